This design comes from an exercise in tuning for small area, a short achievable clock period and few clock cycles on the open sky130 flow, not from production work.
At most, simulation tests tie the RTL to the original design; equivalence was not proved.
The runs stand in the order in which they began. Some may have run side by side, so a run need not build on the results above it, and the first need not be the original design.
Some runs may be left out. An edit can pass the tests and still lose a function that they never use.
The RTL of runs 2 to 8, 10 to 16, 18 to 20, 24, 25 and 28 was laid out without a check of its function.
Power figures rest on the tool's default switching activity, not on a simulated workload.

`run.sh`:
```
#!/bin/bash
# synth_recipe.tcl (not shown) runs the flow's synth.tcl, then flattens the netlist and writes it again
# the make line also repeats each setting of config.mk as NAME=value (left out here)
make -C /OpenROAD-flow-scripts/flow DESIGN_CONFIG=/design/flow/config.mk WORK_HOME=/design/flow/orfs CLKGATE_MAP_FILE= SYNTH_SCRIPT=/design/flow/synth_recipe.tcl finish
```
`config.mk`:
```
export PLATFORM = sky130hd
export DESIGN_NAME = layer_1
export DESIGN_NICKNAME = layer_1
export VERILOG_FILES = /design/flow/design.v
export SDC_FILE = /design/flow/constraint.sdc
export NUM_CORES = 8
export LEC_CHECK = 0
export CAP_MARGIN = 20
export CORE_MARGIN = 2
export CORE_UTILIZATION = 45
export SLEW_MARGIN = 20
```
`constraint.sdc`:
```
create_clock -name core_clock -period 12.0 [get_ports {clk}]
set_input_delay 2.4000 -clock core_clock [delete_from_list [all_inputs] [get_ports {clk}]]
set_output_delay 2.4000 -clock core_clock [all_outputs]
set_load 0.01 [all_outputs]
```
`design.v`:
```
module comp2_gt
    #(parameter
        DW = 32
    )
    (
        i_a, 
        i_b,
        o_a_gt_b
    );
    input [DW-1:0] i_a, 
                   i_b;
    output o_a_gt_b;
    assign o_a_gt_b = i_a > i_b;
endmodule
module Conv1d
    #(parameter
        DW = 32,
        in_ch = 1,
        size_k = 3, 
        stride = 1,
        MaxPool = 2
    )
    (
        clk,
        RSTn,
        i_EN_w,
        i_EN_c,
        o_busy,
        i_data,
        i_stb_in,
        o_ack_in,
        o_data,
        o_stb_out,
        i_ack_out
    );
    input clk,
          RSTn;
    input i_EN_w,
          i_EN_c;
    output o_busy;
    input [DW*in_ch-1:0] i_data;
    input i_stb_in;
    output o_ack_in;
    output [DW*MaxPool-1:0] o_data;
    output o_stb_out;
    input i_ack_out;
    reg r_ack_in;
    assign o_ack_in = r_ack_in;
    reg [DW-1:0] arr_weight[0:in_ch-1][0:size_k-1];
    reg [DW-1:0] arr_data[0:in_ch-1][0:(size_k-1)+(stride*(MaxPool-1))];
    reg [DW-1:0] arr_mult[0:MaxPool-1][0:in_ch-1][0:size_k-1];
    reg [31:0] cnt_arr;
    reg [DW-1:0] r_conv[0:MaxPool-1];
    reg [DW*MaxPool-1:0] r_data;
    assign o_data = r_data;
    reg r_stb_out;
    assign o_stb_out = r_stb_out;
    wire [DW-1:0] arr_sum[0:MaxPool-1][0:in_ch-1][1:size_k-1];
    genvar m, n, o;
    generate
        for (m = 0; m < MaxPool; m = m+1) begin : gen_sum
            for (n = 0; n < in_ch; n = n+1) begin
                assign arr_sum[m][n][1] = arr_mult[m][n][1] + arr_mult[m][n][0];
                for (o = 2; o < size_k; o = o+1) begin
                    assign arr_sum[m][n][o] = arr_sum[m][n][o-1] + arr_mult[m][n][o];
                end
            end
        end
    endgenerate
    reg [2:0] state;
    localparam IDLE = 3'b000,
               LOAD = 3'b110,
               DATA = 3'b111,
               MULT = 3'b100,
               ADD  = 3'b101,
               WAIT = 3'b001;
    integer i, j, k;
    always @(posedge clk, negedge RSTn)
        if (!RSTn) begin
            state <= IDLE;
            r_ack_in <= 0;
            for (i = 0; i < in_ch; i = i+1) begin
                for (j = 0; j < size_k; j = j+1) begin
                    arr_weight[i][j] <= 0;
                    for (k = 0; k < MaxPool; k = k+1) begin 
                        arr_mult[k][i][j] <= 0;
                    end
                end
                for (j = 0; j < size_k+(stride*(MaxPool-1)); j = j+1) begin
                    arr_data[i][j] <= 0;
                end
            end
            for (i = 0; i < MaxPool; i = i+1) begin
                r_conv[i] <= 0;
            end
            r_data <= 0;
            r_stb_out <= 0;
            cnt_arr <= 0;
        end
        else begin
            case (state)
                IDLE : begin
                    r_ack_in <= 0;
                    for (i = 0; i < MaxPool; i = i+1) begin
                        for (j = 0; j < in_ch; j = j+1) begin
                            for (k = 0; k < size_k; k = k+1) begin 
                                arr_mult[i][j][k] <= 0;
                            end
                        end
                    end
                    for (i = 0; i < MaxPool; i = i+1) begin
                        r_conv[i] <= 0;
                    end
                    cnt_arr <= 0;
                    case ({i_EN_w, i_EN_c})
                        2'b10 :
                            state <= LOAD;
                        2'b01 :
                            state <= DATA;
                        default :
                            state <= IDLE;
                    endcase
                end
                LOAD : begin
                    r_ack_in <= 1;
                    if (i_stb_in && o_ack_in) begin
                        r_ack_in <= 0;
                        for (i = 0; i < in_ch; i = i+1) begin
                            for (j = 0; j < size_k-1; j = j+1) begin
                                arr_weight[i][j+1] <= arr_weight[i][j];
                            end
                            arr_weight[i][0] <= i_data[i*DW +: DW];
                        end
                        if (cnt_arr == size_k-1)
                            state <= IDLE;
                        else begin
                            state <= LOAD;
                            cnt_arr <= cnt_arr+1;
                        end
                    end
                end
                DATA : begin
                    r_ack_in <= 1;
                    if (i_stb_in && o_ack_in) begin
                        r_ack_in <= 0;
                        for (i = 0; i < in_ch; i = i+1) begin
                            for (j = 0; j < (size_k-1)+(stride*(MaxPool-1)); j = j+1) begin
                                arr_data[i][j+1] <= arr_data[i][j];
                            end
                            arr_data[i][0] <= i_data[i*DW +: DW];
                        end
                        if (cnt_arr == MaxPool-1) begin
                            state <= MULT;
                            cnt_arr <= 0;
                        end
                        else begin
                            state <= DATA;
                            cnt_arr <= cnt_arr+1;
                        end
                    end
                end
                MULT : begin
                    state <= ADD;
                    r_ack_in <= 0;
                    for (i = 0; i < MaxPool; i = i+1) begin
                        for (j = 0; j < in_ch; j = j+1) begin
                            for (k = 0; k < size_k; k = k+1) begin 
                                arr_mult[i][j][k] <= arr_data[j][(i*stride)+k] * arr_weight[j][k];
                            end
                        end
                    end
                end
                ADD : begin
                    r_ack_in <= 0;
                    for (i = 0; i < MaxPool; i = i+1)
                        r_conv[i] <= r_conv[i] + arr_sum[i][cnt_arr][size_k-1];
                    if (cnt_arr == in_ch-1) begin
                        state <= WAIT;
                        cnt_arr <= 0;
                    end
                    else begin
                        state <= ADD;
                        cnt_arr <= cnt_arr+1;
                    end
                end
                WAIT : begin
                    r_ack_in <= 0;
                    if (!o_stb_out) begin
                        state <= IDLE;
                        for (i = 0; i < MaxPool; i = i+1)
                            r_data[i*DW +: DW] <= r_conv[i];
                        r_stb_out <= 1;
                    end
                    else
                        state <= WAIT;
                end
            endcase
            if (o_stb_out && i_ack_out)
                r_stb_out <= 0;
        end
        assign o_busy = |state;
endmodule
module layer_1
    #(parameter
        DW = 32,
        in_ch = 1,
        out_ch = 2
    )
    (
        clk,
        RSTn,
        i_EN_w,
        i_EN_c,
        o_busy,
        i_data,
        i_stb_in,
        o_ack_in,
        o_data,
        o_stb_out,
        i_ack_out
    );
    input clk,
          RSTn;
    input i_EN_w, 
          i_EN_c;
    output o_busy;
    input [DW*in_ch-1:0] i_data;
    input i_stb_in;
    output o_ack_in;
    output [DW*out_ch-1:0] o_data;
    output o_stb_out;
    input i_ack_out;
    localparam size_k = 3, 
               stride = 1,
               MaxPool = 2;
    reg [DW-1:0] r_bias[0:out_ch-1];
    reg r_ack_w;
    reg r_EN_w;
    reg [31:0] cnt_arr;
    reg [1:0] state;
    localparam IDLE = 2'b00,
               BIAS = 2'b10,
               LOAD = 2'b01;
    integer i;
    always @(posedge clk, negedge RSTn)
        if (!RSTn) begin
            state <= IDLE;
            r_ack_w <= 0;
            r_EN_w <= 0;
            cnt_arr <= 0;
            for (i = 0; i < out_ch; i = i+1)
                r_bias[i] <= 0;
        end
        else begin
            case (state)
                IDLE : begin
                    r_ack_w <= 0;
                    r_EN_w <= 0;
                    cnt_arr <= 0;
                    if (i_EN_w)
                        state <= BIAS;
                    else 
                        state <= IDLE;
                end
                BIAS : begin
                    r_ack_w <= 1;
                    r_EN_w <= 0;
                    if (i_stb_in && o_ack_in) begin
                        r_ack_w <= 0;
                        for (i = 0; i < in_ch; i = i+1)
                            r_bias[(in_ch*cnt_arr)+i] <= i_data[i*DW +: DW];
                        if (cnt_arr == (out_ch/in_ch)-1) begin
                            state <= LOAD;
                            r_EN_w <= 1;
                            cnt_arr <= 0;
                        end
                        else begin
                            state <= BIAS;
                            cnt_arr <= cnt_arr+1;
                        end
                    end
                end
                LOAD : begin
                    r_ack_w <= 0;
                    r_EN_w <= 1;
                    if (i_stb_in && o_ack_in) begin
                        if (cnt_arr == size_k*out_ch-1) begin
                            state <= IDLE;
                            r_EN_w <= 0;
                        end
                        else begin
                            state <= LOAD;
                            cnt_arr <= cnt_arr+1;
                        end
                    end
                end
            endcase
        end
    wire [out_ch-1:0] w_EN_w;
    wire [out_ch-1:0] w_busy;
    wire [out_ch-1:0] w_ack_in;
    wire [DW-1:0] w_conv[0:MaxPool-1][0:out_ch-1];
    wire [DW-1:0] w_max[0:out_ch-1];
    wire [DW-1:0] w_data[0:out_ch-1];
    wire [out_ch-1:0] w_stb_out;
    wire [out_ch-1:0] o_gt_z;
    genvar m;
    generate
        for (m = 0; m < out_ch; m = m + 1) begin : gen_Conv
            assign w_EN_w[m] = r_EN_w && ((cnt_arr/size_k)==m);
            assign w_max[m] = o_gt_z[m] ? w_conv[1][m] : w_conv[0][m];
            assign w_data[m] = w_max[m] + r_bias[m];
            assign o_data[m*DW +: DW] = w_data[m];
            Conv1d
            #(
                .DW(DW),
                .in_ch(in_ch)
            )
            Conv
            (
                .clk(clk),
                .RSTn(RSTn),
                .i_EN_w(w_EN_w[m]),
                .i_EN_c(i_EN_c),
                .o_busy(w_busy[m]),
                .i_data(i_data),
                .i_stb_in(i_stb_in),
                .o_ack_in(w_ack_in[m]),
                .o_data({w_conv[1][m], w_conv[0][m]}),
                .o_stb_out(w_stb_out[m]),
                .i_ack_out(i_ack_out)
            );
            comp2_gt
            #(
                .DW(DW)
            )
            comp
            (
                .i_a(w_conv[1][m]), 
                .i_b(w_conv[0][m]),
                .o_a_gt_b(o_gt_z[m])
            );
        end
    endgenerate
    assign o_busy = (|w_busy) | (|state);
    assign o_ack_in = (state[1] && r_ack_w) | (|w_ack_in);
    assign o_stb_out = &w_stb_out;
endmodule
```
==> results of run 1 <==
## timing repair
action                                  4_1_cts  5_1_grt
pin swaps                                     4       19
endpoints found under the setup margin        5       18
gates resized for setup                      20       50
buffers inserted                              2       10
hold endpoints to repair                      0        0
## kinds of logic (layout without fill, tap and decap cells)
group | Yosys count | after routing | share of synthesized area (%)
DFF | 1262 | 1262 | 12.4
other | 0 | 25 | 0
buffers and inverters | 7906 | 7174 | 11.6
AOI/OAI and AO/OA | 2278 | 2278 | 5.45
xor gates and xnor gates | 1318 | 1318 | 4.52
adders and majority gates | 6904 | 6904 | 48.2
muxes | 737 | 737 | 3.24
and+or+nand+nor | 8455 | 8455 | 14.6
## worst paths after layout
| check | from | endpoint | cells after the start |
|---|---|---|---|
| worst max-delay path | gen_Conv[0].Conv.r_data[1] | o_data[29] | 46 |
| worst min-delay path | gen_Conv[0].Conv.arr_mult[0][2] | gen_Conv[0].Conv.arr_mult[0][2] | 2 |
| worst max register to register | cnt_arr[26] | gen_Conv[0].Conv.state[2] | 47 |
| worst min register to register | gen_Conv[0].Conv.arr_mult[0][2] | gen_Conv[0].Conv.arr_mult[0][2] | 2 |
| max in group asynchronous | RSTn | gen_Conv[1].Conv.state[2] | 3 |
| min in group asynchronous | RSTn | gen_Conv[0].Conv.arr_weight[2][22] | 1 |
## placed cells by master (no fill, tap or decap), types with 133 or more instances in the layout
cell,n
a21boi_0,134
a21oi_1,509
and2_1,1594
buf_4,497
clkbuf_16,173
dfrtp_1,1126
dfrtp_2,133
fa_1,4909
ha_1,1992
inv_1,6248
mux2_2,703
nand2_1,5702
nor2_1,454
o21ai_0,842
o31ai_1,252
xnor2_1,1023
xor2_1,294
## state kept, by name, summed over array words and instances, names as in the netlist
name                      count
gen_Conv.Conv.arr_weight    192
r_bias                       64
gen_Conv.Conv.arr_data      256
gen_Conv.Conv.r_data        128
gen_Conv.Conv.r_ack_in        2
r_ack_w                       1
gen_Conv.Conv.r_conv        128
state                         2
gen_Conv.Conv.r_stb_out       2
gen_Conv.Conv.state           6
gen_Conv.Conv.arr_mult      384
r_EN_w                        1
gen_Conv.Conv.cnt_arr        64
cnt_arr                      32
## critical path, delay by kind of cell (launching register included)
family | cells | cell delay, ns
AO/OA/AOI/OAI | 33 | 5.48
adder cells (fa/ha/maj) | 2 | 0.58
buffers and inverters | 3 | 0.72
flip-flops | 1 | 0.35
multiplexers | 1 | 0.36
AND/OR/NAND/NOR | 7 | 0.59
## report_power, final
group	leakage, uW	internal (uW)	switching [uW]
Clock	0.00289	3240	2400
Combinational	0.122	6660	11400
Sequential	0.0169	4720	1610
Total	0.142	14600	15400
## area by class of cell
cell class | count | area, sq um | area share [%]
timing repair buffer | 613 | 5020 | 1.86
clock buffer | 219 | 4730 | 1.75
multi-input combinational | 19700 | 195000 | 72.0
antenna | 25 | 62.6 | 0.0232
tap | 7506 | 9390 | 3.48
clock inverter | 91 | 1190 | 0.439
inverter | 6251 | 23500 | 8.68
sequential | 1262 | 31800 | 11.8
## per-layer routing
layer  global-route usage (%)  up-vias
li1                         -    83800
met5                        0        -
met1                     36.4    99300
met3                     4.27     1845
met4                     14.5       16
met2                     48.5     6593
## stage by stage
step	hold WS (ns)	util [%]	setup WS, ns
CTS	0.481	47.7	0.0125
detailed placement	0.467	46.7	0.386
floorplan	0.443	-	1.41
finish	0.479	47.8	0.575
global placement	0.466	46.7	0.480
global route	0.499	47.8	-0.0125
==> summary.txt, run 1 <==
CP most frequent cell a21oi_2; fin crit period about 11 ns; worst rel slew slack roughly a fifth; Synth Flop Type dfrtp_1; Pins Over Slew Limit 0; FMAX 0.0875 GHz; Post-DP HPWL 606,000 microns; average cell area after synthesis 8.86 sq um; clk root buf clkbuf_16; Final TNS setup 0 ns; most instantiated cells after synthesis 6,248 x inv_1, 5,705 x nand2_1, 4,910 x fa_1; Post-Layout Cell Count approximately 36k; Pre-antenna DRT Iters 8; DR WL met2 389,000 microns; overall routed net length 812,000 microns; Via density 5.37; initial antenna violation count 51; finished layout cell area 270,000 sq um; #FFs+latches synth 1,262; Nets 34.9k; core area 565,000 sq um; hold buffers post-CTS 0; WL met1 317,000 microns; Setup Crit Path Kind register to output pin; # setup viols final 0; Netlist cell types 108; fin crit share 95.2%; Power Dens Cells 111 nW/um^2; Worst Max-Slew Pin Slew 1.19 ns; P_leak 0.142 uW; vias 191k; Rows 276; Worst Path Required 9.60 ns; Starting Density 45.2%; routability cong. about 0.9; TritonCTS clock tree built; cell taking the most area after synthesis fa_1; Setup crit start kind register; Max-Cap Viols 0; first-pass GRT wire length 1,260,000 microns; met3 wire length ~56,000 microns; vias in the first global route 204k; Post-route DRC 0; largest net degree at the start of global routing 143; CP max stage cell clkdlybuf4s50_1; post-synthesis cell area between 200,000 and 300,000 sq um; Crit. End Element output pin; placed inst area 264,000 sq um; Tot GR Track Use around 29%; layout cells sized above 1 6.31%; CP max FO 3; data arrival time of the worst path between 9 and 10 ns; cell count after placement 35.3k; Port Buffers around 100; Cells after Synth 28.9k; worst-case clock buffer depth 4; Yosys top cell area share roughly two fifths; Overall Power 30,100 uW; Overflow after GRT 0; top sig layer met5; Die Y between 700 and 800 microns; I/O pins 105; count leader, synth inv_1; DR iter-0 viols between 10k and 15k; reg-to-reg slack, setup 0.89 ns; cts bufs inserted 171; Detail Route Antenna Nets 0; die width around 760 microns; FILL cells 54.1k; post-synthesis sequential area ratio roughly an eighth; Setup Skew 0.109 ns; Area contributors post-synth fa_1 38%, dfrtp_1 12%, ha_1 9.8%; peak supply drop 780 uV; slowest stage delay, CP approximately 0.54 ns; Sinks on Clock Net around 1.3k; Hold Crit Class register to register; # H-tree levels 4; ys async rst share 100%; number of synthesized flops with an enable pin 0; full die area ~570,000 sq um; synthesis-to-layout area growth 5.70%; Clock Latency Late Sink between 0.9 and 1 ns; Ys Warns 8; status complete, no violations; routed len/inst 22.8 microns; clk slew on worst S/H paths 0.06 ns; Final Hold Viols 0
Testbench counts, summed over its fixed seeds: cycles 24,072.
## Run 2: large edit since run 1, in outline
design.v: 348 -> 4314 lines; modules unchanged: 0
  comp2_gt: edited, 14 -> 11 lines
  Conv1d: edited, 188 -> 4104 lines, shown in part
  layer_1: edited, 146 -> 199 lines
==> module comp2_gt as of run 2 <==
module comp2_gt
    #(parameter
        DW = 32
    )
    (
        input  [DW-1:0] i_a,
        input  [DW-1:0] i_b,
        output          o_a_gt_b
    );
    assign o_a_gt_b = i_a > i_b;
endmodule
==> module Conv1d as of run 2, first 100 of 4104 lines <==
module Conv1d (
    input clk,
    input [15:0] oneA, input [15:0] twoA, input [15:0] negA,
    input [16:0] oneB, input [16:0] twoB, input [16:0] negB,
    input [16:0] oneC, input [16:0] twoC, input [16:0] negC,
    input [15:0] oneD, input [15:0] twoD, input [15:0] negD,
    input [31:0] Y0, input [32:0] YP, input [32:0] YM, input [31:0] Y2,
    output reg [32:0] SA0, output reg [32:0] SA1,
    output reg [32:0] SB0, output reg [32:0] SB1
);
    reg ra_0;
    reg ra_1;
    reg ra_2;
    reg ra_3;
    reg ra_4;
    reg ra_5;
    reg ra_6;
    reg ra_7;
    reg ra_8;
    reg ra_9;
    reg ra_10;
    reg ra_11;
    reg ra_12;
    reg ra_13;
    reg ra_14;
    reg ra_15;
    reg ra_16;
    reg ra_17;
    reg ra_18;
    reg ra_19;
    reg ra_20;
    reg ra_21;
    reg ra_22;
    reg ra_23;
    reg ra_24;
    reg ra_25;
    reg ra_26;
    reg ra_27;
    reg ra_28;
    reg ra_29;
    reg ra_30;
    reg ra_31;
    reg ra_32;
    reg ra_33;
    reg ra_34;
    reg ra_35;
    reg ra_36;
    reg ra_37;
    reg ra_38;
    reg ra_39;
    reg ra_40;
    reg ra_41;
    reg ra_42;
    reg ra_43;
    reg ra_44;
    reg ra_45;
    reg ra_46;
    reg ra_47;
    reg ra_48;
    reg ra_49;
    reg ra_50;
    reg ra_51;
    reg ra_52;
    reg ra_53;
    reg ra_54;
    reg ra_55;
    reg ra_56;
    reg ra_57;
    reg ra_58;
    reg ra_59;
    reg ra_60;
    reg ra_61;
    reg ra_62;
    reg ra_63;
    reg ra_64;
    reg ra_65;
    reg ra_66;
    reg ra_67;
    reg rq_68;
    reg rq_69;
    reg rq_70;
    reg rq_71;
    reg rq_72;
    reg rq_73;
    reg rq_74;
    reg rq_75;
    reg rq_76;
    reg rq_77;
    reg rq_78;
    reg rq_79;
    reg rq_80;
    reg rq_81;
    reg rq_82;
    reg rq_83;
    reg rq_84;
    reg rq_85;
    reg rq_86;
    reg rq_87;
    reg rq_88;
    reg rq_89;
==> module layer_1 as of run 2 <==
module layer_1
    (
        input         clk,
        input         RSTn,
        input         i_EN_w,
        input         i_EN_c,
        output        o_busy,
        input  [31:0] i_data,
        input         i_stb_in,
        output        o_ack_in,
        output [63:0] o_data,
        output        o_stb_out,
        input         i_ack_out
    );
    function [3*17-1:0] benc;
        input [32:0] x;
        input integer n;
        integer i;
        reg b2, b1, b0;
        begin
            benc = 0;
            for (i = 0; i < 17; i = i + 1) begin
                b2 = x[(2*i+1 < n) ? 2*i+1 : n-1];
                b1 = (2*i < n) ? x[2*i] : x[n-1];
                b0 = (i == 0) ? 1'b0 : x[2*i-1];
                benc[i]      = b1 ^ b0;
                benc[17 + i] = (b2 & ~b1 & ~b0) | (~b2 & b1 & b0);
                benc[34 + i] = b2;
            end
        end
    endfunction
    reg r_ph;
    always @(posedge clk or negedge RSTn)
        if (!RSTn) r_ph <= 1'b0;
        else       r_ph <= ~r_ph;
    reg        r_ack;         
    reg        r_busy;        
    reg  [2:0] r_lcnt;        
    reg        r_par;         
    reg  [1:0] r_nout;        
    reg        r_stb;
    reg        r_lv;          
    reg  [2:0] r_lidx;        
    wire xfer    = i_stb_in & r_ack;
    wire ld_word = xfer & (r_busy | i_EN_w);
    wire smp     = xfer & i_EN_c & ~r_busy;
    wire smp_a   = smp & ~r_par;           
    wire pair    = smp &  r_par;           
    wire take    = r_stb & i_ack_out;
    wire [1:0] nout_next = r_nout + pair - take;
    wire par_next = r_par ^ smp;
    function lch;
        input [2:0] k;
        lch = (k == 3'd1) | (k > 3'd4);
    endfunction
    wire do_ld   = r_lv & (r_ph == lch(r_lidx));
    wire lv_next = ld_word | (r_lv & ~do_ld);
    wire [2:0] lidx_next = ld_word ? r_lcnt : r_lidx;
    wire do_ld_next = lv_next & (~r_ph == lch(lidx_next));
    always @(posedge clk or negedge RSTn)
        if (!RSTn) begin
            r_ack  <= 1'b1;
            r_busy <= 1'b0;
            r_lcnt <= 3'd0;
            r_par  <= 1'b0;
            r_nout <= 2'd0;
            r_lv   <= 1'b0;
            r_lidx <= 3'd0;
        end else begin
            r_nout <= nout_next;
            r_par  <= par_next;
            r_lv   <= lv_next;
            r_lidx <= lidx_next;
            r_ack  <= (~par_next | (nout_next != 2'd3)) & (~lv_next | do_ld_next);
            if (i_EN_w)
                r_busy <= 1'b1;
            if (ld_word)
                r_lcnt <= r_lcnt + 3'd1;
            if (do_ld && r_lidx == 3'd7)
                r_busy <= 1'b0;
        end
    assign o_ack_in = r_ack;
    assign o_busy   = r_busy;
    reg [31:0] r_h;
    always @(posedge clk)
        if (ld_word | smp_a)
            r_h <= i_data;
    reg        r_loaded;      
    always @(posedge clk or negedge RSTn)
        if (!RSTn)
            r_loaded <= 1'b0;
        else if (do_ld && r_lidx == 3'd7)
            r_loaded <= 1'b1;
    reg [31:0] r_b_a,  r_b_b;
    reg [31:0] r_w0_a, r_w0_b, r_w2_a, r_w2_b;
    reg [32:0] r_gp_a, r_gp_b, r_gm_a, r_gm_b;
    wire [32:0] h33 = {1'b0, r_h};
    wire        l_bias  = (r_lidx < 3'd2);
    wire        l_first = (r_lidx == 3'd2) | (r_lidx == 3'd5);
    wire        l_mid   = (r_lidx == 3'd3) | (r_lidx == 3'd6);
    wire        l_last  = (r_lidx == 3'd4) | (r_lidx == 3'd7);
    always @(posedge clk) begin
        r_b_a  <= r_b_b;
        r_w0_a <= r_w0_b;
        r_w2_a <= r_w2_b;
        r_gp_a <= r_gp_b;
        r_gm_a <= r_gm_b;
        r_b_b  <= (do_ld & l_bias)  ? r_h : r_b_a;
        r_w0_b <= (do_ld & l_first) ? r_h : r_w0_a;
        r_w2_b <= (do_ld & l_last)  ? r_h : r_w2_a;
        r_gp_b <= (do_ld & ~l_bias) ? (l_first ? h33 : r_gp_a + h33) : r_gp_a;
        r_gm_b <= (do_ld & ~l_bias) ? (l_first ? h33 : (l_mid ? r_gm_a - h33 : r_gm_a + h33)) : r_gm_a;
    end
    reg [31:0] r_p0, r_p1;         
    always @(posedge clk or negedge RSTn)
        if (!RSTn) begin
            r_p0 <= 32'd0;
            r_p1 <= 32'd0;
        end else if (pair) begin
            r_p0 <= r_h;
            r_p1 <= i_data;
        end
    wire [31:0] opA = r_p0 - r_h;                       
    wire [32:0] opB = {1'b0, r_p1} + {1'b0, r_h};       
    wire [32:0] opC = {1'b0, r_h} - {1'b0, r_p1};       
    wire [31:0] opD = r_p1 - i_data;                    
    wire [50:0] eA = benc({1'b0, opA}, 32);
    wire [50:0] eB = benc(opB, 33);
    wire [50:0] eC = benc(opC, 33);
    wire [50:0] eD = benc({1'b0, opD}, 32);
    reg [15:0] r_oneA, r_twoA, r_negA, r_oneD, r_twoD, r_negD;
    reg [16:0] r_oneB, r_twoB, r_negB, r_oneC, r_twoC, r_negC;
    always @(posedge clk)
        if (pair) begin
            r_oneA <= eA[15:0];  r_twoA <= eA[32:17]; r_negA <= eA[49:34];
            r_oneB <= eB[16:0];  r_twoB <= eB[33:17]; r_negB <= eB[50:34];
            r_oneC <= eC[16:0];  r_twoC <= eC[33:17]; r_negC <= eC[50:34];
            r_oneD <= eD[15:0];  r_twoD <= eD[32:17]; r_negD <= ~eD[49:34];    
        end
    reg v1, v2, v3, v4;
    always @(posedge clk or negedge RSTn)
        if (!RSTn) begin
            v1 <= 1'b0; v2 <= 1'b0; v3 <= 1'b0; v4 <= 1'b0;
        end else begin
            v1 <= pair; v2 <= v1; v3 <= v2; v4 <= v3;
        end
    wire [32:0] sa0, sa1, sb0, sb1;
    Conv1d mult (
        .clk(clk),
        .oneA(r_oneA), .twoA(r_twoA), .negA(r_negA),
        .oneB(r_oneB), .twoB(r_twoB), .negB(r_negB),
        .oneC(r_oneC), .twoC(r_twoC), .negC(r_negC),
        .oneD(r_oneD), .twoD(r_twoD), .negD(r_negD),
        .Y0(r_w0_a), .YP(r_gp_a), .YM(r_gm_a), .Y2(r_w2_a),
        .SA0(sa0), .SA1(sa1), .SB0(sb0), .SB1(sb1)
    );
    wire [32:0] ua = sa0 + sa1;
    wire [32:0] ub = sb0 + sb1;
    wire [32:0] ra = sa0 + sa1 + {r_b_a, 1'b0};
    wire [32:0] rb = sb0 + sb1 + {r_b_a, 1'b0};
    wire a_gt_b;
    comp2_gt #(.DW(32)) comp (.i_a(ua[32:1]), .i_b(ub[32:1]), .o_a_gt_b(a_gt_b));
    wire [31:0] res = (a_gt_b ? ra[32:1] : rb[32:1]) & {32{r_loaded}};
    reg [31:0] r_hold;             
    always @(posedge clk)
        r_hold <= res;
    wire [63:0] nr = r_ph ? {res, r_hold} : {r_hold, res};
    reg        r_s1v, r_s2v;
    reg [63:0] r_out, r_s1, r_s2;
    always @(posedge clk or negedge RSTn)
        if (!RSTn) begin
            r_stb <= 1'b0;
            r_s1v <= 1'b0;
            r_s2v <= 1'b0;
        end else if (r_stb) begin
            r_stb <= ~i_ack_out;
            r_s1v <= r_s1v | v4;
            r_s2v <= r_s2v | (r_s1v & v4);
        end else begin
            r_stb <= r_s1v | v4;
            r_s1v <= r_s1v & (r_s2v | v4);
            r_s2v <= r_s2v & v4;
        end
    always @(posedge clk)
        if (r_stb) begin
            if (!r_s1v)
                r_s1 <= nr;
            else if (!r_s2v)
                r_s2 <= nr;
        end else begin
            r_out <= r_s1v ? r_s1 : nr;
            if (r_s1v)
                r_s1 <= r_s2v ? r_s2 : nr;
            if (r_s2v)
                r_s2 <= nr;
        end
    assign o_data    = r_out;
    assign o_stb_out = r_stb;
endmodule
--- a/config.mk
+++ b/config.mk
@@ -7,5 +7,5 @@
 export LEC_CHECK = 0
 export CAP_MARGIN = 20
 export CORE_MARGIN = 2
-export CORE_UTILIZATION = 45
+export CORE_UTILIZATION = 50
 export SLEW_MARGIN = 20
==> run 2 against run 1 <==
Effect of this change: synthesized cell count decreased by 65%; core utilization rose by 7.0 points; via count fell by 60%; highest routed layer unchanged; die area down 64%; clock skew shrank 0.048 ns; still clean on timing, DRC and antenna; sequential cell count is 6 higher; largest cell class unchanged; final area decreased by 60%; clock-buffer cell count down 21; synthesized area decreased by 61%.
==> summary.txt, run 2 <==
initial antenna violation count 16; post-synthesis cell area approximately 100,000 sq um; Nets 11.3k; Setup Skew 0.0605 ns; met3 wire length 32,000 microns; Die Y 452 microns; full die area 204,000 sq um; routability cong. 0.963; Starting Density between 50% and 60%; Crit. Startpoint mult.SA1[4]; first-pass GRT wire length 520,000 microns; worst rel slew slack 23.2%; post-synthesis mux area share under 10%; DR WL met2 ~160,000 microns; TritonCTS clock tree built; Simple-Gate Fraction of Synth Area 6.12%; vias 75.7k; commonest non-fill, non-tap cells in the layout 1,157 x inv_1, 1,076 x a22oi_1, 1,011 x fa_1; Compound-Gate Fraction of Synth Area 15.3%; CP max FO 25; post-cts sizing count 0; Via density 6.00; routed len/inst 28.2 microns; #FFs+latches synth around 1.3k; top sig layer met5; cts bufs inserted 151; WL met1 ~140,000 microns; Post-Layout Cell Count 12.6k; CP max stage cell and2_1; largest net degree at the start of global routing 178; Rows 164; Hold Crit Class register to register; die width 452 microns; cell count after placement roughly 12k; vias in the first global route ~77k; Overflow after GRT 0; Detail Route Antenna Nets 0; synthesis-to-layout area growth 8.97%; data arrival time of the worst path ~10 ns; # setup viols final 0; most common cell after layout, fill and taps aside inv_1; Final Hold Viols 0; Post-route DRC 0; most instantiated cells after synthesis 1,158 x inv_1, 1,076 x a22oi_1, 1,011 x fa_1; # H-tree levels 4; Post-DP HPWL 265,000 microns; Synth Area in XOR/XNOR 14.0%; worst reg2reg path startpoint mult.SA1[4]; reg-to-reg slack, setup 2.52 ns; core area 200,000 sq um; Clock Latency Late Sink 0.85 ns; r2r worst-path depth 31; number of synthesized flops with an enable pin 417; clk slew on worst S/H paths 0.06 ns; slowest stage delay, CP 0.67 ns; Cells after Synth roughly 10k; overall routed net length 355,000 microns; Setup Crit Path Kind register to register; layout cells sized above 1 7.39%; DR iter-0 viols ~9k; ys async rst share 6.70%; clk root buf clkbuf_16; Crit. End Element register; Setup crit start kind register; Pins Over Slew Limit 0; Netlist cell types 95; Tot GR Track Use 34.5%; count leader, synth inv_1; Area contributors post-synth fa_1 20%, dfxtp_1 15%, edfxtp_1 12%; FMAX 0.106 GHz; largest family of logic cells by synthesized area adder cells; RSZ-0062 raised after global routing no; Sinks on Clock Net 1,268; Port Buffers 104; setup bufs post-CTS 0; Max-Cap Viols 0; Synth Flop Type dfxtp_1; status complete, no violations; Pre-antenna DRT Iters 7; worst-case clock buffer depth 3; FF-to-FF End r_s1[29]; fin crit share 79.0%; post-synthesis sequential area ratio 29.9%; Final TNS setup 0 ns; Ys Warns 2; largest registers r_out (64), r_s1 (64), r_s2 (64); Yosys top cell area share 20.2%; average cell area after synthesis approximately 10 sq um; hold buffers post-CTS 0; CP endpoint r_s1[29]; I/O pins around 110; fin crit period 9.48 ns; cell taking the most area after synthesis fa_1; Worst Path Required 12.58 ns; Post-Synth Adder-Cell Area between 20% and 30%; Worst Max-Slew Pin Slew 1.15 ns
run 2: cell types whose count changed in the layout (fill, tap and decap cells not counted), moves of 417 or more:
| cell | previous run | this run |
|---|---|---|
| nand2_1 | 5702 | 522 |
| inv_1 | 6248 | 1157 |
| fa_1 | 4909 | 1011 |
| ha_1 | 1992 | 392 |
| and2_1 | 1594 | 32 |
| a22oi_1 | 7 | 1076 |
| dfrtp_1 | 1126 | 83 |
| dfxtp_1 | 0 | 762 |
| mux2_2 | 703 | 164 |
| xor2_1 | 294 | 828 |
| o21ai_0 | 842 | 310 |
| edfxtp_1 | 0 | 417 |
run 2: kinds of logic (layout without fill, tap and decap cells):
kind of cell / count (synthesis) / count (layout)
muxes: 246 / 246
buffers and inverters: 1880 / 1799
other: 0 / 10
xor gates and xnor gates: 1598 / 1598
and+or+nand+nor: 1377 / 1377
DFF: 1268 / 1268
AOI/OAI and AO/OA: 2244 / 2244
adders and majority gates: 1404 / 1404
run 2: worst min-delay path by stage:
stage / startpoint / endpoint / cells after the start
after global placement: r_w2_b[15] / r_w2_a[15] / 0
after CTS: r_w0_b[4] / r_w0_a[4] / 0
after floorplan: r_b_b[0] / r_b_a[0] / 0
after detailed placement: r_b_b[0] / r_b_a[0] / 0
after global routing: r_b_b[9] / r_b_a[9] / 0
final: r_b_b[19] / r_b_a[19] / 0
run 2: layer usage:
metal	GRT usage [%]	vias to the layer above
met5	0	-
li1	-	33100
met4	20.4	8
met1	45.2	37800
met3	7.49	790
met2	52.7	4003
run 2: final cells by class:
type                       instances  area [sq um]
fill                           17500         90200
multi-input combinational       6869         63400
sequential                      1268         30000
inverter                        1166          4380
clock buffer                     198          4260
tap                             2656          3320
timing repair buffer             354          2940
clock inverter                    81          1060
antenna                           10          25.0
run 2: worst max-delay path: cells and delay by family, from the launching register on:
family                     cells  cell delay [ns]
AOI/OAI and AO/OA             18             4.92
and+or+nand+nor                4             1.33
muxes                          4             1.15
adders and majority gates      3             1.03
buffers and inverters          1             0.40
DFF                            1             0.30
xor gates and xnor gates       1             0.10
run 2: through the flow:
stage                     hold WS, ns  area [sq um]  util (%)  setup WS [ns]
after floorplan                 0.310        100000         -           2.95
after global placement          0.310        104000      52.1           2.62
after detailed placement        0.312        104000      52.1           2.56
after CTS                       0.313        109000      54.8           2.55
after global routing            0.320        109000      54.8           1.75
final                           0.316        109000      54.8           2.52
Power of run 2 is not shown: default switching activity piles up to over one toggle a cycle in this logic, so the estimate is an artifact.
--- run 3: outline of the changes from run 2 ---
design.v: 4314 -> 5558 lines; modules unchanged: 1
  Conv1d: edited, 4104 -> 5329 lines, shown in part
  csa_fa: new, 4 lines
  csa_ha: new, 4 lines
  booth_sel: new, 3 lines
  add33: new, 3 lines
  layer_1: edited, 199 -> 204 lines
==> module Conv1d as of run 3, first 100 of 5329 lines <==
module Conv1d (
    input clk,
    input [15:0] oneA, input [15:0] twoA, input [15:0] negA,
    input [16:0] oneB, input [16:0] twoB, input [16:0] negB,
    input [16:0] oneC, input [16:0] twoC, input [16:0] negC,
    input [15:0] oneD, input [15:0] twoD, input [15:0] negD,
    input [31:0] Y0, input [32:0] YP, input [32:0] YM, input [31:0] Y2,
    input [31:0] BI,
    output reg [32:0] SA0, output reg [32:0] SA1,
    output reg [32:0] SB0, output reg [32:0] SB1
);
    reg ra_0;
    reg ra_1;
    reg ra_2;
    reg ra_3;
    reg ra_4;
    reg ra_5;
    reg ra_6;
    reg ra_7;
    reg ra_8;
    reg ra_9;
    reg ra_10;
    reg ra_11;
    reg ra_12;
    reg ra_13;
    reg ra_14;
    reg ra_15;
    reg ra_16;
    reg ra_17;
    reg ra_18;
    reg ra_19;
    reg ra_20;
    reg ra_21;
    reg ra_22;
    reg ra_23;
    reg ra_24;
    reg ra_25;
    reg ra_26;
    reg ra_27;
    reg ra_28;
    reg ra_29;
    reg ra_30;
    reg ra_31;
    reg ra_32;
    reg ra_33;
    reg ra_34;
    reg ra_35;
    reg ra_36;
    reg ra_37;
    reg ra_38;
    reg ra_39;
    reg ra_40;
    reg ra_41;
    reg ra_42;
    reg ra_43;
    reg ra_44;
    reg ra_45;
    reg ra_46;
    reg ra_47;
    reg ra_48;
    reg ra_49;
    reg ra_50;
    reg ra_51;
    reg ra_52;
    reg ra_53;
    reg ra_54;
    reg ra_55;
    reg ra_56;
    reg ra_57;
    reg ra_58;
    reg ra_59;
    reg ra_60;
    reg ra_61;
    reg ra_62;
    reg ra_63;
    reg ra_64;
    reg ra_65;
    reg ra_66;
    reg ra_67;
    reg rq_68;
    reg rq_69;
    reg rq_70;
    reg rq_71;
    reg rq_72;
    reg rq_73;
    reg rq_74;
    reg rq_75;
    reg rq_76;
    reg rq_77;
    reg rq_78;
    reg rq_79;
    reg rq_80;
    reg rq_81;
    reg rq_82;
    reg rq_83;
    reg rq_84;
    reg rq_85;
    reg rq_86;
    reg rq_87;
    reg rq_88;
==> module csa_fa as of run 3 <==
module csa_fa (input a, input b, input c, output s, output co);
    assign s = a ^ b ^ c;
    assign co = (a & b) | (a & c) | (b & c);
endmodule
==> module csa_ha as of run 3 <==
module csa_ha (input a, input b, output s, output co);
    assign s = a ^ b;
    assign co = a & b;
endmodule
==> module booth_sel as of run 3 <==
module booth_sel (input one, input two, input neg, input y1, input y0, output p);
    assign p = ((one & y1) | (two & y0)) ^ neg;
endmodule
==> module add33 as of run 3 <==
module add33 (input [32:0] a, input [32:0] b, output [32:0] y);
    assign y = a + b;
endmodule
==> module layer_1, changes in run 3 <==
@@ -152,15 +152,20 @@
         .oneC(r_oneC), .twoC(r_twoC), .negC(r_negC),
         .oneD(r_oneD), .twoD(r_twoD), .negD(r_negD),
         .Y0(r_w0_a), .YP(r_gp_a), .YM(r_gm_a), .Y2(r_w2_a),
+        .BI(r_b_b),                                    
         .SA0(sa0), .SA1(sa1), .SB0(sb0), .SB1(sb1)
     );
-    wire [32:0] ua = sa0 + sa1;
-    wire [32:0] ub = sb0 + sb1;
-    wire [32:0] ra = sa0 + sa1 + {r_b_a, 1'b0};
-    wire [32:0] rb = sb0 + sb1 + {r_b_a, 1'b0};
-    wire a_gt_b;
-    comp2_gt #(.DW(32)) comp (.i_a(ua[32:1]), .i_b(ub[32:1]), .o_a_gt_b(a_gt_b));
-    wire [31:0] res = (a_gt_b ? ra[32:1] : rb[32:1]) & {32{r_loaded}};
+    wire [32:0] ua, ub;
+    add33 add_a (.a(sa0), .b(sa1), .y(ua));
+    add33 add_b (.a(sb0), .b(sb1), .y(ub));
+    wire [31:0] ra = ua[32:1];
+    wire [31:0] rb = ub[32:1];
+    wire ra_gt_rb, oa, ob;
+    comp2_gt #(.DW(32)) cmp_ab (.i_a(ra), .i_b(rb), .o_a_gt_b(ra_gt_rb));
+    comp2_gt #(.DW(32)) cmp_oa (.i_a(r_b_a), .i_b(ra), .o_a_gt_b(oa));
+    comp2_gt #(.DW(32)) cmp_ob (.i_a(r_b_a), .i_b(rb), .o_a_gt_b(ob));
+    wire a_gt_b = (oa & ~ob) | (~(oa ^ ob) & ra_gt_rb);
+    wire [31:0] res = (a_gt_b ? ra : rb) & {32{r_loaded}};
     reg [31:0] r_hold;             
     always @(posedge clk)
         r_hold <= res;
--- a/config.mk
+++ b/config.mk
@@ -9,3 +9,5 @@
 export CORE_MARGIN = 2
 export CORE_UTILIZATION = 50
 export SLEW_MARGIN = 20
+export SYNTH_HIERARCHICAL = 1
+export SYNTH_MINIMUM_KEEP_SIZE = 0
==> run 3 against run 2 <==
Effect of this change: critical path type unchanged; global-route usage shrank 0.48 points; sequential cell count grew 2; clock skew grew 0.0049 ns; fmax grew 28%; final area grew 5.2%; highest routed layer unchanged; sequential share of layout area shrank 1.3 points; synthesized area grew 3.6%.
==> summary.txt, run 3 <==
cts bufs inserted between 100 and 150; Netlist cell types 94; Pins Over Slew Limit 0; largest net degree at the start of global routing 188; # setup viols final 0; Tot GR Track Use 34.1%; FMAX about 0.14 GHz; Starting Density 50.2%; routed len/inst 30.2 microns; Hold Path End r_gm_a[16]; #FFs+latches synth around 1.3k; worst-case clock buffer depth 3; Cells after Synth around 8.6k; Rows around 170; hold buffers post-CTS 0; fin crit share 61.6%; routability cong. 0.963; Area contributors post-synth fa_1 23%, dfxtp_1 15%, a22oi_2 13%; Crit. End Element register; Setup Crit Path Kind register to register; I/O pins 105; overall routed net length approximately 360,000 microns; setup bufs post-CTS 0; Hold Path Origin r_gm_b[16]; Overflow after GRT 0; worst reg2reg path startpoint mult.SB0[0]; layout cells sized above 1 21.4%; Die Y 460 microns; Yosys top cell area share 22.7%; post-cts sizing count 0; Clock Latency Late Sink 0.84 ns; fin worst setup slack between 4 and 5 ns; Crit. Startpoint mult.SB0[0]; Synth Flop Type dfxtp_1; Via density 6.21; # H-tree levels 4; most instantiated cells after synthesis 1,316 x xnor2_1, 1,179 x fa_1, 1,122 x a22oi_2; Post-DP HPWL 267,000 microns; ys async rst share approximately 6.7%; Final TNS setup 0 ns; initial antenna violation count 20; Pre-antenna DRT Iters 6; post-synthesis sequential area ratio 28.9%; number of synthesized flops with an enable pin 419; status complete, no violations; largest registers r_out (64), r_s1 (64), r_s2 (64); Ys Warns 8; die width 460 microns; Hold Path Depth 0; Hold Crit Class register to register; vias in the first global route 76.8k; worst rel slew slack 20.4%; Max-Cap Viols 0; CP most frequent cell ha_1; reg-to-reg slack, setup 4.61 ns; Port Buffers 104; fin crit period 7.39 ns; Sinks on Clock Net 1,270; most common cell after layout, fill and taps aside xnor2_1; Finished Core Util a little under three fifths; commonest non-fill, non-tap cells in the layout 1,316 x xnor2_1, 1,179 x fa_1, 1,122 x a22oi_2; clk slew on worst S/H paths 0.06 ns; first-pass GRT wire length around 530,000 microns; r2r worst-path depth 23; vias 73.9k; Final Hold Viols 0; RSZ-0062 raised after global routing no; slowest stage delay, CP 0.84 ns; data arrival time of the worst path 8.06 ns; CP max stage cell a21oi_4; Setup crit start kind register; count leader, synth xnor2_1; full die area 212,000 sq um; Nets 10.6k; core area ~210,000 sq um; synthesis-to-layout area growth 10.6%; CP Cell Sequence ha_1, fa_1, a211o_1, a211o_1, and4_1, o21ai_1, nand2b_1, a311oi_1, inv_1, ha_1, and4_1, nor4bb_1, o31ai_1, a21oi_1, inv_1, ha_1, a21oi_4, nand2_1, a21boi_0, mux2_2, mux2_2, nor2_1, a21oi_1; post-synthesis cell area 104,000 sq um; DR iter-0 viols about 6.8k; FF-to-FF End r_s1[46]; Post-route DRC 0; Detail Route Antenna Nets 0; average cell area after synthesis 12.1 sq um; TritonCTS clock tree built; Worst Max-Slew Pin Slew about 1.2 ns; cell taking the most area after synthesis fa_1; Setup Skew between 0.06 and 0.07 ns; CP max FO 32; Placement Setup Slack 4.49 ns; worst hold margin between 0.2 and 0.3 ns; Worst Path Required between 10 and 15 ns; clk root buf clkbuf_16
[run 3: changes by cell type after synthesis, moves of 132 or more]
cell / delta
xnor2_1: +547
a22oi_1: -1017
xor2_1: -724
nor2_1: -156
buf_1: -132
clkbuf_1: -411
inv_1: -791
a22oi_2: +1122
fa_1: +168
[run 3: layout make-up]
type	instances	area, sq um
inverters	371	1400
well taps	2788	3490
clock inverters	77	910
repair buffers	341	2830
clock buffers	201	4110
multi-input cells	6857	72300
flip-flops and latches	1270	30100
diodes	4	10.0
fillers	17700	92000
[run 3: logic make-up (layout without fill, tap and decap cells)]
logic type	Yosys count	count (layout)	synth area share (%)
other cells	3	73	0.0108
buf+inv	538	990	1.95
simple gates	1109	1109	5.06
fa+ha+maj	1590	1590	27.6
mux	356	356	3.73
compound gates	2312	2312	20.8
flops	1270	1270	28.9
xor+xnor	1421	1421	12.0
[run 3: how the worst max path moves through the flow]
stage                    end  slack [ns]
floorplan              r_ack        3.06
global placement    r_s1[14]        4.62
detailed placement  r_s1[46]        4.49
CTS                 r_s1[46]        4.47
global route        r_s1[47]        4.14
finish              r_s1[46]        4.61
[run 3: critical path: cells and delay by family, from the launching register on]
family / cells / cell delay, ns
compound gates: 9 / 3.58
buf+inv: 2 / 0.16
simple gates: 6 / 1.37
fa+ha+maj: 4 / 1.31
flops: 1 / 0.30
mux: 2 / 0.49
[run 3: per-stage QoR]
step | cells | cell area (sq um)
2_1_floorplan | 8665 | 104000
3_3_place_gp | 11600 | 110000
3_5_place_dp | 11600 | 110000
4_1_cts | 11900 | 115000
5_1_grt | 11900 | 115000
6_report | 11900 | 115000
[run 3: per-layer routing]
metal | GRT usage [%] | vias up | share of wire (%)
met2 | 54.7 | 3470 | 47
met1 | 43.4 | 38000 | 39
met4 | 18.2 | 4 | 6.1
met3 | 6.61 | 816 | 8.1
met5 | 0 | - | 0.0058
li1 | - | 31600 | -
[run 3: modules after synthesis (local to each module, per instance), a selection]
module	copies in the design	cells	area, sq um
booth_sel	1122	2	21.3
Conv1d	1	472	8440
layer_1	1	3762	41300
csa_fa	1171	1	20.0
csa_ha	54	1	12.5
add33	2	280	1930
Power of run 3 is left out for the same reason.
==> run 4, diff against run 3 <==
--- a/config.mk
+++ b/config.mk
@@ -5,6 +5,7 @@
 export SDC_FILE = /design/flow/constraint.sdc
 export NUM_CORES = 8
 export LEC_CHECK = 0
+export ABC_AREA = 1
 export CAP_MARGIN = 20
 export CORE_MARGIN = 2
 export CORE_UTILIZATION = 50
==> run 4 against run 3 <==
Effect of this change: synthesized area grew 12%; clock-buffer cell count shrank 3; fmax increased by 36%; critical path type unchanged; critical endpoint unchanged.
==> summary.txt, run 4 <==
status complete, no violations; clk slew on worst S/H paths 0.06 ns; Setup Skew 0.0546 ns; Synth Flop Type dfxtp_1; Yosys top cell area share between 20% and 30%; CP max stage cell a21oi_4; cts bufs inserted 152; Final Hold Viols 0; Nets 18.8k; most common cell after layout, fill and taps aside nand2_1; DR iter-0 viols 10.8k; setup bufs post-CTS 0; Via density 5.29; Worst Max-Slew Pin Slew about 1.2 ns; routed len/inst 20.9 microns; Hold Path Origin r_gm_b[15]; die width between 400 and 500 microns; layout cells sized above 1 3.40%; core area 232,000 sq um; Worst Path Required 12.68 ns; vias in the first global route 100k; FF-to-FF End r_s1[46]; #FFs+latches synth 1,270; Sinks on Clock Net ~1.3k; fin crit share ~45%; commonest non-fill, non-tap cells in the layout 8,169 x nand2_1, 2,312 x inv_1, 1,604 x nand3_1; Die Y 486 microns; count leader, synth nand2_1; reg-to-reg slack, setup about 6.6 ns; first-pass GRT wire length 635,000 microns; Setup Crit Path Kind register to register; most instantiated cells after synthesis 8,169 x nand2_1, 2,318 x inv_1, 1,605 x nand3_1; Crit. End Element register; RSZ-0062 raised after global routing no; Detail Route Antenna Nets 0; average cell area after synthesis 6.91 sq um; Pre-antenna DRT Iters 6; fin crit period roughly 5.4 ns; TritonCTS clock tree built; Finished Core Util roughly 55%; Pins Over Slew Limit 0; slowest stage delay, CP 0.65 ns; Clock Latency Late Sink 0.85 ns; post-synthesis sequential area ratio between 20% and 30%; post-cts sizing count 0; Port Buffers 104; synthesis-to-layout area growth 9.99%; Hold Crit Class register to register; # setup viols final 0; Ys Warns 8; worst reg2reg path startpoint mult.SB0[0]; Max-Cap Viols 0; Setup crit start kind register; cell taking the most area after synthesis nand2_1; Hold Path Depth 0; overall routed net length about 430,000 microns; Post-route DRC 0; post-synthesis cell area 116,000 sq um; hold buffers post-CTS 0; Overflow after GRT 0; largest registers r_out (64), r_s1 (64), r_s2 (64); initial antenna violation count 21; Area contributors post-synth nand2_1 26%, fa_1 20%, dfxtp_1 13%; full die area between 200,000 and 250,000 sq um; largest net degree at the start of global routing 169; number of synthesized flops with an enable pin 419; I/O pins around 110; r2r worst-path depth 28; # H-tree levels 4; Rows between 150 and 200; worst-case clock buffer depth 3; Hold Path End r_gm_a[15]; ys async rst share 6.69%; FMAX 0.184 GHz; Final TNS setup 0 ns; FILL cells 22.5k; fin worst setup slack 6.56 ns; worst rel slew slack between 20% and 30%; Starting Density 50.1%; CP max FO 34; Tot GR Track Use 36.0%; Placement Setup Slack between 6 and 7 ns; CP most frequent cell nand2_1; vias 108k; Post-DP HPWL 326,000 microns; clk root buf clkbuf_16; data arrival time of the worst path just over 6 ns; routability cong. 0.986; Cells after Synth 16.8k; Netlist cell types 51
==> run 4: cell type report <==
cell class	instances	area, sq um	share of cell area [%]
flip-flops and latches	1270	30100	23.5
well taps	3043	3810	2.98
clock inverters	87	1180	0.925
multi-input cells	13100	77200	60.3
repair buffers	323	2720	2.12
diodes	18	45.0	0.0352
clock buffers	198	4180	3.27
inverters	2324	8730	6.82
==> run 4: per-module statistics from Yosys (local to each module, per instance), a selection <==
module	cells	flops+latches	area, sq um
csa_ha	1	0	12.5
csa_fa	1	0	20.0
layer_1	5800	860	45300
Conv1d	472	410	8440
add33	525	0	2450
booth_sel	7	0	27.5
==> run 4: cells by family (layout without fill, tap and decap cells) <==
group,after synthesis,count (layout),synth area share [%]
buf+inv,2482,2932,8.04
flops,1270,1270,25.8
other cells,3,87,0.00968
fa+ha+maj,1590,1590,24.7
xor+xnor,201,201,1.52
mux,2,2,0.0172
simple gates,10400,10400,35.9
compound gates,842,842,3.96
==> run 4: through the flow <==
step | std cells | instance area, sq um | hold WS, ns
after floorplan | 16900 | 117000 | 0.310
after global placement | 20100 | 122000 | 0.309
after detailed placement | 20100 | 122000 | 0.312
after CTS | 20400 | 128000 | 0.309
after global routing | 20400 | 128000 | 0.323
final | 20400 | 128000 | 0.313
==> run 4: worst max-delay path by stage <==
stage	start	end	slack, ns	cells after the start
2_1_floorplan	i_stb_in	r_ack	3.15	13
3_3_place_gp	i_stb_in	r_negB[10]	6.04	6
3_5_place_dp	i_stb_in	r_negB[10]	6.04	6
4_1_cts	mult.SB0[0]	r_s1[46]	6.56	28
5_1_grt	mult.SB0[0]	r_s1[46]	5.97	28
6_report	mult.SB0[0]	r_s1[46]	6.56	28
==> run 4: per-layer routing <==
layer	vias to the layer above	global-route usage [%]	part of all wire, %
li1	52700	-	-
met1	50100	48.9	42
met2	4255	56.0	44
met3	753	6.30	8.6
met4	22	16.8	5.2
met5	-	0.939	0.11
==> run 4: critical path: cells and delay by family, from the launching register on <==
kind                     cells  cell delay [ns]
adder cells (fa/ha/maj)      4             1.34
AO/OA/AOI/OAI                5             1.32
flip-flops                   1             0.30
buffers and inverters        3             0.37
AND/OR/NAND/NOR             15             1.60
XOR/XNOR                     1             0.35
Power of run 4 is not shown: the default activity estimate is doubtful for this run.
==> run 5, diff against run 4 <==
--- a/design.v
+++ b/design.v
@@ -5391,7 +5391,7 @@
     reg        r_busy;        
     reg  [2:0] r_lcnt;        
     reg        r_par;         
-    reg  [1:0] r_nout;        
+    reg  [2:0] r_nout;        
     reg        r_stb;
     reg        r_lv;          
     reg  [2:0] r_lidx;        
@@ -5401,7 +5401,7 @@
     wire smp_a   = smp & ~r_par;           
     wire pair    = smp &  r_par;           
     wire take    = r_stb & i_ack_out;
-    wire [1:0] nout_next = r_nout + pair - take;
+    wire [2:0] nout_next = r_nout + pair - take;
     wire par_next = r_par ^ smp;
     function lch;
         input [2:0] k;
@@ -5417,7 +5417,7 @@
             r_busy <= 1'b0;
             r_lcnt <= 3'd0;
             r_par  <= 1'b0;
-            r_nout <= 2'd0;
+            r_nout <= 3'd0;
             r_lv   <= 1'b0;
             r_lidx <= 3'd0;
         end else begin
@@ -5425,7 +5425,7 @@
             r_par  <= par_next;
             r_lv   <= lv_next;
             r_lidx <= lidx_next;
-            r_ack  <= (~par_next | (nout_next != 2'd3)) & (~lv_next | do_ld_next);
+            r_ack  <= (~par_next | (nout_next != 3'd4)) & (~lv_next | do_ld_next);
             if (i_EN_w)
                 r_busy <= 1'b1;
             if (ld_word)
@@ -5453,6 +5453,7 @@
     wire        l_first = (r_lidx == 3'd2) | (r_lidx == 3'd5);
     wire        l_mid   = (r_lidx == 3'd3) | (r_lidx == 3'd6);
     wire        l_last  = (r_lidx == 3'd4) | (r_lidx == 3'd7);
+    wire [33:0] gm_sum = {r_gm_a, 1'b1} + {h33 ^ {33{l_mid}}, l_mid};
     always @(posedge clk) begin
         r_b_a  <= r_b_b;
         r_w0_a <= r_w0_b;
@@ -5463,21 +5464,30 @@
         r_w0_b <= (do_ld & l_first) ? r_h : r_w0_a;
         r_w2_b <= (do_ld & l_last)  ? r_h : r_w2_a;
         r_gp_b <= (do_ld & ~l_bias) ? (l_first ? h33 : r_gp_a + h33) : r_gp_a;
-        r_gm_b <= (do_ld & ~l_bias) ? (l_first ? h33 : (l_mid ? r_gm_a - h33 : r_gm_a + h33)) : r_gm_a;
+        r_gm_b <= (do_ld & ~l_bias) ? (l_first ? h33 : gm_sum[33:1]) : r_gm_a;
     end
     reg [31:0] r_p0, r_p1;         
+    reg [31:0] r_x3;               
+    reg        r_pend;             
+    always @(posedge clk)
+        if (pair)
+            r_x3 <= i_data;
     always @(posedge clk or negedge RSTn)
         if (!RSTn) begin
             r_p0 <= 32'd0;
             r_p1 <= 32'd0;
-        end else if (pair) begin
-            r_p0 <= r_h;
-            r_p1 <= i_data;
+            r_pend <= 1'b0;
+        end else begin
+            r_pend <= pair;
+            if (r_pend) begin
+                r_p0 <= r_h;
+                r_p1 <= r_x3;
+            end
         end
     wire [31:0] opA = r_p0 - r_h;                       
     wire [32:0] opB = {1'b0, r_p1} + {1'b0, r_h};       
     wire [32:0] opC = {1'b0, r_h} - {1'b0, r_p1};       
-    wire [31:0] opD = r_p1 - i_data;                    
+    wire [31:0] opD = r_p1 - r_x3;                      
     wire [50:0] eA = benc({1'b0, opA}, 32);
     wire [50:0] eB = benc(opB, 33);
     wire [50:0] eC = benc(opC, 33);
@@ -5485,18 +5495,18 @@
     reg [15:0] r_oneA, r_twoA, r_negA, r_oneD, r_twoD, r_negD;
     reg [16:0] r_oneB, r_twoB, r_negB, r_oneC, r_twoC, r_negC;
     always @(posedge clk)
-        if (pair) begin
+        if (r_pend) begin
             r_oneA <= eA[15:0];  r_twoA <= eA[32:17]; r_negA <= eA[49:34];
             r_oneB <= eB[16:0];  r_twoB <= eB[33:17]; r_negB <= eB[50:34];
             r_oneC <= eC[16:0];  r_twoC <= eC[33:17]; r_negC <= eC[50:34];
             r_oneD <= eD[15:0];  r_twoD <= eD[32:17]; r_negD <= ~eD[49:34];    
         end
-    reg v1, v2, v3, v4;
+    reg v1, v2, v3, v4, v5;
     always @(posedge clk or negedge RSTn)
         if (!RSTn) begin
-            v1 <= 1'b0; v2 <= 1'b0; v3 <= 1'b0; v4 <= 1'b0;
+            v1 <= 1'b0; v2 <= 1'b0; v3 <= 1'b0; v4 <= 1'b0; v5 <= 1'b0;
         end else begin
-            v1 <= pair; v2 <= v1; v3 <= v2; v4 <= v3;
+            v1 <= r_pend; v2 <= v1; v3 <= v2; v4 <= v3; v5 <= v4;
         end
     wire [32:0] sa0, sa1, sb0, sb1;
     Conv1d mult (
@@ -5512,33 +5522,39 @@
     wire [32:0] ua, ub;
     add33 add_a (.a(sa0), .b(sa1), .y(ua));
     add33 add_b (.a(sb0), .b(sb1), .y(ub));
-    wire [31:0] ra = ua[32:1];
-    wire [31:0] rb = ub[32:1];
+    reg [31:0] r_ra, r_rb;
+    always @(posedge clk) begin
+        r_ra <= ua[32:1];
+        r_rb <= ub[32:1];
+    end
     wire ra_gt_rb, oa, ob;
-    comp2_gt #(.DW(32)) cmp_ab (.i_a(ra), .i_b(rb), .o_a_gt_b(ra_gt_rb));
-    comp2_gt #(.DW(32)) cmp_oa (.i_a(r_b_a), .i_b(ra), .o_a_gt_b(oa));
-    comp2_gt #(.DW(32)) cmp_ob (.i_a(r_b_a), .i_b(rb), .o_a_gt_b(ob));
+    comp2_gt #(.DW(32)) cmp_ab (.i_a(r_ra), .i_b(r_rb), .o_a_gt_b(ra_gt_rb));
+    comp2_gt #(.DW(32)) cmp_oa (.i_a(r_b_b), .i_b(r_ra), .o_a_gt_b(oa));
+    comp2_gt #(.DW(32)) cmp_ob (.i_a(r_b_b), .i_b(r_rb), .o_a_gt_b(ob));
     wire a_gt_b = (oa & ~ob) | (~(oa ^ ob) & ra_gt_rb);
-    wire [31:0] res = (a_gt_b ? ra : rb) & {32{r_loaded}};
+    wire [31:0] res = (a_gt_b ? r_ra : r_rb) & {32{r_loaded}};
     reg [31:0] r_hold;             
     always @(posedge clk)
         r_hold <= res;
-    wire [63:0] nr = r_ph ? {res, r_hold} : {r_hold, res};
-    reg        r_s1v, r_s2v;
-    reg [63:0] r_out, r_s1, r_s2;
+    wire [63:0] nr = r_ph ? {r_hold, res} : {res, r_hold};
+    reg        r_s1v, r_s2v, r_s3v;
+    reg [63:0] r_out, r_s1, r_s2, r_s3;
     always @(posedge clk or negedge RSTn)
         if (!RSTn) begin
             r_stb <= 1'b0;
             r_s1v <= 1'b0;
             r_s2v <= 1'b0;
+            r_s3v <= 1'b0;
         end else if (r_stb) begin
             r_stb <= ~i_ack_out;
-            r_s1v <= r_s1v | v4;
-            r_s2v <= r_s2v | (r_s1v & v4);
+            r_s1v <= r_s1v | v5;
+            r_s2v <= r_s2v | (r_s1v & v5);
+            r_s3v <= r_s3v | (r_s2v & v5);
         end else begin
-            r_stb <= r_s1v | v4;
-            r_s1v <= r_s1v & (r_s2v | v4);
-            r_s2v <= r_s2v & v4;
+            r_stb <= r_s1v | v5;
+            r_s1v <= r_s1v & (r_s2v | v5);
+            r_s2v <= r_s2v & (r_s3v | v5);
+            r_s3v <= r_s3v & v5;
         end
     always @(posedge clk)
         if (r_stb) begin
@@ -5546,12 +5562,16 @@
                 r_s1 <= nr;
             else if (!r_s2v)
                 r_s2 <= nr;
+            else if (!r_s3v)
+                r_s3 <= nr;
         end else begin
             r_out <= r_s1v ? r_s1 : nr;
             if (r_s1v)
                 r_s1 <= r_s2v ? r_s2 : nr;
             if (r_s2v)
-                r_s2 <= nr;
+                r_s2 <= r_s3v ? r_s3 : nr;
+            if (r_s3v)
+                r_s3 <= nr;
         end
     assign o_data    = r_out;
     assign o_stb_out = r_stb;
==> flow/run.sh (new file) <==
#!/bin/bash
# Standard synthesis and layout; repair_timing aims at a setup slack margin so that
# the critical paths are sized for the period the design can reach.
set -uo pipefail
bash standard.sh synth > synth.log 2>&1 || exit 1
bash standard.sh finish SETUP_SLACK_MARGIN=7.6 > layout.log 2>&1 || exit 1
==> standard.sh (new file) <==
#!/bin/bash
# synth_recipe.tcl (not shown) runs the flow's synth.tcl, then flattens the netlist and writes it again
# the make line also repeats each setting of config.mk as NAME=value (left out here)
make -C /OpenROAD-flow-scripts/flow DESIGN_CONFIG=/design/flow/config.mk WORK_HOME=/design/flow/orfs CLKGATE_MAP_FILE= SYNTH_SCRIPT=/design/flow/synth_recipe.tcl "${@:-finish}"
--- a/config.mk
+++ b/config.mk
@@ -5,7 +5,6 @@
 export SDC_FILE = /design/flow/constraint.sdc
 export NUM_CORES = 8
 export LEC_CHECK = 0
-export ABC_AREA = 1
 export CAP_MARGIN = 20
 export CORE_MARGIN = 2
 export CORE_UTILIZATION = 50
removed: run.sh
==> run 5 against run 4 <==
Effect of this change: via count fell by 29%; cell count decreased by 39%; routed wire length is 13% lower; core utilization is 0.99 points higher; sequential share of layout area rose by 4.7 points; die area down 6.0%; still clean; register-to-register slack improved by 1.2 ns; highest routed layer unchanged; non-clock buffer count increased by 55; clock-buffer cell count rose by 26; largest cell class unchanged.
==> summary.txt, run 5 <==
largest net degree at the start of global routing 178; data arrival time of the worst path 1.85 ns; most common cell after layout, fill and taps aside xnor2_1; Worst Path Required 9.60 ns; number of synthesized flops with an enable pin 515; Crit. End Element output pin; post-synthesis sequential area ratio about a third; Finished Core Util 56.1%; Setup crit start kind register; core area 217,000 sq um; cell count after placement 12.1k; overall routed net length 372,000 microns; finished layout cell area 122,000 sq um; I/O pins 105; cell taking the most area after synthesis fa_1; Starting Density 50.3%; Clock Latency Late Sink 0.85 ns; worst reg2reg path startpoint r_h[23]; cts bufs inserted 162; worst rel slew slack 23.9%; Cells after Synth around 9.0k; Netlist cell types 90; vias in the first global route 79.9k; most instantiated cells after synthesis 1,334 x xnor2_1, 1,179 x fa_1, 1,122 x a22oi_2; Yosys top cell area share 21.6%; Detail Route Antenna Nets 0; routability cong. approximately 1; area of the multi-input gates 73,800 sq um; RSZ-0062 raised after global routing no; first-pass GRT wire length about 550,000 microns; Final Hold Viols 0; average cell area after synthesis approximately 12 sq um; Ys Warns 8; clk slew on worst S/H paths 0.06 ns; #FFs+latches synth 1,434; count leader, synth xnor2_1; Post-DP HPWL 275,000 microns; Synth Flop Type dfxtp_1; status complete, no violations; routed len/inst 30.0 microns; # H-tree levels 4; slowest stage delay, CP 0.58 ns; placed inst area 116,000 sq um; TritonCTS clock tree built; Setup Skew 0.0456 ns; CP max FO 1; full die area around 220,000 sq um; DR iter-0 viols 6,627; FILL cells 18.3k; Post-route DRC 0; die width roughly 470 microns; Port Buffers 104; Post-Layout Cell Count ~12k; CP max stage cell clkdlybuf4s50_1; CP Cell Sequence clkdlybuf4s50_1; Crit path buffers/inverters 1; # setup viols final 0; synthesis-to-layout area growth 11.6%; Pre-antenna DRT Iters 6; Tot GR Track Use between 30% and 40%; Sequential Area 34,400 sq um; Overflow after GRT 0; Rows 171; Area contributors post-synth fa_1 22%, dfxtp_1 15%, edfxtp_1 14%; Worst Max-Slew Pin Slew between 1 and 1.5 ns; vias 76.6k; Setup Crit Path Kind register to output pin; ys async rst share under 10%; Sinks on Clock Net 1,434; Crit. Startpoint r_out[33]; commonest non-fill, non-tap cells in the layout 1,327 x xnor2_1, 1,122 x a22oi_2, 1,016 x fa_1; Crit path max-delay family buffers and inverters; Pins Over Slew Limit 0; initial antenna violation count 22; Via density 6.17; worst-case clock buffer depth 3; layout cells sized above 1 23.3%; FMAX between 0.2 and 0.25 GHz; Die Y 471 microns; Hold Path Origin r_w0_b[7]; Max-Cap Viols 0; fin crit share 35.5%; Final TNS setup 0 ns; post-synthesis cell area around 110,000 sq um; Hold Crit Class register to register; Nets approximately 11k; hold buffers post-CTS 0; fin crit period between 4 and 5 ns; clk root buf clkbuf_16
[run 5: changes by cell type in the layout (fill, tap and decap cells not counted), sizes merged, moves of 117 or more]
cell	before	now
xnor2	53	1334
nand2b	0	117
nand2	8198	513
nand3	1605	65
a22oi	1	1134
nor2	451	220
inv	2335	377
mux2	0	257
[run 5: per-module statistics from Yosys (local to each module, per instance), excerpt]
module	copies in the design	cell area [sq um]
layer_1	1	46600
Conv1d	1	8440
add33	2	1930
booth_sel	1122	21.3
csa_fa	1171	20.0
csa_ha	54	12.5
[run 5: final timing paths]
check	slack, ns	to	depth (start not counted)
min in group asynchronous	1.57	r_pend	1
hold / removal	0.30	r_w0_a[7]	0
hold reg to reg	0.30	r_w0_a[7]	0
setup / recovery	7.75	o_data[33]	1
max in group asynchronous	8.94	r_stb	2
setup reg to reg	7.79	r_twoC[15]	12
[run 5: logic make-up (layout without fill, tap and decap cells)]
| kind of cell | Yosys count | count (layout) | share of synthesized area [%] |
|---|---|---|---|
| other cells | 3 | 80 | 0.0103 |
| compound gates | 2441 | 2442 | 20.4 |
| mux | 341 | 341 | 3.42 |
| simple gates | 1176 | 1176 | 5.08 |
| xor+xnor | 1433 | 1433 | 11.5 |
| buf+inv | 565 | 1053 | 1.95 |
| fa+ha+maj | 1589 | 1589 | 26.3 |
| flops | 1434 | 1434 | 31.4 |
[run 5: repair_timing]
item                       4_1_cts  5_1_grt
buffers inserted                33        2
gates resized for setup         37       31
gates cloned                     1        0
pin swaps                        3        2
setup endpoints to repair      250      193
[run 5: final cells by class]
class	instances	share of cell area, %
Multi-Input combinational cell	7050	60.5
Clock inverter	80	0.876
Inverter	371	1.15
Antenna cell	11	0.0226
Tap cell	2854	2.93
Sequential cell	1434	28.2
Clock buffer	224	3.73
Timing Repair Buffer	378	2.61
[run 5: stage by stage]
step | worst slack (ns) | hold slack (ns)
after detailed placement | 6.55 | 0.312
after CTS | 7.60 | 0.301
final | 7.75 | 0.299
after global routing | 7.60 | 0.306
after global placement | 6.53 | 0.310
after floorplan | 7.15 | 0.310
[run 5: metal layers]
layer	vias to the layer above	wire length [microns]	global-route usage [%]	share of wire, %
li1	33000	-	-	-
met1	39300	146000	42.7	39
met2	3458	172000	53.3	46
met3	857	29600	6.87	7.9
met4	2	25000	19.1	6.7
met5	-	13	0.0649	0.0035
Power of run 5 is not shown: default switching activity piles up to over one toggle a cycle in this logic, so the estimate is an artifact.
==> run 6, diff against run 5 <==
==> flow/run.sh (replaced) <==
#!/bin/bash
# Standard synthesis and layout; repair_timing aims at a setup slack margin so that
# the critical paths are sized for the period the design can reach.
set -uo pipefail
bash standard.sh synth > synth.log 2>&1 || exit 1
bash standard.sh finish SETUP_SLACK_MARGIN=8.0 > layout.log 2>&1 || exit 1
==> run 6 against run 5 <==
Effect of this change: sequential share of layout area fell by 0.20 points; final area grew 0.89%; via count is essentially flat; clock-buffer cell count decreased by 9; global-route usage rose by 0.26 points; synthesized cell count is the same; register-to-register slack improved by 0.28 ns; highest routed layer unchanged.
==> summary.txt, run 6 <==
status complete, no violations; Compound-Gate Fraction of Synth Area 20.4%; hold buffers post-CTS 0; Final TNS setup 0 ns; clk root buf clkbuf_16; Crit path max-delay family adder cells; Area contributors post-synth fa_1 22%, dfxtp_1 15%, edfxtp_1 14%; Post-Layout Cell Count 12.5k; Setup crit start kind input pin; Cells after Synth 8,982; Max-Cap Viols 0; fin worst setup slack 8.01 ns; Pre-antenna DRT Iters 7; overall routed net length around 380,000 microns; Tot GR Track Use 33.8%; Setup Skew just under 0.09 ns; full die area 222,000 sq um; RSZ-0062 raised after global routing yes; # H-tree levels 4; Die Y 471 microns; post-synthesis sequential area ratio around a third; Crit. End Element register; count leader, synth xnor2_1; slowest stage delay, CP 0.48 ns; most common cell after layout, fill and taps aside xnor2_1; Ys Warns 8; post-synthesis cell area 109,000 sq um; layout cells sized above 1 25.2%; Detail Route Antenna Nets 0; Pins Over Slew Limit 0; CP Cell Sequence clkdlybuf4s50_1, and4b_2, ha_4, inv_2, ha_4, inv_2, ha_4, inv_2, fa_2, xnor2_2, xnor2_2, a32oi_1; Via density 6.15; #FFs+latches synth ~1.4k; routability cong. 1.01; CP max stage cell clkdlybuf4s50_1; FMAX approximately 0.25 GHz; Nets around 11k; cts bufs inserted 164; DR iter-0 viols 7,529; FILL cells 18.1k; clk slew on worst S/H paths 0.07 ns; Final Hold Viols 0; Setup Crit Path Kind input pin to register; post-synthesis mux area share 3.42%; largest net degree at the start of global routing between 100 and 150; Worst Path Required 12.69 ns; average cell area after synthesis ~12 sq um; routed len/inst around 30 microns; largest family of logic cells by synthesized area adder cells; cell count after placement 12.1k; Port Buffers 104; number of synthesized flops with an enable pin roughly 520; Synth Flop Type dfxtp_1; Post-DP HPWL around 270,000 microns; Placement Setup Slack 6.66 ns; Starting Density approximately half; Sinks on Clock Net roughly 1.4k; initial antenna violation count 21; Synth Area in XOR/XNOR 11.5%; synthesis-to-layout area growth 12.6%; CP max FO 2; ys async rst share 6.21%; most instantiated cells after synthesis 1,334 x xnor2_1, 1,179 x fa_1, 1,122 x a22oi_2; Hold Crit Class register to register; fin crit period 3.99 ns; # setup viols final 0; Yosys top cell area share 21.6%; I/O pins 105; core area 217,000 sq um; Worst Max-Slew Pin Slew 1.19 ns; data arrival time of the worst path 4.69 ns; fin crit share 33.3%; Simple-Gate Fraction of Synth Area under 10%; die width roughly 470 microns; worst rel slew slack 20.0%; Post-route DRC 0; TritonCTS clock tree built; Post-Synth Adder-Cell Area between 20% and 30%; worst-case clock buffer depth 3; Crit path buffers/inverters 4; vias between 70k and 80k; vias in the first global route 78.6k; Overflow after GRT 0; Clock Latency Late Sink 0.86 ns; commonest non-fill, non-tap cells in the layout 1,322 x xnor2_1, 1,122 x a22oi_2, 981 x fa_1; cell taking the most area after synthesis fa_1; Rows 171; first-pass GRT wire length 551,000 microns; Netlist cell types 90
[run 6: kinds of logic after synthesis]
logic type / count (synthesis)
AND/OR/NAND/NOR: 1176
multiplexers: 341
XOR/XNOR: 1433
adder cells (fa/ha/maj): 1589
AO/OA/AOI/OAI: 2441
other: 3
buffers and inverters: 565
flip-flops: 1434
[run 6: final cells by class]
type / instances / area, sq um / share of cell area [%]
Multi-Input combinational cell: 7054 / 74300 / 60.4
Clock inverter: 95 / 1060 / 0.860
Inverter: 371 / 1410 / 1.15
Sequential cell: 1434 / 34400 / 28.0
Tap cell: 2854 / 3570 / 2.90
Clock buffer: 215 / 4640 / 3.77
Timing Repair Buffer: 422 / 3550 / 2.88
Antenna cell: 8 / 20.0 / 0.0163
[run 6: worst register-to-register path: stages (launching register included)]
cell	delay (ns)
dfxtp_2	0.33
buf_4	0.56
a22oi_2	0.22
xnor2_1	0.19
fa_1	0.47
fa_1	0.42
fa_1	0.45
fa_1	0.56
fa_1	0.51
[run 6: layer usage]
layer	share of wire (%)	vias up	global-route usage, %	routed length [microns]
li1	-	33100	-	-
met1	41	39400	45.3	153000
met2	45	3453	51.9	169000
met3	8.0	684	6.14	30300
met4	6.5	14	18.7	24500
met5	0.027	-	0	101
[run 6: what timing repair did]
action | in CTS | in global routing
cloned | 4 | 1
pin swaps | 11 | 17
endpoints found under the setup margin | 442 | 219
resized for setup | 238 | 100
buffers inserted | 33 | 33
[run 6: per-module statistics from Yosys (local to each module, per instance), excerpt]
module	flip-flops and latches	cell area [sq um]	cells inside
layer_1	1024	46600	4145
Conv1d	410	8440	472
add33	0	1930	280
booth_sel	0	21.3	2
csa_fa	0	20.0	1
csa_ha	0	12.5	1
[run 6: final timing paths]
kind                       cells past startpoint  slack, ns    endpoint        from
max                                           12       8.01       r_ack    i_stb_in
min                                            0       0.27  r_w0_a[31]  r_w0_b[31]
max reg2reg                                    8       8.07  mult.ra_42   r_w0_a[0]
min reg2reg                                    0       0.27  r_w0_a[31]  r_w0_b[31]
max in group asynchronous                      2       9.34   r_lidx[1]        RSTn
min in group asynchronous                      1       1.45    r_p1[17]        RSTn
[run 6: metrics by stage]
step / utilization, % / area (sq um) / hold WS, ns
6_report: 56.6 / 123000 / 0.270
5_1_grt: 56.6 / 123000 / 0.282
4_1_cts: 56.3 / 122000 / 0.267
3_5_place_dp: 53.4 / 116000 / 0.312
3_3_place_gp: 53.4 / 116000 / 0.310
2_1_floorplan: - / 110000 / 0.310
Power of run 6 is left out for the same reason.
==> run 7, diff against run 6 <==
==> flow/run.sh (replaced) <==
#!/bin/bash
# Standard synthesis and layout; repair_timing aims at a setup slack margin so that
# the critical paths are sized for the period the design can reach.
set -uo pipefail
bash standard.sh synth > synth.log 2>&1 || exit 1
bash standard.sh finish SETUP_SLACK_MARGIN=8.3 > layout.log 2>&1 || exit 1
==> run 7 against run 6 <==
Effect of this change: via count is 1.9% higher; highest routed layer unchanged; largest cell class unchanged; sequential share of layout area shrank 1.1 points; critical endpoint is now o_ack_in; hold slack worse by 0.010 ns.
==> summary.txt, run 7 <==
Global Route met3 Usage just over 7%; Nets approximately 11k; Sinks on Clock Net 1,434; CP max stage cell dfstp_2; routability cong. 0.974; Pins Over Slew Limit 0; GR Layer Usage met2 between 50 and 60%; Ys Warns 8; layout cells sized above 1 31.7%; Hold Crit Class register to register; Starting Density 50.3%; Area contributors post-synth fa_1 22%, dfxtp_1 15%, edfxtp_1 14%; routed len/inst 30.7 microns; worst rel slew slack 23.5%; count leader, synth xnor2_1; # setup viols final 0; clk root buf clkbuf_16; Crit path max-delay family flip-flops; Yosys top cell area share approximately 22%; Post-DP HPWL 280,000 microns; post-synthesis mux area share between 3 and 4%; first-pass GRT wire length 561,000 microns; fin crit period 4.00 ns; DR iter-0 viols 7,139; Netlist cell types 90; post-synthesis sequential area ratio 31.4%; worst hold margin 0.260 ns; Synth Area in XOR/XNOR 11.5%; Clock Latency Late Sink about 0.86 ns; Tot GR Track Use about a third; Post-Synth Adder-Cell Area 26.3%; Overflow after GRT 0; overall routed net length 387,000 microns; Simple-Gate Fraction of Synth Area 5.08%; # H-tree levels 4; Worst Path Required between 9 and 10 ns; fin crit share 33.4%; Die Y between 400 and 500 microns; cell taking the most area after synthesis fa_1; Crit. End Element output pin; worst-case clock buffer depth 3; #FFs+latches synth 1,434; post-synthesis cell area 109,000 sq um; Cells after Synth 8,982; Setup crit start kind register; largest net degree at the start of global routing 161; Detail Route Antenna Nets 0; Crit path buffers/inverters 1; largest family of logic cells by synthesized area adder cells; FILL cells 17.7k; Rows 171; number of synthesized flops with an enable pin 515; Post-route DRC 0; initial antenna violation count 25; Via density 6.18; FMAX 0.250 GHz; I/O pins ~110; Pre-antenna DRT Iters 6; core area approximately 220,000 sq um; Finished Core Util 59.1%; slowest stage delay, CP 0.67 ns; CP Cell Sequence buf_6; RSZ-0062 raised after global routing yes; Synth Flop Type dfxtp_1; commonest non-fill, non-tap cells in the layout 1,292 x xnor2_1, 1,122 x a22oi_2, 896 x fa_1; CP max FO 2; Port Buffers 104; Final Hold Viols 0; gr busiest metal met2; Worst Max-Slew Pin Slew around 1.1 ns; vias 78.0k; average cell area after synthesis 12.2 sq um; met1 usage 44.6%; data arrival time of the worst path 1.60 ns; synthesis-to-layout area growth 17.5%; Final TNS setup 0 ns; full die area 222,000 sq um; Max-Cap Viols 0; most instantiated cells after synthesis 1,334 x xnor2_1, 1,179 x fa_1, 1,122 x a22oi_2; vias in the first global route approximately 81k; Setup Skew 0.0689 ns; clk slew on worst S/H paths 0.06 ns; status complete, no violations; die width 471 microns; most common cell after layout, fill and taps aside xnor2_1; TritonCTS clock tree built; Compound-Gate Fraction of Synth Area 20.4%; ys async rst share approximately 6.2%; cts bufs inserted between 150 and 200; Setup Crit Path Kind register to output pin
run 7: cell types whose count changed in the layout (fill, tap and decap cells not counted), sizes merged, moves of 3 or more:
cell           before  now
clkinv             63   56
diode               8   11
clkbuf            217  229
clkdlybuf4s15      26    0
a21o              112  109
inv               382  365
clkinvlp           12   24
buf               327  559
dlygate4sd2        31    0
run 7: final cells by class:
class	instances	area, sq um	share of cell area, %
timing repair buffer	601	5660	4.41
inverter	371	1470	1.14
clock inverter	85	1090	0.848
antenna	11	27.5	0.0214
sequential	1434	34500	26.9
clock buffer	224	4660	3.63
tap	2854	3570	2.78
multi-input combinational	7052	77500	60.3
run 7: Yosys stat by module (local to each module, per instance), excerpt:
| module | copies in the design | area (sq um) | flops+latches | cells |
|---|---|---|---|---|
| add33 | 2 | 1930 | 0 | 280 |
| booth_sel | 1122 | 21.3 | 0 | 2 |
| csa_fa | 1171 | 20.0 | 0 | 1 |
| layer_1 | 1 | 46600 | 1024 | 4145 |
| Conv1d | 1 | 8440 | 410 | 472 |
| csa_ha | 54 | 12.5 | 0 | 1 |
run 7: repair_timing:
item,in CTS,in global routing
buffers inserted,148,103
hold buffers,0,0
setup endpoints to repair,614,455
resized for setup,856,643
pin swaps,90,161
cloned,7,3
run 7: logic make-up (layout without fill, tap and decap cells):
kind of cell             count (synthesis)  count (layout)
XOR/XNOR                              1433            1433
adder cells (fa/ha/maj)               1589            1589
flip-flops                            1434            1434
multiplexers                           341             341
other                                    3              80
AO/OA/AOI/OAI                         2441            2442
AND/OR/NAND/NOR                       1176            1178
buffers and inverters                  565            1281
run 7: through the flow:
stage,area [sq um],std cells,setup WS [ns]
4_1_cts,125000,12500,7.95
2_1_floorplan,110000,9048,7.16
6_report,128000,12600,8.00
3_3_place_gp,116000,12100,6.61
5_1_grt,128000,12600,7.96
3_5_place_dp,116000,12100,6.58
run 7: layer usage:
layer,share of wire [%],vias up
met2,46,3382
met4,6.0,6
met1,40,40300
met5,0.0096,-
li1,-,33400
met3,7.9,868
run 7: final timing paths:
check / from / to / slack [ns] / cells past startpoint
min in group asynchronous: RSTn / r_p1[25] / 1.56 / 1
max in group asynchronous: RSTn / r_stb / 8.88 / 2
setup / recovery: r_ack / o_ack_in / 8.00 / 1
hold reg to reg: r_gp_b[16] / r_gp_a[16] / 0.26 / 0
setup reg to reg: r_b_b[19] / r_s1[59] / 8.12 / 17
hold / removal: r_gp_b[16] / r_gp_a[16] / 0.26 / 0
Power of run 7 is left out for the same reason.
==> run 8, diff against run 7 <==
==> flow/run.sh (replaced) <==
#!/bin/bash
# Standard synthesis; every combinational cell resized to its smallest drive
# strength; then the standard layout, with repair_timing aiming at a setup slack
# margin so that the critical paths are sized for the period the design can reach.
set -uo pipefail
bash standard.sh synth > synth.log 2>&1 || exit 1
DS_ODB=orfs/results/sky130hd/layer_1/base/1_synth.odb openroad -no_init -exit flow/downsize.tcl > downsize.log 2>&1 || exit 1
bash standard.sh finish SETUP_SLACK_MARGIN=8.0 > layout.log 2>&1 || exit 1
==> flow/downsize.tcl (new file) <==
# Resize every combinational cell of the synthesized netlist to the smallest
# drive strength of its family; timing repair later upsizes where needed.
# Flip-flops, clock cells and physical cells are left alone.
set db [ord::get_db]
read_db $::env(DS_ODB)
set block [[$db getChip] getBlock]
set fam [dict create]
foreach lib [$db getLibs] {
  foreach m [$lib getMasters] {
    set n [$m getName]
    if {![regexp {^(sky130_fd_sc_hd__[a-z0-9]+)_([0-9]+)$} $n -> base sz]} { continue }
    if {[string match "*lpflow*" $n] || [string match "*probe*" $n]} { continue }
    dict lappend fam $base $m
  }
}
set skip {df edf sdf dl clk tap fill decap conb sdl lpflow probe diode ebuf einv bufbuf}
set nsw 0
set saved 0
foreach inst [$block getInsts] {
  set m [$inst getMaster]
  set n [$m getName]
  if {![regexp {^(sky130_fd_sc_hd__([a-z0-9]+))_([0-9]+)$} $n -> base short sz]} { continue }
  set ok 1
  foreach s $skip { if {[string match "${s}*" $short]} { set ok 0 } }
  if {!$ok} { continue }
  if {![dict exists $fam $base]} { continue }
  set best $m
  set barea [expr {[$m getWidth] * [$m getHeight]}]
  foreach c [dict get $fam $base] {
    set a [expr {[$c getWidth] * [$c getHeight]}]
    if {$a < $barea} { set best $c; set barea $a }
  }
  if {$best ne $m} {
    set old [expr {[$m getWidth] * [$m getHeight]}]
    if {[$inst swapMaster $best]} {
      incr nsw
      set saved [expr {$saved + ($old - $barea) / 1e6}]
    }
  }
}
puts "downsize: swapped $nsw cells, saved [format %.1f $saved] um2"
write_db $::env(DS_ODB)
==> run 8 against run 7 <==
Effect of this change: final area decreased by 9.4%; non-clock buffer count decreased by 225; first-iteration DRC count increased by 26%; register-to-register slack got worse by 0.10 ns; via count decreased by 0.99%; critical path type unchanged.
==> summary.txt, run 8 <==
status complete, no violations; routability cong. 0.998; clk slew on worst S/H paths 0.06 ns; I/O pins 105; Pins Over Slew Limit 0; average cell area after synthesis 11.5 sq um; Setup Crit Path Kind register to output pin; fin crit share 33.5%; fin crit period 4.03 ns; Cells after Synth 8,982; Crit path buffers/inverters 1; Sinks on Clock Net ~1.4k; Pre-antenna DRT Iters 8; core area ~210,000 sq um; Setup crit start kind register; Final Hold Viols 0; Via density 6.31; Max-Cap Viols 0; full die area 211,000 sq um; Hold Crit Class register to register; overall routed net length 367,000 microns; routed len/inst 30.0 microns; vias in the first global route 79.5k; most common cell after layout, fill and taps aside xnor2_1; worst rel slew slack a little over a fifth; Worst Path Required 9.60 ns; Port Buffers 104; # setup viols final 0; worst reg2reg path startpoint r_oneC[8]; Starting Density around 50%; worst-case clock buffer depth 3; largest net degree at the start of global routing 184; Post-route DRC 0; data arrival time of the worst path 1.63 ns; Worst Max-Slew Pin Slew 1.18 ns; Nets ~11k; Clock Latency Late Sink approximately 0.87 ns; Post-DP HPWL 269,000 microns; Crit. Startpoint r_ack; slowest stage delay, CP 0.64 ns; hold buffers post-CTS 0; post-synthesis cell area between 100,000 and 150,000 sq um; Detail Route Antenna Nets 0; Rows 166; CP max FO 2; Tot GR Track Use 34.7%; Hold Path Origin r_w0_b[4]; Crit path max-delay family flip-flops; Die Y 459 microns; FMAX 0.248 GHz; clk root buf clkbuf_16; Setup Skew about 0.07 ns; DR iter-0 viols 8,970; Ys Warns 8; vias slightly below 80k; Finished Core Util 56.7%; TritonCTS clock tree built; CP Cell Sequence buf_6; cts bufs inserted 164; Crit. End Element output pin; layout cells sized above 1 11.5%; RSZ-0062 raised after global routing yes; die width 459 microns; first-pass GRT wire length 536,000 microns; synthesis-to-layout area growth 12.5%; # H-tree levels 4; Final TNS setup 0 ns; CP max stage cell dfstp_2; Overflow after GRT 0; commonest non-fill, non-tap cells in the layout 1,315 x xnor2_1, 1,130 x a22oi_1, 1,103 x fa_1; initial antenna violation count 16
==> run 8: through the flow <==
stage	setup WS, ns	area (sq um)	instances	hold WS, ns
after floorplan	7.66	104000	9048	0.310
after CTS	7.91	116000	12200	0.294
after global routing	7.95	116000	12200	0.299
after global placement	6.64	109000	11900	0.310
final	7.97	116000	12200	0.290
after detailed placement	6.59	109000	11900	0.312
==> run 8: per-layer routing <==
| layer | up-vias | track usage (%) | wire [microns] |
|---|---|---|---|
| met1 | 39000 | 43.3 | 138000 |
| li1 | 33000 | - | - |
| met5 | - | 0 | 47 |
| met2 | 4258 | 55.5 | 170000 |
| met3 | 976 | 8.37 | 35200 |
| met4 | 8 | 19.1 | 24100 |
==> run 8: final cells by class <==
type | count | area, sq um
antenna | 14 | 35.0
clock buffer | 237 | 4750
clock inverter | 70 | 942
fill | 17500 | 88800
inverter | 371 | 1430
multi-input combinational | 7050 | 68300
sequential | 1434 | 34400
tap | 2688 | 3360
timing repair buffer | 376 | 3190
==> run 8: what timing repair did <==
item	in CTS	in global routing
setup buffers	24	33
gates cloned	1	2
pin swaps	11	24
gates resized for setup	245	122
endpoints found under the setup margin	479	253
==> run 8: path summary, 6_finish.rpt <==
check                                    to  cells after the start  slack (ns)
worst max-delay path               o_ack_in                      1        7.97
worst min-delay path              r_w0_a[4]                      0        0.29
worst max register to register  mult.rr_197                      7        8.02
worst min register to register    r_w0_a[4]                      0        0.29
max in group asynchronous             r_s3v                      2        8.96
min in group asynchronous                v1                      1        1.57
Power of run 8 is left out for the same reason.
==> run 9, diff against run 8 <==
--- a/design.v
+++ b/design.v
@@ -5451,9 +5451,7 @@
     wire [32:0] h33 = {1'b0, r_h};
     wire        l_bias  = (r_lidx < 3'd2);
     wire        l_first = (r_lidx == 3'd2) | (r_lidx == 3'd5);
-    wire        l_mid   = (r_lidx == 3'd3) | (r_lidx == 3'd6);
     wire        l_last  = (r_lidx == 3'd4) | (r_lidx == 3'd7);
-    wire [33:0] gm_sum = {r_gm_a, 1'b1} + {h33 ^ {33{l_mid}}, l_mid};
     always @(posedge clk) begin
         r_b_a  <= r_b_b;
         r_w0_a <= r_w0_b;
@@ -5463,8 +5461,8 @@
         r_b_b  <= (do_ld & l_bias)  ? r_h : r_b_a;
         r_w0_b <= (do_ld & l_first) ? r_h : r_w0_a;
         r_w2_b <= (do_ld & l_last)  ? r_h : r_w2_a;
-        r_gp_b <= (do_ld & ~l_bias) ? (l_first ? h33 : r_gp_a + h33) : r_gp_a;
-        r_gm_b <= (do_ld & ~l_bias) ? (l_first ? h33 : gm_sum[33:1]) : r_gm_a;
+        r_gp_b <= (do_ld & ~l_bias) ? (l_first ? h33 : opB) : r_gp_a;
+        r_gm_b <= (do_ld & ~l_bias) ? (l_first ? h33 : opC) : r_gm_a;
     end
     reg [31:0] r_p0, r_p1;         
     reg [31:0] r_x3;               
@@ -5485,8 +5483,10 @@
             end
         end
     wire [31:0] opA = r_p0 - r_h;                       
-    wire [32:0] opB = {1'b0, r_p1} + {1'b0, r_h};       
-    wire [32:0] opC = {1'b0, r_h} - {1'b0, r_p1};       
+    wire [32:0] bc_in = r_busy ? r_gp_a : {1'b0, r_p1};
+    wire [32:0] cc_in = r_busy ? r_gm_a : {1'b0, r_p1};
+    wire [32:0] opB = bc_in + {1'b0, r_h};              
+    wire [32:0] opC = {1'b0, r_h} - cc_in;              
     wire [31:0] opD = r_p1 - r_x3;                      
     wire [50:0] eA = benc({1'b0, opA}, 32);
     wire [50:0] eB = benc(opB, 33);
@@ -5537,42 +5537,33 @@
     always @(posedge clk)
         r_hold <= res;
     wire [63:0] nr = r_ph ? {r_hold, res} : {res, r_hold};
-    reg        r_s1v, r_s2v, r_s3v;
-    reg [63:0] r_out, r_s1, r_s2, r_s3;
+    reg  [1:0] r_wp, r_rp;         
+    reg  [1:0] r_cnt;              
+    reg [63:0] r_out, r_q0, r_q1, r_q2;
+    wire       q_pop  = ~r_stb & (r_cnt != 2'd0);
+    wire       q_push = v5 & (r_stb | (r_cnt != 2'd0));
+    wire [63:0] q_head = (r_rp == 2'd0) ? r_q0 : (r_rp == 2'd1) ? r_q1 : r_q2;
     always @(posedge clk or negedge RSTn)
         if (!RSTn) begin
             r_stb <= 1'b0;
-            r_s1v <= 1'b0;
-            r_s2v <= 1'b0;
-            r_s3v <= 1'b0;
-        end else if (r_stb) begin
-            r_stb <= ~i_ack_out;
-            r_s1v <= r_s1v | v5;
-            r_s2v <= r_s2v | (r_s1v & v5);
-            r_s3v <= r_s3v | (r_s2v & v5);
+            r_wp  <= 2'd0;
+            r_rp  <= 2'd0;
+            r_cnt <= 2'd0;
         end else begin
-            r_stb <= r_s1v | v5;
-            r_s1v <= r_s1v & (r_s2v | v5);
-            r_s2v <= r_s2v & (r_s3v | v5);
-            r_s3v <= r_s3v & v5;
-        end
-    always @(posedge clk)
-        if (r_stb) begin
-            if (!r_s1v)
-                r_s1 <= nr;
-            else if (!r_s2v)
-                r_s2 <= nr;
-            else if (!r_s3v)
-                r_s3 <= nr;
-        end else begin
-            r_out <= r_s1v ? r_s1 : nr;
-            if (r_s1v)
-                r_s1 <= r_s2v ? r_s2 : nr;
-            if (r_s2v)
-                r_s2 <= r_s3v ? r_s3 : nr;
-            if (r_s3v)
-                r_s3 <= nr;
+            r_stb <= r_stb ? ~i_ack_out : ((r_cnt != 2'd0) | v5);
+            if (q_push)
+                r_wp <= (r_wp == 2'd2) ? 2'd0 : r_wp + 2'd1;
+            if (q_pop)
+                r_rp <= (r_rp == 2'd2) ? 2'd0 : r_rp + 2'd1;
+            r_cnt <= r_cnt + q_push - q_pop;
         end
+    always @(posedge clk) begin
+        if (!r_stb)
+            r_out <= (r_cnt != 2'd0) ? q_head : nr;
+        if (q_push && r_wp == 2'd0) r_q0 <= nr;
+        if (q_push && r_wp == 2'd1) r_q1 <= nr;
+        if (q_push && r_wp == 2'd2) r_q2 <= nr;
+    end
     assign o_data    = r_out;
     assign o_stb_out = r_stb;
 endmodule
==> run 9 against run 8 <==
Effect of this change: still clean on timing, DRC and antenna; synthesized area fell by 4.8%; cell count decreased by 6.3%; register-to-register slack got worse by 0.05 ns; via count down 6.5%; critical path type is now register to register; largest cell class unchanged.
==> summary.txt, run 9 <==
status complete, no violations; Cells after Synth approximately 8.3k; vias in the first global route 74.2k; fin worst setup slack 7.97 ns; DR iter-0 viols 8,943; vias a little over 70k; Worst Path Required 12.56 ns; worst rel slew slack 16.2%; finished layout cell area about 110,000 sq um; reg-to-reg slack, setup 7.97 ns; full die area 201,000 sq um; Final Hold Viols 0; first-pass GRT wire length approximately 500,000 microns; Clock Latency Late Sink 0.86 ns; routed len/inst about 30 microns; Crit path max-delay family compound AO/OA/AOI/OAI gates; initial antenna violation count 10; Nets 10.3k; synthesis-to-layout area growth 13.0%; slowest stage delay, CP 0.51 ns; worst reg2reg path startpoint r_busy; placed inst area 104,000 sq um; core area between 150,000 and 200,000 sq um; worst-case clock buffer depth 3; clk root buf clkbuf_16; most common cell after layout, fill and taps aside xnor2_1; Tot GR Track Use 34.3%; CP max stage cell dfrtp_4; Starting Density a little over 50%; CP most frequent cell buf_12; CP max FO 4; die width 448 microns; # setup viols final 0; Max-Cap Viols 0; r2r worst-path depth 15; fin crit period 4.03 ns; average cell area after synthesis 11.9 sq um; routability cong. 0.996; I/O pins 105; Pre-antenna DRT Iters 7; layout cells sized above 1 9.95%; data arrival time of the worst path 4.58 ns; largest net degree at the start of global routing a little over 100; Sinks on Clock Net 1,438; Port Buffers between 100 and 150; Ys Warns 8; Setup crit start kind register; Detail Route Antenna Nets 0; CP Cell Sequence buf_12, buf_12, buf_12, mux2_2, ha_4, o21a_1, o31a_1, o211ai_1, nand4_1, a31o_1, a311o_1, a311o_1, a221oi_2, xnor2_2, xor2_1; overall routed net length ~340,000 microns; TritonCTS clock tree built; Setup Skew 0.0523 ns; Rows approximately 160; Die Y 448 microns; post-synthesis cell area 98,500 sq um; fin crit share 33.6%; Hold Path Depth 0; FF-to-FF End r_oneB[13]; Post-DP HPWL about 250,000 microns; cts bufs inserted 160; commonest non-fill, non-tap cells in the layout 1,245 x xnor2_1, 1,175 x fa_1, 1,156 x a22oi_1; Placement Setup Slack 6.49 ns; Hold Path Origin r_gm_b[1]; Crit path buffers/inverters 3; # H-tree levels 4; Setup Crit Path Kind register to register; RSZ-0062 raised after global routing yes; Via density 6.30; Pins Over Slew Limit 0; Post-route DRC 0; Crit. Startpoint r_busy; FMAX 0.248 GHz; Hold Path End r_gm_a[1]; Crit. End Element register; Overflow after GRT 0; hold buffers post-CTS 0; clk slew on worst S/H paths 0.07 ns; Hold Crit Class register to register; Worst Max-Slew Pin Slew 1.24 ns; Final TNS setup 0 ns
[run 9: changes by cell type in the layout (fill, tap and decap cells not counted), sizes merged, moves of 20 or more]
cell,before,now
ha,410,348
a21oi,338,298
a21o,109,83
o21ai,452,260
nand2,513,548
inv,371,295
nand2b,117,42
o211ai,86,27
a22oi,1134,1156
mux2,257,190
buf,285,265
mux2i,84,109
xnor2,1334,1258
[run 9: worst max path at each step]
stage / endpoint / depth (start not counted)
2_1_floorplan: r_ack / 12
3_3_place_gp: r_ack / 13
3_5_place_dp: r_ack / 13
4_1_cts: r_oneB[13] / 17
5_1_grt: r_twoB[13] / 15
6_report: r_oneB[13] / 15
[run 9: worst register-to-register path: stages, from the launching register on]
cell	delay, ns
dfrtp_4	0.51
buf_12	0.18
buf_12	0.15
buf_12	0.12
mux2_2	0.29
ha_4	0.24
o21a_1	0.20
o31a_1	0.14
o211ai_1	0.19
nand4_1	0.22
a31o_1	0.27
a311o_1	0.29
a311o_1	0.36
a221oi_2	0.29
xnor2_2	0.14
xor2_1	0.16
[run 9: routing by layer]
| metal | vias up | track usage (%) | wire length [microns] |
|---|---|---|---|
| li1 | 30400 | - | - |
| met1 | 36700 | 43.5 | 130000 |
| met2 | 4085 | 53.5 | 155000 |
| met3 | 973 | 8.50 | 34700 |
| met4 | 6 | 19.6 | 24000 |
| met5 | - | 0.0488 | 35 |
[run 9: metrics by stage]
step | utilization, % | hold slack, ns | instances
3_5_place_dp | 53.3 | 0.312 | 11100
2_1_floorplan | - | 0.310 | 8318
3_3_place_gp | 53.3 | 0.310 | 11100
4_1_cts | 56.6 | 0.287 | 11400
6_report | 56.9 | 0.292 | 11500
5_1_grt | 56.9 | 0.290 | 11500
[run 9: layout make-up]
type	count	area [sq um]
tap	2624	3280
multi-input combinational	6450	63500
antenna	5	12.5
timing repair buffer	357	3130
clock buffer	219	4540
sequential	1438	34500
inverter	296	1130
fill	16500	84200
clock inverter	75	1180
[run 9: repair_timing]
item	CTS	global route
gates resized for setup	216	102
setup endpoints to repair	501	260
setup buffers	34	34
pin swaps	14	27
cloned	3	0
Testbench counts for the RTL of run 9, summed over its fixed seeds: cycles 6,072.
Power of run 9 is left out for the same reason.
==> run 10, diff against run 9 <==
--- a/design.v
+++ b/design.v
@@ -5413,7 +5413,7 @@
     wire do_ld_next = lv_next & (~r_ph == lch(lidx_next));
     always @(posedge clk or negedge RSTn)
         if (!RSTn) begin
-            r_ack  <= 1'b1;
+            r_ack  <= 1'b0;
             r_busy <= 1'b0;
             r_lcnt <= 3'd0;
             r_par  <= 1'b0;
@@ -5483,8 +5483,8 @@
             end
         end
     wire [31:0] opA = r_p0 - r_h;                       
-    wire [32:0] bc_in = r_busy ? r_gp_a : {1'b0, r_p1};
-    wire [32:0] cc_in = r_busy ? r_gm_a : {1'b0, r_p1};
+    wire [32:0] bc_in = r_lv ? r_gp_a : {1'b0, r_p1};
+    wire [32:0] cc_in = r_lv ? r_gm_a : {1'b0, r_p1};
     wire [32:0] opB = bc_in + {1'b0, r_h};              
     wire [32:0] opC = {1'b0, r_h} - cc_in;              
     wire [31:0] opD = r_p1 - r_x3;                      
--- a/config.mk
+++ b/config.mk
@@ -8,6 +8,9 @@
 export CAP_MARGIN = 20
 export CORE_MARGIN = 2
 export CORE_UTILIZATION = 50
+export CTS_BUF_LIST = sky130_fd_sc_hd__clkbuf_16
+export CTS_CLUSTER_DIAMETER = 100
+export CTS_CLUSTER_SIZE = 24
 export SLEW_MARGIN = 20
 export SYNTH_HIERARCHICAL = 1
 export SYNTH_MINIMUM_KEEP_SIZE = 0
==> run 10 against run 9 <==
Effect of this change: still clean on timing, DRC and antenna; synthesized area up 0.22%; synthesized cell count grew 0.58%; non-clock buffer count increased by 9; clock-buffer cell count fell by 138; die area increased by 0.22%; cell count fell by 0.61%; setup slack better by 0.019 ns.
==> summary.txt, run 10 <==
status complete, no violations; clk root buf clkbuf_16; commonest non-fill, non-tap cells in the layout 1,244 x xnor2_1, 1,176 x fa_1, 1,146 x a22oi_1; Hold Crit Class register to register; Port Buffers 104; routed len/inst 30.8 microns; data arrival time of the worst path 4.65 ns; first-pass GRT wire length 505,000 microns; RSZ-0062 raised after global routing no; area of the multi-input gates 63,500 sq um; FILL cells 16.9k; vias 72.7k; placed inst area 105,000 sq um; Overflow after GRT 0; Final Hold Viols 0; Crit. End Element register; Pins Over Slew Limit 0; fin crit share between 30% and 40%; Max-Cap Viols 0; post-synthesis cell area roughly 99,000 sq um; Setup crit start kind input pin; most common cell after layout, fill and taps aside xnor2_1; Worst Max-Slew Pin Slew 1.13 ns; cts bufs inserted 81; TritonCTS clock tree built; layout cells sized above 1 8.42%; Detail Route Antenna Nets 0; Clock Latency Late Sink a little under 0.8 ns; # H-tree levels 3; Placement Setup Slack around 6.6 ns; average cell area after synthesis 11.9 sq um; I/O pins 105; Tot GR Track Use 34.7%; Die Y 448 microns; DR iter-0 viols a little over 9k; finished layout cell area 108,000 sq um; Sequential Area between 30,000 and 40,000 sq um; fin crit period 4.01 ns; Nets roughly 10k; Post-route DRC 0; synthesis-to-layout area growth 9.78%; Ys Warns 8; routability cong. 1.02; Sinks on Clock Net 1,438; initial antenna violation count 16; largest net degree at the start of global routing 81; die width 448 microns; Post-DP HPWL 255,000 microns; Final TNS setup 0 ns; worst rel slew slack around a quarter; overall routed net length 351,000 microns; Pre-antenna DRT Iters 7; Starting Density roughly half; Via density 6.38; CP max FO 2; core area between 150,000 and 200,000 sq um; FMAX around 0.25 GHz; # setup viols final 0; Setup Skew 0.0419 ns; worst-case clock buffer depth 3; Cells after Synth 8,300; full die area 201,000 sq um; Rows 163; clk slew on worst S/H paths 0.10 ns; Worst Path Required 12.65 ns; fin worst setup slack roughly 8.0 ns; Setup Crit Path Kind input pin to register; vias in the first global route 73.7k
[run 10: layout make-up]
cell class	count	share of cell area [%]
inverter	306	1.06
clock buffer	81	1.87
tap	2640	3.05
timing repair buffer	366	2.98
multi-input combinational	6483	58.6
sequential	1438	31.8
antenna	11	0.0254
clock inverter	69	0.555
[run 10: final timing paths]
check	startpoint	endpoint	slack, ns	cells past startpoint
setup / recovery	i_EN_c	r_ack	7.99	12
hold reg to reg	r_gm_b[8]	r_gm_a[8]	0.32	0
setup reg to reg	r_oneC[8]	mult.rr_206	8.03	7
min in group asynchronous	RSTn	r_p1[26]	1.62	1
hold / removal	r_gm_b[8]	r_gm_a[8]	0.32	0
max in group asynchronous	RSTn	r_lv	9.00	2
[run 10: worst max-delay path, stage by stage]
cell and delay (ns):
clkdlybuf4s50_1 0.45, nor3b_4 0.30, ha_4 0.19, inv_2 0.04, ha_4 0.23, inv_2 0.07, ha_4 0.12, inv_2 0.03
fa_2 0.34, xnor2_2 0.22, xnor2_2 0.14, a32oi_1 0.11
[run 10: repair_timing]
action	CTS	global route
gates cloned	2	2
endpoints found under the setup margin	504	195
endpoints found under the hold margin	0	0
pin swaps	6	13
resized for setup	157	95
setup buffers	19	32
hold buffers	0	0
[run 10: per-layer routing]
metal | up-vias | global-route usage, % | share of wire (%)
met4 | 4 | 20.2 | 7.1
met2 | 4482 | 53.5 | 45
met5 | - | 0.337 | 0.0066
li1 | 30400 | - | -
met1 | 36700 | 44.4 | 38
met3 | 1055 | 8.90 | 11
[run 10: per-stage QoR]
step                std cells  utilization, %  hold WS [ns]
floorplan                8366               -         0.310
global placement        11200            53.1         0.310
detailed placement      11200            53.1         0.312
CTS                     11300            54.6         0.325
global route            11400            55.0         0.323
finish                  11400            55.1         0.323
Power of run 10 is left out for the same reason.
==> run 11, diff against run 10 <==
--- a/design.v
+++ b/design.v
@@ -298,8 +298,7 @@
     reg rb_275;
     reg rb_276;
     reg rb_277;
-    wire pp1;
-    booth_sel upp1 (.one(oneA[0]), .two(twoA[0]), .neg(negA[0]), .y1(Y0[0]), .y0(1'b0), .p(pp1));
+    wire pp1 = (oneA[0] & Y0[0]) ^ negA[0];
     wire pp2;
     booth_sel upp2 (.one(oneA[0]), .two(twoA[0]), .neg(negA[0]), .y1(Y0[1]), .y0(Y0[0]), .p(pp2));
     wire pp3;
@@ -362,8 +361,7 @@
     booth_sel upp31 (.one(oneA[0]), .two(twoA[0]), .neg(negA[0]), .y1(Y0[30]), .y0(Y0[29]), .p(pp31));
     wire pp32;
     booth_sel upp32 (.one(oneA[0]), .two(twoA[0]), .neg(negA[0]), .y1(Y0[31]), .y0(Y0[30]), .p(pp32));
-    wire pp33;
-    booth_sel upp33 (.one(oneA[1]), .two(twoA[1]), .neg(negA[1]), .y1(Y0[0]), .y0(1'b0), .p(pp33));
+    wire pp33 = (oneA[1] & Y0[0]) ^ negA[1];
     wire pp34;
     booth_sel upp34 (.one(oneA[1]), .two(twoA[1]), .neg(negA[1]), .y1(Y0[1]), .y0(Y0[0]), .p(pp34));
     wire pp35;
@@ -422,8 +420,7 @@
     booth_sel upp61 (.one(oneA[1]), .two(twoA[1]), .neg(negA[1]), .y1(Y0[28]), .y0(Y0[27]), .p(pp61));
     wire pp62;
     booth_sel upp62 (.one(oneA[1]), .two(twoA[1]), .neg(negA[1]), .y1(Y0[29]), .y0(Y0[28]), .p(pp62));
-    wire pp63;
-    booth_sel upp63 (.one(oneA[2]), .two(twoA[2]), .neg(negA[2]), .y1(Y0[0]), .y0(1'b0), .p(pp63));
+    wire pp63 = (oneA[2] & Y0[0]) ^ negA[2];
     wire pp64;
     booth_sel upp64 (.one(oneA[2]), .two(twoA[2]), .neg(negA[2]), .y1(Y0[1]), .y0(Y0[0]), .p(pp64));
     wire pp65;
@@ -478,8 +475,7 @@
     booth_sel upp89 (.one(oneA[2]), .two(twoA[2]), .neg(negA[2]), .y1(Y0[26]), .y0(Y0[25]), .p(pp89));
     wire pp90;
     booth_sel upp90 (.one(oneA[2]), .two(twoA[2]), .neg(negA[2]), .y1(Y0[27]), .y0(Y0[26]), .p(pp90));
-    wire pp91;
-    booth_sel upp91 (.one(oneA[3]), .two(twoA[3]), .neg(negA[3]), .y1(Y0[0]), .y0(1'b0), .p(pp91));
+    wire pp91 = (oneA[3] & Y0[0]) ^ negA[3];
     wire pp92;
     booth_sel upp92 (.one(oneA[3]), .two(twoA[3]), .neg(negA[3]), .y1(Y0[1]), .y0(Y0[0]), .p(pp92));
     wire pp93;
@@ -530,8 +526,7 @@
     booth_sel upp115 (.one(oneA[3]), .two(twoA[3]), .neg(negA[3]), .y1(Y0[24]), .y0(Y0[23]), .p(pp115));
     wire pp116;
     booth_sel upp116 (.one(oneA[3]), .two(twoA[3]), .neg(negA[3]), .y1(Y0[25]), .y0(Y0[24]), .p(pp116));
-    wire pp117;
-    booth_sel upp117 (.one(oneA[4]), .two(twoA[4]), .neg(negA[4]), .y1(Y0[0]), .y0(1'b0), .p(pp117));
+    wire pp117 = (oneA[4] & Y0[0]) ^ negA[4];
     wire pp118;
     booth_sel upp118 (.one(oneA[4]), .two(twoA[4]), .neg(negA[4]), .y1(Y0[1]), .y0(Y0[0]), .p(pp118));
     wire pp119;
@@ -578,8 +573,7 @@
     booth_sel upp139 (.one(oneA[4]), .two(twoA[4]), .neg(negA[4]), .y1(Y0[22]), .y0(Y0[21]), .p(pp139));
     wire pp140;
     booth_sel upp140 (.one(oneA[4]), .two(twoA[4]), .neg(negA[4]), .y1(Y0[23]), .y0(Y0[22]), .p(pp140));
-    wire pp141;
-    booth_sel upp141 (.one(oneA[5]), .two(twoA[5]), .neg(negA[5]), .y1(Y0[0]), .y0(1'b0), .p(pp141));
+    wire pp141 = (oneA[5] & Y0[0]) ^ negA[5];
     wire pp142;
     booth_sel upp142 (.one(oneA[5]), .two(twoA[5]), .neg(negA[5]), .y1(Y0[1]), .y0(Y0[0]), .p(pp142));
     wire pp143;
@@ -622,8 +616,7 @@
     booth_sel upp161 (.one(oneA[5]), .two(twoA[5]), .neg(negA[5]), .y1(Y0[20]), .y0(Y0[19]), .p(pp161));
     wire pp162;
     booth_sel upp162 (.one(oneA[5]), .two(twoA[5]), .neg(negA[5]), .y1(Y0[21]), .y0(Y0[20]), .p(pp162));
-    wire pp163;
-    booth_sel upp163 (.one(oneA[6]), .two(twoA[6]), .neg(negA[6]), .y1(Y0[0]), .y0(1'b0), .p(pp163));
+    wire pp163 = (oneA[6] & Y0[0]) ^ negA[6];
     wire pp164;
     booth_sel upp164 (.one(oneA[6]), .two(twoA[6]), .neg(negA[6]), .y1(Y0[1]), .y0(Y0[0]), .p(pp164));
     wire pp165;
@@ -662,8 +655,7 @@
     booth_sel upp181 (.one(oneA[6]), .two(twoA[6]), .neg(negA[6]), .y1(Y0[18]), .y0(Y0[17]), .p(pp181));
     wire pp182;
     booth_sel upp182 (.one(oneA[6]), .two(twoA[6]), .neg(negA[6]), .y1(Y0[19]), .y0(Y0[18]), .p(pp182));
-    wire pp183;
-    booth_sel upp183 (.one(oneA[7]), .two(twoA[7]), .neg(negA[7]), .y1(Y0[0]), .y0(1'b0), .p(pp183));
+    wire pp183 = (oneA[7] & Y0[0]) ^ negA[7];
     wire pp184;
     booth_sel upp184 (.one(oneA[7]), .two(twoA[7]), .neg(negA[7]), .y1(Y0[1]), .y0(Y0[0]), .p(pp184));
     wire pp185;
@@ -698,8 +690,7 @@
     booth_sel upp199 (.one(oneA[7]), .two(twoA[7]), .neg(negA[7]), .y1(Y0[16]), .y0(Y0[15]), .p(pp199));
     wire pp200;
     booth_sel upp200 (.one(oneA[7]), .two(twoA[7]), .neg(negA[7]), .y1(Y0[17]), .y0(Y0[16]), .p(pp200));
-    wire pp201;
-    booth_sel upp201 (.one(oneA[8]), .two(twoA[8]), .neg(negA[8]), .y1(Y0[0]), .y0(1'b0), .p(pp201));
+    wire pp201 = (oneA[8] & Y0[0]) ^ negA[8];
     wire pp202;
     booth_sel upp202 (.one(oneA[8]), .two(twoA[8]), .neg(negA[8]), .y1(Y0[1]), .y0(Y0[0]), .p(pp202));
     wire pp203;
@@ -730,8 +721,7 @@
     booth_sel upp215 (.one(oneA[8]), .two(twoA[8]), .neg(negA[8]), .y1(Y0[14]), .y0(Y0[13]), .p(pp215));
     wire pp216;
     booth_sel upp216 (.one(oneA[8]), .two(twoA[8]), .neg(negA[8]), .y1(Y0[15]), .y0(Y0[14]), .p(pp216));
-    wire pp217;
-    booth_sel upp217 (.one(oneA[9]), .two(twoA[9]), .neg(negA[9]), .y1(Y0[0]), .y0(1'b0), .p(pp217));
+    wire pp217 = (oneA[9] & Y0[0]) ^ negA[9];
     wire pp218;
     booth_sel upp218 (.one(oneA[9]), .two(twoA[9]), .neg(negA[9]), .y1(Y0[1]), .y0(Y0[0]), .p(pp218));
     wire pp219;
@@ -758,8 +748,7 @@
     booth_sel upp229 (.one(oneA[9]), .two(twoA[9]), .neg(negA[9]), .y1(Y0[12]), .y0(Y0[11]), .p(pp229));
     wire pp230;
     booth_sel upp230 (.one(oneA[9]), .two(twoA[9]), .neg(negA[9]), .y1(Y0[13]), .y0(Y0[12]), .p(pp230));
-    wire pp231;
-    booth_sel upp231 (.one(oneA[10]), .two(twoA[10]), .neg(negA[10]), .y1(Y0[0]), .y0(1'b0), .p(pp231));
+    wire pp231 = (oneA[10] & Y0[0]) ^ negA[10];
     wire pp232;
     booth_sel upp232 (.one(oneA[10]), .two(twoA[10]), .neg(negA[10]), .y1(Y0[1]), .y0(Y0[0]), .p(pp232));
     wire pp233;
@@ -782,8 +771,7 @@
     booth_sel upp241 (.one(oneA[10]), .two(twoA[10]), .neg(negA[10]), .y1(Y0[10]), .y0(Y0[9]), .p(pp241));
     wire pp242;
     booth_sel upp242 (.one(oneA[10]), .two(twoA[10]), .neg(negA[10]), .y1(Y0[11]), .y0(Y0[10]), .p(pp242));
-    wire pp243;
-    booth_sel upp243 (.one(oneA[11]), .two(twoA[11]), .neg(negA[11]), .y1(Y0[0]), .y0(1'b0), .p(pp243));
+    wire pp243 = (oneA[11] & Y0[0]) ^ negA[11];
     wire pp244;
     booth_sel upp244 (.one(oneA[11]), .two(twoA[11]), .neg(negA[11]), .y1(Y0[1]), .y0(Y0[0]), .p(pp244));
     wire pp245;
@@ -802,8 +790,7 @@
     booth_sel upp251 (.one(oneA[11]), .two(twoA[11]), .neg(negA[11]), .y1(Y0[8]), .y0(Y0[7]), .p(pp251));
     wire pp252;
     booth_sel upp252 (.one(oneA[11]), .two(twoA[11]), .neg(negA[11]), .y1(Y0[9]), .y0(Y0[8]), .p(pp252));
-    wire pp253;
-    booth_sel upp253 (.one(oneA[12]), .two(twoA[12]), .neg(negA[12]), .y1(Y0[0]), .y0(1'b0), .p(pp253));
+    wire pp253 = (oneA[12] & Y0[0]) ^ negA[12];
     wire pp254;
     booth_sel upp254 (.one(oneA[12]), .two(twoA[12]), .neg(negA[12]), .y1(Y0[1]), .y0(Y0[0]), .p(pp254));
     wire pp255;
@@ -818,8 +805,7 @@
     booth_sel upp259 (.one(oneA[12]), .two(twoA[12]), .neg(negA[12]), .y1(Y0[6]), .y0(Y0[5]), .p(pp259));
     wire pp260;
     booth_sel upp260 (.one(oneA[12]), .two(twoA[12]), .neg(negA[12]), .y1(Y0[7]), .y0(Y0[6]), .p(pp260));
-    wire pp261;
-    booth_sel upp261 (.one(oneA[13]), .two(twoA[13]), .neg(negA[13]), .y1(Y0[0]), .y0(1'b0), .p(pp261));
+    wire pp261 = (oneA[13] & Y0[0]) ^ negA[13];
     wire pp262;
     booth_sel upp262 (.one(oneA[13]), .two(twoA[13]), .neg(negA[13]), .y1(Y0[1]), .y0(Y0[0]), .p(pp262));
     wire pp263;
@@ -830,20 +816,17 @@
     booth_sel upp265 (.one(oneA[13]), .two(twoA[13]), .neg(negA[13]), .y1(Y0[4]), .y0(Y0[3]), .p(pp265));
     wire pp266;
     booth_sel upp266 (.one(oneA[13]), .two(twoA[13]), .neg(negA[13]), .y1(Y0[5]), .y0(Y0[4]), .p(pp266));
-    wire pp267;
-    booth_sel upp267 (.one(oneA[14]), .two(twoA[14]), .neg(negA[14]), .y1(Y0[0]), .y0(1'b0), .p(pp267));
+    wire pp267 = (oneA[14] & Y0[0]) ^ negA[14];
     wire pp268;
     booth_sel upp268 (.one(oneA[14]), .two(twoA[14]), .neg(negA[14]), .y1(Y0[1]), .y0(Y0[0]), .p(pp268));
     wire pp269;
     booth_sel upp269 (.one(oneA[14]), .two(twoA[14]), .neg(negA[14]), .y1(Y0[2]), .y0(Y0[1]), .p(pp269));
     wire pp270;
     booth_sel upp270 (.one(oneA[14]), .two(twoA[14]), .neg(negA[14]), .y1(Y0[3]), .y0(Y0[2]), .p(pp270));
-    wire pp271;
-    booth_sel upp271 (.one(oneA[15]), .two(twoA[15]), .neg(negA[15]), .y1(Y0[0]), .y0(1'b0), .p(pp271));
+    wire pp271 = (oneA[15] & Y0[0]) ^ negA[15];
     wire pp272;
     booth_sel upp272 (.one(oneA[15]), .two(twoA[15]), .neg(negA[15]), .y1(Y0[1]), .y0(Y0[0]), .p(pp272));
-    wire pp273;
-    booth_sel upp273 (.one(oneB[0]), .two(twoB[0]), .neg(negB[0]), .y1(YP[0]), .y0(1'b0), .p(pp273));
+    wire pp273 = (oneB[0] & YP[0]) ^ negB[0];
     wire pp274;
     booth_sel upp274 (.one(oneB[0]), .two(twoB[0]), .neg(negB[0]), .y1(YP[1]), .y0(YP[0]), .p(pp274));
     wire pp275;
@@ -908,8 +891,7 @@
     booth_sel upp304 (.one(oneB[0]), .two(twoB[0]), .neg(negB[0]), .y1(YP[31]), .y0(YP[30]), .p(pp304));
     wire pp305;
     booth_sel upp305 (.one(oneB[0]), .two(twoB[0]), .neg(negB[0]), .y1(YP[32]), .y0(YP[31]), .p(pp305));
-    wire pp306;
-    booth_sel upp306 (.one(oneB[1]), .two(twoB[1]), .neg(negB[1]), .y1(YP[0]), .y0(1'b0), .p(pp306));
+    wire pp306 = (oneB[1] & YP[0]) ^ negB[1];
     wire pp307;
     booth_sel upp307 (.one(oneB[1]), .two(twoB[1]), .neg(negB[1]), .y1(YP[1]), .y0(YP[0]), .p(pp307));
     wire pp308;
@@ -970,8 +952,7 @@
     booth_sel upp335 (.one(oneB[1]), .two(twoB[1]), .neg(negB[1]), .y1(YP[29]), .y0(YP[28]), .p(pp335));
     wire pp336;
     booth_sel upp336 (.one(oneB[1]), .two(twoB[1]), .neg(negB[1]), .y1(YP[30]), .y0(YP[29]), .p(pp336));
-    wire pp337;
-    booth_sel upp337 (.one(oneB[2]), .two(twoB[2]), .neg(negB[2]), .y1(YP[0]), .y0(1'b0), .p(pp337));
+    wire pp337 = (oneB[2] & YP[0]) ^ negB[2];
     wire pp338;
     booth_sel upp338 (.one(oneB[2]), .two(twoB[2]), .neg(negB[2]), .y1(YP[1]), .y0(YP[0]), .p(pp338));
     wire pp339;
@@ -1028,8 +1009,7 @@
     booth_sel upp364 (.one(oneB[2]), .two(twoB[2]), .neg(negB[2]), .y1(YP[27]), .y0(YP[26]), .p(pp364));
     wire pp365;
     booth_sel upp365 (.one(oneB[2]), .two(twoB[2]), .neg(negB[2]), .y1(YP[28]), .y0(YP[27]), .p(pp365));
-    wire pp366;
-    booth_sel upp366 (.one(oneB[3]), .two(twoB[3]), .neg(negB[3]), .y1(YP[0]), .y0(1'b0), .p(pp366));
+    wire pp366 = (oneB[3] & YP[0]) ^ negB[3];
     wire pp367;
     booth_sel upp367 (.one(oneB[3]), .two(twoB[3]), .neg(negB[3]), .y1(YP[1]), .y0(YP[0]), .p(pp367));
     wire pp368;
@@ -1082,8 +1062,7 @@
     booth_sel upp391 (.one(oneB[3]), .two(twoB[3]), .neg(negB[3]), .y1(YP[25]), .y0(YP[24]), .p(pp391));
     wire pp392;
     booth_sel upp392 (.one(oneB[3]), .two(twoB[3]), .neg(negB[3]), .y1(YP[26]), .y0(YP[25]), .p(pp392));
-    wire pp393;
-    booth_sel upp393 (.one(oneB[4]), .two(twoB[4]), .neg(negB[4]), .y1(YP[0]), .y0(1'b0), .p(pp393));
+    wire pp393 = (oneB[4] & YP[0]) ^ negB[4];
     wire pp394;
     booth_sel upp394 (.one(oneB[4]), .two(twoB[4]), .neg(negB[4]), .y1(YP[1]), .y0(YP[0]), .p(pp394));
     wire pp395;
@@ -1132,8 +1111,7 @@
     booth_sel upp416 (.one(oneB[4]), .two(twoB[4]), .neg(negB[4]), .y1(YP[23]), .y0(YP[22]), .p(pp416));
     wire pp417;
     booth_sel upp417 (.one(oneB[4]), .two(twoB[4]), .neg(negB[4]), .y1(YP[24]), .y0(YP[23]), .p(pp417));
-    wire pp418;
-    booth_sel upp418 (.one(oneB[5]), .two(twoB[5]), .neg(negB[5]), .y1(YP[0]), .y0(1'b0), .p(pp418));
+    wire pp418 = (oneB[5] & YP[0]) ^ negB[5];
     wire pp419;
     booth_sel upp419 (.one(oneB[5]), .two(twoB[5]), .neg(negB[5]), .y1(YP[1]), .y0(YP[0]), .p(pp419));
     wire pp420;
@@ -1178,8 +1156,7 @@
     booth_sel upp439 (.one(oneB[5]), .two(twoB[5]), .neg(negB[5]), .y1(YP[21]), .y0(YP[20]), .p(pp439));
     wire pp440;
     booth_sel upp440 (.one(oneB[5]), .two(twoB[5]), .neg(negB[5]), .y1(YP[22]), .y0(YP[21]), .p(pp440));
-    wire pp441;
-    booth_sel upp441 (.one(oneB[6]), .two(twoB[6]), .neg(negB[6]), .y1(YP[0]), .y0(1'b0), .p(pp441));
+    wire pp441 = (oneB[6] & YP[0]) ^ negB[6];
     wire pp442;
     booth_sel upp442 (.one(oneB[6]), .two(twoB[6]), .neg(negB[6]), .y1(YP[1]), .y0(YP[0]), .p(pp442));
     wire pp443;
@@ -1220,8 +1197,7 @@
     booth_sel upp460 (.one(oneB[6]), .two(twoB[6]), .neg(negB[6]), .y1(YP[19]), .y0(YP[18]), .p(pp460));
     wire pp461;
     booth_sel upp461 (.one(oneB[6]), .two(twoB[6]), .neg(negB[6]), .y1(YP[20]), .y0(YP[19]), .p(pp461));
-    wire pp462;
-    booth_sel upp462 (.one(oneB[7]), .two(twoB[7]), .neg(negB[7]), .y1(YP[0]), .y0(1'b0), .p(pp462));
+    wire pp462 = (oneB[7] & YP[0]) ^ negB[7];
     wire pp463;
     booth_sel upp463 (.one(oneB[7]), .two(twoB[7]), .neg(negB[7]), .y1(YP[1]), .y0(YP[0]), .p(pp463));
     wire pp464;
@@ -1258,8 +1234,7 @@
     booth_sel upp479 (.one(oneB[7]), .two(twoB[7]), .neg(negB[7]), .y1(YP[17]), .y0(YP[16]), .p(pp479));
     wire pp480;
     booth_sel upp480 (.one(oneB[7]), .two(twoB[7]), .neg(negB[7]), .y1(YP[18]), .y0(YP[17]), .p(pp480));
-    wire pp481;
-    booth_sel upp481 (.one(oneB[8]), .two(twoB[8]), .neg(negB[8]), .y1(YP[0]), .y0(1'b0), .p(pp481));
+    wire pp481 = (oneB[8] & YP[0]) ^ negB[8];
     wire pp482;
     booth_sel upp482 (.one(oneB[8]), .two(twoB[8]), .neg(negB[8]), .y1(YP[1]), .y0(YP[0]), .p(pp482));
     wire pp483;
@@ -1292,8 +1267,7 @@
     booth_sel upp496 (.one(oneB[8]), .two(twoB[8]), .neg(negB[8]), .y1(YP[15]), .y0(YP[14]), .p(pp496));
     wire pp497;
     booth_sel upp497 (.one(oneB[8]), .two(twoB[8]), .neg(negB[8]), .y1(YP[16]), .y0(YP[15]), .p(pp497));
-    wire pp498;
-    booth_sel upp498 (.one(oneB[9]), .two(twoB[9]), .neg(negB[9]), .y1(YP[0]), .y0(1'b0), .p(pp498));
+    wire pp498 = (oneB[9] & YP[0]) ^ negB[9];
     wire pp499;
     booth_sel upp499 (.one(oneB[9]), .two(twoB[9]), .neg(negB[9]), .y1(YP[1]), .y0(YP[0]), .p(pp499));
     wire pp500;
@@ -1322,8 +1296,7 @@
     booth_sel upp511 (.one(oneB[9]), .two(twoB[9]), .neg(negB[9]), .y1(YP[13]), .y0(YP[12]), .p(pp511));
     wire pp512;
     booth_sel upp512 (.one(oneB[9]), .two(twoB[9]), .neg(negB[9]), .y1(YP[14]), .y0(YP[13]), .p(pp512));
-    wire pp513;
-    booth_sel upp513 (.one(oneB[10]), .two(twoB[10]), .neg(negB[10]), .y1(YP[0]), .y0(1'b0), .p(pp513));
+    wire pp513 = (oneB[10] & YP[0]) ^ negB[10];
     wire pp514;
     booth_sel upp514 (.one(oneB[10]), .two(twoB[10]), .neg(negB[10]), .y1(YP[1]), .y0(YP[0]), .p(pp514));
     wire pp515;
@@ -1348,8 +1321,7 @@
     booth_sel upp524 (.one(oneB[10]), .two(twoB[10]), .neg(negB[10]), .y1(YP[11]), .y0(YP[10]), .p(pp524));
     wire pp525;
     booth_sel upp525 (.one(oneB[10]), .two(twoB[10]), .neg(negB[10]), .y1(YP[12]), .y0(YP[11]), .p(pp525));
-    wire pp526;
-    booth_sel upp526 (.one(oneB[11]), .two(twoB[11]), .neg(negB[11]), .y1(YP[0]), .y0(1'b0), .p(pp526));
+    wire pp526 = (oneB[11] & YP[0]) ^ negB[11];
     wire pp527;
     booth_sel upp527 (.one(oneB[11]), .two(twoB[11]), .neg(negB[11]), .y1(YP[1]), .y0(YP[0]), .p(pp527));
     wire pp528;
@@ -1370,8 +1342,7 @@
     booth_sel upp535 (.one(oneB[11]), .two(twoB[11]), .neg(negB[11]), .y1(YP[9]), .y0(YP[8]), .p(pp535));
     wire pp536;
     booth_sel upp536 (.one(oneB[11]), .two(twoB[11]), .neg(negB[11]), .y1(YP[10]), .y0(YP[9]), .p(pp536));
-    wire pp537;
-    booth_sel upp537 (.one(oneB[12]), .two(twoB[12]), .neg(negB[12]), .y1(YP[0]), .y0(1'b0), .p(pp537));
+    wire pp537 = (oneB[12] & YP[0]) ^ negB[12];
     wire pp538;
     booth_sel upp538 (.one(oneB[12]), .two(twoB[12]), .neg(negB[12]), .y1(YP[1]), .y0(YP[0]), .p(pp538));
     wire pp539;
@@ -1388,8 +1359,7 @@
     booth_sel upp544 (.one(oneB[12]), .two(twoB[12]), .neg(negB[12]), .y1(YP[7]), .y0(YP[6]), .p(pp544));
     wire pp545;
     booth_sel upp545 (.one(oneB[12]), .two(twoB[12]), .neg(negB[12]), .y1(YP[8]), .y0(YP[7]), .p(pp545));
-    wire pp546;
-    booth_sel upp546 (.one(oneB[13]), .two(twoB[13]), .neg(negB[13]), .y1(YP[0]), .y0(1'b0), .p(pp546));
+    wire pp546 = (oneB[13] & YP[0]) ^ negB[13];
     wire pp547;
     booth_sel upp547 (.one(oneB[13]), .two(twoB[13]), .neg(negB[13]), .y1(YP[1]), .y0(YP[0]), .p(pp547));
     wire pp548;
@@ -1402,8 +1372,7 @@
     booth_sel upp551 (.one(oneB[13]), .two(twoB[13]), .neg(negB[13]), .y1(YP[5]), .y0(YP[4]), .p(pp551));
     wire pp552;
     booth_sel upp552 (.one(oneB[13]), .two(twoB[13]), .neg(negB[13]), .y1(YP[6]), .y0(YP[5]), .p(pp552));
-    wire pp553;
-    booth_sel upp553 (.one(oneB[14]), .two(twoB[14]), .neg(negB[14]), .y1(YP[0]), .y0(1'b0), .p(pp553));
+    wire pp553 = (oneB[14] & YP[0]) ^ negB[14];
     wire pp554;
     booth_sel upp554 (.one(oneB[14]), .two(twoB[14]), .neg(negB[14]), .y1(YP[1]), .y0(YP[0]), .p(pp554));
     wire pp555;
@@ -1412,16 +1381,13 @@
     booth_sel upp556 (.one(oneB[14]), .two(twoB[14]), .neg(negB[14]), .y1(YP[3]), .y0(YP[2]), .p(pp556));
     wire pp557;
     booth_sel upp557 (.one(oneB[14]), .two(twoB[14]), .neg(negB[14]), .y1(YP[4]), .y0(YP[3]), .p(pp557));
-    wire pp558;
-    booth_sel upp558 (.one(oneB[15]), .two(twoB[15]), .neg(negB[15]), .y1(YP[0]), .y0(1'b0), .p(pp558));
+    wire pp558 = (oneB[15] & YP[0]) ^ negB[15];
     wire pp559;
     booth_sel upp559 (.one(oneB[15]), .two(twoB[15]), .neg(negB[15]), .y1(YP[1]), .y0(YP[0]), .p(pp559));
     wire pp560;
     booth_sel upp560 (.one(oneB[15]), .two(twoB[15]), .neg(negB[15]), .y1(YP[2]), .y0(YP[1]), .p(pp560));
-    wire pp561;
-    booth_sel upp561 (.one(oneB[16]), .two(twoB[16]), .neg(negB[16]), .y1(YP[0]), .y0(1'b0), .p(pp561));
-    wire pp562;
-    booth_sel upp562 (.one(oneC[0]), .two(twoC[0]), .neg(negC[0]), .y1(YM[0]), .y0(1'b0), .p(pp562));
+    wire pp561 = (oneB[16] & YP[0]) ^ negB[16];
+    wire pp562 = (oneC[0] & YM[0]) ^ negC[0];
     wire pp563;
     booth_sel upp563 (.one(oneC[0]), .two(twoC[0]), .neg(negC[0]), .y1(YM[1]), .y0(YM[0]), .p(pp563));
     wire pp564;
@@ -1486,8 +1452,7 @@
     booth_sel upp593 (.one(oneC[0]), .two(twoC[0]), .neg(negC[0]), .y1(YM[31]), .y0(YM[30]), .p(pp593));
     wire pp594;
     booth_sel upp594 (.one(oneC[0]), .two(twoC[0]), .neg(negC[0]), .y1(YM[32]), .y0(YM[31]), .p(pp594));
-    wire pp595;
-    booth_sel upp595 (.one(oneC[1]), .two(twoC[1]), .neg(negC[1]), .y1(YM[0]), .y0(1'b0), .p(pp595));
+    wire pp595 = (oneC[1] & YM[0]) ^ negC[1];
     wire pp596;
     booth_sel upp596 (.one(oneC[1]), .two(twoC[1]), .neg(negC[1]), .y1(YM[1]), .y0(YM[0]), .p(pp596));
     wire pp597;
@@ -1548,8 +1513,7 @@
     booth_sel upp624 (.one(oneC[1]), .two(twoC[1]), .neg(negC[1]), .y1(YM[29]), .y0(YM[28]), .p(pp624));
     wire pp625;
     booth_sel upp625 (.one(oneC[1]), .two(twoC[1]), .neg(negC[1]), .y1(YM[30]), .y0(YM[29]), .p(pp625));
-    wire pp626;
-    booth_sel upp626 (.one(oneC[2]), .two(twoC[2]), .neg(negC[2]), .y1(YM[0]), .y0(1'b0), .p(pp626));
+    wire pp626 = (oneC[2] & YM[0]) ^ negC[2];
     wire pp627;
     booth_sel upp627 (.one(oneC[2]), .two(twoC[2]), .neg(negC[2]), .y1(YM[1]), .y0(YM[0]), .p(pp627));
     wire pp628;
@@ -1606,8 +1570,7 @@
     booth_sel upp653 (.one(oneC[2]), .two(twoC[2]), .neg(negC[2]), .y1(YM[27]), .y0(YM[26]), .p(pp653));
     wire pp654;
     booth_sel upp654 (.one(oneC[2]), .two(twoC[2]), .neg(negC[2]), .y1(YM[28]), .y0(YM[27]), .p(pp654));
-    wire pp655;
-    booth_sel upp655 (.one(oneC[3]), .two(twoC[3]), .neg(negC[3]), .y1(YM[0]), .y0(1'b0), .p(pp655));
+    wire pp655 = (oneC[3] & YM[0]) ^ negC[3];
     wire pp656;
     booth_sel upp656 (.one(oneC[3]), .two(twoC[3]), .neg(negC[3]), .y1(YM[1]), .y0(YM[0]), .p(pp656));
     wire pp657;
@@ -1660,8 +1623,7 @@
     booth_sel upp680 (.one(oneC[3]), .two(twoC[3]), .neg(negC[3]), .y1(YM[25]), .y0(YM[24]), .p(pp680));
     wire pp681;
     booth_sel upp681 (.one(oneC[3]), .two(twoC[3]), .neg(negC[3]), .y1(YM[26]), .y0(YM[25]), .p(pp681));
-    wire pp682;
-    booth_sel upp682 (.one(oneC[4]), .two(twoC[4]), .neg(negC[4]), .y1(YM[0]), .y0(1'b0), .p(pp682));
+    wire pp682 = (oneC[4] & YM[0]) ^ negC[4];
     wire pp683;
     booth_sel upp683 (.one(oneC[4]), .two(twoC[4]), .neg(negC[4]), .y1(YM[1]), .y0(YM[0]), .p(pp683));
     wire pp684;
@@ -1710,8 +1672,7 @@
     booth_sel upp705 (.one(oneC[4]), .two(twoC[4]), .neg(negC[4]), .y1(YM[23]), .y0(YM[22]), .p(pp705));
     wire pp706;
     booth_sel upp706 (.one(oneC[4]), .two(twoC[4]), .neg(negC[4]), .y1(YM[24]), .y0(YM[23]), .p(pp706));
-    wire pp707;
-    booth_sel upp707 (.one(oneC[5]), .two(twoC[5]), .neg(negC[5]), .y1(YM[0]), .y0(1'b0), .p(pp707));
+    wire pp707 = (oneC[5] & YM[0]) ^ negC[5];
     wire pp708;
     booth_sel upp708 (.one(oneC[5]), .two(twoC[5]), .neg(negC[5]), .y1(YM[1]), .y0(YM[0]), .p(pp708));
     wire pp709;
@@ -1756,8 +1717,7 @@
     booth_sel upp728 (.one(oneC[5]), .two(twoC[5]), .neg(negC[5]), .y1(YM[21]), .y0(YM[20]), .p(pp728));
     wire pp729;
     booth_sel upp729 (.one(oneC[5]), .two(twoC[5]), .neg(negC[5]), .y1(YM[22]), .y0(YM[21]), .p(pp729));
-    wire pp730;
-    booth_sel upp730 (.one(oneC[6]), .two(twoC[6]), .neg(negC[6]), .y1(YM[0]), .y0(1'b0), .p(pp730));
+    wire pp730 = (oneC[6] & YM[0]) ^ negC[6];
     wire pp731;
     booth_sel upp731 (.one(oneC[6]), .two(twoC[6]), .neg(negC[6]), .y1(YM[1]), .y0(YM[0]), .p(pp731));
     wire pp732;
@@ -1798,8 +1758,7 @@
     booth_sel upp749 (.one(oneC[6]), .two(twoC[6]), .neg(negC[6]), .y1(YM[19]), .y0(YM[18]), .p(pp749));
     wire pp750;
     booth_sel upp750 (.one(oneC[6]), .two(twoC[6]), .neg(negC[6]), .y1(YM[20]), .y0(YM[19]), .p(pp750));
-    wire pp751;
-    booth_sel upp751 (.one(oneC[7]), .two(twoC[7]), .neg(negC[7]), .y1(YM[0]), .y0(1'b0), .p(pp751));
+    wire pp751 = (oneC[7] & YM[0]) ^ negC[7];
     wire pp752;
     booth_sel upp752 (.one(oneC[7]), .two(twoC[7]), .neg(negC[7]), .y1(YM[1]), .y0(YM[0]), .p(pp752));
     wire pp753;
@@ -1836,8 +1795,7 @@
     booth_sel upp768 (.one(oneC[7]), .two(twoC[7]), .neg(negC[7]), .y1(YM[17]), .y0(YM[16]), .p(pp768));
     wire pp769;
     booth_sel upp769 (.one(oneC[7]), .two(twoC[7]), .neg(negC[7]), .y1(YM[18]), .y0(YM[17]), .p(pp769));
-    wire pp770;
-    booth_sel upp770 (.one(oneC[8]), .two(twoC[8]), .neg(negC[8]), .y1(YM[0]), .y0(1'b0), .p(pp770));
+    wire pp770 = (oneC[8] & YM[0]) ^ negC[8];
     wire pp771;
     booth_sel upp771 (.one(oneC[8]), .two(twoC[8]), .neg(negC[8]), .y1(YM[1]), .y0(YM[0]), .p(pp771));
     wire pp772;
@@ -1870,8 +1828,7 @@
     booth_sel upp785 (.one(oneC[8]), .two(twoC[8]), .neg(negC[8]), .y1(YM[15]), .y0(YM[14]), .p(pp785));
     wire pp786;
     booth_sel upp786 (.one(oneC[8]), .two(twoC[8]), .neg(negC[8]), .y1(YM[16]), .y0(YM[15]), .p(pp786));
-    wire pp787;
-    booth_sel upp787 (.one(oneC[9]), .two(twoC[9]), .neg(negC[9]), .y1(YM[0]), .y0(1'b0), .p(pp787));
+    wire pp787 = (oneC[9] & YM[0]) ^ negC[9];
     wire pp788;
     booth_sel upp788 (.one(oneC[9]), .two(twoC[9]), .neg(negC[9]), .y1(YM[1]), .y0(YM[0]), .p(pp788));
     wire pp789;
@@ -1900,8 +1857,7 @@
     booth_sel upp800 (.one(oneC[9]), .two(twoC[9]), .neg(negC[9]), .y1(YM[13]), .y0(YM[12]), .p(pp800));
     wire pp801;
     booth_sel upp801 (.one(oneC[9]), .two(twoC[9]), .neg(negC[9]), .y1(YM[14]), .y0(YM[13]), .p(pp801));
-    wire pp802;
-    booth_sel upp802 (.one(oneC[10]), .two(twoC[10]), .neg(negC[10]), .y1(YM[0]), .y0(1'b0), .p(pp802));
+    wire pp802 = (oneC[10] & YM[0]) ^ negC[10];
     wire pp803;
     booth_sel upp803 (.one(oneC[10]), .two(twoC[10]), .neg(negC[10]), .y1(YM[1]), .y0(YM[0]), .p(pp803));
     wire pp804;
@@ -1926,8 +1882,7 @@
     booth_sel upp813 (.one(oneC[10]), .two(twoC[10]), .neg(negC[10]), .y1(YM[11]), .y0(YM[10]), .p(pp813));
     wire pp814;
     booth_sel upp814 (.one(oneC[10]), .two(twoC[10]), .neg(negC[10]), .y1(YM[12]), .y0(YM[11]), .p(pp814));
-    wire pp815;
-    booth_sel upp815 (.one(oneC[11]), .two(twoC[11]), .neg(negC[11]), .y1(YM[0]), .y0(1'b0), .p(pp815));
+    wire pp815 = (oneC[11] & YM[0]) ^ negC[11];
     wire pp816;
     booth_sel upp816 (.one(oneC[11]), .two(twoC[11]), .neg(negC[11]), .y1(YM[1]), .y0(YM[0]), .p(pp816));
     wire pp817;
@@ -1948,8 +1903,7 @@
     booth_sel upp824 (.one(oneC[11]), .two(twoC[11]), .neg(negC[11]), .y1(YM[9]), .y0(YM[8]), .p(pp824));
     wire pp825;
     booth_sel upp825 (.one(oneC[11]), .two(twoC[11]), .neg(negC[11]), .y1(YM[10]), .y0(YM[9]), .p(pp825));
-    wire pp826;
-    booth_sel upp826 (.one(oneC[12]), .two(twoC[12]), .neg(negC[12]), .y1(YM[0]), .y0(1'b0), .p(pp826));
+    wire pp826 = (oneC[12] & YM[0]) ^ negC[12];
     wire pp827;
     booth_sel upp827 (.one(oneC[12]), .two(twoC[12]), .neg(negC[12]), .y1(YM[1]), .y0(YM[0]), .p(pp827));
     wire pp828;
@@ -1966,8 +1920,7 @@
     booth_sel upp833 (.one(oneC[12]), .two(twoC[12]), .neg(negC[12]), .y1(YM[7]), .y0(YM[6]), .p(pp833));
     wire pp834;
     booth_sel upp834 (.one(oneC[12]), .two(twoC[12]), .neg(negC[12]), .y1(YM[8]), .y0(YM[7]), .p(pp834));
-    wire pp835;
-    booth_sel upp835 (.one(oneC[13]), .two(twoC[13]), .neg(negC[13]), .y1(YM[0]), .y0(1'b0), .p(pp835));
+    wire pp835 = (oneC[13] & YM[0]) ^ negC[13];
     wire pp836;
     booth_sel upp836 (.one(oneC[13]), .two(twoC[13]), .neg(negC[13]), .y1(YM[1]), .y0(YM[0]), .p(pp836));
     wire pp837;
@@ -1980,8 +1933,7 @@
     booth_sel upp840 (.one(oneC[13]), .two(twoC[13]), .neg(negC[13]), .y1(YM[5]), .y0(YM[4]), .p(pp840));
     wire pp841;
     booth_sel upp841 (.one(oneC[13]), .two(twoC[13]), .neg(negC[13]), .y1(YM[6]), .y0(YM[5]), .p(pp841));
-    wire pp842;
-    booth_sel upp842 (.one(oneC[14]), .two(twoC[14]), .neg(negC[14]), .y1(YM[0]), .y0(1'b0), .p(pp842));
+    wire pp842 = (oneC[14] & YM[0]) ^ negC[14];
     wire pp843;
     booth_sel upp843 (.one(oneC[14]), .two(twoC[14]), .neg(negC[14]), .y1(YM[1]), .y0(YM[0]), .p(pp843));
     wire pp844;
@@ -1990,16 +1942,13 @@
     booth_sel upp845 (.one(oneC[14]), .two(twoC[14]), .neg(negC[14]), .y1(YM[3]), .y0(YM[2]), .p(pp845));
     wire pp846;
     booth_sel upp846 (.one(oneC[14]), .two(twoC[14]), .neg(negC[14]), .y1(YM[4]), .y0(YM[3]), .p(pp846));
-    wire pp847;
-    booth_sel upp847 (.one(oneC[15]), .two(twoC[15]), .neg(negC[15]), .y1(YM[0]), .y0(1'b0), .p(pp847));
+    wire pp847 = (oneC[15] & YM[0]) ^ negC[15];
     wire pp848;
     booth_sel upp848 (.one(oneC[15]), .two(twoC[15]), .neg(negC[15]), .y1(YM[1]), .y0(YM[0]), .p(pp848));
     wire pp849;
     booth_sel upp849 (.one(oneC[15]), .two(twoC[15]), .neg(negC[15]), .y1(YM[2]), .y0(YM[1]), .p(pp849));
-    wire pp850;
-    booth_sel upp850 (.one(oneC[16]), .two(twoC[16]), .neg(negC[16]), .y1(YM[0]), .y0(1'b0), .p(pp850));
-    wire pp851;
-    booth_sel upp851 (.one(oneD[0]), .two(twoD[0]), .neg(negD[0]), .y1(Y2[0]), .y0(1'b0), .p(pp851));
+    wire pp850 = (oneC[16] & YM[0]) ^ negC[16];
+    wire pp851 = (oneD[0] & Y2[0]) ^ negD[0];
     wire pp852;
     booth_sel upp852 (.one(oneD[0]), .two(twoD[0]), .neg(negD[0]), .y1(Y2[1]), .y0(Y2[0]), .p(pp852));
     wire pp853;
@@ -2062,8 +2011,7 @@
     booth_sel upp881 (.one(oneD[0]), .two(twoD[0]), .neg(negD[0]), .y1(Y2[30]), .y0(Y2[29]), .p(pp881));
     wire pp882;
     booth_sel upp882 (.one(oneD[0]), .two(twoD[0]), .neg(negD[0]), .y1(Y2[31]), .y0(Y2[30]), .p(pp882));
-    wire pp883;
-    booth_sel upp883 (.one(oneD[1]), .two(twoD[1]), .neg(negD[1]), .y1(Y2[0]), .y0(1'b0), .p(pp883));
+    wire pp883 = (oneD[1] & Y2[0]) ^ negD[1];
     wire pp884;
     booth_sel upp884 (.one(oneD[1]), .two(twoD[1]), .neg(negD[1]), .y1(Y2[1]), .y0(Y2[0]), .p(pp884));
     wire pp885;
@@ -2122,8 +2070,7 @@
     booth_sel upp911 (.one(oneD[1]), .two(twoD[1]), .neg(negD[1]), .y1(Y2[28]), .y0(Y2[27]), .p(pp911));
     wire pp912;
     booth_sel upp912 (.one(oneD[1]), .two(twoD[1]), .neg(negD[1]), .y1(Y2[29]), .y0(Y2[28]), .p(pp912));
-    wire pp913;
-    booth_sel upp913 (.one(oneD[2]), .two(twoD[2]), .neg(negD[2]), .y1(Y2[0]), .y0(1'b0), .p(pp913));
+    wire pp913 = (oneD[2] & Y2[0]) ^ negD[2];
     wire pp914;
     booth_sel upp914 (.one(oneD[2]), .two(twoD[2]), .neg(negD[2]), .y1(Y2[1]), .y0(Y2[0]), .p(pp914));
     wire pp915;
@@ -2178,8 +2125,7 @@
     booth_sel upp939 (.one(oneD[2]), .two(twoD[2]), .neg(negD[2]), .y1(Y2[26]), .y0(Y2[25]), .p(pp939));
     wire pp940;
     booth_sel upp940 (.one(oneD[2]), .two(twoD[2]), .neg(negD[2]), .y1(Y2[27]), .y0(Y2[26]), .p(pp940));
-    wire pp941;
-    booth_sel upp941 (.one(oneD[3]), .two(twoD[3]), .neg(negD[3]), .y1(Y2[0]), .y0(1'b0), .p(pp941));
+    wire pp941 = (oneD[3] & Y2[0]) ^ negD[3];
     wire pp942;
     booth_sel upp942 (.one(oneD[3]), .two(twoD[3]), .neg(negD[3]), .y1(Y2[1]), .y0(Y2[0]), .p(pp942));
     wire pp943;
@@ -2230,8 +2176,7 @@
     booth_sel upp965 (.one(oneD[3]), .two(twoD[3]), .neg(negD[3]), .y1(Y2[24]), .y0(Y2[23]), .p(pp965));
     wire pp966;
     booth_sel upp966 (.one(oneD[3]), .two(twoD[3]), .neg(negD[3]), .y1(Y2[25]), .y0(Y2[24]), .p(pp966));
-    wire pp967;
-    booth_sel upp967 (.one(oneD[4]), .two(twoD[4]), .neg(negD[4]), .y1(Y2[0]), .y0(1'b0), .p(pp967));
+    wire pp967 = (oneD[4] & Y2[0]) ^ negD[4];
     wire pp968;
     booth_sel upp968 (.one(oneD[4]), .two(twoD[4]), .neg(negD[4]), .y1(Y2[1]), .y0(Y2[0]), .p(pp968));
     wire pp969;
@@ -2278,8 +2223,7 @@
     booth_sel upp989 (.one(oneD[4]), .two(twoD[4]), .neg(negD[4]), .y1(Y2[22]), .y0(Y2[21]), .p(pp989));
     wire pp990;
     booth_sel upp990 (.one(oneD[4]), .two(twoD[4]), .neg(negD[4]), .y1(Y2[23]), .y0(Y2[22]), .p(pp990));
-    wire pp991;
-    booth_sel upp991 (.one(oneD[5]), .two(twoD[5]), .neg(negD[5]), .y1(Y2[0]), .y0(1'b0), .p(pp991));
+    wire pp991 = (oneD[5] & Y2[0]) ^ negD[5];
     wire pp992;
     booth_sel upp992 (.one(oneD[5]), .two(twoD[5]), .neg(negD[5]), .y1(Y2[1]), .y0(Y2[0]), .p(pp992));
     wire pp993;
@@ -2322,8 +2266,7 @@
     booth_sel upp1011 (.one(oneD[5]), .two(twoD[5]), .neg(negD[5]), .y1(Y2[20]), .y0(Y2[19]), .p(pp1011));
     wire pp1012;
     booth_sel upp1012 (.one(oneD[5]), .two(twoD[5]), .neg(negD[5]), .y1(Y2[21]), .y0(Y2[20]), .p(pp1012));
-    wire pp1013;
-    booth_sel upp1013 (.one(oneD[6]), .two(twoD[6]), .neg(negD[6]), .y1(Y2[0]), .y0(1'b0), .p(pp1013));
+    wire pp1013 = (oneD[6] & Y2[0]) ^ negD[6];
     wire pp1014;
     booth_sel upp1014 (.one(oneD[6]), .two(twoD[6]), .neg(negD[6]), .y1(Y2[1]), .y0(Y2[0]), .p(pp1014));
     wire pp1015;
@@ -2362,8 +2305,7 @@
     booth_sel upp1031 (.one(oneD[6]), .two(twoD[6]), .neg(negD[6]), .y1(Y2[18]), .y0(Y2[17]), .p(pp1031));
     wire pp1032;
     booth_sel upp1032 (.one(oneD[6]), .two(twoD[6]), .neg(negD[6]), .y1(Y2[19]), .y0(Y2[18]), .p(pp1032));
-    wire pp1033;
-    booth_sel upp1033 (.one(oneD[7]), .two(twoD[7]), .neg(negD[7]), .y1(Y2[0]), .y0(1'b0), .p(pp1033));
+    wire pp1033 = (oneD[7] & Y2[0]) ^ negD[7];
     wire pp1034;
     booth_sel upp1034 (.one(oneD[7]), .two(twoD[7]), .neg(negD[7]), .y1(Y2[1]), .y0(Y2[0]), .p(pp1034));
     wire pp1035;
@@ -2398,8 +2340,7 @@
     booth_sel upp1049 (.one(oneD[7]), .two(twoD[7]), .neg(negD[7]), .y1(Y2[16]), .y0(Y2[15]), .p(pp1049));
     wire pp1050;
     booth_sel upp1050 (.one(oneD[7]), .two(twoD[7]), .neg(negD[7]), .y1(Y2[17]), .y0(Y2[16]), .p(pp1050));
-    wire pp1051;
-    booth_sel upp1051 (.one(oneD[8]), .two(twoD[8]), .neg(negD[8]), .y1(Y2[0]), .y0(1'b0), .p(pp1051));
+    wire pp1051 = (oneD[8] & Y2[0]) ^ negD[8];
     wire pp1052;
     booth_sel upp1052 (.one(oneD[8]), .two(twoD[8]), .neg(negD[8]), .y1(Y2[1]), .y0(Y2[0]), .p(pp1052));
     wire pp1053;
@@ -2430,8 +2371,7 @@
     booth_sel upp1065 (.one(oneD[8]), .two(twoD[8]), .neg(negD[8]), .y1(Y2[14]), .y0(Y2[13]), .p(pp1065));
     wire pp1066;
     booth_sel upp1066 (.one(oneD[8]), .two(twoD[8]), .neg(negD[8]), .y1(Y2[15]), .y0(Y2[14]), .p(pp1066));
-    wire pp1067;
-    booth_sel upp1067 (.one(oneD[9]), .two(twoD[9]), .neg(negD[9]), .y1(Y2[0]), .y0(1'b0), .p(pp1067));
+    wire pp1067 = (oneD[9] & Y2[0]) ^ negD[9];
     wire pp1068;
     booth_sel upp1068 (.one(oneD[9]), .two(twoD[9]), .neg(negD[9]), .y1(Y2[1]), .y0(Y2[0]), .p(pp1068));
     wire pp1069;
@@ -2458,8 +2398,7 @@
     booth_sel upp1079 (.one(oneD[9]), .two(twoD[9]), .neg(negD[9]), .y1(Y2[12]), .y0(Y2[11]), .p(pp1079));
     wire pp1080;
     booth_sel upp1080 (.one(oneD[9]), .two(twoD[9]), .neg(negD[9]), .y1(Y2[13]), .y0(Y2[12]), .p(pp1080));
-    wire pp1081;
-    booth_sel upp1081 (.one(oneD[10]), .two(twoD[10]), .neg(negD[10]), .y1(Y2[0]), .y0(1'b0), .p(pp1081));
+    wire pp1081 = (oneD[10] & Y2[0]) ^ negD[10];
     wire pp1082;
     booth_sel upp1082 (.one(oneD[10]), .two(twoD[10]), .neg(negD[10]), .y1(Y2[1]), .y0(Y2[0]), .p(pp1082));
     wire pp1083;
@@ -2482,8 +2421,7 @@
     booth_sel upp1091 (.one(oneD[10]), .two(twoD[10]), .neg(negD[10]), .y1(Y2[10]), .y0(Y2[9]), .p(pp1091));
     wire pp1092;
     booth_sel upp1092 (.one(oneD[10]), .two(twoD[10]), .neg(negD[10]), .y1(Y2[11]), .y0(Y2[10]), .p(pp1092));
-    wire pp1093;
-    booth_sel upp1093 (.one(oneD[11]), .two(twoD[11]), .neg(negD[11]), .y1(Y2[0]), .y0(1'b0), .p(pp1093));
+    wire pp1093 = (oneD[11] & Y2[0]) ^ negD[11];
     wire pp1094;
     booth_sel upp1094 (.one(oneD[11]), .two(twoD[11]), .neg(negD[11]), .y1(Y2[1]), .y0(Y2[0]), .p(pp1094));
     wire pp1095;
@@ -2502,8 +2440,7 @@
     booth_sel upp1101 (.one(oneD[11]), .two(twoD[11]), .neg(negD[11]), .y1(Y2[8]), .y0(Y2[7]), .p(pp1101));
     wire pp1102;
     booth_sel upp1102 (.one(oneD[11]), .two(twoD[11]), .neg(negD[11]), .y1(Y2[9]), .y0(Y2[8]), .p(pp1102));
-    wire pp1103;
-    booth_sel upp1103 (.one(oneD[12]), .two(twoD[12]), .neg(negD[12]), .y1(Y2[0]), .y0(1'b0), .p(pp1103));
+    wire pp1103 = (oneD[12] & Y2[0]) ^ negD[12];
     wire pp1104;
     booth_sel upp1104 (.one(oneD[12]), .two(twoD[12]), .neg(negD[12]), .y1(Y2[1]), .y0(Y2[0]), .p(pp1104));
     wire pp1105;
@@ -2518,8 +2455,7 @@
     booth_sel upp1109 (.one(oneD[12]), .two(twoD[12]), .neg(negD[12]), .y1(Y2[6]), .y0(Y2[5]), .p(pp1109));
     wire pp1110;
     booth_sel upp1110 (.one(oneD[12]), .two(twoD[12]), .neg(negD[12]), .y1(Y2[7]), .y0(Y2[6]), .p(pp1110));
-    wire pp1111;
-    booth_sel upp1111 (.one(oneD[13]), .two(twoD[13]), .neg(negD[13]), .y1(Y2[0]), .y0(1'b0), .p(pp1111));
+    wire pp1111 = (oneD[13] & Y2[0]) ^ negD[13];
     wire pp1112;
     booth_sel upp1112 (.one(oneD[13]), .two(twoD[13]), .neg(negD[13]), .y1(Y2[1]), .y0(Y2[0]), .p(pp1112));
     wire pp1113;
@@ -2530,16 +2466,14 @@
     booth_sel upp1115 (.one(oneD[13]), .two(twoD[13]), .neg(negD[13]), .y1(Y2[4]), .y0(Y2[3]), .p(pp1115));
     wire pp1116;
     booth_sel upp1116 (.one(oneD[13]), .two(twoD[13]), .neg(negD[13]), .y1(Y2[5]), .y0(Y2[4]), .p(pp1116));
-    wire pp1117;
-    booth_sel upp1117 (.one(oneD[14]), .two(twoD[14]), .neg(negD[14]), .y1(Y2[0]), .y0(1'b0), .p(pp1117));
+    wire pp1117 = (oneD[14] & Y2[0]) ^ negD[14];
     wire pp1118;
     booth_sel upp1118 (.one(oneD[14]), .two(twoD[14]), .neg(negD[14]), .y1(Y2[1]), .y0(Y2[0]), .p(pp1118));
     wire pp1119;
     booth_sel upp1119 (.one(oneD[14]), .two(twoD[14]), .neg(negD[14]), .y1(Y2[2]), .y0(Y2[1]), .p(pp1119));
     wire pp1120;
     booth_sel upp1120 (.one(oneD[14]), .two(twoD[14]), .neg(negD[14]), .y1(Y2[3]), .y0(Y2[2]), .p(pp1120));
-    wire pp1121;
-    booth_sel upp1121 (.one(oneD[15]), .two(twoD[15]), .neg(negD[15]), .y1(Y2[0]), .y0(1'b0), .p(pp1121));
+    wire pp1121 = (oneD[15] & Y2[0]) ^ negD[15];
     wire pp1122;
     booth_sel upp1122 (.one(oneD[15]), .two(twoD[15]), .neg(negD[15]), .y1(Y2[1]), .y0(Y2[0]), .p(pp1122));
     wire s1123, c1124;
@@ -4778,8 +4712,8 @@
     csa_fa us3355 (.a(rb_216), .b(rq_75), .c(iv2982), .s(s3355), .co(c3356));
     wire s3357, c3358;
     csa_fa us3357 (.a(BI[5]), .b(c3352), .c(s3355), .s(s3357), .co(c3358));
-    wire s3359, c3360;
-    csa_fa us3359 (.a(1'b1), .b(rb_217), .c(rq_78), .s(s3359), .co(c3360));
+    wire s3359 = ~(rb_217 ^ rq_78);
+    wire c3360 = rb_217 | rq_78;
     wire s3361, c3362;
     csa_fa us3361 (.a(iv2983), .b(BI[6]), .c(s2835), .s(s3361), .co(c3362));
     wire s3363, c3364;
==> run 11 against run 10 <==
Effect of this change: still clean on timing, DRC and antenna; synthesized area decreased by 0.17%; routed wire length increased by 2.5%; fmax up 1.2%; via count fell by 0.92%; clock-buffer cell count is 4 lower; global-route usage rose by 1.1 points; first-iteration DRC count decreased by 4.1%; non-clock buffer count rose by 5; synthesized cell count about the same; hold slack lost 0.010 ns; clock skew rose by 0.0063 ns; die area decreased by 0.16%; largest cell class unchanged.
==> summary.txt, run 11 <==
status complete, no violations; overall routed net length 360,000 microns; Crit path max-delay family adder cells; Hold Path Origin r_w2_b[4]; r2r worst-path depth 7; Starting Density between 50 and 60%; CP max stage cell edfxtp_1; core area 195,000 sq um; I/O pins 105; hold buffers post-CTS 0; Worst Path Required 12.61 ns; # H-tree levels 3; cts bufs inserted between 70 and 80; cell count after placement 11.1k; Post-Layout Cell Count 11.3k; TritonCTS clock tree built; vias 72.0k; CP Cell Sequence a22oi_1, xnor2_1, fa_1, fa_1, fa_1, fa_1, fa_1; layout cells sized above 1 8.42%; Ys Warns 8; Pre-antenna DRT Iters 9; Sinks on Clock Net 1,438; clk slew on worst S/H paths 0.10 ns; critical path depth 7; worst reg2reg path startpoint r_oneD[6]; Crit path buffers/inverters 0; Cells after Synth 8,292; Crit. End Element register; Nets slightly above 10k; synthesis-to-layout area growth 9.37%; vias in the first global route 73.6k; post-synthesis cell area 98,500 sq um; fin crit period 3.96 ns; # setup viols final 0; fin crit share approximately 33%; worst-case clock buffer depth 3; FF-to-FF End mult.rb_246; Setup Crit Path Kind register to register; most common cell after layout, fill and taps aside xnor2_1; die width 448 microns; Finished Core Util roughly 55%; reg-to-reg slack, setup 8.04 ns; CP max FO 11; full die area 201,000 sq um; Max-Cap Viols 0; data arrival time of the worst path about 4.6 ns; clk root buf clkbuf_16; Setup crit start kind register; worst hold margin 0.313 ns; FMAX 0.253 GHz; Setup Skew 0.0482 ns; worst rel slew slack 23.3%; largest net degree at the start of global routing 94; slowest stage delay, CP 0.91 ns; Detail Route Antenna Nets 0; Final TNS setup 0 ns; routed len/inst 31.9 microns; commonest non-fill, non-tap cells in the layout 1,236 x xnor2_1, 1,176 x fa_1, 1,092 x a22oi_1; Hold Path Depth 0; RSZ-0062 raised after global routing yes; Post-route DRC 0; Clock Latency Late Sink around 0.78 ns; Worst Max-Slew Pin Slew roughly 1.1 ns; Post-DP HPWL 262,000 microns; Pins Over Slew Limit 0; CP most frequent cell fa_1; average cell area after synthesis 11.9 sq um; Overflow after GRT 0; Hold Path End r_w2_a[4]; initial antenna violation count 14; Port Buffers 104; Hold Crit Class register to register; DR iter-0 viols around 8.8k; routability cong. 1.02; first-pass GRT wire length slightly above 500,000 microns; Via density 6.38; Rows between 150 and 200; FILL cells 16.9k; Sequential Area 34,500 sq um; Final Hold Viols 0; Tot GR Track Use a little over a third; area of the multi-input gates around 63,000 sq um; Die Y 448 microns
run 11: layer usage:
metal / vias to the layer above / share of wire [%] / global-route usage, % / wire (microns)
met5: - / 0.0097 / 0.0481 / 35
met4: 6 / 6.7 / 19.6 / 24100
met3: 1037 / 10 / 8.75 / 37000
met2: 4459 / 45 / 55.7 / 162000
met1: 36400 / 38 / 46.2 / 137000
li1: 30100 / - / - / -
run 11: layout make-up:
class                           count  share of cell area, %
Multi-Input combinational cell   6396                   58.5
Sequential cell                  1438                   32.0
Timing Repair Buffer              371                   3.08
Tap cell                         2624                   3.05
Clock buffer                       77                   1.79
Inverter                          304                   1.06
Clock inverter                     61                  0.499
Antenna cell                       13                 0.0302
run 11: what timing repair did:
action | CTS | global route
buffers inserted | 32 | 39
cloned | 2 | 2
pin swaps | 16 | 19
resized for setup | 140 | 84
setup endpoints to repair | 501 | 259
run 11: how the worst max path moves through the flow:
| stage | startpoint | slack [ns] | to |
|---|---|---|---|
| after CTS | r_b_b[19] | 8.00 | r_out[14] |
| after detailed placement | i_stb_in | 6.49 | r_ack |
| after global placement | i_stb_in | 6.57 | r_ack |
| final | r_oneD[6] | 8.04 | mult.rb_246 |
| after global routing | r_lv | 7.99 | r_twoB[15] |
| after floorplan | i_stb_in | 7.51 | r_ack |
run 11: metrics by stage:
stage | cell area (sq um) | setup WS (ns)
after CTS | 107000 | 8.00
after detailed placement | 104000 | 6.49
after floorplan | 98600 | 7.51
final | 108000 | 8.04
after global placement | 104000 | 6.57
after global routing | 108000 | 7.99
Power of run 11 is left out for the same reason.
==> run 12, diff against run 11 <==
--- a/design.v
+++ b/design.v
@@ -5317,10 +5317,15 @@
             end
         end
     endfunction
-    reg r_ph;
+    reg r_ph, r_phn;               
     always @(posedge clk or negedge RSTn)
-        if (!RSTn) r_ph <= 1'b0;
-        else       r_ph <= ~r_ph;
+        if (!RSTn) begin
+            r_ph  <= 1'b0;
+            r_phn <= 1'b1;
+        end else begin
+            r_ph  <= ~r_ph;
+            r_phn <= r_ph;
+        end
     reg        r_ack;         
     reg        r_busy;        
     reg  [2:0] r_lcnt;        
@@ -5337,11 +5342,14 @@
     wire take    = r_stb & i_ack_out;
     wire [2:0] nout_next = r_nout + pair - take;
     wire par_next = r_par ^ smp;
+    wire full_next = ((r_nout == 3'd4) & ~(take & ~pair)) | ((r_nout == 3'd3) & pair & ~take);
     function lch;
         input [2:0] k;
         lch = (k == 3'd1) | (k > 3'd4);
     endfunction
-    wire do_ld   = r_lv & (r_ph == lch(r_lidx));
+    reg  r_do;                             
+    reg  r_we_b, r_we_w0, r_we_w2, r_we_g, r_we_gf;    
+    wire do_ld   = r_do;
     wire lv_next = ld_word | (r_lv & ~do_ld);
     wire [2:0] lidx_next = ld_word ? r_lcnt : r_lidx;
     wire do_ld_next = lv_next & (~r_ph == lch(lidx_next));
@@ -5354,12 +5362,20 @@
             r_nout <= 3'd0;
             r_lv   <= 1'b0;
             r_lidx <= 3'd0;
+            r_do   <= 1'b0;
+            r_we_b <= 1'b0; r_we_w0 <= 1'b0; r_we_w2 <= 1'b0; r_we_g <= 1'b0; r_we_gf <= 1'b0;
         end else begin
+            r_do    <= do_ld_next;
+            r_we_b  <= do_ld_next & (lidx_next < 3'd2);
+            r_we_w0 <= do_ld_next & ((lidx_next == 3'd2) | (lidx_next == 3'd5));
+            r_we_w2 <= do_ld_next & ((lidx_next == 3'd4) | (lidx_next == 3'd7));
+            r_we_g  <= do_ld_next & (lidx_next >= 3'd2);
+            r_we_gf <= (lidx_next == 3'd2) | (lidx_next == 3'd5);
             r_nout <= nout_next;
             r_par  <= par_next;
             r_lv   <= lv_next;
             r_lidx <= lidx_next;
-            r_ack  <= (~par_next | (nout_next != 3'd4)) & (~lv_next | do_ld_next);
+            r_ack  <= (~par_next | ~full_next) & (~lv_next | do_ld_next);
             if (i_EN_w)
                 r_busy <= 1'b1;
             if (ld_word)
@@ -5383,20 +5399,17 @@
     reg [31:0] r_w0_a, r_w0_b, r_w2_a, r_w2_b;
     reg [32:0] r_gp_a, r_gp_b, r_gm_a, r_gm_b;
     wire [32:0] h33 = {1'b0, r_h};
-    wire        l_bias  = (r_lidx < 3'd2);
-    wire        l_first = (r_lidx == 3'd2) | (r_lidx == 3'd5);
-    wire        l_last  = (r_lidx == 3'd4) | (r_lidx == 3'd7);
     always @(posedge clk) begin
         r_b_a  <= r_b_b;
         r_w0_a <= r_w0_b;
         r_w2_a <= r_w2_b;
         r_gp_a <= r_gp_b;
         r_gm_a <= r_gm_b;
-        r_b_b  <= (do_ld & l_bias)  ? r_h : r_b_a;
-        r_w0_b <= (do_ld & l_first) ? r_h : r_w0_a;
-        r_w2_b <= (do_ld & l_last)  ? r_h : r_w2_a;
-        r_gp_b <= (do_ld & ~l_bias) ? (l_first ? h33 : opB) : r_gp_a;
-        r_gm_b <= (do_ld & ~l_bias) ? (l_first ? h33 : opC) : r_gm_a;
+        r_b_b  <= r_we_b  ? r_h : r_b_a;
+        r_w0_b <= r_we_w0 ? r_h : r_w0_a;
+        r_w2_b <= r_we_w2 ? r_h : r_w2_a;
+        r_gp_b <= r_we_g ? (r_we_gf ? h33 : opB) : r_gp_a;
+        r_gm_b <= r_we_g ? (r_we_gf ? h33 : opC) : r_gm_a;
     end
     reg [31:0] r_p0, r_p1;         
     reg [31:0] r_x3;               
@@ -5470,7 +5483,7 @@
     reg [31:0] r_hold;             
     always @(posedge clk)
         r_hold <= res;
-    wire [63:0] nr = r_ph ? {r_hold, res} : {res, r_hold};
+    wire [63:0] nr = r_phn ? {res, r_hold} : {r_hold, res};
     reg  [1:0] r_wp, r_rp;         
     reg  [1:0] r_cnt;              
     reg [63:0] r_out, r_q0, r_q1, r_q2;
@@ -5491,9 +5504,9 @@
                 r_rp <= (r_rp == 2'd2) ? 2'd0 : r_rp + 2'd1;
             r_cnt <= r_cnt + q_push - q_pop;
         end
+    wire [63:0] o_new = (r_cnt != 2'd0) ? q_head : nr;
     always @(posedge clk) begin
-        if (!r_stb)
-            r_out <= (r_cnt != 2'd0) ? q_head : nr;
+        r_out <= ({64{r_stb}} & r_out) | ({64{~r_stb}} & o_new);
         if (q_push && r_wp == 2'd0) r_q0 <= nr;
         if (q_push && r_wp == 2'd1) r_q1 <= nr;
         if (q_push && r_wp == 2'd2) r_q2 <= nr;
--- a/flow/run.sh
+++ b/flow/run.sh
@@ -5,4 +5,4 @@
 set -uo pipefail
 bash standard.sh synth > synth.log 2>&1 || exit 1
 DS_ODB=orfs/results/sky130hd/layer_1/base/1_synth.odb openroad -no_init -exit flow/downsize.tcl > downsize.log 2>&1 || exit 1
-bash standard.sh finish SETUP_SLACK_MARGIN=8.0 > layout.log 2>&1 || exit 1
+bash standard.sh finish SETUP_SLACK_MARGIN=8.2 > layout.log 2>&1 || exit 1
==> run 12 against run 11 <==
Effect of this change: still clean on timing, DRC and antenna; fmax is 4.1% higher; critical path depth grew 5; cell count grew 0.75%.
==> summary.txt, run 12 <==
status complete, no violations; FILL cells around 17k; overall routed net length 331,000 microns; Setup Crit Path Kind register to register; die width 450 microns; first-pass GRT wire length 485,000 microns; initial antenna violation count 33; largest net degree at the start of global routing 149; # H-tree levels 3; Cells after Synth 8,320; Crit path buffers/inverters 1; CP max FO 23; Sinks on Clock Net 1,445; layout cells sized above 1 11.9%; fin crit period 3.81 ns; Nets 10.2k; worst hold margin 0.305 ns; DR iter-0 viols 7,841; Finished Core Util 55.4%; fin crit share 31.7%; Crit. End Element register; slowest stage delay, CP between 0.5 and 0.6 ns; Overflow after GRT 0; Final Hold Viols 0; worst-case clock buffer depth 3; core area 197,000 sq um; Setup crit start kind register; Post-DP HPWL 239,000 microns; Max-Cap Viols 0; Tot GR Track Use around 32%; Die Y roughly 450 microns; cts bufs inserted 78; RSZ-0062 raised after global routing yes; routed len/inst 29.1 microns; Pins Over Slew Limit 0; Pre-antenna DRT Iters 10; Post-route DRC 0; most common cell after layout, fill and taps aside xnor2_1; Setup Skew between 0.05 and 0.06 ns; # setup viols final 0; Crit path max-delay family compound AO/OA/AOI/OAI gates; Detail Route Antenna Nets 0; CP max stage cell dfrtp_4; synthesis-to-layout area growth 10.0%; Starting Density 50.3%; Ys Warns 8; I/O pins about 110; Final TNS setup 0 ns; full die area just over 200,000 sq um; clk root buf clkbuf_16; Worst Path Required 12.52 ns; CP Cell Sequence bufbuf_16, mux2i_1, ha_1, nand4_1, a21oi_1, o31a_1, o21a_1, o21ai_1, and2_1, a31oi_1, xor2_2, mux2_2; routability cong. ~0.95; TritonCTS clock tree built; Rows around 160; largest registers r_q0 (64), r_q1 (64), r_q2 (64); average cell area after synthesis 11.9 sq um; Via density about 6.2; worst rel slew slack 26.4%; Port Buffers 104; Hold Crit Class register to register; FMAX about 0.26 GHz; clk slew on worst S/H paths about 0.1 ns; vias 71.0k; vias in the first global route between 70k and 80k; post-synthesis cell area slightly below 100,000 sq um; Clock Latency Late Sink 0.77 ns; commonest non-fill, non-tap cells in the layout 1,225 x xnor2_1, 1,144 x fa_1, 1,057 x a22oi_1; Worst Max-Slew Pin Slew 1.10 ns; data arrival time of the worst path 4.32 ns
run 12: cell type report:
type / count / area [sq um] / share of cell area, %
Multi-Input combinational cell: 6396 / 64000 / 58.6
Sequential cell: 1445 / 34800 / 31.8
Timing Repair Buffer: 394 / 3480 / 3.19
Tap cell: 2640 / 3300 / 3.02
Clock buffer: 79 / 1980 / 1.81
Inverter: 325 / 1220 / 1.12
Clock inverter: 56 / 457 / 0.418
Antenna cell: 34 / 85.1 / 0.0778
run 12: timing repair:
item | CTS | global route
pin swaps | 4 | 30
resized for setup | 339 | 222
endpoints found under the setup margin | 577 | 302
gates cloned | 1 | 3
setup buffers | 39 | 69
hold buffers | 0 | 0
run 12: stage by stage:
stage	instances	setup slack, ns	instance area (sq um)
after floorplan	8320	7.71	99700
after global placement	11100	6.97	105000
after detailed placement	11100	6.94	105000
after CTS	11300	8.19	108000
after global routing	11300	8.08	109000
final	11400	8.19	109000
run 12: metal layers:
metal | vias up | GRT usage [%] | wire (microns) | share of wire [%]
met3 | 718 | 7.51 | 33100 | 10
met2 | 3825 | 49.8 | 149000 | 45
met1 | 36000 | 42.8 | 130000 | 39
met5 | - | 0 | 97 | 0.029
met4 | 14 | 15.9 | 18800 | 5.7
li1 | 30400 | - | - | -
run 12: worst paths after layout:
check                          start         end  slack, ns  depth (start not counted)
setup / recovery                r_lv  r_twoC[15]       8.19                         12
hold / removal             r_gm_b[9]   r_gm_a[9]       0.31                          0
setup reg to reg                r_lv  r_twoC[15]       8.19                         12
hold reg to reg            r_gm_b[9]   r_gm_a[9]       0.31                          0
max in group asynchronous       RSTn        r_lv       8.99                          2
min in group asynchronous       RSTn    r_p0[13]       1.71                          1
Power of run 12 is left out for the same reason.
==> run 13, diff against run 12 <==
--- a/design.v
+++ b/design.v
@@ -5348,6 +5348,7 @@
         lch = (k == 3'd1) | (k > 3'd4);
     endfunction
     reg  r_do;                             
+    reg  r_lsel;                           
     reg  r_we_b, r_we_w0, r_we_w2, r_we_g, r_we_gf;    
     wire do_ld   = r_do;
     wire lv_next = ld_word | (r_lv & ~do_ld);
@@ -5363,6 +5364,7 @@
             r_lv   <= 1'b0;
             r_lidx <= 3'd0;
             r_do   <= 1'b0;
+            r_lsel <= 1'b0;
             r_we_b <= 1'b0; r_we_w0 <= 1'b0; r_we_w2 <= 1'b0; r_we_g <= 1'b0; r_we_gf <= 1'b0;
         end else begin
             r_do    <= do_ld_next;
@@ -5382,6 +5384,10 @@
                 r_lcnt <= r_lcnt + 3'd1;
             if (do_ld && r_lidx == 3'd7)
                 r_busy <= 1'b0;
+            if (ld_word)
+                r_lsel <= 1'b1;
+            else if (do_ld && r_lidx == 3'd7)
+                r_lsel <= 1'b0;
         end
     assign o_ack_in = r_ack;
     assign o_busy   = r_busy;
@@ -5430,8 +5436,8 @@
             end
         end
     wire [31:0] opA = r_p0 - r_h;                       
-    wire [32:0] bc_in = r_lv ? r_gp_a : {1'b0, r_p1};
-    wire [32:0] cc_in = r_lv ? r_gm_a : {1'b0, r_p1};
+    wire [32:0] bc_in = r_lsel ? r_gp_a : {1'b0, r_p1};
+    wire [32:0] cc_in = r_lsel ? r_gm_a : {1'b0, r_p1};
     wire [32:0] opB = bc_in + {1'b0, r_h};              
     wire [32:0] opC = {1'b0, r_h} - cc_in;              
     wire [31:0] opD = r_p1 - r_x3;                      
@@ -5504,9 +5510,9 @@
                 r_rp <= (r_rp == 2'd2) ? 2'd0 : r_rp + 2'd1;
             r_cnt <= r_cnt + q_push - q_pop;
         end
-    wire [63:0] o_new = (r_cnt != 2'd0) ? q_head : nr;
     always @(posedge clk) begin
-        r_out <= ({64{r_stb}} & r_out) | ({64{~r_stb}} & o_new);
+        if (!r_stb)
+            r_out <= (r_cnt != 2'd0) ? q_head : nr;
         if (q_push && r_wp == 2'd0) r_q0 <= nr;
         if (q_push && r_wp == 2'd1) r_q1 <= nr;
         if (q_push && r_wp == 2'd2) r_q2 <= nr;
==> run 13 against run 12 <==
Effect of this change: routed wire length is 0.27% higher; still clean on timing, DRC and antenna; clock skew is 0.0017 ns lower; critical path type is now input pin to register; largest cell class unchanged; core utilization up 0.37 points; critical path depth shrank 3.
==> summary.txt, run 13 <==
status complete, no violations; data arrival time of the worst path ~4.4 ns; layout cells sized above 1 12.3%; clk root buf clkbuf_16; Die Y approximately 450 microns; TritonCTS clock tree built; Final TNS setup 0 ns; Hold Crit Class register to register; worst-case clock buffer depth 3; full die area 202,000 sq um; first-pass GRT wire length slightly below 500,000 microns; post-synthesis cell area 99,400 sq um; Rows roughly 160; FMAX 0.263 GHz; Post-DP HPWL 241,000 microns; average cell area after synthesis 12.0 sq um; Sinks on Clock Net ~1.4k; Worst Max-Slew Pin Slew approximately 1.2 ns; commonest non-fill, non-tap cells in the layout 1,212 x xnor2_1, 1,143 x fa_1, 1,057 x a22oi_1; Setup Crit Path Kind input pin to register; routability cong. 0.942; GR Layer Usage met2 49.7%; Pins Over Slew Limit 0; Clock Latency Late Sink 0.76 ns; initial antenna violation count 26; Final Hold Viols 0; met1 usage a little over two fifths; Starting Density 50.3%; I/O pins between 100 and 150; Overflow after GRT 0; worst rel slew slack around 18%; largest net degree at the start of global routing 84; Worst Path Required 12.63 ns; Crit. End Element register; core area 197,000 sq um; # H-tree levels 3; Pre-antenna DRT Iters 7; Tot GR Track Use 32.5%; Nets 10.2k; overall routed net length 332,000 microns; Ys Warns 8; clk slew on worst S/H paths 0.10 ns; Cells after Synth 8,307; gr busiest metal met2; cts bufs inserted 79; Global Route met3 Usage 6.86%; synthesis-to-layout area growth 10.7%; RSZ-0062 raised after global routing yes; # setup viols final 0; vias 71.1k; fin crit period 3.80 ns; Max-Cap Viols 0; routed len/inst 29.1 microns; Setup crit start kind input pin; die width between 400 and 500 microns; Port Buffers 104; Detail Route Antenna Nets 0; Post-route DRC 0; fin crit share 31.6%; Setup Skew 0.0525 ns; vias in the first global route 72.4k; most common cell after layout, fill and taps aside xnor2_1; Via density 6.24; CP max FO 3; DR iter-0 viols ~8.4k
## run 13: cell count changes in the layout (fill, tap and decap cells not counted), sizes merged, moves of 13 or more
cell / before / now
and2: 18 / 34
o21ai: 227 / 212
o21bai: 29 / 16
xnor2: 1259 / 1239
buf: 336 / 392
nand2b: 32 / 50
xor2: 80 / 100
diode: 34 / 21
a21oi: 345 / 313
## run 13: final timing paths
kind	endpoint	start	depth (start not counted)	slack (ns)
setup / recovery	r_nout[2]	i_ack_out	9	8.20
min in group asynchronous	r_p0[27]	RSTn	1	1.55
hold reg to reg	r_gm_a[28]	r_gm_b[28]	0	0.31
hold / removal	r_gm_a[28]	r_gm_b[28]	0	0.31
max in group asynchronous	r_pend	RSTn	2	9.42
setup reg to reg	r_rb[24]	mult.SB0[16]	6	8.22
## run 13: per-layer routing
layer  vias up  wire, microns
met2      3918         149000
met1     36100         131000
met3       674          32500
met5         -             65
li1      30400              -
met4        10          19600
## run 13: timing repair
| item | 4_1_cts | 5_1_grt |
|---|---|---|
| pin swaps | 11 | 39 |
| gates cloned | 1 | 0 |
| setup buffers | 55 | 100 |
| hold buffers | 0 | 0 |
| endpoints found under the setup margin | 574 | 256 |
| gates resized for setup | 385 | 173 |
## run 13: area by class of cell
| cell class | instances | area [sq um] |
|---|---|---|
| Fill cell | 16900 | 87400 |
| Multi-Input combinational cell | 6387 | 64200 |
| Sequential cell | 1446 | 34800 |
| Timing Repair Buffer | 442 | 4030 |
| Tap cell | 2640 | 3300 |
| Clock buffer | 80 | 2000 |
| Inverter | 319 | 1210 |
| Clock inverter | 61 | 483 |
| Antenna cell | 21 | 52.6 |
## run 13: metrics by stage
| step | cell area [sq um] | instances | setup WS [ns] | utilization, % | hold slack [ns] |
|---|---|---|---|---|---|
| 3_5_place_dp | 105000 | 11100 | 6.75 | 53.1 | 0.312 |
| 4_1_cts | 108000 | 11300 | 8.04 | 54.8 | 0.316 |
| 5_1_grt | 110000 | 11400 | 8.14 | 55.7 | 0.318 |
| 6_report | 110000 | 11400 | 8.20 | 55.7 | 0.313 |
| 2_1_floorplan | 99700 | 8307 | 7.79 | - | 0.310 |
| 3_3_place_gp | 105000 | 11100 | 6.77 | 53.1 | 0.310 |
## run 13: critical path: stages
cell             delay, ns
clkdlybuf4s50_1       0.46
and2_1                0.44
ha_4                  0.29
inv_4                 0.05
ha_4                  0.11
inv_2                 0.04
fa_2                  0.36
xnor2_2               0.14
xnor2_1               0.12
Power of run 13 is left out for the same reason.
==> run 14, diff against run 13 <==
--- a/flow/run.sh
+++ b/flow/run.sh
@@ -5,4 +5,4 @@
 set -uo pipefail
 bash standard.sh synth > synth.log 2>&1 || exit 1
 DS_ODB=orfs/results/sky130hd/layer_1/base/1_synth.odb openroad -no_init -exit flow/downsize.tcl > downsize.log 2>&1 || exit 1
-bash standard.sh finish SETUP_SLACK_MARGIN=8.2 > layout.log 2>&1 || exit 1
+bash standard.sh finish SETUP_SLACK_MARGIN=8.35 > layout.log 2>&1 || exit 1
==> run 14 against run 13 <==
Effect of this change: non-clock buffer count grew 116; still clean on timing, DRC and antenna; final area rose by 2.8%; sequential cell count is the same; die area is the same; core utilization increased by 1.5 points; synthesized area unchanged; via count up 1.3%; critical endpoint is now r_oneB[14]; cell count increased by 1.1%; synthesized cell count is the same.
==> summary.txt, run 14 <==
largest net degree at the start of global routing 85; Hold Crit Class register to register; cell count after placement ~11k; Post-Layout Cell Count roughly 12k; Setup Skew 0.0568 ns; routed len/inst ~30 microns; post-synthesis cell area ~100,000 sq um; CP max FO 7; die width 450 microns; worst rel slew slack 18.4%; first-pass GRT wire length 497,000 microns; hold buffers post-CTS 0; Via density 6.25; layout cells sized above 1 17.1%; Ys Warns 8; RSZ-0062 raised after global routing yes; Die Y 450 microns; cts bufs inserted between 70 and 80; Setup crit start kind register; Worst Path Required ~12 ns; Pre-antenna DRT Iters 6; area of the multi-input gates about 66,000 sq um; Cells after Synth 8,307; Final TNS setup 0 ns; Hold Path Depth 0; commonest non-fill, non-tap cells in the layout 1,149 x xnor2_1, 1,057 x a22oi_1, 1,001 x fa_1; reg-to-reg slack, setup 8.21 ns; Overflow after GRT 0; routability cong. 0.957; Sinks on Clock Net between 1k and 1.5k; synthesis-to-layout area growth 13.8%; Worst Max-Slew Pin Slew 1.22 ns; Tot GR Track Use 33.1%; Pins Over Slew Limit 0; full die area roughly 200,000 sq um; FF-to-FF End r_oneB[14]; TritonCTS clock tree built; clk slew on worst S/H paths about 0.090 ns; FMAX 0.264 GHz; average cell area after synthesis approximately 12 sq um; Nets 10.4k; clk root buf clkbuf_16; Starting Density 50.3%; FILL cells 16.6k; fin crit share 31.6%; DR iter-0 viols between 8k and 9k; Post-DP HPWL between 200,000 and 250,000 microns; core area 197,000 sq um; Setup Crit Path Kind register to register; Detail Route Antenna Nets 0; # H-tree levels 3; Post-route DRC 0; vias in the first global route 73.8k; Max-Cap Viols 0; fin crit period 3.79 ns; Sequential Area roughly 35,000 sq um; Crit. End Element register; r2r worst-path depth 17; worst-case clock buffer depth 3; worst reg2reg path startpoint r_lsel; I/O pins 105; Hold Path Origin r_w2_b[18]; data arrival time of the worst path 4.27 ns; initial antenna violation count 28; Final Hold Viols 0; Clock Latency Late Sink 0.74 ns; overall routed net length 339,000 microns; Port Buffers between 100 and 150; status complete, no violations; # setup viols final 0; Hold Path End r_w2_a[18]; most common cell after layout, fill and taps aside xnor2_1; vias around 72k; Rows 163; Crit. Startpoint r_lsel
[run 14: layout make-up]
cell class                      count  share of cell area (%)
Clock buffer                       83                    1.84
Inverter                          319                    1.06
Sequential cell                  1446                    30.8
Multi-Input combinational cell   6387                    58.3
Clock inverter                     58                   0.394
Timing Repair Buffer              558                    4.67
Antenna cell                       28                  0.0620
Tap cell                         2640                    2.92
[run 14: metal layers]
metal,routed length (microns),track usage [%]
met5,108,0
met2,152000,50.4
met3,31200,6.65
met1,134000,44.2
met4,21900,18.8
[run 14: worst max-delay path by stage]
stage	end	slack (ns)	cells after the start
after floorplan	r_nout[2]	7.79	10
after global placement	r_out[52]	6.66	15
after detailed placement	r_nout[2]	6.87	11
after CTS	o_data[49]	8.17	1
after global routing	r_twoB[15]	8.10	15
final	r_oneB[14]	8.21	17
[run 14: stage by stage]
step / utilization [%] / worst slack (ns) / hold slack [ns] / cell area [sq um]
final: 57.3 / 8.21 / 0.319 / 113000
after global routing: 57.3 / 8.10 / 0.314 / 113000
after CTS: 55.9 / 8.17 / 0.317 / 110000
after detailed placement: 53.5 / 6.87 / 0.312 / 106000
after global placement: 53.5 / 6.66 / 0.310 / 106000
after floorplan: - / 7.79 / 0.310 / 100000
[run 14: what timing repair did]
item / 4_1_cts / 5_1_grt
gates resized for setup: 553 / 350
setup endpoints to repair: 652 / 407
gates cloned: 4 / 5
setup buffers: 149 / 110
pin swaps: 44 / 80
[run 14: critical path: stages (launching register included)]
cell,delay (ns)
dfrtp_4,0.49
buf_12,0.16
buf_16,0.17
buf_8,0.14
nand2_4,0.06
nand2_4,0.05
ha_4,0.16
inv_2,0.05
fa_2,0.20
nor2b_2,0.05
o31a_1,0.33
o31a_1,0.33
a32oi_4,0.28
a21oi_2,0.11
a221o_1,0.42
a21boi_2,0.25
xnor2_2,0.12
xor2_1,0.15
Power of run 14 is left out for the same reason.
==> run 15, diff against run 14 <==
--- a/flow/run.sh
+++ b/flow/run.sh
@@ -5,4 +5,4 @@
 set -uo pipefail
 bash standard.sh synth > synth.log 2>&1 || exit 1
 DS_ODB=orfs/results/sky130hd/layer_1/base/1_synth.odb openroad -no_init -exit flow/downsize.tcl > downsize.log 2>&1 || exit 1
-bash standard.sh finish SETUP_SLACK_MARGIN=8.35 > layout.log 2>&1 || exit 1
+bash standard.sh finish SETUP_SLACK_MARGIN=8.25 > layout.log 2>&1 || exit 1
--- a/config.mk
+++ b/config.mk
@@ -7,7 +7,7 @@
 export LEC_CHECK = 0
 export CAP_MARGIN = 20
 export CORE_MARGIN = 2
-export CORE_UTILIZATION = 50
+export CORE_UTILIZATION = 62
 export CTS_BUF_LIST = sky130_fd_sc_hd__clkbuf_16
 export CTS_CLUSTER_DIAMETER = 100
 export CTS_CLUSTER_SIZE = 24
==> run 15 against run 14 <==
Effect of this change: still clean on timing, DRC and antenna; cell count is 5.8% lower; register-to-register slack worse by 0.03 ns; die area is 19% lower; setup slack got worse by 0.22 ns; synthesized area unchanged; non-clock buffer count down 74; routed wire length shrank 2.4%; sequential cell count unchanged; synthesized cell count unchanged; clock-buffer cell count decreased by 9.
==> summary.txt, run 15 <==
Post-route DRC 0; hold buffers post-CTS 0; Tot GR Track Use 40.2%; Final TNS setup 0 ns; most common cell after layout, fill and taps aside xnor2_1; layout cells sized above 1 ~14%; Via density between 6 and 7; initial antenna violation count 18; CP max FO 1; routed len/inst 30.5 microns; worst reg2reg path startpoint r_lsel; Post-DP HPWL 237,000 microns; Clock Latency Late Sink 0.75 ns; average cell area after synthesis 12.0 sq um; FF-to-FF End r_twoC[12]; worst-case clock buffer depth 3; r2r worst-path depth 14; Hold Crit Class register to register; # H-tree levels 3; overall routed net length 331,000 microns; critical path depth 1; CP max stage cell edfxtp_1; Setup Crit Path Kind register to output pin; TritonCTS clock tree built; Detail Route Antenna Nets 0; Hold Path Origin r_gm_b[24]; status complete, no violations; slowest stage delay, CP about 0.65 ns; clk slew on worst S/H paths roughly 0.10 ns; Worst Path Required 9.60 ns; Overflow after GRT 0; die width 404 microns; cts bufs inserted 74; fin crit share 33.4%; I/O pins 105; clk root buf clkbuf_16; commonest non-fill, non-tap cells in the layout 1,194 x xnor2_1, 1,067 x fa_1, 1,058 x a22oi_1; worst rel slew slack 23.4%; Crit path buffers/inverters 1; routability cong. just over 1; first-pass GRT wire length 482,000 microns; Pins Over Slew Limit 0; DR iter-0 viols 8,957; Placement Setup Slack 6.79 ns; post-synthesis cell area approximately 99,000 sq um; RSZ-0062 raised after global routing yes; Final Hold Viols 0; CP Cell Sequence buf_2; Max-Cap Viols 0; Pre-antenna DRT Iters 7; vias 72.8k; reg-to-reg slack, setup around 8.2 ns; Setup crit start kind register; FMAX 0.250 GHz; Port Buffers 104; fin crit period 4.00 ns; Rows ~150; fin worst setup slack 8.00 ns; largest net degree at the start of global routing 89; data arrival time of the worst path between 1.5 and 2 ns; Hold Path Depth 0; vias in the first global route between 70k and 80k; Crit path max-delay family flip-flops; Crit. End Element output pin; synthesis-to-layout area growth 10.6%; full die area 164,000 sq um; Worst Max-Slew Pin Slew 1.15 ns; Starting Density between 60 and 70%; Ys Warns 8; Setup Skew 0.0535 ns; Nets 10.3k; Cells after Synth 8,307; # setup viols final 0; Sinks on Clock Net 1,446; Die Y roughly 400 microns; Hold Path End r_gm_a[24]; core area 159,000 sq um
-- run 15: worst max-delay path by stage --
stage | startpoint | endpoint | slack (ns)
after floorplan | i_EN_c | r_nout[2] | 7.79
after global placement | i_stb_in | r_nout[2] | 6.79
after detailed placement | i_stb_in | r_nout[2] | 6.79
after CTS | r_out[5] | o_data[5] | 7.97
after global routing | r_out[5] | o_data[5] | 8.02
final | r_out[5] | o_data[5] | 8.00
-- run 15: final cells by class --
type / instances / area, sq um
clock buffers: 74 / 1850
inverters: 319 / 1200
multi-input cells: 6386 / 64700
fillers: 11700 / 48800
clock inverters: 54 / 383
diodes: 15 / 37.5
well taps: 2072 / 2590
flip-flops and latches: 1446 / 34800
repair buffers: 484 / 4410
-- run 15: stage by stage --
step | hold slack, ns | utilization (%) | cells | area, sq um
floorplan | 0.310 | - | 8307 | 100000
global placement | 0.310 | 65.8 | 10500 | 104000
detailed placement | 0.312 | 65.8 | 10500 | 104000
CTS | 0.297 | 67.9 | 10700 | 108000
global route | 0.317 | 69.2 | 10800 | 110000
finish | 0.306 | 69.2 | 10900 | 110000
-- run 15: per-layer routing --
metal	up-vias	wire, microns	share of wire [%]	global-route usage [%]
li1	30500	-	-	-
met1	36500	120000	36	50.5
met2	4634	148000	45	61.2
met3	1169	36800	11	11.0
met4	10	26600	8.0	26.6
met5	-	71	0.021	0
-- run 15: what timing repair did --
| item | 4_1_cts | 5_1_grt |
|---|---|---|
| buffers inserted | 86 | 106 |
| gates cloned | 0 | 5 |
| setup endpoints to repair | 554 | 352 |
| pin swaps | 9 | 62 |
| resized for setup | 441 | 238 |
Power of run 15 is left out for the same reason.
==> run 16, diff against run 15 <==
--- a/config.mk
+++ b/config.mk
@@ -7,7 +7,7 @@
 export LEC_CHECK = 0
 export CAP_MARGIN = 20
 export CORE_MARGIN = 2
-export CORE_UTILIZATION = 62
+export CORE_UTILIZATION = 50
 export CTS_BUF_LIST = sky130_fd_sc_hd__clkbuf_16
 export CTS_CLUSTER_DIAMETER = 100
 export CTS_CLUSTER_SIZE = 24
==> run 16 against run 15 <==
Effect of this change: via count shrank 2.5%; die area up 24%; clock skew rose by 0.0039 ns; sequential cell count unchanged; cell count is 5.1% higher; synthesized cell count unchanged; hold slack improved by 0.0094 ns; synthesized area did not move; global-route usage shrank 7.3 points; clock-buffer cell count increased by 7; setup slack better by 0.20 ns.
==> summary.txt, run 16 <==
status complete, no violations; data arrival time of the worst path 1.40 ns; # setup viols final 0; fin crit period about 3.8 ns; synthesis-to-layout area growth 11.2%; commonest non-fill, non-tap cells in the layout 1,191 x xnor2_1, 1,069 x fa_1, 1,058 x a22oi_1; Ys Warns 8; post-synthesis cell area 99,400 sq um; Overflow after GRT 0; clk slew on worst S/H paths 0.10 ns; RSZ-0062 raised after global routing yes; Final TNS setup 0 ns; Rows around 160; largest net degree at the start of global routing 162; critical path depth 1; initial antenna violation count 23; TritonCTS clock tree built; Setup Crit Path Kind register to output pin; hold buffers post-CTS 0; routed len/inst 29.4 microns; overall routed net length 335,000 microns; CP Cell Sequence buf_2; r2r worst-path depth 13; Max-Cap Viols 0; gr busiest metal met2; I/O pins 105; met1 usage 44.5%; worst hold margin 0.315 ns; Final Hold Viols 0; Pre-antenna DRT Iters 6; Hold Crit Class register to register; Hold Path Depth 0; Post-Layout Cell Count 11.4k; # H-tree levels 3; Clock Latency Late Sink ~0.76 ns; Global Route met3 Usage 6.41%; FILL cells 17.0k; average cell area after synthesis roughly 12 sq um; GR Layer Usage met2 between 50 and 60%; Sinks on Clock Net 1,446; full die area 202,000 sq um; Cells after Synth 8,307; Post-route DRC 0; Die Y 450 microns; Tot GR Track Use 32.9%; DR iter-0 viols 7,951; fin crit share a little under a third; cts bufs inserted 79; first-pass GRT wire length 492,000 microns; die width 450 microns; layout cells sized above 1 between 10% and 20%; cell count after placement 11.1k; Via density 6.22; CP max FO 1; Port Buffers 104; worst-case clock buffer depth 3; vias in the first global route 72.1k; clk root buf clkbuf_16; Pins Over Slew Limit 0; Worst Max-Slew Pin Slew ~1.1 ns; FMAX 0.263 GHz; core area 197,000 sq um; Setup Skew roughly 0.057 ns; Nets 10.3k; Worst Path Required around 9.6 ns; Setup crit start kind register; Crit path buffers/inverters 1; Crit path max-delay family flip-flops; worst rel slew slack a little under a quarter; Detail Route Antenna Nets 0; most common cell after layout, fill and taps aside xnor2_1; vias 71.0k; Crit. End Element output pin; slowest stage delay, CP 0.47 ns; Starting Density between 50% and 60%; Finished Core Util 56.0%; Post-DP HPWL 245,000 microns; CP max stage cell edfxtp_1; routability cong. 0.941
-- run 16: repair_timing --
action / 4_1_cts / 5_1_grt
pin swaps: 16 / 35
gates resized for setup: 438 / 168
endpoints found under the setup margin: 568 / 295
gates cloned: 2 / 1
buffers inserted: 84 / 78
-- run 16: cell type report --
type	count	area, sq um	area share, %
diodes	17	42.5	0.0385
well taps	2640	3300	2.99
clock inverters	64	541	0.489
flip-flops and latches	1446	34800	31.4
repair buffers	455	4160	3.76
clock buffers	81	2030	1.83
inverters	319	1200	1.08
multi-input cells	6386	64500	58.4
-- run 16: worst paths after layout --
kind	from	to	slack, ns
min in group asynchronous	RSTn	r_p0[26]	1.56
min	r_w2_b[6]	r_w2_a[6]	0.32
max in group asynchronous	RSTn	r_rp[1]	9.49
max reg2reg	r_lsel	r_twoB[15]	8.22
min reg2reg	r_w2_b[6]	r_w2_a[6]	0.32
max	r_out[20]	o_data[20]	8.20
-- run 16: stage by stage --
| stage | worst slack [ns] | area (sq um) |
|---|---|---|
| after floorplan | 7.79 | 100000 |
| after global placement | 6.86 | 105000 |
| after detailed placement | 6.89 | 105000 |
| after CTS | 8.12 | 109000 |
| after global routing | 8.13 | 111000 |
| final | 8.20 | 111000 |
-- run 16: per-layer routing --
| layer | part of all wire, % | wire length (microns) | vias up |
|---|---|---|---|
| met2 | 45 | 151000 | 3749 |
| met5 | 0.010 | 34 | - |
| met4 | 5.7 | 19200 | 6 |
| li1 | - | - | 30400 |
| met1 | 40 | 135000 | 36100 |
| met3 | 9.0 | 30200 | 698 |
Power of run 16 is left out for the same reason.
==> run 17, diff against run 16 <==
--- a/design.v
+++ b/design.v
@@ -5349,6 +5349,7 @@
     endfunction
     reg  r_do;                             
     reg  r_lsel;                           
+    reg  r_lselc;                          
     reg  r_we_b, r_we_w0, r_we_w2, r_we_g, r_we_gf;    
     wire do_ld   = r_do;
     wire lv_next = ld_word | (r_lv & ~do_ld);
@@ -5365,6 +5366,7 @@
             r_lidx <= 3'd0;
             r_do   <= 1'b0;
             r_lsel <= 1'b0;
+            r_lselc <= 1'b0;
             r_we_b <= 1'b0; r_we_w0 <= 1'b0; r_we_w2 <= 1'b0; r_we_g <= 1'b0; r_we_gf <= 1'b0;
         end else begin
             r_do    <= do_ld_next;
@@ -5388,6 +5390,10 @@
                 r_lsel <= 1'b1;
             else if (do_ld && r_lidx == 3'd7)
                 r_lsel <= 1'b0;
+            if (do_ld && r_lidx == 3'd2)
+                r_lselc <= 1'b1;
+            else if (do_ld && r_lidx == 3'd7)
+                r_lselc <= 1'b0;
         end
     assign o_ack_in = r_ack;
     assign o_busy   = r_busy;
@@ -5437,7 +5443,7 @@
         end
     wire [31:0] opA = r_p0 - r_h;                       
     wire [32:0] bc_in = r_lsel ? r_gp_a : {1'b0, r_p1};
-    wire [32:0] cc_in = r_lsel ? r_gm_a : {1'b0, r_p1};
+    wire [32:0] cc_in = r_lselc ? r_gm_a : {1'b0, r_p1};
     wire [32:0] opB = bc_in + {1'b0, r_h};              
     wire [32:0] opC = {1'b0, r_h} - cc_in;              
     wire [31:0] opD = r_p1 - r_x3;                      
--- a/config.mk
+++ b/config.mk
@@ -7,7 +7,7 @@
 export LEC_CHECK = 0
 export CAP_MARGIN = 20
 export CORE_MARGIN = 2
-export CORE_UTILIZATION = 50
+export CORE_UTILIZATION = 42
 export CTS_BUF_LIST = sky130_fd_sc_hd__clkbuf_16
 export CTS_CLUSTER_DIAMETER = 100
 export CTS_CLUSTER_SIZE = 24
==> run 17 against run 16 <==
Effect of this change: largest cell class unchanged; synthesized cell count is 0.78% lower; routed wire length increased by 0.12%; register-to-register slack lost 0.08 ns; clock skew decreased by 0.0047 ns; sequential cell count grew 1; setup slack worse by 0.061 ns; fmax down 1.6%; highest routed layer unchanged; core utilization decreased by 8.5 points; synthesized area shrank 0.47%.
==> summary.txt, run 17 <==
data arrival time of the worst path 4.36 ns; Worst Path Required 12.50 ns; fin crit share 32.2%; core area 235,000 sq um; Overflow after GRT 0; clk root buf clkbuf_16; routed len/inst between 20 and 30 microns; die width 489 microns; DR iter-0 viols 8,018; vias around 70k; Hold Crit Class register to register; post-synthesis cell area 98,900 sq um; FILL cells 21.3k; Cells after Synth around 8.2k; clk slew on worst S/H paths 0.11 ns; FMAX roughly 0.26 GHz; worst rel slew slack between 20% and 30%; Die Y 489 microns; layout cells sized above 1 14.8%; # setup viols final 0; worst-case clock buffer depth 3; Via density 5.98; Crit. End Element register; Port Buffers 104; average cell area after synthesis 12.0 sq um; Post-DP HPWL 241,000 microns; CP max FO 8; fin crit period 3.86 ns; Setup crit start kind register; status complete, no violations; Tot GR Track Use 27.6%; Setup Skew 0.0527 ns; overall routed net length 336,000 microns; initial antenna violation count 23; Starting Density between 40% and 50%; Clock Latency Late Sink 0.79 ns; Final Hold Viols 0; hold buffers post-CTS 0; Setup Crit Path Kind register to register; worst hold margin 0.304 ns; TritonCTS clock tree built; RSZ-0062 raised after global routing yes; Detail Route Antenna Nets 0; routability cong. 0.921; Worst Max-Slew Pin Slew approximately 1.1 ns; Sinks on Clock Net ~1.4k; cts bufs inserted 80; Ys Warns 8; I/O pins approximately 110; Pins Over Slew Limit 0; Final TNS setup 0 ns; Nets 10.2k; commonest non-fill, non-tap cells in the layout 1,200 x xnor2_1, 1,067 x fa_1, 1,055 x a22oi_1; full die area 239,000 sq um; Rows 178; vias in the first global route 72.7k; Max-Cap Viols 0; # H-tree levels 3; Pre-antenna DRT Iters 8; Post-route DRC 0; most common cell after layout, fill and taps aside xnor2_1; synthesis-to-layout area growth 12.7%; first-pass GRT wire length 490,000 microns; largest net degree at the start of global routing 90
==> run 17: routing by layer <==
layer	routed length, microns	track usage (%)	vias to the layer above
met3	28800	5.09	779
met4	20600	14.1	8
met1	135000	36.8	36400
met5	56	0	-
li1	-	-	30300
met2	151000	43.0	3787
==> run 17: worst paths after layout <==
check | start | end | slack [ns] | cells past startpoint
worst min register to register | r_w0_b[24] | r_w0_a[24] | 0.30 | 0
worst max-delay path | r_lsel | r_oneB[16] | 8.14 | 15
worst min-delay path | r_w0_b[24] | r_w0_a[24] | 0.30 | 0
min in group asynchronous | RSTn | r_loaded | 1.64 | 1
max in group asynchronous | RSTn | r_p0[15] | 9.12 | 2
worst max register to register | r_lsel | r_oneB[16] | 8.14 | 15
==> run 17: layout make-up <==
type | count | area (sq um) | share of cell area [%]
Antenna cell | 4 | 10.0 | 0.00898
Sequential cell | 1447 | 34800 | 31.2
Clock buffer | 81 | 2030 | 1.82
Inverter | 320 | 1210 | 1.08
Multi-Input combinational cell | 6327 | 64500 | 57.9
Tap cell | 3150 | 3940 | 3.54
Clock inverter | 63 | 499 | 0.448
Timing Repair Buffer | 509 | 4510 | 4.04
==> run 17: metrics by stage <==
stage | setup slack [ns] | instance area (sq um) | instances | util [%]
global placement | 6.72 | 105000 | 11500 | 44.9
finish | 8.14 | 111000 | 11900 | 47.5
global route | 8.02 | 111000 | 11900 | 47.5
detailed placement | 6.72 | 105000 | 11500 | 44.9
floorplan | 7.79 | 99500 | 8242 | -
CTS | 8.13 | 109000 | 11800 | 46.6
==> run 17: critical path, stage by stage (launching register included) <==
cell and delay [ns]:
dfrtp_2 0.50, buf_12 0.18, buf_6 0.11, mux2_4 0.30, ha_4 0.25, nor2b_4 0.12, o31a_1 0.31, o31a_1 0.35
o41ai_4 0.21, buf_4 0.18, o31ai_4 0.11, a21o_1 0.23, a21oi_4 0.20, mux2i_2 0.27, nor2_2 0.07, xor2_1 0.16
==> run 17: timing repair <==
action | in CTS | in global routing
gates cloned | 2 | 6
buffers inserted | 100 | 104
resized for setup | 433 | 299
setup endpoints to repair | 536 | 313
pin swaps | 21 | 75
Testbench counts for the RTL of run 17, summed over its fixed seeds: cycles 6,072.
Power of run 17 is left out for the same reason.
==> run 18: too many edits to list; what changed since run 17 <==
design.v: 5528 -> 5479 lines; modules unchanged: 6
  Conv1d: edited, 5263 -> 5214 lines, shown in part
==> module Conv1d, changes in run 18, first 105 of 4697 lines <==
@@ -72,11 +72,11 @@
     reg ra_60;
     reg ra_61;
     reg ra_62;
-    reg ra_63;
-    reg ra_64;
-    reg ra_65;
-    reg ra_66;
-    reg ra_67;
+    reg rq_63;
+    reg rq_64;
+    reg rq_65;
+    reg rq_66;
+    reg rq_67;
     reg rq_68;
     reg rq_69;
     reg rq_70;
@@ -138,16 +138,16 @@
     reg rq_126;
     reg rq_127;
     reg rq_128;
-    reg rq_129;
-    reg rq_130;
-    reg rq_131;
-    reg rq_132;
-    reg rq_133;
-    reg rq_134;
-    reg rq_135;
-    reg rq_136;
-    reg rq_137;
-    reg rq_138;
+    reg rr_129;
+    reg rr_130;
+    reg rr_131;
+    reg rr_132;
+    reg rr_133;
+    reg rr_134;
+    reg rr_135;
+    reg rr_136;
+    reg rr_137;
+    reg rr_138;
     reg rr_139;
     reg rr_140;
     reg rr_141;
@@ -204,21 +204,21 @@
     reg rr_192;
     reg rr_193;
     reg rr_194;
-    reg rr_195;
-    reg rr_196;
-    reg rr_197;
-    reg rr_198;
-    reg rr_199;
-    reg rr_200;
-    reg rr_201;
-    reg rr_202;
-    reg rr_203;
-    reg rr_204;
-    reg rr_205;
-    reg rr_206;
-    reg rr_207;
-    reg rr_208;
-    reg rr_209;
+    reg rb_195;
+    reg rb_196;
+    reg rb_197;
+    reg rb_198;
+    reg rb_199;
+    reg rb_200;
+    reg rb_201;
+    reg rb_202;
+    reg rb_203;
+    reg rb_204;
+    reg rb_205;
+    reg rb_206;
+    reg rb_207;
+    reg rb_208;
+    reg rb_209;
     reg rb_210;
     reg rb_211;
     reg rb_212;
@@ -267,26 +267,6 @@
     reg rb_255;
     reg rb_256;
     reg rb_257;
-    reg rb_258;
-    reg rb_259;
-    reg rb_260;
-    reg rb_261;
-    reg rb_262;
-    reg rb_263;
-    reg rb_264;
-    reg rb_265;
-    reg rb_266;
-    reg rb_267;
-    reg rb_268;
-    reg rb_269;
-    reg rb_270;
-    reg rb_271;
-    reg rb_272;
-    reg rb_273;
-    reg rb_274;
-    reg rb_275;
-    reg rb_276;
-    reg rb_277;
--- a/config.mk
+++ b/config.mk
@@ -7,7 +7,7 @@
 export LEC_CHECK = 0
 export CAP_MARGIN = 20
 export CORE_MARGIN = 2
-export CORE_UTILIZATION = 42
+export CORE_UTILIZATION = 50
 export CTS_BUF_LIST = sky130_fd_sc_hd__clkbuf_16
 export CTS_CLUSTER_DIAMETER = 100
 export CTS_CLUSTER_SIZE = 24
==> run 18 against run 17 <==
Effect of this change: fmax rose by 0.64%; still clean; routed wire length is 3.7% higher; hold slack better by 0.0088 ns; critical path depth is 14 lower.
==> summary.txt, run 18 <==
Detail Route Antenna Nets 0; post-synthesis cell area 98,400 sq um; Sinks on Clock Net ~1.4k; CP max FO 1; Final TNS setup 0 ns; Pins Over Slew Limit 0; Final Hold Viols 0; Crit path buffers/inverters 1; cts bufs inserted between 70 and 80; Cells after Synth between 8k and 9k; Worst Path Required 9.60 ns; Die Y approximately 450 microns; hold buffers post-CTS 0; Pre-antenna DRT Iters 7; slowest stage delay, CP 0.50 ns; worst-case clock buffer depth 3; Tot GR Track Use between 30 and 40%; Rows around 160; Nets 10.3k; clk root buf clkbuf_16; Crit. End Element output pin; initial antenna violation count 40; layout cells sized above 1 17.4%; fin crit period 3.84 ns; Post-DP HPWL 246,000 microns; commonest non-fill, non-tap cells in the layout 1,188 x xnor2_1, 1,041 x a22oi_1, 929 x fa_1; Crit path max-delay family flip-flops; clk slew on worst S/H paths 0.10 ns; Ys Warns 8; Hold Crit Class register to register; Setup Skew 0.0532 ns; routability cong. ~0.98; Setup crit start kind register; average cell area after synthesis 12.0 sq um; Starting Density 50.4%; # setup viols final 0; reg-to-reg slack, setup 8.24 ns; finished layout cell area 112,000 sq um; full die area 200,000 sq um; overall routed net length 348,000 microns; vias 71.8k; worst rel slew slack 25.4%; status complete, no violations; CP max stage cell edfxtp_1; vias in the first global route 72.5k; CP Cell Sequence buf_2; synthesis-to-layout area growth 13.9%; most common cell after layout, fill and taps aside xnor2_1; Via density 6.27; FMAX 0.261 GHz; data arrival time of the worst path 1.44 ns; DR iter-0 viols 8,529; Clock Latency Late Sink about 0.77 ns; Worst Max-Slew Pin Slew ~1.1 ns; largest net degree at the start of global routing 156; # H-tree levels 3; Port Buffers 104; Max-Cap Viols 0; Overflow after GRT 0; placed inst area 105,000 sq um; TritonCTS clock tree built; routed len/inst 30.4 microns; core area 195,000 sq um; I/O pins 105; first-pass GRT wire length approximately 500,000 microns; Post-route DRC 0; fin crit share 32.0%; RSZ-0062 raised after global routing yes; Setup Crit Path Kind register to output pin; FILL cells 16.3k; die width 448 microns
-- run 18: layout make-up --
class | count | area (sq um) | share of cell area, %
antenna | 23 | 57.6 | 0.0513
clock buffer | 81 | 2030 | 1.81
clock inverter | 61 | 579 | 0.517
inverter | 319 | 1200 | 1.07
multi-input combinational | 6325 | 64900 | 57.8
sequential | 1427 | 34500 | 30.7
tap | 2624 | 3280 | 2.93
timing repair buffer | 575 | 5680 | 5.06
-- run 18: worst reg2reg max path, delay by kind of cell, from the launching register on --
kind            cells  cell delay [ns]
compound gates      8             1.72
flops               1             0.44
simple gates        3             0.29
buf+inv             5             0.76
xor+xnor            1             0.27
fa+ha+maj           1             0.21
-- run 18: through the flow --
stage	setup WS (ns)	hold WS (ns)	std cells	utilization, %
4_1_cts	8.08	0.313	11300	56.3
3_5_place_dp	6.85	0.312	11000	53.7
5_1_grt	8.12	0.316	11400	57.4
3_3_place_gp	6.72	0.310	11000	53.7
2_1_floorplan	7.79	0.310	8217	-
6_report	8.16	0.313	11400	57.4
-- run 18: worst paths after layout --
kind,from,end,cells past startpoint
setup / recovery,r_out[30],o_data[30],1
hold / removal,r_gp_b[8],r_gp_a[8],0
max in group asynchronous,RSTn,r_rp[0],2
setup reg to reg,r_lsel,r_gp_b[28],18
min in group asynchronous,RSTn,r_p1[5],1
hold reg to reg,r_gp_b[8],r_gp_a[8],0
-- run 18: routing by layer --
metal  vias up  share of wire, %  track usage [%]
li1      30400                 -                -
met5         -             0.034                0
met3       799                10             8.24
met1     36600                40             46.5
met2      3948                44             52.2
met4        18               5.7             18.0
-- run 18: repair_timing --
item / 4_1_cts / 5_1_grt
pin swaps: 33 / 89
cloned: 4 / 6
setup endpoints to repair: 567 / 275
setup buffers: 165 / 96
gates resized for setup: 535 / 286
Power of run 18 is left out for the same reason.
==> run 19: too many edits to list; what changed since run 18 <==
design.v: 5479 -> 5629 lines; modules unchanged: 6
  Conv1d: edited, 5214 -> 5364 lines, shown in part
==> module Conv1d, changes in run 19, first 107 of 4683 lines <==
@@ -72,22 +72,22 @@
     reg ra_60;
     reg ra_61;
     reg ra_62;
-    reg rq_63;
-    reg rq_64;
-    reg rq_65;
-    reg rq_66;
-    reg rq_67;
-    reg rq_68;
-    reg rq_69;
-    reg rq_70;
-    reg rq_71;
-    reg rq_72;
-    reg rq_73;
-    reg rq_74;
-    reg rq_75;
-    reg rq_76;
-    reg rq_77;
-    reg rq_78;
+    reg ra_63;
+    reg ra_64;
+    reg ra_65;
+    reg ra_66;
+    reg ra_67;
+    reg ra_68;
+    reg ra_69;
+    reg ra_70;
+    reg ra_71;
+    reg ra_72;
+    reg ra_73;
+    reg ra_74;
+    reg ra_75;
+    reg ra_76;
+    reg ra_77;
+    reg ra_78;
     reg rq_79;
     reg rq_80;
     reg rq_81;
@@ -138,39 +138,39 @@
     reg rq_126;
     reg rq_127;
     reg rq_128;
-    reg rr_129;
-    reg rr_130;
-    reg rr_131;
-    reg rr_132;
-    reg rr_133;
-    reg rr_134;
-    reg rr_135;
-    reg rr_136;
-    reg rr_137;
-    reg rr_138;
-    reg rr_139;
-    reg rr_140;
-    reg rr_141;
-    reg rr_142;
-    reg rr_143;
-    reg rr_144;
-    reg rr_145;
-    reg rr_146;
-    reg rr_147;
-    reg rr_148;
-    reg rr_149;
-    reg rr_150;
-    reg rr_151;
-    reg rr_152;
-    reg rr_153;
-    reg rr_154;
-    reg rr_155;
-    reg rr_156;
-    reg rr_157;
-    reg rr_158;
-    reg rr_159;
-    reg rr_160;
-    reg rr_161;
+    reg rq_129;
+    reg rq_130;
+    reg rq_131;
+    reg rq_132;
+    reg rq_133;
+    reg rq_134;
+    reg rq_135;
+    reg rq_136;
+    reg rq_137;
+    reg rq_138;
+    reg rq_139;
+    reg rq_140;
+    reg rq_141;
+    reg rq_142;
+    reg rq_143;
+    reg rq_144;
+    reg rq_145;
+    reg rq_146;
+    reg rq_147;
+    reg rq_148;
+    reg rq_149;
+    reg rq_150;
+    reg rq_151;
+    reg rq_152;
+    reg rq_153;
+    reg rq_154;
+    reg rq_155;
+    reg rq_156;
+    reg rq_157;
+    reg rq_158;
+    reg rq_159;
==> run 19 against run 18 <==
Effect of this change: core utilization down 2.2 points; sequential share of layout area is 1.7 points higher; global-route usage fell by 0.83 points; cell count decreased by 0.61%; sequential cell count increased by 66; via count fell by 0.81%; non-clock buffer count fell by 173.
==> summary.txt, run 19 <==
Final Hold Viols 0; RSZ-0062 raised after global routing yes; initial antenna violation count 37; Setup Crit Path Kind register to register; Crit. End Element register; fin crit share 32.0%; Clock Latency Late Sink just under 0.8 ns; FMAX between 0.2 and 0.3 GHz; worst-case clock buffer depth 3; # setup viols final 0; layout cells sized above 1 11.5%; I/O pins 105; Rows 164; TritonCTS clock tree built; Detail Route Antenna Nets 0; Tot GR Track Use between 30% and 40%; Pins Over Slew Limit 0; Port Buffers ~100; DR iter-0 viols around 8.5k; CP max FO 10; slowest stage delay, CP 0.43 ns; Crit path buffers/inverters 3; synthesis-to-layout area growth 10.2%; status complete, no violations; vias in the first global route approximately 72k; Overflow after GRT 0; data arrival time of the worst path 4.48 ns; worst rel slew slack 23.2%; Post-route DRC 0; worst reg2reg path startpoint r_lsel; hold buffers post-CTS 0; first-pass GRT wire length 504,000 microns; Hold Crit Class register to register; routed len/inst between 30 and 40 microns; Hold Path Origin r_w0_b[11]; r2r worst-path depth 15; commonest non-fill, non-tap cells in the layout 1,236 x xnor2_1, 1,173 x fa_1, 1,057 x a22oi_1; vias between 70k and 80k; # H-tree levels 3; Pre-antenna DRT Iters 7; Die Y about 450 microns; clk slew on worst S/H paths 0.10 ns; full die area 203,000 sq um; Worst Path Required 12.64 ns; Starting Density 50.1%; core area 199,000 sq um; routability cong. 0.947; average cell area after synthesis around 12 sq um; most common cell after layout, fill and taps aside xnor2_1; overall routed net length 348,000 microns; Placement Setup Slack 6.86 ns; fin worst setup slack 8.16 ns; Ys Warns 8; CP max stage cell dfrtp_2; Cells after Synth 8,293; Sinks on Clock Net 1,493; Setup crit start kind register; Max-Cap Viols 0; Worst Max-Slew Pin Slew approximately 1.1 ns; CP most frequent cell o31a_1; Hold Path Depth 0; Hold Path End r_w0_a[11]; Nets slightly above 10k; clk root buf clkbuf_16; cts bufs inserted 79; reg-to-reg slack, setup 8.16 ns; largest net degree at the start of global routing 151; post-synthesis cell area 99,900 sq um; Post-DP HPWL 249,000 microns; Final TNS setup 0 ns; Crit path max-delay family compound AO/OA/AOI/OAI gates; Via density ~6.3; Setup Skew 0.0601 ns; CP Cell Sequence buf_12, mux2_4, ha_4, nor2b_1, o31a_1, o31a_1, o41ai_4, buf_4, o31ai_4, a21o_1, a21oi_4, buf_6, xnor2_4, or3b_1, o21ai_1; fin crit period 3.84 ns; die width around 450 microns; FF-to-FF End r_twoB[15]
run 19: changes by cell type in the layout (fill, tap and decap cells not counted), moves of 9 or more:
cell,previous run,this run
xnor2_2,63,12
buf_4,326,248
dfxtp_4,34,10
a22oi_1,1041,1057
buf_6,69,20
buf_2,52,62
fa_1,929,1173
xnor2_1,1188,1236
a22oi_2,16,0
dfxtp_2,59,37
fa_2,246,6
buf_12,66,20
a21boi_2,17,26
dfxtp_1,717,829
run 19: metrics by stage:
step | hold WS [ns] | utilization (%) | cells | cell area (sq um)
after floorplan | 0.310 | - | 8293 | 100000
after global placement | 0.310 | 52.8 | 11100 | 105000
after detailed placement | 0.312 | 52.9 | 11100 | 105000
after CTS | 0.302 | 54.5 | 11300 | 109000
after global routing | 0.314 | 55.3 | 11400 | 110000
final | 0.303 | 55.3 | 11400 | 110000
run 19: area by class of cell:
class / instances / area (sq um)
Antenna cell: 22 / 55.1
Clock buffer: 80 / 2000
Clock inverter: 60 / 510
Fill cell: 17000 / 89100
Inverter: 321 / 1210
Multi-Input combinational cell: 6331 / 63900
Sequential cell: 1493 / 35700
Tap cell: 2656 / 3320
Timing Repair Buffer: 402 / 3480
run 19: per-layer routing:
layer / wire, microns / track usage, % / up-vias
met2: 155000 / 51.6 / 3759
met3: 31000 / 6.33 / 817
met5: 65 / 0 / -
met1: 140000 / 45.9 / 36400
met4: 21700 / 17.6 / 8
li1: - / - / 30200
run 19: worst register-to-register path: cells and delay by family, from the launching register on:
family          cells  cell delay, ns
mux                 1            0.32
xor+xnor            1            0.09
compound gates      7            1.64
flops               1            0.43
simple gates        2            0.51
fa+ha+maj           1            0.23
buf+inv             3            0.48
run 19: what timing repair did:
item | CTS | global route
pin swaps | 27 | 67
resized for setup | 434 | 196
endpoints found under the setup margin | 521 | 270
gates cloned | 2 | 2
setup buffers | 47 | 61
run 19: worst max-delay path by stage:
stage / endpoint / depth (start not counted) / from / slack [ns]
floorplan: r_nout[2] / 10 / i_EN_c / 7.79
global placement: r_out[52] / 15 / r_b_b[17] / 6.94
detailed placement: r_out[20] / 15 / r_b_b[17] / 6.86
CTS: o_data[30] / 1 / r_out[30] / 8.11
global route: r_twoB[15] / 15 / r_lsel / 8.06
finish: r_twoB[15] / 15 / r_lsel / 8.16
Power of run 19 is left out for the same reason.
==> run 20: too many edits to list; what changed since run 19 <==
design.v: 5629 -> 5527 lines; modules unchanged: 5
  Conv1d: edited, 5364 -> 5263 lines, shown in part
  layer_1: edited, 240 -> 239 lines
==> module Conv1d, changes in run 20, first 106 of 4911 lines <==
@@ -77,17 +77,17 @@
     reg ra_65;
     reg ra_66;
     reg ra_67;
-    reg ra_68;
-    reg ra_69;
-    reg ra_70;
-    reg ra_71;
-    reg ra_72;
-    reg ra_73;
-    reg ra_74;
-    reg ra_75;
-    reg ra_76;
-    reg ra_77;
-    reg ra_78;
+    reg rq_68;
+    reg rq_69;
+    reg rq_70;
+    reg rq_71;
+    reg rq_72;
+    reg rq_73;
+    reg rq_74;
+    reg rq_75;
+    reg rq_76;
+    reg rq_77;
+    reg rq_78;
     reg rq_79;
     reg rq_80;
     reg rq_81;
@@ -148,29 +148,29 @@
     reg rq_136;
     reg rq_137;
     reg rq_138;
-    reg rq_139;
-    reg rq_140;
-    reg rq_141;
-    reg rq_142;
-    reg rq_143;
-    reg rq_144;
-    reg rq_145;
-    reg rq_146;
-    reg rq_147;
-    reg rq_148;
-    reg rq_149;
-    reg rq_150;
-    reg rq_151;
-    reg rq_152;
-    reg rq_153;
-    reg rq_154;
-    reg rq_155;
-    reg rq_156;
-    reg rq_157;
-    reg rq_158;
-    reg rq_159;
-    reg rq_160;
-    reg rq_161;
+    reg rr_139;
+    reg rr_140;
+    reg rr_141;
+    reg rr_142;
+    reg rr_143;
+    reg rr_144;
+    reg rr_145;
+    reg rr_146;
+    reg rr_147;
+    reg rr_148;
+    reg rr_149;
+    reg rr_150;
+    reg rr_151;
+    reg rr_152;
+    reg rr_153;
+    reg rr_154;
+    reg rr_155;
+    reg rr_156;
+    reg rr_157;
+    reg rr_158;
+    reg rr_159;
+    reg rr_160;
+    reg rr_161;
     reg rr_162;
     reg rr_163;
     reg rr_164;
@@ -219,41 +219,41 @@
     reg rr_207;
     reg rr_208;
     reg rr_209;
-    reg rr_210;
-    reg rr_211;
-    reg rr_212;
-    reg rr_213;
-    reg rr_214;
-    reg rr_215;
-    reg rr_216;
-    reg rr_217;
-    reg rr_218;
-    reg rr_219;
-    reg rr_220;
-    reg rr_221;
-    reg rr_222;
-    reg rr_223;
-    reg rr_224;
-    reg rr_225;
-    reg rr_226;
-    reg rr_227;
-    reg rr_228;
-    reg rr_229;
==> module layer_1, changes in run 20 <==
@@ -209,31 +209,30 @@
         r_hold <= res;
     wire [63:0] nr = r_phn ? {res, r_hold} : {r_hold, res};
     reg  [1:0] r_wp, r_rp;         
-    reg  [1:0] r_cnt;              
-    reg [63:0] r_out, r_q0, r_q1, r_q2;
-    wire       q_pop  = ~r_stb & (r_cnt != 2'd0);
-    wire       q_push = v5 & (r_stb | (r_cnt != 2'd0));
-    wire [63:0] q_head = (r_rp == 2'd0) ? r_q0 : (r_rp == 2'd1) ? r_q1 : r_q2;
+    reg  [2:0] r_cnt;              
+    reg [63:0] r_out, r_q0, r_q1, r_q2, r_q3;
+    wire        q_pop  = r_stb & i_ack_out;
+    wire [63:0] q_head = r_rp[1] ? (r_rp[0] ? r_q3 : r_q2) : (r_rp[0] ? r_q1 : r_q0);
     always @(posedge clk or negedge RSTn)
         if (!RSTn) begin
             r_stb <= 1'b0;
             r_wp  <= 2'd0;
             r_rp  <= 2'd0;
-            r_cnt <= 2'd0;
-        end else begin
-            r_stb <= r_stb ? ~i_ack_out : ((r_cnt != 2'd0) | v5);
-            if (q_push)
-                r_wp <= (r_wp == 2'd2) ? 2'd0 : r_wp + 2'd1;
+            r_cnt <= 3'd0;
+        end else begin
+            r_stb <= r_stb ? ~i_ack_out : ((r_cnt != 3'd0) | v5);
+            if (v5)
+                r_wp <= r_wp + 2'd1;
             if (q_pop)
-                r_rp <= (r_rp == 2'd2) ? 2'd0 : r_rp + 2'd1;
-            r_cnt <= r_cnt + q_push - q_pop;
+                r_rp <= r_rp + 2'd1;
+            r_cnt <= r_cnt + v5 - q_pop;
         end
     always @(posedge clk) begin
-        if (!r_stb)
-            r_out <= (r_cnt != 2'd0) ? q_head : nr;
-        if (q_push && r_wp == 2'd0) r_q0 <= nr;
-        if (q_push && r_wp == 2'd1) r_q1 <= nr;
-        if (q_push && r_wp == 2'd2) r_q2 <= nr;
+        r_out <= (r_cnt == 3'd0) ? nr : q_head;
+        if (v5 && r_wp == 2'd0) r_q0 <= nr;
+        if (v5 && r_wp == 2'd1) r_q1 <= nr;
+        if (v5 && r_wp == 2'd2) r_q2 <= nr;
+        if (v5 && r_wp == 2'd3) r_q3 <= nr;
     end
     assign o_data    = r_out;
     assign o_stb_out = r_stb;
--- a/flow/run.sh
+++ b/flow/run.sh
@@ -5,4 +5,4 @@
 set -uo pipefail
 bash standard.sh synth > synth.log 2>&1 || exit 1
 DS_ODB=orfs/results/sky130hd/layer_1/base/1_synth.odb openroad -no_init -exit flow/downsize.tcl > downsize.log 2>&1 || exit 1
-bash standard.sh finish SETUP_SLACK_MARGIN=8.25 > layout.log 2>&1 || exit 1
+bash standard.sh finish SETUP_SLACK_MARGIN=8.4 > layout.log 2>&1 || exit 1
==> run 20 against run 19 <==
Effect of this change: final area grew 3.3%; synthesized area rose by 1.2%; still clean on timing, DRC and antenna; non-clock buffer count rose by 61; first-iteration DRC count fell by 8.9%; cell count shrank 0.33%; global-route usage is 0.34 points lower; sequential share of layout area fell by 0.55 points; core utilization grew 1.2 points; sequential cell count increased by 19; hold slack better by 0.011 ns; clock skew is 0.0059 ns lower; synthesized cell count shrank 1.5%.
==> summary.txt, run 20 <==
status complete, no violations; Crit. End Element output pin; # setup viols final 0; Cells after Synth around 8.2k; commonest non-fill, non-tap cells in the layout 1,167 x xnor2_1, 1,051 x a22oi_1, 973 x fa_1; die width 454 microns; # H-tree levels 3; FMAX 0.264 GHz; full die area 206,000 sq um; Post-route DRC 0; CP max FO 2; fin crit period 3.79 ns; routed len/inst 30.4 microns; CP Cell Sequence buf_6; clk root buf clkbuf_16; Setup crit start kind register; Starting Density between 50% and 60%; worst rel slew slack roughly 17%; Die Y 454 microns; largest net degree at the start of global routing ~140; post-synthesis cell area just over 100,000 sq um; Clock Latency Late Sink 0.80 ns; Detail Route Antenna Nets 0; Hold Crit Class register to register; DR iter-0 viols 7,766; cts bufs inserted 82; Nets just over 10k; RSZ-0062 raised after global routing yes; Max-Cap Viols 0; Pre-antenna DRT Iters 8; Sinks on Clock Net ~1.5k; routability cong. 0.967; first-pass GRT wire length 503,000 microns; Crit path max-delay family flip-flops; clk slew on worst S/H paths approximately 0.1 ns; most common cell after layout, fill and taps aside xnor2_1; data arrival time of the worst path 1.39 ns; Crit path buffers/inverters 1; layout cells sized above 1 between 10% and 20%; overall routed net length 345,000 microns; vias 71.3k; vias in the first global route 73.3k; Worst Path Required approximately 9.6 ns; Setup Crit Path Kind register to output pin; core area 201,000 sq um; TritonCTS clock tree built; I/O pins 105; Setup Skew 0.0542 ns; fin crit share 31.5%; worst-case clock buffer depth 3; Final Hold Viols 0; synthesis-to-layout area growth 12.5%; Port Buffers approximately 100; Pins Over Slew Limit 0; CP max stage cell dfrtp_2; average cell area after synthesis 12.4 sq um; Ys Warns 8; Final TNS setup 0 ns; FILL cells approximately 17k; Via density about 6.3; slowest stage delay, CP 0.47 ns; Overflow after GRT 0; Rows 165; Tot GR Track Use 33.4%; Worst Max-Slew Pin Slew 1.23 ns; Post-DP HPWL 247,000 microns; initial antenna violation count 19
run 20: layer usage:
metal | up-vias | track usage, % | share of wire [%]
met4 | 12 | 21.0 | 7.3
met3 | 847 | 7.08 | 8.9
met5 | - | 0.163 | 0.12
li1 | 30200 | - | -
met1 | 36500 | 44.0 | 39
met2 | 3784 | 50.6 | 44
run 20: area by class of cell:
| type | count | area (sq um) | area share (%) |
|---|---|---|---|
| diodes | 21 | 52.6 | 0.0462 |
| clock buffers | 83 | 2080 | 1.83 |
| clock inverters | 63 | 568 | 0.499 |
| inverters | 328 | 1250 | 1.10 |
| multi-input cells | 6185 | 65600 | 57.7 |
| flip-flops and latches | 1512 | 36200 | 31.8 |
| well taps | 2672 | 3340 | 2.94 |
| repair buffers | 463 | 4600 | 4.04 |
run 20: path summary, 6_finish.rpt:
check                           start          to  slack, ns  depth (start not counted)
min in group asynchronous        RSTn          v1       1.59                          1
max reg2reg                    r_lsel  r_twoB[14]       8.42                         13
max                             r_stb   o_stb_out       8.21                          1
max in group asynchronous        RSTn    r_p0[31]       8.71                          3
min reg2reg                r_w2_b[22]  r_w2_a[22]       0.31                          0
min                        r_w2_b[22]  r_w2_a[22]       0.31                          0
run 20: timing repair:
| item | CTS | global route |
|---|---|---|
| resized for setup | 563 | 263 |
| pin swaps | 23 | 41 |
| setup buffers | 104 | 54 |
| setup endpoints to repair | 659 | 518 |
| hold buffers | 0 | 0 |
| cloned | 0 | 3 |
run 20: metrics by stage:
stage               utilization [%]  hold slack [ns]  instances  area [sq um]  setup slack (ns)
detailed placement             53.4            0.312      11000        108000              7.10
floorplan                         -            0.310       8166        102000              7.79
global route                   56.4            0.329      11300        114000              8.15
CTS                            55.6            0.316      11200        112000              8.14
finish                         56.5            0.315      11300        114000              8.21
global placement               53.4            0.310      11000        108000              7.11
Power of run 20 is left out for the same reason.
==> run 21, diff against run 20 <==
--- a/design.v
+++ b/design.v
@@ -5497,30 +5497,31 @@
         r_hold <= res;
     wire [63:0] nr = r_phn ? {res, r_hold} : {r_hold, res};
     reg  [1:0] r_wp, r_rp;         
-    reg  [2:0] r_cnt;              
-    reg [63:0] r_out, r_q0, r_q1, r_q2, r_q3;
-    wire        q_pop  = r_stb & i_ack_out;
-    wire [63:0] q_head = r_rp[1] ? (r_rp[0] ? r_q3 : r_q2) : (r_rp[0] ? r_q1 : r_q0);
+    reg  [1:0] r_cnt;              
+    reg [63:0] r_out, r_q0, r_q1, r_q2;
+    wire       q_pop  = ~r_stb & (r_cnt != 2'd0);
+    wire       q_push = v5 & (r_stb | (r_cnt != 2'd0));
+    wire [63:0] q_head = (r_rp == 2'd0) ? r_q0 : (r_rp == 2'd1) ? r_q1 : r_q2;
     always @(posedge clk or negedge RSTn)
         if (!RSTn) begin
             r_stb <= 1'b0;
             r_wp  <= 2'd0;
             r_rp  <= 2'd0;
-            r_cnt <= 3'd0;
+            r_cnt <= 2'd0;
         end else begin
-            r_stb <= r_stb ? ~i_ack_out : ((r_cnt != 3'd0) | v5);
-            if (v5)
-                r_wp <= r_wp + 2'd1;
+            r_stb <= r_stb ? ~i_ack_out : ((r_cnt != 2'd0) | v5);
+            if (q_push)
+                r_wp <= (r_wp == 2'd2) ? 2'd0 : r_wp + 2'd1;
             if (q_pop)
-                r_rp <= r_rp + 2'd1;
-            r_cnt <= r_cnt + v5 - q_pop;
+                r_rp <= (r_rp == 2'd2) ? 2'd0 : r_rp + 2'd1;
+            r_cnt <= r_cnt + q_push - q_pop;
         end
     always @(posedge clk) begin
-        r_out <= (r_cnt == 3'd0) ? nr : q_head;
-        if (v5 && r_wp == 2'd0) r_q0 <= nr;
-        if (v5 && r_wp == 2'd1) r_q1 <= nr;
-        if (v5 && r_wp == 2'd2) r_q2 <= nr;
-        if (v5 && r_wp == 2'd3) r_q3 <= nr;
+        if (!r_stb)
+            r_out <= (r_cnt != 2'd0) ? q_head : nr;
+        if (q_push && r_wp == 2'd0) r_q0 <= nr;
+        if (q_push && r_wp == 2'd1) r_q1 <= nr;
+        if (q_push && r_wp == 2'd2) r_q2 <= nr;
     end
     assign o_data    = r_out;
     assign o_stb_out = r_stb;
--- a/flow/run.sh
+++ b/flow/run.sh
@@ -5,4 +5,4 @@
 set -uo pipefail
 bash standard.sh synth > synth.log 2>&1 || exit 1
 DS_ODB=orfs/results/sky130hd/layer_1/base/1_synth.odb openroad -no_init -exit flow/downsize.tcl > downsize.log 2>&1 || exit 1
-bash standard.sh finish SETUP_SLACK_MARGIN=8.4 > layout.log 2>&1 || exit 1
+bash standard.sh finish SETUP_SLACK_MARGIN=8.25 > layout.log 2>&1 || exit 1
==> run 21 against run 20 <==
Effect of this change: synthesized area fell by 2.2%; hold slack improved by 0.0017 ns; core utilization fell by 0.28 points; still clean; die area fell by 2.1%; global-route usage rose by 0.35 points; synthesized cell count rose by 0.93%; clock-buffer cell count fell by 1; sequential share of layout area fell by 0.42 points; critical endpoint is now o_data[49]; sequential cell count fell by 65; final area fell by 2.7%.
==> summary.txt, run 21 <==
met3 wire length 33,800 microns; Setup Crit Path Kind register to output pin; fin crit period 3.85 ns; top sig layer met5; Setup Skew 0.0546 ns; most common cell after layout, fill and taps aside xnor2_1; FILL cells ~17k; routed len/inst 30.1 microns; cts bufs inserted 81; vias in the first global route between 70k and 80k; Cells after Synth roughly 8.2k; Clock Latency Late Sink 0.79 ns; Rows 163; synthesis-to-layout area growth 11.9%; Max-Cap Viols 0; commonest non-fill, non-tap cells in the layout 1,207 x xnor2_1, 1,065 x fa_1, 1,057 x a22oi_1; die width 449 microns; I/O pins 105; Worst Path Required 9.60 ns; Die Y 449 microns; Overflow after GRT 0; slowest stage delay, CP between 0.4 and 0.5 ns; post-synthesis cell area roughly 99,000 sq um; Post-DP HPWL 250,000 microns; status complete, no violations; initial antenna violation count 31; fin crit share 32.1%; worst rel slew slack between 30% and 40%; # H-tree levels 3; layout cells sized above 1 between 10% and 20%; CP Cell Sequence buf_2; overall routed net length 343,000 microns; RSZ-0062 raised after global routing yes; Pins Over Slew Limit 0; Final Hold Viols 0; clk slew on worst S/H paths ~0.10 ns; Port Buffers 104; TritonCTS clock tree built; # setup viols final 0; Final TNS setup 0 ns; Sinks on Clock Net between 1k and 1.5k; CP max stage cell edfxtp_1; clk root buf clkbuf_16; CP max FO 1; average cell area after synthesis roughly 12 sq um; routability cong. roughly 0.97; FMAX 0.260 GHz; data arrival time of the worst path 1.45 ns; Via density 6.24; Detail Route Antenna Nets 0; Ys Warns 8; DR WL met2 about 150,000 microns; Hold Crit Class register to register; core area slightly below 200,000 sq um; hold buffers post-CTS 0; first-pass GRT wire length 501,000 microns; Tot GR Track Use around a third; Nets 10.2k; Worst Max-Slew Pin Slew 1.01 ns; WL met1 137,000 microns; largest net degree at the start of global routing 83; Starting Density 50.2%; Pre-antenna DRT Iters 7; worst-case clock buffer depth 3; vias about 71k; full die area 201,000 sq um; Crit path buffers/inverters 1; Crit path max-delay family flip-flops; Post-route DRC 0; Crit. End Element output pin; Setup crit start kind register; DR iter-0 viols 8,624
==> run 21: through the flow <==
step | worst slack, ns | hold WS [ns] | std cells | utilization (%) | area (sq um)
6_report | 8.15 | 0.316 | 11400 | 56.2 | 111000
5_1_grt | 8.08 | 0.324 | 11400 | 56.2 | 111000
4_1_cts | 8.07 | 0.316 | 11300 | 55.3 | 109000
3_5_place_dp | 6.79 | 0.312 | 11000 | 53.2 | 105000
3_3_place_gp | 6.90 | 0.310 | 11000 | 53.2 | 105000
2_1_floorplan | 7.79 | 0.310 | 8242 | - | 99500
==> run 21: final cells by class <==
type	count	area, sq um	share of cell area, %
clock buffer	82	2050	1.85
clock inverter	63	548	0.495
multi-input combinational	6328	64300	58.1
inverter	320	1200	1.09
timing repair buffer	495	4400	3.98
tap	2640	3300	2.98
sequential	1447	34800	31.4
antenna	14	35.0	0.0317
==> run 21: final timing paths <==
| path | end | depth (start not counted) | startpoint | slack, ns |
|---|---|---|---|---|
| max in group asynchronous | r_pend | 3 | RSTn | 8.69 |
| worst max-delay path | o_data[49] | 1 | r_out[49] | 8.15 |
| min in group asynchronous | v3 | 1 | RSTn | 1.48 |
| worst min-delay path | r_gp_a[9] | 0 | r_gp_b[9] | 0.32 |
| worst max register to register | r_twoB[15] | 16 | r_lsel | 8.23 |
| worst min register to register | r_gp_a[9] | 0 | r_gp_b[9] | 0.32 |
==> run 21: routing by layer <==
metal / GRT usage (%) / vias to the layer above
met5: 0.971 / -
met4: 15.4 / 26
met3: 7.89 / 744
met2: 51.5 / 3695
met1: 45.8 / 36400
li1: - / 30300
==> run 21: what timing repair did <==
item                                    in CTS  in global routing
cloned                                       4                  0
setup buffers                              106                 87
gates resized for setup                    433                247
endpoints found under the setup margin     570                297
pin swaps                                   34                 60
Testbench counts for the RTL of run 21, summed over its fixed seeds: cycles 6,072.
Power of run 21 is left out for the same reason.
==> run 22, diff against run 21 <==
--- a/config.mk
+++ b/config.mk
@@ -7,7 +7,7 @@
 export LEC_CHECK = 0
 export CAP_MARGIN = 20
 export CORE_MARGIN = 2
-export CORE_UTILIZATION = 50
+export CORE_UTILIZATION = 55
 export CTS_BUF_LIST = sky130_fd_sc_hd__clkbuf_16
 export CTS_CLUSTER_DIAMETER = 100
 export CTS_CLUSTER_SIZE = 24
==> run 22 against run 21 <==
Effect of this change: setup slack better by 0.014 ns; clock skew down 0.0071 ns; sequential share of layout area about the same; synthesized area unchanged; global-route usage up 3.8 points; final area about the same; sequential cell count unchanged; cell count down 2.4%; critical path depth unchanged.
==> summary.txt, run 22 <==
Starting Density 55.4%; area of the multi-input gates 64,400 sq um; Crit path max-delay family flip-flops; placed inst area between 100,000 and 150,000 sq um; fin crit share 32.0%; DR iter-0 viols 8,342; CP Cell Sequence buf_2; Tot GR Track Use a little under two fifths; I/O pins ~110; Crit. End Element output pin; CP max stage cell edfxtp_1; Clock Latency Late Sink between 0.7 and 0.8 ns; CP max FO 1; Final Hold Viols 0; overall routed net length between 300,000 and 400,000 microns; Pins Over Slew Limit 0; Hold Crit Class register to register; FMAX ~0.26 GHz; worst-case clock buffer depth 3; Finished Core Util between 60% and 70%; Overflow after GRT 0; RSZ-0062 raised after global routing yes; post-synthesis cell area just under 100,000 sq um; Post-DP HPWL 246,000 microns; Nets 10.2k; # H-tree levels 3; Pre-antenna DRT Iters 7; Worst Max-Slew Pin Slew 1.06 ns; clk slew on worst S/H paths 0.10 ns; Port Buffers 104; Setup crit start kind register; cts bufs inserted 80; Setup Crit Path Kind register to output pin; finished layout cell area ~110,000 sq um; clk root buf clkbuf_16; fin crit period 3.84 ns; vias in the first global route 72.4k; Post-route DRC 0; die width 428 microns; commonest non-fill, non-tap cells in the layout 1,200 x xnor2_1, 1,069 x fa_1, 1,057 x a22oi_1; routed len/inst 31.1 microns; Setup Skew between 0.04 and 0.05 ns; routability cong. between 0.9 and 1; full die area 183,000 sq um; # setup viols final 0; slowest stage delay, CP 0.48 ns; synthesis-to-layout area growth 11.8%; FILL cells 14.4k; Via density roughly 6.5; Detail Route Antenna Nets 0; worst rel slew slack ~29%; layout cells sized above 1 14.2%; vias 72.1k; data arrival time of the worst path 1.44 ns; Die Y 428 microns; Ys Warns 8; hold buffers post-CTS 0; most common cell after layout, fill and taps aside xnor2_1; core area 179,000 sq um; Worst Path Required about 9.6 ns; TritonCTS clock tree built; first-pass GRT wire length a little over 500,000 microns; Sequential Area 34,800 sq um; Max-Cap Viols 0; average cell area after synthesis between 10 and 15 sq um; largest net degree at the start of global routing 151; Cells after Synth 8,242; Sinks on Clock Net ~1.4k; Crit path buffers/inverters 1; status complete, no violations; initial antenna violation count 40; Rows ~160; Final TNS setup 0 ns
-- run 22: metrics by stage --
stage	instances	worst slack, ns	hold slack [ns]
2_1_floorplan	8242	7.79	0.310
3_3_place_gp	10700	6.72	0.310
3_5_place_dp	10700	6.73	0.312
4_1_cts	11000	8.08	0.319
5_1_grt	11100	8.11	0.310
6_report	11100	8.16	0.317
-- run 22: final timing paths --
check                           start         end  slack, ns  cells past startpoint
hold reg to reg            r_w2_b[22]  r_w2_a[22]       0.32                      0
max in group asynchronous        RSTn     r_rp[1]       8.82                      2
hold / removal             r_w2_b[22]  r_w2_a[22]       0.32                      0
min in group asynchronous        RSTn      r_pend       1.70                      1
setup reg to reg               r_lsel  r_oneB[13]       8.19                     20
setup / recovery            r_out[29]  o_data[29]       8.16                      1
-- run 22: area by class of cell --
type	instances	area share (%)
Timing Repair Buffer	493	4.20
Inverter	320	1.09
Tap cell	2355	2.66
Clock buffer	80	1.81
Sequential cell	1447	31.4
Multi-Input combinational cell	6329	58.2
Clock inverter	63	0.554
Antenna cell	32	0.0724
-- run 22: layer usage --
metal | part of all wire, % | up-vias | global-route usage [%]
met2 | 44 | 3998 | 55.7
met1 | 40 | 37000 | 51.6
met3 | 10 | 813 | 8.61
met5 | 0.028 | - | 0
li1 | - | 30300 | -
met4 | 5.8 | 14 | 20.1
-- run 22: what timing repair did --
item	in CTS	in global routing
buffers inserted	114	80
cloned	4	0
setup endpoints to repair	578	377
endpoints found under the hold margin	0	0
gates resized for setup	453	228
pin swaps	51	76
Power of run 22 is left out for the same reason.
==> run 23, diff against run 22 <==
--- a/config.mk
+++ b/config.mk
@@ -7,10 +7,10 @@
 export LEC_CHECK = 0
 export CAP_MARGIN = 20
 export CORE_MARGIN = 2
-export CORE_UTILIZATION = 55
+export CORE_UTILIZATION = 50
 export CTS_BUF_LIST = sky130_fd_sc_hd__clkbuf_16
-export CTS_CLUSTER_DIAMETER = 100
-export CTS_CLUSTER_SIZE = 24
+export CTS_CLUSTER_DIAMETER = 60
+export CTS_CLUSTER_SIZE = 30
 export SLEW_MARGIN = 20
 export SYNTH_HIERARCHICAL = 1
 export SYNTH_MINIMUM_KEEP_SIZE = 0
==> run 23 against run 22 <==
Effect of this change: non-clock buffer count decreased by 6; sequential cell count unchanged; cell count increased by 3.2%; global-route usage decreased by 3.7 points; clock skew increased by 0.015 ns; critical path type unchanged; critical endpoint is now o_data[49].
==> summary.txt, run 23 <==
commonest non-fill, non-tap cells in the layout 1,201 x xnor2_1, 1,066 x fa_1, 1,057 x a22oi_1; Crit path max-delay family flip-flops; Worst Max-Slew Pin Slew a little over 1 ns; fin crit period a little under 4 ns; Post-Layout Cell Count about 11k; Global Route met3 Usage ~8.1%; cts bufs inserted 120; Hold Path Depth 0; worst-case clock buffer depth 3; worst rel slew slack 31.8%; Placement Setup Slack around 6.8 ns; critical path depth 1; fin crit share 32.3%; status complete, no violations; Detail Route Antenna Nets 0; # H-tree levels 3; Overflow after GRT 0; die width between 400 and 500 microns; Sinks on Clock Net roughly 1.4k; r2r worst-path depth 18; Cells after Synth 8,242; full die area 201,000 sq um; Post-route DRC 0; CP Cell Sequence buf_2; Ys Warns 8; initial antenna violation count 31; vias in the first global route 72.8k; Final Hold Viols 0; RSZ-0062 raised after global routing yes; core area 197,000 sq um; GR Layer Usage met2 51.5%; I/O pins 105; gr busiest metal met2; most common cell after layout, fill and taps aside xnor2_1; TritonCTS clock tree built; post-synthesis cell area 98,900 sq um; Nets 10.3k; Finished Core Util a little under three fifths; CP max stage cell edfxtp_1; Tot GR Track Use 33.8%; Crit path buffers/inverters 1; largest net degree at the start of global routing 83; Worst Path Required around 9.6 ns; vias 71.4k; routed len/inst approximately 30 microns; Port Buffers approximately 100; Rows 163; cell count after placement approximately 11k; Crit. End Element output pin; clk root buf clkbuf_16; fin worst setup slack 8.13 ns; Setup crit start kind register; FMAX 0.258 GHz; hold buffers post-CTS 0; Pre-antenna DRT Iters 7; DR iter-0 viols 8,713; average cell area after synthesis 12.0 sq um; clk slew on worst S/H paths 0.10 ns; Max-Cap Viols 0; overall routed net length 343,000 microns; Setup Crit Path Kind register to output pin; Post-DP HPWL 250,000 microns; CP max FO 1; Hold Crit Class register to register; slowest stage delay, CP approximately 0.46 ns; # setup viols final 0; routability cong. 0.965; synthesis-to-layout area growth 13.8%; first-pass GRT wire length ~500,000 microns; layout cells sized above 1 between 10% and 20%; Final TNS setup 0 ns; Pins Over Slew Limit 0; data arrival time of the worst path 1.47 ns; met1 usage approximately 46%; Starting Density 50.2%; Setup Skew 0.0621 ns; Clock Latency Late Sink 0.82 ns; Via density just over 6; Die Y 449 microns
-- run 23: what timing repair did --
item / in CTS / in global routing
resized for setup: 441 / 217
setup endpoints to repair: 562 / 364
pin swaps: 34 / 61
cloned: 4 / 0
setup buffers: 115 / 70
-- run 23: cell type report --
cell class	count	area [sq um]
flip-flops and latches	1447	34800
multi-input cells	6328	64400
diodes	24	60.1
clock buffers	123	3080
inverters	320	1200
fillers	16600	84400
well taps	2640	3300
repair buffers	487	4320
clock inverters	105	1470
-- run 23: layer usage --
metal	share of wire, %	vias up
li1	-	30400
met1	40	36600
met2	45	3651
met3	9.8	750
met4	5.5	32
met5	0.14	-
-- run 23: path summary, 6_finish.rpt --
path | start | end | slack [ns]
setup / recovery | r_out[49] | o_data[49] | 8.13
hold / removal | r_w0_b[29] | r_w0_a[29] | 0.31
setup reg to reg | r_lsel | r_twoB[15] | 8.18
hold reg to reg | r_w0_b[29] | r_w0_a[29] | 0.31
max in group asynchronous | RSTn | r_we_g | 8.74
min in group asynchronous | RSTn | r_rp[1] | 1.44
-- run 23: through the flow --
step	cell area, sq um	hold WS [ns]
after detailed placement	105000	0.312
after floorplan	99500	0.310
after global routing	113000	0.313
final	113000	0.310
after global placement	105000	0.310
after CTS	111000	0.280
Power of run 23 is left out for the same reason.
## Run 24: large edit since run 23, in outline
design.v: 5528 -> 5687 lines; modules unchanged: 5
  Conv1d: edited, 5263 -> 5446 lines, shown in part
  layer_1: edited, 240 -> 216 lines
==> module Conv1d, changes in run 24, first 75 of 4289 lines <==
@@ -1,9 +1,6 @@
 module Conv1d (
     input clk,
-    input [15:0] oneA, input [15:0] twoA, input [15:0] negA,
-    input [16:0] oneB, input [16:0] twoB, input [16:0] negB,
-    input [16:0] oneC, input [16:0] twoC, input [16:0] negC,
-    input [15:0] oneD, input [15:0] twoD, input [15:0] negD,
+    input [31:0] A, input [32:0] B, input [32:0] C, input [31:0] D,
     input [31:0] Y0, input [32:0] YP, input [32:0] YM, input [31:0] Y2,
     input [31:0] BI,
     output reg [32:0] SA0, output reg [32:0] SA1,
@@ -75,8 +72,8 @@
     reg ra_63;
     reg ra_64;
     reg ra_65;
-    reg ra_66;
-    reg ra_67;
+    reg rq_66;
+    reg rq_67;
     reg rq_68;
     reg rq_69;
     reg rq_70;
@@ -144,10 +141,10 @@
     reg rq_132;
     reg rq_133;
     reg rq_134;
-    reg rq_135;
-    reg rq_136;
-    reg rq_137;
-    reg rq_138;
+    reg rr_135;
+    reg rr_136;
+    reg rr_137;
+    reg rr_138;
     reg rr_139;
     reg rr_140;
     reg rr_141;
@@ -213,12 +210,12 @@
     reg rr_201;
     reg rr_202;
     reg rr_203;
-    reg rr_204;
-    reg rr_205;
-    reg rr_206;
-    reg rr_207;
-    reg rr_208;
-    reg rr_209;
+    reg rb_204;
+    reg rb_205;
+    reg rb_206;
+    reg rb_207;
+    reg rb_208;
+    reg rb_209;
     reg rb_210;
     reg rb_211;
     reg rb_212;
@@ -279,14 +276,208 @@
     reg rb_267;
     reg rb_268;
     reg rb_269;
-    reg rb_270;
-    reg rb_271;
-    reg rb_272;
-    reg rb_273;
-    reg rb_274;
-    reg rb_275;
-    reg rb_276;
-    reg rb_277;
+    wire [15:0] oneA, twoA, negA;
+    assign oneA[0] = A[0] ^ 1'b0;
+    assign twoA[0] = (A[1] & ~A[0] & ~1'b0) | (~A[1] & A[0] & 1'b0);
+    assign negA[0] = A[1];
+    assign oneA[1] = A[2] ^ A[1];
+    assign twoA[1] = (A[3] & ~A[2] & ~A[1]) | (~A[3] & A[2] & A[1]);
+    assign negA[1] = A[3];
==> module layer_1, changes in run 24 <==
@@ -12,23 +12,6 @@
         output        o_stb_out,
         input         i_ack_out
     );
-    function [3*17-1:0] benc;
-        input [32:0] x;
-        input integer n;
-        integer i;
-        reg b2, b1, b0;
-        begin
-            benc = 0;
-            for (i = 0; i < 17; i = i + 1) begin
-                b2 = x[(2*i+1 < n) ? 2*i+1 : n-1];
-                b1 = (2*i < n) ? x[2*i] : x[n-1];
-                b0 = (i == 0) ? 1'b0 : x[2*i-1];
-                benc[i]      = b1 ^ b0;
-                benc[17 + i] = (b2 & ~b1 & ~b0) | (~b2 & b1 & b0);
-                benc[34 + i] = b2;
-            end
-        end
-    endfunction
     reg r_ph, r_phn;               
     always @(posedge clk or negedge RSTn)
         if (!RSTn) begin
@@ -159,18 +142,14 @@
     wire [32:0] opB = bc_in + {1'b0, r_h};              
     wire [32:0] opC = {1'b0, r_h} - cc_in;              
     wire [31:0] opD = r_p1 - r_x3;                      
-    wire [50:0] eA = benc({1'b0, opA}, 32);
-    wire [50:0] eB = benc(opB, 33);
-    wire [50:0] eC = benc(opC, 33);
-    wire [50:0] eD = benc({1'b0, opD}, 32);
-    reg [15:0] r_oneA, r_twoA, r_negA, r_oneD, r_twoD, r_negD;
-    reg [16:0] r_oneB, r_twoB, r_negB, r_oneC, r_twoC, r_negC;
+    reg [31:0] r_opA, r_opD;
+    reg [32:0] r_opB, r_opC;
     always @(posedge clk)
         if (r_pend) begin
-            r_oneA <= eA[15:0];  r_twoA <= eA[32:17]; r_negA <= eA[49:34];
-            r_oneB <= eB[16:0];  r_twoB <= eB[33:17]; r_negB <= eB[50:34];
-            r_oneC <= eC[16:0];  r_twoC <= eC[33:17]; r_negC <= eC[50:34];
-            r_oneD <= eD[15:0];  r_twoD <= eD[32:17]; r_negD <= ~eD[49:34];    
+            r_opA <= opA;
+            r_opB <= opB;
+            r_opC <= opC;
+            r_opD <= opD;
         end
     reg v1, v2, v3, v4, v5;
     always @(posedge clk or negedge RSTn)
@@ -182,10 +161,7 @@
     wire [32:0] sa0, sa1, sb0, sb1;
     Conv1d mult (
         .clk(clk),
-        .oneA(r_oneA), .twoA(r_twoA), .negA(r_negA),
-        .oneB(r_oneB), .twoB(r_twoB), .negB(r_negB),
-        .oneC(r_oneC), .twoC(r_twoC), .negC(r_negC),
-        .oneD(r_oneD), .twoD(r_twoD), .negD(r_negD),
+        .A(r_opA), .B(r_opB), .C(r_opC), .D(r_opD),
         .Y0(r_w0_a), .YP(r_gp_a), .YM(r_gm_a), .Y2(r_w2_a),
         .BI(r_b_b),                                    
         .SA0(sa0), .SA1(sa1), .SB0(sb0), .SB1(sb1)
--- a/config.mk
+++ b/config.mk
@@ -9,8 +9,8 @@
 export CORE_MARGIN = 2
 export CORE_UTILIZATION = 50
 export CTS_BUF_LIST = sky130_fd_sc_hd__clkbuf_16
-export CTS_CLUSTER_DIAMETER = 60
-export CTS_CLUSTER_SIZE = 30
+export CTS_CLUSTER_DIAMETER = 100
+export CTS_CLUSTER_SIZE = 24
 export SLEW_MARGIN = 20
 export SYNTH_HIERARCHICAL = 1
 export SYNTH_MINIMUM_KEEP_SIZE = 0
==> run 24 against run 23 <==
Effect of this change: still clean on timing, DRC and antenna; clock skew fell by 0.017 ns; sequential share of layout area fell by 3.3 points; non-clock buffer count rose by 460; critical path depth rose by 7; sequential cell count fell by 74; fmax fell by 3.8%; highest routed layer unchanged.
==> summary.txt, run 24 <==
Pre-antenna DRT Iters 8; Die Y 445 microns; CP Cell Sequence xor2_2, a22oi_1, xnor2_1, fa_1, fa_2, fa_2, fa_2, fa_2; initial antenna violation count 35; full die area 198,000 sq um; routed len/inst 31.7 microns; CP most frequent cell fa_2; Cells after Synth 8,175; data arrival time of the worst path between 4 and 5 ns; core area 193,000 sq um; # setup viols final 0; reg-to-reg slack, setup 7.97 ns; Pins Over Slew Limit 0; # H-tree levels 3; hold buffers post-CTS 0; slowest stage delay, CP 0.59 ns; worst rel slew slack between 20% and 30%; status complete, no violations; Clock Latency Late Sink 0.76 ns; post-synthesis cell area 97,100 sq um; Nets 10.6k; Finished Core Util 61.3%; Placement Setup Slack 7.00 ns; worst hold margin approximately 0.31 ns; die width 445 microns; FILL cells 15.1k; largest net degree at the start of global routing around 130; first-pass GRT wire length 523,000 microns; worst-case clock buffer depth 3; fin crit period 4.03 ns; vias 74.4k; Ys Warns 8; RSZ-0062 raised after global routing yes; Overflow after GRT 0; cts bufs inserted 75; commonest non-fill, non-tap cells in the layout 1,119 x xnor2_1, 887 x a22oi_1, 775 x dfxtp_1; average cell area after synthesis approximately 12 sq um; TritonCTS clock tree built; layout cells sized above 1 between 20% and 30%; vias in the first global route 74.5k; DR iter-0 viols 8,488; Sinks on Clock Net ~1.4k; clk root buf clkbuf_16; Worst Path Required 12.67 ns; routability cong. 0.962; Post-route DRC 0; Setup Skew about 0.045 ns; Post-DP HPWL 249,000 microns; synthesis-to-layout area growth 21.8%; Worst Max-Slew Pin Slew 1.11 ns; Starting Density 50.3%; Detail Route Antenna Nets 0; Setup crit start kind register; Final TNS setup 0 ns; FMAX 0.248 GHz; I/O pins around 110; Port Buffers 104; Via density 6.38; Hold Crit Class register to register; CP max stage cell xor2_2; clk slew on worst S/H paths roughly 0.09 ns; Max-Cap Viols 0; Tot GR Track Use 36.5%; Crit. End Element register; most common cell after layout, fill and taps aside xnor2_1; CP max FO 9; fin worst setup slack 7.97 ns; overall routed net length ~370,000 microns; fin crit share between 30 and 40%; Setup Crit Path Kind register to register; Rows about 160; Final Hold Viols 0
[run 24: through the flow]
step           instances  instance area, sq um
2_1_floorplan       8175                 98500
3_3_place_gp       10900                104000
3_5_place_dp       10900                104000
4_1_cts            11500                114000
5_1_grt            11600                118000
6_report           11700                118000
[run 24: worst paths after layout]
kind,start,end,cells past startpoint
max reg2reg,r_opC[24],mult.rr_200,8
min,r_gp_b[22],r_gp_a[22],0
min in group asynchronous,RSTn,r_p1[31],1
min reg2reg,r_gp_b[22],r_gp_a[22],0
max,r_opC[24],mult.rr_200,8
max in group asynchronous,RSTn,r_rp[1],2
[run 24: layout make-up]
type / instances / area [sq um] / share of cell area (%)
antenna: 22 / 55.1 / 0.0466
clock inverter: 54 / 433 / 0.366
timing repair buffer: 947 / 10700 / 9.09
multi-input combinational: 6341 / 68100 / 57.6
clock buffer: 77 / 1930 / 1.63
sequential: 1373 / 32600 / 27.6
inverter: 313 / 1220 / 1.03
timing repair inverter: 5 / 37.5 / 0.0317
tap: 2526 / 3160 / 2.67
[run 24: critical path, delay by kind of cell, from the launching register on]
family	cells	cell delay (ns)
adders and majority gates	5	2.40
xor gates and xnor gates	2	0.79
DFF	1	0.56
AOI/OAI and AO/OA	1	0.21
[run 24: repair_timing]
action / 4_1_cts / 5_1_grt
pin swaps: 371 / 422
resized for setup: 975 / 501
buffers inserted: 396 / 158
cloned: 71 / 12
setup endpoints to repair: 633 / 344
[run 24: routing by layer]
layer | global-route usage [%] | wire length (microns) | share of wire, %
met4 | 21.7 | 27800 | 7.5
met5 | 0.122 | 423 | 0.11
met3 | 10.5 | 39500 | 11
met2 | 56.6 | 165000 | 45
met1 | 45.5 | 136000 | 37
Power of run 24 is left out for the same reason.
==> run 25: too many edits to list; what changed since run 24 <==
design.v: 5687 -> 5804 lines; modules unchanged: 6
  Conv1d: edited, 5446 -> 5563 lines, shown in part
==> module Conv1d, changes in run 25, first 106 of 4937 lines <==
@@ -72,19 +72,19 @@
     reg ra_63;
     reg ra_64;
     reg ra_65;
-    reg rq_66;
-    reg rq_67;
-    reg rq_68;
-    reg rq_69;
-    reg rq_70;
-    reg rq_71;
-    reg rq_72;
-    reg rq_73;
-    reg rq_74;
-    reg rq_75;
-    reg rq_76;
-    reg rq_77;
-    reg rq_78;
+    reg ra_66;
+    reg ra_67;
+    reg ra_68;
+    reg ra_69;
+    reg ra_70;
+    reg ra_71;
+    reg ra_72;
+    reg ra_73;
+    reg ra_74;
+    reg ra_75;
+    reg ra_76;
+    reg ra_77;
+    reg ra_78;
     reg rq_79;
     reg rq_80;
     reg rq_81;
@@ -141,33 +141,33 @@
     reg rq_132;
     reg rq_133;
     reg rq_134;
-    reg rr_135;
-    reg rr_136;
-    reg rr_137;
-    reg rr_138;
-    reg rr_139;
-    reg rr_140;
-    reg rr_141;
-    reg rr_142;
-    reg rr_143;
-    reg rr_144;
-    reg rr_145;
-    reg rr_146;
-    reg rr_147;
-    reg rr_148;
-    reg rr_149;
-    reg rr_150;
-    reg rr_151;
-    reg rr_152;
-    reg rr_153;
-    reg rr_154;
-    reg rr_155;
-    reg rr_156;
-    reg rr_157;
-    reg rr_158;
-    reg rr_159;
-    reg rr_160;
-    reg rr_161;
+    reg rq_135;
+    reg rq_136;
+    reg rq_137;
+    reg rq_138;
+    reg rq_139;
+    reg rq_140;
+    reg rq_141;
+    reg rq_142;
+    reg rq_143;
+    reg rq_144;
+    reg rq_145;
+    reg rq_146;
+    reg rq_147;
+    reg rq_148;
+    reg rq_149;
+    reg rq_150;
+    reg rq_151;
+    reg rq_152;
+    reg rq_153;
+    reg rq_154;
+    reg rq_155;
+    reg rq_156;
+    reg rq_157;
+    reg rq_158;
+    reg rq_159;
+    reg rq_160;
+    reg rq_161;
     reg rr_162;
     reg rr_163;
     reg rr_164;
@@ -210,47 +210,47 @@
     reg rr_201;
     reg rr_202;
     reg rr_203;
-    reg rb_204;
-    reg rb_205;
-    reg rb_206;
-    reg rb_207;
-    reg rb_208;
-    reg rb_209;
-    reg rb_210;
-    reg rb_211;
==> run 25 against run 24 <==
Effect of this change: clock-buffer cell count increased by 1; sequential share of layout area increased by 2.0 points; core utilization decreased by 2.8 points; synthesized cell count increased by 0.73%; first-iteration DRC count decreased by 1.9%; synthesized area increased by 1.2%; final area decreased by 3.5%; via count decreased by 2.9%; sequential cell count increased by 54; fmax increased by 3.4%.
==> summary.txt, run 25 <==
worst rel slew slack 20.9%; Pins Over Slew Limit 0; fin crit period around 3.9 ns; Crit. End Element output pin; gr busiest metal met2; met1 usage around 45%; area of the multi-input gates 66,900 sq um; RSZ-0062 raised after global routing yes; Starting Density 50.4%; vias 72.2k; Detail Route Antenna Nets 0; Crit path max-delay family flip-flops; Worst Max-Slew Pin Slew 1.19 ns; Crit path buffers/inverters 1; GR Layer Usage met2 around 53%; Setup Skew 0.0459 ns; Hold Path Origin r_w0_b[31]; worst reg2reg path startpoint r_ra[17]; Pre-antenna DRT Iters 9; # H-tree levels 3; FILL cells 16.2k; Placement Setup Slack 6.68 ns; FMAX 0.257 GHz; status complete, no violations; Final TNS setup 0 ns; # setup viols final 0; CP max stage cell edfxtp_1; layout cells sized above 1 19.7%; Setup Crit Path Kind register to output pin; CP max FO 1; Ys Warns 8; Die Y 447 microns; Rows ~160; Post-route DRC 0; I/O pins 105; fin worst setup slack 8.11 ns; Port Buffers 104; Max-Cap Viols 0; overall routed net length 351,000 microns; slowest stage delay, CP 0.56 ns; Final Hold Viols 0; Sinks on Clock Net 1,427; Cells after Synth 8,235; hold buffers post-CTS 0; worst-case clock buffer depth 3; Via density 6.28; Crit. Startpoint r_out[7]; Overflow after GRT 0; fin crit share 32.4%; Sequential Area 33,700 sq um; full die area about 200,000 sq um; largest net degree at the start of global routing 142; initial antenna violation count 21; Post-Layout Cell Count 11.5k; Global Route met3 Usage under 10%; average cell area after synthesis between 10 and 15 sq um; most common cell after layout, fill and taps aside xnor2_1; data arrival time of the worst path 1.49 ns; Worst Path Required 9.60 ns; clk slew on worst S/H paths 0.10 ns; core area 195,000 sq um; Hold Crit Class register to register; TritonCTS clock tree built; cell count after placement 11.0k; Tot GR Track Use between 30% and 40%; Nets 10.4k; post-synthesis cell area 98,200 sq um; synthesis-to-layout area growth 16.2%; vias in the first global route 73.4k; Clock Latency Late Sink 0.78 ns; CP Cell Sequence buf_6; first-pass GRT wire length 500,000 microns; DR iter-0 viols 8,327; clk root buf clkbuf_16; die width 447 microns; Post-DP HPWL 246,000 microns; commonest non-fill, non-tap cells in the layout 1,213 x xnor2_1, 1,034 x a22oi_1, 862 x fa_1; routed len/inst 30.5 microns; Setup crit start kind register; routability cong. 0.939; cts bufs inserted 77
## run 25: final cells by class
class | count | area share [%]
Inverter | 314 | 1.07
Sequential cell | 1427 | 29.5
Clock inverter | 59 | 0.459
Antenna cell | 7 | 0.0154
Timing Repair inverter | 5 | 0.0329
Timing Repair Buffer | 640 | 5.68
Tap cell | 2624 | 2.88
Multi-Input combinational cell | 6355 | 58.6
Clock buffer | 78 | 1.71
## run 25: worst paths after layout
path	to	slack (ns)	cells past startpoint
setup / recovery	o_data[7]	8.11	1
hold / removal	r_w0_a[31]	0.32	0
setup reg to reg	r_out[21]	8.20	17
hold reg to reg	r_w0_a[31]	0.32	0
max in group asynchronous	r_we_gf	8.98	2
min in group asynchronous	r_p0[27]	1.70	1
## run 25: repair_timing
action,4_1_cts,5_1_grt
cloned,31,20
resized for setup,591,454
setup buffers,175,131
pin swaps,50,117
endpoints found under the setup margin,678,265
## run 25: metrics by stage
stage	hold WS [ns]	instance area [sq um]	utilization, %
6_report	0.325	114000	58.5
4_1_cts	0.324	111000	56.8
2_1_floorplan	0.310	99700	-
5_1_grt	0.326	114000	58.5
3_3_place_gp	0.310	105000	53.9
3_5_place_dp	0.312	105000	53.9
## run 25: metal layers
metal	routed length (microns)	share of wire [%]
met4	24700	7.0
met3	35100	10
met5	57	0.016
met2	157000	45
met1	135000	38
Power of run 25 is left out for the same reason.
==> run 26, diff against run 25 <==
==> design.v: back to that of run 17 <==
--- a/config.mk
+++ b/config.mk
@@ -9,8 +9,8 @@
 export CORE_MARGIN = 2
 export CORE_UTILIZATION = 50
 export CTS_BUF_LIST = sky130_fd_sc_hd__clkbuf_16
-export CTS_CLUSTER_DIAMETER = 100
-export CTS_CLUSTER_SIZE = 24
+export CTS_CLUSTER_DIAMETER = 120
+export CTS_CLUSTER_SIZE = 20
 export SLEW_MARGIN = 20
 export SYNTH_HIERARCHICAL = 1
 export SYNTH_MINIMUM_KEEP_SIZE = 0
==> run 26 against run 25 <==
Effect of this change: core utilization down 2.5 points; fmax up 0.96%; clock skew up 0.050 ns; highest routed layer unchanged; via count down 1.5%; synthesized area up 0.72%; die area up 0.71%; critical path depth up 18; setup slack better by 0.037 ns; first-iteration DRC count down 0.14%; sequential cell count up 20; clock-buffer cell count up 8.
==> summary.txt, run 26 <==
clk root buf clkbuf_16; Nets about 10k; Post-route DRC 0; Tot GR Track Use 33.8%; first-pass GRT wire length 501,000 microns; Setup Crit Path Kind register to register; FILL cells 16.8k; Pre-antenna DRT Iters 6; # H-tree levels 3; Via density 6.26; Worst Max-Slew Pin Slew just over 1 ns; RSZ-0062 raised after global routing yes; hold buffers post-CTS 0; Clock Latency Late Sink 0.80 ns; Post-DP HPWL 250,000 microns; initial antenna violation count 31; Sequential Area roughly 35,000 sq um; core area 197,000 sq um; Crit. End Element register; layout cells sized above 1 13.8%; Port Buffers around 100; Ys Warns 8; Starting Density about half; Setup Skew between 0.09 and 0.1 ns; # setup viols final 0; Sinks on Clock Net 1,447; status complete, no violations; synthesis-to-layout area growth 11.6%; Die Y 449 microns; Worst Path Required between 10 and 15 ns; Final TNS setup 0 ns; Cells after Synth 8,242; CP Cell Sequence buf_12, buf_6, nand2_2, o21ai_2, ha_2, inv_2, fa_2, nor2b_2, o31a_1, o31a_1, o41ai_4, buf_4, o31ai_4, a21o_1, a21oi_2, buf_4, mux2i_2, nor2_2, xor2_1; most common cell after layout, fill and taps aside xnor2_1; vias between 70k and 80k; CP max stage cell dfrtp_2; I/O pins between 100 and 150; clk slew on worst S/H paths ~0.10 ns; worst rel slew slack roughly 31%; worst-case clock buffer depth 3; FMAX approximately 0.26 GHz; Hold Crit Class register to register; full die area 201,000 sq um; cts bufs inserted 84; slowest stage delay, CP 0.43 ns; commonest non-fill, non-tap cells in the layout 1,204 x xnor2_1, 1,068 x fa_1, 1,057 x a22oi_1; DR iter-0 viols 8,315; largest net degree at the start of global routing 83; vias in the first global route a little over 70k; Pins Over Slew Limit 0; Finished Core Util 56.0%; Final Hold Viols 0; Max-Cap Viols 0; fin crit period around 3.9 ns; routed len/inst around 30 microns; fin crit share 32.1%; Setup crit start kind register; area of the multi-input gates 64,300 sq um; routability cong. 0.965; post-synthesis cell area 98,900 sq um; data arrival time of the worst path around 4.4 ns; average cell area after synthesis around 12 sq um; overall routed net length approximately 340,000 microns; Detail Route Antenna Nets 0; TritonCTS clock tree built; Rows between 150 and 200; Overflow after GRT 0; CP max FO 7; die width 449 microns
==> run 26: critical path: cells and delay by family, from the launching register on <==
family | cells | cell delay (ns)
AOI/OAI and AO/OA | 7 | 1.53
buffers and inverters | 5 | 0.67
DFF | 1 | 0.43
adders and majority gates | 2 | 0.40
muxes | 1 | 0.24
and+or+nand+nor | 3 | 0.19
xor gates and xnor gates | 1 | 0.15
==> run 26: timing repair <==
item,4_1_cts,5_1_grt
buffers inserted,86,88
pin swaps,32,60
resized for setup,448,195
endpoints found under the setup margin,566,297
gates cloned,4,0
==> run 26: final cells by class <==
class,instances,share of cell area (%)
diodes,20,0.0453
clock buffers,86,1.95
clock inverters,57,0.338
inverters,320,1.09
multi-input cells,6328,58.3
flip-flops and latches,1447,31.5
well taps,2640,2.99
repair buffers,476,3.84
==> run 26: layer usage <==
metal / GRT usage, % / share of wire (%)
met1: 45.9 / 40
met2: 51.7 / 45
met3: 7.43 / 9.7
met4: 15.2 / 5.4
met5: 0.971 / 0.13
==> run 26: per-stage QoR <==
stage	cells	setup WS [ns]	hold slack, ns	area, sq um
finish	11400	8.14	0.267	110000
global route	11400	8.04	0.251	110000
CTS	11300	8.10	0.259	109000
detailed placement	11000	6.79	0.312	105000
global placement	11000	6.90	0.310	105000
floorplan	8242	7.79	0.310	99500
==> run 26: final timing paths <==
| kind | depth (start not counted) | slack [ns] | start | end |
|---|---|---|---|---|
| hold / removal | 0 | 0.27 | mult.rr_140 | mult.SA0[0] |
| hold reg to reg | 0 | 0.27 | mult.rr_140 | mult.SA0[0] |
| min in group asynchronous | 1 | 1.50 | RSTn | v3 |
| max in group asynchronous | 3 | 8.69 | RSTn | r_pend |
| setup reg to reg | 19 | 8.14 | r_lsel | r_oneB[16] |
| setup / recovery | 19 | 8.14 | r_lsel | r_oneB[16] |
Testbench counts for the RTL of run 26, summed over its fixed seeds: cycles 6,072.
Power of run 26 is left out for the same reason.
==> run 27, diff against run 26 <==
--- a/flow/run.sh
+++ b/flow/run.sh
@@ -5,4 +5,4 @@
 set -uo pipefail
 bash standard.sh synth > synth.log 2>&1 || exit 1
 DS_ODB=orfs/results/sky130hd/layer_1/base/1_synth.odb openroad -no_init -exit flow/downsize.tcl > downsize.log 2>&1 || exit 1
-bash standard.sh finish SETUP_SLACK_MARGIN=8.25 > layout.log 2>&1 || exit 1
+bash standard.sh finish SETUP_SLACK_MARGIN=8.32 > layout.log 2>&1 || exit 1
--- a/config.mk
+++ b/config.mk
@@ -9,8 +9,8 @@
 export CORE_MARGIN = 2
 export CORE_UTILIZATION = 50
 export CTS_BUF_LIST = sky130_fd_sc_hd__clkbuf_16
-export CTS_CLUSTER_DIAMETER = 120
-export CTS_CLUSTER_SIZE = 20
+export CTS_CLUSTER_DIAMETER = 100
+export CTS_CLUSTER_SIZE = 24
 export SLEW_MARGIN = 20
 export SYNTH_HIERARCHICAL = 1
 export SYNTH_MINIMUM_KEEP_SIZE = 0
==> run 27 against run 26 <==
Effect of this change: still clean; non-clock buffer count grew 49; clock-buffer cell count shrank 5; global-route usage grew 0.45 points.
==> summary.txt, run 27 <==
Crit path buffers/inverters 2; Crit path max-delay family compound AO/OA/AOI/OAI gates; clk slew on worst S/H paths 0.10 ns; Post-route DRC 0; vias in the first global route 72.9k; synthesis-to-layout area growth 12.8%; die width 449 microns; Detail Route Antenna Nets 0; Final Hold Viols 0; Overflow after GRT 0; Pre-antenna DRT Iters 7; Cells after Synth 8,242; data arrival time of the worst path 4.40 ns; RSZ-0062 raised after global routing yes; most common cell after layout, fill and taps aside xnor2_1; CP max FO 11; Hold Crit Class register to register; Pins Over Slew Limit 0; post-synthesis cell area 98,900 sq um; Rows between 150 and 200; average cell area after synthesis 12.0 sq um; slowest stage delay, CP 0.44 ns; Starting Density 50.2%; routed len/inst 30.4 microns; Via density 6.26; Clock Latency Late Sink 0.77 ns; # H-tree levels 3; Setup Crit Path Kind register to register; fin crit share 32.4%; layout cells sized above 1 16.0%; Worst Max-Slew Pin Slew 1.11 ns; first-pass GRT wire length 507,000 microns; Nets 10.3k; # setup viols final 0; largest net degree at the start of global routing between 80 and 90; CP Cell Sequence buf_12, mux2_4, ha_4, nor2b_1, o31a_1, o31a_1, o41ai_4, buf_4, o31ai_4, a21o_1, a21oi_2, xor2_2, or3b_4, o21ai_1; overall routed net length 346,000 microns; Ys Warns 8; Placement Setup Slack a little under 7 ns; Setup crit start kind register; FMAX 0.257 GHz; core area 197,000 sq um; CP most frequent cell o31a_1; CP max stage cell dfrtp_2; worst-case clock buffer depth 3; Tot GR Track Use between 30% and 40%; Worst Path Required 12.51 ns; Post-DP HPWL between 200,000 and 250,000 microns; Sinks on Clock Net 1,447; DR iter-0 viols 8,177; Setup Skew ~0.033 ns; Port Buffers 104; status complete, no violations; Die Y about 450 microns; full die area roughly 200,000 sq um; commonest non-fill, non-tap cells in the layout 1,165 x xnor2_1, 1,056 x a22oi_1, 1,010 x fa_1; vias 71.4k; clk root buf clkbuf_16; Final TNS setup 0 ns; hold buffers post-CTS 0; Crit. End Element register; TritonCTS clock tree built; routability cong. about 0.95; worst rel slew slack 25.2%; initial antenna violation count 25; fin crit period 3.89 ns; fin worst setup slack 8.11 ns; cts bufs inserted 80; I/O pins between 100 and 150; Max-Cap Viols 0
run 27: final timing paths:
path,cells past startpoint,end,slack [ns],start
worst max-delay path,14,r_twoB[9],8.11,r_lsel
worst min-delay path,0,r_gp_a[11],0.33,r_gp_b[11]
worst max register to register,14,r_twoB[9],8.11,r_lsel
worst min register to register,0,r_gp_a[11],0.33,r_gp_b[11]
max in group asynchronous,2,r_we_g,8.83,RSTn
min in group asynchronous,1,r_rp[1],1.63,RSTn
run 27: metrics by stage:
step	cell area, sq um	cells	hold slack, ns	utilization [%]
2_1_floorplan	100000	8242	0.310	-
3_3_place_gp	105000	11000	0.310	53.4
3_5_place_dp	105000	11000	0.312	53.4
4_1_cts	110000	11300	0.327	55.6
5_1_grt	112000	11400	0.329	56.6
6_report	112000	11400	0.326	56.7
run 27: timing repair:
action,4_1_cts,5_1_grt
resized for setup,468,255
setup buffers,122,100
endpoints found under the setup margin,595,318
pin swaps,38,71
gates cloned,3,0
run 27: cell type report:
type                       count  area [sq um]
sequential                  1447         34800
inverter                     320          1210
antenna                        8          20.0
timing repair buffer         525          4720
tap                         2640          3300
multi-input combinational   6328         64900
clock inverter                62           596
fill                       16600         85400
clock buffer                  81          2030
run 27: per-layer routing:
layer  up-vias  global-route usage (%)  wire [microns]
li1      30300                       -               -
met1     36700                    46.1          138000
met2      3622                    51.9          154000
met3       763                    8.01           33800
met4        18                    16.9           20200
met5         -                       0             160
Power of run 27 is left out for the same reason.
==> run 28, diff against run 27 <==
--- a/design.v
+++ b/design.v
@@ -7,7 +7,73 @@
         input  [DW-1:0] i_b,
         output          o_a_gt_b
     );
-    assign o_a_gt_b = i_a > i_b;
+    wire c;
+    sk_carry #(.N(DW)) u_c (.a(i_b), .b(~i_a), .cin(1'b1), .cout(c));
+    assign o_a_gt_b = ~c;
+endmodule
+module sk_add
+    #(parameter N = 33)
+    (
+        input  [N-1:0] a,
+        input  [N-1:0] b,
+        input          cin,
+        output [N-1:0] y,
+        output         cout
+    );
+    localparam M = N + 1;                  
+    localparam L = $clog2(M);
+    wire [M-1:0] g [0:L];
+    wire [M-1:0] p [0:L];
+    assign g[0] = {a & b, cin};
+    assign p[0] = {a ^ b, 1'b0};
+    genvar l, i;
+    generate
+        for (l = 0; l < L; l = l + 1) begin : lvl
+            for (i = 0; i < M; i = i + 1) begin : pos
+                if ((i >> l) & 1) begin : cmb
+                    localparam integer J = ((i >> l) << l) - 1;
+                    assign g[l+1][i] = g[l][i] | (p[l][i] & g[l][J]);
+                    assign p[l+1][i] = p[l][i] & p[l][J];
+                end else begin : pass
+                    assign g[l+1][i] = g[l][i];
+                    assign p[l+1][i] = p[l][i];
+                end
+            end
+        end
+    endgenerate
+    assign y    = p[0][M-1:1] ^ g[L][M-2:0];
+    assign cout = g[L][M-1];
+endmodule
+module sk_carry
+    #(parameter N = 32)
+    (
+        input  [N-1:0] a,
+        input  [N-1:0] b,
+        input          cin,
+        output         cout
+    );
+    localparam M = N + 1;
+    localparam L = $clog2(M);
+    wire [M-1:0] g [0:L];
+    wire [M-1:0] p [0:L];
+    assign g[0] = {a & b, cin};
+    assign p[0] = {a ^ b, 1'b0};
+    genvar l, i;
+    generate
+        for (l = 0; l < L; l = l + 1) begin : lvl
+            for (i = 0; i < M; i = i + 1) begin : pos
+                if ((i >> l) & 1) begin : cmb
+                    localparam integer J = ((i >> l) << l) - 1;
+                    assign g[l+1][i] = g[l][i] | (p[l][i] & g[l][J]);
+                    assign p[l+1][i] = p[l][i] & p[l][J];
+                end else begin : pass
+                    assign g[l+1][i] = g[l][i];
+                    assign p[l+1][i] = p[l][i];
+                end
+            end
+        end
+    endgenerate
+    assign cout = g[L][M-1];
 endmodule
 module Conv1d (
     input clk,
@@ -5283,9 +5349,6 @@
 module booth_sel (input one, input two, input neg, input y1, input y0, output p);
     assign p = ((one & y1) | (two & y0)) ^ neg;
 endmodule
-module add33 (input [32:0] a, input [32:0] b, output [32:0] y);
-    assign y = a + b;
-endmodule
 module layer_1
     (
         input         clk,
@@ -5441,12 +5504,15 @@
                 r_p1 <= r_x3;
             end
         end
-    wire [31:0] opA = r_p0 - r_h;                       
+    wire [31:0] opA;                                    
+    sk_add #(.N(32)) add_opa (.a(r_p0), .b(~r_h), .cin(1'b1), .y(opA), .cout());
     wire [32:0] bc_in = r_lsel ? r_gp_a : {1'b0, r_p1};
     wire [32:0] cc_in = r_lselc ? r_gm_a : {1'b0, r_p1};
-    wire [32:0] opB = bc_in + {1'b0, r_h};              
-    wire [32:0] opC = {1'b0, r_h} - cc_in;              
-    wire [31:0] opD = r_p1 - r_x3;                      
+    wire [32:0] opB, opC;
+    sk_add #(.N(33)) add_opb (.a(bc_in), .b({1'b0, r_h}), .cin(1'b0), .y(opB), .cout());    
+    sk_add #(.N(33)) add_opc (.a({1'b0, r_h}), .b(~cc_in), .cin(1'b1), .y(opC), .cout());   
+    wire [31:0] opD;                                    
+    sk_add #(.N(32)) add_opd (.a(r_p1), .b(~r_x3), .cin(1'b1), .y(opD), .cout());
     wire [50:0] eA = benc({1'b0, opA}, 32);
     wire [50:0] eB = benc(opB, 33);
     wire [50:0] eC = benc(opC, 33);
@@ -5479,8 +5545,8 @@
         .SA0(sa0), .SA1(sa1), .SB0(sb0), .SB1(sb1)
     );
     wire [32:0] ua, ub;
-    add33 add_a (.a(sa0), .b(sa1), .y(ua));
-    add33 add_b (.a(sb0), .b(sb1), .y(ub));
+    sk_add #(.N(33)) add_a (.a(sa0), .b(sa1), .cin(1'b0), .y(ua), .cout());
+    sk_add #(.N(33)) add_b (.a(sb0), .b(sb1), .cin(1'b0), .y(ub), .cout());
     reg [31:0] r_ra, r_rb;
     always @(posedge clk) begin
         r_ra <= ua[32:1];
--- a/flow/run.sh
+++ b/flow/run.sh
@@ -5,4 +5,4 @@
 set -uo pipefail
 bash standard.sh synth > synth.log 2>&1 || exit 1
 DS_ODB=orfs/results/sky130hd/layer_1/base/1_synth.odb openroad -no_init -exit flow/downsize.tcl > downsize.log 2>&1 || exit 1
-bash standard.sh finish SETUP_SLACK_MARGIN=8.32 > layout.log 2>&1 || exit 1
+bash standard.sh finish SETUP_SLACK_MARGIN=8.25 > layout.log 2>&1 || exit 1
==> run 28 against run 27 <==
Effect of this change: critical path depth shrank 13; synthesized area shrank 1.2%; hold slack lost 0.013 ns; critical path type is now register to output pin; highest routed layer unchanged; routed wire length shrank 7.9%.
==> summary.txt, run 28 <==
Nets approximately 10k; FMAX 0.264 GHz; Pins Over Slew Limit 0; clk root buf clkbuf_16; synthesis-to-layout area growth 11.8%; CP Cell Sequence buf_2; Cells after Synth roughly 8k; Setup crit start kind register; overall routed net length 319,000 microns; Crit. End Element output pin; largest net degree at the start of global routing 87; Worst Path Required 9.60 ns; Final TNS setup 0 ns; Final Hold Viols 0; Overflow after GRT 0; Rows about 160; slowest stage delay, CP 0.46 ns; full die area 199,000 sq um; Crit path buffers/inverters 1; Via density 6.15; I/O pins 105; CP max stage cell edfxtp_1; Hold Crit Class register to register; post-synthesis cell area 97,700 sq um; Max-Cap Viols 0; worst rel slew slack 33.6%; Post-DP HPWL around 220,000 microns; layout cells sized above 1 ~14%; Detail Route Antenna Nets 0; hold buffers post-CTS 0; Clock Latency Late Sink ~0.76 ns; RSZ-0062 raised after global routing yes; most common cell after layout, fill and taps aside xnor2_1; Pre-antenna DRT Iters 7; fin crit share 31.5%; die width 446 microns; Post-route DRC 0; Setup Skew 0.0429 ns; data arrival time of the worst path about 1.4 ns; cts bufs inserted 78; TritonCTS clock tree built; CP max FO 1; vias in the first global route 69.8k; clk slew on worst S/H paths 0.10 ns; Crit path max-delay family flip-flops; core area 195,000 sq um; Worst Max-Slew Pin Slew 0.997 ns; Setup Crit Path Kind register to output pin; fin crit period 3.78 ns; first-pass GRT wire length 469,000 microns; status complete, no violations; routability cong. 0.932; vias roughly 67k; finished layout cell area ~110,000 sq um; routed len/inst 29.1 microns; DR iter-0 viols 7,119; Tot GR Track Use roughly 32%; commonest non-fill, non-tap cells in the layout 1,152 x xnor2_1, 1,093 x fa_1, 1,056 x a22oi_1; # H-tree levels 3; Starting Density 50.2%; initial antenna violation count 22; placed inst area 104,000 sq um; worst-case clock buffer depth 3; Die Y ~450 microns; average cell area after synthesis 12.3 sq um; # setup viols final 0; Port Buffers approximately 100; Sinks on Clock Net 1,447; Ys Warns 11
run 28: cell type report:
type / instances / area (sq um)
sequential: 1447 / 34800
tap: 2542 / 3180
antenna: 11 / 27.5
clock inverter: 55 / 427
inverter: 421 / 1580
multi-input combinational: 5937 / 62700
timing repair buffer: 483 / 4450
clock buffer: 82 / 2050
fill: 16400 / 85400
run 28: layer usage:
layer	vias up	global-route usage, %	wire [microns]
met4	12	15.0	17300
met5	-	0	96
li1	28900	-	-
met1	34500	43.3	129000
met2	3354	49.6	144000
met3	622	6.55	28300
run 28: path summary, 6_finish.rpt:
path	from	endpoint	slack [ns]	cells after the start
worst max-delay path	r_out[35]	o_data[35]	8.22	1
worst min-delay path	r_w2_b[20]	r_w2_a[20]	0.31	0
worst max register to register	r_lselc	r_twoC[10]	8.28	14
worst min register to register	r_w2_b[20]	r_w2_a[20]	0.31	0
max in group asynchronous	RSTn	r_pend	9.09	2
min in group asynchronous	RSTn	r_nout[2]	1.67	1
run 28: through the flow:
| stage | std cells | hold WS (ns) | setup slack (ns) | utilization (%) |
|---|---|---|---|---|
| floorplan | 7929 | 0.310 | 7.90 | - |
| global placement | 10600 | 0.310 | 7.18 | 53.2 |
| detailed placement | 10600 | 0.312 | 7.19 | 53.2 |
| CTS | 10900 | 0.322 | 8.14 | 55.2 |
| global route | 11000 | 0.325 | 8.16 | 56.1 |
| finish | 11000 | 0.313 | 8.22 | 56.1 |
run 28: repair_timing:
item	CTS	global route
gates cloned	4	1
pin swaps	21	52
buffers inserted	94	89
setup endpoints to repair	545	185
resized for setup	479	184
Power of run 28 is left out for the same reason.
==> run 29, diff against run 28 <==
--- a/design.v
+++ b/design.v
@@ -21,7 +21,16 @@
         output         cout
     );
     localparam M = N + 1;                  
-    localparam L = $clog2(M);
+    function integer nlev;
+        input integer m;
+        integer k;
+        begin
+            nlev = 0;
+            for (k = 1; k < m; k = k * 2)
+                nlev = nlev + 1;
+        end
+    endfunction
+    localparam L = nlev(M);
     wire [M-1:0] g [0:L];
     wire [M-1:0] p [0:L];
     assign g[0] = {a & b, cin};
@@ -53,7 +62,16 @@
         output         cout
     );
     localparam M = N + 1;
-    localparam L = $clog2(M);
+    function integer nlev;
+        input integer m;
+        integer k;
+        begin
+            nlev = 0;
+            for (k = 1; k < m; k = k * 2)
+                nlev = nlev + 1;
+        end
+    endfunction
+    localparam L = nlev(M);
     wire [M-1:0] g [0:L];
     wire [M-1:0] p [0:L];
     assign g[0] = {a & b, cin};
==> run 29 against run 28 <==
Effect of this change: core utilization stayed put; non-clock buffer count stayed put; clock-buffer cell count stayed put; global-route usage stayed put; sequential cell count stayed put.
==> summary.txt, run 29 <==
Max-Cap Viols 0; largest net degree at the start of global routing 87; synthesis-to-layout area growth 11.8%; data arrival time of the worst path 1.38 ns; met3 wire length 28,300 microns; Clock Latency Late Sink 0.76 ns; fin crit period 3.78 ns; layout cells sized above 1 roughly 14%; worst rel slew slack 33.6%; Tot GR Track Use 32.0%; clk root buf clkbuf_16; routed len/inst 29.1 microns; # H-tree levels 3; WL met1 129,000 microns; first-pass GRT wire length 469,000 microns; slowest stage delay, CP 0.46 ns; Crit path buffers/inverters 1; Cells after Synth 7,923; TritonCTS clock tree built; DR WL met2 144,000 microns; Die Y 446 microns; Via density 6.15; die width 446 microns; # setup viols final 0; Nets 9,956; Crit path max-delay family flip-flops; Detail Route Antenna Nets 0; fin crit share 31.5%; status complete, no violations; clk slew on worst S/H paths 0.10 ns; worst-case clock buffer depth 3; FMAX 0.264 GHz; Starting Density approximately half; full die area 199,000 sq um; core area 195,000 sq um; Rows ~160; Final TNS setup 0 ns; DR iter-0 viols 7,119; initial antenna violation count 22; Hold Crit Class register to register; Worst Max-Slew Pin Slew 0.997 ns; cts bufs inserted 78; Post-route DRC 0; CP max FO 1; Crit. End Element output pin; overall routed net length 319,000 microns; most common cell after layout, fill and taps aside xnor2_1; vias 67.5k; Sinks on Clock Net ~1.4k; Worst Path Required 9.60 ns; RSZ-0062 raised after global routing yes; commonest non-fill, non-tap cells in the layout 1,152 x xnor2_1, 1,093 x fa_1, 1,056 x a22oi_1; Setup Crit Path Kind register to output pin; Ys Warns 11; average cell area after synthesis 12.3 sq um; Post-DP HPWL ~220,000 microns; I/O pins between 100 and 150; Setup crit start kind register; top sig layer met5; routability cong. 0.932; CP Cell Sequence buf_2; post-synthesis cell area 97,700 sq um; reg-to-reg slack, setup roughly 8.3 ns; Pre-antenna DRT Iters 7; Port Buffers 104; Finished Core Util between 50% and 60%; FILL cells 16.4k; CP max stage cell edfxtp_1; Final Hold Viols 0; vias in the first global route 69.8k; Setup Skew around 0.043 ns; Pins Over Slew Limit 0; hold buffers post-CTS 0; Overflow after GRT 0
## run 29: layout make-up
cell class	instances	area (sq um)	share of cell area [%]
multi-input cells	5937	62700	57.4
clock inverters	55	427	0.391
flip-flops and latches	1447	34800	31.9
repair buffers	483	4450	4.08
clock buffers	82	2050	1.88
diodes	11	27.5	0.0252
inverters	421	1580	1.45
well taps	2542	3180	2.91
## run 29: routing by layer
layer | GRT usage, % | up-vias
li1 | - | 28900
met1 | 43.3 | 34500
met2 | 49.6 | 3354
met3 | 6.55 | 622
met4 | 15.0 | 12
met5 | 0 | -
## run 29: timing repair
action / CTS / global route
setup buffers: 94 / 89
setup endpoints to repair: 545 / 185
cloned: 4 / 1
pin swaps: 21 / 52
gates resized for setup: 479 / 184
## run 29: path summary, 6_finish.rpt
check,startpoint,depth (start not counted),to
max in group asynchronous,RSTn,2,r_pend
setup reg to reg,r_lselc,14,r_twoC[10]
setup / recovery,r_out[35],1,o_data[35]
hold reg to reg,r_w2_b[20],0,r_w2_a[20]
hold / removal,r_w2_b[20],0,r_w2_a[20]
min in group asynchronous,RSTn,1,r_nout[2]
## run 29: metrics by stage
step	worst slack (ns)	area, sq um	hold WS, ns	instances
floorplan	7.90	98300	0.310	7929
global placement	7.18	104000	0.310	10600
detailed placement	7.19	104000	0.312	10600
CTS	8.14	107000	0.322	10900
global route	8.16	109000	0.325	11000
finish	8.22	109000	0.313	11000
Testbench counts for the RTL of run 29, summed over its fixed seeds: cycles 6,072.
Power of run 29 is left out for the same reason.

## port drivers added, routing unchanged
The results above use ideal ports. As a check the final layouts listed here were re-extracted and re-timed, cells and wires unchanged.
Step 1 assumes that a clkbuf_16 drives the clock port and a buf_2 every other input.
Step 2 times the ports against the registers' clock, not the clock port: input delays grow and output delays shrink by t, the midpoint of the rising clock arrivals with the driver on.
a / b / c = ideal / step 1 / step 2; a / b = the first two.
| run | shift t [ns] | setup WS [ns] | worst hold slack (ns) |
|---|---|---|---|
| run 1 | 1.058 | 0.575 / 0.440 / 0.891 | 0.479 / 0.479 / 0.479 |
| run 2 | 0.914 | 2.524 / 2.524 / 2.524 | 0.316 / 0.316 / 0.316 |
| run 3 | 0.907 | 4.609 / 4.609 / 4.609 | 0.291 / 0.291 / 0.291 |
| run 4 | 0.925 | 6.561 / 6.561 / 5.913 | 0.313 / 0.313 / 0.313 |
| run 5 | 0.930 | 7.745 / 7.641 / 7.044 | 0.299 / 0.299 / 0.299 |
| run 6 | 0.907 | 8.008 / 7.962 / 7.164 | 0.270 / 0.270 / 0.270 |
| run 7 | 0.921 | 7.997 / 7.898 / 7.418 | 0.260 / 0.260 / 0.260 |
| run 8 | 0.926 | 7.975 / 7.880 / 7.233 | 0.290 / 0.290 / 0.290 |
| run 9 | 0.928 | 7.972 / 7.910 / 7.239 | 0.292 / 0.292 / 0.292 |
| run 10 | 0.843 | 7.992 / 7.976 / 7.208 | 0.323 / 0.323 / 0.323 |
| run 11 | 0.843 | 8.040 / 7.976 / 7.303 | 0.313 / 0.313 / 0.313 |
| run 12 | 0.829 | 8.195 / 8.146 / 7.505 | 0.305 / 0.305 / 0.305 |
| run 13 | 0.831 | 8.204 / 8.111 / 7.442 | 0.313 / 0.313 / 0.313 |
| run 14 | 0.816 | 8.214 / 8.155 / 7.688 | 0.319 / 0.319 / 0.319 |
| run 15 | 0.809 | 7.996 / 7.910 / 7.583 | 0.306 / 0.306 / 0.306 |
| run 16 | 0.821 | 8.200 / 8.115 / 7.573 | 0.315 / 0.315 / 0.315 |
| run 17 | 0.859 | 8.140 / 8.101 / 7.501 | 0.304 / 0.304 / 0.304 |
| run 18 | 0.839 | 8.164 / 8.073 / 7.561 | 0.313 / 0.313 / 0.313 |
| run 19 | 0.844 | 8.161 / 8.084 / 7.492 | 0.303 / 0.303 / 0.303 |
| run 20 | 0.872 | 8.215 / 8.112 / 7.619 | 0.315 / 0.315 / 0.315 |
| run 21 | 0.854 | 8.151 / 8.060 / 7.453 | 0.316 / 0.316 / 0.316 |
| run 22 | 0.861 | 8.164 / 8.069 / 7.534 | 0.317 / 0.317 / 0.317 |
| run 23 | 0.881 | 8.128 / 8.041 / 7.453 | 0.310 / 0.310 / 0.310 |
| run 24 | 0.835 | 7.973 / 7.973 / 7.524 | 0.314 / 0.314 / 0.314 |
| run 25 | 0.845 | 8.107 / 8.016 / 7.533 | 0.325 / 0.325 / 0.325 |
| run 26 | 0.851 | 8.145 / 8.088 / 7.557 | 0.267 / 0.267 / 0.267 |
| run 27 | 0.849 | 8.109 / 8.050 / 7.560 | 0.326 / 0.326 / 0.326 |
| run 28 | 0.837 | 8.218 / 8.122 / 7.613 | 0.313 / 0.313 / 0.313 |
| run 29 | 0.837 | 8.218 / 8.122 / 7.613 | 0.313 / 0.313 / 0.313 |
After both steps every run listed still meets setup and hold. The setup slack of run 6, which loses most, moves by -0.046 ns with the drivers and by -0.844 ns with both steps.
